Background: an optimization exercise with open tools, aiming at small area, a short achievable clock period and few clock cycles per item. Do not read the settings as production practice. Where RTL was checked, it was by simulation tests only, not by an equivalence proof against the original. The runs stand in the order in which they began. Some may have run side by side, so a run need not build on the results above it, and the first need not be the original design. Some runs may be left out. An edit can pass the tests and still lose a function that they never use. Only the layout flow was run in runs 2 to 16, 19, 21, 25 to 31, 36 to 45, 47, 48, 51, 52, 62, 67 and 68; the RTL was not checked for function there. Power figures rest on the tool's default switching activity, not on a simulated workload.

$ cat flow/design.v
module arctan #
	(
		parameter integer C_S00_AXIS_TDATA_WIDTH	= 32,
		parameter integer C_M00_AXIS_TDATA_WIDTH	= 32,
    parameter integer ITERATIONS = 16
	)
	(
		input wire  s00_axis_aclk, s00_axis_aresetn,
		input wire  s00_axis_tlast, s00_axis_tvalid,
		input wire [C_S00_AXIS_TDATA_WIDTH-1 : 0] s00_axis_tdata,
		input wire [(C_S00_AXIS_TDATA_WIDTH/8)-1: 0] s00_axis_tstrb,
		output logic  s00_axis_tready,
		input wire  m00_axis_aclk, m00_axis_aresetn,
		input wire  m00_axis_tready,
		output logic  m00_axis_tvalid, m00_axis_tlast,
		output logic [C_M00_AXIS_TDATA_WIDTH-1 : 0] m00_axis_tdata,
		output logic [(C_M00_AXIS_TDATA_WIDTH/8)-1: 0] m00_axis_tstrb
	);
  parameter int PI_15 = 102943;
  logic m00_axis_tvalid_reg, m00_axis_tlast_reg;
  logic [C_M00_AXIS_TDATA_WIDTH-1 : 0] m00_axis_tdata_reg;
  logic [(C_M00_AXIS_TDATA_WIDTH/8)-1: 0] m00_axis_tstrb_reg;
  logic signed [(C_S00_AXIS_TDATA_WIDTH/2)-1:0] x_pipe [ITERATIONS-1:0];
  logic signed [(C_S00_AXIS_TDATA_WIDTH/2)-1:0] y_pipe [ITERATIONS-1:0];
  logic signed [(C_S00_AXIS_TDATA_WIDTH)-1:0] phase [ITERATIONS-1:0];
  logic [ITERATIONS-1:0] valid_pipe, tlast_pipe;
  logic [(C_S00_AXIS_TDATA_WIDTH/8)-1:0] strobe_pipe [ITERATIONS-1:0];
  assign s00_axis_tready = m00_axis_tready || ~valid_pipe[ITERATIONS-1];
  assign m00_axis_tvalid = valid_pipe[ITERATIONS-1];
  assign m00_axis_tlast = tlast_pipe[ITERATIONS-1];
  assign m00_axis_tstrb = strobe_pipe[ITERATIONS-1];
  logic signed [(C_S00_AXIS_TDATA_WIDTH/2)-1:0] atan_lut [ITERATIONS-1:0];
  always_comb begin
        atan_lut[0] = 16'h6487;   
        atan_lut[1] = 16'h3B58;   
        atan_lut[2] = 16'h1F5B;   
        atan_lut[3] = 16'h0FEA;   
        atan_lut[4] = 16'h07FD;   
        atan_lut[5] = 16'h03FF;   
        atan_lut[6] = 16'h01FF;   
        atan_lut[7] = 16'h00FF;   
        atan_lut[8] = 16'h007F;   
        atan_lut[9] = 16'h003F;   
        atan_lut[10] = 16'h001F;   
        atan_lut[11] = 16'h000F;   
        atan_lut[12] = 16'h0007;   
        atan_lut[13] = 16'h0003;   
        atan_lut[14] = 16'h0001;   
        atan_lut[15] = 16'h0000;   
  end
  wire signed [(C_S00_AXIS_TDATA_WIDTH/2)-1:0] x_in = s00_axis_tdata[(C_S00_AXIS_TDATA_WIDTH/2)-1: 0];
  wire signed [(C_S00_AXIS_TDATA_WIDTH/2)-1:0] y_in = s00_axis_tdata[C_S00_AXIS_TDATA_WIDTH-1:(C_S00_AXIS_TDATA_WIDTH/2)];
  assign m00_axis_tdata = phase[ITERATIONS-1];
  always_ff @(posedge s00_axis_aclk)begin
    if (s00_axis_aresetn==0)begin
      for (int i = 0; i < ITERATIONS; i++) begin
                x_pipe[i] <= '0;
                y_pipe[i] <= '0;
                phase[i] <= '0;
                valid_pipe[i] <= 1'b0;
                strobe_pipe[i] <= '0;
                tlast_pipe[i] <= 1'b0;
      end
    end else begin
      if (s00_axis_tready)begin
        if (s00_axis_tvalid) begin
            if ((x_in < 0 ) && (y_in< 0)) begin
              x_pipe[0] <= -x_in;
              y_pipe[0] <= -y_in;
              phase[0] <= -PI_15;
            end else if ((x_in < 0 ) && (y_in >= 0)) begin
              x_pipe[0] <= -x_in;
              y_pipe[0] <= -y_in;
              phase[0] <= PI_15;
            end else begin
              x_pipe[0] <= x_in;
              y_pipe[0] <= y_in;
              phase[0] <= '0;
            end
            valid_pipe[0] <= 1'b1;
            tlast_pipe[0] <= s00_axis_tlast;
            strobe_pipe[0] <= s00_axis_tstrb;
        end else begin
            valid_pipe[0] <= 1'b0;
            tlast_pipe[0] <= 1'b0;
            strobe_pipe[0] <= '0;
        end
        for (int i = 1; i < ITERATIONS; i++) begin
            if (valid_pipe[i-1]) begin
              if (y_pipe[i-1] >= 0) begin
                x_pipe[i] <= x_pipe[i-1] + (y_pipe[i-1] >>> i-1);
                y_pipe[i] <= y_pipe[i-1] - (x_pipe[i-1] >>> i-1);
                phase[i] <= phase[i-1] + atan_lut[i-1];
              end else begin
                x_pipe[i] <= x_pipe[i-1] - (y_pipe[i-1] >>> i-1);
                y_pipe[i] <= y_pipe[i-1] + (x_pipe[i-1] >>> i-1);
                phase[i] <= phase[i-1] - atan_lut[i-1];
              end
              valid_pipe[i] <= valid_pipe[i-1];
              strobe_pipe[i] <= strobe_pipe[i-1];
              tlast_pipe[i] <= tlast_pipe[i-1];
            end else begin
              valid_pipe[i] <= 0;
              strobe_pipe[i] <= 0;
              tlast_pipe[i] <= 0;
            end
        end
      end
    end
  end
endmodule
$ cat flow/run.sh
#!/bin/bash
# synth_recipe.tcl (not shown) runs the flow's synth.tcl, then flattens the netlist and writes it again
# the make line also repeats each setting of config.mk as NAME=value (left out here)
make -C /OpenROAD-flow-scripts/flow DESIGN_CONFIG=/design/flow/config.mk WORK_HOME=/design/flow/orfs CLKGATE_MAP_FILE= SYNTH_SCRIPT=/design/flow/synth_recipe.tcl finish
$ cat flow/config.mk
export PLATFORM = sky130hd
export DESIGN_NAME = arctan
export DESIGN_NICKNAME = arctan
export VERILOG_FILES = /design/flow/design.v
export SDC_FILE = /design/flow/constraint.sdc
export NUM_CORES = 4
export LEC_CHECK = 0
export CAP_MARGIN = 20
export CORE_MARGIN = 2
export CORE_UTILIZATION = 40
export SLEW_MARGIN = 20
$ cat flow/constraint.sdc
create_clock -name core_clock -period 5.0 [get_ports {s00_axis_aclk}]
set_input_delay 1.0000 -clock core_clock [delete_from_list [all_inputs] [get_ports {s00_axis_aclk}]]
set_output_delay 1.0000 -clock core_clock [all_outputs]
set_load 0.01 [all_outputs]
==> metrics.yaml, run 1 <==
dp_hpwl_mm: 173
netlist_instances: 10700
coreArea_sq_um: 195000
avgSynthCellArea_sq_um: 7.36
setup_tns_ps: 0
grt_max_degree: 147
fin_crit_ps: 3970
synth-main-ff-cell: "dfxtp_1"
drt_iter0_drc: 4545
hold_buffers: 0
ys_seq_area_share_pct: 25.8
tightestPinTransition_ps: 976
dieHeight_microns: 448
synth_cell_types: 111
clk_latency_ps: 790
io_buffers: 79
cp_top_family: "compound AO/OA/AOI/OAI gates"
ios: 82
rows: 162
start_kind: "flip-flop"
vias: 73300
critPathKind: "flip-flop to flip-flop"
clock_skew_ps: 39.9
min_period_over_period_pct: 79.4
area_delta_synth_final_pct: 8.95
setup.worst_path.end_class: "flip-flop"
die-area_sq_um: 200000
finalHoldViolCount: 0
clockRootBuffer: "clkbuf_16"
async_reset_ff_share_pct: 0
final_max_slew_viol_count: 0
die_width_microns: 448
yosysMostFrequentCell: "nand2_1"
post-route-util_pct: 43.9
drv_cap: 0
worstPathMaxFanout: 5
crit_chain: "inv_1, ha_1, nand2_1, o21ai_0, ha_1, a21o_1, a21o_1, a21oi_1, o21ai_0, a41oi_1, a21oi_1, and4_1, a2111oi_0, mux2i_1, a31oi_1"
hp-class: "flip-flop to flip-flop"
first_global_vias: 69500
post_cts_buffers: 0
synth_area_leaders: "dfxtp_1, ha_1, nand2_1"
first_pass_iters: 8
final_nets: 11100
place_area_sq_um: 81400
start_util_pct: 40.3
cts_resized: 0
final_area_sq_um: 85700
cp_slowest_cell: "a2111oi_0"
ctsLongestPathBuffers: 3
clock_sinks: 1014
cts_buffers: 120
globalRouteOverflowTotal: 0
path_buf_inv: 1
yosys_warnings: 6
clk_pin_slew_ps: 60
syn_area_sq_um: 78700
layout-drive-gt1-share_pct: 4.67
peakVddDrop_v: 0.000313
crit_path_start: "y_pipe[11][11]$_SDFFE_PN0P_"
antenna_found_initial: 1
drt_wl_total_mm: 227
slowest_delay_ps: 590
r2r-start: "y_pipe[11][11]$_SDFFE_PN0P_"
grt_pass1_wl_mm: 367
power_density_nw_per_um2: 240
ys_ff_latch: 1014
finalWeightedCongestion: 0.908
setup_viol: 0
crit_required_ps: 5610
rsz0062_at_grt: "no"
synth_top_area_cell: "dfxtp_1"
p_leak_uw: 0.0332
synth_edf_count: 0
htreeDepth: 3
ant_nets: 0
max_freq_mhz: 252
cts_tree: "done"
relSlewSlack_pct: 35.0
grt_usage_pct: 22.0
hold_start: "strobe_pipe[6][1]$_SDFFE_PN0N_"
netlist.area_leader.share_pct: 25.8
arrival_ps: 4580
drc_errors: 0
synth_common_cells: "nand2_1, a21oi_1, dfxtp_1, nor2_1, ha_1"
outcome: "complete, no violations"
viasPerCell: 5.59
r2r_slack_ps: 1030
wire_per_inst_microns: 17.3
==> per-layer routing <==
| metal | vias to the layer above | GRT usage, % | share of wire (%) |
|---|---|---|---|
| met1 | 34300 | 26.4 | 44 |
| met2 | 1277 | 39.5 | 49 |
| met4 | 0 | 9.37 | 4.5 |
| li1 | 37300 | - | - |
| met3 | 390 | 2.14 | 2.9 |
| met5 | - | 0 | 0 |
==> metrics by stage <==
step	instances	hold WS, ps	total power [uW]	worst slack, ps
final	13100	451	20500	1030
after global routing	13100	460	21400	583
after CTS	13100	451	20700	1020
after detailed placement	12900	443	11200	1020
after global placement	12900	439	11200	1010
after floorplan	10700	429	10500	476
==> cell type report <==
| cell class | instances | area (sq um) |
|---|---|---|
| Fill cell | 20000 | 109000 |
| Multi-Input combinational cell | 8702 | 54800 |
| Sequential cell | 1014 | 20300 |
| Clock buffer | 157 | 3380 |
| Tap cell | 2624 | 3280 |
| Timing Repair Buffer | 203 | 1800 |
| Inverter | 337 | 1270 |
| Clock inverter | 70 | 927 |
| Antenna cell | 1 | 2.50 |
==> path summary, 6_finish.rpt <==
check | cells after the start | to
worst max-delay path | 15 | x_pipe[12][15]$_SDFFE_PN0P_
worst min-delay path | 2 | strobe_pipe[6][1]$_SDFFE_PN0N_
worst max register to register | 15 | x_pipe[12][15]$_SDFFE_PN0P_
worst min register to register | 2 | strobe_pipe[6][1]$_SDFFE_PN0N_
==> report_power, final <==
part           total [uW]  internal (uW)  leakage (uW)  switching [uW]
clock network        9480           5660       0.00210            3820
registers            8430           8200       0.00820             229
logic                2650           1040        0.0229            1600
==> state kept, by name, indices dropped and copies added, names as in the netlist <==
name / flops
phase: 483
strobe_pipe: 64
tlast_pipe: 16
valid_pipe: 16
x_pipe: 210
y_pipe: 225
==> cell usage in the layout, fill, tap and decap left out, types with 24 or more instances in the layout <==
master,instances
ha_1,633
xor2_1,309
xnor2_1,610
a21o_1,200
a31oi_1,102
nor2b_1,95
and4_1,25
mux2i_1,100
clkdlybuf4s50_1,78
clkinv_2,27
o31ai_1,106
clkbuf_16,121
nand2_1,1660
and3_1,98
nand3_1,446
o22ai_1,32
a211oi_1,205
nand3b_1,24
nand2b_1,84
or4_1,57
a41oi_1,42
a21oi_1,1129
nor2_1,765
buf_4,118
and2_1,55
o41ai_1,41
or2_2,36
dfxtp_1,1000
inv_1,331
nor3_1,242
fa_1,32
or3_1,186
o21bai_1,41
o21a_1,60
conb_1,54
a21boi_0,42
o211ai_1,70
o21ai_0,528
nor4_1,93
nand4_1,93
==> cell families (layout without fill, tap and decap cells) <==
| logic type | Yosys count | in the layout | share of synthesized area (%) |
|---|---|---|---|
| other | 1 | 55 | 0.00477 |
| and+or+nand+nor | 4078 | 4078 | 24.1 |
| buffers and inverters | 1026 | 767 | 4.96 |
| muxes | 105 | 105 | 1.34 |
| adders and majority gates | 674 | 674 | 11.0 |
| DFF | 1014 | 1014 | 25.8 |
| AOI/OAI and AO/OA | 2872 | 2872 | 22.6 |
| xor gates and xnor gates | 919 | 919 | 10.2 |
==> tightest hold or removal path, delay by kind of cell (launching register included) <==
kind | cells | cell delay, ps
AOI/OAI and AO/OA | 1 | 50
DFF | 1 | 310
and+or+nand+nor | 1 | 50
Testbench counts, summed over its fixed seeds: cycles 16,128, items 16,000.
==> run 2: too many edits to list; what changed since run 1 <==
flow/design.v: 111 -> 912 lines; modules unchanged: 0
  arctan: edited, 111 -> 912 lines, not shown
--- a/flow/config.mk
+++ b/flow/config.mk
@@ -7,5 +7,6 @@
 export LEC_CHECK = 0
 export CAP_MARGIN = 20
 export CORE_MARGIN = 2
-export CORE_UTILIZATION = 40
+export CORE_UTILIZATION = 50
+export SETUP_SLACK_MARGIN = 2.3
 export SLEW_MARGIN = 20
==> metrics.yaml, run 2 <==
grt_usage_pct: 20.4  # -1.6 points
synth-simple-area-share_pct: 10.6  # -13 points
ctsLongestPathBuffers: 3  # unchanged
synth_common_cells: "edfxtp_1, xnor2_1, ha_1, nor2_1, xor2_1"
synth_xor_area_share_pct: 13.8  # +3.6 points
clk_latency_ps: 650  # -140 ps
holdWs_ps: 410  # -40.6 ps
fin_cells: 5722  # -56%
cts_buffers: 86  # -28%
cp_slowest_cell: "edfxtp_1"
coreArea_sq_um: 86900  # -55%
finalWeightedCongestion: 0.842  # -7.3%
final_max_slew_viol_count: 0  # unchanged
synth-main-ff-cell: "edfxtp_1"
topRoutingLayerUsed: "met4"
met1_usage_pct: 25.7  # -0.70 points
die_width_microns: 300  # -33%
netlist.area_leader.share_pct: 46.0  # +20 points
start_util_pct: 50.5  # +10 points
final_nets: 4906  # -56%
ys_ff_latch: 743  # -27%
cts_tree: "done"
viasPerCell: 5.34  # -4.4%
num-fill-cells: 6507  # -67%
grt_max_degree: 189  # +29%
drt_wl_total_mm: 96.4  # -58%
globalRouteOverflowTotal: 0  # unchanged
setup.worst_path.end_class: "flip-flop"
die-area_sq_um: 90100  # -55%
synth_fa_ha_area_share_pct: 10.6  # -0.38 points
regArea_sq_um: 21600  # +6.3%
synth_area_leaders: "edfxtp_1, ha_1, xnor2_1"
outcome: "complete, no violations"
synth.area.mux_share_pct: 1.57  # +0.23 points
syn_area_sq_um: 43900  # -44%
crit_required_ps: 5400  # -210 ps
dieHeight_microns: 300  # -33%
synth_top_area_cell: "edfxtp_1"
avgSynthCellArea_sq_um: 11.3  # +54%
yosysMostFrequentCell: "edfxtp_1"
wl_met3_mm: 2.96  # -55%
clock_skew_ps: 20.7  # -19.2 ps
final_common_cell: "edfxtp_1"
wl_met1_mm: 41.7  # -58%
place_area_sq_um: 46300  # -43%
fin_crit_ps: 4320  # +353 ps
hp-class: "flip-flop to flip-flop"
worstPathMaxFanout: 7  # +2
vias: 30600  # -58%
busiest_layer: "met2"
ys_seq_area_share_pct: 49.3  # +23 points
clk_pin_slew_ps: 60  # about the same
relSlewSlack_pct: 31.7  # -3.2 points
max_freq_mhz: 231  # -8.2%
multi_input_area_sq_um: 24900  # -55%
clock_sinks: 743  # -27%
yosys_warnings: 1  # -5
grt_pass1_wl_mm: 150  # -59%
first_global_vias: 29500  # -58%
final_area_sq_um: 57300  # -33%
clockRootBuffer: "clkbuf_16"
dp_hpwl_mm: 60.8  # -65%
synth_edf_count: 672  # +672
arrival_ps: 4730  # +150 ps
rows: 108  # -33%
antenna_found_initial: 0  # -1
finalHoldViolCount: 0  # unchanged
layout-drive-gt1-share_pct: 29.1  # +24 points
met2_length_mm: 49.8  # -55%
drv_cap: 0  # unchanged
ant_nets: 0  # unchanged
-- run 2: worst paths after layout --
path	startpoint	to	slack, ps	cells after the start
max	s0_x[15]$_DFFE_PN_	s1_y[12]$_DFFE_PN_	680	17
max reg2reg	s0_x[15]$_DFFE_PN_	s1_y[12]$_DFFE_PN_	680	17
min reg2reg	c14_k[0]$_DFF_P_	s14_r[0]$_DFFE_PN_	410	0
min	c14_k[0]$_DFF_P_	s14_r[0]$_DFFE_PN_	410	0
-- run 2: cell type report --
cell class / instances / share of cell area [%]
Timing Repair Buffer: 647 / 10.5
Inverter: 118 / 0.795
Sequential cell: 743 / 37.7
Clock inverter: 62 / 1.17
Tap cell: 1155 / 2.52
Multi-Input combinational cell: 2897 / 43.4
Clock buffer: 100 / 3.87
-- run 2: kinds of logic (layout without fill, tap and decap cells) --
group | Yosys count | count (layout)
AND/OR/NAND/NOR | 958 | 958
AO/OA/AOI/OAI | 813 | 813
flip-flops | 743 | 743
XOR/XNOR | 690 | 690
adder cells (fa/ha/maj) | 371 | 371
buffers and inverters | 230 | 927
multiplexers | 65 | 65
-- run 2: critical path: cells and delay by family (launching register included) --
family	cells	cell delay [ps]
fa+ha+maj	1	340
buf+inv	5	730
xor+xnor	3	640
flops	1	470
simple gates	5	820
compound gates	3	1050
-- run 2: what timing repair did --
action | 4_1_cts | 5_1_grt
buffers inserted | 342 | 180
endpoints found under the hold margin | 0 | 0
pin swaps | 339 | 374
hold buffers | 0 | 0
setup endpoints to repair | 328 | 310
cloned | 5 | 1
gates resized for setup | 434 | 469
Power of run 2 is not shown: default switching activity piles up to over one toggle a cycle in this logic, so the estimate is an artifact.
==> run 3: changes to the inputs <==
--- a/flow/config.mk
+++ b/flow/config.mk
@@ -7,6 +7,5 @@
 export LEC_CHECK = 0
 export CAP_MARGIN = 20
 export CORE_MARGIN = 2
-export CORE_UTILIZATION = 50
-export SETUP_SLACK_MARGIN = 2.3
+export CORE_UTILIZATION = 40
 export SLEW_MARGIN = 20
==> metrics.yaml, run 3 <==
cp_top_family: "compound AO/OA/AOI/OAI gates"
clockRootBuffer: "clkbuf_16"
path_buf_inv: 1  # -4
synth_common_cells: "edfxtp_1, xnor2_1, ha_1, nor2_1, xor2_1"
post-route-util_pct: 45.1
yosys_warnings: 1  # unchanged
ant_nets: 0  # unchanged
antenna_found_initial: 0  # unchanged
crit_required_ps: 5390  # about the same
dp_hpwl_mm: 61.1  # +0.48%
cp_slowest_cell: "edfxtp_1"
coreArea_sq_um: 109000  # +25%
grt_usage_pct: 15.1  # -5.3 points
fin_cells: 5448  # -4.8%
cts_tree: "done"
worstPathMaxFanout: 16  # +9
start_kind: "flip-flop"
rsz0062_at_grt: "no"
ctsLongestPathBuffers: 3  # unchanged
tightestPinTransition_ps: 992
synth-compound-area-share_pct: 12.0
synth_cell_types: 91
synth_fa_ha_area_share_pct: 10.6  # unchanged
max_freq_mhz: 212  # -8.5%
relSlewSlack_pct: 33.9  # +2.2 points
synth-main-ff-cell: "edfxtp_1"
clock_sinks: 743  # unchanged
synth_edf_count: 672  # unchanged
drt_wl_total_mm: 84.3  # -13%
diodes: 0
place_area_sq_um: 46300  # about the same
first_global_vias: 27100  # -8.0%
final_common_cell: "edfxtp_1"
final_nets: 4377  # -11%
synth_area_leaders: "edfxtp_1, ha_1, xnor2_1"
clock_skew_ps: 20.4  # -0.323 ps
synth.area.mux_share_pct: 1.57  # unchanged
avgSynthCellArea_sq_um: 11.3  # unchanged
grt_pass1_wl_mm: 139  # -7.4%
synth_top_area_cell: "edfxtp_1"
post_cts_buffers: 0  # -100%
finalHoldViolCount: 0  # unchanged
r2r_slack_ps: 280  # -400 ps
final_area_sq_um: 49100  # -14%
globalRouteOverflowTotal: 0  # unchanged
grt_max_degree: 162  # -14%
rows: 121  # +12%
final_max_slew_viol_count: 0  # unchanged
die_width_microns: 335  # +12%
layout-drive-gt1-share_pct: 6.05  # -23 points
clk_pin_slew_ps: 60  # about the same
drv_cap: 0  # unchanged
ys_seq_area_share_pct: 49.3  # unchanged
hp-class: "flip-flop to flip-flop"
vias: 28000  # -8.5%
synth-simple-area-share_pct: 10.6  # unchanged
synth_xor_area_share_pct: 13.8  # unchanged
yosysMostFrequentCell: "edfxtp_1"
first_pass_iters: 5
outcome: "complete, no violations"
holdWs_ps: 406  # -3.65 ps
ys_ff_latch: 743  # unchanged
syn_area_sq_um: 43900  # unchanged
die-area_sq_um: 112000  # +25%
setup.worst_path.end_class: "flip-flop"
arrival_ps: 5110  # +380 ps
viasPerCell: 5.14  # -3.9%
hold_buffers: 0  # unchanged
clk_latency_ps: 650  # about the same
cts_buffers: 84  # -2.3%
netlist.area_leader.share_pct: 46.0  # unchanged
run 3: changes by cell type in the layout (fill, tap and decap cells not counted), sizes merged:
cell           change
clkinvlp           -9
clkdlybuf4s50     +15
dlygate4sd2       -14
clkbuf             +8
bufbuf             -2
bufinv             -2
buf              -524
inv                -2
clkinv             -2
clkdlybuf4s15      -1
run 3: cell type report:
class	instances	area (sq um)
Inverter	118	447
Timing Repair Buffer	120	1120
Fill cell	10000	59700
Multi-Input combinational cell	2897	21300
Clock buffer	109	2380
Clock inverter	47	489
Sequential cell	743	21600
Tap cell	1414	1770
run 3: worst paths after layout:
| path | to | depth (start not counted) | from |
|---|---|---|---|
| worst max-delay path | s1_x[14]$_DFFE_PN_ | 16 | s0_x[15]$_DFFE_PN_ |
| worst min-delay path | s8_q[1]$_DFFE_PN_ | 0 | s7_q[1]$_DFFE_PN_ |
| worst max register to register | s1_x[14]$_DFFE_PN_ | 16 | s0_x[15]$_DFFE_PN_ |
| worst min register to register | s8_q[1]$_DFFE_PN_ | 0 | s7_q[1]$_DFFE_PN_ |
run 3: cells by family (layout without fill, tap and decap cells):
family                   count (synthesis)  count (layout)
AND/OR/NAND/NOR                        958             958
AO/OA/AOI/OAI                          813             813
flip-flops                             743             743
XOR/XNOR                               690             690
adder cells (fa/ha/maj)                371             371
buffers and inverters                  230             394
multiplexers                            65              65
run 3: what timing repair did:
action	in CTS	in global routing
setup endpoints to repair	0	3
endpoints found under the hold margin	0	0
gates resized for setup	0	3
run 3: per-layer routing:
layer / vias up / GRT usage, % / wire, microns
met5: - / 0 / 0
met4: 0 / 4.61 / 2420
met3: 153 / 2.26 / 2640
met2: 394 / 26.5 / 41400
met1: 13100 / 19.0 / 37800
li1: 14300 / - / -
Power of run 3 is left out for the same reason.
==> run 4: changes to the inputs <==
--- a/flow/design.v
+++ b/flow/design.v
@@ -16,13 +16,13 @@
 		output logic [C_M00_AXIS_TDATA_WIDTH-1 : 0] m00_axis_tdata,
 		output logic [(C_M00_AXIS_TDATA_WIDTH/8)-1: 0] m00_axis_tstrb
 	);
-  logic sv;   
   logic ov;   
-  wire adv = ~sv;
+  wire adv = m00_axis_tready | ~ov;
   assign s00_axis_tready = adv;
   logic s0_v;
   logic [4:0] s0_side;
   logic signed [15:0] s0_x, s0_y;
+  logic [1:0] s0_q;
   logic s1_v;
   logic [4:0] s1_side;
   logic signed [15:0] s1_x, s1_y;
@@ -92,33 +92,34 @@
   logic [4:0] s14_side;
   logic signed [18:0] s14_r;
   logic [1:0] s14_bl;
+  wire c0_neg = s00_axis_tdata[15:0][15];
+  wire c0_yneg = s00_axis_tdata[31:16][15];
+  logic signed [15:0] c0_xf, c0_yf;
+  assign c0_xf = (s00_axis_tdata[15:0] ^ {16{c0_neg}}) + 16'(c0_neg);
+  assign c0_yf = (s00_axis_tdata[31:16] ^ {16{c0_neg}}) + 16'(c0_neg);
   always_ff @(posedge s00_axis_aclk) begin
     if (s00_axis_aresetn == 1'b0) s0_v <= 1'b0;
     else if (adv) s0_v <= s00_axis_tvalid;
   end
   always_ff @(posedge s00_axis_aclk) begin
     if (adv) begin
-      s0_x <= s00_axis_tdata[15:0];
-      s0_y <= s00_axis_tdata[31:16];
+      s0_x <= c0_xf;
+      s0_y <= c0_yf;
+      s0_q <= {c0_neg, c0_yneg};
       s0_side <= {s00_axis_tlast, s00_axis_tstrb};
     end
   end
-  wire c1_neg = s0_x[15];
-  wire c1_yneg = s0_y[15];
-  logic signed [15:0] c1_xf, c1_yf;
-  assign c1_xf = (s0_x ^ {16{c1_neg}}) + 16'(c1_neg);
-  assign c1_yf = (s0_y ^ {16{c1_neg}}) + 16'(c1_neg);
-  wire c1_d0 = ~c1_yf[15];   
+  wire c1_d0 = ~s0_y[15];   
   logic signed [15:0] c1_x1, c1_y1;
   logic signed [15:0] c1_x1_op;
-  assign c1_x1_op = (c1_yf >>> 0);
+  assign c1_x1_op = (s0_y >>> 0);
   logic [16:0] c1_x1_s;
-  assign c1_x1_s = {c1_xf, 1'b1} + {c1_x1_op ^ {16{~c1_d0}}, ~c1_d0};
+  assign c1_x1_s = {s0_x, 1'b1} + {c1_x1_op ^ {16{~c1_d0}}, ~c1_d0};
   assign c1_x1 = c1_x1_s[16:1];
   logic signed [15:0] c1_y1_op;
-  assign c1_y1_op = (c1_xf >>> 0);
+  assign c1_y1_op = (s0_x >>> 0);
   logic [16:0] c1_y1_s;
-  assign c1_y1_s = {c1_yf, 1'b1} + {c1_y1_op ^ {16{c1_d0}}, c1_d0};
+  assign c1_y1_s = {s0_y, 1'b1} + {c1_y1_op ^ {16{c1_d0}}, c1_d0};
   assign c1_y1 = c1_y1_s[16:1];
   logic [0:0] c1_b;
   assign c1_b = {c1_d0};
@@ -130,7 +131,7 @@
     if (adv) begin
       s1_x <= c1_x1;
       s1_y <= c1_y1;
-      s1_q <= {c1_neg, c1_yneg};
+      s1_q <= s0_q;
       s1_b <= c1_b;
       s1_side <= s0_side;
     end
@@ -880,29 +881,16 @@
   end
   logic signed [18:0] c15_ph;
   assign c15_ph = s14_r + 19'({s14_bl[0] & s14_bl[1], s14_bl[0] & ~s14_bl[1], s14_bl[0] ^ s14_bl[1], 1'b0});
-  logic signed [18:0] o_ph, k_ph;
-  logic [4:0] o_side, k_side;
-  wire push = adv & s14_v;
-  wire load_o = m00_axis_tready | ~ov;
+  logic signed [18:0] o_ph;
+  logic [4:0] o_side;
   always_ff @(posedge s00_axis_aclk) begin
-    if (s00_axis_aresetn == 1'b0) begin
-      ov <= 1'b0;
-      sv <= 1'b0;
-    end else if (load_o) begin
-      ov <= sv | push;
-      sv <= 1'b0;
-    end else begin
-      sv <= sv | push;
-    end
+    if (s00_axis_aresetn == 1'b0) ov <= 1'b0;
+    else if (adv) ov <= s14_v;
   end
   always_ff @(posedge s00_axis_aclk) begin
-    if (load_o) begin
-      o_ph <= sv ? k_ph : c15_ph;
-      o_side <= sv ? k_side : s14_side;
-    end
     if (adv) begin
-      k_ph <= c15_ph;
-      k_side <= s14_side;
+      o_ph <= c15_ph;
+      o_side <= s14_side;
     end
   end
   assign m00_axis_tvalid = ov;
==> metrics.yaml, run 4 <==
outcome: "complete, no violations"
start_kind: "input port"
globalRouteOverflowTotal: 0  # unchanged
synth_cell_types: 71  # -22%
clk_latency_ps: 630  # -20 ps
syn_area_sq_um: 42300  # -3.6%
hp-class: "flip-flop to flip-flop"
synth_edf_count: 660  # -1.8%
yosys_warnings: 1  # unchanged
slowest_delay_ps: 840
clockRootBuffer: "clkbuf_16"
die_width_microns: 329  # -1.8%
synth_area_leaders: "edfxtp_1, ha_1, xnor2_1"
cts_resized: 0  # unchanged
async_reset_ff_share_pct: 0
setup.worst_path.end_class: "output port"
avgSynthCellArea_sq_um: 11.4  # +0.21%
dp_hpwl_mm: 60.5  # -0.97%
diodes: 0  # unchanged
clock_sinks: 706  # -5.0%
dp_cells: 5138
grtUsageMet2_pct: 27.4  # +0.94 points
area_delta_synth_final_pct: 11.9
rows: 119  # -1.7%
critPathKind: "input port to output port"
grt_usage_pct: 15.1  # about the same
max_freq_mhz: 264  # +25%
crit_required_ps: 4000  # -1390 ps
synth-main-ff-cell: "edfxtp_1"
drt_wl_total_mm: 81.2  # -3.7%
io_buffers: 79
netlist.area_leader.share_pct: 46.9  # +0.85 points
busiest_layer: "met2"
htreeDepth: 3
use_met3_pct: 2.03  # -0.23 points
setup_viol: 0
ys_ff_latch: 706  # -5.0%
clk_pin_slew_ps: 60  # about the same
ios: 82
place_ws_ps: 883
finalHoldViolCount: 0  # unchanged
crit_top_cell: "clkdlybuf4s50_1"
ctsLongestPathBuffers: 3  # unchanged
vias: 26800  # -4.1%
final_max_slew_viol_count: 0  # unchanged
arrival_ps: 2790  # -2320 ps
final_nets: 4243  # -3.1%
first_global_vias: 25900  # -4.5%
worstPathMaxFanout: 41  # +25
antenna_found_initial: 0  # unchanged
drc_errors: 0
wire_per_inst_microns: 15.4
die-area_sq_um: 108000  # -3.5%
cts_tree: "done"
drt_iter0_drc: 1414
hold_buffers: 0  # unchanged
finalWeightedCongestion: 0.826
min_period_over_period_pct: 75.8
yosysMostFrequentCell: "edfxtp_1"
grt_max_degree: 176  # +8.6%
first_pass_iters: 7  # +2
clock_skew_ps: 27.8  # +7.38 ps
synth_common_cells: "edfxtp_1, xnor2_1, ha_1, xor2_1, nand2_1"
layout_common_cells: "edfxtp_1, xnor2_1, ha_1"
setup_tns_ps: 0
rsz0062_at_grt: "no"
netlist_instances: 3724
met1_usage_pct: 18.4  # -0.59 points
ys_seq_area_share_pct: 49.0  # -0.21 points
cp_slowest_cell: "clkdlybuf4s50_1"
layout-drive-gt1-share_pct: 4.91  # -1.1 points
fin_cells: 5283  # -3.0%
crit_chain: "clkdlybuf4s50_1, nor2b_4, inv_8, clkdlybuf4s50_1"
cts_buffers: 80  # -4.8%
fin_crit_ps: 3790
dieHeight_microns: 329
holdWs_ps: 415  # +8.87 ps
synth_top_area_cell: "edfxtp_1"
grt_pass1_wl_mm: 133  # -4.1%
ant_nets: 0  # unchanged
post_cts_buffers: 0  # unchanged
drv_cap: 0  # unchanged
relSlewSlack_pct: 29.6  # -4.3 points
tightestPinTransition_ps: 1060  # +64.1 ps
worst_slack_ps: 1210
final_common_cell: "edfxtp_1"
start_util_pct: 40.2
coreArea_sq_um: 105000  # -3.4%
viasPerCell: 5.08  # -1.1%
==> run 4: final cells by class <==
cell class | count | area (sq um)
clock buffers | 95 | 2080
fillers | 9730 | 57800
well taps | 1391 | 1740
repair buffers | 109 | 1040
flip-flops and latches | 706 | 20700
multi-input cells | 2824 | 20800
clock inverters | 49 | 547
inverters | 109 | 417
==> run 4: path summary, 6_finish.rpt <==
kind                                    startpoint                 end  slack [ps]  depth (start not counted)
worst min-delay path             s8_b[3]$_DFFE_PN_   s9_b[3]$_DFFE_PN_         420                          0
worst min register to register   s8_b[3]$_DFFE_PN_   s9_b[3]$_DFFE_PN_         420                          0
worst max register to register  s0_y[15]$_DFFE_PN_  s1_x[15]$_DFFE_PN_        1340                         11
worst max-delay path               m00_axis_tready     s00_axis_tready        1210                          4
==> run 4: layer usage <==
metal | vias up | routed length (microns)
met5 | - | 0
met4 | 0 | 2080
met3 | 124 | 2240
met2 | 362 | 41200
met1 | 12500 | 35700
li1 | 13800 | -
==> run 4: logic make-up (layout without fill, tap and decap cells) <==
| logic type | Yosys count | after routing | synth area share [%] |
|---|---|---|---|
| AO/OA/AOI/OAI | 878 | 878 | 13.4 |
| AND/OR/NAND/NOR | 850 | 850 | 9.53 |
| flip-flops | 706 | 706 | 49.0 |
| XOR/XNOR | 685 | 685 | 14.2 |
| adder cells (fa/ha/maj) | 370 | 370 | 11.0 |
| buffers and inverters | 194 | 362 | 1.88 |
| multiplexers | 41 | 41 | 1.00 |
==> run 4: metrics by stage <==
step,area [sq um],util [%]
detailed placement,44700,42.5
CTS,47300,45.0
global route,47300,45.0
finish,47300,45.0
global placement,44700,42.5
floorplan,42300,-
==> run 4: worst max-delay path: cells and delay by family <==
family / cells / cell delay (ps)
buffers and inverters: 3 / 1670
AND/OR/NAND/NOR: 1 / 100
Power of run 4 is left out for the same reason.
==> run 5: changes to the inputs <==
--- a/flow/config.mk
+++ b/flow/config.mk
@@ -7,5 +7,6 @@
 export LEC_CHECK = 0
 export CAP_MARGIN = 20
 export CORE_MARGIN = 2
-export CORE_UTILIZATION = 40
+export CORE_UTILIZATION = 60
+export PLACE_DENSITY = 0.7
 export SLEW_MARGIN = 20
==> metrics.yaml, run 5 <==
antenna_found_initial: 1  # +1
clk_pin_slew_ps: 60  # about the same
worstPathMaxFanout: 42  # +2.4%
clock_skew_ps: 27.2  # -0.606 ps
wire_per_inst_microns: 17.2  # +12%
finalWeightedCongestion: 0.872  # +5.6%
area_delta_synth_final_pct: 10.5
cts_buffers: 77  # -3.8%
layout-drive-gt1-share_pct: 4.90  # -0.0050 points
first_pass_iters: 6  # -1
async_reset_ff_share_pct: 0  # unchanged
slowest_delay_ps: 760  # -80 ps
synth_top_area_cell: "edfxtp_1"
cts_resized: 0  # unchanged
clk_latency_ps: 620  # about the same
arrival_ps: 3080  # +290 ps
netlist_instances: 3724  # unchanged
rows: 97  # -18%
die_width_microns: 270  # -18%
holdWs_ps: 411  # -4.17 ps
final_nets: 4247  # +0.094%
drt_wl_total_mm: 83.1  # +2.3%
cp_slowest_cell: "clkdlybuf4s50_1"
critPathKind: "input port to output port"
synth_area_leaders: "edfxtp_1, ha_1, xnor2_1"
yosysMostFrequentCell: "edfxtp_1"
yosys_warnings: 1  # unchanged
netlist.area_leader.share_pct: 46.9  # unchanged
first_global_vias: 27800  # +7.3%
place_ws_ps: 709  # -174 ps
holdPathStages: 0  # unchanged
clockRootBuffer: "clkbuf_16"
vias: 27600  # +2.8%
drc_errors: 0  # unchanged
avgSynthCellArea_sq_um: 11.4  # unchanged
synth_cell_types: 71  # unchanged
ys_seq_area_share_pct: 49.0  # unchanged
relSlewSlack_pct: 31.7  # +2.1 points
ys_ff_latch: 706  # unchanged
dieHeight_microns: 270  # -18%
final_common_cell: "edfxtp_1"
finalHoldViolCount: 0  # unchanged
viasPerCell: 5.71  # +12%
grt_max_degree: 157  # -11%
drv_cap: 0  # unchanged
rsz0062_at_grt: "no"
clock_sinks: 706  # unchanged
setup.worst_path.end_class: "output port"
crit_chain: "clkdlybuf4s50_1, nor2b_4, inv_8, clkdlybuf4s50_1"
ant_nets: 0  # unchanged
fin_crit_ps: 4080  # +287 ps
post_cts_buffers: 0  # unchanged
ctsLongestPathBuffers: 3  # unchanged
grt_usage_pct: 22.9  # +7.9 points
ios: 82  # unchanged
outcome: "complete, no violations"
start_util_pct: 60.5  # +20 points
hold_buffers: 0  # unchanged
final_max_slew_viol_count: 0  # unchanged
synth_common_cells: "edfxtp_1, xnor2_1, ha_1, xor2_1, nand2_1"
setup_viol: 0  # unchanged
hp-class: "flip-flop to flip-flop"
synth-main-ff-cell: "edfxtp_1"
synth_edf_count: 660  # unchanged
htreeDepth: 3  # unchanged
max_freq_mhz: 245  # -7.0%
start_kind: "input port"
dp_hpwl_mm: 62.3  # +2.8%
cts_tree: "done"
reg2regPathDepth: 10  # -1
drt_iter0_drc: 1731  # +22%
tightestPinTransition_ps: 1020  # -30.9 ps
syn_area_sq_um: 42300  # unchanged
die-area_sq_um: 72600  # -33%
min_period_over_period_pct: 81.5  # +5.7 points
crit_top_cell: "clkdlybuf4s50_1"
io_buffers: 79  # unchanged
grt_pass1_wl_mm: 138  # +3.4%
globalRouteOverflowTotal: 0  # unchanged
coreArea_sq_um: 69900  # -33%
layout_common_cells: "edfxtp_1, xnor2_1, ha_1"
setup_tns_ps: 0  # unchanged
worst_slack_ps: 923  # -287 ps
crit_required_ps: 4000  # about the same
-- run 5: cell counts after synthesis --
Identical to the previous run, type by type.
-- run 5: final timing paths --
path / endpoint / startpoint / slack (ps)
worst min register to register: s12_b[6]$_DFFE_PN_ / s11_b[6]$_DFFE_PN_ / 410
worst max register to register: s4_x[15]$_DFFE_PN_ / s3_y[15]$_DFFE_PN_ / 1190
worst min-delay path: s12_b[6]$_DFFE_PN_ / s11_b[6]$_DFFE_PN_ / 410
worst max-delay path: s00_axis_tready / m00_axis_tready / 920
-- run 5: cell type report --
cell class                      count  area [sq um]
Inverter                          109           417
Fill cell                        5310         23200
Tap cell                          940          1180
Antenna cell                        1          2.50
Clock inverter                     39           485
Sequential cell                   706         20700
Clock buffer                      102          2070
Timing Repair Buffer              116          1090
Multi-Input combinational cell   2824         20800
-- run 5: routing by layer --
layer	share of wire, %	vias to the layer above	track usage [%]	routed length, microns
met3	4.0	134	3.30	3300
met4	2.5	0	7.28	2120
met5	0	-	0	0
met1	45	13100	29.8	37600
met2	48	517	39.7	40100
li1	-	13900	-	-
-- run 5: through the flow --
step                instance area, sq um  utilization [%]  std cells
finish                             46800             66.9       4837
global route                       46700             66.9       4836
CTS                                46700             66.9       4836
detailed placement                 44200             63.2       4695
global placement                   44200             63.2       4695
floorplan                          42300                -       3724
-- run 5: kinds of logic (layout without fill, tap and decap cells) --
group	count (synthesis)	count (layout)	synth area share, %
other cells	0	1	0
flops	706	706	49.0
mux	41	41	1.00
simple gates	850	850	9.53
fa+ha+maj	370	370	11.0
buf+inv	194	366	1.88
compound gates	878	878	13.4
xor+xnor	685	685	14.2
-- run 5: worst max-delay path: cells and delay by family --
family / cells / cell delay [ps]
and+or+nand+nor: 1 / 530
buffers and inverters: 3 / 1490
Power of run 5 is left out for the same reason.
==> run 6: changes to the inputs <==
--- a/flow/config.mk
+++ b/flow/config.mk
@@ -7,6 +7,6 @@
 export LEC_CHECK = 0
 export CAP_MARGIN = 20
 export CORE_MARGIN = 2
-export CORE_UTILIZATION = 60
-export PLACE_DENSITY = 0.7
+export CORE_UTILIZATION = 40
+export SETUP_SLACK_MARGIN = 1.3
 export SLEW_MARGIN = 20
==> metrics.yaml, run 6 <==
crit_required_ps: 5390  # +1390 ps
dp_hpwl_mm: 61.0  # -2.0%
rsz0062_at_grt: "no"
synth-main-ff-cell: "edfxtp_1"
netlist.area_leader.share_pct: 46.9  # unchanged
htreeDepth: 3  # unchanged
final_common_cell: "edfxtp_1"
synth_edf_count: 660  # unchanged
first_global_vias: 26100  # -6.2%
vias: 26900  # -2.5%
layout-drive-gt1-share_pct: 5.42  # +0.52 points
met2_length_mm: 41.0  # +2.3%
viasPerCell: 5.08  # -11%
regArea_sq_um: 20700  # unchanged
finalHoldViolCount: 0  # unchanged
clock_skew_ps: 14.9  # -12.3 ps
topRoutingLayerUsed: "met4"
diodes: 0  # -1
synth_area_leaders: "edfxtp_1, ha_1, xnor2_1"
syn_area_sq_um: 42300  # unchanged
final_max_slew_viol_count: 0  # unchanged
netlist_instances: 3724  # unchanged
final_nets: 4265  # +0.42%
ant_nets: 0  # unchanged
layout_common_cells: "edfxtp_1, xnor2_1, ha_1"
globalRouteOverflowTotal: 0  # unchanged
start_kind: "flip-flop"
reg2regPathDepth: 10  # unchanged
setup_viol: 0  # unchanged
max_freq_mhz: 291  # +19%
drv_cap: 0  # unchanged
yosys_warnings: 1  # unchanged
tightestPinTransition_ps: 859  # -166 ps
finalWeightedCongestion: 0.848  # -2.7%
ios: 82  # unchanged
setup.worst_path.end_class: "flip-flop"
io_buffers: 79  # unchanged
synth_common_cells: "edfxtp_1, xnor2_1, ha_1, xor2_1, nand2_1"
antenna_found_initial: 0  # -1
slowest_delay_ps: 750  # about the same
cp_slowest_cell: "edfxtp_1"
avgSynthCellArea_sq_um: 11.4  # unchanged
holdPathStages: 0  # unchanged
die-area_sq_um: 108000  # +49%
min_period_over_period_pct: 68.8  # -13 points
outcome: "complete, no violations"
drt_wl_total_mm: 81.5  # -1.9%
met1_usage_pct: 18.2  # -12 points
arrival_ps: 3830  # +750 ps
async_reset_ff_share_pct: 0  # unchanged
critPathKind: "flip-flop to flip-flop"
ys_seq_area_share_pct: 49.0  # unchanged
grtUsageMet2_pct: 27.3  # -12 points
worstPathMaxFanout: 16  # -62%
drt_iter0_drc: 1265  # -27%
path_buf_inv: 1  # -2
fin_crit_ps: 3440  # -638 ps
dieHeight_microns: 329  # +22%
cts_tree: "done"
multi_input_area_sq_um: 20800  # +0.13%
grt_max_degree: 126  # -20%
yosysMostFrequentCell: "edfxtp_1"
first_pass_iters: 5  # -1
num-fill-cells: 9692  # +83%
crit_cells: 10  # +6
ctsLongestPathBuffers: 3  # unchanged
wire_per_inst_microns: 15.4  # -11%
synth_cell_types: 71  # unchanged
area_delta_synth_final_pct: 12.4
setup_tns_ps: 0  # unchanged
busiest_layer: "met2"
## run 6: cell counts after synthesis
No cell type changed its count.
## run 6: final timing paths
path	end	from	slack, ps
setup / recovery	s6_y[15]$_DFFE_PN_	s5_y[15]$_DFFE_PN_	1560
hold / removal	s6_b[4]$_DFFE_PN_	s5_b[4]$_DFFE_PN_	410
setup reg to reg	s6_y[15]$_DFFE_PN_	s5_y[15]$_DFFE_PN_	1560
hold reg to reg	s6_b[4]$_DFFE_PN_	s5_b[4]$_DFFE_PN_	410
## run 6: stage by stage
stage	hold slack [ps]	instance area, sq um	worst slack [ps]	util (%)	std cells
global placement	400	44700	826	42.6	5144
CTS	414	47400	1310	45.1	5285
floorplan	386	42300	834	-	3724
finish	415	47600	1560	45.2	5301
detailed placement	405	44700	890	42.6	5144
global route	423	47600	1300	45.2	5301
## run 6: what timing repair did
item                       in CTS  in global routing
hold buffers                    0                  0
buffers inserted                3                 16
setup endpoints to repair       3                 28
resized for setup               2                  2
## run 6: final cells by class
type                            instances  share of cell area [%]
Clock buffer                          102                    4.58
Tap cell                             1391                    3.66
Inverter                              109                   0.895
Clock inverter                         36                   0.868
Timing Repair Buffer                  133                    2.65
Multi-Input combinational cell       2824                    43.7
Sequential cell                       706                    43.6
## run 6: worst register-to-register path, delay by kind of cell, from the launching register on
family	cells	cell delay (ps)
xor+xnor	2	240
flops	1	750
fa+ha+maj	1	310
compound gates	6	1480
buf+inv	1	400
## run 6: kinds of logic (layout without fill, tap and decap cells)
logic type,count (synthesis),in the layout,share of synthesized area [%]
multiplexers,41,41,1.00
flip-flops,706,706,49.0
AO/OA/AOI/OAI,878,878,13.4
adder cells (fa/ha/maj),370,370,11.0
XOR/XNOR,685,685,14.2
AND/OR/NAND/NOR,850,850,9.53
buffers and inverters,194,380,1.88
Power of run 6 is left out for the same reason.
==> run 7: changes to the inputs <==
--- a/flow/config.mk
+++ b/flow/config.mk
@@ -8,5 +8,5 @@
 export CAP_MARGIN = 20
 export CORE_MARGIN = 2
 export CORE_UTILIZATION = 40
-export SETUP_SLACK_MARGIN = 1.3
+export SETUP_SLACK_MARGIN = 1.7
 export SLEW_MARGIN = 20
==> metrics.yaml, run 7 <==
outcome: "complete, no violations"
crit_path_start: "s1_y[15]$_DFFE_PN_"
dieHeight_microns: 329  # unchanged
layout_common_cells: "edfxtp_1, xnor2_1, ha_1"
rsz0062_at_grt: "yes"
area_delta_synth_final_pct: 13.8
netlist.area_leader.share_pct: 46.9  # unchanged
synth_common_cells: "edfxtp_1, xnor2_1, ha_1, xor2_1, nand2_1"
holdPathStages: 0  # unchanged
drc_errors: 0
antenna_found_initial: 1  # +1
worst_slack_ps: 1810  # +249 ps
synth_top_area_cell: "edfxtp_1"
htreeDepth: 3  # unchanged
relSlewSlack_pct: 28.7
place_ws_ps: 705  # -185 ps
finalHoldViolCount: 0  # unchanged
wire_per_inst_microns: 15.5  # +1.0%
reg2regPathDepth: 11  # +1
r2r-end: "s2_x[14]$_DFFE_PN_"
r2r_slack_ps: 1810  # +250 ps
clockRootBuffer: "clkbuf_16"
critPathKind: "flip-flop to flip-flop"
drv_cap: 0  # unchanged
start_kind: "flip-flop"
globalRouteOverflowTotal: 0  # unchanged
grt_usage_pct: 15.4
yosys_warnings: 1  # unchanged
async_reset_ff_share_pct: 0  # unchanged
whs_endpoint: "s3_side[2]$_DFFE_PN_"
hp-class: "flip-flop to flip-flop"
first_pass_iters: 5  # unchanged
r2r-start: "s1_y[15]$_DFFE_PN_"
final_nets: 4298  # +0.77%
synth_area_leaders: "edfxtp_1, ha_1, xnor2_1"
clk_latency_ps: 640
grt_max_degree: 166  # +32%
rows: 119
clock_skew_ps: 28.4  # +13.5 ps
holdWs_ps: 407  # -7.96 ps
synth_edf_count: 660  # unchanged
ant_nets: 0  # unchanged
ios: 82  # unchanged
yosysMostFrequentCell: "edfxtp_1"
netlist_instances: 3724  # unchanged
fin_crit_ps: 3190  # -249 ps
min_period_over_period_pct: 63.8  # -5.0 points
ys_seq_area_share_pct: 49.0  # unchanged
max_freq_mhz: 313  # +7.8%
worstPathMaxFanout: 7  # -9
viasPerCell: 5.07  # about the same
final_max_slew_viol_count: 0  # unchanged
ctsLongestPathBuffers: 3  # unchanged
arrival_ps: 3580  # -250 ps
fin_cells: 5337  # +0.68%
clock_sinks: 706
synth_cell_types: 71  # unchanged
first_global_vias: 26300  # +0.96%
avgSynthCellArea_sq_um: 11.4  # unchanged
endpoint: "s2_x[14]$_DFFE_PN_"
dp_cells: 5144  # unchanged
die-area_sq_um: 108000  # unchanged
diodes: 0  # unchanged
start_util_pct: 40.2
hold_start: "s2_side[2]$_DFFE_PN_"
final_common_cell: "edfxtp_1"
hold_buffers: 0  # unchanged
setup_tns_ps: 0  # unchanged
dp_hpwl_mm: 61.3  # +0.49%
setup_viol: 0  # unchanged
drt_wl_total_mm: 82.9  # +1.7%
clk_pin_slew_ps: 70
grt_pass1_wl_mm: 136
io_buffers: 79  # unchanged
cts_buffers: 82
vias: 27100  # +0.60%
setup.worst_path.end_class: "flip-flop"
syn_area_sq_um: 42300  # unchanged
die_width_microns: 329
ys_ff_latch: 706
crit_required_ps: 5390  # about the same
cts_tree: "done"
finalWeightedCongestion: 0.818  # -3.5%
tightestPinTransition_ps: 1070  # +210 ps
coreArea_sq_um: 105000
synth-main-ff-cell: "edfxtp_1"
drt_iter0_drc: 1313  # +3.8%
layout-drive-gt1-share_pct: 7.02  # +1.6 points
run 7: changes by cell type in the layout (fill, tap and decap cells not counted), sizes merged:
cell / delta
bufinv: -1
inv: -2
buf: +29
clkinv: +8
clkdlybuf4s50: -1
dlygate4sd2: +1
clkbuf: +2
run 7: logic make-up (layout without fill, tap and decap cells):
family | after synthesis | after routing | synth area share [%]
fa+ha+maj | 370 | 370 | 11.0
mux | 41 | 41 | 1.00
simple gates | 850 | 850 | 9.53
compound gates | 878 | 878 | 13.4
flops | 706 | 706 | 49.0
buf+inv | 194 | 416 | 1.88
xor+xnor | 685 | 685 | 14.2
run 7: critical path: stages, from the launching register on:
cell and delay, ps:
edfxtp_1 370, buf_6 150, xor2_1 160, ha_1 350, and3_4 190, a221o_1 380, a21o_1 220, or4_4 420
o211a_1 160, a311o_1 300, a21oi_2 150, xnor2_1 80
run 7: what timing repair did:
item,in CTS,in global routing
setup buffers,30,18
setup endpoints to repair,73,43
endpoints found under the hold margin,0,0
gates resized for setup,21,29
pin swaps,4,13
run 7: cell type report:
type,count,area [sq um]
Fill cell,9717,57000
Multi-Input combinational cell,2824,21000
Sequential cell,706,20700
Clock buffer,104,2250
Tap cell,1391,1740
Timing Repair Buffer,162,1520
Inverter,109,425
Clock inverter,41,419
run 7: metrics by stage:
step,util (%),cell area (sq um)
after floorplan,-,42400
after global placement,42.6,44800
after detailed placement,42.6,44800
after CTS,45.5,47900
after global routing,45.8,48100
final,45.8,48100
run 7: routing by layer:
layer,GRT usage (%),vias up,share of wire [%]
met3,2.57,120,3.2
li1,-,14000,-
met1,19.3,12600,45
met5,0,-,0
met4,4.41,0,2.6
met2,27.3,364,49
Power of run 7 is left out for the same reason.
--- run 8: outline of the changes from run 7 ---
flow/design.v: 900 -> 918 lines; modules unchanged: 0
  arctan: edited, 900 -> 918 lines, shown in part
==> module arctan, changes in run 8, first 38 of 456 lines <==
@@ -23,71 +23,72 @@
   logic [4:0] s0_side;
   logic signed [15:0] s0_x, s0_y;
   logic [1:0] s0_q;
+  logic [0:0] s0_b;
   logic s1_v;
   logic [4:0] s1_side;
   logic signed [15:0] s1_x, s1_y;
   logic [1:0] s1_q;
-  logic [0:0] s1_b;
+  logic [1:0] s1_b;
   logic s2_v;
   logic [4:0] s2_side;
   logic signed [15:0] s2_x, s2_y;
   logic [1:0] s2_q;
-  logic [1:0] s2_b;
+  logic [2:0] s2_b;
   logic s3_v;
   logic [4:0] s3_side;
   logic signed [15:0] s3_x, s3_y;
   logic [1:0] s3_q;
-  logic [2:0] s3_b;
+  logic [3:0] s3_b;
   logic s4_v;
   logic [4:0] s4_side;
   logic signed [15:0] s4_x, s4_y;
   logic [1:0] s4_q;
-  logic [3:0] s4_b;
+  logic [4:0] s4_b;
   logic s5_v;
   logic [4:0] s5_side;
   logic signed [15:0] s5_x, s5_y;
   logic [1:0] s5_q;
-  logic [4:0] s5_b;
+  logic [5:0] s5_b;
   logic s6_v;
   logic [4:0] s6_side;
   logic signed [15:0] s6_x, s6_y;
--- a/flow/config.mk
+++ b/flow/config.mk
@@ -8,5 +8,5 @@
 export CAP_MARGIN = 20
 export CORE_MARGIN = 2
 export CORE_UTILIZATION = 40
-export SETUP_SLACK_MARGIN = 1.7
+export SETUP_SLACK_MARGIN = 2.1
 export SLEW_MARGIN = 20
==> metrics.yaml, run 8 <==
outcome: "complete, no violations"
fin_crit_ps: 3040  # -155 ps
area_delta_synth_final_pct: 18.8
min_period_over_period_pct: 60.7  # -3.1 points
start_util_pct: 40.4  # +0.13 points
clock_skew_ps: 28.7  # +0.294 ps
synth_top_area_cell: "edfxtp_1"
drv_cap: 0  # unchanged
setup_viol: 0  # unchanged
finalHoldViolCount: 0  # unchanged
synth_common_cells: "edfxtp_1, xor2_1, ha_1, xnor2_1, a21oi_1"
start_kind: "flip-flop"
worst_slack_ps: 1960  # +155 ps
setup_tns_ps: 0  # unchanged
grt_usage_pct: 15.2  # -0.20 points
layout_common_cells: "edfxtp_1, xor2_1, ha_1"
place_ws_ps: 705  # +0.574 ps
crit_chain: "buf_6, xor2_2, ha_1, a21oi_2, and2b_2, o32a_4, a311o_2, a211oi_2, o21bai_1, a21oi_2, xor2_1"
layout-drive-gt1-share_pct: 14.7  # +7.7 points
first_pass_iters: 5  # unchanged
ios: 82  # unchanged
viasPerCell: 5.10  # +0.48%
cp_top_family: "compound AO/OA/AOI/OAI gates"
final_max_slew_viol_count: 0  # unchanged
relSlewSlack_pct: 39.5  # +11 points
wl_met1_mm: 37.4  # +0.88%
arrival_ps: 3410  # -170 ps
die_width_microns: 330  # +0.23%
clock_sinks: 719  # +1.8%
yosysMostFrequentCell: "edfxtp_1"
htreeDepth: 3  # unchanged
synth_edf_count: 673  # +2.0%
grtUsageMet2_pct: 27.2  # -0.14 points
drt_iter0_drc: 1238  # -5.7%
async_reset_ff_share_pct: 0  # unchanged
ant_nets: 0  # unchanged
path_buf_inv: 1  # unchanged
dieHeight_microns: 330  # +0.23%
rows: 119  # unchanged
topRoutingLayerUsed: "met4"
syn_area_sq_um: 42500  # +0.47%
coreArea_sq_um: 105000  # +0.14%
final_common_cell: "edfxtp_1"
vias: 27400  # +1.2%
finalWeightedCongestion: 0.793  # -3.0%
cts_tree: "done"
wire_per_inst_microns: 15.8  # +1.9%
place_area_sq_um: 44900  # +0.33%
final_nets: 4337  # +0.91%
rsz0062_at_grt: "yes"
tightestPinTransition_ps: 907  # -162 ps
crit_required_ps: 5380  # about the same
hp-class: "flip-flop to flip-flop"
synth-main-ff-cell: "edfxtp_1"
setup.worst_path.end_class: "flip-flop"
ys_ff_latch: 719  # +1.8%
busiest_layer: "met2"
antenna_found_initial: 1  # unchanged
met1_usage_pct: 18.9  # -0.40 points
grt_pass1_wl_mm: 135  # -1.0%
wl_met3_mm: 2.48  # -6.7%
max_freq_mhz: 329  # +5.1%
netlist.area_leader.share_pct: 47.6  # +0.70 points
clockRootBuffer: "clkbuf_16"
drt_wl_total_mm: 85.0  # +2.6%
met2_length_mm: 42.9  # +4.6%
clk_pin_slew_ps: 60  # about the same
clk_latency_ps: 640  # about the same
dp_hpwl_mm: 58.8  # -4.0%
avgSynthCellArea_sq_um: 11.7  # +3.1%
use_met3_pct: 2.34  # -0.22 points
==> run 8: final timing paths <==
path	from	endpoint	slack [ps]	cells past startpoint
setup / recovery	s3_b[3]$_DFFE_PN_	s4_y[15]$_DFFE_PN_	1960	11
hold / removal	s11_q[0]$_DFFE_PN_	s12_q[0]$_DFFE_PN_	410	0
setup reg to reg	s3_b[3]$_DFFE_PN_	s4_y[15]$_DFFE_PN_	1960	11
hold reg to reg	s11_q[0]$_DFFE_PN_	s12_q[0]$_DFFE_PN_	410	0
==> run 8: layout make-up <==
class | instances | area (sq um)
multi-input cells | 2732 | 22000
repair buffers | 301 | 2730
clock buffers | 97 | 2080
inverters | 92 | 369
flip-flops and latches | 719 | 21100
clock inverters | 41 | 437
repair inverters | 1 | 8.76
diodes | 1 | 2.50
fillers | 9356 | 54800
well taps | 1391 | 1740
==> run 8: kinds of logic (layout without fill, tap and decap cells) <==
kind of cell             after synthesis  in the layout  share of synthesized area [%]
buffers and inverters                177            532                           1.80
multiplexers                          59             59                           1.45
XOR/XNOR                             716            716                           14.8
AND/OR/NAND/NOR                      726            726                           8.07
flip-flops                           719            719                           49.7
adder cells (fa/ha/maj)              370            370                           10.9
AO/OA/AOI/OAI                        861            861                           13.3
other                                  0              1                              0
==> run 8: repair_timing <==
| item | 4_1_cts | 5_1_grt |
|---|---|---|
| gates resized for setup | 132 | 172 |
| endpoints found under the setup margin | 227 | 118 |
| pin swaps | 78 | 140 |
| gates cloned | 2 | 1 |
| buffers inserted | 120 | 81 |
| hold buffers | 0 | 0 |
==> run 8: per-stage QoR <==
step                instances  utilization, %  hold WS, ps
finish                   5375            47.9          412
floorplan                3628               -          386
global route             5374            47.9          419
CTS                      5292            46.7          413
detailed placement       5032            42.7          405
global placement         5032            42.7          400
Power of run 8 is left out for the same reason.
==> run 9: changes to the inputs <==
--- a/flow/config.mk
+++ b/flow/config.mk
@@ -8,5 +8,5 @@
 export CAP_MARGIN = 20
 export CORE_MARGIN = 2
 export CORE_UTILIZATION = 40
-export SETUP_SLACK_MARGIN = 2.1
+export SETUP_SLACK_MARGIN = 1.7
 export SLEW_MARGIN = 20
==> metrics.yaml, run 9 <==
outcome: "complete, no violations"
rows: 119  # unchanged
multi_input_area_share_pct: 43.0  # -0.54 points
fin_crit_ps: 3140  # +104 ps
grt_usage_pct: 15.0  # -0.27 points
synth_edf_count: 673  # unchanged
setup_viol: 0  # unchanged
top_area_cell_class: "sequential cells"
rsz0062_at_grt: "yes"
final_common_cell: "edfxtp_1"
drt_wl_total_mm: 81.4  # -4.3%
setup.worst_path.end_class: "flip-flop"
sh_seq_area_pct: 43.8  # +1.9 points
synth_common_cells: "edfxtp_1, xor2_1, ha_1, xnor2_1, a21oi_1"
regArea_sq_um: 21100  # about the same
ant_nets: 0  # unchanged
layout-drive-gt1-share_pct: 7.38  # -7.4 points
start_util_pct: 40.4  # unchanged
worst_slack_ps: 1860  # -104 ps
clockBufferCount: 93  # -4.1%
ios: 82  # unchanged
buffer_area_share_pct: 3.40  # -2.0 points
finalWeightedCongestion: 0.801  # +0.97%
area_delta_synth_final_pct: 13.5
htreeDepth: 3  # unchanged
async_reset_ff_share_pct: 0  # unchanged
ys_ff_latch: 719  # unchanged
place_ws_ps: 805  # +100 ps
die_width_microns: 330  # unchanged
layout_common_cells: "edfxtp_1, xor2_1, ha_1"
post_cts_buffers: 36  # -70%
clk_latency_ps: 630  # about the same
reg2regPathDepth: 11  # unchanged
n_all_buffers: 175  # -42%
final_nets: 4211  # -2.9%
clk_pin_slew_ps: 60  # about the same
diodes: 0  # -1
wire_per_inst_microns: 15.5  # -2.1%
holdWs_ps: 404  # -7.60 ps
hp-class: "flip-flop to flip-flop"
drv_cap: 0  # unchanged
syn_area_sq_um: 42500  # unchanged
cts_resized: 7  # -95%
inverters: 92  # -1.1%
synth-main-ff-cell: "edfxtp_1"
relSlewSlack_pct: 32.6  # -7.0 points
first_pass_iters: 5  # unchanged
setup_tns_ps: 0  # unchanged
final-clk-cell-share_pct: 5.44  # +0.46 points
coreArea_sq_um: 105000  # unchanged
multi_input_gates: 2732  # unchanged
clock_sinks: 719  # unchanged
arrival_ps: 3500  # +90 ps
viasPerCell: 5.08  # -0.36%
num-fill-cells: 9572  # +2.3%
synth_top_area_cell: "edfxtp_1"
max_freq_mhz: 319  # -3.3%
yosysMostFrequentCell: "edfxtp_1"
tightestPinTransition_ps: 1010  # +104 ps
crit_required_ps: 5370  # about the same
finalHoldViolCount: 0  # unchanged
dp_hpwl_mm: 59.8  # +1.6%
seq_cells: 719  # unchanged
netlist.area_leader.share_pct: 47.6  # unchanged
holdPathStages: 0  # unchanged
n_tap_cell: 1391  # unchanged
dp_cells: 5036  # +0.079%
clockRootBuffer: "clkbuf_16"
drt_iter0_drc: 1320  # +6.6%
final_max_slew_viol_count: 0  # unchanged
cts_buffers: 79
## run 9: cell count changes in the layout (fill, tap and decap cells not counted), sizes merged
| cell | previous run | this run |
|---|---|---|
| clkbuf | 100 | 94 |
| diode | 1 | 0 |
| clkdlybuf4s50 | 73 | 76 |
| dlymetal6s2s | 3 | 1 |
| inv | 94 | 96 |
| buf | 222 | 97 |
| clkinv | 24 | 34 |
| clkinvlp | 10 | 4 |
| bufinv | 6 | 10 |
## run 9: routing by layer
| layer | up-vias | track usage [%] | part of all wire (%) |
|---|---|---|---|
| met5 | - | 0 | 0 |
| met4 | 0 | 5.46 | 3.3 |
| met3 | 151 | 2.07 | 2.6 |
| met2 | 335 | 26.5 | 49 |
| met1 | 12500 | 18.5 | 45 |
| li1 | 13700 | - | - |
## run 9: worst max-delay path, cell delays in order, from the launching register on
cell and delay (ps):
edfxtp_1 360, buf_4 190, xor2_1 170, ha_1 340, a21oi_1 140, and2b_2 240
o32a_2 410, a311o_2 440, a211oi_2 230, o21bai_1 100, a21oi_2 190, xor2_1 80
## run 9: cell families after synthesis
| group | share of synthesized area, % |
|---|---|
| fa+ha+maj | 10.9 |
| simple gates | 8.07 |
| buf+inv | 1.80 |
| xor+xnor | 14.8 |
| mux | 1.45 |
| compound gates | 13.3 |
| flops | 49.7 |
## run 9: final timing paths
path / startpoint / end / slack [ps]
worst max-delay path: s3_b[3]$_DFFE_PN_ / s4_y[15]$_DFFE_PN_ / 1860
worst min-delay path: s11_b[10]$_DFFE_PN_ / s12_b[10]$_DFFE_PN_ / 400
worst max register to register: s3_b[3]$_DFFE_PN_ / s4_y[15]$_DFFE_PN_ / 1860
worst min register to register: s11_b[10]$_DFFE_PN_ / s12_b[10]$_DFFE_PN_ / 400
Power of run 9 is left out for the same reason.
## Run 10: large edit since run 9, in outline
flow/design.v: 918 -> 906 lines; modules unchanged: 0
  arctan: edited, 918 -> 906 lines, shown in part
==> module arctan, changes in run 10, first 26 of 875 lines <==
@@ -87,12 +87,8 @@
   logic s13_v;
   logic [4:0] s13_side;
   logic signed [15:0] s13_x, s13_y;
-  logic [1:0] s13_q;
-  logic [13:0] s13_b;
-  logic s14_v;
-  logic [4:0] s14_side;
-  logic signed [18:0] s14_r;
-  logic [1:0] s14_bl;
+  logic signed [18:0] s13_r;
+  logic [0:0] s13_bl;
   wire c0_neg = s00_axis_tdata[15:0][15];
   wire c0_yneg = s00_axis_tdata[31:16][15];
   logic signed [15:0] c0_xf, c0_yf;
@@ -462,6 +458,404 @@
   logic [16:0] c13_y13_s;
   assign c13_y13_s = {s12_y, 1'b1} + {c13_y13_op ^ {16{c13_d12}}, c13_d12};
   assign c13_y13 = c13_y13_s[16:1];
+  logic signed [18:0] c13_k;
+  always_comb begin
+    case ({s12_q, s12_b[4:0]})
+      7'd0: c13_k = -19'sd57109;
+      7'd1: c13_k = -19'sd5639;
+      7'd2: c13_k = -19'sd26725;
+      7'd3: c13_k = 19'sd24745;
--- a/flow/config.mk
+++ b/flow/config.mk
@@ -7,6 +7,7 @@
 export LEC_CHECK = 0
 export CAP_MARGIN = 20
 export CORE_MARGIN = 2
-export CORE_UTILIZATION = 40
-export SETUP_SLACK_MARGIN = 1.7
+export CORE_UTILIZATION = 50
+export PLACE_DENSITY = 0.6
+export SETUP_SLACK_MARGIN = 1.9
 export SLEW_MARGIN = 20
==> metrics.yaml, run 10 <==
outcome: "complete, no violations"
relSlewSlack_pct: 40.4  # +7.9 points
wl_met1_mm: 40.5  # +11%
clockRootBuffer: "clkbuf_16"
crit_required_ps: 5490  # +120 ps
r2r-start: "s11_b[11]$_DFFE_PN_"
netlist.area_leader.share_pct: 46.3  # -1.3 points
ys_ff_latch: 698  # -2.9%
cts_buffers: 81  # +2.5%
whs_endpoint: "s9_b[3]$_DFFE_PN_"
slowest_delay_ps: 460  # +20 ps
met2_length_mm: 43.8  # +9.0%
topRoutingLayerUsed: "met4"
start_util_pct: 50.5  # +10 points
synth_area_leaders: "edfxtp_1, ha_1, xor2_1"
ios: 82  # unchanged
met1_usage_pct: 26.4  # +7.9 points
clk_pin_slew_ps: 60  # about the same
synth_top_area_cell: "edfxtp_1"
drt_iter0_drc: 1375  # +4.2%
r2r_slack_ps: 1550  # -310 ps
drc_errors: 0
final_max_slew_viol_count: 0  # unchanged
synth-main-ff-cell: "edfxtp_1"
dp_hpwl_mm: 63.1  # +5.6%
setup_viol: 0  # unchanged
synth_common_cells: "edfxtp_1, xor2_1, ha_1, xnor2_1, a21oi_1"
arrival_ps: 3950  # +450 ps
wl_met3_mm: 2.99  # +39%
cts_resized: 63  # +56
layout-drive-gt1-share_pct: 13.1  # +5.7 points
die_width_microns: 295  # -11%
rsz0062_at_grt: "yes"
io_buffers: 79
area_delta_synth_final_pct: 17.0
cp_slowest_cell: "a2111oi_4"
hold_start: "s8_b[3]$_DFFE_PN_"
htreeDepth: 3  # unchanged
holdPathStages: 0  # unchanged
grt_usage_pct: 20.3  # +5.3 points
clk_latency_ps: 630  # about the same
fin_crit_ps: 3450  # +313 ps
synth_edf_count: 653  # -3.0%
async_reset_ff_share_pct: 0  # unchanged
finalWeightedCongestion: 0.850  # +6.1%
setup_tns_ps: 0  # unchanged
setup.worst_path.end_class: "flip-flop"
reg2regPathDepth: 13  # +2
wire_per_inst_microns: 17.2  # +11%
grtUsageMet2_pct: 35.3  # +8.7 points
r2r-end: "c13_g0[10]$_DFF_P_"
holdWs_ps: 400  # -3.77 ps
yosysMostFrequentCell: "edfxtp_1"
use_met3_pct: 2.51  # +0.44 points
rows: 106  # -11%
final_nets: 4403  # +4.6%
drv_cap: 0  # unchanged
coreArea_sq_um: 83800  # -20%
final_common_cell: "edfxtp_1"
crit_chain: "buf_4, xor2_1, ha_1, a21oi_2, nor2b_2, o41a_1, o2111ai_2, o21ba_4, a31oi_4, xnor2_4, inv_4, a2111oi_4, mux2_4"
max_freq_mhz: 290  # -9.1%
busiest_layer: "met2"
cp_top_family: "compound AO/OA/AOI/OAI gates"
first_pass_iters: 5  # unchanged
ant_nets: 0  # unchanged
tightestPinTransition_ps: 894  # -118 ps
post_cts_buffers: 78  # +120%
layout_common_cells: "edfxtp_1, xor2_1, xnor2_1"
syn_area_sq_um: 42400  # -0.29%
viasPerCell: 5.46  # +7.6%
clock_sinks: 698  # -2.9%
==> run 10: cell count changes after synthesis, sizes merged, moves of 14 or more <==
cell and delta:
edfxtp -20, xnor2 +37, and3 +14, nand3 +34
o21bai -16, buf -29, inv -17, a21oi +24
clkbuf +35, nand2 +19, nor3 +58
==> run 10: layout make-up <==
class                   instances  area [sq um]
multi-input cells            2868         22300
well taps                    1134          1420
clock buffers                  99          2130
clock inverters                52           507
fillers                      6825         34200
inverters                      75           304
flip-flops and latches        698         20500
repair buffers                269          2380
==> run 10: stage by stage <==
stage	std cells	cell area, sq um	util [%]	setup WS, ps
finish	5195	49600	59.1	1550
floorplan	3732	42600	-	836
CTS	5108	48200	57.5	1460
global placement	4879	44600	53.2	810
global route	5195	49600	59.1	1440
detailed placement	4879	44600	53.2	869
==> run 10: cell families after synthesis <==
| family | share of synthesized area [%] |
|---|---|
| compound gates | 12.4 |
| xor+xnor | 15.3 |
| fa+ha+maj | 10.9 |
| buf+inv | 1.61 |
| flops | 48.4 |
| mux | 1.39 |
| simple gates | 9.95 |
==> run 10: worst max-delay path by stage <==
stage | startpoint | to | slack [ps] | cells past startpoint
finish | s11_b[11]$_DFFE_PN_ | c13_g0[10]$_DFF_P_ | 1550 | 13
detailed placement | m00_axis_tready | c13_g0[2]$_DFF_P_ | 870 | 13
floorplan | m00_axis_tready | s00_axis_tready | 840 | 6
global placement | m00_axis_tready | c13_g0[2]$_DFF_P_ | 810 | 13
CTS | s11_b[11]$_DFFE_PN_ | c13_g0[10]$_DFF_P_ | 1460 | 13
global route | s11_b[11]$_DFFE_PN_ | c13_g0[11]$_DFF_P_ | 1440 | 13
Power of run 10 is left out for the same reason.
==> run 11: changes to the inputs <==
--- a/flow/config.mk
+++ b/flow/config.mk
@@ -7,7 +7,6 @@
 export LEC_CHECK = 0
 export CAP_MARGIN = 20
 export CORE_MARGIN = 2
-export CORE_UTILIZATION = 50
-export PLACE_DENSITY = 0.6
-export SETUP_SLACK_MARGIN = 1.9
+export CORE_UTILIZATION = 40
+export SETUP_SLACK_MARGIN = 1.7
 export SLEW_MARGIN = 20
==> metrics.yaml, run 11 <==
yosysMostFrequentCell: "edfxtp_1"
synth_area_leaders: "edfxtp_1, ha_1, xor2_1"
ant_nets: 0  # unchanged
synth-main-ff-cell: "edfxtp_1"
num-fill-cells: 9615  # +41%
endpoint: "c13_g0[10]$_DFF_P_"
arrival_ps: 3920  # -30 ps
first_pass_iters: 5  # unchanged
clock_sinks: 698  # unchanged
holdPathStages: 0  # unchanged
fin_crit_ps: 3400  # -57.1 ps
outcome: "complete, no violations"
syn_area_sq_um: 42400  # unchanged
io_buffers: 79  # unchanged
finalHoldViolCount: 0
tightestPinTransition_ps: 993  # +99.7 ps
synth_edf_count: 653  # unchanged
ios: 82  # unchanged
clock_skew_ps: 19.7
rows: 119  # +12%
met1_usage_pct: 19.1  # -7.3 points
grtUsageMet2_pct: 27.3  # -7.9 points
final_max_slew_viol_count: 0  # unchanged
coreArea_sq_um: 105000  # +25%
setup.worst_path.end_class: "flip-flop"
htreeDepth: 3  # unchanged
setup_tns_ps: 0  # unchanged
clockRootBuffer: "clkbuf_16"
die_width_microns: 329  # +12%
cts_buffers: 80  # -1.2%
regArea_sq_um: 20500  # unchanged
drt_iter0_drc: 1376  # +0.073%
grt_usage_pct: 15.4  # -4.9 points
topRoutingLayerUsed: "met4"
netlist.area_leader.share_pct: 46.3  # unchanged
start_util_pct: 40.3  # -10 points
use_met3_pct: 2.40  # -0.11 points
drt_wl_total_mm: 83.4
cp_slowest_cell: "edfxtp_1"
wl_met1_mm: 37.1  # -8.4%
multi_input_area_sq_um: 21700  # -2.7%
hold_start: "s5_b[0]$_DFFE_PN_"
crit_path_start: "s11_x[13]$_DFFE_PN_"
r2r-start: "s11_x[13]$_DFFE_PN_"
viasPerCell: 5.11  # -6.5%
ys_ff_latch: 698  # unchanged
layout_common_cells: "edfxtp_1, xor2_1, xnor2_1"
final_nets: 4321  # -1.9%
drc_errors: 0  # unchanged
r2r_slack_ps: 1600  # +60 ps
relSlewSlack_pct: 33.8  # -6.6 points
dp_hpwl_mm: 60.2  # -4.6%
reg2regPathDepth: 12  # -1
clk_latency_ps: 640  # about the same
crit_required_ps: 5520  # +30 ps
crit_chain: "xor2_2, ha_4, a21oi_4, nor2b_4, o41a_1, o2111ai_2, o21ba_4, a31oi_4, xnor2_4, inv_2, a2111oi_4, mux2_4"
async_reset_ff_share_pct: 0  # unchanged
rsz0062_at_grt: "yes"
r2r-end: "c13_g0[10]$_DFF_P_"
setup_viol: 0  # unchanged
wire_per_inst_microns: 15.5  # -9.8%
finalWeightedCongestion: 0.852  # +0.20%
clk_pin_slew_ps: 60  # about the same
met2_length_mm: 41.6  # -5.1%
drv_cap: 0  # unchanged
synth_common_cells: "edfxtp_1, xor2_1, ha_1, xnor2_1, a21oi_1"
whs_endpoint: "s6_b[0]$_DFFE_PN_"
layout-drive-gt1-share_pct: 8.61  # -4.4 points
slowest_delay_ps: 470  # about the same
max_freq_mhz: 295  # +1.7%
area_delta_synth_final_pct: 15.0
==> run 11: worst max-delay path: cells and delay by family, from the launching register on <==
| kind | cells | cell delay, ps |
|---|---|---|
| and+or+nand+nor | 1 | 60 |
| muxes | 1 | 330 |
| adders and majority gates | 1 | 240 |
| DFF | 1 | 470 |
| buffers and inverters | 1 | 110 |
| AOI/OAI and AO/OA | 6 | 1580 |
| xor gates and xnor gates | 2 | 480 |
==> run 11: what timing repair did <==
| item | CTS | global route |
|---|---|---|
| setup buffers | 53 | 31 |
| pin swaps | 15 | 15 |
| endpoints found under the setup margin | 69 | 69 |
| gates resized for setup | 25 | 63 |
| cloned | 1 | 0 |
==> run 11: logic make-up after synthesis <==
group | Yosys count | synth area share [%]
xor gates and xnor gates | 740 | 15.3
AOI/OAI and AO/OA | 828 | 12.4
muxes | 56 | 1.39
adders and majority gates | 367 | 10.9
buffers and inverters | 166 | 1.61
and+or+nand+nor | 877 | 9.95
DFF | 698 | 48.4
==> run 11: final cells by class <==
type / count / area share (%)
sequential: 698 / 42.1
clock inverter: 43 / 1.06
timing repair inverter: 1 / 0.0180
inverter: 75 / 0.611
clock buffer: 102 / 4.52
tap: 1391 / 3.57
multi-input combinational: 2868 / 44.6
timing repair buffer: 187 / 3.52
==> run 11: through the flow <==
step / hold slack, ps / util (%) / cell area, sq um / instances / setup WS, ps
finish: 410 / 46.4 / 48700 / 5365 / 1600
global route: 415 / 46.4 / 48700 / 5365 / 1470
CTS: 410 / 45.8 / 48100 / 5334 / 1610
detailed placement: 395 / 42.6 / 44800 / 5135 / 977
global placement: 389 / 42.6 / 44800 / 5135 / 1020
floorplan: 386 / - / 42500 / 3732 / 836
Power of run 11 is left out for the same reason.
--- run 12: outline of the changes from run 11 ---
flow/design.v: 906 -> 526 lines; modules unchanged: 0
  arctan: edited, 906 -> 526 lines, shown in part
==> module arctan, changes in run 12, first 35 of 483 lines <==
@@ -87,8 +87,12 @@
   logic s13_v;
   logic [4:0] s13_side;
   logic signed [15:0] s13_x, s13_y;
-  logic signed [18:0] s13_r;
-  logic [0:0] s13_bl;
+  logic [1:0] s13_q;
+  logic [13:0] s13_b;
+  logic s14_v;
+  logic [4:0] s14_side;
+  logic signed [18:0] s14_r;
+  logic [1:0] s14_bl;
   wire c0_neg = s00_axis_tdata[15:0][15];
   wire c0_yneg = s00_axis_tdata[31:16][15];
   logic signed [15:0] c0_xf, c0_yf;
@@ -458,404 +462,6 @@
   logic [16:0] c13_y13_s;
   assign c13_y13_s = {s12_y, 1'b1} + {c13_y13_op ^ {16{c13_d12}}, c13_d12};
   assign c13_y13 = c13_y13_s[16:1];
-  logic signed [18:0] c13_k;
-  always_comb begin
-    case ({s12_q, s12_b[4:0]})
-      7'd0: c13_k = -19'sd57109;
-      7'd1: c13_k = -19'sd5639;
-      7'd2: c13_k = -19'sd26725;
-      7'd3: c13_k = 19'sd24745;
-      7'd4: c13_k = -19'sd41055;
-      7'd5: c13_k = 19'sd10415;
-      7'd6: c13_k = -19'sd10671;
-      7'd7: c13_k = 19'sd40799;
-      7'd8: c13_k = -19'sd48961;
-      7'd9: c13_k = 19'sd2509;
-      7'd10: c13_k = -19'sd18577;
-      7'd11: c13_k = 19'sd32893;
-      7'd12: c13_k = -19'sd32907;
==> metrics.yaml, run 12 <==
tightestPinTransition_ps: 1080  # +82.6 ps
fin_crit_ps: 3710  # +310 ps
multi_input_area_sq_um: 21000  # -3.5%
viasPerCell: 5.08  # -0.49%
finalHoldViolCount: 0  # unchanged
drt_wl_total_mm: 81.5  # -2.2%
rows: 119  # unchanged
slowest_delay_ps: 470  # about the same
syn_area_sq_um: 42200  # -0.42%
holdPathStages: 0  # unchanged
yosysMostFrequentCell: "edfxtp_1"
drt_iter0_drc: 1311  # -4.7%
wl_met3_mm: 2.42
clk_pin_slew_ps: 60  # about the same
dp_hpwl_mm: 58.8  # -2.4%
clock_skew_ps: 54.9  # +35.2 ps
synth_area_leaders: "edfxtp_1, ha_1, xor2_1"
finalWeightedCongestion: 0.797  # -6.4%
regArea_sq_um: 20600  # +0.24%
crit_required_ps: 5370  # -150 ps
synth-simple-area-share_pct: 8.44  # -1.5 points
synth.area.mux_share_pct: 1.36  # -0.027 points
synth_xor_area_share_pct: 15.2  # -0.10 points
grt_usage_pct: 15.1  # -0.27 points
netlist.area_leader.share_pct: 48.0  # +1.7 points
relSlewSlack_pct: 28.3  # -5.5 points
synth_common_cells: "edfxtp_1, xor2_1, ha_1, xnor2_1, a21oi_1"
synth_fa_ha_area_share_pct: 11.0  # +0.13 points
io_buffers: 79  # unchanged
met2_length_mm: 41.3  # -0.64%
area_delta_synth_final_pct: 14.4
reg2regPathDepth: 20  # +8
final_nets: 4260  # -1.4%
synth_top_area_cell: "edfxtp_1"
synth_top_family_by_area: "XOR/XNOR gates"
ant_nets: 0  # unchanged
topRoutingLayerUsed: "met5"
synth-main-ff-cell: "edfxtp_1"
dp_cells: 5062  # -1.4%
final_area_sq_um: 48300  # -0.90%
cp_top_family: "compound AO/OA/AOI/OAI gates"
setup_viol: 0  # unchanged
fin_cells: 5302  # -1.2%
cp_slowest_cell: "edfxtp_1"
drc_errors: 0  # unchanged
crit_cells: 20  # +8
ys_ff_latch: 690  # -1.1%
htreeDepth: 3  # unchanged
start_util_pct: 40.2  # -0.11 points
drv_cap: 0  # unchanged
layout-drive-gt1-share_pct: 8.11  # -0.50 points
crit_chain: "ha_4, or3_4, o221a_4, nor2_1, a21oi_1, mux2i_1, mux2i_1, mux2_4, fa_2, nor2b_4, o21ai_2, a21boi_2, buf_4, buf_6, buf_6, buf_6, nor3_4, o21bai_1, a21oi_1, xnor2_1"
ios: 82  # unchanged
arrival_ps: 4080  # +160 ps
async_reset_ff_share_pct: 0  # unchanged
path_buf_inv: 4  # +3
clk_latency_ps: 670  # +30 ps
rsz0062_at_grt: "yes"
coreArea_sq_um: 105000  # -0.14%
first_pass_iters: 5  # unchanged
wire_per_inst_microns: 15.4  # -1.1%
layout_common_cells: "edfxtp_1, xor2_1, ha_1"
synth-compound-area-share_pct: 13.1  # +0.63 points
outcome: "complete, no violations"
clockRootBuffer: "clkbuf_16"
cts_buffers: 80  # unchanged
synth_edf_count: 674  # +3.2%
setup_tns_ps: 0  # unchanged
num-fill-cells: 9633  # +0.19%
final_max_slew_viol_count: 0  # unchanged
wl_met1_mm: 35.9  # -3.4%
[run 12: layout make-up]
class / count / share of cell area, %
Inverter: 130 / 1.05
Sequential cell: 690 / 42.6
Timing Repair Buffer: 190 / 3.62
Multi-Input combinational cell: 2754 / 43.5
Timing Repair inverter: 1 / 0.0181
Tap cell: 1391 / 3.60
Clock buffer: 96 / 4.27
Clock inverter: 50 / 1.41
[run 12: timing repair]
action / 4_1_cts / 5_1_grt
gates resized for setup: 23 / 33
endpoints found under the setup margin: 33 / 33
pin swaps: 19 / 34
buffers inserted: 47 / 46
gates cloned: 1 / 0
[run 12: routing by layer]
metal,track usage (%),up-vias
met2,27.1,340
li1,-,13800
met4,4.46,2
met1,18.6,12700
met5,0,-
met3,2.27,124
[run 12: cells by family after synthesis]
kind of cell / Yosys count
AOI/OAI and AO/OA: 856
xor gates and xnor gates: 734
adders and majority gates: 370
buffers and inverters: 222
DFF: 690
muxes: 56
and+or+nand+nor: 738
[run 12: through the flow]
step / setup slack, ps / util, % / hold slack [ps]
detailed placement: 1050 / 42.4 / 405
floorplan: 1030 / - / 400
CTS: 1350 / 45.5 / 391
global route: 1100 / 46.0 / 403
global placement: 1020 / 42.4 / 401
finish: 1290 / 46.0 / 395
[run 12: final timing paths]
kind	start	endpoint	slack, ps
max	s13_b[6]$_DFFE_PP_	s14_r[9]$_DFFE_PP_	1290
max reg2reg	s13_b[6]$_DFFE_PP_	s14_r[9]$_DFFE_PP_	1290
min	s4_b[0]$_DFFE_PP_	s5_b[0]$_DFFE_PP_	400
min reg2reg	s4_b[0]$_DFFE_PP_	s5_b[0]$_DFFE_PP_	400
Power of run 12 is left out for the same reason.
## Run 13: large edit since run 12, in outline
flow/design.v: 526 -> 514 lines; modules unchanged: 0
  arctan: edited, 526 -> 514 lines, shown in part
==> module arctan, changes in run 13, first 20 of 91 lines <==
@@ -87,12 +87,8 @@
   logic s13_v;
   logic [4:0] s13_side;
   logic signed [15:0] s13_x, s13_y;
-  logic [1:0] s13_q;
-  logic [13:0] s13_b;
-  logic s14_v;
-  logic [4:0] s14_side;
-  logic signed [18:0] s14_r;
-  logic [1:0] s14_bl;
+  logic signed [18:0] s13_r;
+  logic [0:0] s13_bl;
   wire c0_neg = s00_axis_tdata[15:0][15];
   wire c0_yneg = s00_axis_tdata[31:16][15];
   logic signed [15:0] c0_xf, c0_yf;
@@ -462,6 +458,12 @@
   logic [16:0] c13_y13_s;
   assign c13_y13_s = {s12_y, 1'b1} + {c13_y13_op ^ {16{c13_d12}}, c13_d12};
   assign c13_y13 = c13_y13_s[16:1];
+  logic signed [18:0] c13_k;
==> metrics.yaml, run 13 <==
outcome: "complete, no violations"
final_nets: 4429  # +4.0%
setup.worst_path.end_class: "flip-flop"
netlist_instances: 3804
grt_max_degree: 190
hold_buffers: 0
ant_nets: 0  # unchanged
vias: 28300
die_width_microns: 330
crit_required_ps: 5350  # -20 ps
cts_tree: "done"
clock_skew_ps: 26.0  # -28.8 ps
synth_area_leaders: "edfxtp_1, ha_1, xor2_1"
relSlewSlack_pct: 20.3  # -8.0 points
tightestPinTransition_ps: 1200  # +120 ps
avgSynthCellArea_sq_um: 11.1
num-fill-cells: 9659  # +0.27%
coreArea_sq_um: 105000  # +0.28%
layout_common_cells: "edfxtp_1, xor2_1, ha_1"
r2r-start: "s12_b[8]$_DFFE_PP_"
htreeDepth: 3  # unchanged
rsz0062_at_grt: "yes"
layout-drive-gt1-share_pct: 9.51  # +1.4 points
drt_iter0_drc: 1589  # +21%
place_area_sq_um: 44800
grt_usage_pct: 15.3  # +0.23 points
ios: 82  # unchanged
crit_chain: "buf_4, buf_6, xnor2_4, o221a_4, maj3_2, o21ai_1, a21oi_1, o32ai_2, inv_1, fa_2, nor2b_4, o21ai_2, a21boi_2, o21ai_1, a21oi_2, a41o_1, o21bai_1, xor2_1"
path_buf_inv: 3  # -1
async_reset_ff_share_pct: 0  # unchanged
drc_errors: 0  # unchanged
drt_wl_total_mm: 84.1  # +3.2%
grt_pass1_wl_mm: 136
ys_seq_area_share_pct: 46.9
synth_cell_types: 93
setup_viol: 0  # unchanged
synth-main-ff-cell: "edfxtp_1"
synth_common_cells: "edfxtp_1, xor2_1, ha_1, xnor2_1, a21oi_1"
max_freq_mhz: 269
final_area_sq_um: 48800  # +0.98%
finalWeightedCongestion: 0.838  # +5.2%
syn_area_sq_um: 42400  # +0.51%
crit_top_cell: "o21ai_1"
hold_start: "s10_b[3]$_DFFE_PP_"
clock_sinks: 668
slowest_delay_ps: 420  # -50 ps
cp_top_family: "compound AO/OA/AOI/OAI gates"
clockRootBuffer: "clkbuf_16"
start_util_pct: 40.3  # +0.091 points
setup_tns_ps: 0  # unchanged
yosysMostFrequentCell: "edfxtp_1"
place_ws_ps: 905  # -148 ps
globalRouteOverflowTotal: 0
dp_hpwl_mm: 60.5  # +2.9%
viasPerCell: 5.17  # +1.7%
post-route-util_pct: 46.3  # +0.32 points
arrival_ps: 4070  # about the same
final_max_slew_viol_count: 0  # unchanged
min_period_over_period_pct: 74.3
netlist.area_leader.share_pct: 46.2  # -1.7 points
rows: 119  # unchanged
finalHoldViolCount: 0  # unchanged
area_delta_synth_final_pct: 15.0
yosys_warnings: 1
clk_pin_slew_ps: 60  # about the same
critPathKind: "flip-flop to flip-flop"
fin_crit_ps: 3720  # +11.0 ps
r2r_slack_ps: 1280  # about the same
worst_slack_ps: 1280  # -11.0 ps
ctsLongestPathBuffers: 3
clk_latency_ps: 650  # -20 ps
wire_per_inst_microns: 15.4  # about the same
cts_buffers: 79  # -1.3%
start_kind: "flip-flop"
crit_path_start: "s12_b[8]$_DFFE_PP_"
final_common_cell: "edfxtp_1"
cts_resized: 33  # +43%
worstPathMaxFanout: 4
drv_cap: 0  # unchanged
synth_edf_count: 653  # -3.1%
io_buffers: 79  # unchanged
hp-class: "flip-flop to flip-flop"
ys_ff_latch: 668  # -3.2%
cp_slowest_cell: "edfxtp_1"
antenna_found_initial: 2
first_global_vias: 27000
die-area_sq_um: 109000
dieHeight_microns: 330
synth_top_area_cell: "edfxtp_1"
first_pass_iters: 5  # unchanged
post_cts_buffers: 60  # +28%
run 13: worst paths after layout:
kind / endpoint / depth (start not counted)
setup / recovery: s13_r[15]$_DFFE_PP_ / 18
hold reg to reg: s11_b[3]$_DFFE_PP_ / 0
setup reg to reg: s13_r[15]$_DFFE_PP_ / 18
hold / removal: s11_b[3]$_DFFE_PP_ / 0
run 13: cell type report:
class | instances | area (sq um) | area share [%]
timing repair buffer | 232 | 2040 | 4.19
clock buffer | 95 | 2070 | 4.24
antenna | 1 | 2.50 | 0.00513
timing repair inverter | 1 | 8.76 | 0.0180
multi-input combinational | 2909 | 21900 | 45.0
inverter | 127 | 497 | 1.02
clock inverter | 49 | 567 | 1.16
sequential | 668 | 19900 | 40.8
tap | 1391 | 1740 | 3.57
run 13: metrics by stage:
| step | hold WS (ps) | cells |
|---|---|---|
| floorplan | 400 | 3804 |
| global placement | 401 | 5195 |
| detailed placement | 405 | 5195 |
| CTS | 400 | 5400 |
| global route | 415 | 5473 |
| finish | 404 | 5473 |
run 13: logic make-up (layout without fill, tap and decap cells):
family | Yosys count | in the layout | synth area share (%)
AO/OA/AOI/OAI | 883 | 883 | 13.6
adder cells (fa/ha/maj) | 369 | 369 | 10.9
other | 0 | 1 | 0
buffers and inverters | 227 | 504 | 2.19
AND/OR/NAND/NOR | 889 | 889 | 10.3
flip-flops | 668 | 668 | 46.9
multiplexers | 44 | 44 | 1.09
XOR/XNOR | 724 | 724 | 15.0
run 13: layer usage:
metal	wire length, microns	GRT usage [%]	vias up
met5	0	0	-
met4	3090	5.95	0
met3	2480	2.02	162
li1	-	-	14500
met1	36500	18.6	13200
met2	42100	27.5	429
Power of run 13 is left out for the same reason.
## Run 14: large edit since run 13, in outline
flow/design.v: 514 -> 540 lines; modules unchanged: 0
  arctan: edited, 514 -> 540 lines, shown in part
==> module arctan, changes in run 14, first 21 of 105 lines <==
@@ -87,8 +87,13 @@
   logic s13_v;
   logic [4:0] s13_side;
   logic signed [15:0] s13_x, s13_y;
-  logic signed [18:0] s13_r;
-  logic [0:0] s13_bl;
+  logic [1:0] s13_q;
+  logic [13:0] s13_b;
+  logic s14_v;
+  logic [4:0] s14_side;
+  logic signed [18:0] s14_r;
+  logic signed [4:0] s14_pc;
+  logic [1:0] s14_bl;
   wire c0_neg = s00_axis_tdata[15:0][15];
   wire c0_yneg = s00_axis_tdata[31:16][15];
   logic signed [15:0] c0_xf, c0_yf;
@@ -458,12 +463,6 @@
   logic [16:0] c13_y13_s;
   assign c13_y13_s = {s12_y, 1'b1} + {c13_y13_op ^ {16{c13_d12}}, c13_d12};
   assign c13_y13 = c13_y13_s[16:1];
-  logic signed [18:0] c13_k;
==> metrics.yaml, run 14 <==
outcome: "complete, no violations"
drt_wl_total_mm: 86.2  # +2.5%
ys_seq_area_share_pct: 48.4  # +1.4 points
cp_slowest_cell: "edfxtp_1"
synth-main-ff-cell: "edfxtp_1"
topRoutingLayerUsed: "met4"
synth-compound-area-share_pct: 14.5  # +0.91 points
start_util_pct: 40.4  # +0.16 points
regArea_sq_um: 20600  # +3.7%
wl_met3_mm: 2.60  # +4.8%
avgSynthCellArea_sq_um: 11.6  # +3.8%
ios: 82  # unchanged
max_freq_mhz: 299  # +11%
rsz0062_at_grt: "yes"
cts_tree: "done"
drv_cap: 0  # unchanged
synth_top_family_by_area: "compound AO/OA/AOI/OAI gates"
grt_pass1_wl_mm: 140  # +2.9%
synth_xor_area_share_pct: 14.5  # -0.53 points
grt_max_degree: 153  # -19%
drc_errors: 0  # unchanged
synth_edf_count: 677  # +3.7%
hp-class: "flip-flop to flip-flop"
drt_iter0_drc: 1289  # -19%
viasPerCell: 5.19  # +0.38%
finalWeightedCongestion: 0.841  # +0.25%
first_pass_iters: 5  # unchanged
final_common_cell: "edfxtp_1"
vias: 27600  # -2.6%
clk_pin_slew_ps: 60  # about the same
first_global_vias: 26800  # -0.62%
yosys_warnings: 1  # unchanged
cts_buffers: 82  # +3.8%
path_buf_inv: 3  # unchanged
dieHeight_microns: 331  # +0.33%
multi_input_area_sq_um: 21400  # -2.6%
setup_viol: 0  # unchanged
netlist.area_leader.share_pct: 47.6  # +1.4 points
async_reset_ff_share_pct: 0  # unchanged
clockRootBuffer: "clkbuf_16"
netlist_instances: 3691  # -3.0%
globalRouteOverflowTotal: 0  # unchanged
synth_fa_ha_area_share_pct: 11.4  # +0.48 points
clock_sinks: 693  # +3.7%
slowest_delay_ps: 360  # -60 ps
holdWs_ps: 399  # -5.20 ps
arrival_ps: 3820  # -250 ps
synth_top_area_cell: "edfxtp_1"
coreArea_sq_um: 106000  # +0.28%
critPathKind: "flip-flop to flip-flop"
area_delta_synth_final_pct: 13.8
setup_tns_ps: 0  # unchanged
cp_top_family: "compound AO/OA/AOI/OAI gates"
dp_hpwl_mm: 62.6  # +3.4%
fin_crit_ps: 3340  # -373 ps
worstPathMaxFanout: 7  # +3
wl_met1_mm: 36.0  # -1.3%
synth_cell_types: 95  # +2.2%
tightestPinTransition_ps: 1020  # -174 ps
met2_length_mm: 44.6  # +6.0%
final_max_slew_viol_count: 0  # unchanged
wire_per_inst_microns: 16.2  # +5.6%
clk_latency_ps: 650  # about the same
die-area_sq_um: 109000  # +0.67%
clock_skew_ps: 31.3  # +5.29 ps
synth-simple-area-share_pct: 7.96  # -2.3 points
io_buffers: 79  # unchanged
htreeDepth: 3  # unchanged
relSlewSlack_pct: 31.9  # +12 points
layout_common_cells: "edfxtp_1, xor2_1, ha_1"
start_kind: "flip-flop"
-- run 14: kinds of logic after synthesis --
family / after synthesis
AO/OA/AOI/OAI: 934
multiplexers: 42
AND/OR/NAND/NOR: 705
buffers and inverters: 228
XOR/XNOR: 705
adder cells (fa/ha/maj): 384
flip-flops: 693
-- run 14: per-stage QoR --
stage          cells  setup WS (ps)  cell area, sq um  util (%)
6_report        5313           1660             48600      46.0
5_1_grt         5313           1460             48600      46.0
4_1_cts         5298           1620             48300      45.8
3_5_place_dp    5090            920             45100      42.7
3_3_place_gp    5090           1000             45100      42.7
2_1_floorplan   3691           1030             42800         -
-- run 14: metal layers --
metal,up-vias,GRT usage (%)
li1,14000,-
met1,13000,18.6
met2,384,29.5
met3,150,2.34
met4,0,5.44
met5,-,0
-- run 14: layout make-up --
cell class | count | share of cell area [%]
inverters | 138 | 1.13
multi-input cells | 2770 | 44.0
well taps | 1391 | 3.58
repair inverters | 2 | 0.0361
clock buffers | 112 | 4.58
flip-flops and latches | 693 | 42.5
clock inverters | 39 | 0.852
repair buffers | 168 | 3.35
-- run 14: path summary, 6_finish.rpt --
| path | endpoint | cells after the start | slack (ps) | start |
|---|---|---|---|---|
| setup / recovery | s14_r[14]$_DFFE_PP_ | 17 | 1660 | s13_b[1]$_DFFE_PP_ |
| hold / removal | s10_side[1]$_DFFE_PP_ | 0 | 400 | s9_side[1]$_DFFE_PP_ |
| setup reg to reg | s14_r[14]$_DFFE_PP_ | 17 | 1660 | s13_b[1]$_DFFE_PP_ |
| hold reg to reg | s10_side[1]$_DFFE_PP_ | 0 | 400 | s9_side[1]$_DFFE_PP_ |
-- run 14: repair_timing --
action                     4_1_cts  5_1_grt
buffers inserted                55       15
setup endpoints to repair       37       25
pin swaps                        7       11
cloned                           2        0
resized for setup               28       27
Power of run 14 is left out for the same reason.
--- run 15: outline of the changes from run 14 ---
flow/design.v: 540 -> 543 lines; modules unchanged: 0
  arctan: edited, 540 -> 543 lines, shown in part
==> module arctan, changes in run 15, first 13 of 46 lines <==
@@ -87,6 +87,7 @@
   logic s13_v;
   logic [4:0] s13_side;
   logic signed [15:0] s13_x, s13_y;
+  logic signed [18:0] s13_kk;
   logic [1:0] s13_q;
   logic [13:0] s13_b;
   logic s14_v;
@@ -463,6 +464,8 @@
   logic [16:0] c13_y13_s;
   assign c13_y13_s = {s12_y, 1'b1} + {c13_y13_op ^ {16{c13_d12}}, c13_d12};
   assign c13_y13 = c13_y13_s[16:1];
+  logic signed [18:0] c13_k;
==> metrics.yaml, run 15 <==
outcome: "complete, no violations"
first_pass_iters: 5  # unchanged
coreArea_sq_um: 110000  # +4.4%
clk_pin_slew_ps: 60  # about the same
place_ws_ps: 1370  # +451 ps
max_freq_mhz: 317  # +5.9%
drt_wl_total_mm: 86.2  # about the same
cts_tree: "done"
topRoutingLayerUsed: "met4"
relSlewSlack_pct: 28.7  # -3.1 points
post_cts_buffers: 25  # -55%
drv_cap: 0  # unchanged
async_reset_ff_share_pct: 0  # unchanged
netlist_instances: 3908  # +5.9%
start_util_pct: 40.2  # -0.28 points
synth-main-ff-cell: "edfxtp_1"
clock_sinks: 706  # +1.9%
hp-class: "flip-flop to flip-flop"
synth_top_area_cell: "edfxtp_1"
yosys_warnings: 1  # unchanged
clk_latency_ps: 670  # +20 ps
first_global_vias: 27800  # +3.7%
synth_edf_count: 690  # +1.9%
holdWs_ps: 409  # +9.82 ps
layout_common_cells: "edfxtp_1, xor2_1, ha_1"
r2r_slack_ps: 1840  # +190 ps
vias: 28800  # +4.4%
area_delta_synth_final_pct: 12.7
hold_start: "s9_side[1]$_DFFE_PP_"
globalRouteOverflowTotal: 0  # unchanged
worstPathMaxFanout: 7  # unchanged
final_max_slew_viol_count: 0  # unchanged
r2r-start: "s9_b[9]$_DFFE_PP_"
wire_per_inst_microns: 15.4  # -4.9%
cts_buffers: 85  # +3.7%
regArea_sq_um: 21000  # +1.9%
clock_skew_ps: 33.7  # +2.34 ps
synth_fa_ha_area_share_pct: 11.0  # -0.35 points
clockRootBuffer: "clkbuf_16"
dp_cells: 5371  # +5.5%
avgSynthCellArea_sq_um: 11.3  # -2.1%
synth_xor_area_share_pct: 13.6  # -0.85 points
io_buffers: 79  # unchanged
holdPathStages: 0  # unchanged
crit_required_ps: 5390
start_kind: "flip-flop"
worst_slack_ps: 1840  # +188 ps
post-route-util_pct: 45.3  # -0.75 points
place_area_sq_um: 46500  # +3.3%
synth_top_family_by_area: "compound AO/OA/AOI/OAI gates"
whs_endpoint: "s10_side[1]$_DFFE_PP_"
final_common_cell: "edfxtp_1"
reg2regPathDepth: 10  # -7
viasPerCell: 5.16  # -0.62%
final_area_sq_um: 49900  # +2.7%
met2_length_mm: 43.2  # -3.1%
critPathKind: "flip-flop to flip-flop"
setup_viol: 0  # unchanged
finalWeightedCongestion: 0.847  # +0.82%
synth-simple-area-share_pct: 9.11  # +1.1 points
fin_crit_ps: 3160  # -188 ps
grt_max_degree: 192  # +25%
r2r-end: "s10_y[14]$_DFFE_PP_"
synth_cell_types: 101  # +6.3%
wl_met1_mm: 37.9  # +5.2%
ios: 82  # unchanged
die-area_sq_um: 113000  # +3.6%
fin_cells: 5584  # +5.1%
tightestPinTransition_ps: 1070  # +47.1 ps
dp_hpwl_mm: 62.5  # -0.11%
multi_input_area_sq_um: 22100  # +3.6%
run 15: cell types whose count changed after synthesis, moves of 16 or more:
cell      change
nand2_1      -23
clkbuf_1     +25
o21ai_1      +49
nor3_1       +33
o211ai_1     +16
o21ai_0      -28
inv_1        +27
run 15: area by class of cell:
| cell class | count | share of cell area [%] |
|---|---|---|
| clock buffer | 99 | 4.37 |
| clock inverter | 56 | 1.26 |
| inverter | 165 | 1.27 |
| multi-input combinational | 2918 | 44.4 |
| sequential | 706 | 42.2 |
| tap | 1488 | 3.73 |
| timing repair buffer | 151 | 2.83 |
| timing repair inverter | 1 | 0.0176 |
run 15: cell families (layout without fill, tap and decap cells):
family | after synthesis | count (layout)
mux | 48 | 48
compound gates | 1000 | 1000
buf+inv | 284 | 472
xor+xnor | 688 | 688
simple gates | 796 | 796
flops | 706 | 706
fa+ha+maj | 386 | 386
run 15: layer usage:
metal  up-vias  global-route usage [%]
met5         -                       0
met4         0                    4.51
met3       156                    2.43
met2       428                    27.3
met1     13500                    18.3
li1      14700                       -
run 15: worst max-delay path by stage:
stage	slack (ps)	to	start
CTS	1730	s6_y[14]$_DFFE_PP_	s5_b[5]$_DFFE_PP_
global route	1690	s10_y[14]$_DFFE_PP_	s9_b[9]$_DFFE_PP_
finish	1840	s10_y[14]$_DFFE_PP_	s9_b[9]$_DFFE_PP_
global placement	1380	s0_b$_DFFE_PP_	s00_axis_tdata[18]
detailed placement	1370	s0_b$_DFFE_PP_	s00_axis_tdata[18]
floorplan	1000	s00_axis_tready	m00_axis_tready
run 15: critical path, stage by stage, from the launching register on:
cell      delay (ps)
edfxtp_1         520
buf_4            230
xor2_1           140
ha_1             330
and3_1           230
a221oi_2         340
a21oi_1          210
a311oi_2         350
o21ai_1          150
o41ai_2          240
xnor2_1          120
Power of run 15 is left out for the same reason.
==> run 16: changes to the inputs <==
--- a/flow/design.v
+++ b/flow/design.v
@@ -464,8 +464,11 @@
   logic [16:0] c13_y13_s;
   assign c13_y13_s = {s12_y, 1'b1} + {c13_y13_op ^ {16{c13_d12}}, c13_d12};
   assign c13_y13 = c13_y13_s[16:1];
-  logic signed [18:0] c13_k;
-  assign c13_k = (s12_q[1] ? (s12_q[0] ? (s12_b[4] ? (s12_b[3] ? (s12_b[2] ? (s12_b[1] ? (s12_b[0] ? -19'sd49906 : -19'sd101376) : (s12_b[0] ? -19'sd80290 : -19'sd131760)) : (s12_b[1] ? (s12_b[0] ? -19'sd65960 : -19'sd117430) : (s12_b[0] ? -19'sd96344 : -19'sd147814))) : (s12_b[2] ? (s12_b[1] ? (s12_b[0] ? -19'sd58054 : -19'sd109524) : (s12_b[0] ? -19'sd88438 : -19'sd139908)) : (s12_b[1] ? (s12_b[0] ? -19'sd74108 : -19'sd125578) : (s12_b[0] ? -19'sd104492 : -19'sd155962)))) : (s12_b[3] ? (s12_b[2] ? (s12_b[1] ? (s12_b[0] ? -19'sd53996 : -19'sd105466) : (s12_b[0] ? -19'sd84380 : -19'sd135850)) : (s12_b[1] ? (s12_b[0] ? -19'sd70050 : -19'sd121520) : (s12_b[0] ? -19'sd100434 : -19'sd151904))) : (s12_b[2] ? (s12_b[1] ? (s12_b[0] ? -19'sd62144 : -19'sd113614) : (s12_b[0] ? -19'sd92528 : -19'sd143998)) : (s12_b[1] ? (s12_b[0] ? -19'sd78198 : -19'sd129668) : (s12_b[0] ? -19'sd108582 : -19'sd160052))))) : (s12_b[4] ? (s12_b[3] ? (s12_b[2] ? (s12_b[1] ? (s12_b[0] ? 19'sd155980 : 19'sd104510) : (s12_b[0] ? 19'sd125596 : 19'sd74126)) : (s12_b[1] ? (s12_b[0] ? 19'sd139926 : 19'sd88456) : (s12_b[0] ? 19'sd109542 : 19'sd58072))) : (s12_b[2] ? (s12_b[1] ? (s12_b[0] ? 19'sd147832 : 19'sd96362) : (s12_b[0] ? 19'sd117448 : 19'sd65978)) : (s12_b[1] ? (s12_b[0] ? 19'sd131778 : 19'sd80308) : (s12_b[0] ? 19'sd101394 : 19'sd49924)))) : (s12_b[3] ? (s12_b[2] ? (s12_b[1] ? (s12_b[0] ? 19'sd151890 : 19'sd100420) : (s12_b[0] ? 19'sd121506 : 19'sd70036)) : (s12_b[1] ? (s12_b[0] ? 19'sd135836 : 19'sd84366) : (s12_b[0] ? 19'sd105452 : 19'sd53982))) : (s12_b[2] ? (s12_b[1] ? (s12_b[0] ? 19'sd143742 : 19'sd92272) : (s12_b[0] ? 19'sd113358 : 19'sd61888)) : (s12_b[1] ? (s12_b[0] ? 19'sd127688 : 19'sd76218) : (s12_b[0] ? 19'sd97304 : 19'sd45834)))))) : (s12_b[4] ? (s12_b[3] ? (s12_b[2] ? (s12_b[1] ? (s12_b[0] ? 19'sd53037 : 19'sd1567) : (s12_b[0] ? 19'sd22653 : -19'sd28817)) : (s12_b[1] ? (s12_b[0] ? 19'sd36983 : -19'sd14487) : (s12_b[0] ? 19'sd6599 : -19'sd44871))) : (s12_b[2] ? (s12_b[1] ? (s12_b[0] ? 19'sd44889 : -19'sd6581) : (s12_b[0] ? 19'sd14505 : -19'sd36965)) : (s12_b[1] ? (s12_b[0] ? 19'sd28835 : -19'sd22635) : (s12_b[0] ? -19'sd1549 : -19'sd53019)))) : (s12_b[3] ? (s12_b[2] ? (s12_b[1] ? (s12_b[0] ? 19'sd48947 : -19'sd2523) : (s12_b[0] ? 19'sd18563 : -19'sd32907)) : (s12_b[1] ? (s12_b[0] ? 19'sd32893 : -19'sd18577) : (s12_b[0] ? 19'sd2509 : -19'sd48961))) : (s12_b[2] ? (s12_b[1] ? (s12_b[0] ? 19'sd40799 : -19'sd10671) : (s12_b[0] ? 19'sd10415 : -19'sd41055)) : (s12_b[1] ? (s12_b[0] ? 19'sd24745 : -19'sd26725) : (s12_b[0] ? -19'sd5639 : -19'sd57109))))));
+  logic signed [18:0] c13_k, c13_kc;
+  logic [18:0] c13_kt;
+  assign c13_kc = s12_q[1] ? (s12_q[0] ? -19'sd160052 : 19'sd45834) : -19'sd57109;
+  assign c13_kt = (s12_b[4] ? (s12_b[3] ? (s12_b[2] ? (s12_b[1] ? (s12_b[0] ? 19'd110146 : 19'd58676) : (s12_b[0] ? 19'd79762 : 19'd28292)) : (s12_b[1] ? (s12_b[0] ? 19'd94092 : 19'd42622) : (s12_b[0] ? 19'd63708 : 19'd12238))) : (s12_b[2] ? (s12_b[1] ? (s12_b[0] ? 19'd101998 : 19'd50528) : (s12_b[0] ? 19'd71614 : 19'd20144)) : (s12_b[1] ? (s12_b[0] ? 19'd85944 : 19'd34474) : (s12_b[0] ? 19'd55560 : 19'd4090)))) : (s12_b[3] ? (s12_b[2] ? (s12_b[1] ? (s12_b[0] ? 19'd106056 : 19'd54586) : (s12_b[0] ? 19'd75672 : 19'd24202)) : (s12_b[1] ? (s12_b[0] ? 19'd90002 : 19'd38532) : (s12_b[0] ? 19'd59618 : 19'd8148))) : (s12_b[2] ? (s12_b[1] ? (s12_b[0] ? 19'd97908 : 19'd46438) : (s12_b[0] ? 19'd67524 : 19'd16054)) : (s12_b[1] ? (s12_b[0] ? 19'd81854 : 19'd30384) : (s12_b[0] ? 19'd51470 : 19'd0)))));
+  assign c13_k = c13_kc + c13_kt;
   wire c13_dn13 = ~c13_y13[15];   
   logic [13:0] c13_b;
   assign c13_b = {c13_dn13, s12_b};
==> metrics.yaml, run 16 <==
multi_input_area_share_pct: 43.2  # -1.1 points
seq_cells: 706  # unchanged
outcome: "complete, no violations"
synth_cell_types: 83  # -18%
cp_slowest_cell: "edfxtp_1"
avgSynthCellArea_sq_um: 11.7  # +3.3%
fin_crit_ps: 3130  # -22.7 ps
final_area_sq_um: 48600  # -2.7%
buffer_area_share_pct: 3.16  # +0.33 points
io_buffers: 79  # unchanged
critPathKind: "flip-flop to flip-flop"
wire_per_inst_microns: 15.2  # -1.3%
rsz0062_at_grt: "yes"
cts_tree: "done"
die_width_microns: 331
grt_max_degree: 176  # -8.3%
synth-simple-area-share_pct: 8.23  # -0.88 points
final_common_cell: "edfxtp_1"
layout_common_cells: "edfxtp_1, xor2_1, ha_1"
dp_cells: 5065  # -5.7%
crit_top_cell: "xor2_1"
async_reset_ff_share_pct: 0  # unchanged
multi_input_area_sq_um: 21000  # -5.1%
worstPathMaxFanout: 4  # -3
die-area_sq_um: 110000  # -3.2%
holdWs_ps: 412  # +3.31 ps
synth-main-ff-cell: "edfxtp_1"
worst_slack_ps: 1870  # +22.7 ps
drv_cap: 0  # unchanged
drt_wl_total_mm: 80.5  # -6.5%
multi_input_gates: 2728  # -6.5%
synth_fa_ha_area_share_pct: 11.6  # +0.56 points
clockBufferCount: 99  # unchanged
first_global_vias: 25700  # -7.5%
dp_hpwl_mm: 58.0  # -7.1%
yosys_warnings: 1  # unchanged
coreArea_sq_um: 107000  # -3.3%
synth_xor_area_share_pct: 14.8  # +1.2 points
clock_skew_ps: 29.7  # -3.98 ps
area_delta_synth_final_pct: 13.4
crit_required_ps: 5390  # about the same
clock_sinks: 706  # unchanged
clk_latency_ps: 660  # about the same
cts_buffers: 83  # -2.4%
ys_seq_area_share_pct: 49.1
top_area_cell_class: "sequential cells"
globalRouteOverflowTotal: 0  # unchanged
start_util_pct: 40.2  # about the same
regArea_sq_um: 21000  # unchanged
tightestPinTransition_ps: 1050  # -21.6 ps
start_kind: "flip-flop"
hp-class: "flip-flop to flip-flop"
clockRootBuffer: "clkbuf_16"
synth_edf_count: 690  # unchanged
slowest_delay_ps: 520  # about the same
fin_cells: 5287  # -5.3%
first_pass_iters: 5  # unchanged
clk_pin_slew_ps: 60  # about the same
vias: 26700  # -7.2%
sh_seq_area_pct: 43.3  # +1.2 points
n_all_buffers: 162  # +7.3%
dieHeight_microns: 331
netlist_instances: 3659  # -6.4%
final_max_slew_viol_count: 0  # unchanged
finalWeightedCongestion: 0.810  # -4.4%
post-route-util_pct: 45.6  # +0.28 points
setup_viol: 0  # unchanged
place_area_sq_um: 45100  # -3.0%
ios: 82  # unchanged
max_freq_mhz: 319  # +0.72%
place_ws_ps: 1360  # -9.94 ps
## run 16: logic make-up after synthesis
| group | Yosys count |
|---|---|
| AOI/OAI and AO/OA | 847 |
| xor gates and xnor gates | 725 |
| adders and majority gates | 392 |
| buffers and inverters | 225 |
| DFF | 706 |
| muxes | 50 |
| and+or+nand+nor | 714 |
## run 16: what timing repair did
item                                    4_1_cts  5_1_grt
endpoints found under the setup margin       27       57
buffers inserted                             28       39
gates cloned                                  0        0
hold buffers                                  0        0
gates resized for setup                       6       19
## run 16: path summary, 6_finish.rpt
path / end / start / slack [ps] / cells after the start
max: s3_x[15]$_DFFE_PP_ / s2_y[15]$_DFFE_PP_ / 1870 / 11
min: s7_side[0]$_DFFE_PP_ / s6_side[0]$_DFFE_PP_ / 410 / 0
max reg2reg: s3_x[15]$_DFFE_PP_ / s2_y[15]$_DFFE_PP_ / 1870 / 11
min reg2reg: s7_side[0]$_DFFE_PP_ / s6_side[0]$_DFFE_PP_ / 410 / 0
## run 16: worst max-delay path, delay by kind of cell, from the launching register on
| family | cells | cell delay [ps] |
|---|---|---|
| adders and majority gates | 1 | 320 |
| AOI/OAI and AO/OA | 5 | 1270 |
| DFF | 1 | 520 |
| and+or+nand+nor | 1 | 160 |
| xor gates and xnor gates | 2 | 330 |
| buffers and inverters | 2 | 270 |
## run 16: layer usage
| metal | global-route usage, % | vias to the layer above | wire length (microns) |
|---|---|---|---|
| li1 | - | 13800 | - |
| met1 | 18.3 | 12500 | 36200 |
| met2 | 25.4 | 317 | 39700 |
| met3 | 2.13 | 117 | 2320 |
| met4 | 4.80 | 0 | 2230 |
| met5 | 0 | - | 0 |
Power of run 16 is left out for the same reason.
==> run 17: changes to the inputs <==
--- a/flow/design.v
+++ b/flow/design.v
@@ -19,6 +19,8 @@
   logic ov;   
   wire adv = m00_axis_tready | ~ov;
   assign s00_axis_tready = adv;
+  wire signed [15:0] x_in = s00_axis_tdata[15:0];
+  wire signed [15:0] y_in = s00_axis_tdata[31:16];
   logic s0_v;
   logic [4:0] s0_side;
   logic signed [15:0] s0_x, s0_y;
@@ -95,11 +97,11 @@
   logic signed [18:0] s14_r;
   logic signed [4:0] s14_pc;
   logic [1:0] s14_bl;
-  wire c0_neg = s00_axis_tdata[15:0][15];
-  wire c0_yneg = s00_axis_tdata[31:16][15];
+  wire c0_neg = x_in[15];
+  wire c0_yneg = y_in[15];
   logic signed [15:0] c0_xf, c0_yf;
-  assign c0_xf = (s00_axis_tdata[15:0] ^ {16{c0_neg}}) + 16'(c0_neg);
-  assign c0_yf = (s00_axis_tdata[31:16] ^ {16{c0_neg}}) + 16'(c0_neg);
+  assign c0_xf = (x_in ^ {16{c0_neg}}) + 16'(c0_neg);
+  assign c0_yf = (y_in ^ {16{c0_neg}}) + 16'(c0_neg);
   wire c0_dn0 = ~c0_yf[15];   
   logic [0:0] c0_b;
   assign c0_b = {c0_dn0};
@@ -508,7 +510,7 @@
   logic [3:0] c14_pc;   
   assign c14_pc = 4'(s13_b[5]) + 4'(s13_b[6]) + 4'(s13_b[7]) + 4'(s13_b[8]) + 4'(s13_b[9]) + 4'(s13_b[10]) + 4'(s13_b[11]) + 4'(s13_b[12]);
   logic signed [4:0] c14_t;
-  assign c14_t = $signed({3'b000, s13_b[13], s13_b[13]}) - $signed({1'b0, c14_pc});
+  assign c14_t = {3'b000, s13_b[13], s13_b[13]} - {1'b0, c14_pc};
   logic [14:0] c14_b;
   assign c14_b = {c14_d14, s13_b};
   always_ff @(posedge s00_axis_aclk) begin
==> metrics.yaml, run 17 <==
outcome: "complete, no violations"
cts_buffers: 82  # -1.2%
antenna_found_initial: 1
crit_chain: "buf_6, ha_4, mux2_2, mux4_2, ha_4, nand4b_1, o211ai_4, a41oi_2, o31a_1, buf_4, a211o_1"
coreArea_sq_um: 110000  # +3.4%
avgSynthCellArea_sq_um: 11.5  # -2.0%
hold_buffers: 0  # unchanged
synth_area_leaders: "edfxtp_1, ha_1, xor2_1"
synth_xor_area_share_pct: 13.8  # -1.1 points
syn_area_sq_um: 44300
hp-class: "flip-flop to flip-flop"
slowest_delay_ps: 490  # -30 ps
clk_pin_slew_ps: 60  # about the same
rsz0062_at_grt: "yes"
setup.worst_path.end_class: "flip-flop"
max_freq_mhz: 308  # -3.5%
synth-compound-area-share_pct: 13.3
io_buffers: 79  # unchanged
synth_edf_count: 702  # +1.7%
first_global_vias: 27400  # +6.6%
viasPerCell: 5.09
clockRootBuffer: "clkbuf_16"
final_area_sq_um: 50200  # +3.3%
synth_top_area_cell: "edfxtp_1"
drt_wl_total_mm: 85.7  # +6.4%
dieHeight_microns: 337  # +1.7%
yosysMostFrequentCell: "edfxtp_1"
ys_seq_area_share_pct: 48.3  # -0.81 points
cts_tree: "done"
synth.area.mux_share_pct: 1.31
drc_errors: 0
crit_required_ps: 5380  # about the same
grt_usage_pct: 14.9
vias: 28400  # +6.4%
synth_top_family_by_area: "XOR/XNOR gates"
synth_fa_ha_area_share_pct: 11.4  # -0.24 points
critPathKind: "flip-flop to flip-flop"
layout-drive-gt1-share_pct: 7.25
grt_max_degree: 135  # -23%
drv_cap: 0  # unchanged
ios: 82  # unchanged
synth-simple-area-share_pct: 9.93  # +1.7 points
place_area_sq_um: 46700  # +3.5%
rows: 122
arrival_ps: 3630
start_util_pct: 40.2  # about the same
synth_common_cells: "edfxtp_1, xor2_1, ha_1, xnor2_1, a21oi_1"
cp_slowest_cell: "mux4_2"
htreeDepth: 3
fin_crit_ps: 3250  # +115 ps
setup_tns_ps: 0
grt_pass1_wl_mm: 138
final_nets: 4474
setup_viol: 0  # unchanged
clock_skew_ps: 25.5  # -4.14 ps
relSlewSlack_pct: 36.4
layout_common_cells: "edfxtp_1, xor2_1, ha_1"
finalHoldViolCount: 0
worstPathMaxFanout: 4  # unchanged
yosys_warnings: 1  # unchanged
netlist.area_leader.share_pct: 47.6
start_kind: "flip-flop"
min_period_over_period_pct: 64.9
ant_nets: 0
wire_per_inst_microns: 15.3  # +0.75%
ys_ff_latch: 718
final_max_slew_viol_count: 0  # unchanged
clock_sinks: 718  # +1.7%
crit_top_cell: "ha_4"
synth_cell_types: 84  # +1.2%
async_reset_ff_share_pct: 0  # unchanged
ctsLongestPathBuffers: 3
globalRouteOverflowTotal: 0  # unchanged
synth-main-ff-cell: "edfxtp_1"
final_common_cell: "edfxtp_1"
die_width_microns: 337  # +1.7%
drt_iter0_drc: 1386
die-area_sq_um: 113000  # +3.4%
clk_latency_ps: 630  # -30 ps
first_pass_iters: 5  # unchanged
tightestPinTransition_ps: 954  # -93.5 ps
area_delta_synth_final_pct: 13.3  # about the same
netlist_instances: 3860  # +5.5%
diodes: 0
finalWeightedCongestion: 0.837  # +3.3%
dp_hpwl_mm: 62.1  # +7.0%
num-fill-cells: 10200
[run 17: area by class of cell]
cell class	count	area [sq um]	area share (%)
tap	1488	1860	3.71
clock buffer	102	2150	4.28
sequential	718	21400	42.6
timing repair buffer	173	1590	3.17
timing repair inverter	2	22.5	0.0449
clock inverter	44	469	0.935
multi-input combinational	2935	22200	44.3
inverter	122	484	0.965
[run 17: stage by stage]
stage	hold slack, ps	util [%]	std cells	worst slack, ps
floorplan	400	-	3860	968
global placement	400	42.4	5364	1220
detailed placement	405	42.4	5364	1190
CTS	399	45.1	5552	1540
global route	407	45.5	5584	1610
finish	401	45.5	5584	1750
[run 17: worst max-delay path, delay by kind of cell (launching register included)]
kind,cells,cell delay (ps)
mux,2,750
compound gates,4,880
simple gates,1,160
flops,1,430
fa+ha+maj,2,470
buf+inv,2,310
[run 17: what timing repair did]
item                                    4_1_cts  5_1_grt
hold endpoints to repair                      0        0
buffers inserted                             42       30
resized for setup                            12       29
cloned                                        0        2
pin swaps                                     6       11
endpoints found under the setup margin       48       31
[run 17: path summary, 6_finish.rpt]
| check | from | cells past startpoint | slack (ps) | to |
|---|---|---|---|---|
| setup reg to reg | s12_b[0]$_DFFE_PP_ | 11 | 1750 | s13_kk[13]$_DFFE_PP_ |
| hold reg to reg | s0_q[1]$_DFFE_PP_ | 0 | 400 | s1_q[1]$_DFFE_PP_ |
| hold / removal | s0_q[1]$_DFFE_PP_ | 0 | 400 | s1_q[1]$_DFFE_PP_ |
| setup / recovery | s12_b[0]$_DFFE_PP_ | 11 | 1750 | s13_kk[13]$_DFFE_PP_ |
[run 17: per-layer routing]
metal | share of wire [%] | track usage [%]
met5 | 0 | 0
met4 | 3.5 | 5.85
met3 | 2.7 | 1.91
met2 | 50 | 26.5
met1 | 44 | 18.3
Testbench counts for the RTL of run 17, summed over its fixed seeds: cycles 16,128, items 16,000.
Power of run 17 is left out for the same reason.
==> run 18: changes to the inputs <==
--- a/flow/config.mk
+++ b/flow/config.mk
@@ -8,5 +8,7 @@
 export CAP_MARGIN = 20
 export CORE_MARGIN = 2
 export CORE_UTILIZATION = 40
+export CTS_BUF_LIST = sky130_fd_sc_hd__clkbuf_4 sky130_fd_sc_hd__clkbuf_8
+export CTS_CLUSTER_SIZE = 40
 export SETUP_SLACK_MARGIN = 1.7
 export SLEW_MARGIN = 20
==> metrics.yaml, run 18 <==
outcome: "complete, no violations"
drv_cap: 0  # unchanged
wl_met1_mm: 38.2  # +0.88%
netlist_instances: 3860  # unchanged
hold_start: "s1_b[0]$_DFFE_PP_"
viasPerCell: 5.07  # -0.47%
finalWeightedCongestion: 0.837  # unchanged
finalHoldViolCount: 0  # unchanged
synth_edf_count: 702  # unchanged
rows: 122  # unchanged
io_buffers: 79  # unchanged
die_width_microns: 337  # unchanged
grt_max_degree: 135  # unchanged
clockRootBuffer: "clkbuf_8"
async_reset_ff_share_pct: 0  # unchanged
layout_common_cells: "edfxtp_1, xor2_1, ha_1"
synth_area_leaders: "edfxtp_1, ha_1, xor2_1"
topRoutingLayerUsed: "met4"
coreArea_sq_um: 110000  # unchanged
area_delta_synth_final_pct: 13.0
die-area_sq_um: 113000  # unchanged
cp_slowest_cell: "mux4_2"
ant_nets: 0  # unchanged
ys_ff_latch: 718  # unchanged
dieHeight_microns: 337  # unchanged
cts_tree: "done"
ctsLongestPathBuffers: 3  # unchanged
layout-drive-gt1-share_pct: 9.21  # +2.0 points
fin_cells: 5669  # +1.5%
dp_hpwl_mm: 62.1  # unchanged
htreeDepth: 4  # +1
min_period_over_period_pct: 65.4  # +0.48 points
drt_iter0_drc: 1549  # +12%
final_area_sq_um: 50100  # -0.24%
grt_pass1_wl_mm: 139  # +1.2%
met2_length_mm: 42.8  # +0.70%
start_kind: "flip-flop"
synth_cell_types: 84  # unchanged
yosysMostFrequentCell: "edfxtp_1"
post_cts_buffers: 40  # -4.8%
avgSynthCellArea_sq_um: 11.5  # unchanged
final_common_cell: "edfxtp_1"
crit_required_ps: 5520  # +140 ps
place_area_sq_um: 46700  # unchanged
crit_path_start: "s12_b[0]$_DFFE_PP_"
netlist.area_leader.share_pct: 47.6  # unchanged
clk_pin_slew_ps: 60  # about the same
worst_slack_ps: 1730  # -24.0 ps
drc_errors: 0  # unchanged
tightestPinTransition_ps: 968  # +13.7 ps
ys_seq_area_share_pct: 48.3  # unchanged
wl_met3_mm: 2.88  # +26%
synth_common_cells: "edfxtp_1, xor2_1, ha_1, xnor2_1, a21oi_1"
syn_area_sq_um: 44300  # unchanged
synth_top_area_cell: "edfxtp_1"
fin_crit_ps: 3270  # +24.0 ps
clk_latency_ps: 800  # +170 ps
crit_chain: "buf_6, ha_4, mux2_2, mux4_2, ha_4, nand2_2, o211ai_4, a41oi_2, o31a_1, buf_4, a211o_1"
relSlewSlack_pct: 35.5  # -0.92 points
hp-class: "flip-flop to flip-flop"
clock_sinks: 718  # unchanged
critPathKind: "flip-flop to flip-flop"
synth-main-ff-cell: "edfxtp_1"
holdWs_ps: 400  # -0.940 ps
final_max_slew_viol_count: 0  # unchanged
place_ws_ps: 1190  # unchanged
setup.worst_path.end_class: "flip-flop"
first_pass_iters: 5  # unchanged
hold_buffers: 0  # unchanged
antenna_found_initial: 2  # +1
vias: 28700  # +1.0%
-- run 18: cell types whose count changed in the layout (fill, tap and decap cells not counted), moves of 2 or more --
cell / change
clkinvlp_4: +3
clkbuf_16: -83
clkbuf_1: -19
inv_8: +4
inv_6: +2
clkinv_2: +3
clkbuf_8: +131
clkinv_1: +14
clkbuf_4: +34
bufinv_16: -5
-- run 18: worst max-delay path: cells and delay by family (launching register included) --
kind | cells | cell delay (ps)
simple gates | 1 | 70
mux | 2 | 750
flops | 1 | 430
compound gates | 4 | 980
buf+inv | 2 | 320
fa+ha+maj | 2 | 460
-- run 18: cell type report --
type | instances | area (sq um)
diodes | 1 | 2.50
inverters | 122 | 484
repair buffers | 174 | 1600
flip-flops and latches | 718 | 21400
clock inverters | 64 | 442
fillers | 10200 | 60100
repair inverters | 2 | 22.5
well taps | 1488 | 1860
multi-input cells | 2935 | 22200
clock buffers | 165 | 2060
-- run 18: per-layer routing --
layer | vias up | global-route usage, %
li1 | 14800 | -
met1 | 13400 | 18.2
met2 | 415 | 26.6
met3 | 183 | 2.70
met4 | 0 | 6.83
met5 | - | 0
-- run 18: worst paths after layout --
path	endpoint	slack [ps]	cells past startpoint
min	s2_b[0]$_DFFE_PP_	400	0
min reg2reg	s2_b[0]$_DFFE_PP_	400	0
max reg2reg	s13_kk[13]$_DFFE_PP_	1730	11
max	s13_kk[13]$_DFFE_PP_	1730	11
-- run 18: kinds of logic after synthesis --
kind of cell	Yosys count	share of synthesized area [%]
DFF	718	48.3
xor gates and xnor gates	696	13.8
buffers and inverters	207	1.99
muxes	52	1.31
and+or+nand+nor	892	9.93
AOI/OAI and AO/OA	898	13.3
adders and majority gates	397	11.4
Power of run 18 is left out for the same reason.
==> run 19: too many edits to list; what changed since run 18 <==
flow/design.v: 548 -> 530 lines; modules unchanged: 0
  arctan: edited, 548 -> 530 lines, not shown
--- a/flow/config.mk
+++ b/flow/config.mk
@@ -8,7 +8,5 @@
 export CAP_MARGIN = 20
 export CORE_MARGIN = 2
 export CORE_UTILIZATION = 40
-export CTS_BUF_LIST = sky130_fd_sc_hd__clkbuf_4 sky130_fd_sc_hd__clkbuf_8
-export CTS_CLUSTER_SIZE = 40
 export SETUP_SLACK_MARGIN = 1.7
 export SLEW_MARGIN = 20
==> metrics.yaml, run 19 <==
multi_input_area_sq_um: 22300  # +0.65%
finalHoldViolCount: 0  # unchanged
synth_fa_ha_area_share_pct: 11.4  # +0.052 points
synth.area.mux_share_pct: 0.793  # -0.51 points
synth_common_cells: "edfxtp_1, xnor2_1, ha_1, nor2_1, a21oi_1"
buffer_area_share_pct: 3.10  # -0.10 points
tightestPinTransition_ps: 1100  # +132 ps
final_max_slew_viol_count: 0  # unchanged
first_pass_iters: 5  # unchanged
dp_hpwl_mm: 62.5  # +0.65%
seq_cells: 705  # -1.8%
avgSynthCellArea_sq_um: 11.2  # -2.1%
clock_skew_ps: 33.0
final_common_cell: "edfxtp_1"
setup.worst_path.end_class: "flip-flop"
wl_met3_mm: 2.29  # -20%
diodes: 0  # -1
topRoutingLayerUsed: "met4"
sh_seq_area_pct: 42.2  # -0.56 points
ctsLongestPathBuffers: 3  # unchanged
hold_start: "s9_side[4]$_DFFE_PP_"
crit_required_ps: 5370  # -150 ps
fin_crit_ps: 3310  # +37.1 ps
layout-drive-gt1-share_pct: 6.82  # -2.4 points
critPathKind: "flip-flop to flip-flop"
regArea_sq_um: 21000  # -1.8%
min_period_over_period_pct: 66.2  # +0.74 points
wl_met1_mm: 39.0  # +2.0%
clockBufferCount: 93  # -44%
drt_iter0_drc: 1487  # -4.0%
relSlewSlack_pct: 26.7  # -8.8 points
n_tap_cell: 1476  # -0.81%
fin_cells: 5626  # -0.76%
start_kind: "flip-flop"
io_buffers: 79  # unchanged
synth-compound-area-share_pct: 13.4  # +0.088 points
hp-class: "flip-flop to flip-flop"
syn_area_sq_um: 44200  # -0.25%
clk_latency_ps: 630  # -170 ps
met2_length_mm: 42.1  # -1.8%
cts_tree: "done"
dieHeight_microns: 336  # -0.13%
num-fill-cells: 10100  # -0.81%
synth-main-ff-cell: "edfxtp_1"
place_ws_ps: 1170  # -22.6 ps
layout_common_cells: "edfxtp_1, xnor2_1, ha_1"
die_width_microns: 336  # -0.13%
final_area_sq_um: 49800  # -0.51%
multi_input_gates: 2994  # +2.0%
coreArea_sq_um: 109000  # -0.96%
synth-simple-area-share_pct: 11.4  # +1.5 points
viasPerCell: 5.15  # +1.6%
final-clk-cell-share_pct: 5.02  # +0.031 points
grt_max_degree: 202  # +50%
synth_xor_area_share_pct: 13.2  # -0.54 points
drv_cap: 0  # unchanged
synth_top_family_by_area: "compound AO/OA/AOI/OAI gates"
outcome: "complete, no violations"
rows: 121  # -0.82%
clockRootBuffer: "clkbuf_16"
netlist.area_leader.share_pct: 46.8  # -0.76 points
htreeDepth: 3  # -1
async_reset_ff_share_pct: 0  # unchanged
die-area_sq_um: 113000  # -0.25%
netlist_instances: 3933  # +1.9%
ys_seq_area_share_pct: 47.6  # -0.76 points
worst_slack_ps: 1690  # -37.1 ps
top_area_cell_class: "multi-input gates"
vias: 29000  # +0.82%
clk_pin_slew_ps: 60  # about the same
finalWeightedCongestion: 0.834  # -0.29%
run 19: cell types whose count changed after synthesis, sizes merged, moves of 11 or more:
cell    delta
xor2     -166
xnor2    +137
nor2      +66
a211oi    -30
inv       +21
o21a      +21
o21bai    -19
nand2     -18
o21ai     +14
edfxtp    -13
mux2i     -12
nand2b    +12
nor2b     +11
run 19: worst max-delay path: stages (launching register included):
cell and delay (ps):
edfxtp_1 480, inv_6 100, ha_4 150, nand2b_4 60
maj3_2 290, a32oi_1 160, o21ai_1 90, ha_1 300
or3b_4 390, o32ai_4 240, a31oi_4 80, o31a_1 340
o21ai_2 160, and4_1 200, nor3_1 50
run 19: timing repair:
| item | in CTS | in global routing |
|---|---|---|
| cloned | 1 | 0 |
| pin swaps | 7 | 8 |
| hold buffers | 0 | 0 |
| gates resized for setup | 9 | 17 |
| setup buffers | 26 | 38 |
| setup endpoints to repair | 54 | 40 |
run 19: logic make-up (layout without fill, tap and decap cells):
family / after synthesis / count (layout)
mux: 33 / 33
buf+inv: 234 / 451
fa+ha+maj: 398 / 398
compound gates: 893 / 893
simple gates: 1003 / 1003
flops: 705 / 705
xor+xnor: 667 / 667
run 19: worst paths after layout:
check                                to  slack [ps]  cells past startpoint
setup / recovery   s13_kk[17]$_DFFE_PP_        1690                     14
setup reg to reg   s13_kk[17]$_DFFE_PP_        1690                     14
hold / removal    s10_side[4]$_DFFE_PP_         410                      0
hold reg to reg   s10_side[4]$_DFFE_PP_         410                      0
run 19: layer usage:
metal  global-route usage [%]  up-vias
met5                        0        -
met4                     4.73        0
met3                     2.02      140
met2                     26.5      321
met1                     19.1    13700
li1                         -    14900
Power of run 19 is left out for the same reason.
==> run 20: changes to the inputs <==
==> flow/design.v: back to that of run 17 <==
--- a/flow/config.mk
+++ b/flow/config.mk
@@ -5,6 +5,7 @@
 export SDC_FILE = /design/flow/constraint.sdc
 export NUM_CORES = 4
 export LEC_CHECK = 0
+export ABC_AREA = 1
 export CAP_MARGIN = 20
 export CORE_MARGIN = 2
 export CORE_UTILIZATION = 40
==> metrics.yaml, run 20 <==
dp_hpwl_mm: 69.9  # +12%
cts_tree: "done"
rows: 122  # +0.83%
whs_endpoint: "s2_b[0]$_DFFE_PP_"
wire_per_inst_microns: 14.7
ctsLongestPathBuffers: 3  # unchanged
drv_cap: 0  # unchanged
wl_met3_mm: 3.48  # +52%
holdWs_ps: 411
arrival_ps: 2130
viasPerCell: 4.89  # -5.1%
path_buf_inv: 3  # +2
synth_cell_types: 58
reg2regPathDepth: 7  # -7
netlist.area_leader.share_pct: 46.9  # +0.063 points
finalWeightedCongestion: 0.883  # +5.8%
met2_length_mm: 44.1  # +4.9%
use_met3_pct: 2.63  # +0.60 points
synth_common_cells: "nand2_1, edfxtp_1, xor2_1, inv_1, ha_1"
netlist_instances: 4509  # +15%
min_period_over_period_pct: 62.6  # -3.6 points
rsz0062_at_grt: "no"
setup_viol: 0
num-fill-cells: 10600  # +4.4%
start_kind: "input port"
vias: 30300  # +4.6%
area_delta_synth_final_pct: 11.7
synth-main-ff-cell: "edfxtp_1"
clock_sinks: 718
async_reset_ff_share_pct: 0  # unchanged
setup_tns_ps: 0
synth_area_leaders: "edfxtp_1, xor2_1, ha_1"
start_util_pct: 40.4
r2r-start: "s13_b[13]$_DFFE_PP_"
met1_usage_pct: 19.7  # +0.53 points
clockRootBuffer: "clkbuf_16"
dieHeight_microns: 339  # +0.86%
wl_met1_mm: 40.5  # +3.9%
grt_pass1_wl_mm: 149
globalRouteOverflowTotal: 0
ant_nets: 0
yosys_warnings: 1
drt_iter0_drc: 1718  # +16%
cp_slowest_cell: "clkdlybuf4s50_1"
hold_buffers: 0  # unchanged
busiest_layer: "met2"
post_cts_buffers: 2  # -92%
hp-class: "flip-flop to flip-flop"
tightestPinTransition_ps: 940  # -159 ps
crit_chain: "clkdlybuf4s50_1, nor2_4, inv_8, dlygate4sd2_1"
syn_area_sq_um: 44900  # +1.8%
fin_crit_ps: 3130  # -179 ps
ys_ff_latch: 718
max_freq_mhz: 320
outcome: "complete, no violations"
layout-drive-gt1-share_pct: 4.08  # -2.7 points
clock_skew_ps: 55.3  # +22.3 ps
cts_resized: 2  # -7
avgSynthCellArea_sq_um: 9.97  # -11%
die-area_sq_um: 115000  # +1.7%
htreeDepth: 3  # unchanged
r2r-end: "s14_pc[2]$_DFFE_PP_"
grt_max_degree: 177  # -12%
final_max_slew_viol_count: 0  # unchanged
grtUsageMet2_pct: 27.3  # +0.76 points
diodes: 0  # unchanged
layout_common_cells: "nand2_1, edfxtp_1, xor2_1"
synth_top_area_cell: "edfxtp_1"
clk_latency_ps: 660  # +30 ps
clk_pin_slew_ps: 60  # about the same
critPathKind: "input port to output port"
first_pass_iters: 6  # +1
relSlewSlack_pct: 37.3  # +11 points
synth_edf_count: 702
cp_top_family: "buffers and inverters"
yosysMostFrequentCell: "nand2_1"
final_common_cell: "nand2_1"
cts_buffers: 82
drt_wl_total_mm: 91.0
coreArea_sq_um: 111000  # +1.8%
setup.worst_path.end_class: "output port"
finalHoldViolCount: 0  # unchanged
antenna_found_initial: 3
grt_usage_pct: 15.7
r2r_slack_ps: 1960  # +270 ps
holdPathStages: 0  # unchanged
drc_errors: 0
worstPathMaxFanout: 11
final_nets: 5082
crit_required_ps: 4000  # -1370 ps
slowest_delay_ps: 440  # -40 ps
first_global_vias: 29400
ios: 82
ys_seq_area_share_pct: 47.6  # +0.050 points
topRoutingLayerUsed: "met5"
hold_start: "s1_b[0]$_DFFE_PP_"
io_buffers: 79  # unchanged
die_width_microns: 339  # +0.86%
-- run 20: cell type report --
| cell class | count | area [sq um] | area share, % |
|---|---|---|---|
| multi-input combinational | 3287 | 21600 | 42.9 |
| clock inverter | 50 | 474 | 0.944 |
| clock buffer | 101 | 2160 | 4.31 |
| timing repair buffer | 114 | 1110 | 2.21 |
| inverter | 439 | 1660 | 3.30 |
| tap | 1488 | 1860 | 3.71 |
| sequential | 718 | 21400 | 42.6 |
-- run 20: kinds of logic (layout without fill, tap and decap cells) --
family | after synthesis | count (layout) | synth area share, %
xor gates and xnor gates | 709 | 709 | 14.0
muxes | 3 | 3 | 0.0696
buffers and inverters | 504 | 704 | 4.53
adders and majority gates | 397 | 397 | 11.2
and+or+nand+nor | 1469 | 1469 | 13.7
DFF | 718 | 718 | 47.6
AOI/OAI and AO/OA | 709 | 709 | 8.90
-- run 20: metrics by stage --
stage | setup WS, ps | utilization [%] | instance area, sq um | cells
detailed placement | 1490 | 42.6 | 47400 | 6023
global placement | 1470 | 42.6 | 47400 | 6023
finish | 1870 | 45.2 | 50200 | 6197
floorplan | 1080 | - | 45000 | 4509
CTS | 1780 | 45.0 | 50000 | 6176
global route | 1720 | 45.2 | 50200 | 6197
-- run 20: worst max-delay path by stage --
stage,start,endpoint,slack [ps],depth (start not counted)
floorplan,m00_axis_tready,s00_axis_tready,1080,3
finish,m00_axis_tready,s00_axis_tready,1870,4
detailed placement,m00_axis_tready,s00_axis_tready,1490,4
global route,s5_b[5]$_DFFE_PP_,s6_y[15]$_DFFE_PP_,1720,9
global placement,m00_axis_tready,s00_axis_tready,1470,4
CTS,s8_b[8]$_DFFE_PP_,s9_y[15]$_DFFE_PP_,1780,8
Testbench counts for the RTL of run 20, summed over its fixed seeds: cycles 16,128, items 16,000.
Power of run 20 is left out for the same reason.
==> run 21: changes to the inputs <==
--- a/flow/design.v
+++ b/flow/design.v
@@ -89,7 +89,7 @@
   logic s13_v;
   logic [4:0] s13_side;
   logic signed [15:0] s13_x, s13_y;
-  logic signed [18:0] s13_kk;
+  logic [17:0] s13_kt;
   logic [1:0] s13_q;
   logic [13:0] s13_b;
   logic s14_v;
@@ -466,11 +466,8 @@
   logic [16:0] c13_y13_s;
   assign c13_y13_s = {s12_y, 1'b1} + {c13_y13_op ^ {16{c13_d12}}, c13_d12};
   assign c13_y13 = c13_y13_s[16:1];
-  logic signed [18:0] c13_k, c13_kc;
-  logic [18:0] c13_kt;
-  assign c13_kc = s12_q[1] ? (s12_q[0] ? -19'sd160052 : 19'sd45834) : -19'sd57109;
-  assign c13_kt = (s12_b[4] ? (s12_b[3] ? (s12_b[2] ? (s12_b[1] ? (s12_b[0] ? 19'd110146 : 19'd58676) : (s12_b[0] ? 19'd79762 : 19'd28292)) : (s12_b[1] ? (s12_b[0] ? 19'd94092 : 19'd42622) : (s12_b[0] ? 19'd63708 : 19'd12238))) : (s12_b[2] ? (s12_b[1] ? (s12_b[0] ? 19'd101998 : 19'd50528) : (s12_b[0] ? 19'd71614 : 19'd20144)) : (s12_b[1] ? (s12_b[0] ? 19'd85944 : 19'd34474) : (s12_b[0] ? 19'd55560 : 19'd4090)))) : (s12_b[3] ? (s12_b[2] ? (s12_b[1] ? (s12_b[0] ? 19'd106056 : 19'd54586) : (s12_b[0] ? 19'd75672 : 19'd24202)) : (s12_b[1] ? (s12_b[0] ? 19'd90002 : 19'd38532) : (s12_b[0] ? 19'd59618 : 19'd8148))) : (s12_b[2] ? (s12_b[1] ? (s12_b[0] ? 19'd97908 : 19'd46438) : (s12_b[0] ? 19'd67524 : 19'd16054)) : (s12_b[1] ? (s12_b[0] ? 19'd81854 : 19'd30384) : (s12_b[0] ? 19'd51470 : 19'd0)))));
-  assign c13_k = c13_kc + c13_kt;
+  logic [17:0] c13_kt;
+  assign c13_kt = (s12_b[4] ? (s12_b[3] ? (s12_b[2] ? (s12_b[1] ? (s12_b[0] ? 18'd110146 : 18'd58676) : (s12_b[0] ? 18'd79762 : 18'd28292)) : (s12_b[1] ? (s12_b[0] ? 18'd94092 : 18'd42622) : (s12_b[0] ? 18'd63708 : 18'd12238))) : (s12_b[2] ? (s12_b[1] ? (s12_b[0] ? 18'd101998 : 18'd50528) : (s12_b[0] ? 18'd71614 : 18'd20144)) : (s12_b[1] ? (s12_b[0] ? 18'd85944 : 18'd34474) : (s12_b[0] ? 18'd55560 : 18'd4090)))) : (s12_b[3] ? (s12_b[2] ? (s12_b[1] ? (s12_b[0] ? 18'd106056 : 18'd54586) : (s12_b[0] ? 18'd75672 : 18'd24202)) : (s12_b[1] ? (s12_b[0] ? 18'd90002 : 18'd38532) : (s12_b[0] ? 18'd59618 : 18'd8148))) : (s12_b[2] ? (s12_b[1] ? (s12_b[0] ? 18'd97908 : 18'd46438) : (s12_b[0] ? 18'd67524 : 18'd16054)) : (s12_b[1] ? (s12_b[0] ? 18'd81854 : 18'd30384) : (s12_b[0] ? 18'd51470 : 18'd0)))));
   wire c13_dn13 = ~c13_y13[15];   
   logic [13:0] c13_b;
   assign c13_b = {c13_dn13, s12_b};
@@ -482,7 +479,7 @@
     if (adv) begin
       s13_x <= c13_x13;
       s13_y <= c13_y13;
-      s13_kk <= c13_k;
+      s13_kt <= c13_kt;
       s13_q <= s12_q;
       s13_b <= c13_b;
       s13_side <= s12_side;
@@ -496,17 +493,12 @@
   assign c14_y14_s = {s13_y, 1'b1} + {c14_y14_op ^ {16{c14_d13}}, c14_d13};
   assign c14_y14 = c14_y14_s[16:1];
   wire c14_d14 = ~c14_y14[15];   
-  logic signed [18:0] c14_k;
-  assign c14_k = s13_kk;
+  logic signed [18:0] c14_kc;
+  assign c14_kc = s13_q[1] ? (s13_q[0] ? -19'sd160052 : 19'sd45834) : -19'sd57109;
   logic [18:0] c14_bv;
   assign c14_bv = {1'b0, 1'b0, 1'b0, 1'b0, 1'b0, 1'b0, 1'b0, s13_b[5], s13_b[6], s13_b[7], s13_b[8], s13_b[9], s13_b[10], s13_b[11], s13_b[12], 1'b0, 1'b0, 1'b0, 1'b0};
   logic signed [18:0] c14_r;
-  logic [8:0] c14_lo;
-  assign c14_lo = {1'b0, c14_k[11:4]} + {1'b0, c14_bv[11:4]};
-  logic [6:0] c14_h0, c14_h1;
-  assign c14_h0 = c14_k[18:12];
-  assign c14_h1 = c14_k[18:12] + 7'd1;
-  assign c14_r = {c14_lo[8] ? c14_h1 : c14_h0, c14_lo[7:0], c14_k[3:0]};
+  assign c14_r = c14_kc + {1'b0, s13_kt} + c14_bv;
   logic [3:0] c14_pc;   
   assign c14_pc = 4'(s13_b[5]) + 4'(s13_b[6]) + 4'(s13_b[7]) + 4'(s13_b[8]) + 4'(s13_b[9]) + 4'(s13_b[10]) + 4'(s13_b[11]) + 4'(s13_b[12]);
   logic signed [4:0] c14_t;
==> metrics.yaml, run 21 <==
die-area_sq_um: 122000  # +6.2%
layout_common_cells: "nand2_1, edfxtp_1, inv_1"
crit_chain: "clkdlybuf4s50_1, nor2_4, inv_12, clkdlybuf4s15_2"
regArea_sq_um: 21400  # unchanged
die_width_microns: 350  # +3.0%
ys_seq_area_share_pct: 44.8  # -2.8 points
htreeDepth: 3  # unchanged
tightestPinTransition_ps: 1070  # +127 ps
finalHoldViolCount: 0  # unchanged
clk_latency_ps: 670  # about the same
start_kind: "input port"
path_buf_inv: 3  # unchanged
cp_top_family: "buffers and inverters"
slowest_delay_ps: 440  # about the same
worst_slack_ps: 1810  # -59.3 ps
setup_viol: 0  # unchanged
yosysMostFrequentCell: "nand2_1"
final_nets: 6025  # +19%
antenna_found_initial: 0  # -3
first_pass_iters: 6  # unchanged
holdWs_ps: 412  # +0.855 ps
rows: 126  # +3.3%
final_max_slew_viol_count: 0  # unchanged
ios: 82  # unchanged
avgSynthCellArea_sq_um: 8.72  # -13%
clockRootBuffer: "clkbuf_16"
diodes: 0  # unchanged
grt_max_degree: 159  # -10%
post-route-util_pct: 45.0  # -0.25 points
netlist_instances: 5476  # +21%
cts_buffers: 85  # +3.7%
vias: 35400  # +17%
setup.worst_path.end_class: "output port"
dp_cells: 7030  # +17%
place_ws_ps: 1240  # -251 ps
layout-drive-gt1-share_pct: 3.20  # -0.88 points
ctsLongestPathBuffers: 3  # unchanged
crit_required_ps: 4000  # about the same
start_util_pct: 40.4  # -0.054 points
cts_tree: "done"
min_period_over_period_pct: 63.8  # +1.2 points
fin_crit_ps: 3190  # +59.3 ps
synth_top_area_cell: "edfxtp_1"
ys_ff_latch: 718  # unchanged
first_global_vias: 32900  # +12%
max_freq_mhz: 314  # -1.9%
drt_iter0_drc: 2189  # +27%
clk_pin_slew_ps: 50  # about the same
synth_common_cells: "nand2_1, edfxtp_1, inv_1, xor2_1, nor2_1"
yosys_warnings: 1  # unchanged
ant_nets: 0  # unchanged
relSlewSlack_pct: 28.8  # -8.5 points
synth_edf_count: 702  # unchanged
area_delta_synth_final_pct: 11.3
grt_usage_pct: 16.9  # +1.2 points
clock_sinks: 718  # unchanged
outcome: "complete, no violations"
multi_input_area_sq_um: 23800  # +11%
fin_cells: 7191  # +16%
synth_cell_types: 44  # -24%
async_reset_ff_share_pct: 0  # unchanged
dieHeight_microns: 350  # +3.0%
cp_slowest_cell: "clkdlybuf4s50_1"
finalWeightedCongestion: 0.890  # +0.82%
io_buffers: 79  # unchanged
grt_pass1_wl_mm: 168  # +13%
setup_tns_ps: 0  # unchanged
hp-class: "flip-flop to flip-flop"
worstPathMaxFanout: 49  # +38
final_area_sq_um: 53200  # +5.8%
wire_per_inst_microns: 14.5  # -1.3%
netlist.area_leader.share_pct: 44.1  # -2.8 points
coreArea_sq_um: 118000  # +6.4%
globalRouteOverflowTotal: 0  # unchanged
hold_buffers: 0  # unchanged
viasPerCell: 4.92  # +0.59%
synth-main-ff-cell: "edfxtp_1"
clock_skew_ps: 68.0  # +12.7 ps
drv_cap: 0  # unchanged
rsz0062_at_grt: "no"
drc_errors: 0  # unchanged
critPathKind: "input port to output port"
final_common_cell: "nand2_1"
dp_hpwl_mm: 80.3  # +15%
drt_wl_total_mm: 104  # +15%
num-fill-cells: 11400  # +8.1%
arrival_ps: 2190  # +60 ps
synth_area_leaders: "edfxtp_1, nand2_1, ha_1"
syn_area_sq_um: 47800  # +6.3%
place_area_sq_um: 50200  # +6.0%
## run 21: timing repair
| item | in CTS | in global routing |
|---|---|---|
| buffers inserted | 1 | 0 |
| gates resized for setup | 4 | 3 |
| endpoints found under the setup margin | 1 | 5 |
| pin swaps | 1 | 0 |
## run 21: worst register-to-register path, cell delays in order, from the launching register on
cell      delay, ps
edfxtp_1        800
xor2_1          710
ha_1            430
a21oi_1         210
o21ai_0         140
a21oi_1         260
nand2_1         110
nand2_1          60
nand2_1          60
## run 21: logic make-up after synthesis
logic type	share of synthesized area, %
buffers and inverters	5.34
flip-flops	44.8
XOR/XNOR	10.4
adder cells (fa/ha/maj)	10.7
AND/OR/NAND/NOR	22.3
AO/OA/AOI/OAI	6.46
## run 21: cell type report
cell class	count	area share [%]
Clock buffer	103	4.17
Inverter	570	4.05
Sequential cell	718	40.3
Multi-Input combinational cell	4120	44.8
Timing Repair Buffer	88	1.70
Clock inverter	56	1.35
Tap cell	1536	3.62
## run 21: final timing paths
kind	startpoint	to	slack, ps	depth (start not counted)
worst max-delay path	m00_axis_tready	s00_axis_tready	1810	4
worst min-delay path	s14_side[0]$_DFFE_PP_	o_side[0]$_DFFE_PP_	410	0
worst max register to register	s8_b[8]$_DFFE_PP_	s9_b[9]$_DFFE_PP_	1960	8
worst min register to register	s14_side[0]$_DFFE_PP_	o_side[0]$_DFFE_PP_	410	0
## run 21: routing by layer
layer	up-vias	share of wire, %	track usage [%]
met3	156	4.1	2.45
met4	0	2.4	5.07
li1	18500	-	-
met2	596	46	27.8
met5	-	0	0
met1	16100	48	23.1
Power of run 21 is left out for the same reason.
==> run 22: changes to the inputs <==
==> flow/design.v: back to that of run 17 <==
--- a/flow/config.mk
+++ b/flow/config.mk
@@ -9,5 +9,5 @@
 export CAP_MARGIN = 20
 export CORE_MARGIN = 2
 export CORE_UTILIZATION = 40
-export SETUP_SLACK_MARGIN = 1.7
+export SETUP_SLACK_MARGIN = 2.0
 export SLEW_MARGIN = 20
==> metrics.yaml, run 22 <==
outcome: "complete, no violations"
grt_pass1_wl_mm: 149  # -12%
first_pass_iters: 6  # unchanged
drt_wl_total_mm: 92.2  # -12%
layout-drive-gt1-share_pct: 5.37  # +2.2 points
vias: 30500  # -14%
start_util_pct: 40.4  # +0.054 points
synth_area_leaders: "edfxtp_1, xor2_1, ha_1"
synth_edf_count: 702  # unchanged
synth-simple-area-share_pct: 13.7  # -8.6 points
coreArea_sq_um: 111000  # -6.0%
dp_hpwl_mm: 70.1  # -13%
drc_errors: 0  # unchanged
yosys_warnings: 1  # unchanged
grt_usage_pct: 15.7  # -1.2 points
wire_per_inst_microns: 14.8  # +1.9%
synth_fa_ha_area_share_pct: 11.2  # +0.51 points
viasPerCell: 4.89  # -0.64%
drv_cap: 0  # unchanged
synth.area.mux_share_pct: 0.0696  # +0.070 points
rsz0062_at_grt: "yes"
syn_area_sq_um: 44900  # -5.9%
final_common_cell: "nand2_1"
ios: 82  # unchanged
diodes: 0  # unchanged
clk_latency_ps: 650  # -20 ps
clk_pin_slew_ps: 60  # about the same
clock_skew_ps: 27.8  # -40.2 ps
setup.worst_path.end_class: "output port"
avgSynthCellArea_sq_um: 9.97  # +14%
netlist_instances: 4509  # -18%
first_global_vias: 29200  # -11%
synth-main-ff-cell: "edfxtp_1"
synth_xor_area_share_pct: 14.0  # +3.6 points
ys_ff_latch: 718  # unchanged
grt_max_degree: 172  # +8.2%
start_kind: "input port"
ant_nets: 0  # unchanged
met2_length_mm: 45.3  # -5.3%
final_nets: 5127  # -15%
min_period_over_period_pct: 59.2  # -4.6 points
hold_buffers: 0  # unchanged
arrival_ps: 1960  # -230 ps
worstPathMaxFanout: 11  # -78%
rows: 122  # -3.2%
use_met3_pct: 2.31  # -0.13 points
synth_top_family_by_area: "XOR/XNOR gates"
area_delta_synth_final_pct: 12.9
final_max_slew_viol_count: 0  # unchanged
synth_top_area_cell: "edfxtp_1"
finalWeightedCongestion: 0.875  # -1.7%
htreeDepth: 3  # unchanged
max_freq_mhz: 338  # +7.8%
async_reset_ff_share_pct: 0  # unchanged
ctsLongestPathBuffers: 3  # unchanged
cts_tree: "done"
clock_sinks: 718  # unchanged
yosysMostFrequentCell: "nand2_1"
wl_met3_mm: 3.25  # -24%
dieHeight_microns: 339  # -3.0%
die-area_sq_um: 115000  # -5.8%
finalHoldViolCount: 0  # unchanged
io_buffers: 79  # unchanged
layout_common_cells: "nand2_1, edfxtp_1, xor2_1"
setup_viol: 0  # unchanged
fin_crit_ps: 2960  # -230 ps
crit_required_ps: 4000  # about the same
setup_tns_ps: 0  # unchanged
hp-class: "flip-flop to flip-flop"
cts_buffers: 81  # -4.7%
critPathKind: "input port to output port"
topRoutingLayerUsed: "met4"
antenna_found_initial: 0  # unchanged
synth_common_cells: "nand2_1, edfxtp_1, xor2_1, inv_1, ha_1"
clockRootBuffer: "clkbuf_16"
ys_seq_area_share_pct: 47.6  # +2.8 points
met1_usage_pct: 20.0  # -3.2 points
synth-compound-area-share_pct: 8.90  # +2.4 points
drt_iter0_drc: 1504  # -31%
tightestPinTransition_ps: 908  # -159 ps
die_width_microns: 339  # -3.0%
busiest_layer: "met2"
relSlewSlack_pct: 39.5  # +11 points
netlist.area_leader.share_pct: 46.9  # +2.8 points
synth_cell_types: 58  # +32%
globalRouteOverflowTotal: 0  # unchanged
wl_met1_mm: 41.5  # -17%
grtUsageMet2_pct: 27.8  # -0.029 points
-- run 22: changes by cell type in the layout (fill, tap and decap cells not counted), sizes merged, moves of 55 or more --
cell	delta
buf	+72
inv	-130
nand2	-768
nand3	-144
nor2	-157
o21ai	+55
xnor2	+70
xor2	+75
-- run 22: final cells by class --
| type | count | area (sq um) |
|---|---|---|
| fillers | 10500 | 60400 |
| multi-input cells | 3287 | 21600 |
| flip-flops and latches | 718 | 21400 |
| clock buffers | 91 | 2120 |
| well taps | 1488 | 1860 |
| inverters | 439 | 1660 |
| repair buffers | 158 | 1540 |
| clock inverters | 57 | 559 |
| repair inverters | 2 | 17.5 |
-- run 22: worst max-delay path, cell delays in order --
cell and delay, ps:
clkdlybuf4s50_1 450, nor2_4 220, inv_12 90, buf_4 180
-- run 22: metrics by stage --
stage               utilization, %  instances  hold slack [ps]  area (sq um)  setup slack, ps
finish                        45.7       6240              411         50700             2040
global route                  45.7       6240              409         50700             1940
floorplan                        -       4509              400         45000             1080
CTS                           45.2       6189              413         50200             1830
detailed placement            42.6       6024              405         47400             1210
global placement              42.6       6024              401         47400             1220
-- run 22: path summary, 6_finish.rpt --
path / startpoint / endpoint / slack (ps) / cells past startpoint
worst min register to register: s10_b[9]$_DFFE_PP_ / s11_b[9]$_DFFE_PP_ / 410 / 0
worst min-delay path: s10_b[9]$_DFFE_PP_ / s11_b[9]$_DFFE_PP_ / 410 / 0
worst max register to register: s13_b[9]$_DFFE_PP_ / s14_pc[2]$_DFFE_PP_ / 2100 / 8
worst max-delay path: m00_axis_tready / s00_axis_tready / 2040 / 4
-- run 22: repair_timing --
item                       CTS  global route
gates resized for setup      8            13
pin swaps                    1             2
setup endpoints to repair  272            50
cloned                       1             1
setup buffers               16            50
Testbench counts for the RTL of run 22, summed over its fixed seeds: cycles 16,128, items 16,000.
Power of run 22 is left out for the same reason.
==> run 23: changes to the inputs <==
--- a/flow/config.mk
+++ b/flow/config.mk
@@ -9,5 +9,5 @@
 export CAP_MARGIN = 20
 export CORE_MARGIN = 2
 export CORE_UTILIZATION = 40
-export SETUP_SLACK_MARGIN = 2.0
+export SETUP_SLACK_MARGIN = 2.3
 export SLEW_MARGIN = 20
==> metrics.yaml, run 23 <==
outcome: "complete, no violations"
fin_crit_ps: 2730  # -232 ps
wire_per_inst_microns: 14.8  # about the same
ys_seq_area_share_pct: 47.6  # unchanged
slowest_delay_ps: 500  # +50 ps
area_delta_synth_final_pct: 14.6
synth-main-ff-cell: "edfxtp_1"
finalWeightedCongestion: 0.869  # -0.67%
setup_viol: 0  # unchanged
clockRootBuffer: "clkbuf_16"
async_reset_ff_share_pct: 0  # unchanged
ant_nets: 0  # unchanged
yosys_warnings: 1  # unchanged
final_nets: 5177  # +0.98%
vias: 30800  # +0.86%
grt_max_degree: 155  # -9.9%
globalRouteOverflowTotal: 0  # unchanged
crit_top_cell: "fa_1"
first_global_vias: 29600  # +1.5%
synth_cell_types: 58  # unchanged
drv_cap: 0  # unchanged
coreArea_sq_um: 111000  # unchanged
max_freq_mhz: 367  # +8.5%
cp_slowest_cell: "fa_1"
finalHoldViolCount: 0  # unchanged
cts_resized: 44  # +36
final_max_slew_viol_count: 0  # unchanged
antenna_found_initial: 0  # unchanged
ys_ff_latch: 718  # unchanged
drc_errors: 0  # unchanged
synth_edf_count: 702  # unchanged
arrival_ps: 3130  # +1170 ps
netlist.area_leader.share_pct: 46.9  # unchanged
avgSynthCellArea_sq_um: 9.97  # unchanged
drt_iter0_drc: 1850  # +23%
dp_hpwl_mm: 69.8  # -0.43%
ctsLongestPathBuffers: 3  # unchanged
synth_common_cells: "nand2_1, edfxtp_1, xor2_1, inv_1, ha_1"
ios: 82  # unchanged
start_kind: "flip-flop"
rsz0062_at_grt: "yes"
layout_common_cells: "nand2_1, edfxtp_1, xor2_1"
clk_latency_ps: 650  # about the same
clk_pin_slew_ps: 60  # about the same
hp-class: "flip-flop to flip-flop"
start_util_pct: 40.4  # unchanged
setup.worst_path.end_class: "flip-flop"
die_width_microns: 339  # unchanged
die-area_sq_um: 115000  # unchanged
rows: 122  # unchanged
htreeDepth: 3  # unchanged
grt_usage_pct: 16.0  # +0.22 points
crit_required_ps: 5400  # +1400 ps
cts_tree: "done"
grt_pass1_wl_mm: 151  # +1.4%
first_pass_iters: 7  # +1
synth_top_area_cell: "edfxtp_1"
layout-drive-gt1-share_pct: 7.54  # +2.2 points
io_buffers: 79  # unchanged
setup_tns_ps: 0  # unchanged
synth_area_leaders: "edfxtp_1, xor2_1, ha_1"
viasPerCell: 4.89  # about the same
relSlewSlack_pct: 43.2  # +3.7 points
syn_area_sq_um: 44900  # unchanged
diodes: 0  # unchanged
clock_sinks: 718  # unchanged
hold_buffers: 0  # unchanged
yosysMostFrequentCell: "nand2_1"
worstPathMaxFanout: 2  # -9
clock_skew_ps: 41.3  # +13.4 ps
final_common_cell: "nand2_1"
cp_top_family: "adder cells"
tightestPinTransition_ps: 853  # -55.7 ps
netlist_instances: 4509  # unchanged
crit_chain: "fa_2, inv_2, fa_1, fa_1, ha_1, inv_1, fa_1, inv_1"
dieHeight_microns: 339  # unchanged
min_period_over_period_pct: 54.5  # -4.6 points
drt_wl_total_mm: 92.9  # +0.73%
post_cts_buffers: 64  # +48
path_buf_inv: 3  # unchanged
critPathKind: "flip-flop to flip-flop"
cts_buffers: 82  # +1.2%
-- run 23: final cells by class --
type / instances / area [sq um]
clock buffer: 102 / 2200
clock inverter: 46 / 429
fill: 10500 / 59600
inverter: 439 / 1660
multi-input combinational: 3287 / 22000
sequential: 718 / 21400
tap: 1488 / 1860
timing repair buffer: 207 / 1910
timing repair inverter: 2 / 17.5
-- run 23: worst paths after layout --
path                         from              endpoint  slack, ps  depth (start not counted)
max            s13_b[9]$_DFFE_PP_   s14_pc[2]$_DFFE_PP_       2270                          8
min          s4_side[2]$_DFFE_PP_  s5_side[2]$_DFFE_PP_        400                          0
max reg2reg    s13_b[9]$_DFFE_PP_   s14_pc[2]$_DFFE_PP_       2270                          8
min reg2reg  s4_side[2]$_DFFE_PP_  s5_side[2]$_DFFE_PP_        400                          0
-- run 23: per-stage QoR --
stage	utilization (%)	cell area, sq um	setup WS [ps]	instances	hold slack [ps]
detailed placement	42.6	47400	1260	6027	405
finish	46.4	51500	2270	6289	401
CTS	45.7	50800	1940	6240	400
floorplan	-	45000	1080	4509	400
global placement	42.6	47400	1260	6027	401
global route	46.4	51500	2180	6289	414
-- run 23: logic make-up (layout without fill, tap and decap cells) --
| kind of cell | Yosys count | after routing | share of synthesized area (%) |
|---|---|---|---|
| and+or+nand+nor | 1469 | 1469 | 13.7 |
| DFF | 718 | 718 | 47.6 |
| AOI/OAI and AO/OA | 709 | 709 | 8.90 |
| xor gates and xnor gates | 709 | 709 | 14.0 |
| buffers and inverters | 504 | 796 | 4.53 |
| adders and majority gates | 397 | 397 | 11.2 |
| muxes | 3 | 3 | 0.0696 |
-- run 23: routing by layer --
layer	global-route usage [%]	wire length, microns
met1	20.0	41700
met2	28.6	46300
met3	2.30	3030
met4	4.17	1930
met5	0	0
Power of run 23 is left out for the same reason.
==> run 24: changes to the inputs <==
--- a/flow/config.mk
+++ b/flow/config.mk
@@ -9,5 +9,5 @@
 export CAP_MARGIN = 20
 export CORE_MARGIN = 2
 export CORE_UTILIZATION = 40
-export SETUP_SLACK_MARGIN = 2.3
+export SETUP_SLACK_MARGIN = 2.6
 export SLEW_MARGIN = 20
==> metrics.yaml, run 24 <==
holdWs_ps: 404  # +3.28 ps
tightestPinTransition_ps: 905  # +52.2 ps
crit_required_ps: 5410  # about the same
drt_wl_total_mm: 102  # +9.8%
met1_usage_pct: 20.2  # +0.20 points
dieHeight_microns: 339  # unchanged
clock_sinks: 718  # unchanged
grt_usage_pct: 16.4  # +0.47 points
synth_common_cells: "nand2_1, edfxtp_1, xor2_1, inv_1, ha_1"
worst_slack_ps: 2190  # -81.8 ps
ys_seq_area_share_pct: 47.6  # unchanged
rows: 122  # unchanged
setup_tns_ps: 0  # unchanged
dp_hpwl_mm: 69.3  # -0.83%
max_freq_mhz: 356  # -2.9%
inverters: 439  # -0.45%
yosysMostFrequentCell: "nand2_1"
die_width_microns: 339  # unchanged
grtUsageMet2_pct: 29.3  # +0.67 points
use_met3_pct: 2.22  # -0.073 points
top_area_cell_class: "multi-input gates"
regArea_sq_um: 21400  # unchanged
buffer_area_share_pct: 7.10  # +3.4 points
start_kind: "flip-flop"
cp_top_family: "adder cells"
rsz0062_at_grt: "yes"
synth_area_leaders: "edfxtp_1, xor2_1, ha_1"
seq_cells: 718  # unchanged
layout_common_cells: "nand2_1, edfxtp_1, xor2_1"
netlist.area_leader.share_pct: 46.9  # unchanged
synth-main-ff-cell: "edfxtp_1"
diodes: 0  # unchanged
drt_iter0_drc: 1954  # +5.6%
first_global_vias: 30200  # +2.1%
fin_crit_ps: 2810  # +81.8 ps
globalRouteOverflowTotal: 0  # unchanged
syn_area_sq_um: 44900  # unchanged
final_nets: 5396  # +4.2%
relSlewSlack_pct: 39.7  # -3.5 points
drv_cap: 0  # unchanged
ctsLongestPathBuffers: 3  # unchanged
die-area_sq_um: 115000  # unchanged
vias: 32300  # +5.2%
clockRootBuffer: "clkbuf_16"
crit_cells: 7  # -1
worstPathMaxFanout: 3  # +1
final_common_cell: "nand2_1"
ant_nets: 0  # unchanged
path_buf_inv: 2  # -1
cp_slowest_cell: "fa_1"
r2r-start: "s13_b[13]$_DFFE_PP_"
area_delta_synth_final_pct: 26.9
crit_path_start: "s13_b[13]$_DFFE_PP_"
antenna_found_initial: 0  # unchanged
ys_ff_latch: 718  # unchanged
wire_per_inst_microns: 15.7  # +6.1%
multi_input_area_sq_um: 25200  # +14%
clk_pin_slew_ps: 60  # about the same
critPathKind: "flip-flop to flip-flop"
outcome: "complete, no violations"
hold_buffers: 0  # unchanged
hp-class: "flip-flop to flip-flop"
holdPathStages: 0  # unchanged
place_ws_ps: 1370  # +114 ps
cts_tree: "done"
min_period_over_period_pct: 56.2  # +1.6 points
netlist_instances: 4509  # unchanged
clk_latency_ps: 660  # about the same
num-fill-cells: 9890  # -6.1%
synth_top_area_cell: "edfxtp_1"
final_max_slew_viol_count: 0  # unchanged
[run 24: cell counts after synthesis]
Identical to the previous run, type by type.
[run 24: path summary, 6_finish.rpt]
check	to	slack [ps]
worst max-delay path	s14_pc[2]$_DFFE_PP_	2190
worst min-delay path	s8_side[2]$_DFFE_PP_	400
worst max register to register	s14_pc[2]$_DFFE_PP_	2190
worst min register to register	s8_side[2]$_DFFE_PP_	400
[run 24: cell families after synthesis]
group                    count (synthesis)  synth area share [%]
AND/OR/NAND/NOR                       1469                  13.7
AO/OA/AOI/OAI                          709                  8.90
adder cells (fa/ha/maj)                397                  11.2
multiplexers                             3                0.0696
flip-flops                             718                  47.6
XOR/XNOR                               709                  14.0
buffers and inverters                  504                  4.53
[run 24: layer usage]
metal	part of all wire, %	up-vias
met4	3.6	0
met3	3.6	201
met5	0	-
met2	51	602
li1	-	16400
met1	42	15200
[run 24: metrics by stage]
stage,instances,instance area (sq um)
after CTS,6309,52400
after global placement,6019,47500
after global routing,6508,57100
after detailed placement,6019,47500
after floorplan,4509,45200
final,6508,57100
[run 24: worst register-to-register path, cell delays in order (launching register included)]
cell,delay [ps]
edfxtp_1,480
fa_2,380
fa_1,460
fa_1,540
ha_4,140
inv_2,30
fa_2,500
inv_1,40
[run 24: timing repair]
| action | CTS | global route |
|---|---|---|
| setup buffers | 138 | 196 |
| hold endpoints to repair | 0 | 0 |
| resized for setup | 276 | 741 |
| cloned | 2 | 3 |
| pin swaps | 63 | 305 |
| endpoints found under the setup margin | 320 | 813 |
Power of run 24 is left out for the same reason.
==> run 25: changes to the inputs <==
--- a/flow/design.v
+++ b/flow/design.v
@@ -89,6 +89,7 @@
   logic s13_v;
   logic [4:0] s13_side;
   logic signed [15:0] s13_x, s13_y;
+  logic [3:0] s13_kpc;
   logic signed [18:0] s13_kk;
   logic [1:0] s13_q;
   logic [13:0] s13_b;
@@ -466,11 +467,13 @@
   logic [16:0] c13_y13_s;
   assign c13_y13_s = {s12_y, 1'b1} + {c13_y13_op ^ {16{c13_d12}}, c13_d12};
   assign c13_y13 = c13_y13_s[16:1];
-  logic signed [18:0] c13_k, c13_kc;
-  logic [18:0] c13_kt;
-  assign c13_kc = s12_q[1] ? (s12_q[0] ? -19'sd160052 : 19'sd45834) : -19'sd57109;
-  assign c13_kt = (s12_b[4] ? (s12_b[3] ? (s12_b[2] ? (s12_b[1] ? (s12_b[0] ? 19'd110146 : 19'd58676) : (s12_b[0] ? 19'd79762 : 19'd28292)) : (s12_b[1] ? (s12_b[0] ? 19'd94092 : 19'd42622) : (s12_b[0] ? 19'd63708 : 19'd12238))) : (s12_b[2] ? (s12_b[1] ? (s12_b[0] ? 19'd101998 : 19'd50528) : (s12_b[0] ? 19'd71614 : 19'd20144)) : (s12_b[1] ? (s12_b[0] ? 19'd85944 : 19'd34474) : (s12_b[0] ? 19'd55560 : 19'd4090)))) : (s12_b[3] ? (s12_b[2] ? (s12_b[1] ? (s12_b[0] ? 19'd106056 : 19'd54586) : (s12_b[0] ? 19'd75672 : 19'd24202)) : (s12_b[1] ? (s12_b[0] ? 19'd90002 : 19'd38532) : (s12_b[0] ? 19'd59618 : 19'd8148))) : (s12_b[2] ? (s12_b[1] ? (s12_b[0] ? 19'd97908 : 19'd46438) : (s12_b[0] ? 19'd67524 : 19'd16054)) : (s12_b[1] ? (s12_b[0] ? 19'd81854 : 19'd30384) : (s12_b[0] ? 19'd51470 : 19'd0)))));
-  assign c13_k = c13_kc + c13_kt;
+  logic signed [18:0] c13_k, c13_k0, c13_k1, c13_k2;
+  assign c13_k0 = (s12_b[4] ? (s12_b[3] ? (s12_b[2] ? (s12_b[1] ? (s12_b[0] ? 19'sd53037 : 19'sd1567) : (s12_b[0] ? 19'sd22653 : -19'sd28817)) : (s12_b[1] ? (s12_b[0] ? 19'sd36983 : -19'sd14487) : (s12_b[0] ? 19'sd6599 : -19'sd44871))) : (s12_b[2] ? (s12_b[1] ? (s12_b[0] ? 19'sd44889 : -19'sd6581) : (s12_b[0] ? 19'sd14505 : -19'sd36965)) : (s12_b[1] ? (s12_b[0] ? 19'sd28835 : -19'sd22635) : (s12_b[0] ? -19'sd1549 : -19'sd53019)))) : (s12_b[3] ? (s12_b[2] ? (s12_b[1] ? (s12_b[0] ? 19'sd48947 : -19'sd2523) : (s12_b[0] ? 19'sd18563 : -19'sd32907)) : (s12_b[1] ? (s12_b[0] ? 19'sd32893 : -19'sd18577) : (s12_b[0] ? 19'sd2509 : -19'sd48961))) : (s12_b[2] ? (s12_b[1] ? (s12_b[0] ? 19'sd40799 : -19'sd10671) : (s12_b[0] ? 19'sd10415 : -19'sd41055)) : (s12_b[1] ? (s12_b[0] ? 19'sd24745 : -19'sd26725) : (s12_b[0] ? -19'sd5639 : -19'sd57109)))));
+  assign c13_k1 = (s12_b[4] ? (s12_b[3] ? (s12_b[2] ? (s12_b[1] ? (s12_b[0] ? 19'sd155980 : 19'sd104510) : (s12_b[0] ? 19'sd125596 : 19'sd74126)) : (s12_b[1] ? (s12_b[0] ? 19'sd139926 : 19'sd88456) : (s12_b[0] ? 19'sd109542 : 19'sd58072))) : (s12_b[2] ? (s12_b[1] ? (s12_b[0] ? 19'sd147832 : 19'sd96362) : (s12_b[0] ? 19'sd117448 : 19'sd65978)) : (s12_b[1] ? (s12_b[0] ? 19'sd131778 : 19'sd80308) : (s12_b[0] ? 19'sd101394 : 19'sd49924)))) : (s12_b[3] ? (s12_b[2] ? (s12_b[1] ? (s12_b[0] ? 19'sd151890 : 19'sd100420) : (s12_b[0] ? 19'sd121506 : 19'sd70036)) : (s12_b[1] ? (s12_b[0] ? 19'sd135836 : 19'sd84366) : (s12_b[0] ? 19'sd105452 : 19'sd53982))) : (s12_b[2] ? (s12_b[1] ? (s12_b[0] ? 19'sd143742 : 19'sd92272) : (s12_b[0] ? 19'sd113358 : 19'sd61888)) : (s12_b[1] ? (s12_b[0] ? 19'sd127688 : 19'sd76218) : (s12_b[0] ? 19'sd97304 : 19'sd45834)))));
+  assign c13_k2 = (s12_b[4] ? (s12_b[3] ? (s12_b[2] ? (s12_b[1] ? (s12_b[0] ? -19'sd49906 : -19'sd101376) : (s12_b[0] ? -19'sd80290 : -19'sd131760)) : (s12_b[1] ? (s12_b[0] ? -19'sd65960 : -19'sd117430) : (s12_b[0] ? -19'sd96344 : -19'sd147814))) : (s12_b[2] ? (s12_b[1] ? (s12_b[0] ? -19'sd58054 : -19'sd109524) : (s12_b[0] ? -19'sd88438 : -19'sd139908)) : (s12_b[1] ? (s12_b[0] ? -19'sd74108 : -19'sd125578) : (s12_b[0] ? -19'sd104492 : -19'sd155962)))) : (s12_b[3] ? (s12_b[2] ? (s12_b[1] ? (s12_b[0] ? -19'sd53996 : -19'sd105466) : (s12_b[0] ? -19'sd84380 : -19'sd135850)) : (s12_b[1] ? (s12_b[0] ? -19'sd70050 : -19'sd121520) : (s12_b[0] ? -19'sd100434 : -19'sd151904))) : (s12_b[2] ? (s12_b[1] ? (s12_b[0] ? -19'sd62144 : -19'sd113614) : (s12_b[0] ? -19'sd92528 : -19'sd143998)) : (s12_b[1] ? (s12_b[0] ? -19'sd78198 : -19'sd129668) : (s12_b[0] ? -19'sd108582 : -19'sd160052)))));
+  assign c13_k = s12_q[1] ? (s12_q[0] ? c13_k2 : c13_k1) : c13_k0;
+  logic [3:0] c13_pc;   
+  assign c13_pc = 4'(s12_b[5]) + 4'(s12_b[6]) + 4'(s12_b[7]) + 4'(s12_b[8]) + 4'(s12_b[9]) + 4'(s12_b[10]) + 4'(s12_b[11]) + 4'(s12_b[12]);
   wire c13_dn13 = ~c13_y13[15];   
   logic [13:0] c13_b;
   assign c13_b = {c13_dn13, s12_b};
@@ -482,6 +485,7 @@
     if (adv) begin
       s13_x <= c13_x13;
       s13_y <= c13_y13;
+      s13_kpc <= c13_pc;
       s13_kk <= c13_k;
       s13_q <= s12_q;
       s13_b <= c13_b;
@@ -507,8 +511,8 @@
   assign c14_h0 = c14_k[18:12];
   assign c14_h1 = c14_k[18:12] + 7'd1;
   assign c14_r = {c14_lo[8] ? c14_h1 : c14_h0, c14_lo[7:0], c14_k[3:0]};
-  logic [3:0] c14_pc;   
-  assign c14_pc = 4'(s13_b[5]) + 4'(s13_b[6]) + 4'(s13_b[7]) + 4'(s13_b[8]) + 4'(s13_b[9]) + 4'(s13_b[10]) + 4'(s13_b[11]) + 4'(s13_b[12]);
+  logic [3:0] c14_pc;
+  assign c14_pc = s13_kpc;
   logic signed [4:0] c14_t;
   assign c14_t = {3'b000, s13_b[13], s13_b[13]} - {1'b0, c14_pc};
   logic [14:0] c14_b;
--- a/flow/config.mk
+++ b/flow/config.mk
@@ -9,5 +9,5 @@
 export CAP_MARGIN = 20
 export CORE_MARGIN = 2
 export CORE_UTILIZATION = 40
-export SETUP_SLACK_MARGIN = 2.6
+export SETUP_SLACK_MARGIN = 2.3
 export SLEW_MARGIN = 20
==> metrics.yaml, run 25 <==
regArea_sq_um: 21600  # +0.70%
area_delta_synth_final_pct: 12.4
globalRouteOverflowTotal: 0  # unchanged
start_kind: "flip-flop"
die-area_sq_um: 125000  # +8.4%
num-fill-cells: 11900  # +20%
clk_pin_slew_ps: 60  # about the same
tightestPinTransition_ps: 834  # -70.8 ps
whs_endpoint: "s5_b[1]$_DFFE_PP_"
holdWs_ps: 403  # -1.42 ps
worst_slack_ps: 1990  # -199 ps
synth_edf_count: 707
crit_required_ps: 5430  # +20 ps
setup.worst_path.end_class: "flip-flop"
synth_area_leaders: "edfxtp_1, nand2_1, ha_1"
r2r-start: "s12_b[8]$_DFFE_PP_"
multi_input_area_sq_um: 24400  # -3.0%
post-route-util_pct: 45.1
ys_ff_latch: 723  # +0.70%
finalWeightedCongestion: 0.910
syn_area_sq_um: 48800  # +8.5%
synth_common_cells: "nand2_1, edfxtp_1, inv_1, xor2_1, nor2_1"
r2r_slack_ps: 1990  # -200 ps
drt_iter0_drc: 2256  # +15%
fin_cells: 7651  # +18%
ctsLongestPathBuffers: 3  # unchanged
relSlewSlack_pct: 44.4  # +4.7 points
clockRootBuffer: "clkbuf_16"
final_nets: 6383  # +18%
yosys_warnings: 1
synth_cell_types: 47
grt_max_degree: 150
setup_tns_ps: 0  # unchanged
cts_buffers: 86
final_max_slew_viol_count: 0  # unchanged
crit_chain: "fa_1, inv_1, fa_1, fa_1, inv_1, ha_2, inv_2, fa_2, inv_1"
htreeDepth: 3
die_width_microns: 353  # +4.1%
slowest_delay_ps: 550
place_area_sq_um: 51300  # +7.9%
outcome: "complete, no violations"
layout-drive-gt1-share_pct: 3.78
holdPathStages: 0  # unchanged
arrival_ps: 3430
clk_latency_ps: 680  # +20 ps
io_buffers: 79
r2r-end: "s13_kpc[1]$_DFFE_PP_"
ios: 82
hold_start: "s4_b[1]$_DFFE_PP_"
synth-main-ff-cell: "edfxtp_1"
dieHeight_microns: 353  # +4.1%
netlist.area_leader.share_pct: 43.5  # -3.4 points
cts_tree: "done"
min_period_over_period_pct: 60.1  # +4.0 points
antenna_found_initial: 1  # +1
async_reset_ff_share_pct: 0
rows: 128  # +4.9%
vias: 37100  # +15%
ant_nets: 0  # unchanged
dp_hpwl_mm: 85.0  # +23%
reg2regPathDepth: 9
final_common_cell: "nand2_1"
layout_common_cells: "nand2_1, edfxtp_1, inv_1"
avgSynthCellArea_sq_um: 8.41
drc_errors: 0
clock_skew_ps: 73.4
crit_path_start: "s12_b[8]$_DFFE_PP_"
grt_pass1_wl_mm: 182
clock_sinks: 723  # +0.70%
cp_slowest_cell: "fa_1"
worstPathMaxFanout: 2  # -1
fin_crit_ps: 3010  # +199 ps
final_area_sq_um: 54800  # -3.9%
first_global_vias: 35100  # +16%
finalHoldViolCount: 0
hold_buffers: 0  # unchanged
grt_usage_pct: 17.8  # +1.4 points
wire_per_inst_microns: 14.7  # -6.4%
place_ws_ps: 1420  # +46.4 ps
ys_seq_area_share_pct: 44.2  # -3.4 points
first_pass_iters: 6
coreArea_sq_um: 121000
setup_viol: 0
critPathKind: "flip-flop to flip-flop"
yosysMostFrequentCell: "nand2_1"
viasPerCell: 4.85
dp_cells: 7435  # +24%
max_freq_mhz: 333  # -6.6%
rsz0062_at_grt: "yes"
synth_top_area_cell: "edfxtp_1"
drt_wl_total_mm: 112  # +10%
netlist_instances: 5801  # +29%
start_util_pct: 40.2
hp-class: "flip-flop to flip-flop"
drv_cap: 0  # unchanged
==> run 25: per-layer routing <==
metal,up-vias,wire (microns),track usage (%)
li1,19500,-,-
met1,16900,51500,23.6
met2,650,53200,30.4
met3,158,4810,2.43
met4,0,2700,5.06
met5,-,0,0
==> run 25: area by class of cell <==
cell class                      count  share of cell area, %
Clock buffer                      107                   4.07
Multi-Input combinational cell   4349                   44.6
Antenna cell                        1                0.00457
Inverter                          650                   4.48
Timing Repair inverter              1                 0.0160
Clock inverter                     52                   1.14
Sequential cell                   723                   39.3
Tap cell                         1625                   3.71
Timing Repair Buffer              143                   2.65
==> run 25: worst max-delay path by stage <==
stage / to / slack, ps / cells after the start
2_1_floorplan: s00_axis_tready / 1070 / 3
4_1_cts: s13_kpc[1]$_DFFE_PP_ / 1970 / 9
3_3_place_gp: s00_axis_tready / 1420 / 4
5_1_grt: s13_kpc[1]$_DFFE_PP_ / 1890 / 9
3_5_place_dp: s00_axis_tready / 1420 / 4
6_report: s13_kpc[1]$_DFFE_PP_ / 1990 / 9
==> run 25: kinds of logic (layout without fill, tap and decap cells) <==
logic type,Yosys count,count (layout),synth area share [%]
AOI/OAI and AO/OA,559,559,6.05
buffers and inverters,729,953,5.92
adders and majority gates,386,386,10.0
muxes,1,1,0.0231
other,0,1,0
xor gates and xnor gates,548,548,10.0
and+or+nand+nor,2855,2855,23.8
DFF,723,723,44.2
==> run 25: timing repair <==
item,CTS,global route
gates cloned,1,0
gates resized for setup,28,7
pin swaps,2,1
endpoints found under the setup margin,98,491
setup buffers,26,29
==> run 25: critical path: cells and delay by family, from the launching register on <==
family / cells / cell delay, ps
DFF: 1 / 410
adders and majority gates: 5 / 2160
buffers and inverters: 4 / 190
Power of run 25 is left out for the same reason.
==> run 26: changes to the inputs <==
--- a/flow/design.v
+++ b/flow/design.v
@@ -467,11 +467,11 @@
   logic [16:0] c13_y13_s;
   assign c13_y13_s = {s12_y, 1'b1} + {c13_y13_op ^ {16{c13_d12}}, c13_d12};
   assign c13_y13 = c13_y13_s[16:1];
-  logic signed [18:0] c13_k, c13_k0, c13_k1, c13_k2;
-  assign c13_k0 = (s12_b[4] ? (s12_b[3] ? (s12_b[2] ? (s12_b[1] ? (s12_b[0] ? 19'sd53037 : 19'sd1567) : (s12_b[0] ? 19'sd22653 : -19'sd28817)) : (s12_b[1] ? (s12_b[0] ? 19'sd36983 : -19'sd14487) : (s12_b[0] ? 19'sd6599 : -19'sd44871))) : (s12_b[2] ? (s12_b[1] ? (s12_b[0] ? 19'sd44889 : -19'sd6581) : (s12_b[0] ? 19'sd14505 : -19'sd36965)) : (s12_b[1] ? (s12_b[0] ? 19'sd28835 : -19'sd22635) : (s12_b[0] ? -19'sd1549 : -19'sd53019)))) : (s12_b[3] ? (s12_b[2] ? (s12_b[1] ? (s12_b[0] ? 19'sd48947 : -19'sd2523) : (s12_b[0] ? 19'sd18563 : -19'sd32907)) : (s12_b[1] ? (s12_b[0] ? 19'sd32893 : -19'sd18577) : (s12_b[0] ? 19'sd2509 : -19'sd48961))) : (s12_b[2] ? (s12_b[1] ? (s12_b[0] ? 19'sd40799 : -19'sd10671) : (s12_b[0] ? 19'sd10415 : -19'sd41055)) : (s12_b[1] ? (s12_b[0] ? 19'sd24745 : -19'sd26725) : (s12_b[0] ? -19'sd5639 : -19'sd57109)))));
-  assign c13_k1 = (s12_b[4] ? (s12_b[3] ? (s12_b[2] ? (s12_b[1] ? (s12_b[0] ? 19'sd155980 : 19'sd104510) : (s12_b[0] ? 19'sd125596 : 19'sd74126)) : (s12_b[1] ? (s12_b[0] ? 19'sd139926 : 19'sd88456) : (s12_b[0] ? 19'sd109542 : 19'sd58072))) : (s12_b[2] ? (s12_b[1] ? (s12_b[0] ? 19'sd147832 : 19'sd96362) : (s12_b[0] ? 19'sd117448 : 19'sd65978)) : (s12_b[1] ? (s12_b[0] ? 19'sd131778 : 19'sd80308) : (s12_b[0] ? 19'sd101394 : 19'sd49924)))) : (s12_b[3] ? (s12_b[2] ? (s12_b[1] ? (s12_b[0] ? 19'sd151890 : 19'sd100420) : (s12_b[0] ? 19'sd121506 : 19'sd70036)) : (s12_b[1] ? (s12_b[0] ? 19'sd135836 : 19'sd84366) : (s12_b[0] ? 19'sd105452 : 19'sd53982))) : (s12_b[2] ? (s12_b[1] ? (s12_b[0] ? 19'sd143742 : 19'sd92272) : (s12_b[0] ? 19'sd113358 : 19'sd61888)) : (s12_b[1] ? (s12_b[0] ? 19'sd127688 : 19'sd76218) : (s12_b[0] ? 19'sd97304 : 19'sd45834)))));
-  assign c13_k2 = (s12_b[4] ? (s12_b[3] ? (s12_b[2] ? (s12_b[1] ? (s12_b[0] ? -19'sd49906 : -19'sd101376) : (s12_b[0] ? -19'sd80290 : -19'sd131760)) : (s12_b[1] ? (s12_b[0] ? -19'sd65960 : -19'sd117430) : (s12_b[0] ? -19'sd96344 : -19'sd147814))) : (s12_b[2] ? (s12_b[1] ? (s12_b[0] ? -19'sd58054 : -19'sd109524) : (s12_b[0] ? -19'sd88438 : -19'sd139908)) : (s12_b[1] ? (s12_b[0] ? -19'sd74108 : -19'sd125578) : (s12_b[0] ? -19'sd104492 : -19'sd155962)))) : (s12_b[3] ? (s12_b[2] ? (s12_b[1] ? (s12_b[0] ? -19'sd53996 : -19'sd105466) : (s12_b[0] ? -19'sd84380 : -19'sd135850)) : (s12_b[1] ? (s12_b[0] ? -19'sd70050 : -19'sd121520) : (s12_b[0] ? -19'sd100434 : -19'sd151904))) : (s12_b[2] ? (s12_b[1] ? (s12_b[0] ? -19'sd62144 : -19'sd113614) : (s12_b[0] ? -19'sd92528 : -19'sd143998)) : (s12_b[1] ? (s12_b[0] ? -19'sd78198 : -19'sd129668) : (s12_b[0] ? -19'sd108582 : -19'sd160052)))));
-  assign c13_k = s12_q[1] ? (s12_q[0] ? c13_k2 : c13_k1) : c13_k0;
+  logic signed [18:0] c13_k, c13_kc;
+  logic [18:0] c13_kt;
+  assign c13_kc = s12_q[1] ? (s12_q[0] ? -19'sd160052 : 19'sd45834) : -19'sd57109;
+  assign c13_kt = (s12_b[4] ? (s12_b[3] ? (s12_b[2] ? (s12_b[1] ? (s12_b[0] ? 19'd110146 : 19'd58676) : (s12_b[0] ? 19'd79762 : 19'd28292)) : (s12_b[1] ? (s12_b[0] ? 19'd94092 : 19'd42622) : (s12_b[0] ? 19'd63708 : 19'd12238))) : (s12_b[2] ? (s12_b[1] ? (s12_b[0] ? 19'd101998 : 19'd50528) : (s12_b[0] ? 19'd71614 : 19'd20144)) : (s12_b[1] ? (s12_b[0] ? 19'd85944 : 19'd34474) : (s12_b[0] ? 19'd55560 : 19'd4090)))) : (s12_b[3] ? (s12_b[2] ? (s12_b[1] ? (s12_b[0] ? 19'd106056 : 19'd54586) : (s12_b[0] ? 19'd75672 : 19'd24202)) : (s12_b[1] ? (s12_b[0] ? 19'd90002 : 19'd38532) : (s12_b[0] ? 19'd59618 : 19'd8148))) : (s12_b[2] ? (s12_b[1] ? (s12_b[0] ? 19'd97908 : 19'd46438) : (s12_b[0] ? 19'd67524 : 19'd16054)) : (s12_b[1] ? (s12_b[0] ? 19'd81854 : 19'd30384) : (s12_b[0] ? 19'd51470 : 19'd0)))));
+  assign c13_k = c13_kc + c13_kt;
   logic [3:0] c13_pc;   
   assign c13_pc = 4'(s12_b[5]) + 4'(s12_b[6]) + 4'(s12_b[7]) + 4'(s12_b[8]) + 4'(s12_b[9]) + 4'(s12_b[10]) + 4'(s12_b[11]) + 4'(s12_b[12]);
   wire c13_dn13 = ~c13_y13[15];   
==> metrics.yaml, run 26 <==
outcome: "complete, no violations"
seq_cells: 724  # +0.14%
final_max_slew_viol_count: 0  # unchanged
clockBufferCount: 99  # -7.5%
antenna_found_initial: 0  # -1
synth-main-ff-cell: "edfxtp_1"
first_global_vias: 30000  # -15%
viasPerCell: 4.90  # +0.89%
layout-drive-gt1-share_pct: 8.89  # +5.1 points
final-clk-cell-share_pct: 5.19  # -0.018 points
synth_top_area_cell: "edfxtp_1"
clk_pin_slew_ps: 60  # about the same
avgSynthCellArea_sq_um: 9.90  # +18%
slowest_delay_ps: 440  # -110 ps
first_pass_iters: 6  # unchanged
clock_sinks: 724  # +0.14%
layout_common_cells: "nand2_1, edfxtp_1, xor2_1"
yosys_warnings: 1  # unchanged
r2r_slack_ps: 2020  # +30 ps
synth_edf_count: 708  # +0.14%
drt_iter0_drc: 1984  # -12%
globalRouteOverflowTotal: 0  # unchanged
n_tap_cell: 1500  # -7.7%
setup_viol: 0  # unchanged
synth_cell_types: 64  # +36%
final_nets: 5271  # -17%
clk_latency_ps: 670  # about the same
ys_seq_area_share_pct: 47.5  # +3.3 points
start_kind: "input port"
synth_area_leaders: "edfxtp_1, xor2_1, ha_1"
diodes: 0  # -1
worst_slack_ps: 1960  # -34.6 ps
n_all_buffers: 219  # +53%
regArea_sq_um: 21600  # +0.14%
drc_errors: 0  # unchanged
cts_buffers: 84  # -2.3%
relSlewSlack_pct: 31.7  # -13 points
max_freq_mhz: 329  # -1.1%
setup.worst_path.end_class: "output port"
arrival_ps: 2040  # -1390 ps
drv_cap: 0  # unchanged
ys_ff_latch: 724  # +0.14%
num-fill-cells: 10500  # -12%
critPathKind: "input port to output port"
die_width_microns: 341  # -3.4%
netlist_instances: 4593  # -21%
rsz0062_at_grt: "yes"
yosysMostFrequentCell: "nand2_1"
synth_common_cells: "nand2_1, edfxtp_1, xor2_1, inv_1, ha_1"
coreArea_sq_um: 113000  # -7.2%
area_delta_synth_final_pct: 15.6
rows: 123  # -3.9%
grt_pass1_wl_mm: 152  # -16%
grt_max_degree: 197  # +31%
drt_wl_total_mm: 94.7  # -16%
path_buf_inv: 3  # -1
setup_tns_ps: 0  # unchanged
place_area_sq_um: 47800  # -6.7%
wire_per_inst_microns: 14.8  # +0.98%
final_common_cell: "nand2_1"
sh_seq_area_pct: 41.0  # +1.7 points
finalHoldViolCount: 0  # unchanged
hold_buffers: 0  # unchanged
htreeDepth: 3  # unchanged
dieHeight_microns: 341  # -3.4%
ios: 82  # unchanged
io_buffers: 79  # unchanged
clock_skew_ps: 34.7  # -38.7 ps
min_period_over_period_pct: 60.8  # +0.69 points
multi_input_area_share_pct: 42.9  # -1.7 points
netlist.area_leader.share_pct: 46.8  # +3.2 points
[run 26: cell types whose count changed after synthesis, moves of 18 or more]
cell	before	now
xor2_1	506	576
buf_2	43	19
o21bai_1	3	36
a21boi_0	1	23
nor3_1	66	39
nand3_1	394	231
and2_1	39	0
a211oi_1	2	24
xnor2_1	36	121
nand2_1	1841	926
o21ai_1	0	18
nor2_1	448	259
inv_1	649	447
[run 26: metal layers]
layer | global-route usage (%) | wire (microns)
met3 | 2.15 | 3540
met4 | 5.70 | 2850
met2 | 27.1 | 45100
met1 | 20.9 | 43200
met5 | 0 | 0
[run 26: kinds of logic after synthesis]
family / count (synthesis) / synth area share (%)
and+or+nand+nor: 1550 / 14.3
DFF: 724 / 47.5
xor gates and xnor gates: 704 / 13.8
AOI/OAI and AO/OA: 694 / 8.69
buffers and inverters: 520 / 4.67
adders and majority gates: 398 / 11.1
muxes: 3 / 0.0688
[run 26: what timing repair did]
item | 4_1_cts | 5_1_grt
pin swaps | 13 | 68
setup buffers | 71 | 61
gates resized for setup | 51 | 164
endpoints found under the hold margin | 0 | 0
endpoints found under the setup margin | 170 | 97
gates cloned | 1 | 0
[run 26: worst paths after layout]
check | startpoint | endpoint | cells past startpoint
worst max-delay path | m00_axis_tready | s00_axis_tready | 4
worst min register to register | s10_b[3]$_DFFE_PP_ | s11_b[3]$_DFFE_PP_ | 0
worst max register to register | s12_b[8]$_DFFE_PP_ | s13_kpc[1]$_DFFE_PP_ | 9
worst min-delay path | s10_b[3]$_DFFE_PP_ | s11_b[3]$_DFFE_PP_ | 0
[run 26: metrics by stage]
stage,std cells,utilization (%)
floorplan,4593,-
global placement,6111,42.5
detailed placement,6111,42.5
CTS,6332,45.6
global route,6393,46.7
finish,6393,46.7
Power of run 26 is left out for the same reason.
==> run 27: changes to the inputs <==
--- a/flow/design.v
+++ b/flow/design.v
@@ -89,7 +89,6 @@
   logic s13_v;
   logic [4:0] s13_side;
   logic signed [15:0] s13_x, s13_y;
-  logic [3:0] s13_kpc;
   logic signed [18:0] s13_kk;
   logic [1:0] s13_q;
   logic [13:0] s13_b;
@@ -472,8 +471,6 @@
   assign c13_kc = s12_q[1] ? (s12_q[0] ? -19'sd160052 : 19'sd45834) : -19'sd57109;
   assign c13_kt = (s12_b[4] ? (s12_b[3] ? (s12_b[2] ? (s12_b[1] ? (s12_b[0] ? 19'd110146 : 19'd58676) : (s12_b[0] ? 19'd79762 : 19'd28292)) : (s12_b[1] ? (s12_b[0] ? 19'd94092 : 19'd42622) : (s12_b[0] ? 19'd63708 : 19'd12238))) : (s12_b[2] ? (s12_b[1] ? (s12_b[0] ? 19'd101998 : 19'd50528) : (s12_b[0] ? 19'd71614 : 19'd20144)) : (s12_b[1] ? (s12_b[0] ? 19'd85944 : 19'd34474) : (s12_b[0] ? 19'd55560 : 19'd4090)))) : (s12_b[3] ? (s12_b[2] ? (s12_b[1] ? (s12_b[0] ? 19'd106056 : 19'd54586) : (s12_b[0] ? 19'd75672 : 19'd24202)) : (s12_b[1] ? (s12_b[0] ? 19'd90002 : 19'd38532) : (s12_b[0] ? 19'd59618 : 19'd8148))) : (s12_b[2] ? (s12_b[1] ? (s12_b[0] ? 19'd97908 : 19'd46438) : (s12_b[0] ? 19'd67524 : 19'd16054)) : (s12_b[1] ? (s12_b[0] ? 19'd81854 : 19'd30384) : (s12_b[0] ? 19'd51470 : 19'd0)))));
   assign c13_k = c13_kc + c13_kt;
-  logic [3:0] c13_pc;   
-  assign c13_pc = 4'(s12_b[5]) + 4'(s12_b[6]) + 4'(s12_b[7]) + 4'(s12_b[8]) + 4'(s12_b[9]) + 4'(s12_b[10]) + 4'(s12_b[11]) + 4'(s12_b[12]);
   wire c13_dn13 = ~c13_y13[15];   
   logic [13:0] c13_b;
   assign c13_b = {c13_dn13, s12_b};
@@ -485,7 +482,6 @@
     if (adv) begin
       s13_x <= c13_x13;
       s13_y <= c13_y13;
-      s13_kpc <= c13_pc;
       s13_kk <= c13_k;
       s13_q <= s12_q;
       s13_b <= c13_b;
@@ -511,8 +507,22 @@
   assign c14_h0 = c14_k[18:12];
   assign c14_h1 = c14_k[18:12] + 7'd1;
   assign c14_r = {c14_lo[8] ? c14_h1 : c14_h0, c14_lo[7:0], c14_k[3:0]};
+  logic [1:0] c14_pc1_0;
+  assign c14_pc1_0 = {1'b0, s13_b[5]} + {1'b0, s13_b[6]};
+  logic [1:0] c14_pc1_1;
+  assign c14_pc1_1 = {1'b0, s13_b[7]} + {1'b0, s13_b[8]};
+  logic [1:0] c14_pc1_2;
+  assign c14_pc1_2 = {1'b0, s13_b[9]} + {1'b0, s13_b[10]};
+  logic [1:0] c14_pc1_3;
+  assign c14_pc1_3 = {1'b0, s13_b[11]} + {1'b0, s13_b[12]};
+  logic [2:0] c14_pc2_4;
+  assign c14_pc2_4 = {1'b0, c14_pc1_0} + {1'b0, c14_pc1_1};
+  logic [2:0] c14_pc2_5;
+  assign c14_pc2_5 = {1'b0, c14_pc1_2} + {1'b0, c14_pc1_3};
+  logic [3:0] c14_pc3_6;
+  assign c14_pc3_6 = {1'b0, c14_pc2_4} + {1'b0, c14_pc2_5};
   logic [3:0] c14_pc;
-  assign c14_pc = s13_kpc;
+  assign c14_pc = 4'(c14_pc3_6);
   logic signed [4:0] c14_t;
   assign c14_t = {3'b000, s13_b[13], s13_b[13]} - {1'b0, c14_pc};
   logic [14:0] c14_b;
==> metrics.yaml, run 27 <==
layout-drive-gt1-share_pct: 7.80  # -1.1 points
hp-class: "flip-flop to flip-flop"
synth_top_family_by_area: "simple AND/OR/NAND/NOR gates"
dp_cells: 6081  # -0.49%
dieHeight_microns: 340  # -0.23%
grt_pass1_wl_mm: 153  # +0.89%
clockRootBuffer: "clkbuf_16"
finalWeightedCongestion: 0.894
max_freq_mhz: 366  # +11%
avgSynthCellArea_sq_um: 9.92  # +0.22%
globalRouteOverflowTotal: 0  # unchanged
setup.worst_path.end_class: "flip-flop"
layout_common_cells: "nand2_1, edfxtp_1, xor2_1"
grt_usage_pct: 16.2
drv_cap: 0  # unchanged
post_cts_buffers: 59  # -17%
clk_pin_slew_ps: 60  # about the same
grtUsageMet2_pct: 28.7  # +1.6 points
setup_viol: 0  # unchanged
crit_required_ps: 5400
synth-compound-area-share_pct: 8.86  # +0.18 points
cts_buffers: 85  # +1.2%
wire_per_inst_microns: 14.9  # +0.81%
start_util_pct: 40.3
synth_common_cells: "nand2_1, edfxtp_1, xor2_1, inv_1, ha_1"
area_delta_synth_final_pct: 15.3
yosysMostFrequentCell: "nand2_1"
diodes: 0  # unchanged
drt_iter0_drc: 1559  # -21%
busiest_layer: "met2"
synth_cell_types: 56  # -13%
reg2regPathDepth: 7  # -2
hold_buffers: 0  # unchanged
synth_area_leaders: "edfxtp_1, xor2_1, ha_1"
drt_wl_total_mm: 95.2  # +0.48%
use_met3_pct: 2.25  # +0.095 points
critPathKind: "flip-flop to flip-flop"
synth-main-ff-cell: "edfxtp_1"
viasPerCell: 4.89  # about the same
clock_skew_ps: 50.9  # +16.2 ps
multi_input_area_sq_um: 22300
vias: 31200
cts_resized: 49  # -3.9%
arrival_ps: 3130  # +1090 ps
synth_top_area_cell: "edfxtp_1"
final_nets: 5240  # -0.59%
yosys_warnings: 1  # unchanged
die_width_microns: 340  # -0.23%
ys_ff_latch: 719  # -0.69%
final_max_slew_viol_count: 0  # unchanged
first_global_vias: 30200  # +0.89%
antenna_found_initial: 0  # unchanged
relSlewSlack_pct: 37.3  # +5.7 points
synth-simple-area-share_pct: 14.2  # -0.084 points
grt_max_degree: 127  # -36%
holdPathStages: 0  # unchanged
coreArea_sq_um: 112000  # -0.27%
synth_xor_area_share_pct: 14.1  # +0.37 points
ys_seq_area_share_pct: 47.3  # -0.11 points
first_pass_iters: 7  # +1
netlist.area_leader.share_pct: 46.6  # -0.12 points
htreeDepth: 3  # unchanged
min_period_over_period_pct: 54.6  # -6.2 points
drc_errors: 0  # unchanged
clk_latency_ps: 670  # about the same
io_buffers: 79  # unchanged
finalHoldViolCount: 0  # unchanged
die-area_sq_um: 116000
fin_cells: 6372  # -0.33%
fin_crit_ps: 2730
rsz0062_at_grt: "yes"
worstPathMaxFanout: 2
rows: 123  # unchanged
clock_sinks: 719  # -0.69%
start_kind: "flip-flop"
synth.area.mux_share_pct: 0  # -0.069 points
async_reset_ff_share_pct: 0
num-fill-cells: 10500  # -0.27%
final_common_cell: "nand2_1"
ios: 82  # unchanged
outcome: "complete, no violations"
ant_nets: 0
dp_hpwl_mm: 70.1
syn_area_sq_um: 45300
ctsLongestPathBuffers: 3
setup_tns_ps: 0  # unchanged
synth_edf_count: 703  # -0.71%
met1_usage_pct: 20.2  # -0.74 points
cts_tree: "done"
tightestPinTransition_ps: 940
synth_fa_ha_area_share_pct: 11.1  # +0.040 points
regArea_sq_um: 21400  # -0.70%
netlist_instances: 4562  # -0.67%
-- run 27: critical path, stage by stage, from the launching register on --
cell      delay, ps
edfxtp_1        470
fa_2            380
fa_1            460
fa_1            500
ha_1            140
inv_1            40
fa_1            470
inv_1            40
-- run 27: metal layers --
layer | vias up | part of all wire [%]
met4 | 0 | 3.1
met5 | - | 0
met3 | 155 | 3.3
li1 | 16200 | -
met2 | 446 | 49
met1 | 14400 | 44
-- run 27: cells by family after synthesis --
family | Yosys count
flip-flops | 719
buffers and inverters | 479
AO/OA/AOI/OAI | 718
AND/OR/NAND/NOR | 1535
XOR/XNOR | 714
adder cells (fa/ha/maj) | 397
-- run 27: metrics by stage --
step                area [sq um]  utilization (%)  hold slack (ps)  setup WS (ps)
finish                     52200             46.5              410           2270
CTS                        51200             45.6              411           1980
detailed placement         47600             42.4              405           1160
floorplan                  45300                -              400           1080
global route               52200             46.5              420           2180
global placement           47600             42.4              400           1160
-- run 27: cell type report --
cell class / count / share of cell area, %
Multi-Input combinational cell: 3364 / 42.7
Sequential cell: 719 / 41.1
Clock buffer: 106 / 4.33
Timing Repair Buffer: 218 / 4.19
Tap cell: 1500 / 3.60
Inverter: 411 / 3.00
Clock inverter: 53 / 1.08
Timing Repair inverter: 1 / 0.0168
-- run 27: path summary, 6_finish.rpt --
kind | from | endpoint | slack [ps]
hold reg to reg | s12_b[11]$_DFFE_PP_ | s13_b[11]$_DFFE_PP_ | 410
setup / recovery | s13_b[13]$_DFFE_PP_ | s14_pc[2]$_DFFE_PP_ | 2270
hold / removal | s12_b[11]$_DFFE_PP_ | s13_b[11]$_DFFE_PP_ | 410
setup reg to reg | s13_b[13]$_DFFE_PP_ | s14_pc[2]$_DFFE_PP_ | 2270
Power of run 27 is left out for the same reason.
==> run 28: changes to the inputs <==
--- a/flow/design.v
+++ b/flow/design.v
@@ -89,6 +89,7 @@
   logic s13_v;
   logic [4:0] s13_side;
   logic signed [15:0] s13_x, s13_y;
+  logic [3:0] s13_kpc;
   logic signed [18:0] s13_kk;
   logic [1:0] s13_q;
   logic [13:0] s13_b;
@@ -471,6 +472,22 @@
   assign c13_kc = s12_q[1] ? (s12_q[0] ? -19'sd160052 : 19'sd45834) : -19'sd57109;
   assign c13_kt = (s12_b[4] ? (s12_b[3] ? (s12_b[2] ? (s12_b[1] ? (s12_b[0] ? 19'd110146 : 19'd58676) : (s12_b[0] ? 19'd79762 : 19'd28292)) : (s12_b[1] ? (s12_b[0] ? 19'd94092 : 19'd42622) : (s12_b[0] ? 19'd63708 : 19'd12238))) : (s12_b[2] ? (s12_b[1] ? (s12_b[0] ? 19'd101998 : 19'd50528) : (s12_b[0] ? 19'd71614 : 19'd20144)) : (s12_b[1] ? (s12_b[0] ? 19'd85944 : 19'd34474) : (s12_b[0] ? 19'd55560 : 19'd4090)))) : (s12_b[3] ? (s12_b[2] ? (s12_b[1] ? (s12_b[0] ? 19'd106056 : 19'd54586) : (s12_b[0] ? 19'd75672 : 19'd24202)) : (s12_b[1] ? (s12_b[0] ? 19'd90002 : 19'd38532) : (s12_b[0] ? 19'd59618 : 19'd8148))) : (s12_b[2] ? (s12_b[1] ? (s12_b[0] ? 19'd97908 : 19'd46438) : (s12_b[0] ? 19'd67524 : 19'd16054)) : (s12_b[1] ? (s12_b[0] ? 19'd81854 : 19'd30384) : (s12_b[0] ? 19'd51470 : 19'd0)))));
   assign c13_k = c13_kc + c13_kt;
+  logic [1:0] c13_pc1_0;
+  assign c13_pc1_0 = {1'b0, s12_b[5]} + {1'b0, s12_b[6]};
+  logic [1:0] c13_pc1_1;
+  assign c13_pc1_1 = {1'b0, s12_b[7]} + {1'b0, s12_b[8]};
+  logic [1:0] c13_pc1_2;
+  assign c13_pc1_2 = {1'b0, s12_b[9]} + {1'b0, s12_b[10]};
+  logic [1:0] c13_pc1_3;
+  assign c13_pc1_3 = {1'b0, s12_b[11]} + {1'b0, s12_b[12]};
+  logic [2:0] c13_pc2_4;
+  assign c13_pc2_4 = {1'b0, c13_pc1_0} + {1'b0, c13_pc1_1};
+  logic [2:0] c13_pc2_5;
+  assign c13_pc2_5 = {1'b0, c13_pc1_2} + {1'b0, c13_pc1_3};
+  logic [3:0] c13_pc3_6;
+  assign c13_pc3_6 = {1'b0, c13_pc2_4} + {1'b0, c13_pc2_5};
+  logic [3:0] c13_pc;
+  assign c13_pc = 4'(c13_pc3_6);
   wire c13_dn13 = ~c13_y13[15];   
   logic [13:0] c13_b;
   assign c13_b = {c13_dn13, s12_b};
@@ -482,6 +499,7 @@
     if (adv) begin
       s13_x <= c13_x13;
       s13_y <= c13_y13;
+      s13_kpc <= c13_pc;
       s13_kk <= c13_k;
       s13_q <= s12_q;
       s13_b <= c13_b;
@@ -507,22 +525,8 @@
   assign c14_h0 = c14_k[18:12];
   assign c14_h1 = c14_k[18:12] + 7'd1;
   assign c14_r = {c14_lo[8] ? c14_h1 : c14_h0, c14_lo[7:0], c14_k[3:0]};
-  logic [1:0] c14_pc1_0;
-  assign c14_pc1_0 = {1'b0, s13_b[5]} + {1'b0, s13_b[6]};
-  logic [1:0] c14_pc1_1;
-  assign c14_pc1_1 = {1'b0, s13_b[7]} + {1'b0, s13_b[8]};
-  logic [1:0] c14_pc1_2;
-  assign c14_pc1_2 = {1'b0, s13_b[9]} + {1'b0, s13_b[10]};
-  logic [1:0] c14_pc1_3;
-  assign c14_pc1_3 = {1'b0, s13_b[11]} + {1'b0, s13_b[12]};
-  logic [2:0] c14_pc2_4;
-  assign c14_pc2_4 = {1'b0, c14_pc1_0} + {1'b0, c14_pc1_1};
-  logic [2:0] c14_pc2_5;
-  assign c14_pc2_5 = {1'b0, c14_pc1_2} + {1'b0, c14_pc1_3};
-  logic [3:0] c14_pc3_6;
-  assign c14_pc3_6 = {1'b0, c14_pc2_4} + {1'b0, c14_pc2_5};
   logic [3:0] c14_pc;
-  assign c14_pc = 4'(c14_pc3_6);
+  assign c14_pc = s13_kpc;
   logic signed [4:0] c14_t;
   assign c14_t = {3'b000, s13_b[13], s13_b[13]} - {1'b0, c14_pc};
   logic [14:0] c14_b;
==> metrics.yaml, run 28 <==
first_global_vias: 28600  # -5.4%
rows: 122  # -0.81%
ys_seq_area_share_pct: 48.6  # +1.2 points
worstPathMaxFanout: 2  # unchanged
critPathKind: "flip-flop to flip-flop"
rsz0062_at_grt: "yes"
coreArea_sq_um: 110000  # -1.8%
slowest_delay_ps: 540  # +40 ps
synth_area_leaders: "edfxtp_1, xor2_1, ha_1"
finalHoldViolCount: 0  # unchanged
outcome: "complete, no violations"
dieHeight_microns: 337  # -0.90%
reg2regPathDepth: 9  # +2
ys_ff_latch: 724  # +0.70%
area_delta_synth_final_pct: 15.4
cp_slowest_cell: "fa_1"
place_ws_ps: 1260  # +98.2 ps
clock_sinks: 724  # +0.70%
final_max_slew_viol_count: 0  # unchanged
avgSynthCellArea_sq_um: 10.2  # +2.8%
wire_per_inst_microns: 14.7  # -1.8%
yosysMostFrequentCell: "nand2_1"
relSlewSlack_pct: 29.8  # -7.5 points
dp_hpwl_mm: 66.4  # -5.4%
diodes: 0  # unchanged
crit_top_cell: "fa_1"
clock_skew_ps: 44.4  # -6.49 ps
htreeDepth: 3  # unchanged
setup_viol: 0  # unchanged
start_util_pct: 40.3  # about the same
globalRouteOverflowTotal: 0  # unchanged
met1_usage_pct: 21.1  # +0.94 points
crit_cells: 9  # +2
regArea_sq_um: 21600  # +0.70%
endpoint: "s13_kpc[1]$_DFFE_PP_"
io_buffers: 79  # unchanged
fin_crit_ps: 2970  # +237 ps
antenna_found_initial: 0  # unchanged
die_width_microns: 337  # -0.90%
crit_chain: "fa_1, inv_1, fa_1, fa_1, inv_2, ha_4, inv_2, fa_2, inv_1"
drv_cap: 0  # unchanged
vias: 29700  # -4.5%
async_reset_ff_share_pct: 0  # unchanged
use_met3_pct: 2.27  # +0.020 points
r2r-start: "s12_b[8]$_DFFE_PP_"
hp-class: "flip-flop to flip-flop"
min_period_over_period_pct: 59.4  # +4.7 points
ant_nets: 0  # unchanged
drt_iter0_drc: 1781  # +14%
hold_buffers: 0  # unchanged
synth_common_cells: "nand2_1, edfxtp_1, xor2_1, inv_1, ha_1"
path_buf_inv: 4  # +2
syn_area_sq_um: 44400  # -1.8%
holdPathStages: 0  # unchanged
clk_latency_ps: 670  # about the same
layout_common_cells: "nand2_1, edfxtp_1, xor2_1"
setup_tns_ps: 0  # unchanged
max_freq_mhz: 337  # -8.0%
layout-drive-gt1-share_pct: 8.65  # +0.85 points
cts_tree: "done"
cp_top_family: "adder cells"
tightestPinTransition_ps: 1050  # +112 ps
grt_usage_pct: 15.7  # -0.49 points
cts_buffers: 82  # -3.5%
final_common_cell: "nand2_1"
crit_path_start: "s12_b[8]$_DFFE_PP_"
start_kind: "flip-flop"
synth_edf_count: 708  # +0.71%
drt_wl_total_mm: 90.2  # -5.2%
num-fill-cells: 10200  # -2.0%
first_pass_iters: 5  # -2
## run 28: changes by cell type after synthesis, sizes merged, moves of 11 or more
cell	previous run	this run
nand2	899	813
a21oi	370	309
o21ai	191	179
nand3	266	178
a31oi	11	34
xor2	568	595
a211oi	4	17
a221oi	3	14
nor2	263	247
## run 28: layout make-up
type | count | share of cell area [%]
Clock buffer | 89 | 4.07
Clock inverter | 55 | 1.09
Inverter | 406 | 3.01
Multi-Input combinational cell | 3161 | 42.1
Sequential cell | 724 | 42.1
Tap cell | 1488 | 3.63
Timing Repair Buffer | 224 | 3.99
Timing Repair inverter | 1 | 0.0122
## run 28: cells by family after synthesis
kind of cell / synth area share (%)
xor+xnor: 14.5
flops: 48.6
fa+ha+maj: 11.3
compound gates: 8.78
buf+inv: 4.31
mux: 0.0704
simple gates: 12.4
## run 28: worst reg2reg max path: stages (launching register included)
cell and delay [ps]:
edfxtp_1 420, fa_1 540, inv_1 50, fa_1 490
fa_1 430, inv_2 80, ha_4 120, inv_2 30
fa_2 510, inv_1 30
## run 28: through the flow
step | hold WS (ps) | area, sq um | std cells
floorplan | 400 | 44500 | 4359
global placement | 400 | 46900 | 5873
detailed placement | 405 | 46900 | 5873
CTS | 388 | 50500 | 6100
global route | 399 | 51300 | 6148
finish | 396 | 51300 | 6148
## run 28: repair_timing
action,CTS,global route
hold endpoints to repair,0,0
endpoints found under the setup margin,457,323
resized for setup,65,133
pin swaps,12,43
setup buffers,82,48
gates cloned,1,0
## run 28: metal layers
layer	share of wire, %	vias up
met5	0	-
met4	2.3	0
met3	2.9	140
met2	47	346
met1	47	13800
li1	-	15500
Power of run 28 is left out for the same reason.
==> run 29: changes to the inputs <==
--- a/flow/design.v
+++ b/flow/design.v
@@ -16,8 +16,9 @@
 		output logic [C_M00_AXIS_TDATA_WIDTH-1 : 0] m00_axis_tdata,
 		output logic [(C_M00_AXIS_TDATA_WIDTH/8)-1: 0] m00_axis_tstrb
 	);
+  logic sv;   
   logic ov;   
-  wire adv = m00_axis_tready | ~ov;
+  wire adv = ~sv;
   assign s00_axis_tready = adv;
   wire signed [15:0] x_in = s00_axis_tdata[15:0];
   wire signed [15:0] y_in = s00_axis_tdata[31:16];
@@ -89,7 +90,6 @@
   logic s13_v;
   logic [4:0] s13_side;
   logic signed [15:0] s13_x, s13_y;
-  logic [3:0] s13_kpc;
   logic signed [18:0] s13_kk;
   logic [1:0] s13_q;
   logic [13:0] s13_b;
@@ -472,22 +472,6 @@
   assign c13_kc = s12_q[1] ? (s12_q[0] ? -19'sd160052 : 19'sd45834) : -19'sd57109;
   assign c13_kt = (s12_b[4] ? (s12_b[3] ? (s12_b[2] ? (s12_b[1] ? (s12_b[0] ? 19'd110146 : 19'd58676) : (s12_b[0] ? 19'd79762 : 19'd28292)) : (s12_b[1] ? (s12_b[0] ? 19'd94092 : 19'd42622) : (s12_b[0] ? 19'd63708 : 19'd12238))) : (s12_b[2] ? (s12_b[1] ? (s12_b[0] ? 19'd101998 : 19'd50528) : (s12_b[0] ? 19'd71614 : 19'd20144)) : (s12_b[1] ? (s12_b[0] ? 19'd85944 : 19'd34474) : (s12_b[0] ? 19'd55560 : 19'd4090)))) : (s12_b[3] ? (s12_b[2] ? (s12_b[1] ? (s12_b[0] ? 19'd106056 : 19'd54586) : (s12_b[0] ? 19'd75672 : 19'd24202)) : (s12_b[1] ? (s12_b[0] ? 19'd90002 : 19'd38532) : (s12_b[0] ? 19'd59618 : 19'd8148))) : (s12_b[2] ? (s12_b[1] ? (s12_b[0] ? 19'd97908 : 19'd46438) : (s12_b[0] ? 19'd67524 : 19'd16054)) : (s12_b[1] ? (s12_b[0] ? 19'd81854 : 19'd30384) : (s12_b[0] ? 19'd51470 : 19'd0)))));
   assign c13_k = c13_kc + c13_kt;
-  logic [1:0] c13_pc1_0;
-  assign c13_pc1_0 = {1'b0, s12_b[5]} + {1'b0, s12_b[6]};
-  logic [1:0] c13_pc1_1;
-  assign c13_pc1_1 = {1'b0, s12_b[7]} + {1'b0, s12_b[8]};
-  logic [1:0] c13_pc1_2;
-  assign c13_pc1_2 = {1'b0, s12_b[9]} + {1'b0, s12_b[10]};
-  logic [1:0] c13_pc1_3;
-  assign c13_pc1_3 = {1'b0, s12_b[11]} + {1'b0, s12_b[12]};
-  logic [2:0] c13_pc2_4;
-  assign c13_pc2_4 = {1'b0, c13_pc1_0} + {1'b0, c13_pc1_1};
-  logic [2:0] c13_pc2_5;
-  assign c13_pc2_5 = {1'b0, c13_pc1_2} + {1'b0, c13_pc1_3};
-  logic [3:0] c13_pc3_6;
-  assign c13_pc3_6 = {1'b0, c13_pc2_4} + {1'b0, c13_pc2_5};
-  logic [3:0] c13_pc;
-  assign c13_pc = 4'(c13_pc3_6);
   wire c13_dn13 = ~c13_y13[15];   
   logic [13:0] c13_b;
   assign c13_b = {c13_dn13, s12_b};
@@ -499,7 +483,6 @@
     if (adv) begin
       s13_x <= c13_x13;
       s13_y <= c13_y13;
-      s13_kpc <= c13_pc;
       s13_kk <= c13_k;
       s13_q <= s12_q;
       s13_b <= c13_b;
@@ -525,8 +508,22 @@
   assign c14_h0 = c14_k[18:12];
   assign c14_h1 = c14_k[18:12] + 7'd1;
   assign c14_r = {c14_lo[8] ? c14_h1 : c14_h0, c14_lo[7:0], c14_k[3:0]};
+  logic [1:0] c14_pc1_0;
+  assign c14_pc1_0 = {1'b0, s13_b[5]} + {1'b0, s13_b[6]};
+  logic [1:0] c14_pc1_1;
+  assign c14_pc1_1 = {1'b0, s13_b[7]} + {1'b0, s13_b[8]};
+  logic [1:0] c14_pc1_2;
+  assign c14_pc1_2 = {1'b0, s13_b[9]} + {1'b0, s13_b[10]};
+  logic [1:0] c14_pc1_3;
+  assign c14_pc1_3 = {1'b0, s13_b[11]} + {1'b0, s13_b[12]};
+  logic [2:0] c14_pc2_4;
+  assign c14_pc2_4 = {1'b0, c14_pc1_0} + {1'b0, c14_pc1_1};
+  logic [2:0] c14_pc2_5;
+  assign c14_pc2_5 = {1'b0, c14_pc1_2} + {1'b0, c14_pc1_3};
+  logic [3:0] c14_pc3_6;
+  assign c14_pc3_6 = {1'b0, c14_pc2_4} + {1'b0, c14_pc2_5};
   logic [3:0] c14_pc;
-  assign c14_pc = s13_kpc;
+  assign c14_pc = 4'(c14_pc3_6);
   logic signed [4:0] c14_t;
   assign c14_t = {3'b000, s13_b[13], s13_b[13]} - {1'b0, c14_pc};
   logic [14:0] c14_b;
@@ -547,20 +544,33 @@
   logic [18:0] c15_su;
   assign c15_su = {s14_r[18:1], 1'b1} + {18'(s14_pc), s14_bl[1]};
   assign c15_ph = {c15_su[18:1], s14_r[0]};
-  logic signed [18:0] o_ph;
-  logic [4:0] o_side;
-  always_ff @(posedge s00_axis_aclk) begin
-    if (s00_axis_aresetn == 1'b0) ov <= 1'b0;
-    else if (adv) ov <= s14_v;
-  end
-  always_ff @(posedge s00_axis_aclk) begin
-    if (adv) begin
-      o_ph <= c15_ph;
-      o_side <= s14_side;
-    end
-  end
-  assign m00_axis_tvalid = ov;
-  assign m00_axis_tdata = {{(C_M00_AXIS_TDATA_WIDTH-19){o_ph[18]}}, o_ph};
-  assign m00_axis_tlast = o_side[4];
-  assign m00_axis_tstrb = o_side[3:0];
-endmodule
+      logic signed [18:0] o_ph, k_ph;
+      logic [4:0] o_side, k_side;
+      wire push = adv & s14_v;
+      wire load_o = m00_axis_tready | ~ov;
+      always_ff @(posedge s00_axis_aclk) begin
+        if (s00_axis_aresetn == 1'b0) begin
+          ov <= 1'b0;
+          sv <= 1'b0;
+        end else if (load_o) begin
+          ov <= sv | push;
+          sv <= 1'b0;
+        end else begin
+          sv <= sv | push;
+        end
+      end
+      always_ff @(posedge s00_axis_aclk) begin
+        if (load_o) begin
+          o_ph <= sv ? k_ph : c15_ph;
+          o_side <= sv ? k_side : s14_side;
+        end
+        if (adv) begin
+          k_ph <= c15_ph;
+          k_side <= s14_side;
+        end
+      end
+      assign m00_axis_tvalid = ov;
+      assign m00_axis_tdata = {{(C_M00_AXIS_TDATA_WIDTH-19){o_ph[18]}}, o_ph};
+      assign m00_axis_tlast = o_side[4];
+      assign m00_axis_tstrb = o_side[3:0];
+    endmodule
==> metrics.yaml, run 29 <==
outcome: "complete, no violations"
drc_errors: 0
setup.worst_path.end_class: "flip-flop"
fin_crit_ps: 2790  # -178 ps
cts_tree: "done"
synth-compound-area-share_pct: 8.55  # -0.22 points
synth.area.mux_share_pct: 0.0463  # -0.024 points
relSlewSlack_pct: 33.8  # +3.9 points
wl_met1_mm: 42.3  # -1.1%
grt_usage_pct: 15.9  # +0.17 points
holdWs_ps: 386  # -9.77 ps
async_reset_ff_share_pct: 0  # unchanged
dp_hpwl_mm: 70.4  # +6.0%
ys_seq_area_share_pct: 47.7  # -0.91 points
yosysMostFrequentCell: "nand2_1"
drv_cap: 0  # unchanged
hp-class: "flip-flop to flip-flop"
setup_tns_ps: 0  # unchanged
netlist.area_leader.share_pct: 45.9
coreArea_sq_um: 114000  # +3.5%
rsz0062_at_grt: "yes"
met2_length_mm: 47.2  # +11%
io_buffers: 79  # unchanged
first_pass_iters: 6  # +1
hold_buffers: 0  # unchanged
place_area_sq_um: 48300  # +3.1%
worstPathMaxFanout: 3  # +1
avgSynthCellArea_sq_um: 9.78  # -4.1%
synth_xor_area_share_pct: 13.2  # -1.3 points
max_freq_mhz: 358  # +6.4%
drt_iter0_drc: 1648  # -7.5%
start_kind: "flip-flop"
tightestPinTransition_ps: 991  # -61.3 ps
path_buf_inv: 2  # -2
clock_skew_ps: 38.5  # -5.88 ps
synth_common_cells: "nand2_1, edfxtp_1, xor2_1, inv_1, ha_1"
slowest_delay_ps: 500  # -40 ps
syn_area_sq_um: 46000  # +3.4%
synth_edf_count: 702  # -0.85%
layout-drive-gt1-share_pct: 7.65  # -1.0 points
met1_usage_pct: 20.1  # -1.0 points
final_common_cell: "nand2_1"
dieHeight_microns: 343  # +1.7%
cp_top_family: "adder cells"
area_delta_synth_final_pct: 15.2
htreeDepth: 3  # unchanged
clk_latency_ps: 690  # +20 ps
crit_chain: "fa_2, fa_1, fa_1, ha_1, inv_1, fa_1, inv_1"
ys_ff_latch: 743  # +2.6%
layout_common_cells: "nand2_1, edfxtp_1, xor2_1"
cts_resized: 50  # -23%
synth_area_leaders: "edfxtp_1, xor2_1, ha_1"
vias: 31800  # +6.7%
diodes: 0  # unchanged
final_area_sq_um: 53000  # +3.2%
crit_top_cell: "fa_1"
setup_viol: 0  # unchanged
rows: 124  # +1.6%
finalHoldViolCount: 0  # unchanged
globalRouteOverflowTotal: 0  # unchanged
cts_buffers: 85  # +3.7%
wl_met3_mm: 2.98  # +13%
synth-simple-area-share_pct: 15.0  # +2.5 points
first_global_vias: 30100  # +5.4%
ant_nets: 0  # unchanged
synth_fa_ha_area_share_pct: 11.0  # -0.39 points
use_met3_pct: 2.29  # +0.023 points
post_cts_buffers: 66  # -20%
final_max_slew_viol_count: 0  # unchanged
critPathKind: "flip-flop to flip-flop"
drt_wl_total_mm: 94.8  # +5.1%
run 29: cell types whose count changed in the layout (fill, tap and decap cells not counted), sizes merged, moves of 20 or more:
| cell | previous run | this run |
|---|---|---|
| nand2 | 813 | 1007 |
| nand3 | 178 | 248 |
| inv | 412 | 446 |
| xor2 | 595 | 568 |
| dfxtp | 16 | 41 |
| a31oi | 34 | 10 |
| nor2 | 247 | 271 |
| o21ai | 179 | 199 |
run 29: stage by stage:
step | utilization (%) | std cells | setup WS (ps)
floorplan | - | 4700 | 1920
global route | 46.4 | 6504 | 2120
CTS | 45.6 | 6449 | 2160
finish | 46.4 | 6504 | 2210
global placement | 42.3 | 6227 | 1640
detailed placement | 42.3 | 6227 | 1650
run 29: worst paths after layout:
kind | from | end | slack (ps) | depth (start not counted)
worst min-delay path | s5_q[0]$_DFFE_PN_ | s6_q[0]$_DFFE_PN_ | 390 | 0
worst max-delay path | s13_b[13]$_DFFE_PN_ | s14_pc[2]$_DFFE_PN_ | 2210 | 7
worst max register to register | s13_b[13]$_DFFE_PN_ | s14_pc[2]$_DFFE_PN_ | 2210 | 7
worst min register to register | s5_q[0]$_DFFE_PN_ | s6_q[0]$_DFFE_PN_ | 390 | 0
run 29: logic make-up after synthesis:
group | count (synthesis)
buf+inv | 522
mux | 2
xor+xnor | 689
fa+ha+maj | 397
flops | 743
simple gates | 1656
compound gates | 691
run 29: area by class of cell:
| class | count | area, sq um |
|---|---|---|
| clock inverter | 55 | 741 |
| timing repair buffer | 209 | 1940 |
| fill | 10800 | 61200 |
| inverter | 449 | 1720 |
| sequential | 743 | 21900 |
| timing repair inverter | 1 | 16.3 |
| multi-input combinational | 3435 | 22600 |
| tap | 1512 | 1890 |
| clock buffer | 100 | 2180 |
Power of run 29 is left out for the same reason.
## Run 30: large edit since run 29, in outline
flow/design.v: 576 -> 548 lines; modules unchanged: 0
  arctan: edited, 576 -> 548 lines, not shown
==> metrics.yaml, run 30 <==
top_area_cell_class: "multi-input gates"
setup_tns_ps: 0  # unchanged
arrival_ps: 3170
sh_seq_area_pct: 40.8  # -0.54 points
ys_ff_latch: 720  # -3.1%
first_global_vias: 30100  # +0.027%
hp-class: "flip-flop to flip-flop"
clk_latency_ps: 660  # -30 ps
tightestPinTransition_ps: 1070  # +75.0 ps
seq_cells: 720  # -3.1%
drt_wl_total_mm: 96.0  # +1.2%
final_max_slew_viol_count: 0  # unchanged
worstPathMaxFanout: 8  # +5
wl_met3_mm: 3.61  # +21%
finalHoldViolCount: 0  # unchanged
use_met3_pct: 2.21  # -0.083 points
final-clk-cell-share_pct: 5.22  # -0.30 points
setup_viol: 0  # unchanged
outcome: "complete, no violations"
vias: 31700  # -0.13%
grt_usage_pct: 16.1  # +0.21 points
layout_common_cells: "nand2_1, edfxtp_1, xor2_1"
multi_input_gates: 3457  # +0.64%
place_ws_ps: 1450  # -202 ps
rsz0062_at_grt: "yes"
multi_input_area_sq_um: 22800  # +0.98%
diodes: 0  # unchanged
async_reset_ff_share_pct: 0  # unchanged
buffer_area_share_pct: 3.89  # +0.23 points
final_common_cell: "nand2_1"
syn_area_sq_um: 45600  # -0.88%
slowest_delay_ps: 410  # -90 ps
drt_iter0_drc: 2050  # +24%
avgSynthCellArea_sq_um: 9.74  # -0.42%
io_buffers: 79  # unchanged
yosysMostFrequentCell: "nand2_1"
rows: 123  # -0.81%
htreeDepth: 3  # unchanged
relSlewSlack_pct: 28.9  # -4.8 points
crit_chain: "buf_4, buf_6, buf_6, ha_2, mux2i_2, nand2_1, o21ai_0, a21oi_2, ha_1, nand3_1, o21ai_1, nand3_1, nand3_1, nand2_1"
n_tap_cell: 1500  # -0.79%
num-fill-cells: 10600  # -2.2%
area_delta_synth_final_pct: 15.4
cts_buffers: 83  # -2.4%
first_pass_iters: 6  # unchanged
fin_crit_ps: 2760  # -30.3 ps
synth_edf_count: 704  # +0.28%
synth_common_cells: "nand2_1, edfxtp_1, xor2_1, inv_1, ha_1"
clockBufferCount: 98  # -2.0%
wl_met1_mm: 44.8  # +5.9%
drc_errors: 0  # unchanged
dieHeight_microns: 341  # -0.44%
multi_input_area_share_pct: 43.3  # +0.73 points
crit_top_cell: "nand3_1"
worst_slack_ps: 2240  # +30.3 ps
drv_cap: 0  # unchanged
finalWeightedCongestion: 0.858
max_freq_mhz: 362  # +1.1%
hold_buffers: 0  # unchanged
post-route-util_pct: 46.7  # +0.29 points
start_kind: "flip-flop"
setup.worst_path.end_class: "flip-flop"
cts_tree: "done"
netlist.area_leader.share_pct: 46.4  # +0.54 points
synth_area_leaders: "edfxtp_1, xor2_1, ha_1"
clock_skew_ps: 42.0  # +3.43 ps
critPathKind: "flip-flop to flip-flop"
dp_hpwl_mm: 71.0  # +0.97%
met2_length_mm: 44.6  # -5.6%
regArea_sq_um: 21500  # -2.0%
inverters: 430  # -4.4%
## run 30: metrics by stage
step                      cell area [sq um]  std cells  hold slack, ps
after global placement                48000       6196             401
after global routing                  52600       6478             421
final                                 52600       6478             415
after CTS                             51500       6413             412
after floorplan                       45600       4678             400
after detailed placement              48000       6196             405
## run 30: repair_timing
item                                    4_1_cts  5_1_grt
buffers inserted                             66       64
pin swaps                                     8       59
gates resized for setup                      51      161
endpoints found under the setup margin      148      117
gates cloned                                  1        1
## run 30: critical path, delay by kind of cell, from the launching register on
kind                     cells  cell delay, ps
AND/OR/NAND/NOR              5             520
adder cells (fa/ha/maj)      2             560
buffers and inverters        3             400
flip-flops                   1             410
AO/OA/AOI/OAI                3             460
multiplexers                 1             190
## run 30: cells by family (layout without fill, tap and decap cells)
kind of cell               count (synthesis)  count (layout)  share of synthesized area [%]
AOI/OAI and AO/OA                        704             704                           8.82
xor gates and xnor gates                 708             709                           13.7
adders and majority gates                395             395                           10.9
buffers and inverters                    502             801                           4.47
DFF                                      720             720                           47.1
muxes                                      3               3                         0.0687
and+or+nand+nor                         1646            1646                           14.9
## run 30: final timing paths
| path | startpoint | cells past startpoint | slack, ps | to |
|---|---|---|---|---|
| worst max-delay path | s12_b[0]$_DFFE_PP_ | 14 | 2240 | s13_kk[14]$_DFFE_PP_ |
| worst min register to register | s9_side[4]$_DFFE_PP_ | 0 | 420 | s10_side[4]$_DFFE_PP_ |
| worst min-delay path | s9_side[4]$_DFFE_PP_ | 0 | 420 | s10_side[4]$_DFFE_PP_ |
| worst max register to register | s12_b[0]$_DFFE_PP_ | 14 | 2240 | s13_kk[14]$_DFFE_PP_ |
Power of run 30 is left out for the same reason.
==> run 31: changes to the inputs <==
--- a/flow/design.v
+++ b/flow/design.v
@@ -16,8 +16,9 @@
 		output logic [C_M00_AXIS_TDATA_WIDTH-1 : 0] m00_axis_tdata,
 		output logic [(C_M00_AXIS_TDATA_WIDTH/8)-1: 0] m00_axis_tstrb
 	);
+  logic sv;   
   logic ov;   
-  wire adv = m00_axis_tready | ~ov;
+  wire adv = ~sv;
   assign s00_axis_tready = adv;
   wire signed [15:0] x_in = s00_axis_tdata[15:0];
   wire signed [15:0] y_in = s00_axis_tdata[31:16];
@@ -466,11 +467,11 @@
   logic [16:0] c13_y13_s;
   assign c13_y13_s = {s12_y, 1'b1} + {c13_y13_op ^ {16{c13_d12}}, c13_d12};
   assign c13_y13 = c13_y13_s[16:1];
-  logic signed [18:0] c13_k, c13_kc;
-  logic [18:0] c13_kt;
-  assign c13_kc = s12_q[1] ? (s12_q[0] ? -19'sd160052 : 19'sd45834) : -19'sd57109;
-  assign c13_kt = (s12_b[4] ? (s12_b[3] ? (s12_b[2] ? (s12_b[1] ? (s12_b[0] ? 19'd110146 : 19'd58676) : (s12_b[0] ? 19'd79762 : 19'd28292)) : (s12_b[1] ? (s12_b[0] ? 19'd94092 : 19'd42622) : (s12_b[0] ? 19'd63708 : 19'd12238))) : (s12_b[2] ? (s12_b[1] ? (s12_b[0] ? 19'd101998 : 19'd50528) : (s12_b[0] ? 19'd71614 : 19'd20144)) : (s12_b[1] ? (s12_b[0] ? 19'd85944 : 19'd34474) : (s12_b[0] ? 19'd55560 : 19'd4090)))) : (s12_b[3] ? (s12_b[2] ? (s12_b[1] ? (s12_b[0] ? 19'd106056 : 19'd54586) : (s12_b[0] ? 19'd75672 : 19'd24202)) : (s12_b[1] ? (s12_b[0] ? 19'd90002 : 19'd38532) : (s12_b[0] ? 19'd59618 : 19'd8148))) : (s12_b[2] ? (s12_b[1] ? (s12_b[0] ? 19'd97908 : 19'd46438) : (s12_b[0] ? 19'd67524 : 19'd16054)) : (s12_b[1] ? (s12_b[0] ? 19'd81854 : 19'd30384) : (s12_b[0] ? 19'd51470 : 19'd0)))));
-  assign c13_k = c13_kc + c13_kt;
+  logic signed [18:0] c13_k, c13_k0, c13_k1, c13_k2;
+  assign c13_k0 = (s12_b[4] ? (s12_b[3] ? (s12_b[2] ? (s12_b[1] ? (s12_b[0] ? 19'sd53037 : 19'sd1567) : (s12_b[0] ? 19'sd22653 : -19'sd28817)) : (s12_b[1] ? (s12_b[0] ? 19'sd36983 : -19'sd14487) : (s12_b[0] ? 19'sd6599 : -19'sd44871))) : (s12_b[2] ? (s12_b[1] ? (s12_b[0] ? 19'sd44889 : -19'sd6581) : (s12_b[0] ? 19'sd14505 : -19'sd36965)) : (s12_b[1] ? (s12_b[0] ? 19'sd28835 : -19'sd22635) : (s12_b[0] ? -19'sd1549 : -19'sd53019)))) : (s12_b[3] ? (s12_b[2] ? (s12_b[1] ? (s12_b[0] ? 19'sd48947 : -19'sd2523) : (s12_b[0] ? 19'sd18563 : -19'sd32907)) : (s12_b[1] ? (s12_b[0] ? 19'sd32893 : -19'sd18577) : (s12_b[0] ? 19'sd2509 : -19'sd48961))) : (s12_b[2] ? (s12_b[1] ? (s12_b[0] ? 19'sd40799 : -19'sd10671) : (s12_b[0] ? 19'sd10415 : -19'sd41055)) : (s12_b[1] ? (s12_b[0] ? 19'sd24745 : -19'sd26725) : (s12_b[0] ? -19'sd5639 : -19'sd57109)))));
+  assign c13_k1 = (s12_b[4] ? (s12_b[3] ? (s12_b[2] ? (s12_b[1] ? (s12_b[0] ? 19'sd155980 : 19'sd104510) : (s12_b[0] ? 19'sd125596 : 19'sd74126)) : (s12_b[1] ? (s12_b[0] ? 19'sd139926 : 19'sd88456) : (s12_b[0] ? 19'sd109542 : 19'sd58072))) : (s12_b[2] ? (s12_b[1] ? (s12_b[0] ? 19'sd147832 : 19'sd96362) : (s12_b[0] ? 19'sd117448 : 19'sd65978)) : (s12_b[1] ? (s12_b[0] ? 19'sd131778 : 19'sd80308) : (s12_b[0] ? 19'sd101394 : 19'sd49924)))) : (s12_b[3] ? (s12_b[2] ? (s12_b[1] ? (s12_b[0] ? 19'sd151890 : 19'sd100420) : (s12_b[0] ? 19'sd121506 : 19'sd70036)) : (s12_b[1] ? (s12_b[0] ? 19'sd135836 : 19'sd84366) : (s12_b[0] ? 19'sd105452 : 19'sd53982))) : (s12_b[2] ? (s12_b[1] ? (s12_b[0] ? 19'sd143742 : 19'sd92272) : (s12_b[0] ? 19'sd113358 : 19'sd61888)) : (s12_b[1] ? (s12_b[0] ? 19'sd127688 : 19'sd76218) : (s12_b[0] ? 19'sd97304 : 19'sd45834)))));
+  assign c13_k2 = (s12_b[4] ? (s12_b[3] ? (s12_b[2] ? (s12_b[1] ? (s12_b[0] ? -19'sd49906 : -19'sd101376) : (s12_b[0] ? -19'sd80290 : -19'sd131760)) : (s12_b[1] ? (s12_b[0] ? -19'sd65960 : -19'sd117430) : (s12_b[0] ? -19'sd96344 : -19'sd147814))) : (s12_b[2] ? (s12_b[1] ? (s12_b[0] ? -19'sd58054 : -19'sd109524) : (s12_b[0] ? -19'sd88438 : -19'sd139908)) : (s12_b[1] ? (s12_b[0] ? -19'sd74108 : -19'sd125578) : (s12_b[0] ? -19'sd104492 : -19'sd155962)))) : (s12_b[3] ? (s12_b[2] ? (s12_b[1] ? (s12_b[0] ? -19'sd53996 : -19'sd105466) : (s12_b[0] ? -19'sd84380 : -19'sd135850)) : (s12_b[1] ? (s12_b[0] ? -19'sd70050 : -19'sd121520) : (s12_b[0] ? -19'sd100434 : -19'sd151904))) : (s12_b[2] ? (s12_b[1] ? (s12_b[0] ? -19'sd62144 : -19'sd113614) : (s12_b[0] ? -19'sd92528 : -19'sd143998)) : (s12_b[1] ? (s12_b[0] ? -19'sd78198 : -19'sd129668) : (s12_b[0] ? -19'sd108582 : -19'sd160052)))));
+  assign c13_k = s12_q[1] ? (s12_q[0] ? c13_k2 : c13_k1) : c13_k0;
   wire c13_dn13 = ~c13_y13[15];   
   logic [13:0] c13_b;
   assign c13_b = {c13_dn13, s12_b};
@@ -529,20 +530,33 @@
   logic [18:0] c15_su;
   assign c15_su = {s14_r[18:1], 1'b1} + {18'(s14_pc), s14_bl[1]};
   assign c15_ph = {c15_su[18:1], s14_r[0]};
-  logic signed [18:0] o_ph;
-  logic [4:0] o_side;
-  always_ff @(posedge s00_axis_aclk) begin
-    if (s00_axis_aresetn == 1'b0) ov <= 1'b0;
-    else if (adv) ov <= s14_v;
-  end
-  always_ff @(posedge s00_axis_aclk) begin
-    if (adv) begin
-      o_ph <= c15_ph;
-      o_side <= s14_side;
-    end
-  end
-  assign m00_axis_tvalid = ov;
-  assign m00_axis_tdata = {{(C_M00_AXIS_TDATA_WIDTH-19){o_ph[18]}}, o_ph};
-  assign m00_axis_tlast = o_side[4];
-  assign m00_axis_tstrb = o_side[3:0];
-endmodule
+      logic signed [18:0] o_ph, k_ph;
+      logic [4:0] o_side, k_side;
+      wire push = adv & s14_v;
+      wire load_o = m00_axis_tready | ~ov;
+      always_ff @(posedge s00_axis_aclk) begin
+        if (s00_axis_aresetn == 1'b0) begin
+          ov <= 1'b0;
+          sv <= 1'b0;
+        end else if (load_o) begin
+          ov <= sv | push;
+          sv <= 1'b0;
+        end else begin
+          sv <= sv | push;
+        end
+      end
+      always_ff @(posedge s00_axis_aclk) begin
+        if (load_o) begin
+          o_ph <= sv ? k_ph : c15_ph;
+          o_side <= sv ? k_side : s14_side;
+        end
+        if (adv) begin
+          k_ph <= c15_ph;
+          k_side <= s14_side;
+        end
+      end
+      assign m00_axis_tvalid = ov;
+      assign m00_axis_tdata = {{(C_M00_AXIS_TDATA_WIDTH-19){o_ph[18]}}, o_ph};
+      assign m00_axis_tlast = o_side[4];
+      assign m00_axis_tstrb = o_side[3:0];
+    endmodule
==> metrics.yaml, run 31 <==
multi_input_area_sq_um: 22600  # -0.93%
rows: 124  # +0.81%
regArea_sq_um: 22000  # +2.3%
yosysMostFrequentCell: "nand2_1"
arrival_ps: 2960  # -210 ps
outcome: "complete, no violations"
crit_top_cell: "nand2_1"
dieHeight_microns: 344  # +0.87%
syn_area_sq_um: 46400  # +1.8%
holdWs_ps: 412  # -3.48 ps
setup_viol: 0  # unchanged
cts_tree: "done"
synth_top_area_cell: "edfxtp_1"
async_reset_ff_share_pct: 0  # unchanged
finalHoldViolCount: 0  # unchanged
final_common_cell: "nand2_1"
synth_common_cells: "nand2_1, edfxtp_1, xor2_1, inv_1, ha_1"
cts_buffers: 86  # +3.6%
rsz0062_at_grt: "yes"
relSlewSlack_pct: 32.6  # +3.7 points
netlist.area_leader.share_pct: 45.6  # -0.80 points
htreeDepth: 3  # unchanged
critPathKind: "flip-flop to flip-flop"
drt_wl_total_mm: 99.2  # +3.4%
dp_hpwl_mm: 74.2  # +4.5%
place_ws_ps: 1840  # +391 ps
diodes: 0  # unchanged
globalRouteOverflowTotal: 0
drt_iter0_drc: 1947  # -5.0%
final_max_slew_viol_count: 0  # unchanged
tightestPinTransition_ps: 1010  # -57.3 ps
drc_errors: 0  # unchanged
fin_cells: 6500  # +0.34%
clock_skew_ps: 35.6  # -6.37 ps
io_buffers: 79  # unchanged
wl_met3_mm: 3.36  # -6.9%
wl_met1_mm: 46.0  # +2.6%
use_met3_pct: 2.18  # -0.023 points
finalWeightedCongestion: 0.882  # +2.8%
synth_area_leaders: "edfxtp_1, xor2_1, ha_1"
hp-class: "flip-flop to flip-flop"
start_kind: "flip-flop"
area_delta_synth_final_pct: 13.3
fin_crit_ps: 2590  # -174 ps
grtUsageMet2_pct: 28.6
clk_latency_ps: 660  # about the same
place_area_sq_um: 48700  # +1.5%
synth_edf_count: 704  # unchanged
final_area_sq_um: 52500  # about the same
layout_common_cells: "nand2_1, edfxtp_1, xor2_1"
cp_top_family: "compound AO/OA/AOI/OAI gates"
slowest_delay_ps: 460  # +50 ps
setup_tns_ps: 0  # unchanged
worstPathMaxFanout: 12  # +4
num-fill-cells: 10800  # +1.7%
path_buf_inv: 1  # -2
first_global_vias: 31000  # +2.8%
viasPerCell: 4.94
ys_ff_latch: 745  # +3.5%
vias: 32100  # +1.3%
max_freq_mhz: 387  # +6.7%
first_pass_iters: 5  # -1
hold_buffers: 0  # unchanged
crit_chain: "buf_4, xor2_1, ha_1, o21ai_0, o21ai_0, nand3_1, nand2_1, nand3_1, nand2_1, nand2_1, nand2_1"
drv_cap: 0  # unchanged
grt_usage_pct: 16.8  # +0.63 points
clk_pin_slew_ps: 60
worst_slack_ps: 2410  # +174 ps
post-route-util_pct: 45.8  # -0.86 points
met2_length_mm: 47.2  # +6.0%
ant_nets: 0
## run 31: cell count changes after synthesis, sizes merged, moves of 13 or more
cell    previous run  this run
a21oi            325       347
clkbuf            12        26
dfxtp             16        41
inv              427       405
nand2           1000       897
nand3b             9        24
nor2             276       320
nor3              31        60
nor4              25         5
o211ai             8        21
o21ai            195       234
xnor2            124       141
## run 31: worst paths after layout
check                                        start            endpoint  slack, ps  cells after the start
worst max-delay path             s5_b[5]$_DFFE_PN_   s6_y[8]$_DFFE_PN_       2410                     11
worst min-delay path            s11_b[4]$_DFFE_PN_  s12_b[4]$_DFFE_PN_        410                      0
worst max register to register   s5_b[5]$_DFFE_PN_   s6_y[8]$_DFFE_PN_       2410                     11
worst min register to register  s11_b[4]$_DFFE_PN_  s12_b[4]$_DFFE_PN_        410                      0
## run 31: cells by family (layout without fill, tap and decap cells)
logic type / count (synthesis) / count (layout) / share of synthesized area (%)
AOI/OAI and AO/OA: 781 / 781 / 9.57
and+or+nand+nor: 1618 / 1618 / 14.6
adders and majority gates: 382 / 382 / 10.4
DFF: 745 / 745 / 47.4
buffers and inverters: 492 / 746 / 4.35
xor gates and xnor gates: 713 / 713 / 13.7
muxes: 3 / 3 / 0.0702
## run 31: final cells by class
type                    instances  share of cell area [%]
inverters                     408                    2.97
repair inverters                1                  0.0310
repair buffers                178                    3.21
clock buffers                 110                    4.49
flip-flops and latches        745                    41.8
well taps                    1512                    3.60
multi-input cells            3497                    43.0
clock inverters                49                   0.912
## run 31: what timing repair did
action                                  in CTS  in global routing
pin swaps                                    0                  5
setup buffers                               52                 38
endpoints found under the setup margin     209                 70
gates cloned                                 1                  0
gates resized for setup                     26                 33
Power of run 31 is left out for the same reason.
==> run 32: changes to the inputs <==
--- a/flow/design.v
+++ b/flow/design.v
@@ -16,9 +16,8 @@
 		output logic [C_M00_AXIS_TDATA_WIDTH-1 : 0] m00_axis_tdata,
 		output logic [(C_M00_AXIS_TDATA_WIDTH/8)-1: 0] m00_axis_tstrb
 	);
-  logic sv;   
   logic ov;   
-  wire adv = ~sv;
+  wire adv = m00_axis_tready | ~ov;
   assign s00_axis_tready = adv;
   wire signed [15:0] x_in = s00_axis_tdata[15:0];
   wire signed [15:0] y_in = s00_axis_tdata[31:16];
@@ -530,33 +529,20 @@
   logic [18:0] c15_su;
   assign c15_su = {s14_r[18:1], 1'b1} + {18'(s14_pc), s14_bl[1]};
   assign c15_ph = {c15_su[18:1], s14_r[0]};
-      logic signed [18:0] o_ph, k_ph;
-      logic [4:0] o_side, k_side;
-      wire push = adv & s14_v;
-      wire load_o = m00_axis_tready | ~ov;
-      always_ff @(posedge s00_axis_aclk) begin
-        if (s00_axis_aresetn == 1'b0) begin
-          ov <= 1'b0;
-          sv <= 1'b0;
-        end else if (load_o) begin
-          ov <= sv | push;
-          sv <= 1'b0;
-        end else begin
-          sv <= sv | push;
-        end
-      end
-      always_ff @(posedge s00_axis_aclk) begin
-        if (load_o) begin
-          o_ph <= sv ? k_ph : c15_ph;
-          o_side <= sv ? k_side : s14_side;
-        end
-        if (adv) begin
-          k_ph <= c15_ph;
-          k_side <= s14_side;
-        end
-      end
-      assign m00_axis_tvalid = ov;
-      assign m00_axis_tdata = {{(C_M00_AXIS_TDATA_WIDTH-19){o_ph[18]}}, o_ph};
-      assign m00_axis_tlast = o_side[4];
-      assign m00_axis_tstrb = o_side[3:0];
-    endmodule
+  logic signed [18:0] o_ph;
+  logic [4:0] o_side;
+  always_ff @(posedge s00_axis_aclk) begin
+    if (s00_axis_aresetn == 1'b0) ov <= 1'b0;
+    else if (adv) ov <= s14_v;
+  end
+  always_ff @(posedge s00_axis_aclk) begin
+    if (adv) begin
+      o_ph <= c15_ph;
+      o_side <= s14_side;
+    end
+  end
+  assign m00_axis_tvalid = ov;
+  assign m00_axis_tdata = {{(C_M00_AXIS_TDATA_WIDTH-19){o_ph[18]}}, o_ph};
+  assign m00_axis_tlast = o_side[4];
+  assign m00_axis_tstrb = o_side[3:0];
+endmodule
==> metrics.yaml, run 32 <==
htreeDepth: 3  # unchanged
worstPathMaxFanout: 1  # -11
regArea_sq_um: 21400  # -2.4%
drt_iter0_drc: 2182  # +12%
setup.worst_path.end_class: "output port"
wire_per_inst_microns: 15.3
max_freq_mhz: 380  # -1.8%
synth.area.mux_share_pct: 0.0907  # +0.021 points
grt_usage_pct: 16.7  # -0.041 points
globalRouteOverflowTotal: 0  # unchanged
ys_ff_latch: 719  # -3.5%
outcome: "complete, no violations"
clk_latency_ps: 660  # about the same
synth-simple-area-share_pct: 13.8  # -0.83 points
synth_top_area_cell: "edfxtp_1"
hold_buffers: 0  # unchanged
synth_fa_ha_area_share_pct: 10.6  # +0.19 points
setup_viol: 0  # unchanged
avgSynthCellArea_sq_um: 9.86
rows: 123  # -0.81%
io_buffers: 79  # unchanged
num-fill-cells: 10700  # -0.55%
critPathKind: "flip-flop to output port"
synth_edf_count: 703  # -0.14%
arrival_ps: 1630  # -1330 ps
first_global_vias: 30200  # -2.7%
start_kind: "flip-flop"
ctsLongestPathBuffers: 3
ys_seq_area_share_pct: 47.1
synth_common_cells: "nand2_1, edfxtp_1, xor2_1, inv_1, ha_1"
syn_area_sq_um: 45500  # -1.8%
clockRootBuffer: "clkbuf_16"
first_pass_iters: 6  # +1
clock_skew_ps: 45.9  # +10.3 ps
ios: 82
layout_common_cells: "nand2_1, edfxtp_1, xor2_1"
min_period_over_period_pct: 52.7
netlist.area_leader.share_pct: 46.4  # +0.78 points
path_buf_inv: 1  # unchanged
cts_tree: "done"
drv_cap: 0  # unchanged
synth_xor_area_share_pct: 14.5  # +0.82 points
synth-compound-area-share_pct: 9.46  # -0.11 points
ant_nets: 0  # unchanged
post_cts_buffers: 51  # -1.9%
area_delta_synth_final_pct: 13.5
r2r_slack_ps: 2380  # -30 ps
fin_crit_ps: 2630  # +47.4 ps
synth_area_leaders: "edfxtp_1, xor2_1, ha_1"
setup_tns_ps: 0  # unchanged
synth_cell_types: 61
multi_input_area_sq_um: 22200  # -1.6%
grt_pass1_wl_mm: 159
drc_errors: 0  # unchanged
crit_required_ps: 4000
cts_buffers: 83  # -3.5%
coreArea_sq_um: 113000
cp_slowest_cell: "clkdlybuf4s50_1"
finalHoldViolCount: 0  # unchanged
dp_hpwl_mm: 73.2  # -1.4%
grt_max_degree: 187
viasPerCell: 4.93  # -0.15%
clk_pin_slew_ps: 70  # about the same
clock_sinks: 719
yosysMostFrequentCell: "nand2_1"
final_nets: 5231
die-area_sq_um: 117000
final_common_cell: "nand2_1"
relSlewSlack_pct: 34.8  # +2.2 points
slowest_delay_ps: 600  # +140 ps
vias: 31500  # -2.1%
synth-main-ff-cell: "edfxtp_1"
die_width_microns: 341
netlist_instances: 4617
hp-class: "flip-flop to flip-flop"
antenna_found_initial: 0
dieHeight_microns: 341  # -0.90%
cp_top_family: "buffers and inverters"
final_max_slew_viol_count: 0  # unchanged
synth_top_family_by_area: "XOR/XNOR gates"
drt_wl_total_mm: 97.5  # -1.7%
finalWeightedCongestion: 0.907  # +2.9%
layout-drive-gt1-share_pct: 6.13
async_reset_ff_share_pct: 0  # unchanged
yosys_warnings: 1
crit_chain: "clkdlybuf4s50_1"
cts_resized: 35  # +35%
start_util_pct: 40.4
tightestPinTransition_ps: 978  # -30.7 ps
diodes: 0  # unchanged
rsz0062_at_grt: "yes"
==> run 32: changes by cell type after synthesis, sizes merged, moves of 13 or more <==
cell / change
nand2: -75
xor2: +34
nand3: -33
inv: +32
dfxtp: -25
nor2: -13
==> run 32: kinds of logic after synthesis <==
kind of cell,after synthesis
muxes,4
AOI/OAI and AO/OA,763
adders and majority gates,382
xor gates and xnor gates,742
buffers and inverters,513
and+or+nand+nor,1494
DFF,719
==> run 32: per-layer routing <==
metal,GRT usage (%),routed length (microns),up-vias
li1,-,-,16300
met1,23.5,46900,14500
met2,27.0,44500,560
met3,2.39,4200,114
met4,4.30,1920,0
met5,0,0,-
==> run 32: worst paths after layout <==
path / cells after the start / from / end
min: 0 / s7_side[1]$_DFFE_PP_ / s8_side[1]$_DFFE_PP_
max: 1 / o_ph[8]$_DFFE_PP_ / m00_axis_tdata[8]
max reg2reg: 9 / s0_y[15]$_DFFE_PP_ / s1_x[8]$_DFFE_PP_
min reg2reg: 0 / s7_side[1]$_DFFE_PP_ / s8_side[1]$_DFFE_PP_
==> run 32: per-stage QoR <==
step	cell area [sq um]	utilization, %	hold slack [ps]	setup slack, ps	std cells
3_3_place_gp	47900	42.5	401	1160	6133
5_1_grt	51600	45.8	416	2300	6376
4_1_cts	51200	45.5	412	1950	6341
6_report	51600	45.8	408	2370	6376
3_5_place_dp	47900	42.5	405	1170	6133
2_1_floorplan	45500	-	400	1080	4617
==> run 32: cell type report <==
| type | instances | area share [%] |
|---|---|---|
| repair inverters | 2 | 0.0339 |
| clock inverters | 53 | 0.998 |
| multi-input cells | 3385 | 43.0 |
| flip-flops and latches | 719 | 41.5 |
| clock buffers | 102 | 4.42 |
| inverters | 438 | 3.21 |
| repair buffers | 177 | 3.19 |
| well taps | 1500 | 3.63 |
Testbench counts for the RTL of run 32, summed over its fixed seeds: cycles 16,128, items 16,000.
Power of run 32 is left out for the same reason.
==> run 33: changes to the inputs <==
--- a/flow/config.mk
+++ b/flow/config.mk
@@ -9,5 +9,5 @@
 export CAP_MARGIN = 20
 export CORE_MARGIN = 2
 export CORE_UTILIZATION = 40
-export SETUP_SLACK_MARGIN = 2.3
+export SETUP_SLACK_MARGIN = 2.5
 export SLEW_MARGIN = 20
==> metrics.yaml, run 33 <==
tightestPinTransition_ps: 1030  # +51.0 ps
clockRootBuffer: "clkbuf_16"
synth_edf_count: 703  # unchanged
vias: 32000  # +1.6%
yosysMostFrequentCell: "nand2_1"
slowest_delay_ps: 210  # -390 ps
critPathKind: "input port to output port"
num-fill-cells: 10600  # -0.83%
crit_chain: "clkbuf_2, nor2_4, inv_12, buf_8"
start_kind: "input port"
r2r-end: "s14_pc[3]$_DFFE_PP_"
outcome: "complete, no violations"
viasPerCell: 4.97  # +0.76%
clock_skew_ps: 35.3  # -10.6 ps
setup_tns_ps: 0  # unchanged
setup.worst_path.end_class: "output port"
ant_nets: 0  # unchanged
avgSynthCellArea_sq_um: 9.86  # unchanged
async_reset_ff_share_pct: 0  # unchanged
finalHoldViolCount: 0  # unchanged
coreArea_sq_um: 113000  # unchanged
met2_length_mm: 47.0  # +5.6%
dp_hpwl_mm: 72.8  # -0.53%
rows: 123  # unchanged
path_buf_inv: 3  # +2
use_met3_pct: 2.53  # +0.14 points
grt_pass1_wl_mm: 158  # -0.31%
worst_slack_ps: 2450  # +82.0 ps
yosys_warnings: 1  # unchanged
synth-simple-area-share_pct: 13.8  # unchanged
hp-class: "flip-flop to flip-flop"
grt_max_degree: 199  # +6.4%
cts_buffers: 85  # +2.4%
holdPathStages: 0  # unchanged
antenna_found_initial: 0  # unchanged
ios: 82  # unchanged
wire_per_inst_microns: 15.5  # +1.5%
r2r_slack_ps: 2490  # +110 ps
clk_latency_ps: 660  # about the same
area_delta_synth_final_pct: 15.8
die-area_sq_um: 117000  # unchanged
rsz0062_at_grt: "yes"
first_global_vias: 30300  # +0.53%
clk_pin_slew_ps: 60  # about the same
wl_met3_mm: 4.14  # -1.4%
cp_top_family: "buffers and inverters"
cp_slowest_cell: "nor2_4"
synth_common_cells: "nand2_1, edfxtp_1, xor2_1, inv_1, ha_1"
hold_start: "s11_b[9]$_DFFE_PP_"
max_freq_mhz: 392  # +3.2%
netlist_instances: 4617  # unchanged
netlist.area_leader.share_pct: 46.4  # unchanged
reg2regPathDepth: 14  # +5
dieHeight_microns: 341  # unchanged
ctsLongestPathBuffers: 3  # unchanged
synth-main-ff-cell: "edfxtp_1"
holdWs_ps: 403  # -5.07 ps
diodes: 0  # unchanged
topRoutingLayerUsed: "met4"
arrival_ps: 1550  # -80 ps
worstPathMaxFanout: 2  # +1
relSlewSlack_pct: 31.4  # -3.4 points
grtUsageMet2_pct: 27.8  # +0.80 points
final_max_slew_viol_count: 0  # unchanged
cts_tree: "done"
ys_seq_area_share_pct: 47.1  # unchanged
drt_wl_total_mm: 99.8  # +2.3%
synth_cell_types: 61  # unchanged
drt_iter0_drc: 1983  # -9.1%
clock_sinks: 719  # unchanged
dp_cells: 6134  # +0.016%
-- run 33: cell counts after synthesis --
Identical to the previous run, type by type.
-- run 33: area by class of cell --
class	instances	area (sq um)	area share (%)
Inverter	438	1660	3.15
Clock inverter	59	583	1.11
Tap cell	1500	1880	3.56
Clock buffer	91	2160	4.10
Timing Repair Buffer	236	2150	4.08
Multi-Input combinational cell	3386	22900	43.3
Sequential cell	719	21400	40.6
Timing Repair inverter	1	8.76	0.0166
-- run 33: metrics by stage --
| stage | instance area [sq um] | utilization (%) |
|---|---|---|
| finish | 52700 | 46.8 |
| global route | 52700 | 46.8 |
| CTS | 51500 | 45.7 |
| global placement | 47900 | 42.5 |
| detailed placement | 47900 | 42.5 |
| floorplan | 45600 | - |
-- run 33: repair_timing --
| action | 4_1_cts | 5_1_grt |
|---|---|---|
| setup buffers | 74 | 70 |
| pin swaps | 3 | 66 |
| resized for setup | 111 | 244 |
| hold endpoints to repair | 0 | 0 |
| gates cloned | 1 | 1 |
| setup endpoints to repair | 236 | 572 |
| hold buffers | 0 | 0 |
-- run 33: how the worst max path moves through the flow --
stage                               start  cells past startpoint              end
after floorplan           m00_axis_tready                      3  s00_axis_tready
after global placement    m00_axis_tready                      4  s00_axis_tready
after detailed placement  m00_axis_tready                      4  s00_axis_tready
after CTS                 m00_axis_tready                      4  s00_axis_tready
after global routing      ov$_SDFFE_PN0P_                      4  s00_axis_tready
final                     m00_axis_tready                      4  s00_axis_tready
-- run 33: worst reg2reg max path, cell delays in order, from the launching register on --
cell and delay, ps:
edfxtp_1 470, inv_2 100, ha_4 170, o211ai_1 240, nand3_1 160, nand3_2 120
a21oi_1 70, o21ai_1 150, nand2_2 110, ha_4 270, inv_1 30, o21bai_1 170
nand3_1 90, nand2_1 70, nand2_1 40
Power of run 33 is left out for the same reason.
==> run 34: changes to the inputs <==
--- a/flow/config.mk
+++ b/flow/config.mk
@@ -8,6 +8,6 @@
 export ABC_AREA = 1
 export CAP_MARGIN = 20
 export CORE_MARGIN = 2
-export CORE_UTILIZATION = 40
+export CORE_UTILIZATION = 55
 export SETUP_SLACK_MARGIN = 2.5
 export SLEW_MARGIN = 20
==> metrics.yaml, run 34 <==
ios: 82  # unchanged
critPathKind: "input port to output port"
async_reset_ff_share_pct: 0  # unchanged
use_met3_pct: 2.88  # +0.35 points
grtUsageMet2_pct: 39.3  # +12 points
max_freq_mhz: 389  # -0.79%
busiest_layer: "met2"
cp_slowest_cell: "nor2_4"
ant_nets: 0  # unchanged
coreArea_sq_um: 82000  # -27%
setup_tns_ps: 0  # unchanged
hp-class: "flip-flop to flip-flop"
r2r_slack_ps: 2490  # about the same
drv_cap: 0
cp_top_family: "buffers and inverters"
rsz0062_at_grt: "yes"
finalWeightedCongestion: 0.878
ys_seq_area_share_pct: 47.1  # unchanged
dp_hpwl_mm: 73.2  # +0.55%
relSlewSlack_pct: 34.9  # +3.5 points
worstPathMaxFanout: 3  # +1
final_nets: 5312
grt_pass1_wl_mm: 158  # -0.17%
clk_latency_ps: 630  # -30 ps
met1_usage_pct: 30.8
start_kind: "input port"
cts_tree: "done"
num-fill-cells: 6799  # -36%
synth.area.mux_share_pct: 0.0907
clk_pin_slew_ps: 60  # about the same
tightestPinTransition_ps: 977  # -52.3 ps
antenna_found_initial: 1  # +1
reg2regPathDepth: 14  # unchanged
drt_iter0_drc: 1686  # -15%
netlist_instances: 4617  # unchanged
r2r-start: "s13_b[5]$_DFFE_PP_"
holdPathStages: 0  # unchanged
yosysMostFrequentCell: "nand2_1"
drt_wl_total_mm: 99.6  # -0.15%
yosys_warnings: 1  # unchanged
crit_chain: "dlymetal6s2s_1, nor2_4, inv_12, buf_2"
post_cts_buffers: 96  # +30%
ctsLongestPathBuffers: 3  # unchanged
clock_skew_ps: 14.4  # -20.8 ps
setup.worst_path.end_class: "output port"
regArea_sq_um: 21400  # unchanged
viasPerCell: 5.31  # +6.7%
wire_per_inst_microns: 16.6  # +6.7%
dieHeight_microns: 292  # -15%
synth-main-ff-cell: "edfxtp_1"
area_delta_synth_final_pct: 15.4
synth_edf_count: 703  # unchanged
rows: 105  # -15%
layout_common_cells: "nand2_1, edfxtp_1, xor2_1"
fin_crit_ps: 2570
synth_common_cells: "nand2_1, edfxtp_1, xor2_1, inv_1, ha_1"
whs_endpoint: "s7_side[2]$_DFFE_PP_"
cts_resized: 103  # -7.2%
die-area_sq_um: 85100  # -27%
clock_sinks: 719  # unchanged
multi_input_area_sq_um: 23200  # +1.3%
avgSynthCellArea_sq_um: 9.86  # unchanged
vias: 31900  # -0.12%
path_buf_inv: 3  # unchanged
slowest_delay_ps: 190  # -20 ps
grt_max_degree: 188  # -5.5%
clockRootBuffer: "clkbuf_16"
outcome: "complete, no violations"
crit_path_start: "m00_axis_tready"
hold_start: "s6_side[2]$_DFFE_PP_"
min_period_over_period_pct: 51.4
-- run 34: logic make-up after synthesis --
kind of cell / Yosys count
adders and majority gates: 382
muxes: 4
DFF: 719
buffers and inverters: 513
xor gates and xnor gates: 742
AOI/OAI and AO/OA: 763
and+or+nand+nor: 1494
-- run 34: layout make-up --
cell class	instances	area share, %
antenna	1	0.00476
clock inverter	42	0.839
clock buffer	99	3.99
tap	1070	2.55
multi-input combinational	3386	44.1
timing repair inverter	1	0.0167
timing repair buffer	261	4.54
inverter	438	3.16
sequential	719	40.8
-- run 34: how the worst max path moves through the flow --
| stage | slack, ps | depth (start not counted) | end |
|---|---|---|---|
| floorplan | 1080 | 3 | s00_axis_tready |
| global placement | 1410 | 4 | s00_axis_tready |
| detailed placement | 1420 | 4 | s00_axis_tready |
| CTS | 2080 | 4 | s00_axis_tready |
| global route | 2310 | 14 | s14_pc[3]$_DFFE_PP_ |
| finish | 2430 | 4 | s00_axis_tready |
-- run 34: per-layer routing --
| metal | vias up | part of all wire, % | routed length [microns] |
|---|---|---|---|
| met5 | - | 0 | 0 |
| met4 | 0 | 2.6 | 2590 |
| met3 | 152 | 3.2 | 3160 |
| met2 | 527 | 49 | 48600 |
| met1 | 14800 | 45 | 45300 |
| li1 | 16400 | - | - |
-- run 34: per-stage QoR --
step | instances | util (%) | area (sq um) | setup slack (ps) | hold WS [ps]
2_1_floorplan | 4617 | - | 45600 | 1080 | 400
3_3_place_gp | 5703 | 57.8 | 47400 | 1410 | 400
6_report | 6017 | 64.1 | 52500 | 2430 | 412
3_5_place_dp | 5703 | 57.8 | 47400 | 1420 | 405
5_1_grt | 6017 | 64.1 | 52500 | 2310 | 419
4_1_cts | 5941 | 62.2 | 51000 | 2080 | 411
Power of run 34 is left out for the same reason.
==> run 35: changes to the inputs <==
--- a/flow/config.mk
+++ b/flow/config.mk
@@ -8,6 +8,6 @@
 export ABC_AREA = 1
 export CAP_MARGIN = 20
 export CORE_MARGIN = 2
-export CORE_UTILIZATION = 55
-export SETUP_SLACK_MARGIN = 2.5
+export CORE_UTILIZATION = 40
+export SETUP_SLACK_MARGIN = 2.7
 export SLEW_MARGIN = 20
==> metrics.yaml, run 35 <==
outcome: "complete, no violations"
rows: 123  # +17%
wl_met3_mm: 3.91  # +24%
viasPerCell: 5.05  # -4.9%
setup.worst_path.end_class: "output port"
hold_buffers: 0
holdWs_ps: 396  # -17.0 ps
avgSynthCellArea_sq_um: 9.86  # unchanged
ctsLongestPathBuffers: 3  # unchanged
setup_viol: 0
globalRouteOverflowTotal: 0
synth_cell_types: 61
drc_errors: 0
synth_area_leaders: "edfxtp_1, xor2_1, ha_1"
layout-drive-gt1-share_pct: 31.1
whs_endpoint: "s10_b[4]$_DFFE_PP_"
crit_required_ps: 4000
ios: 82  # unchanged
netlist.area_leader.share_pct: 46.4
cts_tree: "done"
clk_latency_ps: 670  # +40 ps
drv_cap: 0  # unchanged
setup_tns_ps: 0  # unchanged
antenna_found_initial: 0  # -1
synth-main-ff-cell: "edfxtp_1"
drt_iter0_drc: 2041  # +21%
place_ws_ps: 1350  # -72.8 ps
async_reset_ff_share_pct: 0  # unchanged
worst_slack_ps: 2460  # +27.7 ps
met2_length_mm: 56.2  # +16%
coreArea_sq_um: 113000  # +37%
final_nets: 5623  # +5.9%
rsz0062_at_grt: "yes"
start_kind: "input port"
grt_max_degree: 153  # -19%
grt_usage_pct: 17.5
worstPathMaxFanout: 2  # -1
fin_crit_ps: 2540  # -27.7 ps
finalWeightedCongestion: 0.909  # +3.6%
netlist_instances: 4617  # unchanged
tightestPinTransition_ps: 954  # -22.7 ps
final_max_slew_viol_count: 0
wl_met1_mm: 48.9  # +8.0%
slowest_delay_ps: 200  # about the same
layout_common_cells: "edfxtp_1, nand2_1, xor2_1"
drt_wl_total_mm: 112  # +12%
synth_edf_count: 703  # unchanged
clock_sinks: 719  # unchanged
grt_pass1_wl_mm: 167  # +5.5%
cp_top_family: "buffers and inverters"
die-area_sq_um: 117000  # +37%
finalHoldViolCount: 0
min_period_over_period_pct: 50.9  # -0.55 points
htreeDepth: 3
ant_nets: 0  # unchanged
die_width_microns: 341
r2r-end: "s14_pc[3]$_DFFE_PP_"
dp_hpwl_mm: 72.8  # -0.49%
crit_top_cell: "buf_6"
hold_start: "s9_b[4]$_DFFE_PP_"
dieHeight_microns: 341  # +17%
hp-class: "flip-flop to flip-flop"
synth_top_area_cell: "edfxtp_1"
path_buf_inv: 3  # unchanged
crit_chain: "buf_6, nor2_4, inv_12, buf_6"
cp_slowest_cell: "nor2_4"
yosys_warnings: 1  # unchanged
topRoutingLayerUsed: "met4"
r2r_slack_ps: 2510  # +20 ps
arrival_ps: 1540
syn_area_sq_um: 45500
reg2regPathDepth: 14  # unchanged
first_pass_iters: 5
clk_pin_slew_ps: 60  # about the same
relSlewSlack_pct: 36.4  # +1.5 points
synth_common_cells: "nand2_1, edfxtp_1, xor2_1, inv_1, ha_1"
critPathKind: "input port to output port"
clock_skew_ps: 52.2  # +37.8 ps
ys_seq_area_share_pct: 47.1  # unchanged
diodes: 0  # -1
area_delta_synth_final_pct: 33.1
first_global_vias: 32200
wire_per_inst_microns: 16.5  # -0.28%
final_common_cell: "edfxtp_1"
vias: 34100  # +6.9%
max_freq_mhz: 393  # +1.1%
ys_ff_latch: 719
cts_buffers: 85
start_util_pct: 40.4
r2r-start: "s13_b[5]$_DFFE_PP_"
num-fill-cells: 9557  # +41%
clockRootBuffer: "clkbuf_16"
holdPathStages: 0  # unchanged
yosysMostFrequentCell: "nand2_1"
io_buffers: 79
run 35: cell counts after synthesis:
Identical to the previous run, type by type.
run 35: worst max path at each step:
| stage | start | end | depth (start not counted) |
|---|---|---|---|
| 2_1_floorplan | m00_axis_tready | s00_axis_tready | 3 |
| 3_3_place_gp | m00_axis_tready | s00_axis_tready | 4 |
| 3_5_place_dp | m00_axis_tready | s00_axis_tready | 4 |
| 4_1_cts | m00_axis_tready | s00_axis_tready | 4 |
| 5_1_grt | s13_b[5]$_DFFE_PP_ | s14_pc[3]$_DFFE_PP_ | 14 |
| 6_report | m00_axis_tready | s00_axis_tready | 4 |
run 35: logic make-up after synthesis:
group	after synthesis	share of synthesized area (%)
multiplexers	4	0.0907
AND/OR/NAND/NOR	1494	13.8
adder cells (fa/ha/maj)	382	10.6
AO/OA/AOI/OAI	763	9.46
XOR/XNOR	742	14.5
buffers and inverters	513	4.54
flip-flops	719	47.1
run 35: metal layers:
metal  GRT usage, %  up-vias
met5              0        -
li1               -    17000
met4           4.47        0
met2           30.2      600
met3           2.42      194
met1           23.1    16300
run 35: what timing repair did:
item,in CTS,in global routing
pin swaps,162,517
gates resized for setup,493,982
cloned,2,4
setup buffers,232,238
endpoints found under the setup margin,890,455
run 35: stage by stage:
step	cells	utilization [%]	area [sq um]
floorplan	4617	-	45700
detailed placement	6135	42.7	48100
finish	6765	53.8	60600
global placement	6135	42.7	48100
CTS	6523	48.3	54400
global route	6765	53.8	60600
run 35: layout make-up:
cell class	instances	area, sq um	area share, %
Clock inverter	52	698	1.15
Timing Repair inverter	1	8.76	0.0145
Multi-Input combinational cell	3386	27500	45.4
Tap cell	1500	1880	3.10
Sequential cell	719	21400	35.4
Clock buffer	102	2270	3.75
Inverter	438	1670	2.75
Timing Repair Buffer	567	5100	8.42
Power of run 35 is left out for the same reason.
==> run 36: too many edits to list; what changed since run 35 <==
flow/design.v: 548 -> 566 lines; modules unchanged: 0
  arctan: edited, 548 -> 566 lines, shown in part
==> module arctan, changes in run 36, first 20 of 96 lines <==
@@ -16,8 +16,9 @@
 		output logic [C_M00_AXIS_TDATA_WIDTH-1 : 0] m00_axis_tdata,
 		output logic [(C_M00_AXIS_TDATA_WIDTH/8)-1: 0] m00_axis_tstrb
 	);
+  logic sv;   
   logic ov;   
-  wire adv = m00_axis_tready | ~ov;
+  wire adv = ~sv;
   assign s00_axis_tready = adv;
   wire signed [15:0] x_in = s00_axis_tdata[15:0];
   wire signed [15:0] y_in = s00_axis_tdata[31:16];
@@ -89,6 +90,7 @@
   logic s13_v;
   logic [4:0] s13_side;
   logic signed [15:0] s13_x, s13_y;
+  logic [3:0] s13_kpc;
   logic signed [18:0] s13_kk;
   logic [1:0] s13_q;
   logic [13:0] s13_b;
@@ -471,6 +473,8 @@
==> metrics.yaml, run 36 <==
post-route-util_pct: 50.6  # -3.2 points
vias: 36200  # +6.1%
drc_errors: 0  # unchanged
synth-main-ff-cell: "edfxtp_1"
r2r-end: "s4_y[13]$_DFFE_PN_"
multi_input_area_sq_um: 27200  # -1.4%
crit_chain: "buf_6, buf_16, buf_6"
clockRootBuffer: "clkbuf_16"
num-fill-cells: 10600  # +11%
critPathKind: "flip-flop to output port"
whs_endpoint: "s5_q[0]$_DFFE_PN_"
regArea_sq_um: 22100  # +3.0%
drv_cap: 0  # unchanged
io_buffers: 79  # unchanged
holdPathStages: 0  # unchanged
die-area_sq_um: 122000  # +4.4%
globalRouteOverflowTotal: 0  # unchanged
start_kind: "flip-flop"
ys_ff_latch: 749  # +4.2%
htreeDepth: 3  # unchanged
dieHeight_microns: 349  # +2.2%
hold_buffers: 0  # unchanged
crit_path_start: "o_ph[18]$_DFFE_PP_"
drt_iter0_drc: 2198  # +7.7%
ant_nets: 0  # unchanged
netlist_instances: 5123  # +11%
layout-drive-gt1-share_pct: 21.8  # -9.3 points
wire_per_inst_microns: 15.8  # -4.0%
syn_area_sq_um: 47600  # +4.5%
die_width_microns: 349  # +2.2%
tightestPinTransition_ps: 897  # -56.9 ps
cp_slowest_cell: "edfxtp_1"
outcome: "complete, no violations"
r2r-start: "s3_b[3]$_DFFE_PN_"
finalWeightedCongestion: 0.910  # +0.12%
avgSynthCellArea_sq_um: 9.28  # -5.8%
area_delta_synth_final_pct: 25.4
dp_hpwl_mm: 78.5  # +7.8%
yosysMostFrequentCell: "nand2_1"
layout_common_cells: "nand2_1, edfxtp_1, xor2_1"
synth_edf_count: 708  # +0.71%
ys_seq_area_share_pct: 46.4  # -0.65 points
reg2regPathDepth: 12  # -2
coreArea_sq_um: 118000  # +4.7%
yosys_warnings: 1  # unchanged
min_period_over_period_pct: 49.5  # -1.4 points
crit_cells: 3  # -1
clock_skew_ps: 45.8  # -6.45 ps
drt_wl_total_mm: 113  # +1.4%
synth_top_area_cell: "edfxtp_1"
first_pass_iters: 6  # +1
grt_max_degree: 154  # +0.65%
setup_viol: 0  # unchanged
cts_buffers: 85  # unchanged
start_util_pct: 40.3  # -0.075 points
clock_sinks: 749  # +4.2%
rows: 126  # +2.4%
async_reset_ff_share_pct: 0  # unchanged
synth_common_cells: "nand2_1, edfxtp_1, xor2_1, inv_1, ha_1"
antenna_found_initial: 1  # +1
clk_latency_ps: 690  # +20 ps
crit_required_ps: 4000  # about the same
cts_tree: "done"
diodes: 0  # unchanged
final_nets: 5964  # +6.1%
arrival_ps: 1470  # -70 ps
synth_area_leaders: "edfxtp_1, ha_1, nand2_1"
setup.worst_path.end_class: "output port"
clk_pin_slew_ps: 60  # about the same
endpoint: "m00_axis_tdata[20]"
hold_start: "s4_q[0]$_DFFE_PN_"
-- run 36: cell families (layout without fill, tap and decap cells) --
group           after synthesis  in the layout  share of synthesized area [%]
compound gates              751            751                           8.87
xor+xnor                    637            638                           12.0
fa+ha+maj                   382            382                           10.1
buf+inv                     506            991                           4.31
flops                       749            749                           46.4
mux                           1              1                         0.0210
simple gates               2097           2097                           18.3
-- run 36: worst register-to-register path: cells and delay by family (launching register included) --
kind	cells	cell delay, ps
AO/OA/AOI/OAI	3	470
XOR/XNOR	1	150
adder cells (fa/ha/maj)	1	390
buffers and inverters	4	530
flip-flops	1	410
AND/OR/NAND/NOR	3	210
-- run 36: layout make-up --
type / count / area share (%)
clock inverters: 62 / 1.32
multi-input cells: 3869 / 45.5
repair buffers: 410 / 6.46
well taps: 1536 / 3.22
clock buffers: 95 / 3.65
repair inverters: 3 / 0.0650
inverters: 421 / 2.70
flip-flops and latches: 749 / 37.0
-- run 36: per-stage QoR --
step | setup slack [ps] | instances | instance area, sq um | hold slack [ps]
after CTS | 2340 | 6930 | 54400 | 386
after global placement | 1800 | 6662 | 50000 | 401
after detailed placement | 1770 | 6662 | 50000 | 405
final | 2530 | 7145 | 59600 | 381
after floorplan | 1800 | 5123 | 47700 | 400
after global routing | 2460 | 7145 | 59600 | 413
-- run 36: metal layers --
metal  vias up  routed length [microns]  global-route usage, %
li1      18300                        -                      -
met3       171                     3830                   2.25
met4         0                     2610                   4.52
met5         -                        0                      0
met1     17000                    51200                   22.6
met2       697                    55600                   29.3
-- run 36: repair_timing --
item	CTS	global route
gates resized for setup	252	856
setup endpoints to repair	702	591
cloned	3	9
pin swaps	25	340
setup buffers	108	206
Power of run 36 is left out for the same reason.
==> run 37: changes to the inputs <==
--- a/flow/config.mk
+++ b/flow/config.mk
@@ -9,5 +9,5 @@
 export CAP_MARGIN = 20
 export CORE_MARGIN = 2
 export CORE_UTILIZATION = 40
-export SETUP_SLACK_MARGIN = 2.7
+export SETUP_SLACK_MARGIN = 2.5
 export SLEW_MARGIN = 20
==> metrics.yaml, run 37 <==
busiest_layer: "met2"
netlist_instances: 5123  # unchanged
hold_buffers: 0  # unchanged
start_util_pct: 40.3  # unchanged
r2r-start: "s1_b[1]$_DFFE_PN_"
cts_tree: "done"
dieHeight_microns: 349  # unchanged
outcome: "complete, no violations"
holdPathStages: 0  # unchanged
wl_met3_mm: 3.89  # +1.5%
layout_common_cells: "nand2_1, edfxtp_1, xor2_1"
synth_area_leaders: "edfxtp_1, ha_1, nand2_1"
vias: 34500  # -4.8%
async_reset_ff_share_pct: 0  # unchanged
yosys_warnings: 1  # unchanged
ys_ff_latch: 749  # unchanged
die_width_microns: 349  # unchanged
synth-main-ff-cell: "edfxtp_1"
yosysMostFrequentCell: "nand2_1"
cts_buffers: 87  # +2.4%
clk_latency_ps: 710  # +20 ps
htreeDepth: 3  # unchanged
globalRouteOverflowTotal: 0  # unchanged
synth_common_cells: "nand2_1, edfxtp_1, xor2_1, inv_1, ha_1"
grt_pass1_wl_mm: 168
dp_cells: 6662  # unchanged
avgSynthCellArea_sq_um: 9.28  # unchanged
relSlewSlack_pct: 33.2
ys_seq_area_share_pct: 46.4  # unchanged
crit_required_ps: 4000  # about the same
io_buffers: 79  # unchanged
drv_cap: 0  # unchanged
clk_pin_slew_ps: 60  # about the same
wl_met1_mm: 48.1  # -5.9%
final_nets: 5751  # -3.6%
finalWeightedCongestion: 0.904  # -0.65%
drt_wl_total_mm: 104  # -7.9%
coreArea_sq_um: 118000  # unchanged
setup_viol: 0  # unchanged
ant_nets: 0  # unchanged
dp_hpwl_mm: 78.0  # -0.57%
rows: 126  # unchanged
reg2regPathDepth: 8  # -4
wire_per_inst_microns: 15.0  # -5.1%
critPathKind: "flip-flop to output port"
synth_top_area_cell: "edfxtp_1"
r2r-end: "s2_y[12]$_DFFE_PN_"
cts_resized: 62  # -75%
met2_length_mm: 49.7  # -11%
start_kind: "flip-flop"
grt_max_degree: 177  # +15%
hold_start: "s11_b[6]$_DFFE_PN_"
whs_endpoint: "s12_b[6]$_DFFE_PN_"
antenna_found_initial: 2  # +1
crit_chain: "buf_12, buf_2, clkdlybuf4s15_1"
first_pass_iters: 6  # unchanged
post-route-util_pct: 45.9  # -4.7 points
die-area_sq_um: 122000  # unchanged
cp_slowest_cell: "edfxtp_1"
min_period_over_period_pct: 51.6  # +2.1 points
fin_cells: 6937  # -2.9%
arrival_ps: 1580  # +110 ps
post_cts_buffers: 61  # -44%
clockRootBuffer: "clkbuf_16"
met1_usage_pct: 22.5  # -0.10 points
tightestPinTransition_ps: 999  # +102 ps
syn_area_sq_um: 47600  # unchanged
drt_iter0_drc: 2243  # +2.0%
clock_sinks: 749  # unchanged
layout-drive-gt1-share_pct: 6.48  # -15 points
synth_edf_count: 708  # unchanged
run 37: cell families after synthesis:
| kind of cell | synth area share [%] |
|---|---|
| buf+inv | 4.31 |
| fa+ha+maj | 10.1 |
| simple gates | 18.3 |
| flops | 46.4 |
| mux | 0.0210 |
| compound gates | 8.87 |
| xor+xnor | 12.0 |
run 37: layout make-up:
cell class / instances / area, sq um / area share, %
Clock buffer: 112 / 2300 / 4.25
Antenna cell: 1 / 2.50 / 0.00462
Timing Repair Buffer: 196 / 1860 / 3.43
Timing Repair inverter: 3 / 43.8 / 0.0809
Inverter: 421 / 1610 / 2.97
Sequential cell: 749 / 22100 / 40.8
Tap cell: 1536 / 1920 / 3.55
Multi-Input combinational cell: 3868 / 23700 / 43.9
Clock inverter: 51 / 562 / 1.04
run 37: through the flow:
step,hold slack [ps],worst slack [ps],area [sq um]
finish,392,2420,54100
global route,400,2320,54100
CTS,396,2270,53500
floorplan,400,1800,47600
global placement,401,1880,49900
detailed placement,405,1860,49900
run 37: how the worst max path moves through the flow:
| stage | startpoint | to | slack, ps | cells after the start |
|---|---|---|---|---|
| 2_1_floorplan | sv$_SDFF_PP0_ | s00_axis_tready | 1800 | 3 |
| 3_3_place_gp | s00_axis_tdata[15] | s0_x[12]$_DFFE_PN_ | 1880 | 10 |
| 3_5_place_dp | s00_axis_tdata[15] | s0_b$_DFFE_PN_ | 1860 | 7 |
| 4_1_cts | o_ph[18]$_DFFE_PP_ | m00_axis_tdata[24] | 2270 | 3 |
| 5_1_grt | o_ph[18]$_DFFE_PP_ | m00_axis_tdata[28] | 2320 | 3 |
| 6_report | o_ph[18]$_DFFE_PP_ | m00_axis_tdata[28] | 2420 | 3 |
Power of run 37 is left out for the same reason.
==> run 38: changes to the inputs <==
--- a/flow/design.v
+++ b/flow/design.v
@@ -16,9 +16,8 @@
 		output logic [C_M00_AXIS_TDATA_WIDTH-1 : 0] m00_axis_tdata,
 		output logic [(C_M00_AXIS_TDATA_WIDTH/8)-1: 0] m00_axis_tstrb
 	);
-  logic sv;   
   logic ov;   
-  wire adv = ~sv;
+  wire adv = m00_axis_tready | ~ov;
   assign s00_axis_tready = adv;
   wire signed [15:0] x_in = s00_axis_tdata[15:0];
   wire signed [15:0] y_in = s00_axis_tdata[31:16];
@@ -534,33 +533,24 @@
   logic [18:0] c15_su;
   assign c15_su = {s14_r[18:1], 1'b1} + {18'(s14_pc), s14_bl[1]};
   assign c15_ph = {c15_su[18:1], s14_r[0]};
-      logic signed [18:0] o_ph, k_ph;
-      logic [4:0] o_side, k_side;
-      wire push = adv & s14_v;
-      wire load_o = m00_axis_tready | ~ov;
-      always_ff @(posedge s00_axis_aclk) begin
-        if (s00_axis_aresetn == 1'b0) begin
-          ov <= 1'b0;
-          sv <= 1'b0;
-        end else if (load_o) begin
-          ov <= sv | push;
-          sv <= 1'b0;
-        end else begin
-          sv <= sv | push;
-        end
-      end
-      always_ff @(posedge s00_axis_aclk) begin
-        if (load_o) begin
-          o_ph <= sv ? k_ph : c15_ph;
-          o_side <= sv ? k_side : s14_side;
-        end
-        if (adv) begin
-          k_ph <= c15_ph;
-          k_side <= s14_side;
-        end
-      end
-      assign m00_axis_tvalid = ov;
-      assign m00_axis_tdata = {{(C_M00_AXIS_TDATA_WIDTH-19){o_ph[18]}}, o_ph};
-      assign m00_axis_tlast = o_side[4];
-      assign m00_axis_tstrb = o_side[3:0];
-    endmodule
+  logic signed [18:0] o_ph;
+  logic [4:0] o_side;
+  always_ff @(posedge s00_axis_aclk) begin
+    if (s00_axis_aresetn == 1'b0) ov <= 1'b0;
+    else if (adv) ov <= s14_v;
+  end
+  always_ff @(posedge s00_axis_aclk) begin
+    if (adv) begin
+      o_ph <= c15_ph;
+      o_side <= s14_side;
+    end
+  end
+  assign m00_axis_tvalid = ov;
+  logic o_nsx;
+  always_ff @(posedge s00_axis_aclk) begin
+    if (adv) o_nsx <= ~c15_ph[18];
+  end
+  assign m00_axis_tdata = {{(C_M00_AXIS_TDATA_WIDTH-19){~o_nsx}}, o_ph};
+  assign m00_axis_tlast = o_side[4];
+  assign m00_axis_tstrb = o_side[3:0];
+endmodule
==> metrics.yaml, run 38 <==
multi_input_area_share_pct: 44.6  # +0.74 points
setup_viol: 0  # unchanged
multi_input_area_sq_um: 24300  # +2.3%
io_buffers: 79  # unchanged
layout_common_cells: "nand2_1, edfxtp_1, xor2_1"
drt_iter0_drc: 2178  # -2.9%
rows: 127  # +0.79%
fin_cells: 7288  # +5.1%
r2r-end: "s10_y[13]$_DFFE_PP_"
max_freq_mhz: 391
critPathKind: "flip-flop to output port"
whs_endpoint: "s12_b[7]$_DFFE_PP_"
synth_edf_count: 709  # +0.14%
yosysMostFrequentCell: "nand2_1"
min_period_over_period_pct: 51.1  # -0.45 points
syn_area_sq_um: 48000  # +0.88%
hold_buffers: 0  # unchanged
sh_seq_area_pct: 39.7  # -1.1 points
clockBufferCount: 107  # -4.5%
dieHeight_microns: 350  # +0.43%
final_nets: 6036  # +5.0%
layout-drive-gt1-share_pct: 5.64  # -0.84 points
holdWs_ps: 409  # +17.4 ps
dp_hpwl_mm: 82.2  # +5.4%
synth_common_cells: "nand2_1, edfxtp_1, xor2_1, inv_1, nor2_1"
inverters: 495  # +17%
drv_cap: 0  # unchanged
relSlewSlack_pct: 35.4  # +2.2 points
seq_cells: 725  # -3.2%
netlist_instances: 5407  # +5.5%
setup_tns_ps: 0
clock_sinks: 725  # -3.2%
avgSynthCellArea_sq_um: 8.87  # -4.4%
synth_top_area_cell: "edfxtp_1"
coreArea_sq_um: 119000  # +1.3%
yosys_warnings: 1  # unchanged
reg2regPathDepth: 9  # +1
clockRootBuffer: "clkbuf_16"
finalWeightedCongestion: 0.888  # -1.8%
clk_pin_slew_ps: 60  # about the same
cts_buffers: 86  # -1.1%
regArea_sq_um: 21600  # -2.1%
die-area_sq_um: 123000  # +0.87%
arrival_ps: 1560  # -20 ps
diodes: 0  # -1
wire_per_inst_microns: 15.0  # -0.46%
antenna_found_initial: 4  # +2
first_pass_iters: 5  # -1
synth_area_leaders: "edfxtp_1, nand2_1, ha_1"
synth-main-ff-cell: "edfxtp_1"
async_reset_ff_share_pct: 0  # unchanged
holdPathStages: 0  # unchanged
htreeDepth: 3  # unchanged
drt_wl_total_mm: 109  # +4.6%
tightestPinTransition_ps: 968  # -31.0 ps
globalRouteOverflowTotal: 0  # unchanged
grt_pass1_wl_mm: 174  # +3.8%
outcome: "complete, no violations"
vias: 36100  # +4.7%
multi_input_gates: 4111  # +6.3%
n_tap_cell: 1612  # +4.9%
n_all_buffers: 192  # -2.0%
crit_path_start: "o_nsx$_DFFE_PP_"
hold_start: "s11_b[7]$_DFFE_PP_"
top_area_cell_class: "multi-input gates"
ys_ff_latch: 725  # -3.2%
start_kind: "flip-flop"
buffer_area_share_pct: 3.23  # -0.20 points
start_util_pct: 40.1  # -0.18 points
r2r-start: "s9_b[9]$_DFFE_PP_"
die_width_microns: 350  # +0.43%
run 38: cell families (layout without fill, tap and decap cells):
| kind of cell | count (synthesis) | after routing | share of synthesized area (%) |
|---|---|---|---|
| adder cells (fa/ha/maj) | 382 | 382 | 10.0 |
| AO/OA/AOI/OAI | 657 | 657 | 7.73 |
| flip-flops | 725 | 725 | 45.0 |
| AND/OR/NAND/NOR | 2460 | 2460 | 21.1 |
| buffers and inverters | 572 | 840 | 4.87 |
| XOR/XNOR | 611 | 612 | 11.2 |
run 38: through the flow:
stage	worst slack (ps)	area (sq um)	util, %
final	2440	54400	45.6
after floorplan	1060	48000	-
after global routing	2370	54400	45.6
after detailed placement	1450	50400	42.2
after CTS	2270	53800	45.0
after global placement	1440	50400	42.2
run 38: critical path, cell delays in order, from the launching register on:
cell and delay (ps):
edfxtp_1 460, buf_6 160, inv_6 50, buf_6 110
buf_6 100
run 38: how the worst max path moves through the flow:
stage	to	slack, ps	depth (start not counted)
global route	m00_axis_tdata[28]	2370	4
floorplan	s00_axis_tready	1060	3
finish	m00_axis_tdata[28]	2440	4
CTS	s00_axis_tready	2270	4
detailed placement	s00_axis_tready	1450	4
global placement	s00_axis_tready	1440	4
run 38: timing repair:
| item | 4_1_cts | 5_1_grt |
|---|---|---|
| setup endpoints to repair | 261 | 144 |
| gates resized for setup | 111 | 64 |
| cloned | 2 | 1 |
| pin swaps | 2 | 8 |
| buffers inserted | 54 | 50 |
run 38: routing by layer:
metal	track usage, %	vias up	wire (microns)
met5	0	-	13
met4	6.97	2	3780
met3	2.42	193	4190
met2	30.0	654	51600
met1	22.6	16600	49400
li1	-	18700	-
Power of run 38 is left out for the same reason.
==> run 39: changes to the inputs <==
--- a/flow/design.v
+++ b/flow/design.v
@@ -16,8 +16,9 @@
 		output logic [C_M00_AXIS_TDATA_WIDTH-1 : 0] m00_axis_tdata,
 		output logic [(C_M00_AXIS_TDATA_WIDTH/8)-1: 0] m00_axis_tstrb
 	);
+  logic sv;   
   logic ov;   
-  wire adv = m00_axis_tready | ~ov;
+  wire adv = ~sv;
   assign s00_axis_tready = adv;
   wire signed [15:0] x_in = s00_axis_tdata[15:0];
   wire signed [15:0] y_in = s00_axis_tdata[31:16];
@@ -533,24 +534,37 @@
   logic [18:0] c15_su;
   assign c15_su = {s14_r[18:1], 1'b1} + {18'(s14_pc), s14_bl[1]};
   assign c15_ph = {c15_su[18:1], s14_r[0]};
-  logic signed [18:0] o_ph;
-  logic [4:0] o_side;
-  always_ff @(posedge s00_axis_aclk) begin
-    if (s00_axis_aresetn == 1'b0) ov <= 1'b0;
-    else if (adv) ov <= s14_v;
-  end
-  always_ff @(posedge s00_axis_aclk) begin
-    if (adv) begin
-      o_ph <= c15_ph;
-      o_side <= s14_side;
-    end
-  end
-  assign m00_axis_tvalid = ov;
+      logic signed [18:0] o_ph, k_ph;
+      logic [4:0] o_side, k_side;
+      wire push = adv & s14_v;
+      wire load_o = m00_axis_tready | ~ov;
+      always_ff @(posedge s00_axis_aclk) begin
+        if (s00_axis_aresetn == 1'b0) begin
+          ov <= 1'b0;
+          sv <= 1'b0;
+        end else if (load_o) begin
+          ov <= sv | push;
+          sv <= 1'b0;
+        end else begin
+          sv <= sv | push;
+        end
+      end
+      always_ff @(posedge s00_axis_aclk) begin
+        if (load_o) begin
+          o_ph <= sv ? k_ph : c15_ph;
+          o_side <= sv ? k_side : s14_side;
+        end
+        if (adv) begin
+          k_ph <= c15_ph;
+          k_side <= s14_side;
+        end
+      end
+      assign m00_axis_tvalid = ov;
   logic o_nsx;
   always_ff @(posedge s00_axis_aclk) begin
-    if (adv) o_nsx <= ~c15_ph[18];
+    if (load_o) o_nsx <= ~(sv ? k_ph[18] : c15_ph[18]);
   end
   assign m00_axis_tdata = {{(C_M00_AXIS_TDATA_WIDTH-19){~o_nsx}}, o_ph};
-  assign m00_axis_tlast = o_side[4];
-  assign m00_axis_tstrb = o_side[3:0];
-endmodule
+      assign m00_axis_tlast = o_side[4];
+      assign m00_axis_tstrb = o_side[3:0];
+    endmodule
==> metrics.yaml, run 39 <==
outcome: "complete, no violations"
place_area_sq_um: 50000  # -0.93%
cts_resized: 121  # +9.0%
fin_cells: 7012  # -3.8%
n_tap_cell: 1536  # -4.7%
drv_cap: 0  # unchanged
final_nets: 5831  # -3.4%
antenna_found_initial: 0  # -4
seq_cells: 750  # +3.4%
synth-main-ff-cell: "edfxtp_1"
finalWeightedCongestion: 0.889  # +0.10%
syn_area_sq_um: 47500  # -0.89%
synth_common_cells: "nand2_1, edfxtp_1, xor2_1, inv_1, ha_1"
crit_chain: "clkinvlp_4, buf_6, buf_6"
relSlewSlack_pct: 28.5  # -6.9 points
synth_top_family_by_area: "simple AND/OR/NAND/NOR gates"
multi_input_area_share_pct: 43.4  # -1.2 points
synth.area.mux_share_pct: 0.0211  # +0.021 points
start_kind: "flip-flop"
buffer_area_share_pct: 3.49  # +0.26 points
setup_tns_ps: 0  # unchanged
arrival_ps: 1640  # +80 ps
synth_edf_count: 709  # unchanged
diodes: 0  # unchanged
layout-drive-gt1-share_pct: 6.10  # +0.46 points
tightestPinTransition_ps: 1070  # +104 ps
drt_wl_total_mm: 104  # -4.3%
regArea_sq_um: 22100  # +2.3%
critPathKind: "flip-flop to output port"
dieHeight_microns: 349  # -0.44%
globalRouteOverflowTotal: 0  # unchanged
ys_ff_latch: 750  # +3.4%
synth_fa_ha_area_share_pct: 10.1  # +0.090 points
synth_xor_area_share_pct: 11.7  # +0.46 points
top_area_cell_class: "multi-input gates"
holdWs_ps: 410  # +0.989 ps
clockRootBuffer: "clkbuf_16"
wire_per_inst_microns: 14.9  # -0.58%
cts_buffers: 86  # unchanged
crit_top_cell: "buf_6"
clk_pin_slew_ps: 60  # about the same
vias: 34700  # -3.8%
avgSynthCellArea_sq_um: 9.14  # +3.1%
cp_slowest_cell: "edfxtp_1"
min_period_over_period_pct: 52.8  # +1.6 points
slowest_delay_ps: 480  # +20 ps
hold_buffers: 0  # unchanged
post-route-util_pct: 46.2  # +0.60 points
max_freq_mhz: 379  # -3.1%
dp_hpwl_mm: 78.3  # -4.7%
htreeDepth: 3  # unchanged
die_width_microns: 349  # -0.44%
io_buffers: 79  # unchanged
first_pass_iters: 6  # +1
n_all_buffers: 194  # +1.0%
sh_seq_area_pct: 40.6  # +0.92 points
die-area_sq_um: 122000  # -0.89%
drt_iter0_drc: 2186  # +0.37%
multi_input_area_sq_um: 23600  # -2.8%
grt_pass1_wl_mm: 170  # -2.3%
synth_area_leaders: "edfxtp_1, nand2_1, ha_1"
clockBufferCount: 103  # -3.7%
clock_sinks: 750  # +3.4%
place_ws_ps: 1810  # +363 ps
worst_slack_ps: 2360  # -82.1 ps
yosys_warnings: 1  # unchanged
rows: 126  # -0.79%
start_util_pct: 40.3  # +0.17 points
final_area_sq_um: 54400  # about the same
netlist_instances: 5200  # -3.8%
async_reset_ff_share_pct: 0  # unchanged
-- run 39: cell types whose count changed in the layout (fill, tap and decap cells not counted), sizes merged, moves of 7 or more --
cell / before / now
dfxtp: 16 / 41
nor3: 83 / 60
nor2: 458 / 374
a31oi: 13 / 22
o21a: 14 / 6
xnor2: 82 / 108
o31ai: 5 / 12
nand2: 1431 / 1310
inv: 492 / 467
o21bai: 38 / 18
nand3: 406 / 368
a21oi: 314 / 348
o21ai: 175 / 195
a21o: 55 / 68
-- run 39: path summary, 6_finish.rpt --
| check | startpoint | endpoint | slack [ps] | depth (start not counted) |
|---|---|---|---|---|
| setup / recovery | o_nsx$_DFFE_PP_ | m00_axis_tdata[28] | 2360 | 3 |
| hold / removal | s4_q[0]$_DFFE_PN_ | s5_q[0]$_DFFE_PN_ | 410 | 0 |
| setup reg to reg | s6_b[6]$_DFFE_PN_ | s7_y[13]$_DFFE_PN_ | 2620 | 11 |
| hold reg to reg | s4_q[0]$_DFFE_PN_ | s5_q[0]$_DFFE_PN_ | 410 | 0 |
-- run 39: critical path: cells and delay by family (launching register included) --
family / cells / cell delay (ps)
DFF: 1 / 480
buffers and inverters: 3 / 480
-- run 39: kinds of logic after synthesis --
family                     count (synthesis)
adders and majority gates                382
and+or+nand+nor                         2180
muxes                                      1
xor gates and xnor gates                 631
DFF                                      750
buffers and inverters                    543
AOI/OAI and AO/OA                        713
-- run 39: metal layers --
| layer | routed length, microns | GRT usage (%) | vias up | part of all wire, % |
|---|---|---|---|---|
| li1 | - | - | 18100 | - |
| met1 | 47600 | 22.3 | 15900 | 46 |
| met2 | 50700 | 29.9 | 560 | 49 |
| met3 | 3670 | 2.26 | 151 | 3.5 |
| met4 | 2280 | 4.20 | 0 | 2.2 |
| met5 | 0 | 0 | - | 0 |
Power of run 39 is left out for the same reason.
==> run 40: changes to the inputs <==
--- a/flow/design.v
+++ b/flow/design.v
@@ -16,9 +16,8 @@
 		output logic [C_M00_AXIS_TDATA_WIDTH-1 : 0] m00_axis_tdata,
 		output logic [(C_M00_AXIS_TDATA_WIDTH/8)-1: 0] m00_axis_tstrb
 	);
-  logic sv;   
   logic ov;   
-  wire adv = ~sv;
+  wire adv = m00_axis_tready | ~ov;
   assign s00_axis_tready = adv;
   wire signed [15:0] x_in = s00_axis_tdata[15:0];
   wire signed [15:0] y_in = s00_axis_tdata[31:16];
@@ -534,37 +533,24 @@
   logic [18:0] c15_su;
   assign c15_su = {s14_r[18:1], 1'b1} + {18'(s14_pc), s14_bl[1]};
   assign c15_ph = {c15_su[18:1], s14_r[0]};
-      logic signed [18:0] o_ph, k_ph;
-      logic [4:0] o_side, k_side;
-      wire push = adv & s14_v;
-      wire load_o = m00_axis_tready | ~ov;
-      always_ff @(posedge s00_axis_aclk) begin
-        if (s00_axis_aresetn == 1'b0) begin
-          ov <= 1'b0;
-          sv <= 1'b0;
-        end else if (load_o) begin
-          ov <= sv | push;
-          sv <= 1'b0;
-        end else begin
-          sv <= sv | push;
-        end
-      end
-      always_ff @(posedge s00_axis_aclk) begin
-        if (load_o) begin
-          o_ph <= sv ? k_ph : c15_ph;
-          o_side <= sv ? k_side : s14_side;
-        end
-        if (adv) begin
-          k_ph <= c15_ph;
-          k_side <= s14_side;
-        end
-      end
-      assign m00_axis_tvalid = ov;
+  logic signed [18:0] o_ph;
+  logic [4:0] o_side;
+  always_ff @(posedge s00_axis_aclk) begin
+    if (s00_axis_aresetn == 1'b0) ov <= 1'b0;
+    else if (adv) ov <= s14_v;
+  end
+  always_ff @(posedge s00_axis_aclk) begin
+    if (adv) begin
+      o_ph <= c15_ph;
+      o_side <= s14_side;
+    end
+  end
+  assign m00_axis_tvalid = ov;
   logic o_nsx;
   always_ff @(posedge s00_axis_aclk) begin
-    if (load_o) o_nsx <= ~(sv ? k_ph[18] : c15_ph[18]);
+    if (adv) o_nsx <= ~c15_ph[18];
   end
-  assign m00_axis_tdata = {{(C_M00_AXIS_TDATA_WIDTH-19){~o_nsx}}, o_ph};
-      assign m00_axis_tlast = o_side[4];
-      assign m00_axis_tstrb = o_side[3:0];
-    endmodule
+  assign m00_axis_tdata = {{(C_M00_AXIS_TDATA_WIDTH-25){~o_nsx}}, {6{o_ph[18]}}, o_ph};
+  assign m00_axis_tlast = o_side[4];
+  assign m00_axis_tstrb = o_side[3:0];
+endmodule
--- a/flow/config.mk
+++ b/flow/config.mk
@@ -9,5 +9,5 @@
 export CAP_MARGIN = 20
 export CORE_MARGIN = 2
 export CORE_UTILIZATION = 40
-export SETUP_SLACK_MARGIN = 2.5
+export SETUP_SLACK_MARGIN = 2.6
 export SLEW_MARGIN = 20
==> metrics.yaml, run 40 <==
outcome: "complete, no violations"
synth_top_family_by_area: "simple AND/OR/NAND/NOR gates"
globalRouteOverflowTotal: 0  # unchanged
yosysMostFrequentCell: "nand2_1"
rows: 127  # +0.79%
drv_cap: 0  # unchanged
start_util_pct: 40.1  # -0.17 points
synth_edf_count: 709  # unchanged
first_pass_iters: 6  # unchanged
r2r-end: "s13_b[13]$_DFFE_PP_"
vias: 36500  # +5.1%
min_period_over_period_pct: 50.4  # -2.4 points
crit_chain: "clkbuf_2, nor2_4, inv_8, buf_6"
yosys_warnings: 1  # unchanged
die-area_sq_um: 123000  # +0.89%
synth_common_cells: "nand2_1, edfxtp_1, xor2_1, inv_1, nor2_1"
netlist.area_leader.share_pct: 44.4
diodes: 0  # unchanged
hold_buffers: 0  # unchanged
slowest_delay_ps: 180  # -300 ps
r2r-start: "s12_b[12]$_DFFE_PP_"
io_buffers: 79  # unchanged
antenna_found_initial: 0  # unchanged
hold_start: "s5_q[1]$_DFFE_PP_"
whs_endpoint: "s6_q[1]$_DFFE_PP_"
holdWs_ps: 397  # -12.8 ps
die_width_microns: 350  # +0.45%
final_nets: 6095  # +4.5%
synth.area.mux_share_pct: 0  # -0.021 points
htreeDepth: 3  # unchanged
worst_slack_ps: 2480  # +119 ps
wire_per_inst_microns: 15.2  # +2.4%
reg2regPathDepth: 11  # unchanged
netlist_instances: 5407  # +4.0%
final_area_sq_um: 56100  # +3.1%
critPathKind: "input port to output port"
drt_iter0_drc: 2279  # +4.3%
tightestPinTransition_ps: 840  # -232 ps
r2r_slack_ps: 2660  # +40 ps
synth_area_leaders: "edfxtp_1, nand2_1, ha_1"
place_ws_ps: 1490  # -327 ps
finalWeightedCongestion: 0.880  # -0.95%
grt_pass1_wl_mm: 178  # +4.6%
synth_xor_area_share_pct: 11.2  # -0.46 points
async_reset_ff_share_pct: 0  # unchanged
layout-drive-gt1-share_pct: 10.4  # +4.3 points
syn_area_sq_um: 48000  # +0.90%
avgSynthCellArea_sq_um: 8.87  # -3.0%
crit_required_ps: 4000
clock_sinks: 725  # -3.3%
max_freq_mhz: 397  # +4.7%
clockRootBuffer: "clkbuf_16"
synth-main-ff-cell: "edfxtp_1"
dp_hpwl_mm: 83.3  # +6.3%
ys_seq_area_share_pct: 45.0
synth_fa_ha_area_share_pct: 10.0  # -0.090 points
relSlewSlack_pct: 44.0  # +15 points
fin_cells: 7355  # +4.9%
place_area_sq_um: 50500  # +1.1%
cts_buffers: 88  # +2.3%
arrival_ps: 1520  # -120 ps
dp_cells: 7030
clk_pin_slew_ps: 50  # about the same
dieHeight_microns: 350  # +0.45%
post-route-util_pct: 47.0  # +0.82 points
cp_slowest_cell: "nor2_4"
setup_tns_ps: 0  # unchanged
drt_wl_total_mm: 112  # +7.4%
start_kind: "input port"
ys_ff_latch: 725  # -3.3%
layout_common_cells: "nand2_1, edfxtp_1, xor2_1"
==> run 40: cell types whose count changed in the layout (fill, tap and decap cells not counted), moves of 43 or more <==
cell,before,now
a21oi_1,342,256
nand2_1,1308,1382
nor2_1,371,437
a21oi_2,6,57
o21ai_0,171,126
buf_4,89,133
nand2_2,2,45
==> run 40: how the worst max path moves through the flow <==
stage	startpoint	slack, ps	to	cells past startpoint
6_report	m00_axis_tready	2480	s00_axis_tready	4
5_1_grt	ov$_SDFFE_PN0P_	2460	s00_axis_tready	4
4_1_cts	m00_axis_tready	2240	s00_axis_tready	4
3_5_place_dp	m00_axis_tready	1490	s00_axis_tready	4
3_3_place_gp	m00_axis_tready	1490	s00_axis_tready	4
2_1_floorplan	m00_axis_tready	1060	s00_axis_tready	3
==> run 40: repair_timing <==
item / CTS / global route
setup buffers: 81 / 80
endpoints found under the setup margin: 668 / 332
gates resized for setup: 134 / 322
pin swaps: 6 / 82
gates cloned: 1 / 0
==> run 40: cell type report <==
cell class / count / area [sq um]
repair buffers: 252 / 2400
inverters: 493 / 1870
fillers: 11500 / 63300
clock buffers: 111 / 2350
clock inverters: 52 / 597
well taps: 1612 / 2020
flip-flops and latches: 725 / 21600
multi-input cells: 4110 / 25300
==> run 40: worst max-delay path, delay by kind of cell <==
kind | cells | cell delay [ps]
buffers and inverters | 3 | 320
and+or+nand+nor | 1 | 180
==> run 40: per-layer routing <==
metal  track usage, %  vias up  part of all wire, %  routed length (microns)
li1                 -    18800                    -                        -
met1             22.7    16900                   44                    49500
met2             31.5      625                   49                    54900
met3             2.24      184                  3.6                     4050
met4             5.93        0                  3.2                     3580
met5                0        -                    0                        0
Power of run 40 is left out for the same reason.
==> run 41: changes to the inputs <==
--- a/flow/config.mk
+++ b/flow/config.mk
@@ -9,5 +9,5 @@
 export CAP_MARGIN = 20
 export CORE_MARGIN = 2
 export CORE_UTILIZATION = 40
-export SETUP_SLACK_MARGIN = 2.6
+export SETUP_SLACK_MARGIN = 2.5
 export SLEW_MARGIN = 20
==> metrics.yaml, run 41 <==
outcome: "complete, no violations"
clock_sinks: 725  # unchanged
place_ws_ps: 1340  # -149 ps
netlist_instances: 5407  # unchanged
grt_pass1_wl_mm: 178  # about the same
dieHeight_microns: 350  # unchanged
synth-main-ff-cell: "edfxtp_1"
cts_buffers: 86  # -2.3%
die-area_sq_um: 123000  # unchanged
yosys_warnings: 1  # unchanged
slowest_delay_ps: 260  # +80 ps
io_buffers: 79  # unchanged
area_delta_synth_final_pct: 13.6
start_util_pct: 40.1  # unchanged
tightestPinTransition_ps: 942  # +102 ps
max_freq_mhz: 367  # -7.6%
hold_buffers: 0  # unchanged
layout_common_cells: "nand2_1, edfxtp_1, xor2_1"
ant_nets: 0
vias: 36000  # -1.3%
fin_crit_ps: 2730
synth_edf_count: 709  # unchanged
rows: 127  # unchanged
clock_skew_ps: 41.7
cts_tree: "done"
setup_viol: 0
grt_usage_pct: 17.9
yosysMostFrequentCell: "nand2_1"
ctsLongestPathBuffers: 3
relSlewSlack_pct: 37.2  # -6.8 points
start_kind: "input port"
drt_iter0_drc: 2169  # -4.8%
wire_per_inst_microns: 15.1  # -1.2%
drc_errors: 0
drv_cap: 0  # unchanged
coreArea_sq_um: 119000
crit_chain: "dlygate4sd2_1, nor2_4, inv_12, buf_4"
htreeDepth: 3  # unchanged
first_global_vias: 34500
path_buf_inv: 3  # unchanged
worst_slack_ps: 2270  # -207 ps
clockRootBuffer: "clkbuf_16"
cp_slowest_cell: "dlygate4sd2_1"
avgSynthCellArea_sq_um: 8.87  # unchanged
grt_max_degree: 166
worstPathMaxFanout: 2
die_width_microns: 350  # unchanged
finalHoldViolCount: 0
fin_cells: 7294  # -0.83%
dp_cells: 7029  # -0.014%
ys_seq_area_share_pct: 45.0  # unchanged
syn_area_sq_um: 48000  # unchanged
synth_common_cells: "nand2_1, edfxtp_1, xor2_1, inv_1, nor2_1"
holdWs_ps: 406  # +8.14 ps
ios: 82
cp_top_family: "buffers and inverters"
antenna_found_initial: 1  # +1
drt_wl_total_mm: 110  # -2.0%
synth_cell_types: 52
min_period_over_period_pct: 54.5  # +4.1 points
final_nets: 6036  # -0.97%
arrival_ps: 1730  # +210 ps
clk_pin_slew_ps: 50  # about the same
netlist.area_leader.share_pct: 44.4  # unchanged
final_max_slew_viol_count: 0
hp-class: "flip-flop to flip-flop"
synth_top_area_cell: "edfxtp_1"
synth_area_leaders: "edfxtp_1, nand2_1, ha_1"
async_reset_ff_share_pct: 0  # unchanged
dp_hpwl_mm: 82.8  # -0.67%
critPathKind: "input port to output port"
finalWeightedCongestion: 0.870  # -1.2%
ys_ff_latch: 725  # unchanged
diodes: 0  # unchanged
clk_latency_ps: 670
first_pass_iters: 7  # +1
rsz0062_at_grt: "yes"
crit_required_ps: 4000  # about the same
final_common_cell: "nand2_1"
setup.worst_path.end_class: "output port"
layout-drive-gt1-share_pct: 5.81  # -4.6 points
setup_tns_ps: 0  # unchanged
viasPerCell: 4.94
globalRouteOverflowTotal: 0  # unchanged
## run 41: metrics by stage
stage | util [%] | instance area (sq um)
after floorplan | - | 48000
after global placement | 42.2 | 50400
after detailed placement | 42.2 | 50400
after CTS | 45.1 | 53900
after global routing | 45.6 | 54500
final | 45.6 | 54500
## run 41: logic make-up after synthesis
family | after synthesis | share of synthesized area, %
flops | 725 | 45.0
buf+inv | 572 | 4.87
simple gates | 2460 | 21.1
compound gates | 657 | 7.73
fa+ha+maj | 382 | 10.0
xor+xnor | 611 | 11.2
## run 41: worst paths after layout
check / start / slack [ps] / end / depth (start not counted)
min: s7_side[3]$_DFFE_PP_ / 410 / s8_side[3]$_DFFE_PP_ / 0
max reg2reg: s13_b[13]$_DFFE_PP_ / 2610 / s14_bl[1]$_DFFE_PP_ / 8
max: m00_axis_tready / 2270 / s00_axis_tready / 4
min reg2reg: s7_side[3]$_DFFE_PP_ / 410 / s8_side[3]$_DFFE_PP_ / 0
## run 41: final cells by class
type | instances | area (sq um)
Fill cell | 11600 | 65000
Multi-Input combinational cell | 4110 | 24300
Sequential cell | 725 | 21600
Clock buffer | 97 | 2240
Tap cell | 1612 | 2020
Inverter | 493 | 1870
Timing Repair Buffer | 194 | 1790
Clock inverter | 62 | 616
Timing Repair inverter | 1 | 8.76
## run 41: repair_timing
item / CTS / global route
setup buffers: 65 / 40
setup endpoints to repair: 353 / 140
pin swaps: 1 / 16
cloned: 1 / 0
resized for setup: 68 / 74
## run 41: routing by layer
layer  global-route usage [%]  part of all wire (%)  up-vias
li1                         -                     -    18700
met1                     22.9                    45    16500
met2                     31.1                    48      615
met3                     2.40                   4.0      177
met4                     6.01                   3.1        0
met5                        0                     0        -
Power of run 41 is left out for the same reason.
==> run 42: changes to the inputs <==
--- a/flow/design.v
+++ b/flow/design.v
@@ -16,8 +16,9 @@
 		output logic [C_M00_AXIS_TDATA_WIDTH-1 : 0] m00_axis_tdata,
 		output logic [(C_M00_AXIS_TDATA_WIDTH/8)-1: 0] m00_axis_tstrb
 	);
+  logic sv;   
   logic ov;   
-  wire adv = m00_axis_tready | ~ov;
+  wire adv = ~sv;
   assign s00_axis_tready = adv;
   wire signed [15:0] x_in = s00_axis_tdata[15:0];
   wire signed [15:0] y_in = s00_axis_tdata[31:16];
@@ -533,24 +534,37 @@
   logic [18:0] c15_su;
   assign c15_su = {s14_r[18:1], 1'b1} + {18'(s14_pc), s14_bl[1]};
   assign c15_ph = {c15_su[18:1], s14_r[0]};
-  logic signed [18:0] o_ph;
-  logic [4:0] o_side;
-  always_ff @(posedge s00_axis_aclk) begin
-    if (s00_axis_aresetn == 1'b0) ov <= 1'b0;
-    else if (adv) ov <= s14_v;
-  end
-  always_ff @(posedge s00_axis_aclk) begin
-    if (adv) begin
-      o_ph <= c15_ph;
-      o_side <= s14_side;
-    end
-  end
-  assign m00_axis_tvalid = ov;
+      logic signed [18:0] o_ph, k_ph;
+      logic [4:0] o_side, k_side;
+      wire push = adv & s14_v;
+      wire load_o = m00_axis_tready | ~ov;
+      always_ff @(posedge s00_axis_aclk) begin
+        if (s00_axis_aresetn == 1'b0) begin
+          ov <= 1'b0;
+          sv <= 1'b0;
+        end else if (load_o) begin
+          ov <= sv | push;
+          sv <= 1'b0;
+        end else begin
+          sv <= sv | push;
+        end
+      end
+      always_ff @(posedge s00_axis_aclk) begin
+        if (load_o) begin
+          o_ph <= sv ? k_ph : c15_ph;
+          o_side <= sv ? k_side : s14_side;
+        end
+        if (adv) begin
+          k_ph <= c15_ph;
+          k_side <= s14_side;
+        end
+      end
+      assign m00_axis_tvalid = ov;
   logic o_nsx;
   always_ff @(posedge s00_axis_aclk) begin
-    if (adv) o_nsx <= ~c15_ph[18];
+    if (load_o) o_nsx <= ~(sv ? k_ph[18] : c15_ph[18]);
   end
   assign m00_axis_tdata = {{(C_M00_AXIS_TDATA_WIDTH-25){~o_nsx}}, {6{o_ph[18]}}, o_ph};
-  assign m00_axis_tlast = o_side[4];
-  assign m00_axis_tstrb = o_side[3:0];
-endmodule
+      assign m00_axis_tlast = o_side[4];
+      assign m00_axis_tstrb = o_side[3:0];
+    endmodule
==> metrics.yaml, run 42 <==
first_global_vias: 33100  # -4.2%
worstPathMaxFanout: 4  # +2
worst_slack_ps: 2480  # +209 ps
drv_cap: 0  # unchanged
vias: 34900  # -3.3%
reg2regPathDepth: 11  # +3
ys_ff_latch: 750  # +3.4%
drt_iter0_drc: 2442  # +13%
fin_crit_ps: 2520  # -209 ps
num-fill-cells: 11300  # -2.3%
ant_nets: 0  # unchanged
clk_pin_slew_ps: 60  # about the same
tightestPinTransition_ps: 1010  # +64.7 ps
place_area_sq_um: 50000  # -0.95%
clockRootBuffer: "clkbuf_16"
start_util_pct: 40.3  # +0.17 points
dieHeight_microns: 349  # -0.44%
die-area_sq_um: 122000  # -0.89%
layout-drive-gt1-share_pct: 6.28  # +0.47 points
clock_skew_ps: 29.1  # -12.6 ps
drc_errors: 0  # unchanged
place_ws_ps: 1770  # +432 ps
ctsLongestPathBuffers: 3  # unchanged
cts_tree: "done"
diodes: 0  # unchanged
final_nets: 5836  # -3.3%
crit_path_start: "o_ph[18]$_DFFE_PP_"
final_area_sq_um: 54300  # -0.43%
rsz0062_at_grt: "yes"
yosysMostFrequentCell: "nand2_1"
setup_tns_ps: 0  # unchanged
synth_cell_types: 54  # +3.8%
final_max_slew_viol_count: 0  # unchanged
avgSynthCellArea_sq_um: 9.14  # +3.1%
yosys_warnings: 1  # unchanged
setup.worst_path.end_class: "output port"
post-route-util_pct: 46.0  # +0.41 points
ys_seq_area_share_pct: 46.5  # +1.5 points
io_buffers: 79  # unchanged
area_delta_synth_final_pct: 14.1
critPathKind: "flip-flop to output port"
arrival_ps: 1520  # -210 ps
viasPerCell: 4.97  # +0.54%
layout_common_cells: "nand2_1, edfxtp_1, xor2_1"
ios: 82  # unchanged
clk_latency_ps: 670  # about the same
dp_hpwl_mm: 79.0  # -4.5%
synth_top_area_cell: "edfxtp_1"
hp-class: "flip-flop to flip-flop"
antenna_found_initial: 1  # unchanged
min_period_over_period_pct: 50.4  # -4.2 points
setup_viol: 0  # unchanged
grt_usage_pct: 17.0  # -0.86 points
max_freq_mhz: 397  # +8.3%
finalHoldViolCount: 0  # unchanged
outcome: "complete, no violations"
holdPathStages: 0  # unchanged
synth-main-ff-cell: "edfxtp_1"
relSlewSlack_pct: 32.9  # -4.3 points
start_kind: "flip-flop"
wire_per_inst_microns: 14.9  # -0.75%
netlist_instances: 5200  # -3.8%
r2r-start: "s6_b[6]$_DFFE_PN_"
synth_common_cells: "nand2_1, edfxtp_1, xor2_1, inv_1, ha_1"
cts_buffers: 87  # +1.2%
grt_max_degree: 175  # +5.4%
async_reset_ff_share_pct: 0  # unchanged
grt_pass1_wl_mm: 169  # -5.1%
htreeDepth: 3  # unchanged
synth_area_leaders: "edfxtp_1, nand2_1, ha_1"
hold_start: "s7_q[0]$_DFFE_PN_"
crit_required_ps: 4000  # about the same
finalWeightedCongestion: 0.910  # +4.5%
syn_area_sq_um: 47500  # -0.89%
coreArea_sq_um: 118000  # -1.3%
first_pass_iters: 6  # -1
die_width_microns: 349  # -0.44%
drt_wl_total_mm: 105  # -4.5%
hold_buffers: 0  # unchanged
synth_edf_count: 709  # unchanged
globalRouteOverflowTotal: 0  # unchanged
netlist.area_leader.share_pct: 44.8  # +0.40 points
final_common_cell: "nand2_1"
rows: 126  # -0.79%
clock_sinks: 750  # +3.4%
run 42: worst paths after layout:
check	endpoint	slack (ps)
max	m00_axis_tdata[24]	2480
min	s8_q[0]$_DFFE_PN_	400
max reg2reg	s7_y[13]$_DFFE_PN_	2580
min reg2reg	s8_q[0]$_DFFE_PN_	400
run 42: repair_timing:
item / CTS / global route
setup buffers: 61 / 49
pin swaps: 2 / 10
setup endpoints to repair: 345 / 104
gates resized for setup: 66 / 81
gates cloned: 1 / 2
run 42: final cells by class:
cell class / count / area [sq um] / area share, %
inverter: 462 / 1760 / 3.25
sequential: 750 / 22100 / 40.8
tap: 1536 / 1920 / 3.54
multi-input combinational: 3908 / 23600 / 43.6
timing repair buffer: 200 / 1790 / 3.30
clock buffer: 98 / 2240 / 4.13
timing repair inverter: 2 / 27.5 / 0.0507
clock inverter: 61 / 757 / 1.40
run 42: cell families after synthesis:
family / share of synthesized area [%]
AOI/OAI and AO/OA: 8.37
muxes: 0.0211
and+or+nand+nor: 18.7
xor gates and xnor gates: 11.7
buffers and inverters: 4.56
adders and majority gates: 10.1
DFF: 46.5
run 42: layer usage:
metal	share of wire [%]	up-vias	GRT usage [%]	wire, microns
li1	-	18100	-	-
met1	46	16000	22.5	48200
met2	48	595	29.4	50400
met3	3.8	135	2.05	3930
met4	2.1	0	4.46	2240
met5	0	-	0	0
run 42: critical path: stages, from the launching register on:
cell and delay (ps):
edfxtp_1 470, buf_6 160, buf_4 120, buf_6 110
run 42: per-stage QoR:
stage	std cells	hold slack, ps
3_3_place_gp	6745	400
3_5_place_dp	6745	405
6_report	7017	402
2_1_floorplan	5200	400
5_1_grt	7017	411
4_1_cts	6966	400
Power of run 42 is left out for the same reason.
==> run 43: changes to the inputs <==
--- a/flow/config.mk
+++ b/flow/config.mk
@@ -9,5 +9,5 @@
 export CAP_MARGIN = 20
 export CORE_MARGIN = 2
 export CORE_UTILIZATION = 40
-export SETUP_SLACK_MARGIN = 2.5
+export SETUP_SLACK_MARGIN = 2.65
 export SLEW_MARGIN = 20
==> metrics.yaml, run 43 <==
outcome: "complete, no violations"
layout-drive-gt1-share_pct: 15.1  # +8.9 points
yosys_warnings: 1  # unchanged
final_max_slew_viol_count: 0  # unchanged
drt_iter0_drc: 2278  # -6.7%
layout_common_cells: "nand2_1, edfxtp_1, xor2_1"
seq_cells: 750  # unchanged
drc_errors: 0  # unchanged
clockBufferCount: 98  # unchanged
rows: 126  # unchanged
rsz0062_at_grt: "yes"
die-area_sq_um: 122000  # unchanged
worstPathMaxFanout: 3  # -1
setup_viol: 0  # unchanged
top_area_cell_class: "multi-input gates"
coreArea_sq_um: 118000  # unchanged
viasPerCell: 5.00  # +0.73%
synth_common_cells: "nand2_1, edfxtp_1, xor2_1, inv_1, ha_1"
clock_sinks: 750  # unchanged
vias: 35800  # +2.7%
start_util_pct: 40.3  # unchanged
first_pass_iters: 5  # -1
max_freq_mhz: 386  # -2.8%
dieHeight_microns: 349  # unchanged
grt_max_degree: 175  # unchanged
first_global_vias: 33300  # +0.62%
wl_met3_mm: 3.83  # -2.6%
multi_input_gates: 3909  # +0.026%
ys_seq_area_share_pct: 46.5  # unchanged
io_buffers: 79  # unchanged
synth-main-ff-cell: "edfxtp_1"
area_delta_synth_final_pct: 20.8
wl_met1_mm: 49.9  # +3.4%
ys_ff_latch: 750  # unchanged
sh_seq_area_pct: 38.5  # -2.2 points
clk_pin_slew_ps: 60  # about the same
netlist_instances: 5200  # unchanged
topRoutingLayerUsed: "met4"
clk_latency_ps: 670  # about the same
die_width_microns: 349  # unchanged
async_reset_ff_share_pct: 0  # unchanged
reg2regPathDepth: 14  # +3
multi_input_area_sq_um: 25500  # +7.9%
met2_length_mm: 53.4  # +6.0%
arrival_ps: 1590  # +70 ps
synth_edf_count: 709  # unchanged
ant_nets: 0  # unchanged
setup.worst_path.end_class: "output port"
ios: 82  # unchanged
holdPathStages: 0  # unchanged
syn_area_sq_um: 47500  # unchanged
drt_wl_total_mm: 109  # +4.4%
htreeDepth: 3  # unchanged
multi_input_area_share_pct: 44.4  # +0.83 points
start_kind: "flip-flop"
synth_area_leaders: "edfxtp_1, nand2_1, ha_1"
dp_hpwl_mm: 79.0  # unchanged
grt_usage_pct: 17.1  # +0.083 points
avgSynthCellArea_sq_um: 9.14  # unchanged
crit_required_ps: 4000  # about the same
setup_tns_ps: 0  # unchanged
antenna_found_initial: 1  # unchanged
final-clk-cell-share_pct: 5.22  # -0.30 points
synth_top_area_cell: "edfxtp_1"
clockRootBuffer: "clkbuf_16"
yosysMostFrequentCell: "nand2_1"
n_tap_cell: 1536  # unchanged
n_all_buffers: 340  # +70%
regArea_sq_um: 22100  # unchanged
clock_skew_ps: 28.8  # -0.331 ps
diodes: 0  # unchanged
## run 43: logic make-up after synthesis
kind of cell             Yosys count  share of synthesized area [%]
AO/OA/AOI/OAI                    713                           8.37
buffers and inverters            543                           4.56
adder cells (fa/ha/maj)          382                           10.1
XOR/XNOR                         631                           11.7
multiplexers                       1                         0.0211
flip-flops                       750                           46.5
AND/OR/NAND/NOR                 2180                           18.7
## run 43: path summary, 6_finish.rpt
kind / from / to / slack, ps
worst max-delay path: o_nsx$_DFFE_PP_ / m00_axis_tdata[30] / 2410
worst min-delay path: s7_q[0]$_DFFE_PN_ / s8_q[0]$_DFFE_PN_ / 400
worst max register to register: s2_b[2]$_DFFE_PN_ / s3_y[15]$_DFFE_PN_ / 2640
worst min register to register: s7_q[0]$_DFFE_PN_ / s8_q[0]$_DFFE_PN_ / 400
## run 43: through the flow
step	std cells	setup WS [ps]	cell area, sq um	utilization, %	hold slack, ps
3_5_place_dp	6745	1770	50000	42.4	405
6_report	7157	2410	57400	48.7	401
3_3_place_gp	6745	1830	50000	42.4	400
5_1_grt	7157	2350	57400	48.7	411
4_1_cts	7002	2270	54100	45.9	400
2_1_floorplan	5200	1900	47600	-	400
## run 43: what timing repair did
| action | CTS | global route |
|---|---|---|
| hold buffers | 0 | 0 |
| cloned | 1 | 4 |
| endpoints found under the setup margin | 427 | 307 |
| setup buffers | 97 | 151 |
| gates resized for setup | 175 | 506 |
| pin swaps | 5 | 177 |
## run 43: layer usage
metal / global-route usage (%) / up-vias
met4: 4.36 / 0
met5: 0 / -
met1: 22.6 / 16600
met3: 2.08 / 156
met2: 29.6 / 629
li1: - / 18400
## run 43: critical path: stages, from the launching register on
cell      delay (ps)
edfxtp_1         340
inv_2             50
buf_6            110
buf_6            110
buf_6            100
buf_6            100
buf_6            110
Power of run 43 is left out for the same reason.
==> run 44: changes to the inputs <==
--- a/flow/design.v
+++ b/flow/design.v
@@ -534,7 +534,8 @@
   logic [18:0] c15_su;
   assign c15_su = {s14_r[18:1], 1'b1} + {18'(s14_pc), s14_bl[1]};
   assign c15_ph = {c15_su[18:1], s14_r[0]};
-      logic signed [18:0] o_ph, k_ph;
+      logic signed [18:0] o_ph;
+      logic signed [18:0] k_ph;
       logic [4:0] o_side, k_side;
       wire push = adv & s14_v;
       wire load_o = m00_axis_tready | ~ov;
@@ -551,7 +552,7 @@
       end
       always_ff @(posedge s00_axis_aclk) begin
         if (load_o) begin
-          o_ph <= sv ? k_ph : c15_ph;
+          o_ph <= sv ? 19'(k_ph) : c15_ph;
           o_side <= sv ? k_side : s14_side;
         end
         if (adv) begin
@@ -560,11 +561,12 @@
         end
       end
       assign m00_axis_tvalid = ov;
-  logic o_nsx;
+  logic [12:0] o_sx;
   always_ff @(posedge s00_axis_aclk) begin
-    if (load_o) o_nsx <= ~(sv ? k_ph[18] : c15_ph[18]);
+    o_sx[0] <= load_o ? (sv ? k_ph[18] : c15_ph[18]) : o_ph[18];
+    for (int i = 1; i < 13; i++) o_sx[i] <= load_o ? (sv ? k_ph[18] : c15_ph[18]) : o_sx[i-1];
   end
-  assign m00_axis_tdata = {{(C_M00_AXIS_TDATA_WIDTH-25){~o_nsx}}, {6{o_ph[18]}}, o_ph};
+  assign m00_axis_tdata = {o_sx, o_ph};
       assign m00_axis_tlast = o_side[4];
       assign m00_axis_tstrb = o_side[3:0];
     endmodule
==> metrics.yaml, run 44 <==
dp_cells: 6287  # -6.8%
coreArea_sq_um: 116000  # -1.7%
yosys_warnings: 1  # unchanged
drt_wl_total_mm: 107  # -1.8%
synth-simple-area-share_pct: 14.8  # -4.0 points
avgSynthCellArea_sq_um: 9.81  # +7.3%
synth-compound-area-share_pct: 9.55  # +1.2 points
die_width_microns: 345  # -1.0%
worstPathMaxFanout: 4  # +1
synth_fa_ha_area_share_pct: 10.4  # +0.27 points
grt_usage_pct: 16.7  # -0.36 points
globalRouteOverflowTotal: 0
io_buffers: 79  # unchanged
fin_cells: 6773  # -5.4%
clock_skew_ps: 34.7  # +5.91 ps
antenna_found_initial: 0  # -1
cp_slowest_cell: "edfxtp_1"
synth_common_cells: "nand2_1, edfxtp_1, xor2_1, inv_1, ha_1"
final_nets: 5606
clockRootBuffer: "clkbuf_16"
synth_edf_count: 708  # -0.14%
viasPerCell: 5.02  # +0.39%
crit_cells: 11  # +5
grt_max_degree: 177  # +1.1%
hold_buffers: 0  # unchanged
max_freq_mhz: 406  # +5.2%
crit_chain: "buf_12, buf_6, xor2_1, ha_1, a21oi_2, o21ai_1, nor2_1, o21ai_2, and2_1, o21bai_1, nand2_1"
ant_nets: 0  # unchanged
syn_area_sq_um: 46600  # -2.0%
synth_top_family_by_area: "simple AND/OR/NAND/NOR gates"
first_pass_iters: 6  # +1
met1_usage_pct: 21.8  # -0.76 points
wl_met1_mm: 47.6  # -4.6%
synth_xor_area_share_pct: 13.3  # +1.7 points
rows: 125  # -0.79%
diodes: 0  # unchanged
vias: 34000  # -5.0%
use_met3_pct: 2.03  # -0.048 points
dieHeight_microns: 345  # -1.0%
synth_area_leaders: "edfxtp_1, xor2_1, ha_1"
setup.worst_path.end_class: "flip-flop"
ios: 82  # unchanged
start_kind: "flip-flop"
worst_slack_ps: 2540  # +128 ps
wl_met3_mm: 3.49  # -9.0%
crit_required_ps: 5400  # +1400 ps
clk_latency_ps: 670  # about the same
drc_errors: 0  # unchanged
rsz0062_at_grt: "yes"
htreeDepth: 3  # unchanged
synth_top_area_cell: "edfxtp_1"
ys_seq_area_share_pct: 48.0  # +1.4 points
synth-main-ff-cell: "edfxtp_1"
die-area_sq_um: 119000  # -2.0%
drt_iter0_drc: 2070  # -9.1%
path_buf_inv: 2  # -4
async_reset_ff_share_pct: 0  # unchanged
netlist_instances: 4747  # -8.7%
ys_ff_latch: 762  # +1.6%
reg2regPathDepth: 11  # -3
grtUsageMet2_pct: 29.1  # -0.51 points
clk_pin_slew_ps: 60  # about the same
yosysMostFrequentCell: "nand2_1"
slowest_delay_ps: 410  # +70 ps
holdPathStages: 0  # unchanged
arrival_ps: 2860  # +1270 ps
outcome: "complete, no violations"
busiest_layer: "met2"
topRoutingLayerUsed: "met4"
dp_hpwl_mm: 74.2  # -6.1%
place_ws_ps: 1560  # -206 ps
## run 44: cell count changes after synthesis, sizes merged, moves of 51 or more
cell,change
nand2,-371
nand3,-101
nor2,-88
inv,-66
o21ai,+51
xor2,+51
## run 44: cell type report
| cell class | count | area [sq um] |
|---|---|---|
| flip-flops and latches | 762 | 22300 |
| repair inverters | 2 | 20.0 |
| clock buffers | 107 | 2340 |
| well taps | 1524 | 1910 |
| clock inverters | 53 | 587 |
| repair buffers | 408 | 3800 |
| multi-input cells | 3521 | 25900 |
| inverters | 396 | 1520 |
| fillers | 10300 | 57500 |
## run 44: metrics by stage
| stage | area (sq um) | hold WS [ps] | utilization, % |
|---|---|---|---|
| finish | 58400 | 400 | 50.4 |
| global route | 58400 | 408 | 50.4 |
| CTS | 53900 | 401 | 46.5 |
| detailed placement | 49200 | 405 | 42.5 |
| global placement | 49200 | 400 | 42.5 |
| floorplan | 46900 | 400 | - |
## run 44: cells by family after synthesis
| family | Yosys count |
|---|---|
| AND/OR/NAND/NOR | 1639 |
| AO/OA/AOI/OAI | 797 |
| flip-flops | 762 |
| XOR/XNOR | 698 |
| buffers and inverters | 468 |
| adder cells (fa/ha/maj) | 383 |
## run 44: path summary, 6_finish.rpt
kind | slack (ps) | to | startpoint
hold / removal | 400 | s12_q[0]$_DFFE_PN_ | s11_q[0]$_DFFE_PN_
setup reg to reg | 2540 | s3_x[8]$_DFFE_PN_ | s2_y[15]$_DFFE_PN_
hold reg to reg | 400 | s12_q[0]$_DFFE_PN_ | s11_q[0]$_DFFE_PN_
setup / recovery | 2540 | s3_x[8]$_DFFE_PN_ | s2_y[15]$_DFFE_PN_
## run 44: repair_timing
action,CTS,global route
endpoints found under the setup margin,506,378
gates cloned,3,7
buffers inserted,121,195
resized for setup,263,676
pin swaps,51,281
Power of run 44 is left out for the same reason.
==> run 45: changes to the inputs <==
--- a/flow/config.mk
+++ b/flow/config.mk
@@ -9,5 +9,5 @@
 export CAP_MARGIN = 20
 export CORE_MARGIN = 2
 export CORE_UTILIZATION = 40
-export SETUP_SLACK_MARGIN = 2.65
+export SETUP_SLACK_MARGIN = 2.5
 export SLEW_MARGIN = 20
==> metrics.yaml, run 45 <==
synth-main-ff-cell: "edfxtp_1"
wl_met3_mm: 3.06  # -12%
coreArea_sq_um: 116000  # unchanged
clockRootBuffer: "clkbuf_16"
drt_iter0_drc: 1956  # -5.5%
yosysMostFrequentCell: "nand2_1"
worstPathMaxFanout: 45  # +41
setup_tns_ps: 0
clock_sinks: 762
synth-compound-area-share_pct: 9.55  # unchanged
synth_edf_count: 708  # unchanged
area_delta_synth_final_pct: 15.9
clock_skew_ps: 36.3  # +1.58 ps
syn_area_sq_um: 46600  # unchanged
yosys_warnings: 1  # unchanged
vias: 32600  # -4.2%
min_period_over_period_pct: 54.1
drc_errors: 0  # unchanged
first_pass_iters: 8  # +2
clk_pin_slew_ps: 60  # about the same
final_max_slew_viol_count: 0
start_kind: "flip-flop"
rows: 125  # unchanged
drt_wl_total_mm: 101  # -5.9%
num-fill-cells: 10800  # +5.0%
setup_viol: 0
synth-simple-area-share_pct: 14.8  # unchanged
ctsLongestPathBuffers: 3
dieHeight_microns: 345  # unchanged
finalWeightedCongestion: 0.885
final_common_cell: "nand2_1"
layout-drive-gt1-share_pct: 9.25
netlist_instances: 4747  # unchanged
first_global_vias: 31500
synth_top_area_cell: "edfxtp_1"
grt_max_degree: 177  # unchanged
grt_pass1_wl_mm: 162
ys_ff_latch: 762  # unchanged
dp_hpwl_mm: 74.1  # -0.15%
viasPerCell: 4.96  # -1.2%
holdWs_ps: 411  # +10.7 ps
relSlewSlack_pct: 33.8
avgSynthCellArea_sq_um: 9.81  # unchanged
fin_crit_ps: 2700
tightestPinTransition_ps: 992
synth_xor_area_share_pct: 13.3  # unchanged
place_ws_ps: 1650  # +87.8 ps
worst_slack_ps: 2300  # -243 ps
wire_per_inst_microns: 15.4
synth_fa_ha_area_share_pct: 10.4  # unchanged
finalHoldViolCount: 0
synth_top_family_by_area: "simple AND/OR/NAND/NOR gates"
arrival_ps: 1700  # -1160 ps
clk_latency_ps: 670  # about the same
globalRouteOverflowTotal: 0  # unchanged
hold_buffers: 0  # unchanged
die-area_sq_um: 119000  # unchanged
ant_nets: 0  # unchanged
cts_buffers: 88
netlist.area_leader.share_pct: 45.6
ys_seq_area_share_pct: 48.0  # unchanged
synth_area_leaders: "edfxtp_1, xor2_1, ha_1"
place_area_sq_um: 49100  # -0.30%
hp-class: "flip-flop to flip-flop"
cts_tree: "done"
diodes: 0  # unchanged
drv_cap: 0
ios: 82  # unchanged
met2_length_mm: 48.9
max_freq_mhz: 370  # -9.0%
topRoutingLayerUsed: "met4"
grt_usage_pct: 16.5  # -0.26 points
synth.area.mux_share_pct: 0
synth_common_cells: "nand2_1, edfxtp_1, xor2_1, inv_1, ha_1"
synth_cell_types: 56
async_reset_ff_share_pct: 0  # unchanged
setup.worst_path.end_class: "output port"
die_width_microns: 345  # unchanged
crit_required_ps: 4000  # -1400 ps
htreeDepth: 3  # unchanged
wl_met1_mm: 46.2  # -2.8%
io_buffers: 79  # unchanged
final_area_sq_um: 54000  # -7.6%
final_nets: 5406  # -3.6%
critPathKind: "flip-flop to output port"
outcome: "complete, no violations"
antenna_found_initial: 1  # +1
layout_common_cells: "nand2_1, edfxtp_1, xor2_1"
rsz0062_at_grt: "yes"
start_util_pct: 40.2
run 45: metal layers:
metal / up-vias / GRT usage [%]
li1: 16900 / -
met1: 15000 / 21.3
met2: 517 / 28.4
met3: 175 / 2.28
met4: 0 / 5.28
met5: - / 0
run 45: cell families (layout without fill, tap and decap cells):
logic type,after synthesis,in the layout
DFF,762,762
xor gates and xnor gates,698,699
and+or+nand+nor,1639,1639
buffers and inverters,468,767
AOI/OAI and AO/OA,797,797
adders and majority gates,383,383
run 45: cell type report:
cell class                 instances  area, sq um  area share [%]
clock buffer                     107         2360            4.36
clock inverter                    50          572            1.06
inverter                         396         1510            2.80
multi-input combinational       3518        23200            43.0
sequential                       762        22300            41.4
tap                             1524         1910            3.53
timing repair buffer             213         2060            3.82
timing repair inverter             1         8.76          0.0162
run 45: what timing repair did:
action,in CTS,in global routing
cloned,1,2
gates resized for setup,75,200
pin swaps,2,41
endpoints found under the setup margin,519,414
setup buffers,74,49
run 45: path summary, 6_finish.rpt:
kind / from / end / slack [ps] / depth (start not counted)
setup / recovery: sv$_SDFF_PP0_ / s00_axis_tready / 2300 / 3
setup reg to reg: sv$_SDFF_PP0_ / s3_y[3]$_DFFE_PN_ / 2550 / 4
hold / removal: s4_b[2]$_DFFE_PN_ / s5_b[2]$_DFFE_PN_ / 410 / 0
hold reg to reg: s4_b[2]$_DFFE_PN_ / s5_b[2]$_DFFE_PN_ / 410 / 0
run 45: stage by stage:
step	cells	util, %
final	6571	46.6
after global routing	6571	46.6
after CTS	6520	45.6
after detailed placement	6288	42.4
after global placement	6288	42.4
after floorplan	4747	-
run 45: critical path, stage by stage (launching register included):
cell      delay (ps)
dfxtp_1          320
buf_12           190
inv_16           200
clkbuf_2         240
Power of run 45 is left out for the same reason.
==> run 46: changes to the inputs <==
--- a/flow/design.v
+++ b/flow/design.v
@@ -19,7 +19,8 @@
   logic sv;   
   logic ov;   
   wire adv = ~sv;
-  assign s00_axis_tready = adv;
+  logic rdy;   
+  assign s00_axis_tready = rdy;
   wire signed [15:0] x_in = s00_axis_tdata[15:0];
   wire signed [15:0] y_in = s00_axis_tdata[31:16];
   logic s0_v;
@@ -550,6 +551,11 @@
           sv <= sv | push;
         end
       end
+  always_ff @(posedge s00_axis_aclk) begin
+    if (s00_axis_aresetn == 1'b0) rdy <= 1'b1;
+    else if (load_o) rdy <= 1'b1;
+    else rdy <= ~(sv | push);
+  end
       always_ff @(posedge s00_axis_aclk) begin
         if (load_o) begin
           o_ph <= sv ? 19'(k_ph) : c15_ph;
--- a/flow/config.mk
+++ b/flow/config.mk
@@ -9,5 +9,5 @@
 export CAP_MARGIN = 20
 export CORE_MARGIN = 2
 export CORE_UTILIZATION = 40
-export SETUP_SLACK_MARGIN = 2.5
+export SETUP_SLACK_MARGIN = 2.6
 export SLEW_MARGIN = 20
==> metrics.yaml, run 46 <==
final_max_slew_viol_count: 0  # unchanged
synth_top_area_cell: "edfxtp_1"
min_period_over_period_pct: 48.6  # -5.5 points
synth-main-ff-cell: "edfxtp_1"
finalWeightedCongestion: 0.851  # -3.8%
setup.worst_path.end_class: "flip-flop"
endpoint: "s7_x[11]$_DFFE_PN_"
n_all_buffers: 311  # +46%
synth_edf_count: 708  # unchanged
critPathKind: "flip-flop to flip-flop"
ant_nets: 0  # unchanged
path_buf_inv: 1  # -2
avgSynthCellArea_sq_um: 9.82  # about the same
final_area_sq_um: 55900  # +3.6%
crit_chain: "buf_4, xor2_1, ha_1, a21oi_1, o21ai_1, nand2_1, o221ai_1, xor2_1"
hp-class: "flip-flop to flip-flop"
seq_cells: 763  # +0.13%
first_global_vias: 31400  # -0.35%
start_util_pct: 40.2  # about the same
synth_area_leaders: "edfxtp_1, xor2_1, ha_1"
cp_top_family: "compound AO/OA/AOI/OAI gates"
first_pass_iters: 6  # -2
setup_tns_ps: 0  # unchanged
die_width_microns: 345  # about the same
max_freq_mhz: 412  # +11%
synth_cell_types: 58  # +3.6%
rows: 125  # unchanged
start_kind: "flip-flop"
crit_required_ps: 5390  # +1390 ps
wire_per_inst_microns: 15.4  # +0.33%
clock_skew_ps: 38.0  # +1.71 ps
fin_crit_ps: 2430  # -276 ps
area_delta_synth_final_pct: 20.1
drt_iter0_drc: 1737  # -11%
coreArea_sq_um: 116000  # -0.13%
multi_input_area_sq_um: 24400  # +5.2%
reg2regPathDepth: 8  # +4
outcome: "complete, no violations"
inverters: 395  # -0.50%
ios: 82  # unchanged
setup_viol: 0  # unchanged
final_common_cell: "nand2_1"
yosys_warnings: 1  # unchanged
async_reset_ff_share_pct: 0  # unchanged
ctsLongestPathBuffers: 3  # unchanged
place_area_sq_um: 49000  # about the same
n_tap_cell: 1524  # unchanged
ys_seq_area_share_pct: 48.0  # +0.080 points
dp_hpwl_mm: 74.2  # +0.15%
final_nets: 5500  # +1.7%
grt_usage_pct: 16.4  # -0.031 points
num-fill-cells: 10600  # -2.1%
rsz0062_at_grt: "yes"
synth_common_cells: "nand2_1, edfxtp_1, xor2_1, inv_1, a21oi_1"
drt_wl_total_mm: 103  # +1.9%
clockRootBuffer: "clkbuf_16"
viasPerCell: 4.98  # +0.34%
buffer_area_share_pct: 5.07  # +1.2 points
final-clk-cell-share_pct: 5.15  # -0.27 points
clockBufferCount: 106  # -0.93%
io_buffers: 79  # unchanged
crit_cells: 8  # +5
layout_common_cells: "nand2_1, edfxtp_1, xor2_1"
cts_tree: "done"
grt_pass1_wl_mm: 161  # -0.18%
crit_top_cell: "xor2_1"
r2r-start: "s6_y[15]$_DFFE_PN_"
layout-drive-gt1-share_pct: 15.3  # +6.1 points
clk_pin_slew_ps: 60  # about the same
netlist_instances: 4739  # -0.17%
arrival_ps: 2820  # +1120 ps
==> run 46: worst min path at each step <==
stage,startpoint,end,slack [ps],depth (start not counted)
final,s9_side[1]$_DFFE_PN_,s10_side[1]$_DFFE_PN_,400,0
after global routing,s0_q[0]$_DFFE_PN_,s1_q[0]$_DFFE_PN_,420,0
after CTS,s9_side[1]$_DFFE_PN_,s10_side[1]$_DFFE_PN_,410,0
after detailed placement,s10_b[4]$_DFFE_PN_,s11_b[4]$_DFFE_PN_,400,0
after global placement,s10_b[4]$_DFFE_PN_,s11_b[4]$_DFFE_PN_,400,0
after floorplan,s9_b[0]$_DFFE_PN_,s10_b[0]$_DFFE_PN_,400,0
==> run 46: cell families (layout without fill, tap and decap cells) <==
| family | count (synthesis) | count (layout) | share of synthesized area [%] |
|---|---|---|---|
| compound gates | 814 | 814 | 9.76 |
| xor+xnor | 702 | 702 | 13.4 |
| fa+ha+maj | 383 | 383 | 10.4 |
| buf+inv | 463 | 871 | 3.92 |
| flops | 763 | 763 | 48.0 |
| mux | 1 | 1 | 0.0215 |
| simple gates | 1613 | 1614 | 14.5 |
==> run 46: per-stage QoR <==
step	util [%]	instances	hold WS, ps	setup WS [ps]
floorplan	-	4739	400	2400
global placement	42.4	6283	401	1710
detailed placement	42.4	6283	405	1630
CTS	45.9	6542	407	2540
global route	48.3	6672	417	2420
finish	48.3	6672	405	2570
==> run 46: per-layer routing <==
layer	GRT usage [%]	vias up	share of wire, %
met5	0	-	0
met4	5.00	0	2.2
met3	2.14	151	3.2
met2	28.5	489	49
met1	21.4	15600	45
li1	-	17000	-
==> run 46: repair_timing <==
item	CTS	global route
resized for setup	136	463
gates cloned	0	2
buffers inserted	94	128
hold buffers	0	0
pin swaps	17	197
endpoints found under the setup margin	297	187
Testbench counts for the RTL of run 46, summed over its fixed seeds: cycles 16,128, items 16,000.
Power of run 46 is left out for the same reason.
==> run 47: too many edits to list; what changed since run 46 <==
flow/design.v: 578 -> 634 lines; modules unchanged: 0
  arctan: edited, 578 -> 634 lines, shown in part
==> module arctan, changes in run 47, first 40 of 352 lines <==
@@ -28,66 +28,79 @@
   logic signed [15:0] s0_x, s0_y;
   logic [1:0] s0_q;
   logic [0:0] s0_b;
+  logic s0_sd;
   logic s1_v;
   logic [4:0] s1_side;
   logic signed [15:0] s1_x, s1_y;
   logic [1:0] s1_q;
   logic [1:0] s1_b;
+  logic s1_sd;
   logic s2_v;
   logic [4:0] s2_side;
   logic signed [15:0] s2_x, s2_y;
   logic [1:0] s2_q;
   logic [2:0] s2_b;
+  logic s2_sd;
   logic s3_v;
   logic [4:0] s3_side;
   logic signed [15:0] s3_x, s3_y;
   logic [1:0] s3_q;
   logic [3:0] s3_b;
+  logic s3_sd;
   logic s4_v;
   logic [4:0] s4_side;
   logic signed [15:0] s4_x, s4_y;
   logic [1:0] s4_q;
   logic [4:0] s4_b;
+  logic s4_sd;
   logic s5_v;
   logic [4:0] s5_side;
   logic signed [15:0] s5_x, s5_y;
   logic [1:0] s5_q;
   logic [5:0] s5_b;
+  logic s5_sd;
   logic s6_v;
   logic [4:0] s6_side;
   logic signed [15:0] s6_x, s6_y;
   logic [1:0] s6_q;
   logic [6:0] s6_b;
--- a/flow/config.mk
+++ b/flow/config.mk
@@ -9,5 +9,5 @@
 export CAP_MARGIN = 20
 export CORE_MARGIN = 2
 export CORE_UTILIZATION = 40
-export SETUP_SLACK_MARGIN = 2.6
+export SETUP_SLACK_MARGIN = 2.5
 export SLEW_MARGIN = 20
==> metrics.yaml, run 47 <==
ios: 82  # unchanged
met2_length_mm: 50.8  # +0.27%
grt_usage_pct: 17.1  # +0.68 points
whs_endpoint: "s6_q[0]$_DFFE_PN_"
start_util_pct: 40.2  # about the same
async_reset_ff_share_pct: 0  # unchanged
avgSynthCellArea_sq_um: 9.71  # -1.1%
hp-class: "flip-flop to flip-flop"
r2r-start: "s1_y[15]$_DFFE_PN_"
post_cts_buffers: 41  # -56%
drt_wl_total_mm: 106  # +3.1%
dp_hpwl_mm: 78.2  # +5.3%
coreArea_sq_um: 118000  # +1.6%
viasPerCell: 4.98  # about the same
synth_area_leaders: "edfxtp_1, xor2_1, ha_1"
dp_cells: 6418  # +2.1%
dieHeight_microns: 348
synth_common_cells: "nand2_1, edfxtp_1, xor2_1, inv_1, ha_1"
layout-drive-gt1-share_pct: 7.61  # -7.7 points
min_period_over_period_pct: 49.2  # +0.59 points
post-route-util_pct: 46.1  # -2.2 points
setup_tns_ps: 0  # unchanged
first_pass_iters: 7  # +1
synth-main-ff-cell: "edfxtp_1"
clock_skew_ps: 35.2  # -2.81 ps
fin_cells: 6688  # +0.24%
holdWs_ps: 404  # -0.880 ps
drt_iter0_drc: 1971  # +13%
crit_required_ps: 5400  # about the same
wire_per_inst_microns: 15.9  # +2.8%
layout_common_cells: "nand2_1, edfxtp_1, xor2_1"
first_global_vias: 31700  # +1.0%
synth_edf_count: 708  # unchanged
crit_chain: "buf_6, buf_4, xor2_1, ha_1, inv_1, o21bai_2, a21boi_2, nor3_1, a21oi_1, nand3_1, nand2_1"
reg2regPathDepth: 11  # +3
fin_crit_ps: 2460  # +29.4 ps
met1_usage_pct: 22.6  # +1.2 points
io_buffers: 79  # unchanged
holdPathStages: 0  # unchanged
max_freq_mhz: 407  # -1.2%
clockRootBuffer: "clkbuf_16"
setup.worst_path.end_class: "flip-flop"
synth_cell_types: 62  # +6.9%
arrival_ps: 2860  # +40 ps
synth_top_area_cell: "edfxtp_1"
hold_start: "s5_q[0]$_DFFE_PN_"
wl_met3_mm: 3.48  # +6.9%
num-fill-cells: 11100  # +5.0%
area_delta_synth_final_pct: 14.7
outcome: "complete, no violations"
yosys_warnings: 1  # unchanged
cp_top_family: "flip-flops"
cts_tree: "done"
wl_met1_mm: 48.7  # +4.3%
finalWeightedCongestion: 0.898  # +5.5%
hold_buffers: 0  # unchanged
final_max_slew_viol_count: 0  # unchanged
path_buf_inv: 3  # +2
start_kind: "flip-flop"
ys_seq_area_share_pct: 47.8  # -0.20 points
final_nets: 5502  # +0.036%
use_met3_pct: 2.06  # -0.081 points
die-area_sq_um: 121000
netlist_instances: 4869  # +2.7%
final_common_cell: "nand2_1"
multi_input_area_sq_um: 23100  # -5.4%
ant_nets: 0  # unchanged
ctsLongestPathBuffers: 3  # unchanged
grtUsageMet2_pct: 29.1  # +0.60 points
cts_resized: 74  # -46%
rsz0062_at_grt: "yes"
-- run 47: cell count changes after synthesis, sizes merged, moves of 10 or more --
cell	previous run	this run
a21oi	384	343
dfxtp	55	68
inv	393	458
nand2	942	994
nand3	246	267
o21ai	246	225
o21bai	23	41
o31ai	20	10
xor2	560	573
-- run 47: cell families (layout without fill, tap and decap cells) --
logic type / Yosys count / count (layout) / share of synthesized area [%]
flip-flops: 776 / 776 / 47.8
AO/OA/AOI/OAI: 772 / 772 / 9.26
buffers and inverters: 533 / 815 / 4.43
AND/OR/NAND/NOR: 1698 / 1698 / 15.0
XOR/XNOR: 706 / 707 / 13.3
adder cells (fa/ha/maj): 383 / 383 / 10.2
multiplexers: 1 / 1 / 0.0212
-- run 47: cell type report --
cell class | instances | share of cell area, %
flip-flops and latches | 776 | 41.8
inverters | 459 | 3.23
multi-input cells | 3561 | 42.6
repair buffers | 188 | 3.28
clock buffers | 124 | 4.75
repair inverters | 1 | 0.0208
well taps | 1536 | 3.54
clock inverters | 43 | 0.855
-- run 47: how the worst max path moves through the flow --
| stage | endpoint | slack (ps) |
|---|---|---|
| 2_1_floorplan | s0_q[0]$_DFFE_PN_ | 2370 |
| 3_3_place_gp | s0_x[12]$_DFFE_PN_ | 1650 |
| 3_5_place_dp | s0_x[12]$_DFFE_PN_ | 1650 |
| 4_1_cts | s13_kk[5]$_DFFE_PN_ | 2490 |
| 5_1_grt | s4_x[15]$_DFFE_PN_ | 2420 |
| 6_report | s2_x[15]$_DFFE_PN_ | 2540 |
-- run 47: per-stage QoR --
step,instance area (sq um),worst slack [ps]
after floorplan,47300,2370
after global placement,49700,1650
after detailed placement,49700,1650
after CTS,53300,2490
after global routing,54300,2420
final,54300,2540
Power of run 47 is left out for the same reason.
==> run 48: too many edits to list; what changed since run 47 <==
flow/design.v: 634 -> 662 lines; modules unchanged: 0
  arctan: edited, 634 -> 662 lines, shown in part
==> module arctan, changes in run 48, first 53 of 316 lines <==
@@ -29,78 +29,91 @@
   logic [1:0] s0_q;
   logic [0:0] s0_b;
   logic s0_sd;
+  logic s0_sa;
   logic s1_v;
   logic [4:0] s1_side;
   logic signed [15:0] s1_x, s1_y;
   logic [1:0] s1_q;
   logic [1:0] s1_b;
   logic s1_sd;
+  logic s1_sa;
   logic s2_v;
   logic [4:0] s2_side;
   logic signed [15:0] s2_x, s2_y;
   logic [1:0] s2_q;
   logic [2:0] s2_b;
   logic s2_sd;
+  logic s2_sa;
   logic s3_v;
   logic [4:0] s3_side;
   logic signed [15:0] s3_x, s3_y;
   logic [1:0] s3_q;
   logic [3:0] s3_b;
   logic s3_sd;
+  logic s3_sa;
   logic s4_v;
   logic [4:0] s4_side;
   logic signed [15:0] s4_x, s4_y;
   logic [1:0] s4_q;
   logic [4:0] s4_b;
   logic s4_sd;
+  logic s4_sa;
   logic s5_v;
   logic [4:0] s5_side;
   logic signed [15:0] s5_x, s5_y;
   logic [1:0] s5_q;
   logic [5:0] s5_b;
   logic s5_sd;
+  logic s5_sa;
   logic s6_v;
   logic [4:0] s6_side;
   logic signed [15:0] s6_x, s6_y;
   logic [1:0] s6_q;
   logic [6:0] s6_b;
   logic s6_sd;
+  logic s6_sa;
   logic s7_v;
   logic [4:0] s7_side;
   logic signed [15:0] s7_x, s7_y;
   logic [1:0] s7_q;
   logic [7:0] s7_b;
   logic s7_sd;
==> metrics.yaml, run 48 <==
fin_crit_ps: 2430  # -31.4 ps
whs_endpoint: "s12_side[2]$_DFFE_PN_"
synth_cell_types: 57  # -8.1%
clock_skew_ps: 27.2  # -7.99 ps
holdPathStages: 0  # unchanged
finalWeightedCongestion: 0.904  # +0.74%
cts_resized: 101  # +36%
io_buffers: 79  # unchanged
setup.worst_path.end_class: "output port"
clockRootBuffer: "clkbuf_16"
ant_nets: 0  # unchanged
seq_cells: 789  # +1.7%
multi_input_gates: 3934  # +10%
drt_wl_total_mm: 112  # +5.5%
clockBufferCount: 116  # -6.5%
drt_iter0_drc: 2069  # +5.0%
first_global_vias: 33700  # +6.3%
start_util_pct: 40.4  # +0.20 points
sh_seq_area_pct: 40.6  # -1.2 points
setup_tns_ps: 0  # unchanged
hold_start: "s11_side[2]$_DFFE_PN_"
final_common_cell: "nand2_1"
crit_chain: "buf_2"
first_pass_iters: 7  # unchanged
outcome: "complete, no violations"
layout_common_cells: "nand2_1, edfxtp_1, xor2_1"
n_all_buffers: 140  # -26%
start_kind: "flip-flop"
area_delta_synth_final_pct: 13.0
dieHeight_microns: 358  # +2.9%
final-clk-cell-share_pct: 5.24  # -0.36 points
coreArea_sq_um: 124000  # +5.4%
rsz0062_at_grt: "yes"
place_ws_ps: 1680  # +24.5 ps
synth_area_leaders: "edfxtp_1, ha_1, xor2_1"
die-area_sq_um: 128000  # +5.8%
drc_errors: 0
arrival_ps: 1430  # -1430 ps
r2r-start: "s10_x[15]$_DFFE_PN_"
n_tap_cell: 1637  # +6.6%
buffer_area_share_pct: 2.32  # -0.96 points
hold_buffers: 0  # unchanged
min_period_over_period_pct: 48.5  # -0.63 points
top_area_cell_class: "multi-input gates"
ios: 82  # unchanged
syn_area_sq_um: 50100
inverters: 477  # +3.7%
final_max_slew_viol_count: 0  # unchanged
synth-main-ff-cell: "edfxtp_1"
hp-class: "flip-flop to flip-flop"
avgSynthCellArea_sq_um: 9.50  # -2.2%
post_cts_buffers: 8  # -80%
async_reset_ff_share_pct: 0  # unchanged
layout-drive-gt1-share_pct: 5.59  # -2.0 points
multi_input_area_sq_um: 25500  # +10%
ys_seq_area_share_pct: 45.7  # -2.2 points
wire_per_inst_microns: 15.7  # -1.2%
ctsLongestPathBuffers: 3  # unchanged
synth_top_area_cell: "edfxtp_1"
cts_tree: "done"
num-fill-cells: 11800  # +5.9%
synth_common_cells: "nand2_1, edfxtp_1, xor2_1, inv_1, ha_1"
cp_top_family: "flip-flops"
grt_usage_pct: 17.2  # +0.080 points
yosys_warnings: 1  # unchanged
path_buf_inv: 1  # -2
worst_slack_ps: 2570  # +31.4 ps
synth_edf_count: 708  # unchanged
crit_required_ps: 4000  # -1400 ps
netlist_instances: 5272  # +8.3%
dp_hpwl_mm: 84.4  # +8.0%
## run 48: changes by cell type in the layout (fill, tap and decap cells not counted), moves of 10 or more
cell	delta
a21oi_1	+98
ha_1	+79
nand2_1	+77
nand3_1	+63
buf_4	-40
xor2_1	+40
o21ai_0	+39
inv_1	+18
nor2_1	+15
o31ai_1	+14
xor2_2	-11
a21boi_0	+10
dfxtp_4	+10
## run 48: metrics by stage
step	utilization (%)	hold WS (ps)	std cells	instance area [sq um]
finish	45.7	412	7145	56600
CTS	45.1	408	7094	55900
detailed placement	42.5	405	6921	52700
floorplan	-	400	5272	50100
global placement	42.5	402	6921	52700
global route	45.7	418	7142	56600
## run 48: worst max path at each step
stage	to	from	slack, ps	depth (start not counted)
floorplan	s0_q[0]$_DFFE_PN_	sv$_SDFF_PP0_	2360	3
global placement	o_sx[6]$_DFF_P_	m00_axis_tready	1670	7
detailed placement	o_sx[4]$_DFF_P_	m00_axis_tready	1680	7
CTS	s7_b[7]$_DFFE_PN_	s6_sd$_DFF_P_	2500	10
global route	s7_b[7]$_DFFE_PN_	s6_x[7]$_DFFE_PN_	2480	11
finish	m00_axis_tstrb[3]	o_side[3]$_DFFE_PN_	2570	1
## run 48: cell families after synthesis
kind of cell	share of synthesized area (%)
flip-flops	45.7
multiplexers	0.0225
XOR/XNOR	13.0
adder cells (fa/ha/maj)	11.6
AO/OA/AOI/OAI	10.1
buffers and inverters	4.36
AND/OR/NAND/NOR	15.2
## run 48: metal layers
metal | track usage [%] | routed length (microns) | up-vias
li1 | - | - | 18500
met2 | 29.4 | 53300 | 500
met4 | 4.31 | 2410 | 0
met1 | 23.0 | 52700 | 16400
met5 | 0 | 0 | -
met3 | 2.31 | 3470 | 139
Power of run 48 is left out for the same reason.
==> run 49: changes to the inputs <==
==> flow/design.v: back to that of run 46 <==
==> metrics.yaml, run 49 <==
outcome: "complete, no violations"
max_freq_mhz: 402
grt_max_degree: 190
synth.area.mux_share_pct: 0.0215  # -0.00098 points
dp_hpwl_mm: 74.2  # -12%
clockRootBuffer: "clkbuf_16"
start_kind: "flip-flop"
path_buf_inv: 2  # +1
endpoint: "s13_y[14]$_DFFE_PN_"
clk_latency_ps: 670
synth_area_leaders: "edfxtp_1, xor2_1, ha_1"
vias: 32700
grt_usage_pct: 16.3  # -0.86 points
ios: 82  # unchanged
tightestPinTransition_ps: 1040
final_max_slew_viol_count: 0  # unchanged
crit_cells: 10  # +9
critPathKind: "flip-flop to flip-flop"
netlist.area_leader.share_pct: 45.7
first_global_vias: 31200  # -7.5%
ys_seq_area_share_pct: 48.0  # +2.4 points
drc_errors: 0  # unchanged
r2r-end: "s13_y[14]$_DFFE_PN_"
synth_cell_types: 58  # +1.8%
antenna_found_initial: 0
cts_tree: "done"
holdPathStages: 0  # unchanged
setup_tns_ps: 0  # unchanged
dieHeight_microns: 345  # -3.6%
ctsLongestPathBuffers: 3  # unchanged
clock_skew_ps: 39.3  # +12.1 ps
r2r-start: "s12_b[12]$_DFFE_PN_"
synth-compound-area-share_pct: 9.76  # -0.37 points
whs_endpoint: "s10_side[1]$_DFFE_PN_"
reg2regPathDepth: 10
first_pass_iters: 7  # unchanged
avgSynthCellArea_sq_um: 9.82  # +3.4%
fin_crit_ps: 2490  # +59.0 ps
yosys_warnings: 1  # unchanged
synth-main-ff-cell: "edfxtp_1"
layout_common_cells: "nand2_1, edfxtp_1, xor2_1"
syn_area_sq_um: 46600  # -7.1%
async_reset_ff_share_pct: 0  # unchanged
synth_common_cells: "nand2_1, edfxtp_1, xor2_1, inv_1, a21oi_1"
synth_fa_ha_area_share_pct: 10.4  # -1.2 points
clk_pin_slew_ps: 60
wire_per_inst_microns: 15.3  # -2.7%
crit_path_start: "s12_b[12]$_DFFE_PN_"
htreeDepth: 3
synth_top_family_by_area: "simple AND/OR/NAND/NOR gates"
finalHoldViolCount: 0
globalRouteOverflowTotal: 0
slowest_delay_ps: 510
clock_sinks: 763
finalWeightedCongestion: 0.851  # -5.9%
drt_wl_total_mm: 100  # -10%
coreArea_sq_um: 116000  # -6.6%
synth_top_area_cell: "edfxtp_1"
crit_top_cell: "buf_4"
hold_start: "s9_side[1]$_DFFE_PN_"
die-area_sq_um: 119000  # -7.0%
synth_xor_area_share_pct: 13.4  # +0.44 points
ys_ff_latch: 763
setup.worst_path.end_class: "flip-flop"
cts_buffers: 89
die_width_microns: 345
final_nets: 5414
cp_top_family: "simple AND/OR/NAND/NOR gates"
hp-class: "flip-flop to flip-flop"
min_period_over_period_pct: 49.7  # +1.2 points
cp_slowest_cell: "edfxtp_1"
viasPerCell: 4.97
hold_buffers: 0  # unchanged
rsz0062_at_grt: "yes"
setup_viol: 0
netlist_instances: 4739  # -10%
rows: 125
worstPathMaxFanout: 4
io_buffers: 79  # unchanged
synth-simple-area-share_pct: 14.5  # -0.76 points
diodes: 0
synth_edf_count: 708  # unchanged
start_util_pct: 40.2  # -0.18 points
relSlewSlack_pct: 30.4
grt_pass1_wl_mm: 160
drt_iter0_drc: 1829  # -12%
ant_nets: 0  # unchanged
crit_chain: "buf_4, buf_4, xor2_4, ha_1, nand2_1, nor2_1, nand3_1, nand3_2, a21oi_2, xor2_1"
yosysMostFrequentCell: "nand2_1"
r2r_slack_ps: 2510
crit_required_ps: 5420  # +1420 ps
layout-drive-gt1-share_pct: 9.52  # +3.9 points
drv_cap: 0
arrival_ps: 2910  # +1480 ps
area_delta_synth_final_pct: 16.1
final_common_cell: "nand2_1"
run 49: final cells by class:
cell class	instances	area, sq um
multi-input combinational	3514	23300
clock inverter	59	549
tap	1524	1910
timing repair buffer	225	2120
sequential	763	22400
inverter	395	1510
clock buffer	106	2330
fill	10800	61700
run 49: cell families (layout without fill, tap and decap cells):
logic type,count (synthesis),in the layout
buffers and inverters,463,785
xor gates and xnor gates,702,703
muxes,1,1
DFF,763,763
AOI/OAI and AO/OA,814,814
adders and majority gates,383,383
and+or+nand+nor,1613,1613
run 49: layer usage:
layer | GRT usage, % | up-vias | wire length (microns)
met5 | 0 | - | 0
met4 | 5.08 | 0 | 2340
met3 | 2.14 | 152 | 3500
met2 | 28.2 | 543 | 48800
met1 | 21.3 | 15200 | 45900
li1 | - | 16900 | -
run 49: metrics by stage:
step | hold WS, ps | instances | instance area [sq um] | worst slack, ps | utilization (%)
detailed placement | 405 | 6283 | 49000 | 1630 | 42.4
floorplan | 400 | 4739 | 46600 | 2400 | -
global placement | 401 | 6283 | 49000 | 1710 | 42.4
CTS | 407 | 6514 | 52700 | 2500 | 45.5
finish | 405 | 6586 | 54000 | 2510 | 46.7
global route | 417 | 6586 | 54000 | 2420 | 46.7
run 49: timing repair:
item | 4_1_cts | 5_1_grt
buffers inserted | 66 | 70
gates cloned | 0 | 2
endpoints found under the setup margin | 255 | 152
gates resized for setup | 64 | 238
pin swaps | 1 | 65
Testbench counts for the RTL of run 49, summed over its fixed seeds: cycles 16,128, items 16,000.
Power of run 49 is left out for the same reason.
==> run 50: changes to the inputs <==
--- a/flow/config.mk
+++ b/flow/config.mk
@@ -9,5 +9,5 @@
 export CAP_MARGIN = 20
 export CORE_MARGIN = 2
 export CORE_UTILIZATION = 40
-export SETUP_SLACK_MARGIN = 2.5
+export SETUP_SLACK_MARGIN = 2.4
 export SLEW_MARGIN = 20
==> metrics.yaml, run 50 <==
outcome: "complete, no violations"
wl_met1_mm: 45.6  # -0.62%
ys_seq_area_share_pct: 48.0  # unchanged
drv_cap: 0  # unchanged
layout_common_cells: "nand2_1, edfxtp_1, xor2_1"
coreArea_sq_um: 116000  # unchanged
min_period_over_period_pct: 50.7  # +0.93 points
num-fill-cells: 10900  # +0.65%
finalHoldViolCount: 0  # unchanged
ant_nets: 0  # unchanged
dieHeight_microns: 345  # unchanged
synth-main-ff-cell: "edfxtp_1"
avgSynthCellArea_sq_um: 9.82  # unchanged
ys_ff_latch: 763  # unchanged
die-area_sq_um: 119000  # unchanged
layout-drive-gt1-share_pct: 6.80  # -2.7 points
max_freq_mhz: 395  # -1.8%
start_kind: "flip-flop"
synth_area_leaders: "edfxtp_1, xor2_1, ha_1"
finalWeightedCongestion: 0.859  # +0.93%
critPathKind: "flip-flop to output port"
synth_cell_types: 58  # unchanged
tightestPinTransition_ps: 832  # -211 ps
wire_per_inst_microns: 15.1  # -0.94%
reg2regPathDepth: 10  # unchanged
drt_iter0_drc: 1801  # -1.5%
crit_required_ps: 4000  # -1420 ps
synth_edf_count: 708  # unchanged
io_buffers: 79  # unchanged
yosysMostFrequentCell: "nand2_1"
fin_crit_ps: 2530  # +46.7 ps
clock_skew_ps: 36.2  # -3.02 ps
async_reset_ff_share_pct: 0  # unchanged
netlist_instances: 4739  # unchanged
clk_pin_slew_ps: 60  # about the same
arrival_ps: 1530  # -1380 ps
drc_errors: 0  # unchanged
synth_common_cells: "nand2_1, edfxtp_1, xor2_1, inv_1, a21oi_1"
start_util_pct: 40.2  # unchanged
cp_top_family: "buffers and inverters"
ctsLongestPathBuffers: 3  # unchanged
viasPerCell: 4.93  # -0.73%
netlist.area_leader.share_pct: 45.7  # unchanged
final_common_cell: "nand2_1"
ios: 82  # unchanged
place_ws_ps: 1690  # +60.2 ps
worstPathMaxFanout: 1  # -3
clockRootBuffer: "clkbuf_16"
area_delta_synth_final_pct: 14.7
setup.worst_path.end_class: "output port"
met2_length_mm: 48.0  # -1.5%
yosys_warnings: 1  # unchanged
slowest_delay_ps: 530  # +20 ps
syn_area_sq_um: 46600  # unchanged
hp-class: "flip-flop to flip-flop"
globalRouteOverflowTotal: 0  # unchanged
topRoutingLayerUsed: "met4"
relSlewSlack_pct: 44.5  # +14 points
setup_tns_ps: 0  # unchanged
holdPathStages: 0  # unchanged
htreeDepth: 3  # unchanged
post-route-util_pct: 46.1  # -0.57 points
rsz0062_at_grt: "yes"
clk_latency_ps: 670  # about the same
final_nets: 5381  # -0.61%
grt_max_degree: 154  # -19%
grt_pass1_wl_mm: 160  # +0.13%
cp_slowest_cell: "clkdlybuf4s50_1"
rows: 125  # unchanged
first_global_vias: 31000  # -0.58%
vias: 32300  # -1.2%
antenna_found_initial: 0  # unchanged
final_max_slew_viol_count: 0  # unchanged
synth_top_area_cell: "edfxtp_1"
dp_hpwl_mm: 74.0  # -0.25%
diodes: 0  # unchanged
setup_viol: 0  # unchanged
wl_met3_mm: 3.12  # -11%
drt_wl_total_mm: 99.0  # -1.5%
crit_chain: "clkdlybuf4s50_1"
cts_buffers: 87  # -2.2%
clock_sinks: 763  # unchanged
crit_cells: 1  # -9
grt_usage_pct: 16.3  # -0.021 points
first_pass_iters: 5  # -2
path_buf_inv: 1  # -1
worst_slack_ps: 2470  # -46.7 ps
cts_tree: "done"
die_width_microns: 345  # unchanged
==> run 50: what timing repair did <==
item / CTS / global route
cloned: 0 / 2
endpoints found under the setup margin: 162 / 126
gates resized for setup: 19 / 94
setup buffers: 66 / 40
pin swaps: 1 / 11
hold buffers: 0 / 0
==> run 50: logic make-up after synthesis <==
family                   synth area share, %
AO/OA/AOI/OAI                           9.76
XOR/XNOR                                13.4
adder cells (fa/ha/maj)                 10.4
buffers and inverters                   3.92
flip-flops                              48.0
multiplexers                          0.0215
AND/OR/NAND/NOR                         14.5
==> run 50: worst paths after layout <==
path / from / end / slack (ps)
min: s4_q[1]$_DFFE_PN_ / s5_q[1]$_DFFE_PN_ / 390
max reg2reg: s12_b[12]$_DFFE_PN_ / s13_y[13]$_DFFE_PN_ / 2500
max: o_ph[4]$_DFFE_PN_ / m00_axis_tdata[4] / 2470
min reg2reg: s4_q[1]$_DFFE_PN_ / s5_q[1]$_DFFE_PN_ / 390
==> run 50: per-stage QoR <==
step	instances	cell area (sq um)	hold slack, ps
after floorplan	4739	46600	400
after global placement	6282	49100	400
after detailed placement	6282	49100	405
after CTS	6510	52800	387
after global routing	6552	53400	405
final	6552	53400	390
==> run 50: cell type report <==
class | count | area, sq um | area share [%]
Tap cell | 1524 | 1910 | 3.57
Sequential cell | 763 | 22400 | 41.9
Clock inverter | 53 | 641 | 1.20
Clock buffer | 109 | 2350 | 4.41
Multi-Input combinational cell | 3515 | 22700 | 42.5
Inverter | 395 | 1510 | 2.83
Timing Repair Buffer | 193 | 1910 | 3.57
==> run 50: layer usage <==
metal	up-vias	GRT usage (%)
li1	16800	-
met1	14900	21.4
met2	471	28.3
met4	0	4.24
met5	-	0
met3	130	2.20
Power of run 50 is left out for the same reason.
## Run 51: large edit since run 50, in outline
flow/design.v: 578 -> 556 lines; modules unchanged: 0
  arctan: edited, 578 -> 556 lines, shown in part
==> module arctan, changes in run 51, first 20 of 133 lines <==
@@ -91,15 +91,9 @@
   logic s13_v;
   logic [4:0] s13_side;
   logic signed [15:0] s13_x, s13_y;
-  logic [3:0] s13_kpc;
-  logic signed [18:0] s13_kk;
-  logic [1:0] s13_q;
-  logic [13:0] s13_b;
-  logic s14_v;
-  logic [4:0] s14_side;
-  logic signed [18:0] s14_r;
-  logic signed [4:0] s14_pc;
-  logic [1:0] s14_bl;
+  logic signed [18:0] s13_r;
+  logic signed [4:0] s13_pc;
+  logic [0:0] s13_bl;
   wire c0_neg = x_in[15];
   wire c0_yneg = y_in[15];
   logic signed [15:0] c0_xf, c0_yf;
@@ -474,6 +468,15 @@
--- a/flow/config.mk
+++ b/flow/config.mk
@@ -9,5 +9,5 @@
 export CAP_MARGIN = 20
 export CORE_MARGIN = 2
 export CORE_UTILIZATION = 40
-export SETUP_SLACK_MARGIN = 2.4
+export SETUP_SLACK_MARGIN = 2.5
 export SLEW_MARGIN = 20
==> metrics.yaml, run 51 <==
ys_ff_latch: 724  # -5.1%
outcome: "complete, no violations"
diodes: 0  # unchanged
hp-class: "flip-flop to flip-flop"
cts_tree: "done"
antenna_found_initial: 0  # unchanged
htreeDepth: 3  # unchanged
synth-simple-area-share_pct: 13.7  # -0.79 points
drv_cap: 0  # unchanged
cts_buffers: 85  # -2.3%
tightestPinTransition_ps: 1010  # +174 ps
hold_buffers: 0  # unchanged
critPathKind: "flip-flop to flip-flop"
synth_top_area_cell: "edfxtp_1"
regArea_sq_um: 21200  # -5.2%
slowest_delay_ps: 470  # -60 ps
avgSynthCellArea_sq_um: 9.99  # +1.7%
io_buffers: 79  # unchanged
ctsLongestPathBuffers: 3  # unchanged
yosys_warnings: 1  # unchanged
min_period_over_period_pct: 64.4  # +14 points
setup_viol: 0  # unchanged
place_area_sq_um: 46800  # -4.6%
synth_common_cells: "nand2_1, edfxtp_1, xor2_1, ha_1, a21oi_1"
wl_met3_mm: 2.98  # -4.7%
fin_cells: 6437  # -1.8%
topRoutingLayerUsed: "met4"
crit_required_ps: 5420  # +1420 ps
synth_top_family_by_area: "XOR/XNOR gates"
hold_start: "s5_q[1]$_DFFE_PN_"
final_area_sq_um: 55600  # +4.2%
finalHoldViolCount: 0  # unchanged
crit_chain: "inv_4, ha_4, or2_4, o21ai_1, nand2_1, nand3_2, a21oi_2, a221oi_2, ha_1, a21oi_2, nand2_1, nand2_1, nand2_1, a21oi_2, nor2_1, o21ai_1, nand2_1, xor2_1"
clk_latency_ps: 680  # about the same
ant_nets: 0  # unchanged
dp_hpwl_mm: 68.6  # -7.3%
crit_path_start: "s12_b[1]$_DFFE_PN_"
start_kind: "flip-flop"
first_global_vias: 29800  # -4.0%
layout-drive-gt1-share_pct: 21.2  # +14 points
async_reset_ff_share_pct: 0  # unchanged
final_nets: 5309  # -1.3%
wl_met1_mm: 44.5  # -2.4%
first_pass_iters: 6  # +1
wire_per_inst_microns: 15.6  # +3.3%
drc_errors: 0  # unchanged
r2r-start: "s12_b[1]$_DFFE_PN_"
ys_seq_area_share_pct: 47.8  # -0.26 points
synth_fa_ha_area_share_pct: 10.9  # +0.49 points
die_width_microns: 337  # -2.3%
synth-compound-area-share_pct: 8.90  # -0.86 points
area_delta_synth_final_pct: 25.4
clockRootBuffer: "clkbuf_16"
dp_cells: 5943  # -5.4%
synth.area.mux_share_pct: 0.0226  # +0.0011 points
grt_usage_pct: 16.8  # +0.46 points
grt_pass1_wl_mm: 154  # -4.0%
setup_tns_ps: 0  # unchanged
clock_skew_ps: 58.3  # +22.0 ps
globalRouteOverflowTotal: 0  # unchanged
synth_area_leaders: "edfxtp_1, xor2_1, ha_1"
rsz0062_at_grt: "yes"
cp_slowest_cell: "edfxtp_1"
multi_input_area_sq_um: 24500  # +8.0%
synth_edf_count: 670  # -5.4%
final_common_cell: "nand2_1"
synth_cell_types: 63  # +8.6%
post-route-util_pct: 50.4  # +4.3 points
finalWeightedCongestion: 0.911  # +6.0%
syn_area_sq_um: 44400  # -4.7%
setup.worst_path.end_class: "flip-flop"
==> run 51: cell count changes in the layout (fill, tap and decap cells not counted), sizes merged, moves of 21 or more <==
cell | before | now
buf | 115 | 350
inv | 404 | 331
nand2 | 942 | 885
nand3 | 246 | 196
edfxtp | 708 | 670
a21oi | 384 | 347
xor2 | 562 | 598
dlygate4sd2 | 9 | 39
nor2 | 284 | 261
nand3b | 25 | 4
==> run 51: path summary, 6_finish.rpt <==
kind | to | slack (ps) | cells past startpoint
max | s13_r[11]$_DFFE_PN_ | 1780 | 18
max reg2reg | s13_r[11]$_DFFE_PN_ | 1780 | 18
min reg2reg | s6_q[1]$_DFFE_PN_ | 390 | 0
min | s6_q[1]$_DFFE_PN_ | 390 | 0
==> run 51: worst register-to-register path: stages (launching register included) <==
cell and delay [ps]:
edfxtp_1 470, inv_4 160, ha_4 220, or2_4 240, o21ai_1 70, nand2_1 90
nand3_2 80, a21oi_2 40, a221oi_2 330, ha_1 360, a21oi_2 150, nand2_1 90
nand2_1 60, nand2_1 60, a21oi_2 160, nor2_1 60, o21ai_1 120, nand2_1 80
xor2_1 140
==> run 51: metal layers <==
metal	vias to the layer above	GRT usage, %
li1	16200	-
met1	15000	21.4
met2	469	29.4
met3	168	2.46
met4	0	4.88
met5	-	0
==> run 51: final cells by class <==
| cell class | count | area share, % |
|---|---|---|
| clock inverter | 46 | 0.760 |
| inverter | 328 | 2.28 |
| multi-input combinational | 3314 | 44.1 |
| timing repair buffer | 430 | 7.15 |
| tap | 1488 | 3.35 |
| sequential | 724 | 38.1 |
| clock buffer | 107 | 4.24 |
==> run 51: what timing repair did <==
item,CTS,global route
pin swaps,122,253
gates cloned,5,2
buffers inserted,175,159
endpoints found under the setup margin,315,199
resized for setup,363,470
Power of run 51 is left out for the same reason.
## Run 52: large edit since run 51, in outline
flow/design.v: 556 -> 562 lines; modules unchanged: 0
  arctan: edited, 556 -> 562 lines, shown in part
==> module arctan, changes in run 52, first 49 of 558 lines <==
@@ -27,81 +27,83 @@
   logic [4:0] s0_side;
   logic signed [15:0] s0_x, s0_y;
   logic [1:0] s0_q;
-  logic [0:0] s0_b;
   logic s1_v;
   logic [4:0] s1_side;
   logic signed [15:0] s1_x, s1_y;
   logic [1:0] s1_q;
-  logic [1:0] s1_b;
+  logic [0:0] s1_b;
   logic s2_v;
   logic [4:0] s2_side;
   logic signed [15:0] s2_x, s2_y;
   logic [1:0] s2_q;
-  logic [2:0] s2_b;
+  logic [1:0] s2_b;
   logic s3_v;
   logic [4:0] s3_side;
   logic signed [15:0] s3_x, s3_y;
   logic [1:0] s3_q;
-  logic [3:0] s3_b;
+  logic [2:0] s3_b;
   logic s4_v;
   logic [4:0] s4_side;
   logic signed [15:0] s4_x, s4_y;
   logic [1:0] s4_q;
-  logic [4:0] s4_b;
+  logic [3:0] s4_b;
   logic s5_v;
   logic [4:0] s5_side;
   logic signed [15:0] s5_x, s5_y;
   logic [1:0] s5_q;
-  logic [5:0] s5_b;
+  logic [4:0] s5_b;
   logic s6_v;
   logic [4:0] s6_side;
   logic signed [15:0] s6_x, s6_y;
   logic [1:0] s6_q;
-  logic [6:0] s6_b;
+  logic [5:0] s6_b;
   logic s7_v;
   logic [4:0] s7_side;
   logic signed [15:0] s7_x, s7_y;
   logic [1:0] s7_q;
-  logic [7:0] s7_b;
+  logic [6:0] s7_b;
   logic s8_v;
   logic [4:0] s8_side;
==> metrics.yaml, run 52 <==
busiest_layer: "met2"
min_period_over_period_pct: 49.9  # -14 points
avgSynthCellArea_sq_um: 9.70  # -3.0%
start_kind: "flip-flop"
rows: 123
htreeDepth: 3  # unchanged
use_met3_pct: 2.45  # -0.0059 points
synth_common_cells: "nand2_1, edfxtp_1, inv_1, xor2_1, ha_1"
antenna_found_initial: 0  # unchanged
met1_usage_pct: 21.9  # +0.50 points
dp_cells: 6237  # +4.9%
drc_errors: 0  # unchanged
slowest_delay_ps: 410  # -60 ps
crit_path_start: "s6_y[15]$_DFFE_PN_"
topRoutingLayerUsed: "met4"
drv_cap: 0  # unchanged
setup_viol: 0  # unchanged
hp-class: "flip-flop to flip-flop"
ctsLongestPathBuffers: 3  # unchanged
critPathKind: "flip-flop to flip-flop"
ys_seq_area_share_pct: 48.1  # +0.30 points
reg2regPathDepth: 11  # -7
r2r-start: "s6_y[15]$_DFFE_PN_"
wl_met1_mm: 45.2  # +1.6%
whs_endpoint: "s5_q[0]$_DFFE_PN_"
ys_ff_latch: 749  # +3.5%
final_nets: 5385  # +1.4%
setup.worst_path.end_class: "flip-flop"
first_pass_iters: 6  # unchanged
r2r-end: "s7_x[13]$_DFFE_PN_"
first_global_vias: 31000  # +3.9%
grt_pass1_wl_mm: 159  # +3.4%
grtUsageMet2_pct: 29.0  # -0.35 points
synth_top_area_cell: "edfxtp_1"
holdPathStages: 0  # unchanged
diodes: 0  # unchanged
syn_area_sq_um: 45600  # +2.9%
tightestPinTransition_ps: 831  # -175 ps
die_width_microns: 342  # +1.4%
outcome: "complete, no violations"
die-area_sq_um: 117000
wire_per_inst_microns: 15.4  # -1.6%
multi_input_area_sq_um: 23200  # -5.5%
clk_latency_ps: 680  # about the same
endpoint: "s7_x[13]$_DFFE_PN_"
layout-drive-gt1-share_pct: 12.1  # -9.0 points
crit_cells: 11  # -7
crit_chain: "buf_12, buf_12, buf_6, xor2_1, ha_1, nand2_2, nor2_4, nand2_1, o211ai_1, nand2_1, xnor2_2"
yosysMostFrequentCell: "nand2_1"
clock_skew_ps: 44.5  # -13.7 ps
io_buffers: 79  # unchanged
wl_met3_mm: 3.63  # +22%
grt_usage_pct: 16.8  # about the same
yosys_warnings: 1  # unchanged
async_reset_ff_share_pct: 0  # unchanged
regArea_sq_um: 21900  # +3.5%
hold_buffers: 0  # unchanged
synth_edf_count: 694  # +3.6%
crit_required_ps: 5420  # about the same
synth_area_leaders: "edfxtp_1, ha_1, nand2_1"
ant_nets: 0  # unchanged
hold_start: "s4_q[0]$_DFFE_PN_"
dp_hpwl_mm: 73.7  # +7.3%
final_common_cell: "nand2_1"
rsz0062_at_grt: "yes"
clk_pin_slew_ps: 60
finalWeightedCongestion: 0.881  # -3.2%
synth_cell_types: 59  # -6.3%
r2r_slack_ps: 2510  # +720 ps
cts_tree: "done"
cts_buffers: 87  # +2.4%
[run 52: changes by cell type in the layout (fill, tap and decap cells not counted), sizes merged, moves of 11 or more]
| cell | change |
|---|---|
| nand3 | +40 |
| nor2 | +36 |
| inv | +93 |
| xnor2 | +127 |
| a31oi | -12 |
| nor3 | +21 |
| edfxtp | +24 |
| o21ai | -11 |
| a21oi | -11 |
| nand2 | +144 |
| xor2 | -217 |
| buf | -197 |
| o21bai | +15 |
[run 52: kinds of logic (layout without fill, tap and decap cells)]
logic type      Yosys count  count (layout)  share of synthesized area, %
compound gates          719             719                          8.84
xor+xnor                664             664                          12.8
fa+ha+maj               383             383                          10.6
buf+inv                 493             817                          4.25
flops                   749             749                          48.1
mux                       1               1                        0.0247
simple gates           1697            1697                          15.4
[run 52: final cells by class]
class	count	share of cell area (%)
Timing Repair Buffer	234	4.02
Sequential cell	749	40.9
Clock buffer	106	4.23
Inverter	423	3.01
Multi-Input combinational cell	3464	43.2
Tap cell	1500	3.50
Clock inverter	54	1.18
[run 52: stage by stage]
step / hold slack, ps / instance area, sq um / setup WS (ps) / utilization (%)
after global placement: 400 / 48200 / 1340 / 42.7
after CTS: 379 / 51700 / 2450 / 45.9
after global routing: 399 / 53700 / 2410 / 47.6
after detailed placement: 405 / 48200 / 1340 / 42.7
final: 396 / 53700 / 2510 / 47.6
after floorplan: 400 / 45700 / 2290 / -
[run 52: what timing repair did]
action,CTS,global route
endpoints found under the hold margin,0,0
cloned,0,2
gates resized for setup,109,344
setup endpoints to repair,342,359
setup buffers,52,79
pin swaps,18,126
Power of run 52 is left out for the same reason.
==> run 53: changes to the inputs <==
==> flow/design.v: back to that of run 46 <==
--- a/flow/config.mk
+++ b/flow/config.mk
@@ -9,5 +9,7 @@
 export CAP_MARGIN = 20
 export CORE_MARGIN = 2
 export CORE_UTILIZATION = 40
+export CTS_CLUSTER_DIAMETER = 40
+export CTS_CLUSTER_SIZE = 20
 export SETUP_SLACK_MARGIN = 2.5
 export SLEW_MARGIN = 20
==> metrics.yaml, run 53 <==
synth_edf_count: 708  # +2.0%
worst_slack_ps: 2550  # +43.0 ps
synth_common_cells: "nand2_1, edfxtp_1, xor2_1, inv_1, a21oi_1"
post_cts_buffers: 71  # +37%
wire_per_inst_microns: 15.1  # -1.6%
tightestPinTransition_ps: 1090  # +261 ps
synth_fa_ha_area_share_pct: 10.4  # -0.21 points
grt_max_degree: 190
final_common_cell: "nand2_1"
yosysMostFrequentCell: "nand2_1"
diodes: 0  # unchanged
critPathKind: "flip-flop to flip-flop"
io_buffers: 79  # unchanged
die-area_sq_um: 119000  # +2.0%
avgSynthCellArea_sq_um: 9.82  # +1.3%
cts_buffers: 113  # +30%
drv_cap: 0  # unchanged
final_area_sq_um: 55200  # +2.8%
whs_endpoint: "s11_b[5]$_DFFE_PN_"
drc_errors: 0  # unchanged
holdPathStages: 0  # unchanged
crit_required_ps: 5450  # +30 ps
ant_nets: 0  # unchanged
synth_top_area_cell: "edfxtp_1"
r2r-start: "s12_b[12]$_DFFE_PN_"
cts_tree: "done"
rsz0062_at_grt: "yes"
synth_top_family_by_area: "simple AND/OR/NAND/NOR gates"
start_kind: "flip-flop"
antenna_found_initial: 0  # unchanged
ys_ff_latch: 763  # +1.9%
yosys_warnings: 1  # unchanged
r2r-end: "s13_y[13]$_DFFE_PN_"
dp_hpwl_mm: 74.2  # +0.76%
dp_cells: 6283  # +0.74%
hp-class: "flip-flop to flip-flop"
synth_xor_area_share_pct: 13.4  # +0.64 points
cts_resized: 67  # -39%
final_nets: 5447  # +1.2%
synth_cell_types: 58  # -1.7%
grt_usage_pct: 16.4  # -0.36 points
layout-drive-gt1-share_pct: 11.1  # -1.0 points
finalWeightedCongestion: 0.851  # -3.5%
ys_seq_area_share_pct: 48.0  # about the same
outcome: "complete, no violations"
r2r_slack_ps: 2550  # +40 ps
place_ws_ps: 1630  # +293 ps
clk_pin_slew_ps: 60  # about the same
setup_viol: 0  # unchanged
synth-compound-area-share_pct: 9.76  # +0.91 points
post-route-util_pct: 47.7  # +0.074 points
first_global_vias: 31400  # +1.3%
place_area_sq_um: 49000  # +1.8%
crit_chain: "buf_4, xor2_1, ha_1, nand2_1, o21ai_1, inv_1, o21ai_1, nand3_1, nand3_1, nand2_1"
clock_skew_ps: 36.7  # -7.84 ps
min_period_over_period_pct: 49.0  # -0.86 points
grt_pass1_wl_mm: 161  # +1.0%
holdWs_ps: 393  # -2.82 ps
reg2regPathDepth: 10  # -1
crit_cells: 10  # -1
hold_buffers: 0  # unchanged
die_width_microns: 345  # +0.98%
async_reset_ff_share_pct: 0  # unchanged
first_pass_iters: 5  # -1
htreeDepth: 3  # unchanged
ctsLongestPathBuffers: 3  # unchanged
synth.area.mux_share_pct: 0.0215  # -0.0032 points
slowest_delay_ps: 540  # +130 ps
synth-simple-area-share_pct: 14.5  # -0.97 points
syn_area_sq_um: 46600  # +2.0%
rows: 125  # +1.6%
run 53: cell types whose count changed after synthesis, sizes merged, moves of 26 or more:
| cell | change |
|---|---|
| a21oi | +48 |
| inv | -27 |
| nand2 | -87 |
| o21ai | +26 |
| xnor2 | -141 |
| xor2 | +179 |
run 53: worst max-delay path by stage:
stage	from	end	slack [ps]
2_1_floorplan	s12_b[12]$_DFFE_PN_	s13_y[8]$_DFFE_PN_	2400
3_3_place_gp	s00_axis_tdata[15]	s0_x[14]$_DFFE_PN_	1710
3_5_place_dp	s00_axis_tdata[15]	s0_x[14]$_DFFE_PN_	1630
4_1_cts	s5_b[5]$_DFFE_PN_	s6_y[15]$_DFFE_PN_	2500
5_1_grt	s12_b[12]$_DFFE_PN_	s13_y[13]$_DFFE_PN_	2410
6_report	s12_b[12]$_DFFE_PN_	s13_y[13]$_DFFE_PN_	2550
run 53: logic make-up (layout without fill, tap and decap cells):
group	after synthesis	count (layout)
adders and majority gates	383	383
muxes	1	1
DFF	763	763
AOI/OAI and AO/OA	814	814
and+or+nand+nor	1613	1613
buffers and inverters	463	841
xor gates and xnor gates	702	703
run 53: per-layer routing:
| layer | vias up | track usage (%) | wire [microns] |
|---|---|---|---|
| met5 | - | 0 | 0 |
| met4 | 0 | 5.72 | 2760 |
| met3 | 171 | 2.27 | 3360 |
| met2 | 495 | 28.1 | 48500 |
| met1 | 15200 | 21.2 | 45700 |
| li1 | 17000 | - | - |
run 53: layout make-up:
class	count	area (sq um)
Tap cell	1524	1910
Clock inverter	85	976
Timing Repair Buffer	234	2170
Clock buffer	127	2950
Inverter	395	1510
Sequential cell	763	22400
Multi-Input combinational cell	3514	23300
Fill cell	10700	60600
Testbench counts for the RTL of run 53, summed over its fixed seeds: cycles 16,128, items 16,000.
Power of run 53 is left out for the same reason.
==> run 54: changes to the inputs <==
--- a/flow/config.mk
+++ b/flow/config.mk
@@ -9,7 +9,7 @@
 export CAP_MARGIN = 20
 export CORE_MARGIN = 2
 export CORE_UTILIZATION = 40
-export CTS_CLUSTER_DIAMETER = 40
-export CTS_CLUSTER_SIZE = 20
+export CTS_CLUSTER_DIAMETER = 60
+export CTS_CLUSTER_SIZE = 30
 export SETUP_SLACK_MARGIN = 2.5
 export SLEW_MARGIN = 20
==> metrics.yaml, run 54 <==
outcome: "complete, no violations"
fin_cells: 6565
htreeDepth: 3  # unchanged
use_met3_pct: 2.29  # +0.027 points
netlist.area_leader.share_pct: 45.7
place_area_sq_um: 49000  # unchanged
cts_buffers: 78  # -31%
crit_path_start: "s12_b[12]$_DFFE_PN_"
layout-drive-gt1-share_pct: 9.26  # -1.8 points
final_nets: 5405  # -0.77%
dp_hpwl_mm: 74.2  # unchanged
finalHoldViolCount: 0
synth_common_cells: "nand2_1, edfxtp_1, xor2_1, inv_1, a21oi_1"
busiest_layer: "met2"
post-route-util_pct: 46.5  # -1.1 points
relSlewSlack_pct: 29.6
layout_common_cells: "nand2_1, edfxtp_1, xor2_1"
reg2regPathDepth: 9  # -1
r2r-start: "s12_b[12]$_DFFE_PN_"
coreArea_sq_um: 116000
first_global_vias: 31000  # -1.1%
crit_required_ps: 5400  # -50 ps
cts_tree: "done"
clk_pin_slew_ps: 80  # +20 ps
endpoint: "s13_y[14]$_DFFE_PN_"
tightestPinTransition_ps: 1060  # -36.4 ps
rsz0062_at_grt: "yes"
clk_latency_ps: 670
viasPerCell: 4.96
clock_sinks: 763
drc_errors: 0  # unchanged
die_width_microns: 345  # unchanged
area_delta_synth_final_pct: 15.7
drv_cap: 0  # unchanged
wire_per_inst_microns: 15.2  # +0.49%
netlist_instances: 4739
final_area_sq_um: 53900  # -2.4%
topRoutingLayerUsed: "met4"
wl_met3_mm: 3.18  # -5.4%
globalRouteOverflowTotal: 0
ys_seq_area_share_pct: 48.0  # unchanged
arrival_ps: 2870
grt_usage_pct: 16.3  # -0.12 points
final_common_cell: "nand2_1"
setup.worst_path.end_class: "flip-flop"
max_freq_mhz: 406
start_kind: "flip-flop"
yosysMostFrequentCell: "nand2_1"
hold_buffers: 0  # unchanged
synth_edf_count: 708  # unchanged
hp-class: "flip-flop to flip-flop"
drt_wl_total_mm: 99.7
synth-main-ff-cell: "edfxtp_1"
rows: 125  # unchanged
async_reset_ff_share_pct: 0  # unchanged
fin_crit_ps: 2460
io_buffers: 79  # unchanged
syn_area_sq_um: 46600  # unchanged
worstPathMaxFanout: 5
grtUsageMet2_pct: 28.2  # +0.10 points
place_ws_ps: 1630  # unchanged
ctsLongestPathBuffers: 3  # unchanged
met2_length_mm: 48.5  # about the same
ios: 82
clock_skew_ps: 42.3  # +5.61 ps
min_period_over_period_pct: 49.3  # +0.28 points
drt_iter0_drc: 1734
avgSynthCellArea_sq_um: 9.82  # unchanged
die-area_sq_um: 119000  # unchanged
ant_nets: 0  # unchanged
setup_tns_ps: 0
first_pass_iters: 5  # unchanged
start_util_pct: 40.2
synth_top_area_cell: "edfxtp_1"
finalWeightedCongestion: 0.851  # unchanged
diodes: 0  # unchanged
clockRootBuffer: "clkbuf_16"
final_max_slew_viol_count: 0
wl_met1_mm: 45.6  # -0.31%
yosys_warnings: 1  # unchanged
setup_viol: 0  # unchanged
synth_area_leaders: "edfxtp_1, xor2_1, ha_1"
dieHeight_microns: 345
antenna_found_initial: 0  # unchanged
vias: 32500
synth_cell_types: 58  # unchanged
grt_pass1_wl_mm: 160  # -0.52%
ys_ff_latch: 763  # unchanged
grt_max_degree: 190  # unchanged
dp_cells: 6283  # unchanged
worst_slack_ps: 2540  # -13.9 ps
critPathKind: "flip-flop to flip-flop"
met1_usage_pct: 21.3  # about the same
r2r-end: "s13_y[14]$_DFFE_PN_"
r2r_slack_ps: 2540  # about the same
holdWs_ps: 389  # -3.96 ps
run 54: logic make-up (layout without fill, tap and decap cells):
family / after synthesis / in the layout / synth area share, %
AOI/OAI and AO/OA: 814 / 814 / 9.76
xor gates and xnor gates: 702 / 703 / 13.4
adders and majority gates: 383 / 383 / 10.4
buffers and inverters: 463 / 764 / 3.92
DFF: 763 / 763 / 48.0
muxes: 1 / 1 / 0.0215
and+or+nand+nor: 1613 / 1613 / 14.5
run 54: what timing repair did:
action	4_1_cts	5_1_grt
gates cloned	0	2
gates resized for setup	64	211
setup endpoints to repair	250	163
pin swaps	1	55
setup buffers	65	73
run 54: layout make-up:
| class | instances | area [sq um] |
|---|---|---|
| repair buffers | 227 | 2130 |
| inverters | 395 | 1510 |
| multi-input cells | 3514 | 23100 |
| clock inverters | 61 | 846 |
| well taps | 1524 | 1910 |
| fillers | 10800 | 61900 |
| clock buffers | 81 | 1980 |
| flip-flops and latches | 763 | 22400 |
run 54: worst max-delay path, stage by stage (launching register included):
cell	delay [ps]
edfxtp_1	480
buf_4	190
xor2_2	210
ha_1	390
nand2_1	100
nor2_1	210
nand3_1	140
nand3_1	200
a21oi_1	120
xor2_1	150
run 54: worst min-delay path by stage:
stage,from,to,slack (ps),depth (start not counted)
global route,s11_q[1]$_DFFE_PN_,s12_q[1]$_DFFE_PN_,400,0
global placement,s10_b[4]$_DFFE_PN_,s11_b[4]$_DFFE_PN_,400,0
detailed placement,s10_b[4]$_DFFE_PN_,s11_b[4]$_DFFE_PN_,400,0
CTS,s11_q[1]$_DFFE_PN_,s12_q[1]$_DFFE_PN_,390,0
finish,s11_q[1]$_DFFE_PN_,s12_q[1]$_DFFE_PN_,390,0
floorplan,s9_b[0]$_DFFE_PN_,s10_b[0]$_DFFE_PN_,400,0
Power of run 54 is left out for the same reason.
==> run 55: changes to the inputs <==
--- a/flow/design.v
+++ b/flow/design.v
@@ -567,12 +567,12 @@
         end
       end
       assign m00_axis_tvalid = ov;
-  logic [12:0] o_sx;
+  logic [3:0] o_sx;
   always_ff @(posedge s00_axis_aclk) begin
     o_sx[0] <= load_o ? (sv ? k_ph[18] : c15_ph[18]) : o_ph[18];
-    for (int i = 1; i < 13; i++) o_sx[i] <= load_o ? (sv ? k_ph[18] : c15_ph[18]) : o_sx[i-1];
+    for (int i = 1; i < 4; i++) o_sx[i] <= load_o ? (sv ? k_ph[18] : c15_ph[18]) : o_sx[i-1];
   end
-  assign m00_axis_tdata = {o_sx, o_ph};
+  assign m00_axis_tdata = {o_sx[3], o_sx[3], o_sx[3], o_sx[2], o_sx[2], o_sx[2], o_sx[1], o_sx[1], o_sx[1], o_sx[0], o_sx[0], o_sx[0], o_sx[0], o_ph};
       assign m00_axis_tlast = o_side[4];
       assign m00_axis_tstrb = o_side[3:0];
     endmodule
--- a/flow/config.mk
+++ b/flow/config.mk
@@ -9,7 +9,5 @@
 export CAP_MARGIN = 20
 export CORE_MARGIN = 2
 export CORE_UTILIZATION = 40
-export CTS_CLUSTER_DIAMETER = 60
-export CTS_CLUSTER_SIZE = 30
 export SETUP_SLACK_MARGIN = 2.5
 export SLEW_MARGIN = 20
==> metrics.yaml, run 55 <==
outcome: "complete, no violations"
relSlewSlack_pct: 32.2  # +2.6 points
grt_max_degree: 182  # -4.2%
hold_buffers: 0  # unchanged
first_global_vias: 31100  # +0.30%
ant_nets: 0  # unchanged
arrival_ps: 2970  # +100 ps
start_kind: "flip-flop"
drt_iter0_drc: 1900  # +9.6%
dp_cells: 6275  # -0.13%
synth_top_area_cell: "edfxtp_1"
clk_latency_ps: 690  # +20 ps
endpoint: "s12_y[14]$_DFFE_PN_"
setup_viol: 0  # unchanged
reg2regPathDepth: 9  # unchanged
drc_errors: 0  # unchanged
viasPerCell: 4.95  # -0.12%
diodes: 0  # unchanged
hold_start: "s13_kk[1]$_DFFE_PN_"
vias: 32600  # +0.074%
setup_tns_ps: 0  # unchanged
clk_pin_slew_ps: 60  # -20 ps
use_met3_pct: 2.19  # -0.11 points
ios: 82  # unchanged
globalRouteOverflowTotal: 0  # unchanged
die-area_sq_um: 119000  # -0.15%
yosysMostFrequentCell: "nand2_1"
htreeDepth: 3  # unchanged
whs_endpoint: "s14_r[1]$_DFFE_PN_"
busiest_layer: "met2"
ys_seq_area_share_pct: 47.7  # -0.31 points
setup.worst_path.end_class: "flip-flop"
grt_pass1_wl_mm: 160  # -0.10%
final_max_slew_viol_count: 0  # unchanged
synth_common_cells: "nand2_1, edfxtp_1, xor2_1, inv_1, ha_1"
post-route-util_pct: 46.5  # -0.085 points
antenna_found_initial: 0  # unchanged
rsz0062_at_grt: "yes"
netlist.area_leader.share_pct: 45.7  # +0.071 points
drv_cap: 0  # unchanged
clock_skew_ps: 67.0  # +24.7 ps
dp_hpwl_mm: 73.8  # -0.53%
final_common_cell: "nand2_1"
layout_common_cells: "nand2_1, edfxtp_1, xor2_1"
met1_usage_pct: 21.7  # +0.49 points
ys_ff_latch: 754  # -1.2%
r2r_slack_ps: 2550  # +20 ps
wl_met3_mm: 3.84  # +21%
netlist_instances: 4739  # unchanged
dieHeight_microns: 345  # about the same
synth-main-ff-cell: "edfxtp_1"
start_util_pct: 40.2  # -0.063 points
rows: 125  # unchanged
critPathKind: "flip-flop to flip-flop"
worstPathMaxFanout: 5  # unchanged
r2r-start: "s11_x[15]$_DFFE_PN_"
first_pass_iters: 5  # unchanged
max_freq_mhz: 409  # +0.73%
synth_edf_count: 708  # unchanged
grtUsageMet2_pct: 28.3  # +0.11 points
wire_per_inst_microns: 15.2  # +0.18%
clockRootBuffer: "clkbuf_16"
layout-drive-gt1-share_pct: 9.38  # +0.11 points
syn_area_sq_um: 46500  # -0.16%
ctsLongestPathBuffers: 3  # unchanged
synth_area_leaders: "edfxtp_1, xor2_1, ha_1"
final_nets: 5406  # +0.019%
cts_tree: "done"
num-fill-cells: 10900  # +0.15%
clock_sinks: 754  # -1.2%
drt_wl_total_mm: 100  # +0.38%
==> run 55: changes by cell type in the layout (fill, tap and decap cells not counted), sizes merged, moves of 6 or more <==
cell,change
a21o,-12
clkinvlp,+7
clkinv,+19
nand2,-6
inv,-9
dfxtp,-9
xnor2,-14
clkbuf,+25
o211ai,+8
a21oi,-17
xor2,+9
==> run 55: area by class of cell <==
type                            instances  area [sq um]  area share (%)
Clock inverter                         58           576            1.07
Multi-Input combinational cell       3497         23100            42.9
Sequential cell                       754         22200            41.3
Timing Repair Buffer                  225          2060            3.83
Tap cell                             1524          1910            3.55
Clock buffer                          106          2390            4.45
Inverter                              414          1590            2.96
==> run 55: kinds of logic after synthesis <==
logic type | synth area share (%)
buf+inv | 4.25
fa+ha+maj | 10.4
xor+xnor | 13.4
simple gates | 14.6
mux | 0.0215
flops | 47.7
compound gates | 9.56
==> run 55: metrics by stage <==
stage          cell area (sq um)  hold slack [ps]  worst slack, ps
5_1_grt                    53800              371             2390
6_report                   53800              364             2550
4_1_cts                    52700              356             2440
3_5_place_dp               48900              405             1780
3_3_place_gp               48900              400             1810
2_1_floorplan              46600              400             2370
==> run 55: repair_timing <==
action,4_1_cts,5_1_grt
buffers inserted,75,63
gates resized for setup,64,188
cloned,0,1
pin swaps,3,41
setup endpoints to repair,706,162
==> run 55: critical path, cell delays in order (launching register included) <==
cell and delay [ps]:
edfxtp_1 500, buf_4 210, xor2_4 190, ha_1 360, nand2_1 130, a21oi_1 70
nor3b_1 230, nand3_1 230, a21oi_2 180, xor2_1 180
Testbench counts for the RTL of run 55, summed over its fixed seeds: cycles 16,128, items 16,000.
Power of run 55 is left out for the same reason.
==> run 56: changes to the inputs <==
--- a/flow/config.mk
+++ b/flow/config.mk
@@ -9,5 +9,7 @@
 export CAP_MARGIN = 20
 export CORE_MARGIN = 2
 export CORE_UTILIZATION = 40
+export CTS_CLUSTER_DIAMETER = 80
+export CTS_CLUSTER_SIZE = 35
 export SETUP_SLACK_MARGIN = 2.5
 export SLEW_MARGIN = 20
==> metrics.yaml, run 56 <==
final-clk-cell-share_pct: 3.81  # -1.7 points
first_pass_iters: 6  # +1
final_common_cell: "nand2_1"
whs_endpoint: "s2_b[0]$_DFFE_PN_"
die-area_sq_um: 119000  # unchanged
worstPathMaxFanout: 4  # -1
multi_input_gates: 3497  # unchanged
top_area_cell_class: "multi-input gates"
synth_top_family_by_area: "simple AND/OR/NAND/NOR gates"
synth_area_leaders: "edfxtp_1, xor2_1, ha_1"
drt_iter0_drc: 2077  # +9.3%
path_buf_inv: 3  # +2
viasPerCell: 4.96  # +0.19%
buffer_area_share_pct: 3.97  # +0.14 points
synth_top_area_cell: "edfxtp_1"
regArea_sq_um: 22200  # about the same
drc_errors: 0  # unchanged
synth-compound-area-share_pct: 9.56  # unchanged
drt_wl_total_mm: 99.0  # -1.1%
syn_area_sq_um: 46500  # unchanged
arrival_ps: 2950  # -20 ps
final_area_sq_um: 52800  # -1.7%
synth_cell_types: 63
hold_buffers: 0  # unchanged
area_delta_synth_final_pct: 13.7
ios: 82  # unchanged
inverters: 414  # unchanged
r2r_slack_ps: 2550  # about the same
netlist.area_leader.share_pct: 45.7  # unchanged
setup_tns_ps: 0  # unchanged
crit_chain: "buf_4, buf_4, xor2_1, ha_1, nand2_1, inv_1, nand3_1, o21ai_1, nand4_1, nand2_1, xor2_1"
seq_cells: 754  # unchanged
htreeDepth: 2  # -1
synth_xor_area_share_pct: 13.4  # unchanged
clock_skew_ps: 38.6  # -28.4 ps
grt_pass1_wl_mm: 159  # -0.79%
n_all_buffers: 224  # -0.44%
final_max_slew_viol_count: 0  # unchanged
ctsLongestPathBuffers: 3  # unchanged
cp_slowest_cell: "edfxtp_1"
clock_sinks: 754  # unchanged
relSlewSlack_pct: 32.5  # +0.28 points
r2r-start: "s0_b$_DFFE_PN_"
hold_start: "s1_b[0]$_DFFE_PN_"
drv_cap: 0  # unchanged
clk_latency_ps: 680  # about the same
outcome: "complete, no violations"
setup.worst_path.end_class: "flip-flop"
multi_input_area_share_pct: 43.6  # +0.74 points
ant_nets: 0  # unchanged
rows: 125  # unchanged
multi_input_area_sq_um: 23100  # about the same
yosysMostFrequentCell: "nand2_1"
slowest_delay_ps: 410  # -90 ps
dp_hpwl_mm: 73.8  # unchanged
max_freq_mhz: 408  # -0.15%
final_nets: 5366  # -0.74%
grt_max_degree: 182  # unchanged
synth_fa_ha_area_share_pct: 10.4  # unchanged
sh_seq_area_pct: 42.0  # +0.72 points
ys_ff_latch: 754  # unchanged
critPathKind: "flip-flop to flip-flop"
ys_seq_area_share_pct: 47.7  # unchanged
clockRootBuffer: "clkbuf_16"
synth.area.mux_share_pct: 0.0215  # unchanged
dieHeight_microns: 345  # unchanged
start_kind: "flip-flop"
synth-main-ff-cell: "edfxtp_1"
clockBufferCount: 51  # -52%
layout-drive-gt1-share_pct: 8.41  # -0.97 points
dp_cells: 6275  # unchanged
run 56: cell counts after synthesis:
Identical to the previous run, type by type.
run 56: worst max path at each step:
stage                   startpoint             endpoint  depth (start not counted)
3_5_place_dp    s00_axis_tdata[15]   s0_x[12]$_DFFE_PN_                          9
6_report            s0_b$_DFFE_PN_   s1_y[13]$_DFFE_PN_                         11
4_1_cts         s1_y[15]$_DFFE_PN_   s2_x[14]$_DFFE_PN_                         10
2_1_floorplan        sv$_SDFF_PP0_       s0_b$_DFFE_PN_                          3
3_3_place_gp    s00_axis_tdata[15]   s0_x[12]$_DFFE_PN_                          9
5_1_grt        s11_x[15]$_DFFE_PN_  s12_b[12]$_DFFE_PN_                          9
run 56: layer usage:
layer	GRT usage, %	wire [microns]
met5	0	0
met3	1.61	2870
met1	21.8	45400
met2	28.2	48200
met4	4.93	2530
run 56: timing repair:
action                                  in CTS  in global routing
cloned                                       1                  0
resized for setup                           71                190
pin swaps                                    4                 48
setup buffers                               76                 61
endpoints found under the setup margin     747                164
run 56: through the flow:
step	setup WS, ps	hold slack, ps	util [%]
floorplan	2370	400	-
global placement	1810	400	42.3
detailed placement	1780	405	42.3
CTS	2460	419	44.7
global route	2440	431	45.7
finish	2550	418	45.7
run 56: worst register-to-register path, stage by stage, from the launching register on:
cell and delay [ps]:
edfxtp_1 410, buf_4 170, buf_4 130, xor2_1 140, ha_1 360, nand2_1 90, inv_1 80, nand3_1 70
o21ai_1 360, nand4_1 160, nand2_1 120, xor2_1 220
Power of run 56 is left out for the same reason.
==> run 57: changes to the inputs <==
--- a/flow/config.mk
+++ b/flow/config.mk
@@ -9,7 +9,7 @@
 export CAP_MARGIN = 20
 export CORE_MARGIN = 2
 export CORE_UTILIZATION = 40
-export CTS_CLUSTER_DIAMETER = 80
-export CTS_CLUSTER_SIZE = 35
+export CTS_CLUSTER_DIAMETER = 70
+export CTS_CLUSTER_SIZE = 40
 export SETUP_SLACK_MARGIN = 2.5
 export SLEW_MARGIN = 20
==> metrics.yaml, run 57 <==
clock_skew_ps: 86.8  # +48.3 ps
clk_pin_slew_ps: 100
ios: 82  # unchanged
synth_cell_types: 63  # unchanged
vias: 32300
min_period_over_period_pct: 48.5
drt_wl_total_mm: 99.6  # +0.61%
clk_latency_ps: 740  # +60 ps
clockRootBuffer: "clkbuf_16"
drt_iter0_drc: 2073  # -0.19%
layout-drive-gt1-share_pct: 9.04  # +0.62 points
start_util_pct: 40.2
crit_required_ps: 5470
ys_ff_latch: 754  # unchanged
crit_top_cell: "nand3_1"
final_max_slew_viol_count: 0  # unchanged
final_common_cell: "nand2_1"
start_kind: "flip-flop"
syn_area_sq_um: 46500  # unchanged
post_cts_buffers: 78  # +2.6%
die_width_microns: 345
layout_common_cells: "nand2_1, edfxtp_1, xor2_1"
dieHeight_microns: 345  # unchanged
setup_viol: 0
grt_max_degree: 182  # unchanged
netlist_instances: 4739
crit_chain: "xor2_4, buf_4, ha_1, nand2_1, nor2_1, nand3_1, nand3_1, a21boi_1, xnor2_1"
synth_common_cells: "nand2_1, edfxtp_1, xor2_1, inv_1, ha_1"
relSlewSlack_pct: 34.9  # +2.4 points
diodes: 0
globalRouteOverflowTotal: 0
use_met3_pct: 1.70  # +0.088 points
cts_tree: "done"
topRoutingLayerUsed: "met4"
clock_sinks: 754  # unchanged
finalWeightedCongestion: 0.875
ant_nets: 0  # unchanged
async_reset_ff_share_pct: 0
rsz0062_at_grt: "yes"
netlist.area_leader.share_pct: 45.7  # unchanged
cts_buffers: 61
wire_per_inst_microns: 15.3
first_global_vias: 30800
met1_usage_pct: 21.8  # +0.054 points
drc_errors: 0  # unchanged
grt_pass1_wl_mm: 159  # +0.53%
cp_slowest_cell: "edfxtp_1"
grtUsageMet2_pct: 28.4  # +0.18 points
final_area_sq_um: 53400  # +1.1%
rows: 125  # unchanged
holdWs_ps: 344  # -73.9 ps
num-fill-cells: 10800
coreArea_sq_um: 116000
grt_usage_pct: 16.5
wl_met1_mm: 45.7  # +0.61%
first_pass_iters: 6  # unchanged
tightestPinTransition_ps: 975
viasPerCell: 4.95  # -0.24%
critPathKind: "flip-flop to flip-flop"
synth_edf_count: 708
setup.worst_path.end_class: "flip-flop"
fin_crit_ps: 2420
synth-main-ff-cell: "edfxtp_1"
arrival_ps: 2900  # -50 ps
worstPathMaxFanout: 4  # unchanged
synth_area_leaders: "edfxtp_1, xor2_1, ha_1"
area_delta_synth_final_pct: 14.9
setup_tns_ps: 0  # unchanged
busiest_layer: "met2"
synth_top_area_cell: "edfxtp_1"
hold_buffers: 0  # unchanged
ctsLongestPathBuffers: 3  # unchanged
avgSynthCellArea_sq_um: 9.81
yosysMostFrequentCell: "nand2_1"
finalHoldViolCount: 0
slowest_delay_ps: 510  # +100 ps
htreeDepth: 2  # unchanged
dp_hpwl_mm: 73.8  # unchanged
yosys_warnings: 1
hp-class: "flip-flop to flip-flop"
drv_cap: 0  # unchanged
outcome: "complete, no violations"
final_nets: 5375  # +0.17%
max_freq_mhz: 413  # +1.1%
path_buf_inv: 1  # -2
wl_met3_mm: 2.92  # +1.8%
place_area_sq_um: 48900
io_buffers: 79
met2_length_mm: 48.3  # +0.23%
die-area_sq_um: 119000  # unchanged
antenna_found_initial: 0
ys_seq_area_share_pct: 47.7  # unchanged
cp_top_family: "simple AND/OR/NAND/NOR gates"
cts_resized: 74  # +4.2%
run 57: path summary, 6_finish.rpt:
kind / cells after the start / start / slack, ps / to
max reg2reg: 9 / s10_b[10]$_DFFE_PN_ / 2580 / s11_y[11]$_DFFE_PN_
min: 0 / s13_kk[1]$_DFFE_PN_ / 340 / s14_r[1]$_DFFE_PN_
max: 9 / s10_b[10]$_DFFE_PN_ / 2580 / s11_y[11]$_DFFE_PN_
min reg2reg: 0 / s13_kk[1]$_DFFE_PN_ / 340 / s14_r[1]$_DFFE_PN_
run 57: cell families (layout without fill, tap and decap cells):
| group | count (synthesis) | count (layout) | share of synthesized area (%) |
|---|---|---|---|
| xor+xnor | 697 | 698 | 13.4 |
| simple gates | 1620 | 1620 | 14.6 |
| buf+inv | 489 | 751 | 4.25 |
| compound gates | 795 | 795 | 9.56 |
| fa+ha+maj | 383 | 383 | 10.4 |
| mux | 1 | 1 | 0.0215 |
| flops | 754 | 754 | 47.7 |
run 57: cell type report:
class                      instances  area [sq um]  area share [%]
multi-input combinational       3497         23100            43.3
clock inverter                    51           950            1.78
timing repair buffer             221          2070            3.88
sequential                       754         22200            41.5
inverter                         414          1590            2.97
tap                             1524          1910            3.57
clock buffer                      65          1580            2.96
run 57: metrics by stage:
| step | worst slack, ps | instances | utilization, % |
|---|---|---|---|
| floorplan | 2370 | 4739 | - |
| global route | 2410 | 6526 | 46.2 |
| CTS | 2460 | 6470 | 45.2 |
| detailed placement | 1780 | 6275 | 42.3 |
| global placement | 1810 | 6275 | 42.3 |
| finish | 2580 | 6526 | 46.2 |
run 57: worst register-to-register path: stages (launching register included):
cell and delay (ps):
edfxtp_1 510, xor2_4 210, buf_4 160, ha_1 360
nand2_1 120, nor2_1 240, nand3_1 140, nand3_1 180
a21boi_1 100, xnor2_1 150
Power of run 57 is left out for the same reason.
==> run 58: changes to the inputs <==
--- a/flow/config.mk
+++ b/flow/config.mk
@@ -8,8 +8,9 @@
 export ABC_AREA = 1
 export CAP_MARGIN = 20
 export CORE_MARGIN = 2
-export CORE_UTILIZATION = 40
+export CORE_UTILIZATION = 50
 export CTS_CLUSTER_DIAMETER = 70
 export CTS_CLUSTER_SIZE = 40
+export PLACE_DENSITY = 0.7
 export SETUP_SLACK_MARGIN = 2.5
 export SLEW_MARGIN = 20
==> metrics.yaml, run 58 <==
ant_nets: 0  # unchanged
dp_cells: 5997  # -4.4%
r2r-start: "s1_b[1]$_DFFE_PN_"
first_pass_iters: 6  # unchanged
setup.worst_path.end_class: "flip-flop"
reg2regPathDepth: 14  # +5
diodes: 0  # unchanged
fin_crit_ps: 2530  # +106 ps
r2r-end: "s2_y[15]$_DFFE_PN_"
cts_tree: "done"
clk_latency_ps: 640  # -100 ps
netlist_instances: 4739  # unchanged
grt_usage_pct: 20.2  # +3.7 points
tightestPinTransition_ps: 1030  # +54.7 ps
start_kind: "flip-flop"
crit_required_ps: 5390  # -80 ps
finalWeightedCongestion: 0.893  # +2.1%
topRoutingLayerUsed: "met4"
min_period_over_period_pct: 50.6  # +2.1 points
final_max_slew_viol_count: 0  # unchanged
htreeDepth: 2  # unchanged
clock_sinks: 754  # unchanged
max_freq_mhz: 395  # -4.2%
wl_met3_mm: 3.90  # +34%
netlist.area_leader.share_pct: 45.7  # unchanged
synth_area_leaders: "edfxtp_1, xor2_1, ha_1"
avgSynthCellArea_sq_um: 9.81  # unchanged
coreArea_sq_um: 91900  # -21%
synth_cell_types: 63  # unchanged
crit_path_start: "s1_b[1]$_DFFE_PN_"
ys_ff_latch: 754  # unchanged
yosys_warnings: 1  # unchanged
die_width_microns: 309  # -10%
outcome: "complete, no violations"
drv_cap: 0  # unchanged
wl_met1_mm: 45.6  # -0.15%
vias: 32800  # +1.5%
async_reset_ff_share_pct: 0  # unchanged
clockRootBuffer: "clkbuf_16"
first_global_vias: 31100  # +0.94%
crit_chain: "buf_6, xor2_1, ha_1, nand2_1, nor2_1, nand2_1, nand3_4, nand2_2, nand2_2, nand3b_1, nand2_1, nand2_1, nand2_1, inv_1"
r2r_slack_ps: 2470  # -110 ps
synth_edf_count: 708  # unchanged
holdPathStages: 0  # unchanged
final_common_cell: "nand2_1"
met2_length_mm: 47.2  # -2.4%
viasPerCell: 5.24  # +5.9%
hold_buffers: 0  # unchanged
drt_iter0_drc: 2422  # +17%
relSlewSlack_pct: 31.4  # -3.6 points
drc_errors: 0  # unchanged
clk_pin_slew_ps: 100  # about the same
grt_max_degree: 189  # +3.8%
synth_common_cells: "nand2_1, edfxtp_1, xor2_1, inv_1, ha_1"
hold_start: "s13_side[4]$_DFFE_PN_"
die-area_sq_um: 95400  # -20%
regArea_sq_um: 22200  # about the same
finalHoldViolCount: 0  # unchanged
setup_tns_ps: 0  # unchanged
crit_cells: 14  # +5
wire_per_inst_microns: 15.8  # +3.4%
whs_endpoint: "s14_side[4]$_DFFE_PN_"
fin_cells: 6254  # -4.2%
rsz0062_at_grt: "yes"
num-fill-cells: 7880  # -27%
clock_skew_ps: 50.3  # -36.5 ps
ctsLongestPathBuffers: 3  # unchanged
syn_area_sq_um: 46500  # unchanged
antenna_found_initial: 1  # +1
globalRouteOverflowTotal: 0  # unchanged
yosysMostFrequentCell: "nand2_1"
==> run 58: changes by cell type in the layout (fill, tap and decap cells not counted), moves of 6 or more <==
cell       change
buf_4         +36
buf_12         -8
clkbuf_16     -10
ha_1           -9
o21ai_2        +6
o21ai_0        -8
inv_1          -6
ha_2           +8
clkinv_8       -6
==> run 58: kinds of logic (layout without fill, tap and decap cells) <==
family / Yosys count / after routing / share of synthesized area (%)
AO/OA/AOI/OAI: 795 / 795 / 9.56
adder cells (fa/ha/maj): 383 / 383 / 10.4
multiplexers: 1 / 1 / 0.0215
buffers and inverters: 489 / 761 / 4.25
flip-flops: 754 / 754 / 47.7
AND/OR/NAND/NOR: 1620 / 1620 / 14.6
XOR/XNOR: 697 / 697 / 13.4
==> run 58: timing repair <==
action,in CTS,in global routing
cloned,0,2
resized for setup,79,244
endpoints found under the setup margin,698,170
pin swaps,9,71
setup buffers,88,73
==> run 58: cell type report <==
type	count	area share, %
Sequential cell	754	42.0
Clock buffer	51	2.41
Inverter	414	3.00
Tap cell	1243	2.94
Clock inverter	42	1.32
Timing Repair Buffer	254	4.29
Multi-Input combinational cell	3496	44.1
==> run 58: layer usage <==
layer  up-vias  global-route usage, %
met2       613                   34.7
met4         0                   4.46
met1     15300                   27.6
li1      16800                      -
met5         -                      0
met3       130                   2.22
==> run 58: per-stage QoR <==
stage	setup slack, ps	utilization [%]	cell area (sq um)	hold slack, ps
global placement	1830	52.8	48600	402
finish	2470	57.5	52900	414
floorplan	2370	-	46600	400
detailed placement	1750	52.8	48600	405
CTS	2490	55.9	51400	412
global route	2380	57.5	52900	407
Power of run 58 is left out for the same reason.
==> run 59: changes to the inputs <==
--- a/flow/config.mk
+++ b/flow/config.mk
@@ -8,9 +8,8 @@
 export ABC_AREA = 1
 export CAP_MARGIN = 20
 export CORE_MARGIN = 2
-export CORE_UTILIZATION = 50
+export CORE_UTILIZATION = 40
 export CTS_CLUSTER_DIAMETER = 70
 export CTS_CLUSTER_SIZE = 40
-export PLACE_DENSITY = 0.7
-export SETUP_SLACK_MARGIN = 2.5
+export SETUP_SLACK_MARGIN = 2.6
 export SLEW_MARGIN = 20
==> metrics.yaml, run 59 <==
outcome: "complete, no violations"
hp-class: "flip-flop to flip-flop"
synth_cell_types: 63  # unchanged
first_pass_iters: 6  # unchanged
yosysMostFrequentCell: "nand2_1"
synth_top_area_cell: "edfxtp_1"
hold_buffers: 0  # unchanged
avgSynthCellArea_sq_um: 9.81  # unchanged
fin_crit_ps: 2420  # -107 ps
clk_latency_ps: 720  # +80 ps
cts_tree: "done"
netlist.area_leader.share_pct: 45.7  # unchanged
final_nets: 5454
area_delta_synth_final_pct: 18.3
ctsLongestPathBuffers: 3  # unchanged
start_kind: "flip-flop"
critPathKind: "flip-flop to flip-flop"
setup_viol: 0
min_period_over_period_pct: 48.4  # -2.1 points
drv_cap: 0  # unchanged
place_ws_ps: 1750  # +1.73 ps
cts_buffers: 57
synth-main-ff-cell: "edfxtp_1"
clk_pin_slew_ps: 90  # about the same
io_buffers: 79
finalWeightedCongestion: 0.894  # about the same
finalHoldViolCount: 0  # unchanged
dp_cells: 6273  # +4.6%
ys_seq_area_share_pct: 47.7
busiest_layer: "met2"
post-route-util_pct: 47.5  # -10 points
rsz0062_at_grt: "yes"
use_met3_pct: 1.76  # -0.46 points
diodes: 0  # unchanged
coreArea_sq_um: 116000  # +26%
viasPerCell: 4.99  # -4.9%
tightestPinTransition_ps: 1040  # +8.71 ps
holdWs_ps: 370  # -44.1 ps
ys_ff_latch: 754  # unchanged
final_area_sq_um: 55000  # +4.0%
htreeDepth: 2  # unchanged
arrival_ps: 2850
setup.worst_path.end_class: "flip-flop"
max_freq_mhz: 413  # +4.4%
layout_common_cells: "nand2_1, edfxtp_1, xor2_1"
grtUsageMet2_pct: 28.0  # -6.8 points
worst_slack_ps: 2580  # +107 ps
layout-drive-gt1-share_pct: 15.1
synth_common_cells: "nand2_1, edfxtp_1, xor2_1, inv_1, ha_1"
dp_hpwl_mm: 73.6
grt_pass1_wl_mm: 157
worstPathMaxFanout: 6
rows: 125
wire_per_inst_microns: 15.4  # -2.6%
relSlewSlack_pct: 30.7  # -0.66 points
clockRootBuffer: "clkbuf_16"
synth_edf_count: 708  # unchanged
clock_sinks: 754  # unchanged
die-area_sq_um: 119000  # +25%
drc_errors: 0  # unchanged
die_width_microns: 345  # +12%
final_max_slew_viol_count: 0  # unchanged
vias: 32900  # +0.42%
place_area_sq_um: 48900  # +0.77%
drt_iter0_drc: 2196  # -9.3%
antenna_found_initial: 0  # -1
final_common_cell: "nand2_1"
met2_length_mm: 49.4  # +4.6%
setup_tns_ps: 0  # unchanged
topRoutingLayerUsed: "met4"
drt_wl_total_mm: 101
ant_nets: 0  # unchanged
globalRouteOverflowTotal: 0  # unchanged
syn_area_sq_um: 46500  # unchanged
ios: 82
met1_usage_pct: 21.5  # -6.1 points
synth_area_leaders: "edfxtp_1, xor2_1, ha_1"
start_util_pct: 40.2
crit_required_ps: 5430  # +40 ps
dieHeight_microns: 345
netlist_instances: 4739  # unchanged
grt_usage_pct: 16.2  # -4.0 points
wl_met3_mm: 3.20  # -18%
fin_cells: 6601  # +5.5%
yosys_warnings: 1  # unchanged
clock_skew_ps: 75.6  # +25.3 ps
wl_met1_mm: 46.0  # +0.98%
first_global_vias: 30600  # -1.6%
async_reset_ff_share_pct: 0  # unchanged
grt_max_degree: 166  # -12%
## run 59: cell counts after synthesis
No cell type changed its count.
## run 59: cell families (layout without fill, tap and decap cells)
| group | after synthesis | count (layout) | synth area share, % |
|---|---|---|---|
| adder cells (fa/ha/maj) | 383 | 383 | 10.4 |
| buffers and inverters | 489 | 825 | 4.25 |
| XOR/XNOR | 697 | 699 | 13.4 |
| multiplexers | 1 | 1 | 0.0215 |
| AO/OA/AOI/OAI | 795 | 795 | 9.56 |
| flip-flops | 754 | 754 | 47.7 |
| AND/OR/NAND/NOR | 1620 | 1620 | 14.6 |
## run 59: area by class of cell
cell class | count | area [sq um]
timing repair buffer | 302 | 2740
fill | 10700 | 60700
tap | 1524 | 1910
clock buffer | 59 | 1480
sequential | 754 | 22200
clock inverter | 49 | 733
timing repair inverter | 1 | 11.3
multi-input combinational | 3498 | 24300
inverter | 414 | 1590
## run 59: repair_timing
action                                  CTS  global route
gates cloned                              2             1
buffers inserted                         99           118
pin swaps                                14           149
endpoints found under the setup margin  857           285
resized for setup                       159           450
## run 59: worst paths after layout
check                                        start            endpoint  slack, ps  cells after the start
worst min-delay path            s10_b[7]$_DFFE_PN_  s11_b[7]$_DFFE_PN_        370                      0
worst max register to register  s1_y[15]$_DFFE_PN_  s2_x[14]$_DFFE_PN_       2580                     13
worst min register to register  s10_b[7]$_DFFE_PN_  s11_b[7]$_DFFE_PN_        370                      0
worst max-delay path            s1_y[15]$_DFFE_PN_  s2_x[14]$_DFFE_PN_       2580                     13
## run 59: worst max-delay path: stages (launching register included)
cell      delay (ps)
edfxtp_1         420
buf_12           160
buf_4            130
buf_4            150
xor2_1           200
ha_2             350
a21oi_2          170
nor2_1            50
o21ai_0          140
nand2_1           80
a21oi_2          130
nand2_1           70
nand2_1           50
nand2_1           80
Power of run 59 is left out for the same reason.
==> run 60: too many edits to list; what changed since run 59 <==
flow/design.v: 578 -> 562 lines; modules unchanged: 0
  arctan: edited, 578 -> 562 lines, shown in part
==> module arctan, changes in run 60, first 37 of 467 lines <==
@@ -27,74 +27,73 @@
   logic [4:0] s0_side;
   logic signed [15:0] s0_x, s0_y;
   logic [1:0] s0_q;
-  logic [0:0] s0_b;
   logic s1_v;
   logic [4:0] s1_side;
   logic signed [15:0] s1_x, s1_y;
   logic [1:0] s1_q;
-  logic [1:0] s1_b;
+  logic [0:0] s1_b;
   logic s2_v;
   logic [4:0] s2_side;
   logic signed [15:0] s2_x, s2_y;
   logic [1:0] s2_q;
-  logic [2:0] s2_b;
+  logic [1:0] s2_b;
   logic s3_v;
   logic [4:0] s3_side;
   logic signed [15:0] s3_x, s3_y;
   logic [1:0] s3_q;
-  logic [3:0] s3_b;
+  logic [2:0] s3_b;
   logic s4_v;
   logic [4:0] s4_side;
   logic signed [15:0] s4_x, s4_y;
   logic [1:0] s4_q;
-  logic [4:0] s4_b;
+  logic [3:0] s4_b;
   logic s5_v;
   logic [4:0] s5_side;
   logic signed [15:0] s5_x, s5_y;
   logic [1:0] s5_q;
-  logic [5:0] s5_b;
+  logic [4:0] s5_b;
   logic s6_v;
   logic [4:0] s6_side;
--- a/flow/config.mk
+++ b/flow/config.mk
@@ -11,5 +11,5 @@
 export CORE_UTILIZATION = 40
 export CTS_CLUSTER_DIAMETER = 70
 export CTS_CLUSTER_SIZE = 40
-export SETUP_SLACK_MARGIN = 2.6
+export SETUP_SLACK_MARGIN = 2.55
 export SLEW_MARGIN = 20
==> metrics.yaml, run 60 <==
outcome: "complete, no violations"
ant_nets: 0  # unchanged
synth_cell_types: 62  # -1.6%
die_width_microns: 342  # -0.89%
clockBufferCount: 62  # +5.1%
arrival_ps: 2960  # +110 ps
clk_pin_slew_ps: 90  # about the same
ctsLongestPathBuffers: 3  # unchanged
synth_edf_count: 693  # -2.1%
cp_top_family: "buffers and inverters"
vias: 32200  # -2.3%
yosys_warnings: 1  # unchanged
synth_top_family_by_area: "simple AND/OR/NAND/NOR gates"
viasPerCell: 4.99  # +0.15%
seq_cells: 739  # -2.0%
start_util_pct: 40.5  # +0.31 points
ios: 82  # unchanged
buffer_area_share_pct: 3.99  # -0.99 points
io_buffers: 79  # unchanged
synth_xor_area_share_pct: 13.2  # -0.20 points
layout-drive-gt1-share_pct: 10.8  # -4.3 points
clock_sinks: 739  # -2.0%
async_reset_ff_share_pct: 0  # unchanged
multi_input_area_share_pct: 44.2  # -0.059 points
drt_iter0_drc: 1985  # -9.6%
path_buf_inv: 5  # +2
num-fill-cells: 10600  # -0.91%
finalHoldViolCount: 0  # unchanged
cp_slowest_cell: "edfxtp_1"
n_tap_cell: 1500  # -1.6%
setup_tns_ps: 0  # unchanged
dp_hpwl_mm: 73.3  # -0.31%
clock_skew_ps: 86.7  # +11.1 ps
globalRouteOverflowTotal: 0  # unchanged
diodes: 0  # unchanged
drt_wl_total_mm: 99.5  # -1.9%
first_global_vias: 30600  # +0.082%
met2_length_mm: 48.5  # -1.8%
slowest_delay_ps: 490  # +70 ps
clockRootBuffer: "clkbuf_16"
avgSynthCellArea_sq_um: 9.76  # -0.46%
first_pass_iters: 6  # unchanged
met1_usage_pct: 22.2  # +0.77 points
hp-class: "flip-flop to flip-flop"
synth-simple-area-share_pct: 14.3  # -0.35 points
worstPathMaxFanout: 8  # +2
final-clk-cell-share_pct: 4.27  # +0.25 points
grt_max_degree: 193  # +16%
multi_input_area_sq_um: 23400  # -4.0%
fin_crit_ps: 2450  # +29.0 ps
antenna_found_initial: 1  # +1
start_kind: "flip-flop"
synth_area_leaders: "edfxtp_1, ha_1, xor2_1"
rsz0062_at_grt: "yes"
netlist.area_leader.share_pct: 45.6  # -0.16 points
dieHeight_microns: 342  # -0.89%
area_delta_synth_final_pct: 15.8
synth_top_area_cell: "edfxtp_1"
finalWeightedCongestion: 0.871  # -2.6%
grt_usage_pct: 16.6  # +0.39 points
layout_common_cells: "nand2_1, edfxtp_1, xor2_1"
use_met3_pct: 1.71  # -0.059 points
die-area_sq_um: 117000  # -1.8%
synth.area.mux_share_pct: 0.0247  # +0.0031 points
drv_cap: 0  # unchanged
netlist_instances: 4676  # -1.3%
cts_tree: "done"
setup_viol: 0  # unchanged
busiest_layer: "met2"
rows: 123  # -1.6%
yosysMostFrequentCell: "nand2_1"
-- run 60: cell count changes after synthesis, moves of 13 or more --
cell | previous run | this run
o21bai_1 | 28 | 13
o31ai_1 | 17 | 30
nand2_1 | 933 | 900
xor2_1 | 563 | 413
xnor2_1 | 125 | 260
inv_1 | 410 | 390
a21o_1 | 39 | 66
nor3_1 | 57 | 73
edfxtp_1 | 708 | 693
o21ai_0 | 218 | 247
-- run 60: kinds of logic after synthesis --
| family | count (synthesis) |
|---|---|
| compound gates | 832 |
| mux | 1 |
| xor+xnor | 681 |
| simple gates | 1569 |
| fa+ha+maj | 383 |
| flops | 739 |
| buf+inv | 471 |
-- run 60: what timing repair did --
item	in CTS	in global routing
cloned	0	3
setup endpoints to repair	300	205
setup buffers	51	80
hold buffers	0	0
resized for setup	127	311
pin swaps	14	99
-- run 60: path summary, 6_finish.rpt --
kind	to	cells after the start	slack (ps)	start
worst min-delay path	s5_b[1]$_DFFE_PN_	0	340	s4_b[1]$_DFFE_PN_
worst min register to register	s5_b[1]$_DFFE_PN_	0	340	s4_b[1]$_DFFE_PN_
worst max-delay path	s10_y[15]$_DFFE_PN_	13	2550	s9_y[15]$_DFFE_PN_
worst max register to register	s10_y[15]$_DFFE_PN_	13	2550	s9_y[15]$_DFFE_PN_
-- run 60: through the flow --
step                      cell area, sq um  hold WS (ps)  utilization (%)  instances  setup WS (ps)
final                                52900           339             46.9       6442           2550
after global routing                 52900           336             46.9       6442           2400
after CTS                            51100           328             45.3       6359           2450
after detailed placement             48200           405             42.7       6194           1800
after global placement               48200           400             42.7       6194           1820
after floorplan                      45800           400                -       4676           2410
Testbench counts for the RTL of run 60, summed over its fixed seeds: cycles 16,128, items 16,000.
Power of run 60 is left out for the same reason.
==> run 61: changes to the inputs <==
--- a/flow/config.mk
+++ b/flow/config.mk
@@ -11,5 +11,5 @@
 export CORE_UTILIZATION = 40
 export CTS_CLUSTER_DIAMETER = 70
 export CTS_CLUSTER_SIZE = 40
-export SETUP_SLACK_MARGIN = 2.55
+export SETUP_SLACK_MARGIN = 2.4
 export SLEW_MARGIN = 20
==> metrics.yaml, run 61 <==
place_area_sq_um: 48100  # -0.10%
setup.worst_path.end_class: "flip-flop"
grt_max_degree: 167  # -13%
synth_top_family_by_area: "simple AND/OR/NAND/NOR gates"
worst_slack_ps: 2480  # -69.6 ps
syn_area_sq_um: 45700
yosys_warnings: 1  # unchanged
final_common_cell: "nand2_1"
post-route-util_pct: 45.2  # -1.7 points
fin_cells: 6359  # -1.3%
post_cts_buffers: 37  # -27%
ant_nets: 0  # unchanged
avgSynthCellArea_sq_um: 9.76  # unchanged
relSlewSlack_pct: 39.9
arrival_ps: 2940  # -20 ps
grt_usage_pct: 16.4  # -0.21 points
crit_required_ps: 5420
wire_per_inst_microns: 15.3
synth_top_area_cell: "edfxtp_1"
synth-main-ff-cell: "edfxtp_1"
netlist.area_leader.share_pct: 45.6  # unchanged
synth_xor_area_share_pct: 13.2  # unchanged
holdWs_ps: 388  # +49.1 ps
worstPathMaxFanout: 5  # -3
synth_common_cells: "nand2_1, edfxtp_1, xor2_1, inv_1, ha_1"
htreeDepth: 2
rows: 123  # unchanged
grt_pass1_wl_mm: 157
setup_tns_ps: 0  # unchanged
drc_errors: 0
synth_fa_ha_area_share_pct: 10.6
fin_crit_ps: 2520  # +69.6 ps
dp_cells: 6195  # +0.016%
num-fill-cells: 10600  # +0.57%
first_global_vias: 30400  # -0.78%
dieHeight_microns: 342  # unchanged
area_delta_synth_final_pct: 11.7
max_freq_mhz: 397
critPathKind: "flip-flop to flip-flop"
coreArea_sq_um: 113000
vias: 31600  # -1.6%
first_pass_iters: 5  # -1
io_buffers: 79  # unchanged
clk_pin_slew_ps: 80  # about the same
ctsLongestPathBuffers: 3  # unchanged
tightestPinTransition_ps: 901
synth-compound-area-share_pct: 10.2
synth.area.mux_share_pct: 0.0247  # unchanged
synth-simple-area-share_pct: 14.3  # unchanged
cts_buffers: 59
hp-class: "flip-flop to flip-flop"
clk_latency_ps: 700
synth_cell_types: 62  # unchanged
final_area_sq_um: 51000  # -3.6%
start_util_pct: 40.5  # unchanged
cts_tree: "done"
yosysMostFrequentCell: "nand2_1"
async_reset_ff_share_pct: 0  # unchanged
globalRouteOverflowTotal: 0  # unchanged
cts_resized: 57  # -55%
antenna_found_initial: 0  # -1
place_ws_ps: 1740  # -58.7 ps
hold_buffers: 0  # unchanged
ys_ff_latch: 739
finalWeightedCongestion: 0.885  # +1.6%
dp_hpwl_mm: 73.0  # -0.45%
outcome: "complete, no violations"
layout_common_cells: "nand2_1, edfxtp_1, xor2_1"
layout-drive-gt1-share_pct: 5.35  # -5.4 points
viasPerCell: 4.98  # -0.36%
diodes: 0  # unchanged
rsz0062_at_grt: "yes"
drt_wl_total_mm: 97.1  # -2.4%
die-area_sq_um: 117000  # unchanged
min_period_over_period_pct: 50.4
synth_edf_count: 693  # unchanged
final_max_slew_viol_count: 0
synth_area_leaders: "edfxtp_1, ha_1, xor2_1"
setup_viol: 0  # unchanged
drt_iter0_drc: 1990  # +0.25%
finalHoldViolCount: 0  # unchanged
ys_seq_area_share_pct: 47.6
clock_skew_ps: 54.0  # -32.7 ps
die_width_microns: 342  # unchanged
ios: 82  # unchanged
netlist_instances: 4676  # unchanged
start_kind: "flip-flop"
drv_cap: 0  # unchanged
clock_sinks: 739  # unchanged
final_nets: 5236
clockRootBuffer: "clkbuf_16"
==> run 61: cell counts after synthesis <==
Identical to the previous run, type by type.
==> run 61: kinds of logic after synthesis <==
| kind of cell | Yosys count |
|---|---|
| AND/OR/NAND/NOR | 1569 |
| AO/OA/AOI/OAI | 832 |
| flip-flops | 739 |
| XOR/XNOR | 681 |
| buffers and inverters | 471 |
| adder cells (fa/ha/maj) | 383 |
| multiplexers | 1 |
==> run 61: per-layer routing <==
layer	wire, microns	GRT usage [%]
met5	0	0
met4	2970	5.52
met3	3290	1.84
met2	45600	27.5
met1	45200	22.1
==> run 61: worst paths after layout <==
path,cells past startpoint,slack (ps),from,to
setup / recovery,13,2480,s9_y[15]$_DFFE_PN_,s10_x[15]$_DFFE_PN_
hold / removal,0,390,s5_q[0]$_DFFE_PN_,s6_q[0]$_DFFE_PN_
setup reg to reg,13,2480,s9_y[15]$_DFFE_PN_,s10_x[15]$_DFFE_PN_
hold reg to reg,0,390,s5_q[0]$_DFFE_PN_,s6_q[0]$_DFFE_PN_
==> run 61: final cells by class <==
| cell class | instances | area [sq um] | share of cell area (%) |
|---|---|---|---|
| Sequential cell | 739 | 21700 | 42.6 |
| Tap cell | 1500 | 1880 | 3.68 |
| Multi-Input combinational cell | 3466 | 22300 | 43.8 |
| Inverter | 396 | 1510 | 2.97 |
| Clock buffer | 62 | 1540 | 3.02 |
| Timing Repair Buffer | 148 | 1360 | 2.67 |
| Clock inverter | 48 | 623 | 1.22 |
==> run 61: worst max-delay path: stages (launching register included) <==
cell and delay [ps]:
edfxtp_1 480, buf_6 170, buf_4 120, xor2_1 160, ha_1 370, nand2_2 90, nor2_2 110, nand3b_1 80
o211ai_1 170, nand2_1 110, nor2_2 170, nand2_1 100, nand2_2 80, nand2_2 70
Power of run 61 is left out for the same reason.
==> run 62: changes to the inputs <==
--- a/flow/design.v
+++ b/flow/design.v
@@ -16,11 +16,10 @@
 		output logic [C_M00_AXIS_TDATA_WIDTH-1 : 0] m00_axis_tdata,
 		output logic [(C_M00_AXIS_TDATA_WIDTH/8)-1: 0] m00_axis_tstrb
 	);
-  logic sv;   
   logic ov;   
-  wire adv = ~sv;
-  logic rdy;   
-  assign s00_axis_tready = rdy;
+  wire adv = m00_axis_tready | ~ov;
+  logic ovn;   
+  assign s00_axis_tready = m00_axis_tready | ovn;
   wire signed [15:0] x_in = s00_axis_tdata[15:0];
   wire signed [15:0] y_in = s00_axis_tdata[31:16];
   logic s0_v;
@@ -519,44 +518,29 @@
   logic [18:0] c15_su;
   assign c15_su = {s14_r[18:1], 1'b1} + {18'(s14_pc), s14_bl[1]};
   assign c15_ph = {c15_su[18:1], s14_r[0]};
-      logic signed [18:0] o_ph;
-      logic signed [18:0] k_ph;
-      logic [4:0] o_side, k_side;
-      wire push = adv & s14_v;
-      wire load_o = m00_axis_tready | ~ov;
-      always_ff @(posedge s00_axis_aclk) begin
-        if (s00_axis_aresetn == 1'b0) begin
-          ov <= 1'b0;
-          sv <= 1'b0;
-        end else if (load_o) begin
-          ov <= sv | push;
-          sv <= 1'b0;
-        end else begin
-          sv <= sv | push;
-        end
-      end
-  always_ff @(posedge s00_axis_aclk) begin
-    if (s00_axis_aresetn == 1'b0) rdy <= 1'b1;
-    else if (load_o) rdy <= 1'b1;
-    else rdy <= ~(sv | push);
-  end
-      always_ff @(posedge s00_axis_aclk) begin
-        if (load_o) begin
-          o_ph <= sv ? 19'(k_ph) : c15_ph;
-          o_side <= sv ? k_side : s14_side;
-        end
-        if (adv) begin
-          k_ph <= c15_ph;
-          k_side <= s14_side;
-        end
-      end
-      assign m00_axis_tvalid = ov;
+  logic signed [18:0] o_ph;
+  logic [4:0] o_side;
+  always_ff @(posedge s00_axis_aclk) begin
+    if (s00_axis_aresetn == 1'b0) ov <= 1'b0;
+    else if (adv) ov <= s14_v;
+  end
+  always_ff @(posedge s00_axis_aclk) begin
+    if (s00_axis_aresetn == 1'b0) ovn <= 1'b1;
+    else if (adv) ovn <= ~s14_v;
+  end
+  always_ff @(posedge s00_axis_aclk) begin
+    if (adv) begin
+      o_ph <= c15_ph;
+      o_side <= s14_side;
+    end
+  end
+  assign m00_axis_tvalid = ov;
   logic [3:0] o_sx;
   always_ff @(posedge s00_axis_aclk) begin
-    o_sx[0] <= load_o ? (sv ? k_ph[18] : c15_ph[18]) : o_ph[18];
-    for (int i = 1; i < 4; i++) o_sx[i] <= load_o ? (sv ? k_ph[18] : c15_ph[18]) : o_sx[i-1];
+    o_sx[0] <= adv ? c15_ph[18] : o_ph[18];
+    for (int i = 1; i < 4; i++) o_sx[i] <= adv ? c15_ph[18] : o_sx[i-1];
   end
   assign m00_axis_tdata = {o_sx[3], o_sx[3], o_sx[3], o_sx[2], o_sx[2], o_sx[2], o_sx[1], o_sx[1], o_sx[1], o_sx[0], o_sx[0], o_sx[0], o_sx[0], o_ph};
-      assign m00_axis_tlast = o_side[4];
-      assign m00_axis_tstrb = o_side[3:0];
-    endmodule
+  assign m00_axis_tlast = o_side[4];
+  assign m00_axis_tstrb = o_side[3:0];
+endmodule
--- a/flow/config.mk
+++ b/flow/config.mk
@@ -11,5 +11,5 @@
 export CORE_UTILIZATION = 40
 export CTS_CLUSTER_DIAMETER = 70
 export CTS_CLUSTER_SIZE = 40
-export SETUP_SLACK_MARGIN = 2.4
+export SETUP_SLACK_MARGIN = 2.5
 export SLEW_MARGIN = 20
==> metrics.yaml, run 62 <==
syn_area_sq_um: 46000  # +0.87%
rows: 124  # +0.81%
yosysMostFrequentCell: "nand2_1"
finalWeightedCongestion: 0.867  # -2.0%
outcome: "complete, no violations"
synth_common_cells: "nand2_1, edfxtp_1, inv_1, ha_1, nor2_1"
synth_cell_types: 55  # -11%
async_reset_ff_share_pct: 0  # unchanged
layout_common_cells: "nand2_1, edfxtp_1, inv_1"
drv_cap: 0  # unchanged
setup_viol: 0  # unchanged
grtUsageMet2_pct: 28.9  # +1.4 points
hold_buffers: 0  # unchanged
drc_errors: 0  # unchanged
clk_pin_slew_ps: 90  # about the same
first_pass_iters: 8  # +3
ctsLongestPathBuffers: 3  # unchanged
met1_usage_pct: 23.6  # +1.4 points
drt_iter0_drc: 2405  # +21%
met2_length_mm: 47.6  # +4.3%
slowest_delay_ps: 300  # -180 ps
wl_met1_mm: 48.7  # +7.7%
ys_ff_latch: 715  # -3.2%
dp_hpwl_mm: 77.7  # +6.4%
netlist_instances: 4976  # +6.4%
worstPathMaxFanout: 2  # -3
cts_tree: "done"
netlist.area_leader.share_pct: 45.3  # -0.33 points
yosys_warnings: 1  # unchanged
globalRouteOverflowTotal: 0  # unchanged
tightestPinTransition_ps: 887  # -13.5 ps
cp_slowest_cell: "or2_2"
diodes: 0  # unchanged
area_delta_synth_final_pct: 13.1
dp_cells: 6523  # +5.3%
dieHeight_microns: 343  # +0.43%
synth_area_leaders: "edfxtp_1, ha_1, nand2_1"
fin_cells: 6705  # +5.4%
final_nets: 5571  # +6.4%
wl_met3_mm: 3.59  # +9.0%
worst_slack_ps: 2360  # -123 ps
die-area_sq_um: 118000  # +0.86%
finalHoldViolCount: 0  # unchanged
clk_latency_ps: 710  # about the same
final_common_cell: "nand2_1"
grt_usage_pct: 17.1  # +0.69 points
grt_max_degree: 96  # -43%
max_freq_mhz: 378  # -4.7%
arrival_ps: 1640  # -1300 ps
layout-drive-gt1-share_pct: 6.03  # +0.68 points
final_area_sq_um: 52100  # +2.1%
drt_wl_total_mm: 102  # +4.9%
place_area_sq_um: 48600  # +1.0%
grt_pass1_wl_mm: 165  # +5.3%
path_buf_inv: 2  # unchanged
vias: 33500  # +5.9%
rsz0062_at_grt: "yes"
clock_skew_ps: 91.4  # +37.4 ps
holdWs_ps: 360  # -28.3 ps
synth_edf_count: 694  # +0.14%
num-fill-cells: 11000  # +3.1%
crit_required_ps: 4000  # -1420 ps
clock_sinks: 715  # -3.2%
final_max_slew_viol_count: 0  # unchanged
fin_crit_ps: 2640  # +123 ps
antenna_found_initial: 0  # unchanged
ant_nets: 0  # unchanged
start_util_pct: 40.3  # -0.14 points
post-route-util_pct: 45.6  # +0.41 points
start_kind: "input port"
die_width_microns: 343  # +0.43%
-- run 62: cell count changes in the layout (fill, tap and decap cells not counted), moves of 48 or more --
cell,delta
nand2_1,+269
nand3_1,+90
nor2_1,+81
xor2_1,-57
a21oi_1,-52
inv_1,+48
-- run 62: what timing repair did --
action / CTS / global route
buffers inserted: 35 / 41
pin swaps: 2 / 19
setup endpoints to repair: 794 / 467
endpoints found under the hold margin: 0 / 0
resized for setup: 57 / 133
gates cloned: 1 / 1
-- run 62: cells by family after synthesis --
logic type      after synthesis  share of synthesized area (%)
compound gates              756                           9.32
flops                       715                           46.2
xor+xnor                    614                           11.7
buf+inv                     507                           4.43
simple gates               2001                           17.9
fa+ha+maj                   382                           10.4
mux                           1                         0.0245
-- run 62: final timing paths --
check / startpoint / end / slack [ps] / depth (start not counted)
worst min-delay path: s4_b[3]$_DFFE_PN_ / s5_b[3]$_DFFE_PN_ / 360 / 0
worst max-delay path: m00_axis_tready / s00_axis_tready / 2360 / 3
worst min register to register: s4_b[3]$_DFFE_PN_ / s5_b[3]$_DFFE_PN_ / 360 / 0
worst max register to register: s6_y[15]$_DFFE_PN_ / s7_x[13]$_DFFE_PN_ / 2560 / 10
-- run 62: layout make-up --
class	instances	area [sq um]	share of cell area (%)
multi-input combinational	3755	23300	44.8
sequential	715	21300	40.8
tap	1512	1890	3.63
inverter	439	1670	3.21
timing repair buffer	179	1640	3.16
clock buffer	56	1400	2.69
clock inverter	48	871	1.67
timing repair inverter	1	16.3	0.0312
-- run 62: worst register-to-register path: stages, from the launching register on --
cell	delay, ps
edfxtp_1	470
buf_4	200
buf_4	160
xor2_1	160
ha_1	370
nand2_1	130
nor2_1	150
nand3_1	100
nand3_1	170
nand2_1	90
xor2_1	150
Power of run 62 is left out for the same reason.
==> run 63: changes to the inputs <==
==> flow/design.v: back to that of run 60 <==
==> metrics.yaml, run 63 <==
outcome: "complete, no violations"
die-area_sq_um: 117000  # -0.85%
rows: 123  # -0.81%
wl_met1_mm: 45.4  # -6.8%
r2r-start: "s5_y[15]$_DFFE_PN_"
ctsLongestPathBuffers: 3  # unchanged
cts_buffers: 59
post-route-util_pct: 46.2  # +0.60 points
synth_edf_count: 693  # -0.14%
topRoutingLayerUsed: "met4"
layout_common_cells: "nand2_1, edfxtp_1, xor2_1"
ys_ff_latch: 739  # +3.4%
grt_usage_pct: 16.4  # -0.67 points
yosys_warnings: 1  # unchanged
diodes: 0  # unchanged
synth_area_leaders: "edfxtp_1, ha_1, xor2_1"
hold_buffers: 0  # unchanged
clk_latency_ps: 720  # about the same
start_kind: "flip-flop"
dieHeight_microns: 342  # -0.43%
grt_pass1_wl_mm: 158  # -4.6%
post_cts_buffers: 34  # -2.9%
max_freq_mhz: 409  # +8.1%
syn_area_sq_um: 45700  # -0.86%
die_width_microns: 342  # -0.43%
finalWeightedCongestion: 0.906  # +4.5%
num-fill-cells: 10600  # -3.4%
reg2regPathDepth: 10  # unchanged
fin_cells: 6413  # -4.4%
clk_pin_slew_ps: 80  # about the same
fin_crit_ps: 2450  # -197 ps
setup_viol: 0  # unchanged
dp_hpwl_mm: 73.1  # -6.0%
globalRouteOverflowTotal: 0  # unchanged
vias: 32000  # -4.3%
netlist_instances: 4676  # -6.0%
drc_errors: 0  # unchanged
yosysMostFrequentCell: "nand2_1"
synth_common_cells: "nand2_1, edfxtp_1, xor2_1, inv_1, ha_1"
worstPathMaxFanout: 10  # +8
holdWs_ps: 411  # +51.0 ps
r2r_slack_ps: 2550  # about the same
endpoint: "s6_y[8]$_DFFE_PN_"
antenna_found_initial: 0  # unchanged
dp_cells: 6197  # -5.0%
final_max_slew_viol_count: 0  # unchanged
hold_start: "s0_side[3]$_DFFE_PN_"
worst_slack_ps: 2550  # +197 ps
ios: 82
relSlewSlack_pct: 43.7
clock_sinks: 739  # +3.4%
drv_cap: 0  # unchanged
drt_wl_total_mm: 98.3  # -3.4%
drt_iter0_drc: 1865  # -22%
wl_met3_mm: 3.18  # -11%
start_util_pct: 40.5  # +0.14 points
arrival_ps: 2890  # +1250 ps
grt_max_degree: 165  # +72%
first_pass_iters: 6  # -2
final_nets: 5288  # -5.1%
grtUsageMet2_pct: 27.9  # -1.0 points
crit_required_ps: 5440  # +1440 ps
met1_usage_pct: 22.2  # -1.4 points
layout-drive-gt1-share_pct: 8.49  # +2.5 points
synth_cell_types: 62  # +13%
netlist.area_leader.share_pct: 45.6  # +0.33 points
area_delta_synth_final_pct: 14.2
crit_path_start: "s5_y[15]$_DFFE_PN_"
final_area_sq_um: 52100  # about the same
rsz0062_at_grt: "yes"
finalHoldViolCount: 0  # unchanged
run 63: cell types whose count changed in the layout (fill, tap and decap cells not counted), moves of 23 or more:
cell     delta
nand2_1   -281
nand3_1    -98
nor2_1     -87
xor2_1     +56
inv_1      -51
o21ai_0    +26
dfxtp_1    +24
o21ai_1    +23
run 63: worst max-delay path, stage by stage, from the launching register on:
cell and delay, ps:
edfxtp_1 520, buf_4 250, xnor2_1 200, ha_2 340, a21oi_2 170, o21ai_0 100
nor2_1 180, o21ai_2 90, and2_1 150, o21bai_1 120, nand2_1 60
run 63: how the worst min path moves through the flow:
stage                                 end  slack [ps]  cells after the start
global placement        s2_q[0]$_DFFE_PN_         400                      0
detailed placement  s10_side[4]$_DFFE_PN_         400                      0
floorplan              s10_b[0]$_DFFE_PN_         400                      0
finish               s1_side[3]$_DFFE_PN_         410                      0
global route           s12_b[2]$_DFFE_PN_         410                      0
CTS                    s12_b[3]$_DFFE_PN_         410                      0
run 63: logic make-up after synthesis:
group / count (synthesis) / synth area share (%)
multiplexers: 1 / 0.0247
XOR/XNOR: 681 / 13.2
buffers and inverters: 471 / 4.10
flip-flops: 739 / 47.6
AND/OR/NAND/NOR: 1569 / 14.3
adder cells (fa/ha/maj): 383 / 10.6
AO/OA/AOI/OAI: 832 / 10.2
run 63: final cells by class:
class	count	area [sq um]	share of cell area, %
Sequential cell	739	21700	41.7
Inverter	396	1520	2.91
Multi-Input combinational cell	3466	22800	43.8
Timing Repair inverter	1	11.3	0.0216
Clock buffer	62	1500	2.87
Clock inverter	50	823	1.58
Tap cell	1500	1880	3.60
Timing Repair Buffer	199	1850	3.56
Testbench counts for the RTL of run 63, summed over its fixed seeds: cycles 16,128, items 16,000.
Power of run 63 is left out for the same reason.
==> run 64: changes to the inputs <==
--- a/flow/config.mk
+++ b/flow/config.mk
@@ -11,5 +11,6 @@
 export CORE_UTILIZATION = 40
 export CTS_CLUSTER_DIAMETER = 70
 export CTS_CLUSTER_SIZE = 40
+export GPL_ROUTABILITY_DRIVEN = 0
 export SETUP_SLACK_MARGIN = 2.5
 export SLEW_MARGIN = 20
==> metrics.yaml, run 64 <==
outcome: "complete, no violations"
die-area_sq_um: 117000  # unchanged
clockRootBuffer: "clkbuf_16"
setup_viol: 0  # unchanged
yosysMostFrequentCell: "nand2_1"
rows: 123  # unchanged
met1_usage_pct: 21.6  # -0.62 points
cts_buffers: 59  # unchanged
r2r-start: "s6_y[15]$_DFFE_PN_"
dieHeight_microns: 342  # unchanged
netlist_instances: 4676  # unchanged
synth_common_cells: "nand2_1, edfxtp_1, xor2_1, inv_1, ha_1"
viasPerCell: 5.01
hold_buffers: 0  # unchanged
final_nets: 5274  # -0.26%
clock_sinks: 739  # unchanged
drv_cap: 0  # unchanged
final_max_slew_viol_count: 0  # unchanged
finalHoldViolCount: 0  # unchanged
worstPathMaxFanout: 8  # -2
grtUsageMet2_pct: 27.6  # -0.25 points
crit_required_ps: 5400  # -40 ps
relSlewSlack_pct: 23.3  # -20 points
drt_iter0_drc: 1961  # +5.1%
layout_common_cells: "nand2_1, edfxtp_1, xor2_1"
antenna_found_initial: 2  # +2
synth-simple-area-share_pct: 14.3  # unchanged
wl_met3_mm: 3.09  # -2.7%
diodes: 0  # unchanged
netlist.area_leader.share_pct: 45.6  # unchanged
fin_cells: 6399  # -0.22%
crit_path_start: "s6_y[15]$_DFFE_PN_"
drc_errors: 0  # unchanged
endpoint: "s7_y[8]$_DFFE_PN_"
num-fill-cells: 10600  # +0.25%
dp_hpwl_mm: 72.2  # -1.2%
synth_top_family_by_area: "simple AND/OR/NAND/NOR gates"
layout-drive-gt1-share_pct: 7.98  # -0.51 points
grt_pass1_wl_mm: 155  # -1.4%
ctsLongestPathBuffers: 3  # unchanged
arrival_ps: 2910  # +20 ps
die_width_microns: 342  # unchanged
fin_crit_ps: 2510  # +60.0 ps
topRoutingLayerUsed: "met4"
post-route-util_pct: 46.0  # -0.23 points
start_kind: "flip-flop"
drt_wl_total_mm: 96.9  # -1.4%
globalRouteOverflowTotal: 0  # unchanged
ys_ff_latch: 739  # unchanged
yosys_warnings: 1  # unchanged
synth-compound-area-share_pct: 10.2  # unchanged
synth_area_leaders: "edfxtp_1, ha_1, xor2_1"
clk_latency_ps: 710  # about the same
holdWs_ps: 381  # -29.4 ps
synth_cell_types: 62  # unchanged
ios: 82  # unchanged
post_cts_buffers: 40  # +18%
reg2regPathDepth: 12  # +2
worst_slack_ps: 2490  # -60.0 ps
synth.area.mux_share_pct: 0.0247  # unchanged
max_freq_mhz: 399  # -2.4%
dp_cells: 6193  # -0.065%
tightestPinTransition_ps: 1150
syn_area_sq_um: 45700  # unchanged
vias: 32000  # -0.034%
area_delta_synth_final_pct: 13.6
r2r_slack_ps: 2490  # -60 ps
synth_fa_ha_area_share_pct: 10.6  # unchanged
grt_usage_pct: 16.2  # -0.22 points
synth_xor_area_share_pct: 13.2  # unchanged
synth_edf_count: 693  # unchanged
## run 64: cell counts after synthesis
Identical to the previous run, type by type.
## run 64: layout make-up
| class | count | area [sq um] | area share, % |
|---|---|---|---|
| Multi-Input combinational cell | 3466 | 22800 | 43.9 |
| Sequential cell | 739 | 21700 | 41.9 |
| Tap cell | 1500 | 1880 | 3.62 |
| Timing Repair Buffer | 186 | 1720 | 3.32 |
| Inverter | 396 | 1520 | 2.93 |
| Clock buffer | 63 | 1500 | 2.90 |
| Clock inverter | 49 | 736 | 1.42 |
## run 64: critical path, cell delays in order, from the launching register on
cell and delay, ps:
edfxtp_1 420, buf_12 170, buf_12 140, xnor2_1 120, ha_1 380, nand2_2 120
nor3_2 180, nor2_2 70, o21ai_1 210, and2_1 190, nor2_1 50, nand2_1 50
nand2_1 90
## run 64: cells by family after synthesis
group / count (synthesis)
AOI/OAI and AO/OA: 832
xor gates and xnor gates: 681
adders and majority gates: 383
buffers and inverters: 471
DFF: 739
muxes: 1
and+or+nand+nor: 1569
## run 64: worst min path at each step
stage | from | end | slack, ps | cells past startpoint
final | s7_q[0]$_DFFE_PN_ | s8_q[0]$_DFFE_PN_ | 380 | 0
after global routing | s10_b[2]$_DFFE_PN_ | s11_b[2]$_DFFE_PN_ | 390 | 0
after CTS | s7_q[0]$_DFFE_PN_ | s8_q[0]$_DFFE_PN_ | 370 | 0
after detailed placement | s9_side[3]$_DFFE_PN_ | s10_side[3]$_DFFE_PN_ | 400 | 0
after global placement | s4_b[0]$_DFFE_PN_ | s5_b[0]$_DFFE_PN_ | 400 | 0
after floorplan | s9_b[0]$_DFFE_PN_ | s10_b[0]$_DFFE_PN_ | 400 | 0
Power of run 64 is left out for the same reason.
==> run 65: changes to the inputs <==
--- a/flow/config.mk
+++ b/flow/config.mk
@@ -8,9 +8,9 @@
 export ABC_AREA = 1
 export CAP_MARGIN = 20
 export CORE_MARGIN = 2
-export CORE_UTILIZATION = 40
+export CORE_UTILIZATION = 45
 export CTS_CLUSTER_DIAMETER = 70
 export CTS_CLUSTER_SIZE = 40
-export GPL_ROUTABILITY_DRIVEN = 0
+export PLACE_DENSITY = 0.65
 export SETUP_SLACK_MARGIN = 2.5
 export SLEW_MARGIN = 20
==> metrics.yaml, run 65 <==
outcome: "complete, no violations"
final_nets: 5331  # +1.1%
setup.worst_path.end_class: "flip-flop"
critPathKind: "flip-flop to flip-flop"
avgSynthCellArea_sq_um: 9.76
synth_cell_types: 62  # unchanged
crit_required_ps: 5430  # +30 ps
netlist_instances: 4676  # unchanged
slowest_delay_ps: 480  # +60 ps
clock_skew_ps: 36.8
yosysMostFrequentCell: "nand2_1"
clk_pin_slew_ps: 100
synth_top_family_by_area: "simple AND/OR/NAND/NOR gates"
synth_fa_ha_area_share_pct: 10.6  # unchanged
fin_cells: 6307  # -1.4%
synth_top_area_cell: "edfxtp_1"
drt_wl_total_mm: 99.1  # +2.3%
viasPerCell: 5.15  # +2.9%
antenna_found_initial: 1  # -1
met1_usage_pct: 24.7  # +3.2 points
grt_usage_pct: 18.4  # +2.2 points
die_width_microns: 323  # -5.7%
io_buffers: 79
synth-compound-area-share_pct: 10.2  # unchanged
min_period_over_period_pct: 50.3
synth_area_leaders: "edfxtp_1, ha_1, xor2_1"
start_kind: "flip-flop"
grtUsageMet2_pct: 31.4  # +3.7 points
setup_viol: 0  # unchanged
clock_sinks: 739  # unchanged
wire_per_inst_microns: 15.7
arrival_ps: 2940  # +30 ps
netlist.area_leader.share_pct: 45.6  # unchanged
drc_errors: 0  # unchanged
place_ws_ps: 1700
synth_common_cells: "nand2_1, edfxtp_1, xor2_1, inv_1, ha_1"
synth.area.mux_share_pct: 0.0247  # unchanged
area_delta_synth_final_pct: 15.1
use_met3_pct: 1.95
holdWs_ps: 411  # +29.3 ps
crit_top_cell: "nand2_1"
layout_common_cells: "nand2_1, edfxtp_1, xor2_1"
final_max_slew_viol_count: 0  # unchanged
clockRootBuffer: "clkbuf_16"
hp-class: "flip-flop to flip-flop"
finalHoldViolCount: 0  # unchanged
drv_cap: 0  # unchanged
synth-simple-area-share_pct: 14.3  # unchanged
rsz0062_at_grt: "yes"
max_freq_mhz: 398  # -0.27%
first_pass_iters: 6
synth_xor_area_share_pct: 13.2  # unchanged
worstPathMaxFanout: 4  # -4
vias: 32500  # +1.5%
finalWeightedCongestion: 0.885
coreArea_sq_um: 100000
synth-main-ff-cell: "edfxtp_1"
start_util_pct: 45.5
diodes: 0  # unchanged
worst_slack_ps: 2490  # -6.77 ps
grt_max_degree: 158
rows: 116  # -5.7%
htreeDepth: 2
post-route-util_pct: 52.4  # +6.4 points
ant_nets: 0
place_area_sq_um: 48000
syn_area_sq_um: 45700  # unchanged
first_global_vias: 30700
ys_ff_latch: 739  # unchanged
final_common_cell: "nand2_1"
cts_buffers: 53  # -10%
setup_tns_ps: 0
grt_pass1_wl_mm: 156  # +0.39%
cp_slowest_cell: "edfxtp_1"
ys_seq_area_share_pct: 47.6
async_reset_ff_share_pct: 0
globalRouteOverflowTotal: 0  # unchanged
final_area_sq_um: 52600
dp_hpwl_mm: 72.6  # +0.61%
ios: 82  # unchanged
synth_edf_count: 693  # unchanged
crit_chain: "buf_6, buf_6, xor2_1, ha_1, nand2_2, o21ai_1, nand2_1, o211ai_1, nand2_1, nor2_4, nand2_1, nand2_1, nand2_1"
dp_cells: 6052  # -2.3%
fin_crit_ps: 2510  # +6.77 ps
layout-drive-gt1-share_pct: 10.5  # +2.5 points
ctsLongestPathBuffers: 3  # unchanged
dieHeight_microns: 323  # -5.7%
clk_latency_ps: 680  # -30 ps
die-area_sq_um: 104000  # -11%
tightestPinTransition_ps: 827  # -324 ps
drt_iter0_drc: 2072  # +5.7%
busiest_layer: "met2"
relSlewSlack_pct: 44.9  # +22 points
yosys_warnings: 1  # unchanged
cts_tree: "done"
[run 65: cell types whose count changed in the layout (fill, tap and decap cells not counted), moves of 8 or more]
cell	previous run	this run
a21oi_1	348	333
nor2_1	275	266
nand3_1	227	217
nand2_2	15	30
nand3_2	10	18
nand2_1	886	871
o21ai_1	51	61
a21oi_2	26	37
o21ai_0	194	176
buf_4	88	135
[run 65: final timing paths]
kind	startpoint	end	slack [ps]	cells after the start
worst max register to register	s9_y[15]$_DFFE_PN_	s10_x[15]$_DFFE_PN_	2490	13
worst max-delay path	s9_y[15]$_DFFE_PN_	s10_x[15]$_DFFE_PN_	2490	13
worst min-delay path	s11_b[0]$_DFFE_PN_	s12_b[0]$_DFFE_PN_	410	0
worst min register to register	s11_b[0]$_DFFE_PN_	s12_b[0]$_DFFE_PN_	410	0
[run 65: layer usage]
metal | routed length, microns | up-vias
li1 | - | 16600
met4 | 2730 | 2
met2 | 47900 | 549
met1 | 45100 | 15200
met5 | 17 | -
met3 | 3340 | 145
[run 65: layout make-up]
class                      count  area (sq um)
tap                         1357          1700
clock buffer                  55          1360
timing repair buffer         248          2300
multi-input combinational   3467         23200
sequential                   739         21700
fill                        8942         47700
inverter                     396          1520
clock inverter                45           703
[run 65: critical path, delay by kind of cell (launching register included)]
kind                     cells  cell delay (ps)
AO/OA/AOI/OAI                2              300
adder cells (fa/ha/maj)      1              380
flip-flops                   1              480
XOR/XNOR                     1              150
buffers and inverters        2              280
AND/OR/NAND/NOR              7              660
[run 65: timing repair]
action,4_1_cts,5_1_grt
hold buffers,0,0
gates resized for setup,95,289
buffers inserted,49,102
setup endpoints to repair,295,180
pin swaps,8,135
cloned,0,4
Power of run 65 is left out for the same reason.
==> run 66: changes to the inputs <==
==> flow/config.mk (replaced) <==
export PLATFORM = sky130hd
export DESIGN_NAME = arctan
export DESIGN_NICKNAME = arctan
export VERILOG_FILES = /design/flow/design.v
export SDC_FILE = /design/flow/constraint.sdc
export NUM_CORES = 4
export LEC_CHECK = 0
export CAP_MARGIN = 20
export CORE_MARGIN = 2
export CORE_UTILIZATION = 40
export CTS_CLUSTER_DIAMETER = 70
export CTS_CLUSTER_SIZE = 40
export SETUP_SLACK_MARGIN = 2.5
export SLEW_MARGIN = 20
==> metrics.yaml, run 66 <==
relSlewSlack_pct: 33.4  # -11 points
synth_common_cells: "edfxtp_1, xnor2_1, ha_1, a21oi_1, xor2_1"
drv_cap: 0  # unchanged
outcome: "complete, no violations"
synth_top_area_cell: "edfxtp_1"
ys_seq_area_share_pct: 47.9  # +0.29 points
antenna_found_initial: 0  # -1
drt_iter0_drc: 1848  # -11%
vias: 31900  # -1.9%
die_width_microns: 341  # +5.7%
arrival_ps: 3300  # +360 ps
ant_nets: 0  # unchanged
cp_top_family: "compound AO/OA/AOI/OAI gates"
final_nets: 5002  # -6.2%
place_ws_ps: 1360  # -334 ps
globalRouteOverflowTotal: 0  # unchanged
final_common_cell: "edfxtp_1"
setup_viol: 0  # unchanged
viasPerCell: 5.21  # +1.2%
ctsLongestPathBuffers: 3  # unchanged
dp_hpwl_mm: 64.7  # -11%
die-area_sq_um: 116000  # +12%
setup_tns_ps: 0  # unchanged
ys_ff_latch: 739  # unchanged
dieHeight_microns: 341  # +5.7%
synth-main-ff-cell: "edfxtp_1"
start_util_pct: 40.3  # -5.2 points
drt_wl_total_mm: 98.6  # -0.54%
num-fill-cells: 9734  # +8.9%
rows: 123  # +6.0%
fin_crit_ps: 2890  # +379 ps
yosys_warnings: 1  # unchanged
dp_cells: 5589  # -7.7%
slowest_delay_ps: 500  # +20 ps
crit_required_ps: 5410  # -20 ps
worst_slack_ps: 2110  # -379 ps
setup.worst_path.end_class: "flip-flop"
post-route-util_pct: 51.4  # -1.0 points
crit_top_cell: "a311o_1"
wire_per_inst_microns: 16.1  # +2.6%
path_buf_inv: 1  # -1
hold_buffers: 0  # unchanged
holdWs_ps: 398  # -12.3 ps
async_reset_ff_share_pct: 0  # unchanged
final_area_sq_um: 57800  # +9.9%
clk_pin_slew_ps: 110  # about the same
crit_chain: "buf_4, xor2_1, ha_1, nand2_1, o21ai_2, o31a_1, a311o_1, a311o_1, a21oi_2, xnor2_1"
first_pass_iters: 5  # -1
coreArea_sq_um: 112000  # +12%
yosysMostFrequentCell: "edfxtp_1"
hp-class: "flip-flop to flip-flop"
cp_slowest_cell: "edfxtp_1"
drc_errors: 0  # unchanged
synth_cell_types: 81  # +31%
rsz0062_at_grt: "yes"
grt_usage_pct: 15.9  # -2.5 points
netlist_instances: 4098  # -12%
fin_cells: 6113  # -3.1%
critPathKind: "flip-flop to flip-flop"
crit_path_start: "s0_y[15]$_DFFE_PN_"
diodes: 0  # unchanged
io_buffers: 79  # unchanged
layout_common_cells: "edfxtp_1, buf_4, xnor2_1"
min_period_over_period_pct: 57.8  # +7.6 points
cts_tree: "done"
finalWeightedCongestion: 0.845  # -4.5%
clockRootBuffer: "clkbuf_16"
area_delta_synth_final_pct: 27.3
first_global_vias: 30100  # -1.7%
finalHoldViolCount: 0  # unchanged
cts_buffers: 48  # -9.4%
run 66: cell count changes after synthesis, moves of 46 or more:
cell / previous run / this run
nor2_1: 283 / 233
nand3_1: 236 / 82
nor2b_1: 0 / 68
o21a_1: 13 / 59
inv_1: 390 / 161
mux2i_1: 0 / 47
xor2_1: 413 / 255
o21ai_0: 247 / 180
nand2_1: 900 / 248
xnor2_1: 260 / 403
nand2b_1: 1 / 75
a21oi_1: 376 / 290
run 66: what timing repair did:
action                                  CTS  global route
buffers inserted                        221           208
pin swaps                               198           370
gates resized for setup                 427           512
cloned                                    7             1
endpoints found under the setup margin  355           255
run 66: metal layers:
layer / up-vias / GRT usage, % / wire, microns
met1: 15200 / 21.4 / 44500
met3: 128 / 1.78 / 2960
met5: - / 0 / 0
li1: 16100 / - / -
met4: 0 / 4.25 / 2280
met2: 447 / 27.3 / 48900
run 66: area by class of cell:
type	count	area [sq um]	area share, %
multi-input combinational	3085	26900	46.5
sequential	739	21700	37.6
timing repair buffer	541	4940	8.56
tap	1500	1880	3.25
clock buffer	51	1240	2.14
inverter	161	614	1.06
clock inverter	36	480	0.832
run 66: final timing paths:
kind | end | slack, ps | cells after the start
max | s1_x[14]$_DFFE_PN_ | 2110 | 10
min | s4_b[2]$_DFFE_PN_ | 400 | 0
max reg2reg | s1_x[14]$_DFFE_PN_ | 2110 | 10
min reg2reg | s4_b[2]$_DFFE_PN_ | 400 | 0
run 66: logic make-up after synthesis:
logic type | synth area share, %
AOI/OAI and AO/OA | 13.8
xor gates and xnor gates | 12.7
adders and majority gates | 10.7
buffers and inverters | 2.37
DFF | 47.9
muxes | 1.41
and+or+nand+nor | 11.1
Power of run 66 is left out for the same reason.
==> run 67: changes to the inputs <==
--- a/flow/design.v
+++ b/flow/design.v
@@ -452,11 +452,11 @@
   logic [16:0] c13_y13_s;
   assign c13_y13_s = {s12_y, 1'b1} + {c13_y13_op ^ {16{c13_d12}}, c13_d12};
   assign c13_y13 = c13_y13_s[16:1];
-  logic signed [18:0] c13_k, c13_k0, c13_k1, c13_k2;
-  assign c13_k0 = (s12_b[4] ? (s12_b[3] ? (s12_b[2] ? (s12_b[1] ? (s12_b[0] ? 19'sd53037 : 19'sd1567) : (s12_b[0] ? 19'sd22653 : -19'sd28817)) : (s12_b[1] ? (s12_b[0] ? 19'sd36983 : -19'sd14487) : (s12_b[0] ? 19'sd6599 : -19'sd44871))) : (s12_b[2] ? (s12_b[1] ? (s12_b[0] ? 19'sd44889 : -19'sd6581) : (s12_b[0] ? 19'sd14505 : -19'sd36965)) : (s12_b[1] ? (s12_b[0] ? 19'sd28835 : -19'sd22635) : (s12_b[0] ? -19'sd1549 : -19'sd53019)))) : (s12_b[3] ? (s12_b[2] ? (s12_b[1] ? (s12_b[0] ? 19'sd48947 : -19'sd2523) : (s12_b[0] ? 19'sd18563 : -19'sd32907)) : (s12_b[1] ? (s12_b[0] ? 19'sd32893 : -19'sd18577) : (s12_b[0] ? 19'sd2509 : -19'sd48961))) : (s12_b[2] ? (s12_b[1] ? (s12_b[0] ? 19'sd40799 : -19'sd10671) : (s12_b[0] ? 19'sd10415 : -19'sd41055)) : (s12_b[1] ? (s12_b[0] ? 19'sd24745 : -19'sd26725) : (s12_b[0] ? -19'sd5639 : -19'sd57109)))));
-  assign c13_k1 = (s12_b[4] ? (s12_b[3] ? (s12_b[2] ? (s12_b[1] ? (s12_b[0] ? 19'sd155980 : 19'sd104510) : (s12_b[0] ? 19'sd125596 : 19'sd74126)) : (s12_b[1] ? (s12_b[0] ? 19'sd139926 : 19'sd88456) : (s12_b[0] ? 19'sd109542 : 19'sd58072))) : (s12_b[2] ? (s12_b[1] ? (s12_b[0] ? 19'sd147832 : 19'sd96362) : (s12_b[0] ? 19'sd117448 : 19'sd65978)) : (s12_b[1] ? (s12_b[0] ? 19'sd131778 : 19'sd80308) : (s12_b[0] ? 19'sd101394 : 19'sd49924)))) : (s12_b[3] ? (s12_b[2] ? (s12_b[1] ? (s12_b[0] ? 19'sd151890 : 19'sd100420) : (s12_b[0] ? 19'sd121506 : 19'sd70036)) : (s12_b[1] ? (s12_b[0] ? 19'sd135836 : 19'sd84366) : (s12_b[0] ? 19'sd105452 : 19'sd53982))) : (s12_b[2] ? (s12_b[1] ? (s12_b[0] ? 19'sd143742 : 19'sd92272) : (s12_b[0] ? 19'sd113358 : 19'sd61888)) : (s12_b[1] ? (s12_b[0] ? 19'sd127688 : 19'sd76218) : (s12_b[0] ? 19'sd97304 : 19'sd45834)))));
-  assign c13_k2 = (s12_b[4] ? (s12_b[3] ? (s12_b[2] ? (s12_b[1] ? (s12_b[0] ? -19'sd49906 : -19'sd101376) : (s12_b[0] ? -19'sd80290 : -19'sd131760)) : (s12_b[1] ? (s12_b[0] ? -19'sd65960 : -19'sd117430) : (s12_b[0] ? -19'sd96344 : -19'sd147814))) : (s12_b[2] ? (s12_b[1] ? (s12_b[0] ? -19'sd58054 : -19'sd109524) : (s12_b[0] ? -19'sd88438 : -19'sd139908)) : (s12_b[1] ? (s12_b[0] ? -19'sd74108 : -19'sd125578) : (s12_b[0] ? -19'sd104492 : -19'sd155962)))) : (s12_b[3] ? (s12_b[2] ? (s12_b[1] ? (s12_b[0] ? -19'sd53996 : -19'sd105466) : (s12_b[0] ? -19'sd84380 : -19'sd135850)) : (s12_b[1] ? (s12_b[0] ? -19'sd70050 : -19'sd121520) : (s12_b[0] ? -19'sd100434 : -19'sd151904))) : (s12_b[2] ? (s12_b[1] ? (s12_b[0] ? -19'sd62144 : -19'sd113614) : (s12_b[0] ? -19'sd92528 : -19'sd143998)) : (s12_b[1] ? (s12_b[0] ? -19'sd78198 : -19'sd129668) : (s12_b[0] ? -19'sd108582 : -19'sd160052)))));
-  assign c13_k = s12_q[1] ? (s12_q[0] ? c13_k2 : c13_k1) : c13_k0;
+  logic signed [18:0] c13_k, c13_kc;
+  logic [18:0] c13_kt;
+  assign c13_kc = s12_q[1] ? (s12_q[0] ? -19'sd160052 : 19'sd45834) : -19'sd57109;
+  assign c13_kt = (s12_b[4] ? (s12_b[3] ? (s12_b[2] ? (s12_b[1] ? (s12_b[0] ? 19'd110146 : 19'd58676) : (s12_b[0] ? 19'd79762 : 19'd28292)) : (s12_b[1] ? (s12_b[0] ? 19'd94092 : 19'd42622) : (s12_b[0] ? 19'd63708 : 19'd12238))) : (s12_b[2] ? (s12_b[1] ? (s12_b[0] ? 19'd101998 : 19'd50528) : (s12_b[0] ? 19'd71614 : 19'd20144)) : (s12_b[1] ? (s12_b[0] ? 19'd85944 : 19'd34474) : (s12_b[0] ? 19'd55560 : 19'd4090)))) : (s12_b[3] ? (s12_b[2] ? (s12_b[1] ? (s12_b[0] ? 19'd106056 : 19'd54586) : (s12_b[0] ? 19'd75672 : 19'd24202)) : (s12_b[1] ? (s12_b[0] ? 19'd90002 : 19'd38532) : (s12_b[0] ? 19'd59618 : 19'd8148))) : (s12_b[2] ? (s12_b[1] ? (s12_b[0] ? 19'd97908 : 19'd46438) : (s12_b[0] ? 19'd67524 : 19'd16054)) : (s12_b[1] ? (s12_b[0] ? 19'd81854 : 19'd30384) : (s12_b[0] ? 19'd51470 : 19'd0)))));
+  assign c13_k = c13_kc + c13_kt;
   logic [12:0] c13_bp;
   assign c13_bp = {~s12_y[15], s12_b};
   logic [3:0] c13_pc;
--- a/flow/config.mk
+++ b/flow/config.mk
@@ -5,6 +5,7 @@
 export SDC_FILE = /design/flow/constraint.sdc
 export NUM_CORES = 4
 export LEC_CHECK = 0
+export ABC_AREA = 1
 export CAP_MARGIN = 20
 export CORE_MARGIN = 2
 export CORE_UTILIZATION = 40
==> metrics.yaml, run 67 <==
cts_tree: "done"
die-area_sq_um: 117000  # +1.1%
n_tap_cell: 1512  # +0.80%
clockBufferCount: 71  # +39%
wl_met3_mm: 3.01  # +1.9%
final-clk-cell-share_pct: 4.59  # +1.6 points
use_met3_pct: 1.95  # +0.17 points
synth_top_area_cell: "edfxtp_1"
holdWs_ps: 376  # -22.4 ps
setup.worst_path.end_class: "flip-flop"
seq_cells: 740  # +0.14%
slowest_delay_ps: 510  # about the same
synth-main-ff-cell: "edfxtp_1"
clk_pin_slew_ps: 120  # about the same
yosysMostFrequentCell: "nand2_1"
drc_errors: 0  # unchanged
viasPerCell: 4.92  # -5.7%
crit_required_ps: 5420  # about the same
dieHeight_microns: 343  # +0.55%
drv_cap: 0  # unchanged
async_reset_ff_share_pct: 0  # unchanged
grtUsageMet2_pct: 28.5  # +1.2 points
setup_viol: 0  # unchanged
n_all_buffers: 315  # -42%
io_buffers: 79  # unchanged
busiest_layer: "met2"
place_ws_ps: 1630  # +268 ps
hold_buffers: 0  # unchanged
multi_input_area_share_pct: 43.9  # -2.6 points
inverters: 459  # +190%
worst_slack_ps: 2260  # +156 ps
final_nets: 5506  # +10%
netlist_instances: 4752  # +16%
relSlewSlack_pct: 33.0  # -0.37 points
ant_nets: 0  # unchanged
rsz0062_at_grt: "yes"
finalWeightedCongestion: 0.872  # +3.2%
hp-class: "flip-flop to flip-flop"
topRoutingLayerUsed: "met4"
finalHoldViolCount: 0  # unchanged
top_area_cell_class: "multi-input gates"
globalRouteOverflowTotal: 0  # unchanged
first_global_vias: 30900  # +2.6%
final_common_cell: "nand2_1"
setup_tns_ps: 0  # unchanged
multi_input_area_sq_um: 24100  # -10%
met2_length_mm: 48.7  # -0.27%
vias: 32600  # +2.3%
regArea_sq_um: 21800  # +0.15%
start_util_pct: 40.2  # -0.10 points
crit_chain: "clkinv_4, buf_6, buf_6, ha_4, mux2i_2, nand2_1, a21oi_2, a21oi_2, ha_4, a21oi_4, o21ai_2, a21oi_2, o21ai_4, nand2_2, nand2_1, nand2_1, nand2_2"
wire_per_inst_microns: 15.0  # -6.9%
min_period_over_period_pct: 54.7  # -3.1 points
outcome: "complete, no violations"
area_delta_synth_final_pct: 19.5
coreArea_sq_um: 114000  # +1.4%
ys_ff_latch: 740  # +0.14%
dp_hpwl_mm: 72.2  # +12%
grt_usage_pct: 16.6  # +0.64 points
diodes: 1  # +1
arrival_ps: 3150  # -150 ps
ys_seq_area_share_pct: 47.4  # -0.46 points
drt_wl_total_mm: 99.6  # +1.0%
met1_usage_pct: 22.1  # +0.69 points
layout_common_cells: "nand2_1, edfxtp_1, inv_1"
buffer_area_share_pct: 5.13  # -3.4 points
cp_slowest_cell: "edfxtp_1"
yosys_warnings: 1  # unchanged
fin_crit_ps: 2740  # -156 ps
cp_top_family: "compound AO/OA/AOI/OAI gates"
path_buf_inv: 3  # +2
[run 67: cell count changes in the layout (fill, tap and decap cells not counted), sizes merged, moves of 139 or more]
| cell | previous run | this run |
|---|---|---|
| buf | 460 | 236 |
| inv | 178 | 483 |
| nand3 | 82 | 243 |
| nand2 | 248 | 1045 |
| xor2 | 255 | 408 |
| xnor2 | 403 | 264 |
[run 67: kinds of logic (layout without fill, tap and decap cells)]
group / count (synthesis) / count (layout) / synth area share (%)
buffers and inverters: 528 / 897 / 4.57
AND/OR/NAND/NOR: 1685 / 1685 / 15.2
flip-flops: 740 / 740 / 47.4
multiplexers: 4 / 4 / 0.0900
XOR/XNOR: 672 / 672 / 12.9
adder cells (fa/ha/maj): 395 / 395 / 10.8
other: 0 / 1 / 0
AO/OA/AOI/OAI: 728 / 728 / 8.98
[run 67: worst paths after layout]
kind	depth (start not counted)	to	slack [ps]	startpoint
worst min-delay path	0	s10_b[3]$_DFFE_PN_	380	s9_b[3]$_DFFE_PN_
worst max register to register	17	s13_kk[17]$_DFFE_PN_	2260	s12_b[0]$_DFFE_PN_
worst min register to register	0	s10_b[3]$_DFFE_PN_	380	s9_b[3]$_DFFE_PN_
worst max-delay path	17	s13_kk[17]$_DFFE_PN_	2260	s12_b[0]$_DFFE_PN_
[run 67: through the flow]
step / cell area [sq um] / std cells / utilization (%)
floorplan: 46000 / 4752 / -
global placement: 48400 / 6289 / 42.5
detailed placement: 48400 / 6289 / 42.5
CTS: 52300 / 6513 / 45.8
global route: 54800 / 6633 / 48.1
finish: 54800 / 6634 / 48.1
[run 67: what timing repair did]
action	4_1_cts	5_1_grt
endpoints found under the setup margin	848	200
pin swaps	78	192
resized for setup	188	428
setup buffers	101	119
Power of run 67 is left out for the same reason.
==> run 68: changes to the inputs <==
--- a/flow/design.v
+++ b/flow/design.v
@@ -452,11 +452,11 @@
   logic [16:0] c13_y13_s;
   assign c13_y13_s = {s12_y, 1'b1} + {c13_y13_op ^ {16{c13_d12}}, c13_d12};
   assign c13_y13 = c13_y13_s[16:1];
-  logic signed [18:0] c13_k, c13_kc;
-  logic [18:0] c13_kt;
-  assign c13_kc = s12_q[1] ? (s12_q[0] ? -19'sd160052 : 19'sd45834) : -19'sd57109;
-  assign c13_kt = (s12_b[4] ? (s12_b[3] ? (s12_b[2] ? (s12_b[1] ? (s12_b[0] ? 19'd110146 : 19'd58676) : (s12_b[0] ? 19'd79762 : 19'd28292)) : (s12_b[1] ? (s12_b[0] ? 19'd94092 : 19'd42622) : (s12_b[0] ? 19'd63708 : 19'd12238))) : (s12_b[2] ? (s12_b[1] ? (s12_b[0] ? 19'd101998 : 19'd50528) : (s12_b[0] ? 19'd71614 : 19'd20144)) : (s12_b[1] ? (s12_b[0] ? 19'd85944 : 19'd34474) : (s12_b[0] ? 19'd55560 : 19'd4090)))) : (s12_b[3] ? (s12_b[2] ? (s12_b[1] ? (s12_b[0] ? 19'd106056 : 19'd54586) : (s12_b[0] ? 19'd75672 : 19'd24202)) : (s12_b[1] ? (s12_b[0] ? 19'd90002 : 19'd38532) : (s12_b[0] ? 19'd59618 : 19'd8148))) : (s12_b[2] ? (s12_b[1] ? (s12_b[0] ? 19'd97908 : 19'd46438) : (s12_b[0] ? 19'd67524 : 19'd16054)) : (s12_b[1] ? (s12_b[0] ? 19'd81854 : 19'd30384) : (s12_b[0] ? 19'd51470 : 19'd0)))));
-  assign c13_k = c13_kc + c13_kt;
+  logic signed [18:0] c13_k, c13_k0, c13_k1, c13_k2;
+  assign c13_k0 = (s12_b[4] ? (s12_b[3] ? (s12_b[2] ? (s12_b[1] ? (s12_b[0] ? 19'sd53037 : 19'sd1567) : (s12_b[0] ? 19'sd22653 : -19'sd28817)) : (s12_b[1] ? (s12_b[0] ? 19'sd36983 : -19'sd14487) : (s12_b[0] ? 19'sd6599 : -19'sd44871))) : (s12_b[2] ? (s12_b[1] ? (s12_b[0] ? 19'sd44889 : -19'sd6581) : (s12_b[0] ? 19'sd14505 : -19'sd36965)) : (s12_b[1] ? (s12_b[0] ? 19'sd28835 : -19'sd22635) : (s12_b[0] ? -19'sd1549 : -19'sd53019)))) : (s12_b[3] ? (s12_b[2] ? (s12_b[1] ? (s12_b[0] ? 19'sd48947 : -19'sd2523) : (s12_b[0] ? 19'sd18563 : -19'sd32907)) : (s12_b[1] ? (s12_b[0] ? 19'sd32893 : -19'sd18577) : (s12_b[0] ? 19'sd2509 : -19'sd48961))) : (s12_b[2] ? (s12_b[1] ? (s12_b[0] ? 19'sd40799 : -19'sd10671) : (s12_b[0] ? 19'sd10415 : -19'sd41055)) : (s12_b[1] ? (s12_b[0] ? 19'sd24745 : -19'sd26725) : (s12_b[0] ? -19'sd5639 : -19'sd57109)))));
+  assign c13_k1 = (s12_b[4] ? (s12_b[3] ? (s12_b[2] ? (s12_b[1] ? (s12_b[0] ? 19'sd155980 : 19'sd104510) : (s12_b[0] ? 19'sd125596 : 19'sd74126)) : (s12_b[1] ? (s12_b[0] ? 19'sd139926 : 19'sd88456) : (s12_b[0] ? 19'sd109542 : 19'sd58072))) : (s12_b[2] ? (s12_b[1] ? (s12_b[0] ? 19'sd147832 : 19'sd96362) : (s12_b[0] ? 19'sd117448 : 19'sd65978)) : (s12_b[1] ? (s12_b[0] ? 19'sd131778 : 19'sd80308) : (s12_b[0] ? 19'sd101394 : 19'sd49924)))) : (s12_b[3] ? (s12_b[2] ? (s12_b[1] ? (s12_b[0] ? 19'sd151890 : 19'sd100420) : (s12_b[0] ? 19'sd121506 : 19'sd70036)) : (s12_b[1] ? (s12_b[0] ? 19'sd135836 : 19'sd84366) : (s12_b[0] ? 19'sd105452 : 19'sd53982))) : (s12_b[2] ? (s12_b[1] ? (s12_b[0] ? 19'sd143742 : 19'sd92272) : (s12_b[0] ? 19'sd113358 : 19'sd61888)) : (s12_b[1] ? (s12_b[0] ? 19'sd127688 : 19'sd76218) : (s12_b[0] ? 19'sd97304 : 19'sd45834)))));
+  assign c13_k2 = (s12_b[4] ? (s12_b[3] ? (s12_b[2] ? (s12_b[1] ? (s12_b[0] ? -19'sd49906 : -19'sd101376) : (s12_b[0] ? -19'sd80290 : -19'sd131760)) : (s12_b[1] ? (s12_b[0] ? -19'sd65960 : -19'sd117430) : (s12_b[0] ? -19'sd96344 : -19'sd147814))) : (s12_b[2] ? (s12_b[1] ? (s12_b[0] ? -19'sd58054 : -19'sd109524) : (s12_b[0] ? -19'sd88438 : -19'sd139908)) : (s12_b[1] ? (s12_b[0] ? -19'sd74108 : -19'sd125578) : (s12_b[0] ? -19'sd104492 : -19'sd155962)))) : (s12_b[3] ? (s12_b[2] ? (s12_b[1] ? (s12_b[0] ? -19'sd53996 : -19'sd105466) : (s12_b[0] ? -19'sd84380 : -19'sd135850)) : (s12_b[1] ? (s12_b[0] ? -19'sd70050 : -19'sd121520) : (s12_b[0] ? -19'sd100434 : -19'sd151904))) : (s12_b[2] ? (s12_b[1] ? (s12_b[0] ? -19'sd62144 : -19'sd113614) : (s12_b[0] ? -19'sd92528 : -19'sd143998)) : (s12_b[1] ? (s12_b[0] ? -19'sd78198 : -19'sd129668) : (s12_b[0] ? -19'sd108582 : -19'sd160052)))));
+  assign c13_k = s12_q[1] ? (s12_q[0] ? c13_k2 : c13_k1) : c13_k0;
   logic [12:0] c13_bp;
   assign c13_bp = {~s12_y[15], s12_b};
   logic [3:0] c13_pc;
@@ -551,12 +551,12 @@
         end
       end
       assign m00_axis_tvalid = ov;
-  logic [3:0] o_sx;
+  logic [1:0] o_sx;
   always_ff @(posedge s00_axis_aclk) begin
     o_sx[0] <= load_o ? (sv ? k_ph[18] : c15_ph[18]) : o_ph[18];
-    for (int i = 1; i < 4; i++) o_sx[i] <= load_o ? (sv ? k_ph[18] : c15_ph[18]) : o_sx[i-1];
+    for (int i = 1; i < 2; i++) o_sx[i] <= load_o ? (sv ? k_ph[18] : c15_ph[18]) : o_sx[i-1];
   end
-  assign m00_axis_tdata = {o_sx[3], o_sx[3], o_sx[3], o_sx[2], o_sx[2], o_sx[2], o_sx[1], o_sx[1], o_sx[1], o_sx[0], o_sx[0], o_sx[0], o_sx[0], o_ph};
+  assign m00_axis_tdata = {o_sx[1], o_sx[1], o_sx[1], o_sx[1], o_sx[1], o_sx[1], o_sx[0], o_sx[0], o_sx[0], o_sx[0], o_sx[0], o_sx[0], o_sx[0], o_ph};
       assign m00_axis_tlast = o_side[4];
       assign m00_axis_tstrb = o_side[3:0];
     endmodule
==> metrics.yaml, run 68 <==
cts_buffers: 60
finalWeightedCongestion: 0.874  # +0.14%
final_common_cell: "nand2_1"
whs_endpoint: "s11_side[1]$_DFFE_PN_"
fin_crit_ps: 2450  # -285 ps
drt_wl_total_mm: 100  # +0.49%
r2r_slack_ps: 2550  # +280 ps
area_delta_synth_final_pct: 13.9
start_kind: "flip-flop"
coreArea_sq_um: 114000  # unchanged
r2r-end: "s8_y[7]$_DFFE_PN_"
antenna_found_initial: 0
place_area_sq_um: 48400  # about the same
num-fill-cells: 10800
slowest_delay_ps: 530  # +20 ps
globalRouteOverflowTotal: 0  # unchanged
first_global_vias: 30900  # -0.074%
viasPerCell: 5.02  # +2.0%
ant_nets: 0  # unchanged
vias: 32300  # -0.85%
path_buf_inv: 2  # -1
setup_viol: 0  # unchanged
drc_errors: 0  # unchanged
relSlewSlack_pct: 33.3  # +0.28 points
setup_tns_ps: 0  # unchanged
cp_top_family: "flip-flops"
dp_hpwl_mm: 74.2  # +2.6%
synth.area.mux_share_pct: 0  # -0.090 points
reg2regPathDepth: 8  # -9
outcome: "complete, no violations"
synth-simple-area-share_pct: 14.6  # -0.58 points
crit_required_ps: 5460  # +40 ps
layout_common_cells: "nand2_1, edfxtp_1, xor2_1"
yosys_warnings: 1  # unchanged
post-route-util_pct: 45.9  # -2.2 points
synth_xor_area_share_pct: 13.3  # +0.41 points
synth_fa_ha_area_share_pct: 10.5  # -0.32 points
arrival_ps: 2910  # -240 ps
synth_top_area_cell: "edfxtp_1"
drv_cap: 0  # unchanged
holdPathStages: 0  # unchanged
start_util_pct: 40.3  # about the same
synth-compound-area-share_pct: 10.1  # +1.1 points
final_area_sq_um: 52300  # -4.6%
ys_seq_area_share_pct: 47.3  # -0.12 points
hold_start: "s10_side[1]$_DFFE_PN_"
dp_cells: 6234  # -0.87%
wire_per_inst_microns: 15.5  # +3.4%
worst_slack_ps: 2550  # +285 ps
cp_slowest_cell: "edfxtp_1"
final_nets: 5308  # -3.6%
netlist_instances: 4705  # -0.99%
die-area_sq_um: 117000  # about the same
holdWs_ps: 405  # +28.9 ps
min_period_over_period_pct: 49.0  # -5.7 points
synth_top_family_by_area: "simple AND/OR/NAND/NOR gates"
post_cts_buffers: 38  # -62%
fin_cells: 6446  # -2.8%
yosysMostFrequentCell: "nand2_1"
place_ws_ps: 1640  # +3.67 ps
cts_resized: 80  # -57%
rsz0062_at_grt: "yes"
diodes: 0  # -1
cts_tree: "done"
ys_ff_latch: 738  # -0.27%
synth-main-ff-cell: "edfxtp_1"
crit_chain: "buf_4, xnor2_1, ha_1, nand2_1, o21ai_1, inv_1, o21ai_2, xor2_1"
dieHeight_microns: 343  # about the same
setup.worst_path.end_class: "flip-flop"
async_reset_ff_share_pct: 0  # unchanged
hp-class: "flip-flop to flip-flop"
==> run 68: routing by layer <==
metal	routed length, microns	share of wire (%)	up-vias	GRT usage, %
li1	-	-	16600	-
met1	46100	46	15100	22.4
met2	47900	48	502	28.2
met3	3540	3.5	142	1.88
met4	2530	2.5	0	4.89
met5	0	0	-	0
==> run 68: area by class of cell <==
cell class | count | area [sq um] | share of cell area (%)
Clock inverter | 51 | 801 | 1.53
Tap cell | 1512 | 1890 | 3.62
Timing Repair Buffer | 188 | 1800 | 3.44
Sequential cell | 738 | 21700 | 41.5
Clock buffer | 63 | 1540 | 2.95
Inverter | 400 | 1530 | 2.92
Multi-Input combinational cell | 3493 | 23000 | 44.0
Timing Repair inverter | 1 | 11.3 | 0.0215
==> run 68: worst reg2reg max path, cell delays in order (launching register included) <==
cell and delay (ps):
edfxtp_1 530, buf_4 200, xnor2_1 120, ha_1 350
nand2_1 80, o21ai_1 230, inv_1 120, o21ai_2 220
xor2_1 370
==> run 68: worst max-delay path by stage <==
stage / start / end / slack, ps / cells after the start
after floorplan: sv$_SDFF_PP0_ / s0_q[0]$_DFFE_PN_ / 2400 / 3
after global placement: s00_axis_tdata[15] / s0_x[14]$_DFFE_PN_ / 1660 / 7
after detailed placement: s00_axis_tdata[15] / s0_x[14]$_DFFE_PN_ / 1640 / 7
after CTS: s2_y[15]$_DFFE_PN_ / s3_y[14]$_DFFE_PN_ / 2500 / 9
after global routing: s2_y[15]$_DFFE_PN_ / s3_x[11]$_DFFE_PN_ / 2410 / 11
final: s7_y[15]$_DFFE_PN_ / s8_y[7]$_DFFE_PN_ / 2550 / 8
Power of run 68 is left out for the same reason.

[separate check: timing with driven ports]
In the flow no input, the clock included, has a driving cell. The finished layouts below were timed again as built, in two steps.
Step 1 sets driving cells, clkbuf_16 on the clock port and buf_2 on the other inputs (assumed; they add their load-dependent delay and slew).
Step 2 moves the port delays by t, midway between the first and last clock arrival at a register: inputs arrive t later, outputs are due t later. That takes back most of the time a late clock gives input paths.
Slacks: ideal ports / drivers / drivers and shift; pairs: ideal ports / drivers.
run | shift t [ns] | setup WS [ns] | worst setup path at the end | slew at the worst register clock pin (ns)
run 1 | 0.861 | 1.029 / 1.029 / 1.015 | input to register | 0.06 / 0.06
run 2 | 0.712 | 0.676 / 0.676 / 0.676 | register to register | 0.06 / 0.06
run 3 | 0.699 | 0.275 / 0.275 / 0.275 | register to register | 0.06 / 0.06
run 4 | 0.691 | 1.209 / 1.136 / 0.775 | input to register | 0.06 / 0.06
run 5 | 0.667 | 0.923 / 0.889 / 0.652 | input to register | 0.07 / 0.07
run 6 | 0.705 | 1.561 / 1.505 / 0.878 | input to register | 0.07 / 0.07
run 7 | 0.699 | 1.810 / 1.810 / 1.172 | input to register | 0.07 / 0.07
run 8 | 0.701 | 1.965 / 1.965 / 1.574 | input to register | 0.06 / 0.06
run 9 | 0.691 | 1.861 / 1.861 / 1.322 | input to register | 0.07 / 0.07
run 10 | 0.683 | 1.547 / 1.547 / 1.178 | input to register | 0.07 / 0.07
run 11 | 0.698 | 1.604 / 1.604 / 1.081 | input to register | 0.06 / 0.06
run 12 | 0.712 | 1.295 / 1.295 / 1.295 | register to register | 0.07 / 0.07
run 13 | 0.702 | 1.284 / 1.284 / 1.284 | input to register | 0.06 / 0.06
run 14 | 0.703 | 1.657 / 1.657 / 1.457 | input to register | 0.06 / 0.06
run 15 | 0.712 | 1.844 / 1.825 / 1.350 | input to register | 0.06 / 0.06
run 16 | 0.712 | 1.867 / 1.867 / 1.358 | input to register | 0.06 / 0.06
run 17 | 0.685 | 1.753 / 1.753 / 1.270 | input to register | 0.06 / 0.06
run 18 | 0.855 | 1.729 / 1.729 / 1.295 | input to register | 0.06 / 0.06
run 19 | 0.679 | 1.692 / 1.692 / 1.469 | input to register | 0.07 / 0.07
run 20 | 0.700 | 1.871 / 1.843 / 1.647 | input to register | 0.07 / 0.07
run 21 | 0.712 | 1.812 / 1.790 / 1.433 | input to register | 0.07 / 0.07
run 22 | 0.704 | 2.042 / 2.021 / 1.510 | input to register | 0.06 / 0.06
run 23 | 0.710 | 2.274 / 2.274 / 1.846 | input to register | 0.06 / 0.06
run 24 | 0.717 | 2.192 / 2.192 / 2.028 | input to register | 0.06 / 0.06
run 25 | 0.719 | 1.993 / 1.993 / 1.828 | input to register | 0.06 / 0.06
run 26 | 0.720 | 1.959 / 1.938 / 1.840 | input to register | 0.06 / 0.06
run 27 | 0.716 | 2.269 / 2.269 / 1.926 | input to register | 0.06 / 0.06
run 28 | 0.707 | 2.032 / 2.032 / 1.793 | input to register | 0.07 / 0.07
run 29 | 0.738 | 2.210 / 2.210 / 1.893 | input to register | 0.07 / 0.07
run 30 | 0.709 | 2.241 / 2.241 / 1.755 | input to register | 0.06 / 0.06
run 31 | 0.716 | 2.415 / 2.399 / 1.865 | input to register | 0.06 / 0.06
run 32 | 0.713 | 2.367 / 2.298 / 1.891 | input to register | 0.07 / 0.07
run 33 | 0.715 | 2.449 / 2.411 / 1.902 | input to register | 0.07 / 0.07
run 34 | 0.685 | 2.429 / 2.410 / 1.996 | input to register | 0.06 / 0.06
run 35 | 0.718 | 2.457 / 2.425 / 1.991 | input to register | 0.06 / 0.06
run 36 | 0.744 | 2.526 / 2.449 / 2.164 | input to register | 0.07 / 0.07
run 37 | 0.752 | 2.422 / 2.350 / 2.035 | input to register | 0.06 / 0.06
run 38 | 0.752 | 2.444 / 2.370 / 1.972 | input to register | 0.06 / 0.06
run 39 | 0.731 | 2.362 / 2.290 / 2.011 | input to register | 0.06 / 0.06
run 40 | 0.726 | 2.481 / 2.460 / 2.098 | input to register | 0.06 / 0.06
run 41 | 0.728 | 2.273 / 2.256 / 1.955 | input to register | 0.07 / 0.07
run 42 | 0.736 | 2.482 / 2.403 / 1.995 | input to register | 0.07 / 0.07
run 43 | 0.738 | 2.410 / 2.331 / 2.056 | input to register | 0.07 / 0.07
run 44 | 0.732 | 2.538 / 2.477 / 2.063 | input to register | 0.06 / 0.06
run 45 | 0.722 | 2.296 / 2.229 / 2.034 | input to register | 0.06 / 0.06
run 46 | 0.721 | 2.571 / 2.571 / 2.031 | input to register | 0.06 / 0.06
run 47 | 0.732 | 2.542 / 2.522 / 1.965 | input to register | 0.07 / 0.07
run 48 | 0.726 | 2.573 / 2.502 / 1.945 | input to register | 0.07 / 0.07
run 49 | 0.718 | 2.514 / 2.514 / 1.927 | input to register | 0.06 / 0.06
run 50 | 0.726 | 2.467 / 2.394 / 1.856 | input to register | 0.07 / 0.07
run 51 | 0.718 | 1.782 / 1.782 / 1.782 | register to register | 0.08 / 0.08
run 52 | 0.727 | 2.506 / 2.506 / 1.950 | input to register | 0.07 / 0.07
run 53 | 0.744 | 2.549 / 2.549 / 1.898 | input to register | 0.06 / 0.06
run 54 | 0.725 | 2.535 / 2.535 / 1.935 | input to register | 0.09 / 0.09
run 55 | 0.722 | 2.553 / 2.527 / 1.933 | input to register | 0.06 / 0.06
run 56 | 0.723 | 2.550 / 2.531 / 1.940 | input to register | 0.12 / 0.12
run 57 | 0.764 | 2.577 / 2.520 / 1.942 | input to register | 0.11 / 0.11
run 58 | 0.683 | 2.471 / 2.471 / 2.045 | input to register | 0.11 / 0.11
run 59 | 0.746 | 2.578 / 2.578 / 1.966 | input to register | 0.10 / 0.10
run 60 | 0.770 | 2.549 / 2.549 / 2.013 | input to register | 0.09 / 0.09
run 61 | 0.746 | 2.480 / 2.431 / 1.931 | input to register | 0.09 / 0.09
run 62 | 0.731 | 2.357 / 2.330 / 1.817 | input to register | 0.11 / 0.11
run 63 | 0.758 | 2.554 / 2.511 / 1.971 | input to register | 0.10 / 0.10
run 64 | 0.751 | 2.494 / 2.494 / 1.994 | input to register | 0.09 / 0.09
run 65 | 0.732 | 2.487 / 2.487 / 1.965 | input to register | 0.11 / 0.11
run 66 | 0.712 | 2.108 / 2.108 / 1.896 | input to register | 0.11 / 0.11
run 67 | 0.706 | 2.264 / 2.264 / 1.934 | input to register | 0.12 / 0.12
run 68 | 0.749 | 2.549 / 2.511 / 1.931 | input to register | 0.10 / 0.10
After both steps setup and hold are still met in every run listed. For run 6, which loses most, drivers alone change the setup slack by -0.056 ns; drivers and shift together by -0.683 ns.
